What follows belongs to an exercise in optimizing a design on an open flow for small area, a short achievable clock period and few clock cycles per item; a production flow would make more cautious choices.
At most, simulation tests tie the RTL to the original design; equivalence was not proved.
Runs are listed by start time; runs that overlapped did not see each other's results, and the first one shown may already differ from the original design.
Some runs may be left out. An edit can pass the tests and still lose a function that they never use.
The RTL of runs 2 to 15, 17, 18, 20 to 28, 30, 31, 33, 38, 40, 43, 44 and 47 was laid out without a check of its function.
Power figures rest on the tool's default switching activity, not on a simulated workload.

## config.mk

```make
export PLATFORM = sky130hd
export DESIGN_NAME = systolic_pe
export DESIGN_NICKNAME = systolic_pe
export VERILOG_FILES = /design/flow/design.v
export SDC_FILE = /design/flow/constraint.sdc
export NUM_CORES = 4
export LEC_CHECK = 0
export CAP_MARGIN = 20
export CORE_MARGIN = 2
export CORE_UTILIZATION = 40
export SLEW_MARGIN = 20
```

## design.v

```verilog
`default_nettype none
module systolic_pe(
  clk, reset, cntrl,
  i_stb, o_stb, i_busy, o_busy,
  data_in, weight_in, acc_in,
  acc_out, data_out, weight_out
);
  parameter data_size = 8;
  parameter acc_width = 32;
  input wire clk;
  input wire reset;
  input wire cntrl;
  input wire i_stb;
  input wire i_busy;
  input [data_size - 1:0] data_in;
  input [data_size - 1:0] weight_in;
  input [acc_width - 1:0] acc_in;
  output reg [acc_width - 1:0] acc_out;
  output reg [data_size - 1:0] data_out;
  output reg [data_size - 1:0] weight_out;
  output reg o_stb;
  output reg o_busy;
  reg [data_size + data_size - 1:0] mul_result; 
  reg [acc_width - 1:0] acc_reg;                 
  reg [data_size - 1:0] weight_reg;
  reg [data_size - 1:0] data_reg;
  localparam IDLE = 3'b000;
  localparam PROCESSING1 = 3'b001;
  localparam PROCESSING2 = 3'b010;
  localparam PROCESSING3 = 3'b011;
  localparam OUTPUT_READY = 3'b100;
  reg [2:0] state;
  always @(posedge clk) begin
    if (reset) begin
      o_stb <= 1'b0;
      o_busy <= 1'b0;
      acc_reg <= 0;
      mul_result <= 0;
      weight_reg <= 0;
      data_reg <= 0;
      state <= IDLE;
      acc_out <= 0;
      data_out <= 0;
      weight_out <= 0;
    end
    else begin
      case (state)
        IDLE: begin
          o_stb <= 1'b0;   
          if (i_stb) begin
            data_reg <= data_in;
            weight_reg <= weight_in;
            acc_reg <= acc_in;
            o_busy <= 1'b1;   
            state <= PROCESSING1;
          end
          else begin
            o_busy <= 1'b0;   
          end
        end
        PROCESSING1: begin
          mul_result <= data_reg * weight_reg;          
          state <= PROCESSING2;
        end
        PROCESSING2: begin
          acc_reg <= acc_reg + mul_result;   
          state <= PROCESSING3;
        end
        PROCESSING3: begin
          acc_out <= acc_reg;  
          data_out <= data_reg;  
          weight_out <= weight_reg;  
          o_stb <= 1'b1;   
          state <= OUTPUT_READY;  
        end
        OUTPUT_READY: begin
          if (!i_busy) begin
            o_stb <= 1'b0;
            if (i_stb) begin
              data_reg <= data_in;
              weight_reg <= weight_in;
              acc_reg <= acc_in;
              state <= PROCESSING1;
            end
            else begin
              o_busy <= 1'b0;
              state <= IDLE;
            end
          end else begin
            o_stb <= 1'b1;
            state <= OUTPUT_READY;
          end
        end
        default: state <= IDLE;
      endcase
    end
  end
endmodule
```

## constraint.sdc

```tcl
create_clock -name core_clock -period 5.0 [get_ports {clk}]
set_input_delay 1.0000 -clock core_clock [delete_from_list [all_inputs] [get_ports {clk}]]
set_output_delay 1.0000 -clock core_clock [all_outputs]
set_load 0.01 [all_outputs]
```

## run.sh

```bash
#!/bin/bash
# synth_recipe.tcl (not shown) runs the flow's synth.tcl, then flattens the netlist and writes it again
# the make line also repeats each setting of config.mk as NAME=value (left out here)
make -C /OpenROAD-flow-scripts/flow DESIGN_CONFIG=/design/flow/config.mk WORK_HOME=/design/flow/orfs CLKGATE_MAP_FILE= SYNTH_SCRIPT=/design/flow/synth_recipe.tcl finish
```

==> key figures, run 1 <==
Worst setup path
  – Critical Path AT: 4950 ps
  – RR Startpoint: data_reg[0]$_SDFFE_PP0P_
  – CP Launch Type: register
  – Critical path class: reg2reg
  – Reg2reg end: mul_result[12]$_SDFFE_PP0P_
  – Largest fanout on the critical path: 10
  – Slowest library cell on the worst path: fa_1
  – Reg2Reg Setup Slack: between 300 and 400 ps
  – Critical path cell sequence: nand2_1, fa_1, fa_1, inv_1, fa_1, inv_1, fa_1, inv_1, ha_1, o21a_1, o21ai_0, o21a_1, nor3_1, nor4b_1, a211o_1
  – Crit path to: mul_result[12]$_SDFFE_PP0P_
  – CP startpoint: data_reg[0]$_SDFFE_PP0P_
  – Most used cell, CP: fa_1
  – Reg2Reg Depth: 15
  – Crit. End Element: register
  – CP peak stage delay: ~570 ps
  – Worst EP required: approximately 5300 ps

Power
  – Clock group share of total power: 0.442
  – Cell Pwr Density: 319.5 nW/um^2
  – Comb pwr share: 0.186
  – Peak supply drop: roughly 0.23 mV
  – Leak Pwr: 3.821 nW
  – Net Sw Frac: 0.2979
  – Reported net switching power: 0.8842 mW
  – Pint: 2.084 mW
  – Power Total: ~3 mW
  – Seq pwr share: 0.372

Clock network
  – Clock Latency Late Sink: 430 ps
  – Root buf cell: clkbuf_16
  – Hold_buf cts: 0
  – Clock Path Buffers: 2
  – Clk sinks: around 120
  – H-tree Lvls: 4
  – CTS buffer count: 17
  – Cts repair resizes: 0
  – Clock-pin slew on the worst setup and hold paths: 60 ps
  – Clock tree from TritonCTS: built
  – Buffer count from post-CTS setup fixing: 0

Job
  – Maxcap violations: 0

Floorplanning
  – Total I/O pin count: 103
  – Die Y: between 100 and 150 um
  – Floorplan core area: 18520 um^2
  – Initial Util: 0.4047
  – Row count: 50
  – Die area: 19840 um^2
  – Die W: 140.9 um

Synth
  – Cell taking the most area after synthesis: dfxtp_1
  – Mapped Nets: 1090
  – Primary FF master, synth: dfxtp_1
  – Cell Area, Synth: 7493 um^2
  – FF+latch count, synth: 117
  – Seq/Total Area, Yosys: 0.3126
  – Syn avg cell area: 7.904 um^2
  – Yosys Warn Count: 1
  – Most instantiated library cell after synthesis: nand2_1
  – Synth top area share: 0.3126
  – Number of synthesized flops with an enable pin: 0
  – Post-synth top cells: nand2_1, dfxtp_1, a21oi_1
  – Top cells by area, synth: dfxtp_1, nand2_1, fa_1
  – Cells after Synth: 948
  – Synth cell types: 61
  – Post-synth ARST share: 0

STA
  – Final setup viols: 0
  – Final TNS setup: 0 ps
  – Worst-margin pin slew: 1064 ps
  – Fmax: 215.8 MHz
  – Crit share post-route: 0.9267
  – Tmin final: 4633 ps
  – Final Hold Viols: 0
  – Relative slew margins: 0.2882
  – Final worst slack: 366.6 ps
  – Hold_ws: 451.7 ps
  – Max-slew violation count: 0
  – Unrepaired setup endpoints after global routing: no
  – Skew final: 6.800 ps

Run status
  – Status: complete, no violations

Layout
  – Area growth, synth to finish: 23.96%
  – Non-filler cells, final: between 1000 and 1500
  – FILL cells: 1813
  – Fin util: 0.5016
  – Ratio of cells with drive above 1 in the final layout: 0.05604
  – N_diodes: 0
  – Fin nets: 1164
  – Final Cell Area: just over 9000 um^2

Global route
  – Pin count of the biggest net entering global routing: 82
  – Initial antenna violation count: 0
  – Gr usage total: 0.2115
  – Grt total ovfl: 0
  – First-pass GRT wire length: around 34000 um
  – Number of global-route vias before repair: ~6400

Drt
  – Wire per inst: between 15 and 20 um
  – Drt pass-1 iters: 4
  – Vias: between 6000 and 7000
  – Final ANT Viol Nets: 0
  – DR iter-0 viols: 476
  – Residual DRC count: 0
  – Final wirelength: 20210 um
  – Routed vias/inst: 5.222

Placed design
  – Pre-CTS WS: 425.4 ps
  – Dpl cells: 1237
  – Dpl hpwl: 14140 um
  – Placer Congestion: 0.8483
  – PortBufs: 101
  – Dpl cell area: between 8000 and 9000 um^2

Hold path
  – Hold Crit Class: reg2reg
-- critical path: cells and delay by family, from the launching register on --
| family | cells | cell delay, ps |
|---|---|---|
| flops | 1 | 520 |
| fa+ha+maj | 5 | 2480 |
| simple gates | 3 | 540 |
| buf+inv | 3 | 160 |
| compound gates | 4 | 800 |
-- cell type report --
type / instances / area (um^2) / area share
sequential: 117 / 2342 / 0.2522
clock buffer: 19 / 452.9 / 0.04876
multi-input combinational: 724 / 4750 / 0.5113
tap: 234 / 292.8 / 0.03152
inverter: 52 / 195.2 / 0.02101
clock inverter: 13 / 180.2 / 0.01940
timing repair buffer: 110 / 1076 / 0.1158
-- layer usage --
metal / GRT usage / part of all wire
met1: 0.2881 / 0.48
met2: 0.3425 / 0.46
met3: 0.04620 / 0.047
met4: 0.05421 / 0.0092
met5: 0 / 0
-- power by group through the flow --
stage	clock [mW]	combinational (mW)	sequential [mW]
2_1_floorplan	0	0.403	1.08
3_3_place_gp	0	0.547	1.12
3_5_place_dp	0	0.550	1.12
4_1_cts	1.33	0.556	1.10
5_1_grt	1.37	0.627	1.12
6_report	1.31	0.553	1.10
-- worst min path at each step --
stage | from | to | depth (start not counted)
global route | weight_out[4]$_SDFFE_PP0N_ | weight_out[4]$_SDFFE_PP0N_ | 2
detailed placement | data_out[1]$_SDFFE_PP0N_ | data_out[1]$_SDFFE_PP0N_ | 2
finish | weight_out[4]$_SDFFE_PP0N_ | weight_out[4]$_SDFFE_PP0N_ | 2
CTS | data_out[1]$_SDFFE_PP0N_ | data_out[1]$_SDFFE_PP0N_ | 2
floorplan | mul_result[10]$_SDFFE_PP0P_ | mul_result[10]$_SDFFE_PP0P_ | 2
global placement | data_out[1]$_SDFFE_PP0N_ | data_out[1]$_SDFFE_PP0N_ | 2
-- cells in the final DEF (no fill, tap or decap), types with 4 or more instances in the layout --
master | Yosys | layout
a21o_1 | 12 | 12
nand3_1 | 25 | 24
clkdlybuf4s50_1 | 0 | 100
nor2b_1 | 7 | 7
bufinv_16 | 0 | 4
a211oi_1 | 6 | 6
nor3_1 | 12 | 12
fa_1 | 37 | 37
xnor2_1 | 14 | 14
ha_1 | 52 | 52
clkbuf_16 | 0 | 17
and2_1 | 55 | 54
a31oi_1 | 9 | 9
a21oi_1 | 113 | 113
o21a_1 | 5 | 5
a311oi_1 | 5 | 5
xor2_1 | 12 | 12
dfxtp_1 | 117 | 117
nand4_1 | 6 | 6
a2111oi_0 | 4 | 4
and3_1 | 11 | 11
nor2_1 | 45 | 45
nand2_1 | 219 | 218
buf_4 | 1 | 10
nor4b_1 | 5 | 5
o21ai_0 | 16 | 16
clkinv_2 | 0 | 4
inv_1 | 52 | 52
o22ai_1 | 5 | 5
-- kinds of logic after synthesis --
family	after synthesis	share of synthesized area
XOR/XNOR	26	0.03039
flip-flops	117	0.3126
AO/OA/AOI/OAI	203	0.1660
buffers and inverters	107	0.05477
multiplexers	3	0.004174
adder cells (fa/ha/maj)	89	0.1857
AND/OR/NAND/NOR	403	0.2465
Testbench counts, summed over its fixed seeds: cycles 8,200, items 2,048.
==> run 2: changes to the inputs <==
==> design.v (replaced) <==
`default_nettype none
module systolic_pe(
  clk, reset, cntrl,
  i_stb, o_stb, i_busy, o_busy,
  data_in, weight_in, acc_in,
  acc_out, data_out, weight_out
);
  input wire clk;
  input wire reset;
  input wire cntrl;
  input wire i_stb;
  input wire i_busy;
  input wire [7:0] data_in;
  input wire [7:0] weight_in;
  input wire [31:0] acc_in;
  output wire [31:0] acc_out;
  output wire [7:0] data_out;
  output wire [7:0] weight_out;
  output wire o_stb;
  output wire o_busy;
  reg valid;
  wire load = ~valid | ~i_busy;
  always @(posedge clk) begin
    if (reset) valid <= 1'b0;
    else if (load) valid <= i_stb;
  end
  assign o_stb  = valid;
  assign o_busy = valid;
  wire pp0_0 = data_in[0] & weight_in[0];
  wire pp0_1 = data_in[0] & weight_in[1];
  wire pp0_2 = data_in[0] & weight_in[2];
  wire pp0_3 = data_in[0] & weight_in[3];
  wire pp0_4 = data_in[0] & weight_in[4];
  wire pp0_5 = data_in[0] & weight_in[5];
  wire pp0_6 = data_in[0] & weight_in[6];
  wire pp0_7 = data_in[0] & weight_in[7];
  wire pp1_0 = data_in[1] & weight_in[0];
  wire pp1_1 = data_in[1] & weight_in[1];
  wire pp1_2 = data_in[1] & weight_in[2];
  wire pp1_3 = data_in[1] & weight_in[3];
  wire pp1_4 = data_in[1] & weight_in[4];
  wire pp1_5 = data_in[1] & weight_in[5];
  wire pp1_6 = data_in[1] & weight_in[6];
  wire pp1_7 = data_in[1] & weight_in[7];
  wire pp2_0 = data_in[2] & weight_in[0];
  wire pp2_1 = data_in[2] & weight_in[1];
  wire pp2_2 = data_in[2] & weight_in[2];
  wire pp2_3 = data_in[2] & weight_in[3];
  wire pp2_4 = data_in[2] & weight_in[4];
  wire pp2_5 = data_in[2] & weight_in[5];
  wire pp2_6 = data_in[2] & weight_in[6];
  wire pp2_7 = data_in[2] & weight_in[7];
  wire pp3_0 = data_in[3] & weight_in[0];
  wire pp3_1 = data_in[3] & weight_in[1];
  wire pp3_2 = data_in[3] & weight_in[2];
  wire pp3_3 = data_in[3] & weight_in[3];
  wire pp3_4 = data_in[3] & weight_in[4];
  wire pp3_5 = data_in[3] & weight_in[5];
  wire pp3_6 = data_in[3] & weight_in[6];
  wire pp3_7 = data_in[3] & weight_in[7];
  wire pp4_0 = data_in[4] & weight_in[0];
  wire pp4_1 = data_in[4] & weight_in[1];
  wire pp4_2 = data_in[4] & weight_in[2];
  wire pp4_3 = data_in[4] & weight_in[3];
  wire pp4_4 = data_in[4] & weight_in[4];
  wire pp4_5 = data_in[4] & weight_in[5];
  wire pp4_6 = data_in[4] & weight_in[6];
  wire pp4_7 = data_in[4] & weight_in[7];
  wire pp5_0 = data_in[5] & weight_in[0];
  wire pp5_1 = data_in[5] & weight_in[1];
  wire pp5_2 = data_in[5] & weight_in[2];
  wire pp5_3 = data_in[5] & weight_in[3];
  wire pp5_4 = data_in[5] & weight_in[4];
  wire pp5_5 = data_in[5] & weight_in[5];
  wire pp5_6 = data_in[5] & weight_in[6];
  wire pp5_7 = data_in[5] & weight_in[7];
  wire pp6_0 = data_in[6] & weight_in[0];
  wire pp6_1 = data_in[6] & weight_in[1];
  wire pp6_2 = data_in[6] & weight_in[2];
  wire pp6_3 = data_in[6] & weight_in[3];
  wire pp6_4 = data_in[6] & weight_in[4];
  wire pp6_5 = data_in[6] & weight_in[5];
  wire pp6_6 = data_in[6] & weight_in[6];
  wire pp6_7 = data_in[6] & weight_in[7];
  wire pp7_0 = data_in[7] & weight_in[0];
  wire pp7_1 = data_in[7] & weight_in[1];
  wire pp7_2 = data_in[7] & weight_in[2];
  wire pp7_3 = data_in[7] & weight_in[3];
  wire pp7_4 = data_in[7] & weight_in[4];
  wire pp7_5 = data_in[7] & weight_in[5];
  wire pp7_6 = data_in[7] & weight_in[6];
  wire pp7_7 = data_in[7] & weight_in[7];
  wire ha0_s = pp0_5 ^ pp1_4;
  wire ha0_c = pp0_5 & pp1_4;
  wire fa0_s = pp0_6 ^ pp1_5 ^ pp2_4;
  wire fa0_c = (pp0_6 & pp1_5) | (pp0_6 & pp2_4) | (pp1_5 & pp2_4);
  wire ha1_s = pp3_3 ^ pp4_2;
  wire ha1_c = pp3_3 & pp4_2;
  wire fa1_s = pp0_7 ^ pp1_6 ^ pp2_5;
  wire fa1_c = (pp0_7 & pp1_6) | (pp0_7 & pp2_5) | (pp1_6 & pp2_5);
  wire fa2_s = pp3_4 ^ pp4_3 ^ pp5_2;
  wire fa2_c = (pp3_4 & pp4_3) | (pp3_4 & pp5_2) | (pp4_3 & pp5_2);
  wire ha2_s = pp6_1 ^ pp7_0;
  wire ha2_c = pp6_1 & pp7_0;
  wire fa3_s = pp1_7 ^ pp2_6 ^ pp3_5;
  wire fa3_c = (pp1_7 & pp2_6) | (pp1_7 & pp3_5) | (pp2_6 & pp3_5);
  wire fa4_s = pp4_4 ^ pp5_3 ^ pp6_2;
  wire fa4_c = (pp4_4 & pp5_3) | (pp4_4 & pp6_2) | (pp5_3 & pp6_2);
  wire ha3_s = pp7_1 ^ acc_in[8];
  wire ha3_c = pp7_1 & acc_in[8];
  wire fa5_s = pp2_7 ^ pp3_6 ^ pp4_5;
  wire fa5_c = (pp2_7 & pp3_6) | (pp2_7 & pp4_5) | (pp3_6 & pp4_5);
  wire fa6_s = pp5_4 ^ pp6_3 ^ pp7_2;
  wire fa6_c = (pp5_4 & pp6_3) | (pp5_4 & pp7_2) | (pp6_3 & pp7_2);
  wire fa7_s = pp3_7 ^ pp4_6 ^ pp5_5;
  wire fa7_c = (pp3_7 & pp4_6) | (pp3_7 & pp5_5) | (pp4_6 & pp5_5);
  wire ha4_s = pp0_3 ^ pp1_2;
  wire ha4_c = pp0_3 & pp1_2;
  wire fa8_s = pp0_4 ^ pp1_3 ^ pp2_2;
  wire fa8_c = (pp0_4 & pp1_3) | (pp0_4 & pp2_2) | (pp1_3 & pp2_2);
  wire ha5_s = pp3_1 ^ pp4_0;
  wire ha5_c = pp3_1 & pp4_0;
  wire fa9_s = pp2_3 ^ pp3_2 ^ pp4_1;
  wire fa9_c = (pp2_3 & pp3_2) | (pp2_3 & pp4_1) | (pp3_2 & pp4_1);
  wire fa10_s = pp5_0 ^ acc_in[5] ^ ha0_s;
  wire fa10_c = (pp5_0 & acc_in[5]) | (pp5_0 & ha0_s) | (acc_in[5] & ha0_s);
  wire fa11_s = ha0_c ^ pp5_1 ^ pp6_0;
  wire fa11_c = (ha0_c & pp5_1) | (ha0_c & pp6_0) | (pp5_1 & pp6_0);
  wire fa12_s = acc_in[6] ^ fa0_s ^ ha1_s;
  wire fa12_c = (acc_in[6] & fa0_s) | (acc_in[6] & ha1_s) | (fa0_s & ha1_s);
  wire fa13_s = fa0_c ^ ha1_c ^ acc_in[7];
  wire fa13_c = (fa0_c & ha1_c) | (fa0_c & acc_in[7]) | (ha1_c & acc_in[7]);
  wire fa14_s = fa1_s ^ fa2_s ^ ha2_s;
  wire fa14_c = (fa1_s & fa2_s) | (fa1_s & ha2_s) | (fa2_s & ha2_s);
  wire fa15_s = fa1_c ^ fa2_c ^ ha2_c;
  wire fa15_c = (fa1_c & fa2_c) | (fa1_c & ha2_c) | (fa2_c & ha2_c);
  wire fa16_s = fa3_s ^ fa4_s ^ ha3_s;
  wire fa16_c = (fa3_s & fa4_s) | (fa3_s & ha3_s) | (fa4_s & ha3_s);
  wire fa17_s = fa3_c ^ fa4_c ^ ha3_c;
  wire fa17_c = (fa3_c & fa4_c) | (fa3_c & ha3_c) | (fa4_c & ha3_c);
  wire fa18_s = acc_in[9] ^ fa5_s ^ fa6_s;
  wire fa18_c = (acc_in[9] & fa5_s) | (acc_in[9] & fa6_s) | (fa5_s & fa6_s);
  wire fa19_s = fa5_c ^ fa6_c ^ pp6_4;
  wire fa19_c = (fa5_c & fa6_c) | (fa5_c & pp6_4) | (fa6_c & pp6_4);
  wire fa20_s = pp7_3 ^ acc_in[10] ^ fa7_s;
  wire fa20_c = (pp7_3 & acc_in[10]) | (pp7_3 & fa7_s) | (acc_in[10] & fa7_s);
  wire fa21_s = fa7_c ^ pp4_7 ^ pp5_6;
  wire fa21_c = (fa7_c & pp4_7) | (fa7_c & pp5_6) | (pp4_7 & pp5_6);
  wire fa22_s = pp6_5 ^ pp7_4 ^ acc_in[11];
  wire fa22_c = (pp6_5 & pp7_4) | (pp6_5 & acc_in[11]) | (pp7_4 & acc_in[11]);
  wire fa23_s = pp5_7 ^ pp6_6 ^ pp7_5;
  wire fa23_c = (pp5_7 & pp6_6) | (pp5_7 & pp7_5) | (pp6_6 & pp7_5);
  wire ha6_s = pp0_2 ^ pp1_1;
  wire ha6_c = pp0_2 & pp1_1;
  wire fa24_s = pp2_1 ^ pp3_0 ^ acc_in[3];
  wire fa24_c = (pp2_1 & pp3_0) | (pp2_1 & acc_in[3]) | (pp3_0 & acc_in[3]);
  wire fa25_s = ha4_c ^ acc_in[4] ^ fa8_s;
  wire fa25_c = (ha4_c & acc_in[4]) | (ha4_c & fa8_s) | (acc_in[4] & fa8_s);
  wire fa26_s = fa8_c ^ ha5_c ^ fa9_s;
  wire fa26_c = (fa8_c & ha5_c) | (fa8_c & fa9_s) | (ha5_c & fa9_s);
  wire fa27_s = fa9_c ^ fa10_c ^ fa11_s;
  wire fa27_c = (fa9_c & fa10_c) | (fa9_c & fa11_s) | (fa10_c & fa11_s);
  wire fa28_s = fa11_c ^ fa12_c ^ fa13_s;
  wire fa28_c = (fa11_c & fa12_c) | (fa11_c & fa13_s) | (fa12_c & fa13_s);
  wire fa29_s = fa13_c ^ fa14_c ^ fa15_s;
  wire fa29_c = (fa13_c & fa14_c) | (fa13_c & fa15_s) | (fa14_c & fa15_s);
  wire fa30_s = fa15_c ^ fa16_c ^ fa17_s;
  wire fa30_c = (fa15_c & fa16_c) | (fa15_c & fa17_s) | (fa16_c & fa17_s);
  wire fa31_s = fa17_c ^ fa18_c ^ fa19_s;
  wire fa31_c = (fa17_c & fa18_c) | (fa17_c & fa19_s) | (fa18_c & fa19_s);
  wire fa32_s = fa19_c ^ fa20_c ^ fa21_s;
  wire fa32_c = (fa19_c & fa20_c) | (fa19_c & fa21_s) | (fa20_c & fa21_s);
  wire fa33_s = fa21_c ^ fa22_c ^ acc_in[12];
  wire fa33_c = (fa21_c & fa22_c) | (fa21_c & acc_in[12]) | (fa22_c & acc_in[12]);
  wire fa34_s = fa23_c ^ pp6_7 ^ pp7_6;
  wire fa34_c = (fa23_c & pp6_7) | (fa23_c & pp7_6) | (pp6_7 & pp7_6);
  wire ha7_s = pp0_1 ^ pp1_0;
  wire ha7_c = pp0_1 & pp1_0;
  wire fa35_s = pp2_0 ^ acc_in[2] ^ ha6_s;
  wire fa35_c = (pp2_0 & acc_in[2]) | (pp2_0 & ha6_s) | (acc_in[2] & ha6_s);
  wire fa36_s = ha6_c ^ ha4_s ^ fa24_s;
  wire fa36_c = (ha6_c & ha4_s) | (ha6_c & fa24_s) | (ha4_s & fa24_s);
  wire fa37_s = fa24_c ^ ha5_s ^ fa25_s;
  wire fa37_c = (fa24_c & ha5_s) | (fa24_c & fa25_s) | (ha5_s & fa25_s);
  wire fa38_s = fa25_c ^ fa10_s ^ fa26_s;
  wire fa38_c = (fa25_c & fa10_s) | (fa25_c & fa26_s) | (fa10_s & fa26_s);
  wire fa39_s = fa26_c ^ fa12_s ^ fa27_s;
  wire fa39_c = (fa26_c & fa12_s) | (fa26_c & fa27_s) | (fa12_s & fa27_s);
  wire fa40_s = fa27_c ^ fa14_s ^ fa28_s;
  wire fa40_c = (fa27_c & fa14_s) | (fa27_c & fa28_s) | (fa14_s & fa28_s);
  wire fa41_s = fa28_c ^ fa16_s ^ fa29_s;
  wire fa41_c = (fa28_c & fa16_s) | (fa28_c & fa29_s) | (fa16_s & fa29_s);
  wire fa42_s = fa29_c ^ fa18_s ^ fa30_s;
  wire fa42_c = (fa29_c & fa18_s) | (fa29_c & fa30_s) | (fa18_s & fa30_s);
  wire fa43_s = fa30_c ^ fa20_s ^ fa31_s;
  wire fa43_c = (fa30_c & fa20_s) | (fa30_c & fa31_s) | (fa20_s & fa31_s);
  wire fa44_s = fa31_c ^ fa22_s ^ fa32_s;
  wire fa44_c = (fa31_c & fa22_s) | (fa31_c & fa32_s) | (fa22_s & fa32_s);
  wire fa45_s = fa32_c ^ fa23_s ^ fa33_s;
  wire fa45_c = (fa32_c & fa23_s) | (fa32_c & fa33_s) | (fa23_s & fa33_s);
  wire fa46_s = fa33_c ^ acc_in[13] ^ fa34_s;
  wire fa46_c = (fa33_c & acc_in[13]) | (fa33_c & fa34_s) | (acc_in[13] & fa34_s);
  wire fa47_s = fa34_c ^ pp7_7 ^ acc_in[14];
  wire fa47_c = (fa34_c & pp7_7) | (fa34_c & acc_in[14]) | (pp7_7 & acc_in[14]);
  wire [16:0] row0 = {1'b0, fa47_c, fa46_c, fa45_c, fa44_c, fa43_c, fa42_c, fa41_c, fa40_c, fa39_c, fa38_c, fa37_c, fa36_c, fa35_c, ha7_c, acc_in[1], pp0_0};
  wire [16:0] row1 = {1'b0, acc_in[15], fa47_s, fa46_s, fa45_s, fa44_s, fa43_s, fa42_s, fa41_s, fa40_s, fa39_s, fa38_s, fa37_s, fa36_s, fa35_s, ha7_s, acc_in[0]};
  reg [7:0]  data_r;
  reg [7:0]  weight_r;
  reg [15:0] acc_hi_r;
  reg  [16:0] row0_r;
  reg  [16:0] row1_r;
  always @(posedge clk) begin
    if (load) begin
      data_r   <= data_in;
      weight_r <= weight_in;
      acc_hi_r <= acc_in[31:16];
      row0_r   <= row0;
      row1_r   <= row1;
    end
  end
  assign acc_out    = {acc_hi_r, row0_r[15:0]} + {15'd0, row1_r[16] | row0_r[16], row1_r[15:0]};
  assign data_out   = data_r;
  assign weight_out = weight_r;
endmodule
==> run 2 against run 1 <==
  * Final cell count decreased by 51%
  * Non-clock buffer count decreased by 8
  * Sequential power decreased by 31%
  * Highest routed layer unchanged
==> key figures, run 2 <==
STA
  – Worst-margin pin slew: 595.9 ps (was 1064 ps)
  – Tmin final: 4460 ps (was 4633 ps)
  – Final setup viols: 0 (unchanged)
  – Max-slew violation count: 0 (unchanged)
  – Crit share post-route: 0.8919 (was 0.9267)
  – Final TNS setup: 0 ps (unchanged)
  – Unrepaired setup endpoints after global routing: no (unchanged)
  – Relative slew margins: 0.6014 (was 0.2882)
  – Fmax: 224.2 MHz (was 215.8 MHz)
  – Skew final: 5.343 ps (was 6.800 ps)
  – Final Hold Viols: 0 (unchanged)

Clock network
  – Clock Path Buffers: 2 (unchanged)
  – Clock Latency Late Sink: 330 ps (was 430 ps)
  – CTS buffer count: 9 (was 17)
  – H-tree Lvls: 3 (was 4)
  – Cts repair resizes: 0 (unchanged)
  – Buffer count from post-CTS setup fixing: 0 (unchanged)
  – Clk sinks: 65 (was 117)
  – Clock tree from TritonCTS: built (unchanged)
  – Root buf cell: clkbuf_16 (unchanged)
  – Hold_buf cts: 0 (unchanged)
  – Clock-pin slew on the worst setup and hold paths: 60 ps (about the same)

Job
  – Maxcap violations: 0 (unchanged)

Synth
  – Seq/Total Area, Yosys: 0.4264 (was 0.3126)
  – Yosys Warn Count: 1 (unchanged)
  – Most instantiated library cell after synthesis: edfxtp_1 (was nand2_1)
  – Cell taking the most area after synthesis: edfxtp_1 (was dfxtp_1)
  – Synth top area share: 0.4220 (was 0.3126)
  – Primary FF master, synth: edfxtp_1 (was dfxtp_1)
  – Post-synth top cells: edfxtp_1, fa_1, and2_1 (was nand2_1, dfxtp_1, a21oi_1)
  – Number of synthesized flops with an enable pin: 64 (was 0)
  – Post-synth ARST share: 0 (unchanged)
  – Top cells by area, synth: edfxtp_1, fa_1, ha_1 (was dfxtp_1, nand2_1, fa_1)
  – Mapped Nets: 491 (was 1090)
  – Cell Area, Synth: 4554 um^2 (was 7493 um^2)
  – Syn avg cell area: 12.48 um^2 (was 7.904 um^2)
  – Synth cell types: 38 (was 61)
  – FF+latch count, synth: 65 (was 117)
  – Cells after Synth: 365 (was 948)

Floorplanning
  – Die W: 110.7 um (was 140.9 um)
  – Die Y: 110.7 um (was 140.9 um)
  – Total I/O pin count: 103 (unchanged)
  – Row count: 38 (was 50)
  – Die area: 12260 um^2 (was 19840 um^2)
  – Floorplan core area: 10980 um^2 (was 18520 um^2)
  – Initial Util: 0.4147 (was 0.4047)

Layout
  – Area growth, synth to finish: 32.64% (was 23.96%)
  – N_diodes: 0 (unchanged)
  – Most frequent cells in the layout: clkdlybuf4s50_1, edfxtp_1, fa_1 (was nand2_1, dfxtp_1, a21oi_1)
  – Ratio of cells with drive above 1 in the final layout: 0.04802 (was 0.05604)
  – FILL cells: 987 (was 1813)
  – Fin nets: 600 (was 1164)
  – Commonest non-fill, non-tap cell in the layout: clkdlybuf4s50_1 (was nand2_1)
  – Fin util: 0.5500 (was 0.5016)

Hold path
  – HP Start: valid$_SDFFE_PP0P_ (was weight_out[4]$_SDFFE_PP0N_)
  – Hold Crit Class: reg2reg (unchanged)
  – Worst Hold End: valid$_SDFFE_PP0P_ (was weight_out[4]$_SDFFE_PP0N_)
  – Hold path cells: 2 (unchanged)

Worst setup path
  – Reg2Reg Setup Slack: 3460 ps (was 370 ps)
  – Crit. End Element: output pin (was register)
  – Reg2Reg Depth: 2 (was 15)
  – CP Launch Type: register (unchanged)
  – Critical path class: reg2out (was reg2reg)
  – Critical Path AT: 3460 ps (was 4950 ps)
  – Reg2reg end: row1_r[4]$_DFFE_PP_ (was mul_result[12]$_SDFFE_PP0P_)
  – Worst EP required: 4000 ps (was 5310 ps)
  – Largest fanout on the critical path: 7 (was 10)
  – RR Startpoint: valid$_SDFFE_PP0P_ (was data_reg[0]$_SDFFE_PP0P_)

Power
  – Cell Pwr Density: 441.9 nW/um^2 (was 319.5 nW/um^2)
  – Leak Pwr: 2.538 nW (was 3.821 nW)
  – Peak supply drop: 0.2205 mV (was 0.2308 mV)

Drt
  – Residual DRC count: 0 (unchanged)
  – Final wirelength: 9320 um (was 20210 um)
  – Final ANT Viol Nets: 0 (unchanged)
  – Vias: 3020 (was 6627)
  – Wire per inst: 15.06 um (was 15.93 um)
  – Routed vias/inst: 4.879 (was 5.222)
  – DR iter-0 viols: 134 (was 476)
  – Drt pass-1 iters: 5 (was 4)

Global route
  – Initial antenna violation count: 0 (unchanged)
  – Number of global-route vias before repair: 3234 (was 6436)
  – Gr usage total: 0.1630 (was 0.2115)
  – Pin count of the biggest net entering global routing: 45 (was 82)
  – Grt total ovfl: 0 (unchanged)
  – First-pass GRT wire length: 15770 um (was 33530 um)

Placed design
  – PortBufs: 101 (unchanged)
  – Placer Congestion: 0.8228 (was 0.8483)
  – Dpl hpwl: 7301 um (was 14140 um)

Run status
  – Status: complete, no violations (unchanged)
run 2: cell types whose count changed in the layout (fill, tap and decap cells not counted), sizes merged, moves of 9 or more:
| cell | before | now |
|---|---|---|
| inv | 52 | 38 |
| o21ai | 17 | 6 |
| ha | 52 | 24 |
| nor3 | 12 | 1 |
| edfxtp | 0 | 64 |
| nand3 | 25 | 9 |
| dfxtp | 117 | 1 |
| nor2 | 45 | 10 |
| nand2 | 219 | 36 |
| and2 | 55 | 43 |
| fa | 37 | 49 |
| clkbuf | 19 | 10 |
| a21oi | 115 | 13 |
| buf | 10 | 1 |
run 2: cell families (layout without fill, tap and decap cells):
logic type | Yosys count | count (layout) | synth area share
simple gates | 111 | 111 | 0.1261
fa+ha+maj | 73 | 73 | 0.2813
flops | 65 | 65 | 0.4264
compound gates | 46 | 46 | 0.07582
buf+inv | 41 | 155 | 0.03462
xor+xnor | 29 | 29 | 0.05577
run 2: report_power, final:
part	total (mW)	switching, mW	internal, mW
logic	1.28	0.638	0.643
clock network	0.628	0.228	0.400
registers	0.760	0.0354	0.725
run 2: per-stage QoR:
| step | cells | setup WS, ps | hold slack (ps) | area, um^2 | power [mW] |
|---|---|---|---|---|---|
| 2_1_floorplan | 365 | 1651 | 548.9 | 4554 | 1.508 |
| 3_3_place_gp | 603 | 881.2 | 528.8 | 5732 | 2.053 |
| 3_5_place_dp | 603 | 878.6 | 544.9 | 5732 | 2.069 |
| 4_1_cts | 619 | 519.4 | 562.8 | 6036 | 2.707 |
| 5_1_grt | 619 | 233.2 | 629.4 | 6041 | 2.867 |
| 6_report | 619 | 540.3 | 577.6 | 6041 | 2.670 |
run 2: critical path: stages (launching register included):
cell	delay, ps
edfxtp_1	410
ha_1	300
a21oi_1	70
nand4b_1	250
a2111oi_2	500
nor2_2	110
o41ai_4	580
nand3_1	180
xnor2_1	180
clkdlybuf4s50_1	550
run 2: worst max-delay path by stage:
stage	slack, ps	cells past startpoint	start	to
2_1_floorplan	1650	8	row0_r[1]$_DFFE_PP_	acc_out[27]
3_3_place_gp	880	7	data_in[3]	row1_r[8]$_DFFE_PP_
3_5_place_dp	880	7	weight_in[4]	row1_r[9]$_DFFE_PP_
4_1_cts	520	9	row0_r[1]$_DFFE_PP_	acc_out[29]
5_1_grt	230	9	row0_r[1]$_DFFE_PP_	acc_out[29]
6_report	540	9	row0_r[1]$_DFFE_PP_	acc_out[29]
run 2: layout make-up:
type	instances	area (um^2)	area share
clock buffer	10	239.0	0.03956
sequential	65	1942	0.3215
inverter	37	138.9	0.02299
multi-input combinational	259	2462	0.4076
timing repair buffer	102	1018	0.1686
tap	140	175.2	0.02900
clock inverter	6	65.06	0.01077
run 2: metal layers:
metal,vias to the layer above,global-route usage,share of wire
li1,1471,-,-
met3,9,0.02515,0.033
met1,1474,0.2133,0.46
met2,66,0.2658,0.50
met5,-,0,0
met4,0,0.08000,0.015
==> run 3: changes to the inputs <==
--- a/design.v
+++ b/design.v
@@ -208,6 +208,9 @@
   reg [7:0]  weight_r;
   reg [15:0] acc_hi_r;
-  reg  [16:0] row0_r;
-  reg  [16:0] row1_r;
+  wire [8:0] sum_lo = row0[7:0] + row1[7:0];
+  reg  [7:0] sum_lo_r;
+  reg  [16:8] row0_r;
+  reg  [16:8] row1_r;
+  reg  cin_r;
   always @(posedge clk) begin
     if (load) begin
@@ -215,9 +218,12 @@
       weight_r <= weight_in;
       acc_hi_r <= acc_in[31:16];
-      row0_r   <= row0;
-      row1_r   <= row1;
+      sum_lo_r <= sum_lo[7:0];
+      cin_r    <= sum_lo[8];
+      row0_r   <= row0[16:8];
+      row1_r   <= row1[16:8];
     end
   end
-  assign acc_out    = {acc_hi_r, row0_r[15:0]} + {15'd0, row1_r[16] | row0_r[16], row1_r[15:0]};
+  wire [31:8] hi = {acc_hi_r, row0_r[15:8]} + {15'd0, row1_r[16] | row0_r[16], row1_r[15:8]} + cin_r;
+  assign acc_out    = {hi, sum_lo_r};
   assign data_out   = data_r;
   assign weight_out = weight_r;
==> run 3 against run 2 <==
  * Clock skew hardly changed
  * Global-route usage increased by 0.81 points
  * Sequential cell count down 7
  * Hold slack lost 16 ps
  * Synthesized cell count increased by 3.6%
  * Critical endpoint is now cin_r$_DFFE_PP_
  * Sequential share of layout area is 2.6 points lower
==> key figures, run 3 <==
Synth
  – Synth cell types: 42 (was 38)
  – Seq/Total Area, Yosys: 0.3937 (was 0.4264)
  – Primary FF master, synth: edfxtp_1 (unchanged)
  – Number of synthesized flops with an enable pin: 57 (was 64)
  – Cells after Synth: 378 (was 365)
  – Synth top area share: 0.3892 (was 0.4220)
  – Most instantiated library cell after synthesis: inv_1 (was edfxtp_1)
  – Cell Area, Synth: 4398 um^2 (was 4554 um^2)
  – Post-synth top cells: inv_1, edfxtp_1, fa_1 (was edfxtp_1, fa_1, and2_1)
  – FF+latch count, synth: 58 (was 65)
  – Syn avg cell area: 11.63 um^2 (was 12.48 um^2)
  – Top cells by area, synth: edfxtp_1, fa_1, ha_1 (unchanged)
  – Mapped Nets: 505 (was 491)
  – Yosys Warn Count: 1 (unchanged)
  – Cell taking the most area after synthesis: edfxtp_1 (unchanged)
  – Post-synth ARST share: 0 (unchanged)

Global route
  – Initial antenna violation count: 0 (unchanged)
  – Pin count of the biggest net entering global routing: 32 (was 45)
  – Gr usage total: 0.1711 (was 0.1630)
  – Grt total ovfl: 0 (unchanged)
  – First-pass GRT wire length: 15410 um (was 15770 um)
  – Number of global-route vias before repair: 3164 (was 3234)

STA
  – Tmin final: 4307 ps (was 4460 ps)
  – Unrepaired setup endpoints after global routing: no (unchanged)
  – Max-slew violation count: 0 (unchanged)
  – Worst-margin pin slew: 713.4 ps (was 595.9 ps)
  – Fmax: 232.2 MHz (was 224.2 MHz)
  – Final setup viols: 0 (unchanged)
  – Relative slew margins: 0.5227 (was 0.6014)
  – Skew final: 5.623 ps (was 5.343 ps)
  – Final Hold Viols: 0 (unchanged)
  – Final TNS setup: 0 ps (unchanged)
  – Crit share post-route: 0.8614 (was 0.8919)
  – Hold_ws: 561.9 ps (was 577.6 ps)

Worst setup path
  – Slowest library cell on the worst path: clkdlybuf4s50_1 (was o41ai_4)
  – Crit. End Element: register (was output pin)
  – CP peak stage delay: 680 ps (was 580 ps)
  – Critical Path AT: 4390 ps (was 3460 ps)
  – Worst EP required: 5080 ps (was 4000 ps)
  – Critical path cell sequence: clkdlybuf4s50_1, nand2_1, fa_1, fa_1, inv_1, fa_1, fa_1, ha_1, nor4_1, nor3_1 (was ha_1, a21oi_1, nand4b_1, a2111oi_2, nor2_2, o41ai_4, nand3_1, xnor2_1, clkdlybuf4s50_1)
  – Largest fanout on the critical path: 9 (was 7)
  – Critical path class: in2reg (was reg2out)
  – Most used cell, CP: fa_1
  – CP Launch Type: input port (was register)

Layout
  – Top reg by flops: acc_hi_r
  – Fin util: 0.5435 (was 0.5500)
  – Area growth, synth to finish: 33.37% (was 32.64%)
  – Final Cell Area: 5866 um^2 (was 6041 um^2)
  – N_diodes: 0 (unchanged)
  – Most frequent cells in the layout: clkdlybuf4s50_1, inv_1, edfxtp_1 (was clkdlybuf4s50_1, edfxtp_1, fa_1)
  – Fin nets: 623 (was 600)
  – Commonest non-fill, non-tap cell in the layout: clkdlybuf4s50_1 (unchanged)
  – Max FFs per register: 16
  – Ratio of cells with drive above 1 in the final layout: 0.06587 (was 0.04802)

Clock network
  – Clk sinks: 58 (was 65)
  – Clock tree from TritonCTS: built (unchanged)
  – Buffer count from post-CTS setup fixing: 0 (unchanged)
  – CTS buffer count: 9 (unchanged)
  – Hold_buf cts: 0 (unchanged)
  – Clock Path Buffers: 2 (unchanged)
  – H-tree Lvls: 3 (unchanged)
  – Clock-pin slew on the worst setup and hold paths: 70 ps (was 60 ps)
  – Root buf cell: clkbuf_8 (was clkbuf_16)
  – Cts repair resizes: 0 (unchanged)
  – Clock Latency Late Sink: 340 ps (was 330 ps)

Placed design
  – PortBufs: 101 (unchanged)
  – Dpl cell area: 5640 um^2 (was 5732 um^2)
  – Placer Congestion: 0.7843 (was 0.8228)
  – Dpl hpwl: 7456 um (was 7301 um)

Floorplanning
  – Total I/O pin count: 103 (unchanged)
  – Die W: 108.9 um (was 110.7 um)
  – Row count: 38 (unchanged)
  – Floorplan core area: 10790 um^2 (was 10980 um^2)
  – Die Y: 108.9 um (was 110.7 um)
  – Die area: 11850 um^2 (was 12260 um^2)
  – Initial Util: 0.4075 (was 0.4147)

Drt
  – Vias: 3037 (was 3020)
  – Residual DRC count: 0 (unchanged)
  – Routed vias/inst: 4.738 (was 4.879)
  – Final wirelength: 9164 um (was 9320 um)
  – Wire per inst: 14.30 um (was 15.06 um)
  – Final ANT Viol Nets: 0 (unchanged)
  – Drt pass-1 iters: 4 (was 5)
  – DR iter-0 viols: 66 (was 134)

Power
  – Cell Pwr Density: 391.6 nW/um^2 (was 441.9 nW/um^2)
  – Peak supply drop: 0.1648 mV (was 0.2205 mV)
  – Leak Pwr: 2.503 nW (was 2.538 nW)

Job
  – Maxcap violations: 0 (unchanged)

Run status
  – Status: complete, no violations (unchanged)

Hold path
  – Hold Crit Class: reg2reg (unchanged)
## run 3: changes by cell type after synthesis, moves of 5 or more
cell / before / now
inv_1: 37 / 68
xnor2_1: 22 / 14
edfxtp_1: 64 / 57
nand3_1: 9 / 2
nor2_1: 9 / 15
a21oi_1: 13 / 8
## run 3: area by class of cell
type / instances / area (um^2)
timing repair buffer: 111 / 1086
clock inverter: 7 / 101.3
inverter: 68 / 255.2
clock buffer: 9 / 123.9
tap: 140 / 175.2
sequential: 58 / 1732
fill: 979 / 4927
multi-input combinational: 248 / 2392
## run 3: through the flow
step                      power [mW]  cells  worst slack (ps)
after detailed placement       1.833    625             287.2
after global placement         1.808    625             348.2
after CTS                      2.329    641             665.0
after global routing           2.483    641             554.6
after floorplan                1.356    378              1129
final                          2.297    641             692.8
## run 3: path summary, 6_finish.rpt
kind | startpoint | slack (ps) | endpoint | cells after the start
min reg2reg | valid$_SDFFE_PP0P_ | 560 | valid$_SDFFE_PP0P_ | 2
max reg2reg | valid$_SDFFE_PP0P_ | 3290 | sum_lo_r[4]$_DFFE_PP_ | 2
max | data_in[0] | 690 | cin_r$_DFFE_PP_ | 10
min | valid$_SDFFE_PP0P_ | 560 | valid$_SDFFE_PP0P_ | 2
## run 3: cells by family (layout without fill, tap and decap cells)
logic type               after synthesis  count (layout)  synth area share
AND/OR/NAND/NOR                      109             109            0.1280
adder cells (fa/ha/maj)               74              74            0.2976
buffers and inverters                 72             195           0.06287
AO/OA/AOI/OAI                         40              40           0.06800
flip-flops                            58              58            0.3937
XOR/XNOR                              25              25           0.04979
## run 3: metal layers
metal	vias up	GRT usage	routed length [um]
met2	89	0.2786	4395
met3	6	0.03885	542
li1	1480	-	-
met4	0	0.05403	110
met5	-	0	0
met1	1462	0.2282	4115
## run 3: report_power, final
part | switching [mW] | internal, mW | total (mW)
clock network | 0.203 | 0.284 | 0.487
logic | 0.542 | 0.565 | 1.11
registers | 0.0378 | 0.666 | 0.704
## run 3: worst max-delay path: cells and delay by family
| kind | cells | cell delay, ps |
|---|---|---|
| adders and majority gates | 5 | 2150 |
| buffers and inverters | 2 | 730 |
| and+or+nand+nor | 3 | 500 |
==> run 4: changes to the inputs <==
==> flow/run.sh (new file) <==
#!/bin/bash
# The standard layout, with the port buffers made of plain buffer cells.
set -euo pipefail
export BUFFER_PORTS_ARGS="-buffer_cell sky130_fd_sc_hd__buf_2"
bash standard.sh finish > standard_flow.log 2>&1
==> standard.sh (new file) <==
#!/bin/bash
# synth_recipe.tcl (not shown) runs the flow's synth.tcl, then flattens the netlist and writes it again
# the make line also repeats each setting of config.mk as NAME=value (left out here)
make -C /OpenROAD-flow-scripts/flow DESIGN_CONFIG=/design/flow/config.mk WORK_HOME=/design/flow/orfs CLKGATE_MAP_FILE= SYNTH_SCRIPT=/design/flow/synth_recipe.tcl "${@:-finish}"
removed: run.sh
==> run 4 against run 3 <==
  * Count of clock-buffer cells in the layout is the same
  * Global-route usage fell by 0.71 points
  * First-iteration DRC count is 83% higher
  * Final cell count fell by 1.4%
  * Die area is the same
  * Maximum frequency grew 13%
  * Critical path depth up 2
  * Area after synthesis unchanged
  * Combinational power down 15%
  * Sequential cell count did not move
  * Core utilization down 5.3 points
  * Critical endpoint is now sum_lo_r[7]$_DFFE_PP_
  * Largest power group unchanged
==> key figures, run 4 <==
Run status
  – Status: complete, no violations (unchanged)

Synth
  – Primary FF master, synth: edfxtp_1 (unchanged)
  – Number of synthesized flops with an enable pin: 57 (unchanged)
  – Yosys Warn Count: 1 (unchanged)
  – Synth top area share: 0.3892 (unchanged)
  – Cell Area, Synth: 4398 um^2 (unchanged)
  – Seq/Total Area, Yosys: 0.3937 (unchanged)
  – FF+latch count, synth: 58 (unchanged)
  – Top cells by area, synth: edfxtp_1, fa_1, ha_1 (unchanged)
  – Cells after Synth: 378 (unchanged)
  – Mapped Nets: 505 (unchanged)
  – Post-synth ARST share: 0 (unchanged)
  – Synth cell types: 42 (unchanged)
  – Most instantiated library cell after synthesis: inv_1 (unchanged)
  – Post-synth top cells: inv_1, edfxtp_1, fa_1 (unchanged)
  – Cell taking the most area after synthesis: edfxtp_1 (unchanged)
  – Syn avg cell area: 11.63 um^2 (unchanged)

Global route
  – Pin count of the biggest net entering global routing: 58 (was 32)
  – Initial antenna violation count: 0 (unchanged)
  – First-pass GRT wire length: 14850 um (was 15410 um)
  – Grt total ovfl: 0 (unchanged)
  – Gr usage total: 0.1639 (was 0.1711)
  – Number of global-route vias before repair: 3133 (was 3164)

Layout
  – Final Cell Area: 5293 um^2 (was 5866 um^2)
  – Ratio of cells with drive above 1 in the final layout: 0.2541 (was 0.06587)
  – Most frequent cells in the layout: buf_2, inv_1, edfxtp_1 (was clkdlybuf4s50_1, inv_1, edfxtp_1)
  – FILL cells: 1015 (was 979)
  – Max FFs per register: 16 (unchanged)
  – Non-filler cells, final: 632 (was 641)
  – Area growth, synth to finish: 20.34% (was 33.37%)
  – Fin nets: 614 (was 623)
  – Commonest non-fill, non-tap cell in the layout: buf_2 (was clkdlybuf4s50_1)
  – Top reg by flops: acc_hi_r (unchanged)
  – N_diodes: 0 (unchanged)

Worst setup path
  – CP Launch Type: input port (unchanged)
  – Reg2Reg Setup Slack: 3620 ps (was 3290 ps)
  – RR Startpoint: valid$_SDFFE_PP0P_ (unchanged)
  – Reg2Reg Depth: 2 (unchanged)
  – Reg2reg end: row1_r[3]$_DFFE_PP_ (was sum_lo_r[4]$_DFFE_PP_)
  – Critical path class: in2reg (unchanged)
  – Largest fanout on the critical path: 9 (unchanged)
  – Worst EP required: 5090 ps (was 5080 ps)
  – Critical Path AT: 3920 ps (was 4390 ps)
  – Crit. End Element: register (unchanged)

Hold path
  – Hold Crit Class: reg2reg (unchanged)
  – HP Start: valid$_SDFFE_PP0P_ (unchanged)
  – Worst Hold End: valid$_SDFFE_PP0P_ (unchanged)
  – Hold path cells: 2 (unchanged)

Job
  – Maxcap violations: 0 (unchanged)

Clock network
  – Clock Path Buffers: 2 (unchanged)
  – Clk sinks: 58 (unchanged)
  – Clock-pin slew on the worst setup and hold paths: 80 ps (was 70 ps)
  – Root buf cell: clkbuf_8 (unchanged)
  – Clock tree from TritonCTS: built (unchanged)
  – Buffer count from post-CTS setup fixing: 0 (unchanged)
  – Hold_buf cts: 0 (unchanged)
  – Cts repair resizes: 0 (unchanged)
  – CTS buffer count: 9 (unchanged)
  – Clock Latency Late Sink: 330 ps (was 340 ps)
  – H-tree Lvls: 3 (unchanged)

Placed design
  – Pre-CTS WS: 847.5 ps (was 287.2 ps)
  – Dpl cells: 616 (was 625)
  – PortBufs: 101 (unchanged)
  – Dpl cell area: 5067 um^2 (was 5640 um^2)
  – Dpl hpwl: 6998 um (was 7456 um)
  – Placer Congestion: 0.8109 (was 0.7843)

STA
  – Crit share post-route: 0.7654 (was 0.8614)
  – Skew final: 9.990 ps (was 5.623 ps)
  – Final TNS setup: 0 ps (unchanged)
  – Max-slew violation count: 0 (unchanged)
  – Relative slew margins: 0.5144 (was 0.5227)
  – Fmax: 261.3 MHz (was 232.2 MHz)
  – Final worst slack: 1173 ps (was 692.8 ps)
  – Tmin final: 3827 ps (was 4307 ps)
  – Final setup viols: 0 (unchanged)
  – Unrepaired setup endpoints after global routing: no (unchanged)
  – Final Hold Viols: 0 (unchanged)
  – Worst-margin pin slew: 728.4 ps (was 713.4 ps)

Power
  – Cell Pwr Density: 402.3 nW/um^2 (was 391.6 nW/um^2)
  – Leak Pwr: 2.464 nW (was 2.503 nW)
  – Peak supply drop: 0.1438 mV (was 0.1648 mV)

Floorplanning
  – Initial Util: 0.4075 (unchanged)
  – Floorplan core area: 10790 um^2 (unchanged)
  – Die area: 11850 um^2 (unchanged)
  – Die Y: 108.9 um (unchanged)
  – Die W: 108.9 um (unchanged)
  – Row count: 38 (unchanged)
  – Total I/O pin count: 103 (unchanged)

Drt
  – Final ANT Viol Nets: 0 (unchanged)
  – Drt pass-1 iters: 4 (unchanged)
  – Wire per inst: 14.24 um (was 14.30 um)
  – Routed vias/inst: 4.809 (was 4.738)
  – Vias: 3039 (was 3037)
  – Final wirelength: 9001 um (was 9164 um)
  – Residual DRC count: 0 (unchanged)
  – DR iter-0 viols: 121 (was 66)
run 4: worst max-delay path by stage:
stage                         from                     to  slack, ps  depth (start not counted)
4_1_cts               weight_in[3]  sum_lo_r[7]$_DFFE_PP_       1200                         12
3_5_place_dp          weight_in[6]        cin_r$_DFFE_PP_        850                         10
6_report              weight_in[3]  sum_lo_r[7]$_DFFE_PP_       1170                         12
3_3_place_gp          weight_in[3]  sum_lo_r[7]$_DFFE_PP_        860                         12
2_1_floorplan         weight_in[3]  sum_lo_r[7]$_DFFE_PP_       1130                         11
5_1_grt        row0_r[0]$_DFFE_PP_            acc_out[22]       1070                         10
run 4: power by group:
| part | internal, mW | switching, mW |
|---|---|---|
| sequential | 0.666 | 0.0347 |
| clock | 0.284 | 0.199 |
| combinational | 0.408 | 0.537 |
run 4: cells by family after synthesis:
logic type,after synthesis,synth area share
simple gates,109,0.1280
fa+ha+maj,74,0.2976
buf+inv,72,0.06287
flops,58,0.3937
compound gates,40,0.06800
xor+xnor,25,0.04979
run 4: critical path, cell delays in order:
cell,delay (ps)
buf_2,170
and2_1,190
fa_1,530
inv_1,50
fa_1,450
fa_1,490
inv_1,40
ha_1,340
or2_2,290
a21oi_1,160
a31oi_1,70
xor2_1,150
run 4: metal layers:
| metal | GRT usage | routed length, um | part of all wire |
|---|---|---|---|
| met3 | 0.02391 | 474 | 0.053 |
| met1 | 0.2172 | 4094 | 0.45 |
| met2 | 0.2705 | 4295 | 0.48 |
| met5 | 0 | 0 | 0 |
| met4 | 0.06868 | 136 | 0.015 |
run 4: final cells by class:
cell class / instances / area, um^2 / area share
flip-flops and latches: 58 / 1732 / 0.3272
multi-input cells: 248 / 2392 / 0.4520
well taps: 140 / 175.2 / 0.03310
repair buffers: 102 / 513.0 / 0.09693
clock buffers: 9 / 123.9 / 0.02340
clock inverters: 7 / 101.3 / 0.01915
inverters: 68 / 255.2 / 0.04823
run 4: through the flow:
stage                       util  power (mW)  hold slack, ps
after CTS                 0.4904       2.158           556.7
after global placement    0.4695       1.644           520.5
after global routing      0.4904       2.312           615.1
after floorplan                -       1.356           548.9
final                     0.4904       2.129           554.4
after detailed placement  0.4695       1.663           546.1
==> run 5: changes to the inputs <==
==> run.sh (new file) <==
#!/bin/bash
# synth_recipe.tcl (not shown) runs the flow's synth.tcl, then flattens the netlist and writes it again
# the make line also repeats each setting of config.mk as NAME=value (left out here)
make -C /OpenROAD-flow-scripts/flow DESIGN_CONFIG=/design/flow/config.mk WORK_HOME=/design/flow/orfs CLKGATE_MAP_FILE= SYNTH_SCRIPT=/design/flow/synth_recipe.tcl finish
--- a/config.mk
+++ b/config.mk
@@ -9,3 +9,4 @@
 export CORE_MARGIN = 2
 export CORE_UTILIZATION = 40
+export SETUP_SLACK_MARGIN = 1.5
 export SLEW_MARGIN = 20
removed: flow/run.sh
removed: standard.sh
==> run 5 against run 4 <==
  * Register-to-register slack lost 350 ps
  * Final cell count grew 3.2%
  * Critical endpoint is now acc_out[26]
  * Sequential share of layout area shrank 4.9 points
  * Critical path type is now reg2out
  * Still clean
  * Combinational power grew 41%
  * Total power grew 21%
  * Non-clock buffer count grew 20
==> key figures, run 5 <==
Run status
  – Status: complete, no violations (unchanged)

Worst setup path
  – Critical Path AT: 2600 ps (was 3920 ps)
  – CP startpoint: row0_r[0]$_DFFE_PP_ (was weight_in[3])
  – Crit. End Element: output pin (was register)
  – Worst EP required: 4000 ps (was 5090 ps)
  – Critical path class: reg2out (was in2reg)
  – Crit path to: acc_out[26] (was sum_lo_r[7]$_DFFE_PP_)
  – RR Startpoint: valid$_SDFFE_PP0P_ (unchanged)
  – Reg2reg end: sum_lo_r[3]$_DFFE_PP_ (was row1_r[3]$_DFFE_PP_)
  – Reg2Reg Setup Slack: 3270 ps (was 3620 ps)
  – CP Launch Type: register (was input port)
  – Largest fanout on the critical path: 2 (was 9)
  – Reg2Reg Depth: 2 (unchanged)

Synth
  – Seq/Total Area, Yosys: 0.3937 (unchanged)
  – Post-synth ARST share: 0 (unchanged)
  – Primary FF master, synth: edfxtp_1 (unchanged)
  – Cell taking the most area after synthesis: edfxtp_1 (unchanged)
  – Post-synth top cells: inv_1, edfxtp_1, fa_1 (unchanged)
  – Cell Area, Synth: 4398 um^2 (unchanged)
  – Most instantiated library cell after synthesis: inv_1 (unchanged)
  – Top cells by area, synth: edfxtp_1, fa_1, ha_1 (unchanged)
  – Syn avg cell area: 11.63 um^2 (unchanged)
  – Synth cell types: 42 (unchanged)
  – Number of synthesized flops with an enable pin: 57 (unchanged)
  – Mapped Nets: 505 (unchanged)
  – Yosys Warn Count: 1 (unchanged)
  – Synth top area share: 0.3892 (unchanged)
  – Cells after Synth: 378 (unchanged)
  – FF+latch count, synth: 58 (unchanged)

STA
  – Fmax: 278.0 MHz (was 261.3 MHz)
  – Unrepaired setup endpoints after global routing: yes (was no)
  – Relative slew margins: 0.5590 (was 0.5144)
  – Worst-margin pin slew: 659.2 ps (was 728.4 ps)
  – Hold_ws: 558.8 ps (was 554.4 ps)
  – Final Hold Viols: 0 (unchanged)
  – Crit share post-route: 0.7195 (was 0.7654)
  – Final TNS setup: 0 ps (unchanged)
  – Max-slew violation count: 0 (unchanged)
  – Skew final: 13.65 ps (was 9.990 ps)
  – Tmin final: 3597 ps (was 3827 ps)
  – Final setup viols: 0 (unchanged)

Floorplanning
  – Floorplan core area: 10790 um^2 (unchanged)
  – Die W: 108.9 um (unchanged)
  – Die area: 11850 um^2 (unchanged)
  – Die Y: 108.9 um (unchanged)
  – Initial Util: 0.4075 (unchanged)
  – Row count: 38 (unchanged)
  – Total I/O pin count: 103 (unchanged)

Global route
  – Initial antenna violation count: 0 (unchanged)
  – Number of global-route vias before repair: 3289 (was 3133)
  – First-pass GRT wire length: 15700 um (was 14850 um)
  – Pin count of the biggest net entering global routing: 32 (was 58)
  – Gr usage total: 0.1764 (was 0.1639)
  – Grt total ovfl: 0 (unchanged)

Layout
  – Ratio of cells with drive above 1 in the final layout: 0.2129 (was 0.2541)
  – Area growth, synth to finish: 41.71% (was 20.34%)
  – Top reg by flops: acc_hi_r (unchanged)
  – N_diodes: 0 (unchanged)
  – Most frequent cells in the layout: clkdlybuf4s50_1, inv_1, edfxtp_1 (was buf_2, inv_1, edfxtp_1)
  – Commonest non-fill, non-tap cell in the layout: clkdlybuf4s50_1 (was buf_2)
  – Fin nets: 634 (was 614)
  – FILL cells: 945 (was 1015)
  – Max FFs per register: 16 (unchanged)

Power
  – Leak Pwr: 2.709 nW (was 2.464 nW)
  – Power Total: 2.576 mW (was 2.129 mW)
  – Peak supply drop: 0.1554 mV (was 0.1438 mV)
  – Cell Pwr Density: 413.3 nW/um^2 (was 402.3 nW/um^2)

Drt
  – Residual DRC count: 0 (unchanged)
  – Wire per inst: 15.30 um (was 14.24 um)
  – DR iter-0 viols: 75 (was 121)
  – Final ANT Viol Nets: 0 (unchanged)
  – Vias: 3149 (was 3039)
  – Final wirelength: 9975 um (was 9001 um)
  – Drt pass-1 iters: 4 (unchanged)
  – Routed vias/inst: 4.830 (was 4.809)

Clock network
  – Clock tree from TritonCTS: built (unchanged)
  – H-tree Lvls: 3 (unchanged)
  – Clk sinks: 58 (unchanged)
  – Clock Latency Late Sink: 350 ps (was 330 ps)
  – Clock Path Buffers: 2 (unchanged)
  – Root buf cell: clkbuf_8 (unchanged)
  – CTS buffer count: 9 (unchanged)
  – Clock-pin slew on the worst setup and hold paths: 80 ps (about the same)

Placed design
  – PortBufs: 101 (unchanged)
  – Placer Congestion: 0.8233 (was 0.8109)
  – Dpl hpwl: 7487 um (was 6998 um)

Hold path
  – Hold Crit Class: reg2reg (unchanged)

Job
  – Maxcap violations: 0 (unchanged)
## run 5: cell counts after synthesis
Identical to the previous run, type by type.
## run 5: per-layer routing
metal | wire, um | track usage | up-vias
li1 | - | - | 1500
met2 | 4871 | 0.2920 | 82
met5 | 0 | 0 | -
met4 | 144 | 0.05861 | 0
met3 | 559 | 0.03825 | 10
met1 | 4399 | 0.2313 | 1557
## run 5: through the flow
stage,util,cell area (um^2),setup WS (ps),cells
final,0.5774,6232,1403,652
after CTS,0.5633,6080,1337,648
after detailed placement,0.5274,5692,402.7,622
after floorplan,-,4472,1267,378
after global placement,0.5274,5692,436.1,622
after global routing,0.5774,6232,1263,652
## run 5: critical path, cell delays in order (launching register included)
cell and delay [ps]:
edfxtp_1 380, inv_1 80, fa_2 210, inv_2 40, fa_2 380, a211oi_2 220
o21ai_2 120, o2111ai_4 250, buf_6 150, buf_6 90, nor2_2 30, xor2_1 130
buf_2 150
## run 5: worst min-delay path by stage
stage                        from                 end  slack, ps  cells after the start
2_1_floorplan  valid$_SDFFE_PP0P_  valid$_SDFFE_PP0P_        550                      2
3_5_place_dp   valid$_SDFFE_PP0P_  valid$_SDFFE_PP0P_        550                      2
3_3_place_gp   valid$_SDFFE_PP0P_  valid$_SDFFE_PP0P_        530                      2
6_report       valid$_SDFFE_PP0P_  valid$_SDFFE_PP0P_        560                      2
5_1_grt        valid$_SDFFE_PP0P_  valid$_SDFFE_PP0P_        610                      2
4_1_cts        valid$_SDFFE_PP0P_  valid$_SDFFE_PP0P_        560                      2
## run 5: final cells by class
type,instances,area [um^2],area share
Sequential cell,58,1732,0.2779
Multi-Input combinational cell,248,2633,0.4224
Tap cell,140,175.2,0.02811
Clock inverter,7,125.1,0.02008
Inverter,68,255.2,0.04096
Timing Repair Buffer,122,1189,0.1907
Clock buffer,9,123.9,0.01988
## run 5: what timing repair did
item                                    4_1_cts  5_1_grt
gates resized for setup                     139       40
pin swaps                                    25       22
endpoints found under the setup margin       36       25
setup buffers                                10        4
hold buffers                                  0        0
## run 5: cell families (layout without fill, tap and decap cells)
group	after synthesis	after routing	share of synthesized area
adder cells (fa/ha/maj)	74	74	0.2976
XOR/XNOR	25	25	0.04979
AO/OA/AOI/OAI	40	40	0.06800
AND/OR/NAND/NOR	109	109	0.1280
buffers and inverters	72	206	0.06287
flip-flops	58	58	0.3937
## run 5: where the power goes
| group | switching (mW) | internal, mW | leakage, nW | total, mW |
|---|---|---|---|---|
| logic | 0.643 | 0.690 | 1.98 | 1.33 |
| clock network | 0.205 | 0.335 | 0.124 | 0.540 |
| registers | 0.0366 | 0.666 | 0.605 | 0.702 |
| total | 0.884 | 1.69 | 2.71 | 2.58 |
==> run 6: changes to the inputs <==
==> flow/run.sh (new file) <==
#!/bin/bash
# The standard layout, with two changes: Yosys's synth runs without its quick
# internal abc pass (so the full adders extract without inverters; the final
# abc mapping still runs), and the port buffers are plain buffer cells.
set -euo pipefail
export SYNTH_ARGS="-noabc"
export BUFFER_PORTS_ARGS="-buffer_cell sky130_fd_sc_hd__buf_2"
bash standard.sh finish > standard_flow.log 2>&1
==> standard.sh (new file) <==
#!/bin/bash
# synth_recipe.tcl (not shown) runs the flow's synth.tcl, then flattens the netlist and writes it again
# the make line also repeats each setting of config.mk as NAME=value (left out here)
make -C /OpenROAD-flow-scripts/flow DESIGN_CONFIG=/design/flow/config.mk WORK_HOME=/design/flow/orfs CLKGATE_MAP_FILE= SYNTH_SCRIPT=/design/flow/synth_recipe.tcl "${@:-finish}"
--- a/config.mk
+++ b/config.mk
@@ -9,4 +9,4 @@
 export CORE_MARGIN = 2
 export CORE_UTILIZATION = 40
-export SETUP_SLACK_MARGIN = 1.5
+export SETUP_SLACK_MARGIN = 0
 export SLEW_MARGIN = 20
removed: run.sh
==> run 6 against run 5 <==
  * Wire length decreased by 15%
  * Total power decreased by 18%
  * Count of clock-buffer cells in the layout increased by 1
  * Highest routed layer unchanged
  * Hold slack improved by 0.52 ps
  * Non-clock buffer count decreased by 20
  * Still clean on timing, DRC and antenna
  * Design area decreased by 19%
  * Area after synthesis decreased by 5.3%
  * Clock skew decreased by 6.0 ps
  * Final cell count decreased by 15%
  * Critical path depth decreased by 4
  * First-iteration DRC count increased by 12%
  * Sequential power about the same
==> key figures, run 6 <==
Power
  – Clock group share of total power: 0.216 (was 0.210)
  – Cell Pwr Density: 416.2 nW/um^2 (was 413.3 nW/um^2)
  – Net Sw Frac: 0.3500 (was 0.3434)
  – Reported net switching power: 0.7361 mW (was 0.8845 mW)
  – Peak supply drop: 0.1425 mV (was 0.1554 mV)
  – Leak Pwr: 2.205 nW (was 2.709 nW)
  – Seq pwr share: 0.335 (was 0.273)
  – Pint: 1.367 mW (was 1.691 mW)
  – Comb pwr share: 0.449 (was 0.518)

STA
  – Final setup viols: 0 (unchanged)
  – Unrepaired setup endpoints after global routing: no (was yes)
  – Final TNS setup: 0 ps (unchanged)
  – Final worst slack: 1081 ps (was 1403 ps)
  – Final Hold Viols: 0 (unchanged)
  – Tmin final: 3919 ps (was 3597 ps)
  – Hold_ws: 559.3 ps (was 558.8 ps)
  – Crit share post-route: 0.7837 (was 0.7195)
  – Worst-margin pin slew: 674.3 ps (was 659.2 ps)
  – Max-slew violation count: 0 (unchanged)
  – Fmax: 255.2 MHz (was 278.0 MHz)
  – Relative slew margins: 0.5489 (was 0.5590)
  – Skew final: 7.628 ps (was 13.65 ps)

Worst setup path
  – CP Launch Type: register (unchanged)
  – CP peak stage delay: 470 ps (was 380 ps)
  – Most used cell, CP: fa_1
  – Slowest library cell on the worst path: fa_1 (was edfxtp_1)
  – Critical path cell sequence: fa_1, fa_1, a211oi_1, nor2_2, o21ai_2, nor3_1, xor2_1, buf_2 (was inv_1, fa_2, inv_2, fa_2, a211oi_2, o21ai_2, o2111ai_4, buf_6, buf_6, nor2_2, xor2_1, buf_2)
  – Worst EP required: 4000 ps (about the same)
  – Critical Path AT: 2920 ps (was 2600 ps)
  – Top delay family on crit path: adder cells (unchanged)
  – Reg2Reg Setup Slack: 3340 ps (was 3270 ps)
  – Crit. End Element: output pin (unchanged)
  – Critical path class: reg2out (unchanged)
  – Worst path buffer plus inverter count: 1 (was 5)
  – Largest fanout on the critical path: 8 (was 2)

Layout
  – Commonest non-fill, non-tap cell in the layout: buf_2 (was clkdlybuf4s50_1)
  – Top reg by flops: acc_hi_r (unchanged)
  – Multi-input gate area: 2430 um^2 (was 2633 um^2)
  – FILL cells: 943 (was 945)
  – Area growth, synth to finish: 21.29% (was 41.71%)
  – Fin nets: 538 (was 634)
  – Fin util: 0.4939 (was 0.5774)
  – Ratio of cells with drive above 1 in the final layout: 0.3101 (was 0.2129)
  – N_diodes: 0 (unchanged)
  – Final Cell Area: 5054 um^2 (was 6232 um^2)
  – Area occupied by registers: 1732 um^2 (unchanged)
  – Most frequent cells in the layout: buf_2, and2_1, edfxtp_1 (was clkdlybuf4s50_1, inv_1, edfxtp_1)
  – Max FFs per register: 16 (unchanged)

Synth
  – Top cells by area, synth: edfxtp_1, fa_1, and2_1 (was edfxtp_1, fa_1, ha_1)
  – Syn avg cell area: 13.93 um^2 (was 11.63 um^2)
  – Cell Area, Synth: 4166 um^2 (was 4398 um^2)
  – Most instantiated library cell after synthesis: and2_1 (was inv_1)
  – Mapped Nets: 426 (was 505)
  – Synth cell types: 35 (was 42)
  – Primary FF master, synth: edfxtp_1 (unchanged)
  – Cell taking the most area after synthesis: edfxtp_1 (unchanged)
  – Synth top area share: 0.4108 (was 0.3892)
  – Post-synth ARST share: 0 (unchanged)
  – Cells after Synth: 299 (was 378)
  – Number of synthesized flops with an enable pin: 57 (unchanged)
  – Yosys Warn Count: 1 (unchanged)
  – Seq/Total Area, Yosys: 0.4156 (was 0.3937)
  – Post-synth top cells: and2_1, edfxtp_1, fa_1 (was inv_1, edfxtp_1, fa_1)
  – FF+latch count, synth: 58 (unchanged)

Placed design
  – Dpl cell area: 4845 um^2 (was 5692 um^2)
  – Placer Congestion: 0.7968 (was 0.8233)
  – Pre-CTS WS: 859.9 ps (was 402.7 ps)
  – Dpl hpwl: 6791 um (was 7487 um)
  – PortBufs: 101 (unchanged)

Global route
  – Gr usage total: 0.1622 (was 0.1764)
  – Pin count of the biggest net entering global routing: 30 (was 32)
  – Number of global-route vias before repair: 2853 (was 3289)
  – First-pass GRT wire length: 13890 um (was 15700 um)
  – Initial antenna violation count: 0 (unchanged)
  – Grt total ovfl: 0 (unchanged)

Drt
  – Routed vias/inst: 4.844 (was 4.830)
  – DR iter-0 viols: 84 (was 75)
  – Final ANT Viol Nets: 0 (unchanged)
  – Final wirelength: 8518 um (was 9975 um)
  – Drt pass-1 iters: 4 (unchanged)
  – Wire per inst: 15.43 um (was 15.30 um)
  – Vias: 2674 (was 3149)
  – Residual DRC count: 0 (unchanged)

Job
  – Maxcap violations: 0 (unchanged)

Clock network
  – Clock tree from TritonCTS: built (unchanged)
  – Hold_buf cts: 0 (unchanged)
  – Clk sinks: 58 (unchanged)
  – CTS buffer count: 9 (unchanged)
  – Buffer count from post-CTS setup fixing: 0 (was 10)
  – Clock-pin slew on the worst setup and hold paths: 60 ps (was 80 ps)
  – Clock Latency Late Sink: 330 ps (was 350 ps)
  – Root buf cell: clkbuf_8 (unchanged)
  – Clock Path Buffers: 2 (unchanged)
  – H-tree Lvls: 3 (unchanged)
  – Cts repair resizes: 0 (was 139)

Hold path
  – Hold Crit Class: reg2reg (unchanged)

Floorplanning
  – Die W: 106.1 um (was 108.9 um)
  – Die Y: 106.1 um (was 108.9 um)
  – Total I/O pin count: 103 (unchanged)
  – Die area: 11250 um^2 (was 11850 um^2)
  – Initial Util: 0.4072 (was 0.4075)
  – Row count: 37 (was 38)
  – Floorplan core area: 10230 um^2 (was 10790 um^2)

Run status
  – Status: complete, no violations (unchanged)
run 6: power groups by stage:
stage                     Sequential (mW)  Clock, mW  Combinational [mW]
after floorplan                     0.730          0               0.626
after global placement              0.713          0               0.927
after global routing                0.718      0.488                1.07
after detailed placement            0.716          0               0.949
final                               0.705      0.453               0.945
after CTS                           0.707      0.470               0.956
run 6: logic make-up after synthesis:
kind of cell               count (synthesis)  synth area share
AOI/OAI and AO/OA                         28           0.04895
xor gates and xnor gates                  27           0.05676
adders and majority gates                 74            0.3141
buffers and inverters                      1          0.001802
DFF                                       58            0.4156
and+or+nand+nor                          111            0.1628
run 6: layout make-up:
cell class / instances / area share
Sequential cell: 58 / 0.3427
Multi-Input combinational cell: 240 / 0.4808
Clock buffer: 10 / 0.02525
Timing Repair Buffer: 102 / 0.1015
Tap cell: 136 / 0.03367
Clock inverter: 6 / 0.01609
run 6: worst paths after layout:
| check | startpoint | to | cells after the start |
|---|---|---|---|
| max reg2reg | valid$_SDFFE_PP0P_ | weight_r[6]$_DFFE_PP_ | 2 |
| max | row1_r[0]$_DFFE_PP_ | acc_out[20] | 8 |
| min reg2reg | valid$_SDFFE_PP0P_ | valid$_SDFFE_PP0P_ | 2 |
| min | valid$_SDFFE_PP0P_ | valid$_SDFFE_PP0P_ | 2 |
run 6: metal layers:
| metal | track usage | routed length (um) | part of all wire |
|---|---|---|---|
| met5 | 0 | 0 | 0 |
| met4 | 0.05921 | 107 | 0.013 |
| met3 | 0.03311 | 416 | 0.049 |
| met2 | 0.2705 | 4114 | 0.48 |
| met1 | 0.2107 | 3879 | 0.46 |
run 6: worst min-delay path, delay by kind of cell (launching register included):
kind | cells | cell delay, ps
flip-flops | 1 | 340
AO/OA/AOI/OAI | 1 | 130
AND/OR/NAND/NOR | 1 | 50
run 6: through the flow:
step | power (mW) | instances
after floorplan | 1.355 | 299
after global placement | 1.641 | 536
after detailed placement | 1.665 | 536
after CTS | 2.134 | 552
after global routing | 2.272 | 552
final | 2.103 | 552
==> run 7: changes to the inputs <==
--- a/design.v
+++ b/design.v
@@ -208,8 +208,8 @@
   reg [7:0]  weight_r;
   reg [15:0] acc_hi_r;
-  wire [8:0] sum_lo = row0[7:0] + row1[7:0];
-  reg  [7:0] sum_lo_r;
-  reg  [16:8] row0_r;
-  reg  [16:8] row1_r;
+  wire [4:0] sum_lo = row0[3:0] + row1[3:0];
+  reg  [3:0] sum_lo_r;
+  reg  [16:4] row0_r;
+  reg  [16:4] row1_r;
   reg  cin_r;
   always @(posedge clk) begin
@@ -218,11 +218,11 @@
       weight_r <= weight_in;
       acc_hi_r <= acc_in[31:16];
-      sum_lo_r <= sum_lo[7:0];
-      cin_r    <= sum_lo[8];
-      row0_r   <= row0[16:8];
-      row1_r   <= row1[16:8];
+      sum_lo_r <= sum_lo[3:0];
+      cin_r    <= sum_lo[4];
+      row0_r   <= row0[16:4];
+      row1_r   <= row1[16:4];
     end
   end
-  wire [31:8] hi = {acc_hi_r, row0_r[15:8]} + {15'd0, row1_r[16] | row0_r[16], row1_r[15:8]} + cin_r;
+  wire [31:4] hi = {acc_hi_r, row0_r[15:4]} + {15'd0, row1_r[16] | row0_r[16], row1_r[15:4]} + cin_r;
   assign acc_out    = {hi, sum_lo_r};
   assign data_out   = data_r;
==> run 7 against run 6 <==
  * Still clean
  * Critical endpoint is now acc_out[12]
  * Maximum frequency up 1.0%
  * Total power rose by 5.6%
  * Core utilization rose by 0.64 points
  * Wire length is 2.2% higher
==> key figures, run 7 <==
Floorplanning
  – Floorplan core area: 10420 um^2 (was 10230 um^2)
  – Total I/O pin count: 103 (unchanged)
  – Die W: 107.8 um (was 106.1 um)
  – Die Y: 107.8 um (was 106.1 um)
  – Die area: 11630 um^2 (was 11250 um^2)
  – Row count: 37 (unchanged)
  – Initial Util: 0.4141 (was 0.4072)

STA
  – Final TNS setup: 0 ps (unchanged)
  – Unrepaired setup endpoints after global routing: no (unchanged)
  – Hold_ws: 543.1 ps (was 559.3 ps)
  – Relative slew margins: 0.4184 (was 0.5489)
  – Skew final: 6.629 ps (was 7.628 ps)
  – Worst-margin pin slew: 869.3 ps (was 674.3 ps)
  – Final setup viols: 0 (unchanged)
  – Final Hold Viols: 0 (unchanged)
  – Final worst slack: 1122 ps (was 1081 ps)
  – Tmin final: 3878 ps (was 3919 ps)
  – Crit share post-route: 0.7756 (was 0.7837)
  – Max-slew violation count: 0 (unchanged)
  – Fmax: 257.9 MHz (was 255.2 MHz)

Placed design
  – Dpl cell area: 4991 um^2 (was 4845 um^2)
  – Dpl hpwl: 6799 um (was 6791 um)
  – Pre-CTS WS: 1445 ps (was 859.9 ps)
  – PortBufs: 101 (unchanged)
  – Placer Congestion: 0.8537 (was 0.7968)

Power
  – Leak Pwr: 2.309 nW (was 2.205 nW)
  – Cell Pwr Density: 426.3 nW/um^2 (was 416.2 nW/um^2)
  – Peak supply drop: 0.1799 mV (was 0.1425 mV)

Run status
  – Status: complete, no violations (unchanged)

Layout
  – Top reg by flops: acc_hi_r (unchanged)
  – Final Cell Area: 5211 um^2 (was 5054 um^2)
  – N_diodes: 0 (unchanged)
  – Ratio of cells with drive above 1 in the final layout: 0.2984 (was 0.3101)
  – FILL cells: 944 (was 943)
  – Max FFs per register: 16 (unchanged)
  – Fin util: 0.5003 (was 0.4939)
  – Commonest non-fill, non-tap cell in the layout: buf_2 (unchanged)
  – Most frequent cells in the layout: buf_2, and2_1, edfxtp_1 (unchanged)
  – Fin nets: 551 (was 538)
  – Area growth, synth to finish: 20.83% (was 21.29%)

Synth
  – Cell Area, Synth: 4313 um^2 (was 4166 um^2)
  – Post-synth ARST share: 0 (unchanged)
  – Synth cell types: 32 (was 35)
  – Seq/Total Area, Yosys: 0.4294 (was 0.4156)
  – Post-synth top cells: and2_1, edfxtp_1, fa_1 (unchanged)
  – Number of synthesized flops with an enable pin: 61 (was 57)
  – Cell taking the most area after synthesis: edfxtp_1 (unchanged)
  – Syn avg cell area: 13.82 um^2 (was 13.93 um^2)
  – Yosys Warn Count: 1 (unchanged)
  – Top cells by area, synth: edfxtp_1, fa_1, and2_1 (unchanged)
  – Cells after Synth: 312 (was 299)
  – Synth top area share: 0.4247 (was 0.4108)
  – Mapped Nets: 439 (was 426)
  – Most instantiated library cell after synthesis: and2_1 (unchanged)
  – FF+latch count, synth: 62 (was 58)
  – Primary FF master, synth: edfxtp_1 (unchanged)

Clock network
  – Clock Latency Late Sink: 340 ps (was 330 ps)
  – Clock-pin slew on the worst setup and hold paths: 70 ps (was 60 ps)
  – Clk sinks: 62 (was 58)
  – Clock Path Buffers: 2 (unchanged)
  – H-tree Lvls: 3 (unchanged)
  – Hold_buf cts: 0 (unchanged)
  – Clock tree from TritonCTS: built (unchanged)
  – Cts repair resizes: 0 (unchanged)
  – Buffer count from post-CTS setup fixing: 0 (unchanged)
  – Root buf cell: clkbuf_8 (unchanged)
  – CTS buffer count: 9 (unchanged)

Worst setup path
  – Largest fanout on the critical path: 3 (was 8)
  – Crit. End Element: output pin (unchanged)
  – CP Launch Type: register (unchanged)
  – Critical path class: reg2out (unchanged)
  – Worst EP required: 4000 ps (about the same)
  – Critical Path AT: 2880 ps (was 2920 ps)

Drt
  – Routed vias/inst: 4.881 (was 4.844)
  – DR iter-0 viols: 118 (was 84)
  – Vias: 2758 (was 2674)
  – Final ANT Viol Nets: 0 (unchanged)
  – Wire per inst: 15.41 um (was 15.43 um)
  – Drt pass-1 iters: 4 (unchanged)
  – Residual DRC count: 0 (unchanged)
  – Final wirelength: 8705 um (was 8518 um)

Global route
  – Gr usage total: 0.1593 (was 0.1622)
  – Number of global-route vias before repair: 2862 (was 2853)
  – Pin count of the biggest net entering global routing: 36 (was 30)
  – First-pass GRT wire length: 14090 um (was 13890 um)
  – Initial antenna violation count: 0 (unchanged)
  – Grt total ovfl: 0 (unchanged)

Hold path
  – Hold Crit Class: reg2reg (unchanged)

Job
  – Maxcap violations: 0 (unchanged)
## run 7: cell types whose count changed in the layout (fill, tap and decap cells not counted), moves of 3 or more
cell / previous run / this run
edfxtp_1: 57 / 61
nand3_1: 2 / 7
xnor2_1: 10 / 13
inv_1: 0 / 4
a21o_1: 3 / 7
o21ai_0: 2 / 6
nor4b_2: 3 / 0
a21oi_1: 10 / 14
nor3b_1: 4 / 0
a211oi_1: 4 / 0
## run 7: cells by family (layout without fill, tap and decap cells)
kind of cell               count (synthesis)  count (layout)  synth area share
buffers and inverters                      5             122          0.005222
and+or+nand+nor                          108             108            0.1511
AOI/OAI and AO/OA                         35              35           0.05396
adders and majority gates                 74              74            0.3035
xor gates and xnor gates                  28              28           0.05686
DFF                                       62              62            0.4294
## run 7: layer usage
metal  share of wire  global-route usage
met5               0                   0
met4           0.013             0.06227
met2            0.49              0.2592
met3           0.048             0.02663
met1            0.45              0.2134
## run 7: power by group
group          internal [mW]  switching (mW)  total (mW)  leakage [nW]
clock                  0.281           0.209       0.490         0.102
combinational          0.446           0.547       0.993          1.56
sequential             0.701          0.0384       0.739         0.649
total                   1.43           0.794        2.22          2.31
## run 7: final timing paths
path                       startpoint             endpoint  slack (ps)  depth (start not counted)
setup reg to reg   valid$_SDFFE_PP0P_  row0_r[5]$_DFFE_PP_        3210                          2
setup / recovery  row0_r[0]$_DFFE_PP_          acc_out[12]        1120                          9
hold / removal     valid$_SDFFE_PP0P_   valid$_SDFFE_PP0P_         540                          2
hold reg to reg    valid$_SDFFE_PP0P_   valid$_SDFFE_PP0P_         540                          2
## run 7: final cells by class
class	instances	area, um^2	area share
multi-input cells	245	2441	0.4684
flip-flops and latches	62	1852	0.3553
repair buffers	102	513.0	0.09844
well taps	136	170.2	0.03265
clock buffers	9	123.9	0.02377
clock inverters	7	96.34	0.01849
inverters	4	15.01	0.002881
## run 7: through the flow
step | instances | total power [mW]
global placement | 549 | 1.736
global route | 565 | 2.404
detailed placement | 549 | 1.754
finish | 565 | 2.222
floorplan | 312 | 1.409
CTS | 565 | 2.253
## run 7: worst max-delay path, cell delays in order, from the launching register on
cell and delay, ps:
edfxtp_1 400, fa_1 500, fa_1 430, a21o_2 220, nand3_1 100, a21o_1 170, or2b_1 230, a21oi_1 170
xnor2_1 160, buf_2 160
==> run 8: changes to the inputs <==
--- a/design.v
+++ b/design.v
@@ -208,8 +208,8 @@
   reg [7:0]  weight_r;
   reg [15:0] acc_hi_r;
-  wire [4:0] sum_lo = row0[3:0] + row1[3:0];
-  reg  [3:0] sum_lo_r;
-  reg  [16:4] row0_r;
-  reg  [16:4] row1_r;
+  wire [8:0] sum_lo = row0[7:0] + row1[7:0];
+  reg  [7:0] sum_lo_r;
+  reg  [16:8] row0_r;
+  reg  [16:8] row1_r;
   reg  cin_r;
   always @(posedge clk) begin
@@ -218,11 +218,11 @@
       weight_r <= weight_in;
       acc_hi_r <= acc_in[31:16];
-      sum_lo_r <= sum_lo[3:0];
-      cin_r    <= sum_lo[4];
-      row0_r   <= row0[16:4];
-      row1_r   <= row1[16:4];
+      sum_lo_r <= sum_lo[7:0];
+      cin_r    <= sum_lo[8];
+      row0_r   <= row0[16:8];
+      row1_r   <= row1[16:8];
     end
   end
-  wire [31:4] hi = {acc_hi_r, row0_r[15:4]} + {15'd0, row1_r[16] | row0_r[16], row1_r[15:4]} + cin_r;
+  wire [31:8] hi = {acc_hi_r, row0_r[15:8]} + {15'd0, row1_r[16] | row0_r[16], row1_r[15:8]} + cin_r;
   assign acc_out    = {hi, sum_lo_r};
   assign data_out   = data_r;
--- a/config.mk
+++ b/config.mk
@@ -9,4 +9,4 @@
 export CORE_MARGIN = 2
 export CORE_UTILIZATION = 40
-export SETUP_SLACK_MARGIN = 0
+export SETUP_SLACK_MARGIN = 1.0
 export SLEW_MARGIN = 20
==> run 8 against run 7 <==
  * Area after synthesis fell by 3.4%
  * Clock power is 7.1% lower
  * Register-to-register slack improved by 130 ps
  * Count of clock-buffer cells in the layout up 1
  * Clock skew grew 1.0 ps
  * Hold slack improved by 16 ps
  * Critical path type is now in2reg
  * Largest cell class unchanged
  * Highest routed layer unchanged
==> key figures, run 8 <==
Worst setup path
  – Largest fanout on the critical path: 9 (was 3)
  – Critical path class: in2reg (was reg2out)
  – Worst EP required: 5080 ps (was 4000 ps)
  – Crit. End Element: register (was output pin)
  – Reg2Reg Depth: 2 (unchanged)
  – CP Launch Type: input port (was register)
  – Critical Path AT: 3880 ps (was 2880 ps)

Synth
  – Number of synthesized flops with an enable pin: 57 (was 61)
  – Yosys Warn Count: 1 (unchanged)
  – Top cells by area, synth: edfxtp_1, fa_1, and2_1 (unchanged)
  – Mapped Nets: 426 (was 439)
  – Most instantiated library cell after synthesis: and2_1 (unchanged)
  – Synth top area share: 0.4108 (was 0.4247)
  – Post-synth top cells: and2_1, edfxtp_1, fa_1 (unchanged)
  – Seq/Total Area, Yosys: 0.4156 (was 0.4294)
  – Synth cell types: 35 (was 32)
  – Syn avg cell area: 13.93 um^2 (was 13.82 um^2)
  – Cell taking the most area after synthesis: edfxtp_1 (unchanged)
  – Cell Area, Synth: 4166 um^2 (was 4313 um^2)
  – Primary FF master, synth: edfxtp_1 (unchanged)
  – FF+latch count, synth: 58 (was 62)
  – Cells after Synth: 299 (was 312)
  – Post-synth ARST share: 0 (unchanged)

Layout
  – Top reg by flops: acc_hi_r (unchanged)
  – Area occupied by registers: 1732 um^2 (was 1852 um^2)
  – Fin util: 0.4952 (was 0.5003)
  – Most frequent cells in the layout: buf_2, and2_1, edfxtp_1 (unchanged)
  – Ratio of cells with drive above 1 in the final layout: 0.3125 (was 0.2984)
  – FILL cells: 945 (was 944)
  – N_diodes: 0 (unchanged)
  – Area growth, synth to finish: 21.59% (was 20.83%)
  – Multi-input gate area: 2442 um^2 (was 2441 um^2)
  – Fin nets: 538 (was 551)
  – Max FFs per register: 16 (unchanged)
  – Final Cell Area: 5066 um^2 (was 5211 um^2)
  – Commonest non-fill, non-tap cell in the layout: buf_2 (unchanged)
  – Non-filler cells, final: 552 (was 565)

Clock network
  – Buffer count from post-CTS setup fixing: 0 (unchanged)
  – Clock Path Buffers: 2 (unchanged)
  – Clk sinks: 58 (was 62)
  – Clock-pin slew on the worst setup and hold paths: 60 ps (was 70 ps)
  – Clock tree from TritonCTS: built (unchanged)
  – CTS buffer count: 9 (unchanged)
  – Root buf cell: clkbuf_8 (unchanged)
  – Clock Latency Late Sink: 330 ps (was 340 ps)
  – H-tree Lvls: 3 (unchanged)

Floorplanning
  – Total I/O pin count: 103 (unchanged)
  – Die Y: 106.1 um (was 107.8 um)
  – Die W: 106.1 um (was 107.8 um)
  – Die area: 11250 um^2 (was 11630 um^2)
  – Row count: 37 (unchanged)
  – Floorplan core area: 10230 um^2 (was 10420 um^2)
  – Initial Util: 0.4072 (was 0.4141)

Drt
  – Drt pass-1 iters: 4 (unchanged)
  – Residual DRC count: 0 (unchanged)
  – Final ANT Viol Nets: 0 (unchanged)
  – Final wirelength: 8533 um (was 8705 um)
  – Wire per inst: 15.46 um (was 15.41 um)
  – Vias: 2682 (was 2758)
  – Routed vias/inst: 4.859 (was 4.881)
  – DR iter-0 viols: 60 (was 118)

STA
  – Skew final: 7.628 ps (was 6.629 ps)
  – Crit share post-route: 0.7613 (was 0.7756)
  – Final worst slack: 1193 ps (was 1122 ps)
  – Final Hold Viols: 0 (unchanged)
  – Final setup viols: 0 (unchanged)
  – Relative slew margins: 0.5492 (was 0.4184)
  – Tmin final: 3807 ps (was 3878 ps)
  – Fmax: 262.7 MHz (was 257.9 MHz)
  – Worst-margin pin slew: 673.8 ps (was 869.3 ps)
  – Max-slew violation count: 0 (unchanged)
  – Final TNS setup: 0 ps (unchanged)
  – Unrepaired setup endpoints after global routing: no (unchanged)
  – Hold_ws: 559.3 ps (was 543.1 ps)

Placed design
  – Dpl hpwl: 6791 um (was 6799 um)
  – PortBufs: 101 (unchanged)
  – Placer Congestion: 0.7968 (was 0.8537)
  – Dpl cells: 536 (was 549)
  – Dpl cell area: 4845 um^2 (was 4991 um^2)
  – Pre-CTS WS: 859.9 ps (was 1445 ps)

Power
  – Net Sw Frac: 0.3522 (was 0.3574)
  – Reported net switching power: 0.7464 mW (was 0.7941 mW)
  – Cell Pwr Density: 418.3 nW/um^2 (was 426.3 nW/um^2)
  – Comb pwr share: 0.453 (was 0.447)
  – Peak supply drop: 0.1424 mV (was 0.1799 mV)
  – Power Total: 2.119 mW (was 2.222 mW)
  – Leak Pwr: 2.207 nW (was 2.309 nW)
  – Pint: 1.373 mW (was 1.428 mW)
  – Clock group share of total power: 0.215 (was 0.220)
  – Seq pwr share: 0.333 (about the same)

Hold path
  – Hold Crit Class: reg2reg (unchanged)
  – Hold path cells: 2 (unchanged)

Job
  – Maxcap violations: 0 (unchanged)

Global route
  – Pin count of the biggest net entering global routing: 30 (was 36)
  – First-pass GRT wire length: 13890 um (was 14090 um)
  – Initial antenna violation count: 0 (unchanged)
  – Gr usage total: 0.1622 (was 0.1593)
  – Grt total ovfl: 0 (unchanged)
  – Number of global-route vias before repair: 2853 (was 2862)

Run status
  – Status: complete, no violations (unchanged)
==> run 8: power groups by stage <==
stage | registers [mW] | clock network, mW | logic [mW]
after floorplan | 0.730 | 0 | 0.626
after global placement | 0.713 | 0 | 0.927
after detailed placement | 0.716 | 0 | 0.949
after CTS | 0.707 | 0.470 | 0.956
after global routing | 0.718 | 0.488 | 1.08
final | 0.705 | 0.455 | 0.959
==> run 8: per-layer routing <==
metal / vias up / share of wire / global-route usage
met4: 0 / 0.013 / 0.05921
li1: 1273 / - / -
met2: 78 / 0.48 / 0.2705
met1: 1323 / 0.45 / 0.2107
met5: - / 0 / 0
met3: 8 / 0.051 / 0.03311
==> run 8: kinds of logic (layout without fill, tap and decap cells) <==
kind of cell	after synthesis	after routing	share of synthesized area
adder cells (fa/ha/maj)	74	74	0.3141
AO/OA/AOI/OAI	28	28	0.04895
buffers and inverters	1	118	0.001802
AND/OR/NAND/NOR	111	111	0.1628
XOR/XNOR	27	27	0.05676
flip-flops	58	58	0.4156
==> run 8: repair_timing <==
action,in CTS,in global routing
resized for setup,0,2
hold buffers,0,0
endpoints found under the setup margin,0,8
==> run 8: path summary, 6_finish.rpt <==
path	startpoint	end	slack [ps]
min reg2reg	valid$_SDFFE_PP0P_	valid$_SDFFE_PP0P_	560
max	weight_in[5]	sum_lo_r[7]$_DFFE_PP_	1190
max reg2reg	valid$_SDFFE_PP0P_	weight_r[6]$_DFFE_PP_	3340
min	valid$_SDFFE_PP0P_	valid$_SDFFE_PP0P_	560
==> run 8: layout make-up <==
type / count / share of cell area
Multi-Input combinational cell: 240 / 0.4821
Sequential cell: 58 / 0.3418
Timing Repair Buffer: 102 / 0.1013
Tap cell: 136 / 0.03359
Clock buffer: 10 / 0.02519
Clock inverter: 6 / 0.01605
==> run 8: critical path: stages <==
cell and delay (ps):
buf_2 160, and2_1 180, ha_1 310, fa_1 410, fa_1 530, fa_1 420, ha_1 230, or3_1 360
o211ai_1 200, xnor2_1 90
==> run 9: changes to the inputs <==
--- a/config.mk
+++ b/config.mk
@@ -9,4 +9,4 @@
 export CORE_MARGIN = 2
 export CORE_UTILIZATION = 40
-export SETUP_SLACK_MARGIN = 1.0
+export SETUP_SLACK_MARGIN = 2.0
 export SLEW_MARGIN = 20
==> run 9 against run 8 <==
  * Sequential power about the same
  * Critical path type is now reg2out
  * Via count grew 0.34%
  * Core utilization grew 5.3 points
  * Clock skew up 0.81 ps
  * Sequential cell count did not move
  * Still clean on timing, DRC and antenna
  * Combinational power rose by 26%
  * Clock power decreased by 5.7%
  * Non-clock buffer count up 9
  * Total power up 11%
  * Maximum frequency grew 5.4%
  * Wire length up 0.42%
  * Critical endpoint is now acc_out[26]
  * Highest routed layer unchanged
  * Critical path depth shrank 1
  * Largest cell class unchanged
==> key figures, run 9 <==
Synth
  – Top cells by area, synth: edfxtp_1, fa_1, and2_1 (unchanged)
  – Cell taking the most area after synthesis: edfxtp_1 (unchanged)
  – Cell Area, Synth: 4166 um^2 (unchanged)
  – Number of synthesized flops with an enable pin: 57 (unchanged)
  – Mapped Nets: 426 (unchanged)
  – Yosys Warn Count: 1 (unchanged)
  – Synth top area share: 0.4108 (unchanged)
  – Cells after Synth: 299 (unchanged)
  – Post-synth top cells: and2_1, edfxtp_1, fa_1 (unchanged)
  – Primary FF master, synth: edfxtp_1 (unchanged)
  – FF+latch count, synth: 58 (unchanged)
  – Post-synth ARST share: 0 (unchanged)
  – Seq/Total Area, Yosys: 0.4156 (unchanged)
  – Syn avg cell area: 13.93 um^2 (unchanged)
  – Most instantiated library cell after synthesis: and2_1 (unchanged)
  – Synth cell types: 35 (unchanged)

Global route
  – Pin count of the biggest net entering global routing: 58 (was 30)
  – Grt total ovfl: 0 (unchanged)
  – First-pass GRT wire length: 13910 um (was 13890 um)
  – Gr usage total: 0.1596 (was 0.1622)
  – Number of global-route vias before repair: 2881 (was 2853)
  – Initial antenna violation count: 0 (unchanged)

Floorplanning
  – Total I/O pin count: 103 (unchanged)
  – Die Y: 106.1 um (unchanged)
  – Row count: 37 (unchanged)
  – Die area: 11250 um^2 (unchanged)
  – Floorplan core area: 10230 um^2 (unchanged)
  – Initial Util: 0.4072 (unchanged)
  – Die W: 106.1 um (unchanged)

Hold path
  – HP Start: valid$_SDFFE_PP0P_ (unchanged)
  – Hold path cells: 2 (unchanged)
  – Hold Crit Class: reg2reg (unchanged)
  – Worst Hold End: valid$_SDFFE_PP0P_ (unchanged)

STA
  – Max-slew violation count: 0 (unchanged)
  – Relative slew margins: 0.5323 (was 0.5492)
  – Tmin final: 3612 ps (was 3807 ps)
  – Final setup viols: 0 (unchanged)
  – Final Hold Viols: 0 (unchanged)
  – Fmax: 276.8 MHz (was 262.7 MHz)
  – Unrepaired setup endpoints after global routing: yes (was no)
  – Crit share post-route: 0.7224 (was 0.7613)
  – Worst-margin pin slew: 701.5 ps (was 673.8 ps)
  – Skew final: 8.439 ps (was 7.628 ps)
  – Final TNS setup: 0 ps (unchanged)

Placed design
  – Dpl hpwl: 6533 um (was 6791 um)
  – PortBufs: 101 (unchanged)
  – Placer Congestion: 0.7826 (was 0.7968)

Clock network
  – Clock-pin slew on the worst setup and hold paths: 70 ps (was 60 ps)
  – Root buf cell: clkbuf_8 (unchanged)
  – Clock tree from TritonCTS: built (unchanged)
  – Clock Latency Late Sink: 330 ps (about the same)
  – CTS buffer count: 9 (unchanged)
  – Hold_buf cts: 0 (unchanged)
  – Clock Path Buffers: 2 (unchanged)
  – Clk sinks: 58 (unchanged)
  – H-tree Lvls: 3 (unchanged)

Worst setup path
  – Crit. End Element: output pin (was register)
  – Critical path class: reg2out (was in2reg)
  – Critical Path AT: 2610 ps (was 3880 ps)
  – Largest fanout on the critical path: 8 (was 9)
  – Reg2Reg Depth: 2 (unchanged)
  – CP Launch Type: register (was input port)
  – Reg2reg end: row1_r[4]$_DFFE_PP_ (was weight_r[6]$_DFFE_PP_)
  – Reg2Reg Setup Slack: 3660 ps (was 3340 ps)
  – RR Startpoint: valid$_SDFFE_PP0P_ (unchanged)
  – Worst EP required: 4000 ps (was 5080 ps)

Power
  – Power Total: 2.351 mW (was 2.119 mW)
  – Peak supply drop: 0.2261 mV (was 0.1424 mV)
  – Leak Pwr: 2.395 nW (was 2.207 nW)
  – Cell Pwr Density: 418.9 nW/um^2 (was 418.3 nW/um^2)

Drt
  – Residual DRC count: 0 (unchanged)
  – Wire per inst: 15.27 um (was 15.46 um)
  – Final ANT Viol Nets: 0 (unchanged)
  – Final wirelength: 8569 um (was 8533 um)
  – DR iter-0 viols: 87 (was 60)
  – Routed vias/inst: 4.797 (was 4.859)
  – Vias: 2691 (was 2682)
  – Drt pass-1 iters: 4 (unchanged)

Layout
  – Fin nets: 547 (was 538)
  – Ratio of cells with drive above 1 in the final layout: 0.5082 (was 0.3125)
  – Area growth, synth to finish: 34.71% (was 21.59%)
  – Most frequent cells in the layout: buf_2, edfxtp_1, and2_1 (was buf_2, and2_1, edfxtp_1)
  – Top reg by flops: acc_hi_r (unchanged)
  – N_diodes: 0 (unchanged)
  – Commonest non-fill, non-tap cell in the layout: buf_2 (unchanged)
  – Max FFs per register: 16 (unchanged)

Run status
  – Status: complete, no violations (unchanged)

Job
  – Maxcap violations: 0 (unchanged)
run 9: changes by cell type in the layout (fill, tap and decap cells not counted), sizes merged:
cell | previous run | this run
inv | 0 | 2
buf | 102 | 111
bufinv | 2 | 1
clkbuf | 10 | 9
run 9: cell families after synthesis:
logic type,Yosys count,share of synthesized area
AOI/OAI and AO/OA,28,0.04895
xor gates and xnor gates,27,0.05676
adders and majority gates,74,0.3141
buffers and inverters,1,0.001802
DFF,58,0.4156
and+or+nand+nor,111,0.1628
run 9: worst max-delay path by stage:
stage	start	end	slack (ps)
floorplan	weight_in[5]	sum_lo_r[7]$_DFFE_PP_	1250
global route	cin_r$_DFFE_PP_	acc_out[26]	1290
CTS	data_in[1]	sum_lo_r[7]$_DFFE_PP_	1340
finish	cin_r$_DFFE_PP_	acc_out[26]	1390
detailed placement	data_in[0]	sum_lo_r[7]$_DFFE_PP_	920
global placement	data_in[0]	sum_lo_r[7]$_DFFE_PP_	980
run 9: what timing repair did:
action | 4_1_cts | 5_1_grt
gates cloned | 0 | 0
pin swaps | 32 | 45
gates resized for setup | 55 | 31
endpoints found under the setup margin | 30 | 31
setup buffers | 4 | 5
run 9: per-stage QoR:
step	area [um^2]	hold slack, ps	setup WS [ps]	util	instances
global placement	4975	520.2	984.2	0.4862	536
CTS	5438	550.3	1337	0.5315	556
floorplan	4297	548.9	1247	-	299
global route	5613	577.2	1289	0.5486	561
detailed placement	4975	537.0	918.7	0.4862	536
finish	5613	547.5	1388	0.5486	561
run 9: critical path: stages, from the launching register on:
cell and delay, ps:
edfxtp_1 410, fa_2 440, fa_2 390, a211oi_2 240
nor2_2 100, o21ai_4 150, buf_12 170, nor4b_4 60
xor2_1 160, buf_2 150
run 9: cell type report:
cell class | count | area [um^2]
Timing Repair Buffer | 111 | 716.9
Sequential cell | 58 | 1732
Multi-Input combinational cell | 240 | 2794
Fill cell | 896 | 4618
Clock buffer | 9 | 123.9
Clock inverter | 7 | 76.32
Tap cell | 136 | 170.2
run 9: where the power goes:
part	switching, mW	leakage, nW	internal (mW)	total, mW
registers	0.0402	0.605	0.667	0.707
clock network	0.196	0.0979	0.233	0.429
logic	0.618	1.69	0.597	1.21
run 9: per-layer routing:
metal,part of all wire,up-vias,wire length [um],global-route usage
met2,0.49,72,4165,0.2650
met4,0.0089,0,76,0.04793
met5,0,-,0,0
li1,-,1295,-,-
met1,0.46,1319,3955,0.2144
met3,0.043,5,372,0.03004
==> run 10: changes to the inputs <==
--- a/config.mk
+++ b/config.mk
@@ -9,4 +9,4 @@
 export CORE_MARGIN = 2
 export CORE_UTILIZATION = 40
-export SETUP_SLACK_MARGIN = 2.0
+export SETUP_SLACK_MARGIN = 2.5
 export SLEW_MARGIN = 20
==> run 10 against run 9 <==
  * Still clean
  * Combinational power up 6%
  * Wire length up 6.6%
  * Synthesized cell count unchanged
  * Worst setup slack better by 46 ps
  * Hold slack better by 0.62 ps
  * Final cell count up 1.8%
  * Sequential share of layout area down 1.3 points
  * Non-clock buffer count up 10
  * Via count up 2.3%
  * First-iteration DRC count down 6.9%
  * Core utilization up 2.5 points
  * Sequential cell count unchanged
  * Largest cell class unchanged
==> key figures, run 10 <==
STA
  – Hold_ws: 548.1 ps (was 547.5 ps)
  – Worst-margin pin slew: 762.2 ps (was 701.5 ps)
  – Final setup viols: 0 (unchanged)
  – Crit share post-route: 0.7131 (was 0.7224)
  – Skew final: 9.073 ps (was 8.439 ps)
  – Tmin final: 3566 ps (was 3612 ps)
  – Relative slew margins: 0.4903 (was 0.5323)
  – Fmax: 280.4 MHz (was 276.8 MHz)
  – Unrepaired setup endpoints after global routing: yes (unchanged)
  – Final Hold Viols: 0 (unchanged)
  – Final TNS setup: 0 ps (unchanged)
  – Max-slew violation count: 0 (unchanged)

Synth
  – Number of synthesized flops with an enable pin: 57 (unchanged)
  – Cell taking the most area after synthesis: edfxtp_1 (unchanged)
  – Primary FF master, synth: edfxtp_1 (unchanged)
  – Cell Area, Synth: 4166 um^2 (unchanged)
  – Most instantiated library cell after synthesis: and2_1 (unchanged)
  – Synth cell types: 35 (unchanged)
  – Post-synth top cells: and2_1, edfxtp_1, fa_1 (unchanged)
  – Top cells by area, synth: edfxtp_1, fa_1, and2_1 (unchanged)
  – Post-synth ARST share: 0 (unchanged)
  – Mapped Nets: 426 (unchanged)
  – FF+latch count, synth: 58 (unchanged)
  – Yosys Warn Count: 1 (unchanged)
  – Seq/Total Area, Yosys: 0.4156 (unchanged)
  – Synth top area share: 0.4108 (unchanged)
  – Cells after Synth: 299 (unchanged)
  – Syn avg cell area: 13.93 um^2 (unchanged)

Layout
  – Commonest non-fill, non-tap cell in the layout: buf_2 (unchanged)
  – N_diodes: 0 (unchanged)
  – Ratio of cells with drive above 1 in the final layout: 0.5448 (was 0.5082)
  – Most frequent cells in the layout: buf_2, edfxtp_1, and2_1 (unchanged)
  – Fin nets: 557 (was 547)
  – Area growth, synth to finish: 40.81% (was 34.71%)
  – Max FFs per register: 16 (unchanged)
  – Top reg by flops: acc_hi_r (unchanged)

Drt
  – Wire per inst: 16.00 um (was 15.27 um)
  – Vias: 2753 (was 2691)
  – Final wirelength: 9135 um (was 8569 um)
  – Final ANT Viol Nets: 0 (unchanged)
  – Routed vias/inst: 4.821 (was 4.797)
  – DR iter-0 viols: 81 (was 87)
  – Residual DRC count: 0 (unchanged)
  – Drt pass-1 iters: 4 (unchanged)

Floorplanning
  – Initial Util: 0.4072 (unchanged)
  – Die W: 106.1 um (unchanged)
  – Floorplan core area: 10230 um^2 (unchanged)
  – Row count: 37 (unchanged)
  – Total I/O pin count: 103 (unchanged)
  – Die area: 11250 um^2 (unchanged)
  – Die Y: 106.1 um (unchanged)

Worst setup path
  – RR Startpoint: valid$_SDFFE_PP0P_ (unchanged)
  – Reg2Reg Setup Slack: 3630 ps (was 3660 ps)
  – Critical path class: in2reg (was reg2out)
  – Reg2reg end: sum_lo_r[1]$_DFFE_PP_ (was row1_r[4]$_DFFE_PP_)
  – Largest fanout on the critical path: 5 (was 8)
  – CP Launch Type: input port (was register)
  – CP startpoint: data_in[0] (was cin_r$_DFFE_PP_)
  – Crit path to: cin_r$_DFFE_PP_ (was acc_out[26])
  – Critical Path AT: 3650 ps (was 2610 ps)
  – Crit. End Element: register (was output pin)
  – Reg2Reg Depth: 2 (unchanged)
  – Worst EP required: 5080 ps (was 4000 ps)

Clock network
  – H-tree Lvls: 3 (unchanged)
  – CTS buffer count: 9 (unchanged)
  – Clock-pin slew on the worst setup and hold paths: 70 ps (about the same)
  – Hold_buf cts: 0 (unchanged)
  – Clock Path Buffers: 2 (unchanged)
  – Clk sinks: 58 (unchanged)
  – Clock Latency Late Sink: 330 ps (about the same)
  – Root buf cell: clkbuf_8 (unchanged)
  – Clock tree from TritonCTS: built (unchanged)

Run status
  – Status: complete, no violations (unchanged)

Power
  – Leak Pwr: 2.512 nW (was 2.395 nW)
  – Cell Pwr Density: 416.2 nW/um^2 (was 418.9 nW/um^2)
  – Peak supply drop: 0.2379 mV (was 0.2261 mV)

Job
  – Maxcap violations: 0 (unchanged)

Placed design
  – Dpl hpwl: 6729 um (was 6533 um)
  – Placer Congestion: 0.7785 (was 0.7826)
  – PortBufs: 101 (unchanged)

Global route
  – Number of global-route vias before repair: 3001 (was 2881)
  – Grt total ovfl: 0 (unchanged)
  – First-pass GRT wire length: 14550 um (was 13910 um)
  – Pin count of the biggest net entering global routing: 58 (unchanged)
  – Gr usage total: 0.1694 (was 0.1596)
  – Initial antenna violation count: 0 (unchanged)

Hold path
  – HP Start: valid$_SDFFE_PP0P_ (unchanged)
  – Hold path cells: 2 (unchanged)
  – Hold Crit Class: reg2reg (unchanged)
[run 10: cell families (layout without fill, tap and decap cells)]
kind of cell | after synthesis | count (layout) | share of synthesized area
adder cells (fa/ha/maj) | 74 | 74 | 0.3141
flip-flops | 58 | 58 | 0.4156
buffers and inverters | 1 | 137 | 0.001802
AO/OA/AOI/OAI | 28 | 28 | 0.04895
XOR/XNOR | 27 | 27 | 0.05676
AND/OR/NAND/NOR | 111 | 111 | 0.1628
[run 10: worst max-delay path: stages]
cell and delay, ps:
buf_12 100, and2_4 150, fa_2 400, fa_2 560, fa_1 430, fa_2 540
ha_1 260, a21oi_1 140, a21oi_1 60
[run 10: area by class of cell]
type | instances | area [um^2]
tap | 136 | 170.2
timing repair buffer | 121 | 879.6
fill | 876 | 4364
sequential | 58 | 1732
multi-input combinational | 240 | 2878
clock buffer | 9 | 123.9
clock inverter | 7 | 83.83
[run 10: power breakdown]
part	total (mW)	switching, mW	internal, mW
clock network	0.452	0.177	0.274
registers	0.709	0.0420	0.667
logic	1.28	0.628	0.653
[run 10: metal layers]
metal  global-route usage  up-vias  routed length [um]
met5                    0        -                   0
met4              0.05545        0                  82
met3              0.02820        5                 315
met2               0.2945       58                4737
met1               0.2162     1377                3999
li1                     -     1313                   -
[run 10: repair_timing]
action | 4_1_cts | 5_1_grt
setup endpoints to repair | 42 | 43
cloned | 1 | 0
setup buffers | 10 | 8
resized for setup | 76 | 30
pin swaps | 54 | 42
[run 10: worst min-delay path by stage]
stage	endpoint	slack, ps
after floorplan	valid$_SDFFE_PP0P_	560
after global placement	valid$_SDFFE_PP0P_	530
after detailed placement	valid$_SDFFE_PP0P_	540
after CTS	valid$_SDFFE_PP0P_	550
after global routing	valid$_SDFFE_PP0P_	590
final	valid$_SDFFE_PP0P_	550
[run 10: metrics by stage]
step / worst slack [ps] / std cells / utilization / total power [mW] / instance area (um^2)
finish: 1434 / 571 / 0.5734 / 2.442 / 5867
global route: 1324 / 571 / 0.5734 / 2.619 / 5867
global placement: 980.1 / 536 / 0.4931 / 1.732 / 5045
detailed placement: 974.2 / 536 / 0.4931 / 1.754 / 5045
CTS: 1349 / 563 / 0.5556 / 2.396 / 5684
floorplan: 1247 / 299 / - / 1.446 / 4369
==> run 11: changes to the inputs <==
--- a/design.v
+++ b/design.v
@@ -224,6 +224,7 @@
     end
   end
-  wire [31:8] hi = {acc_hi_r, row0_r[15:8]} + {15'd0, row1_r[16] | row0_r[16], row1_r[15:8]} + cin_r;
-  assign acc_out    = {hi, sum_lo_r};
+  wire [9:0] mid = {row0_r[15:8], cin_r} + {row1_r[15:8], cin_r};
+  wire [15:0] hi = acc_hi_r + {15'd0, mid[9] | row0_r[16] | row1_r[16]};
+  assign acc_out    = {hi, mid[8:1], sum_lo_r};
   assign data_out   = data_r;
   assign weight_out = weight_r;
--- a/config.mk
+++ b/config.mk
@@ -9,4 +9,4 @@
 export CORE_MARGIN = 2
 export CORE_UTILIZATION = 40
-export SETUP_SLACK_MARGIN = 2.5
+export SETUP_SLACK_MARGIN = 0
 export SLEW_MARGIN = 20
==> run 11 against run 10 <==
  * Still clean on timing, DRC and antenna
  * Sequential power shrank 1%
  * Global-route usage shrank 1.7 points
  * Critical path depth increased by 2
  * Worst setup slack got worse by 500 ps
  * Total power shrank 12%
  * Register-to-register slack got worse by 290 ps
  * First-iteration DRC count rose by 60%
  * Maximum frequency fell by 12%
  * Core utilization decreased by 8.2 points
==> key figures, run 11 <==
Run status
  – Status: complete, no violations (unchanged)

Worst setup path
  – Reg2Reg Setup Slack: 3340 ps (was 3630 ps)
  – Crit. End Element: output pin (was register)
  – CP Launch Type: register (was input port)
  – Reg2Reg Depth: 2 (unchanged)
  – Reg2reg end: row0_r[1]$_DFFE_PP_ (was sum_lo_r[1]$_DFFE_PP_)
  – CP startpoint: row1_r[0]$_DFFE_PP_ (was data_in[0])
  – Worst EP required: 4000 ps (was 5080 ps)
  – RR Startpoint: valid$_SDFFE_PP0P_ (unchanged)
  – Critical Path AT: 3060 ps (was 3650 ps)
  – Largest fanout on the critical path: 4 (was 5)
  – Critical path class: reg2out (was in2reg)

Synth
  – Yosys Warn Count: 1 (unchanged)
  – Top cells by area, synth: edfxtp_1, fa_1, and2_1 (unchanged)
  – Seq/Total Area, Yosys: 0.4180 (was 0.4156)
  – Mapped Nets: 430 (was 426)
  – Cell taking the most area after synthesis: edfxtp_1 (unchanged)
  – Cell Area, Synth: 4143 um^2 (was 4166 um^2)
  – FF+latch count, synth: 58 (unchanged)
  – Post-synth top cells: and2_1, edfxtp_1, fa_1 (unchanged)
  – Synth top area share: 0.4132 (was 0.4108)
  – Cells after Synth: 301 (was 299)
  – Synth cell types: 31 (was 35)
  – Number of synthesized flops with an enable pin: 57 (unchanged)
  – Syn avg cell area: 13.76 um^2 (was 13.93 um^2)
  – Primary FF master, synth: edfxtp_1 (unchanged)
  – Most instantiated library cell after synthesis: and2_1 (unchanged)
  – Post-synth ARST share: 0 (unchanged)

Drt
  – Wire per inst: 14.86 um (was 16.00 um)
  – Residual DRC count: 0 (unchanged)
  – Routed vias/inst: 4.769 (was 4.821)
  – Final ANT Viol Nets: 0 (unchanged)
  – Vias: 2604 (was 2753)
  – DR iter-0 viols: 130 (was 81)
  – Final wirelength: 8115 um (was 9135 um)
  – Drt pass-1 iters: 4 (unchanged)

Clock network
  – Clock Latency Late Sink: 330 ps (about the same)
  – Root buf cell: clkbuf_8 (unchanged)
  – Cts repair resizes: 0 (was 76)
  – Clk sinks: 58 (unchanged)
  – Clock-pin slew on the worst setup and hold paths: 70 ps (about the same)
  – CTS buffer count: 9 (unchanged)
  – Clock Path Buffers: 2 (unchanged)
  – Buffer count from post-CTS setup fixing: 0 (was 10)
  – Hold_buf cts: 0 (unchanged)
  – Clock tree from TritonCTS: built (unchanged)
  – H-tree Lvls: 3 (unchanged)

Hold path
  – HP Start: valid$_SDFFE_PP0P_ (unchanged)
  – Worst Hold End: valid$_SDFFE_PP0P_ (unchanged)
  – Hold path cells: 2 (unchanged)
  – Hold Crit Class: reg2reg (unchanged)

Layout
  – Area occupied by registers: 1732 um^2 (unchanged)
  – Ratio of cells with drive above 1 in the final layout: 0.3000 (was 0.5448)
  – FILL cells: 930 (was 876)
  – Commonest non-fill, non-tap cell in the layout: buf_2 (unchanged)
  – Fin util: 0.4919 (was 0.5734)
  – Top reg by flops: acc_hi_r (unchanged)
  – Max FFs per register: 16 (unchanged)
  – Multi-input gate area: 2335 um^2 (was 2878 um^2)
  – Most frequent cells in the layout: buf_2, and2_1, edfxtp_1 (was buf_2, edfxtp_1, and2_1)
  – N_diodes: 0 (unchanged)
  – Area growth, synth to finish: 20.93% (was 40.81%)
  – Fin nets: 534 (was 557)

Global route
  – Gr usage total: 0.1521 (was 0.1694)
  – Number of global-route vias before repair: 2668 (was 3001)
  – Initial antenna violation count: 0 (unchanged)
  – First-pass GRT wire length: 13030 um (was 14550 um)
  – Pin count of the biggest net entering global routing: 30 (was 58)
  – Grt total ovfl: 0 (unchanged)

STA
  – Relative slew margins: 0.5360 (was 0.4903)
  – Final Hold Viols: 0 (unchanged)
  – Tmin final: 4061 ps (was 3566 ps)
  – Max-slew violation count: 0 (unchanged)
  – Final worst slack: 938.8 ps (was 1434 ps)
  – Skew final: 7.427 ps (was 9.073 ps)
  – Final TNS setup: 0 ps (unchanged)
  – Crit share post-route: 0.8122 (was 0.7131)
  – Hold_ws: 545.9 ps (was 548.1 ps)
  – Unrepaired setup endpoints after global routing: no (was yes)
  – Final setup viols: 0 (unchanged)
  – Worst-margin pin slew: 693.6 ps (was 762.2 ps)
  – Fmax: 246.2 MHz (was 280.4 MHz)

Floorplanning
  – Initial Util: 0.4068 (was 0.4072)
  – Die Y: 105.8 um (was 106.1 um)
  – Die W: 105.8 um (was 106.1 um)
  – Total I/O pin count: 103 (unchanged)
  – Row count: 37 (unchanged)
  – Die area: 11190 um^2 (was 11250 um^2)
  – Floorplan core area: 10180 um^2 (was 10230 um^2)

Placed design
  – Placer Congestion: 0.7557 (was 0.7785)
  – Pre-CTS WS: 716.5 ps (was 974.2 ps)
  – Dpl hpwl: 6582 um (was 6729 um)
  – PortBufs: 101 (unchanged)

Power
  – Cell Pwr Density: 428.6 nW/um^2 (was 416.2 nW/um^2)
  – Leak Pwr: 2.226 nW (was 2.512 nW)
  – Peak supply drop: 0.1682 mV (was 0.2379 mV)

Job
  – Maxcap violations: 0 (unchanged)
[run 11: changes by cell type in the layout (fill, tap and decap cells not counted), moves of 14 or more]
cell | before | now
fa_2 | 33 | 0
and2_4 | 21 | 0
buf_4 | 15 | 1
buf_2 | 84 | 101
fa_1 | 18 | 50
and2_1 | 44 | 64
[run 11: critical path: stages (launching register included)]
cell and delay [ps]:
edfxtp_1 430, ha_1 300, a21o_1 100, a21oi_1 110, o31ai_1 420, a31o_2 230
ha_1 220, ha_1 250, and3_1 250, nand4_1 130, xnor2_1 140, buf_2 140
[run 11: final cells by class]
class	count	share of cell area
multi-input cells	231	0.4660
inverters	3	0.002248
clock buffers	9	0.02473
flip-flops and latches	58	0.3457
clock inverters	7	0.02498
well taps	136	0.03397
repair buffers	102	0.1024
[run 11: stage by stage]
step / area, um^2 / power [mW] / std cells
6_report: 5010 / 2.147 / 546
5_1_grt: 5010 / 2.299 / 546
4_1_cts: 5010 / 2.179 / 546
3_5_place_dp: 4761 / 1.642 / 530
3_3_place_gp: 4761 / 1.611 / 530
2_1_floorplan: 4143 / 1.444 / 301
[run 11: cell families after synthesis]
family | share of synthesized area
compound gates | 0.03957
xor+xnor | 0.05708
fa+ha+maj | 0.3201
buf+inv | 0.01903
flops | 0.4180
simple gates | 0.1462
[run 11: worst max-delay path by stage]
stage                            end
4_1_cts                  acc_out[28]
3_5_place_dp   sum_lo_r[7]$_DFFE_PP_
2_1_floorplan  sum_lo_r[7]$_DFFE_PP_
5_1_grt                  acc_out[26]
6_report                 acc_out[26]
3_3_place_gp   sum_lo_r[7]$_DFFE_PP_
[run 11: metal layers]
metal	share of wire	up-vias	routed length, um	GRT usage
met5	0	-	0	0
met4	0.012	0	99	0.04511
met3	0.038	9	309	0.03340
met2	0.50	60	4051	0.2622
met1	0.45	1282	3654	0.1922
li1	-	1253	-	-
[run 11: power by group]
part | switching [mW] | total (mW) | leakage [nW] | internal, mW
clock network | 0.195 | 0.530 | 0.124 | 0.335
logic | 0.497 | 0.916 | 1.50 | 0.419
registers | 0.0357 | 0.702 | 0.605 | 0.666
==> run 12: changes to the inputs <==
--- a/design.v
+++ b/design.v
@@ -208,8 +208,8 @@
   reg [7:0]  weight_r;
   reg [15:0] acc_hi_r;
-  wire [8:0] sum_lo = row0[7:0] + row1[7:0];
-  reg  [7:0] sum_lo_r;
-  reg  [16:8] row0_r;
-  reg  [16:8] row1_r;
+  wire [4:0] sum_lo = row0[3:0] + row1[3:0];
+  reg  [3:0] sum_lo_r;
+  reg  [16:4] row0_r;
+  reg  [16:4] row1_r;
   reg  cin_r;
   always @(posedge clk) begin
@@ -218,13 +218,13 @@
       weight_r <= weight_in;
       acc_hi_r <= acc_in[31:16];
-      sum_lo_r <= sum_lo[7:0];
-      cin_r    <= sum_lo[8];
-      row0_r   <= row0[16:8];
-      row1_r   <= row1[16:8];
+      sum_lo_r <= sum_lo[3:0];
+      cin_r    <= sum_lo[4];
+      row0_r   <= row0[16:4];
+      row1_r   <= row1[16:4];
     end
   end
-  wire [9:0] mid = {row0_r[15:8], cin_r} + {row1_r[15:8], cin_r};
-  wire [15:0] hi = acc_hi_r + {15'd0, mid[9] | row0_r[16] | row1_r[16]};
-  assign acc_out    = {hi, mid[8:1], sum_lo_r};
+  wire [13:0] mid = {row0_r[15:4], cin_r} + {row1_r[15:4], cin_r};
+  wire [15:0] hi = acc_hi_r + {15'd0, mid[13] | row0_r[16] | row1_r[16]};
+  assign acc_out    = {hi, mid[12:1], sum_lo_r};
   assign data_out   = data_r;
   assign weight_out = weight_r;
==> run 12 against run 11 <==
  * Sequential cell count up 4
  * Register-to-register slack got worse by 60 ps
  * Design area is 2.4% higher
  * Worst setup slack lost 160 ps
  * Global-route usage increased by 0.89 points
  * Wire length rose by 7.2%
  * Die area up 4.7%
  * First-iteration DRC count up 3.8%
  * Maximum frequency fell by 3.7%
  * Critical endpoint is now acc_out[30]
==> key figures, run 12 <==
Global route
  – First-pass GRT wire length: 14170 um (was 13030 um)
  – Initial antenna violation count: 0 (unchanged)
  – Number of global-route vias before repair: 2882 (was 2668)
  – Pin count of the biggest net entering global routing: 35 (was 30)
  – Gr usage total: 0.1610 (was 0.1521)
  – Grt total ovfl: 0 (unchanged)

Clock network
  – Cts repair resizes: 0 (unchanged)
  – Clock Path Buffers: 2 (unchanged)
  – Hold_buf cts: 0 (unchanged)
  – Clock Latency Late Sink: 350 ps (was 330 ps)
  – Clock-pin slew on the worst setup and hold paths: 80 ps (was 70 ps)
  – Root buf cell: clkbuf_8 (unchanged)
  – Buffer count from post-CTS setup fixing: 0 (unchanged)
  – H-tree Lvls: 3 (unchanged)
  – CTS buffer count: 9 (unchanged)
  – Clock tree from TritonCTS: built (unchanged)
  – Clk sinks: 62 (was 58)

Layout
  – Area growth, synth to finish: 18.12% (was 20.93%)
  – Most frequent cells in the layout: buf_2, and2_1, edfxtp_1 (unchanged)
  – Max FFs per register: 16 (unchanged)
  – Fin nets: 545 (was 534)
  – Final Cell Area: 5131 um^2 (was 5010 um^2)
  – Top reg by flops: acc_hi_r (unchanged)
  – Ratio of cells with drive above 1 in the final layout: 0.2827 (was 0.3000)
  – Commonest non-fill, non-tap cell in the layout: buf_2 (unchanged)
  – N_diodes: 0 (unchanged)

Drt
  – Drt pass-1 iters: 4 (unchanged)
  – Vias: 2710 (was 2604)
  – Wire per inst: 15.50 um (was 14.86 um)
  – Final ANT Viol Nets: 0 (unchanged)
  – Final wirelength: 8698 um (was 8115 um)
  – DR iter-0 viols: 135 (was 130)
  – Residual DRC count: 0 (unchanged)
  – Routed vias/inst: 4.831 (was 4.769)

STA
  – Max-slew violation count: 0 (unchanged)
  – Unrepaired setup endpoints after global routing: no (unchanged)
  – Worst-margin pin slew: 781.2 ps (was 693.6 ps)
  – Relative slew margins: 0.4774 (was 0.5360)
  – Crit share post-route: 0.8436 (was 0.8122)
  – Tmin final: 4218 ps (was 4061 ps)
  – Fmax: 237.1 MHz (was 246.2 MHz)
  – Final Hold Viols: 0 (unchanged)
  – Final TNS setup: 0 ps (unchanged)
  – Skew final: 5.579 ps (was 7.427 ps)
  – Final setup viols: 0 (unchanged)
  – Final worst slack: 782.0 ps (was 938.8 ps)

Hold path
  – Hold path cells: 2 (unchanged)
  – Hold Crit Class: reg2reg (unchanged)

Synth
  – Top cells by area, synth: edfxtp_1, fa_1, and2_1 (unchanged)
  – Most instantiated library cell after synthesis: and2_1 (unchanged)
  – FF+latch count, synth: 62 (was 58)
  – Cell taking the most area after synthesis: edfxtp_1 (unchanged)
  – Mapped Nets: 446 (was 430)
  – Seq/Total Area, Yosys: 0.4263 (was 0.4180)
  – Cells after Synth: 317 (was 301)
  – Post-synth ARST share: 0 (unchanged)
  – Primary FF master, synth: edfxtp_1 (unchanged)
  – Synth cell types: 36 (was 31)
  – Number of synthesized flops with an enable pin: 61 (was 57)
  – Yosys Warn Count: 1 (unchanged)
  – Cell Area, Synth: 4344 um^2 (was 4143 um^2)
  – Synth top area share: 0.4217 (was 0.4132)
  – Syn avg cell area: 13.70 um^2 (was 13.76 um^2)
  – Post-synth top cells: and2_1, edfxtp_1, fa_1 (unchanged)

Placed design
  – Dpl cell area: 4933 um^2 (was 4761 um^2)
  – Pre-CTS WS: 1105 ps (was 716.5 ps)
  – Dpl hpwl: 6783 um (was 6582 um)
  – PortBufs: 101 (unchanged)
  – Placer Congestion: 0.7904 (was 0.7557)

Floorplanning
  – Die Y: 108.2 um (was 105.8 um)
  – Die W: 108.2 um (was 105.8 um)
  – Total I/O pin count: 103 (unchanged)
  – Die area: 11710 um^2 (was 11190 um^2)
  – Floorplan core area: 10700 um^2 (was 10180 um^2)
  – Row count: 38 (was 37)
  – Initial Util: 0.4061 (was 0.4068)

Run status
  – Status: complete, no violations (unchanged)

Worst setup path
  – Reg2Reg Setup Slack: 3280 ps (was 3340 ps)
  – Crit. End Element: output pin (unchanged)
  – Largest fanout on the critical path: 5 (was 4)
  – Critical path class: reg2out (unchanged)
  – Critical Path AT: 3220 ps (was 3060 ps)
  – CP Launch Type: register (unchanged)
  – Worst EP required: 4000 ps (about the same)
  – Reg2Reg Depth: 2 (unchanged)

Job
  – Maxcap violations: 0 (unchanged)

Power
  – Leak Pwr: 2.245 nW (was 2.226 nW)
  – Power Total: 2.198 mW (was 2.147 mW)
  – Cell Pwr Density: 428.4 nW/um^2 (was 428.6 nW/um^2)
  – Peak supply drop: 0.1672 mV (was 0.1682 mV)
run 12: cell types whose count changed in the layout (fill, tap and decap cells not counted), sizes merged, moves of 2 or more:
cell      before  now
a21oi          8   12
clkinvlp       0    3
and3           5    3
o41ai          2    0
a21o           4    8
nor3           4    1
o21ai          2    7
bufinv         3    1
nor2          11    4
a211o          0    2
nand4          2    4
edfxtp        57   61
run 12: worst paths after layout:
check                           start                  end
setup / recovery  row0_r[2]$_DFFE_PP_          acc_out[30]
hold / removal     valid$_SDFFE_PP0P_   valid$_SDFFE_PP0P_
setup reg to reg   valid$_SDFFE_PP0P_  row0_r[8]$_DFFE_PP_
hold reg to reg    valid$_SDFFE_PP0P_   valid$_SDFFE_PP0P_
run 12: logic make-up (layout without fill, tap and decap cells):
family / Yosys count / in the layout / share of synthesized area
fa+ha+maj: 76 / 76 / 0.3053
xor+xnor: 25 / 25 / 0.05040
simple gates: 100 / 100 / 0.1362
compound gates: 38 / 38 / 0.05675
buf+inv: 16 / 120 / 0.02506
flops: 62 / 62 / 0.4263
run 12: final cells by class:
type / instances / area, um^2
inverters: 2 / 7.507
clock inverters: 7 / 73.82
well taps: 140 / 175.2
multi-input cells: 239 / 2386
clock buffers: 9 / 123.9
repair buffers: 102 / 513.0
fillers: 990 / 5567
flip-flops and latches: 62 / 1852
run 12: power breakdown:
group | total (mW) | switching [mW] | internal [mW]
combinational | 1.02 | 0.567 | 0.451
clock | 0.445 | 0.214 | 0.231
sequential | 0.735 | 0.0352 | 0.700
run 12: metal layers:
metal / vias to the layer above / GRT usage / share of wire
li1: 1308 / - / -
met1: 1304 / 0.2088 / 0.46
met2: 83 / 0.2565 / 0.46
met3: 15 / 0.04099 / 0.057
met4: 0 / 0.07051 / 0.020
met5: - / 0 / 0
run 12: worst max-delay path: stages (launching register included):
cell	delay [ps]
edfxtp_1	380
ha_1	370
a21o_1	210
a21oi_1	210
nand2_1	130
a41oi_1	310
o21ai_0	170
ha_1	240
ha_1	250
and3_1	210
nand3_1	120
xnor2_1	120
buf_2	150
run 12: per-stage QoR:
| step | cells | hold slack, ps | util |
|---|---|---|---|
| CTS | 561 | 544.7 | 0.4796 |
| floorplan | 317 | 548.9 | - |
| detailed placement | 545 | 531.8 | 0.4612 |
| global route | 561 | 620.7 | 0.4796 |
| finish | 561 | 544.0 | 0.4796 |
| global placement | 545 | 519.2 | 0.4612 |
==> run 13: changes to the inputs <==
--- a/design.v
+++ b/design.v
@@ -225,5 +225,23 @@
   end
   wire [13:0] mid = {row0_r[15:4], cin_r} + {row1_r[15:4], cin_r};
-  wire [15:0] hi = acc_hi_r + {15'd0, mid[13] | row0_r[16] | row1_r[16]};
+  wire inc = mid[13] | row0_r[16] | row1_r[16];
+  wire [15:0] all1;
+  assign all1[0] = 1'b1;
+  assign all1[1] = &acc_hi_r[0:0];
+  assign all1[2] = &acc_hi_r[1:0];
+  assign all1[3] = &acc_hi_r[2:0];
+  assign all1[4] = &acc_hi_r[3:0];
+  assign all1[5] = &acc_hi_r[4:0];
+  assign all1[6] = &acc_hi_r[5:0];
+  assign all1[7] = &acc_hi_r[6:0];
+  assign all1[8] = &acc_hi_r[7:0];
+  assign all1[9] = &acc_hi_r[8:0];
+  assign all1[10] = &acc_hi_r[9:0];
+  assign all1[11] = &acc_hi_r[10:0];
+  assign all1[12] = &acc_hi_r[11:0];
+  assign all1[13] = &acc_hi_r[12:0];
+  assign all1[14] = &acc_hi_r[13:0];
+  assign all1[15] = &acc_hi_r[14:0];
+  wire [15:0] hi = acc_hi_r ^ (all1 & {16{inc}});
   assign acc_out    = {hi, mid[12:1], sum_lo_r};
   assign data_out   = data_r;
==> run 13 against run 12 <==
  * Still clean on timing, DRC and antenna
  * Worst setup slack improved by 570 ps
  * Via count increased by 2.0%
  * Total power rose by 6.5%
  * Synthesized cell count shrank 1.6%
  * Sequential power hardly changed
  * Wire length rose by 0.72%
  * Area after synthesis is 0.17% lower
  * Non-clock buffer count is the same
  * Maximum frequency increased by 16%
  * Global-route usage is 0.54 points higher
  * Hold slack better by 7.4 ps
  * Largest cell class unchanged
  * Largest power group unchanged
  * Highest routed layer unchanged
==> key figures, run 13 <==
Run status
  – Status: complete, no violations (unchanged)

Synth
  – Synth cell types: 40 (was 36)
  – Number of synthesized flops with an enable pin: 61 (unchanged)
  – FF+latch count, synth: 62 (unchanged)
  – Mux cell area share after synthesis: 0 (unchanged)
  – Post-synthesis xor/xnor area fraction: 0.05655 (was 0.05040)
  – Synth Area in Adders: 0.3029 (was 0.3053)
  – Syn avg cell area: 13.90 um^2 (was 13.70 um^2)
  – Cells after Synth: 312 (was 317)
  – Post-synth top cells: and2_1, edfxtp_1, fa_1 (unchanged)
  – Yosys Warn Count: 1 (unchanged)
  – Top cells by area, synth: edfxtp_1, fa_1, and2_1 (unchanged)
  – Synth Area in Compound Gates: 0.06809 (was 0.05674)
  – Main combinational cell family by area after synthesis: adder cells (unchanged)
  – Most instantiated library cell after synthesis: and2_1 (unchanged)
  – Cell taking the most area after synthesis: edfxtp_1 (unchanged)
  – Synth Area in Simple Gates: 0.1399 (was 0.1362)
  – Mapped Nets: 440 (was 446)
  – Primary FF master, synth: edfxtp_1 (unchanged)
  – Synth top area share: 0.4224 (was 0.4217)
  – Seq/Total Area, Yosys: 0.4270 (was 0.4263)
  – Post-synth ARST share: 0 (unchanged)
  – Cell Area, Synth: 4337 um^2 (was 4344 um^2)

Power
  – Power Total: 2.341 mW (was 2.198 mW)
  – Leak Pwr: 2.305 nW (was 2.245 nW)
  – Seq pwr share: 0.315 (was 0.335)
  – Net Sw Frac: 0.3574 (was 0.3712)
  – Pint: 1.504 mW (was 1.382 mW)
  – Peak supply drop: 0.2188 mV (was 0.1672 mV)
  – Cell Pwr Density: 444.9 nW/um^2 (was 428.4 nW/um^2)
  – Comb pwr share: 0.454 (was 0.463)
  – Clock group share of total power: 0.231 (was 0.202)
  – Reported net switching power: 0.8366 mW (was 0.8160 mW)

Clock network
  – Cts repair resizes: 0 (unchanged)
  – Clk sinks: 62 (unchanged)
  – Root buf cell: clkbuf_8 (unchanged)
  – Buffer count from post-CTS setup fixing: 0 (unchanged)
  – Clock tree from TritonCTS: built (unchanged)
  – Clock Path Buffers: 2 (unchanged)
  – H-tree Lvls: 3 (unchanged)
  – CTS buffer count: 9 (unchanged)
  – Hold_buf cts: 0 (unchanged)
  – Clock Latency Late Sink: 360 ps (was 350 ps)
  – Clock-pin slew on the worst setup and hold paths: 70 ps (was 80 ps)

Drt
  – Final wirelength: 8761 um (was 8698 um)
  – Residual DRC count: 0 (unchanged)
  – Final ANT Viol Nets: 0 (unchanged)
  – DR iter-0 viols: 116 (was 135)
  – Wire per inst: 15.42 um (was 15.50 um)
  – Drt pass-1 iters: 4 (unchanged)
  – Routed vias/inst: 4.866 (was 4.831)
  – Vias: 2764 (was 2710)

STA
  – Worst-margin pin slew: 688.2 ps (was 781.2 ps)
  – Fmax: 274.0 MHz (was 237.1 MHz)
  – Unrepaired setup endpoints after global routing: no (unchanged)
  – Final Hold Viols: 0 (unchanged)
  – Skew final: 10.50 ps (was 5.579 ps)
  – Final setup viols: 0 (unchanged)
  – Final TNS setup: 0 ps (unchanged)
  – Tmin final: 3649 ps (was 4218 ps)
  – Relative slew margins: 0.5396 (was 0.4774)
  – Crit share post-route: 0.7299 (was 0.8436)
  – Max-slew violation count: 0 (unchanged)

Floorplanning
  – Die W: 108.1 um (was 108.2 um)
  – Initial Util: 0.4054 (was 0.4061)
  – Die Y: 108.1 um (was 108.2 um)
  – Floorplan core area: 10700 um^2 (unchanged)
  – Die area: 11690 um^2 (was 11710 um^2)
  – Row count: 38 (unchanged)
  – Total I/O pin count: 103 (unchanged)

Global route
  – Grt total ovfl: 0 (unchanged)
  – Initial antenna violation count: 0 (unchanged)
  – Number of global-route vias before repair: 3056 (was 2882)
  – Gr usage total: 0.1664 (was 0.1610)
  – Pin count of the biggest net entering global routing: 37 (was 35)
  – First-pass GRT wire length: 14560 um (was 14170 um)

Hold path
  – Hold Crit Class: reg2reg (unchanged)
  – Worst Hold End: valid$_SDFFE_PP0P_ (unchanged)
  – HP Start: valid$_SDFFE_PP0P_ (unchanged)
  – Hold path cells: 2 (unchanged)

Worst setup path
  – Critical path class: reg2out (unchanged)
  – Worst EP required: 4000 ps (about the same)
  – CP Launch Type: register (unchanged)
  – Critical Path AT: 2650 ps (was 3220 ps)
  – Reg2reg end: row1_r[0]$_DFFE_PP_ (was row0_r[8]$_DFFE_PP_)
  – Largest fanout on the critical path: 3 (was 5)
  – Reg2Reg Depth: 2 (unchanged)
  – Crit. End Element: output pin (unchanged)
  – Reg2Reg Setup Slack: 3270 ps (was 3280 ps)
  – RR Startpoint: valid$_SDFFE_PP0P_ (unchanged)

Job
  – Maxcap violations: 0 (unchanged)

Placed design
  – Dpl hpwl: 6739 um (was 6783 um)
  – PortBufs: 101 (unchanged)
  – Placer Congestion: 0.7793 (was 0.7904)

Layout
  – N_diodes: 0 (unchanged)
  – FILL cells: 978 (was 990)
  – Fin nets: 551 (was 545)
  – Most frequent cells in the layout: buf_2, and2_1, edfxtp_1 (unchanged)
  – Area growth, synth to finish: 21.32% (was 18.12%)
  – Commonest non-fill, non-tap cell in the layout: buf_2 (unchanged)
  – Ratio of cells with drive above 1 in the final layout: 0.2967 (was 0.2827)
  – Top reg by flops: acc_hi_r (unchanged)
  – Max FFs per register: 16 (unchanged)
==> run 13: cell count changes in the layout (fill, tap and decap cells not counted), moves of 2 or more <==
cell	before	now
and3_1	3	0
a211o_1	2	0
bufinv_16	1	3
nand2b_1	0	2
nand3_1	7	5
o21a_1	0	2
xnor2_1	18	20
==> run 13: per-layer routing <==
layer | global-route usage | vias up | wire length (um)
li1 | - | 1323 | -
met4 | 0.06502 | 0 | 138
met3 | 0.04099 | 11 | 481
met5 | 0 | - | 0
met2 | 0.2794 | 72 | 4172
met1 | 0.2076 | 1358 | 3968
==> run 13: power by group through the flow <==
stage | combinational [mW] | sequential [mW] | clock, mW
global placement | 1.06 | 0.745 | 0
detailed placement | 1.07 | 0.749 | 0
CTS | 1.07 | 0.738 | 0.557
global route | 1.20 | 0.748 | 0.583
finish | 1.06 | 0.737 | 0.542
floorplan | 0.714 | 0.752 | 0
==> run 13: critical path: stages, from the launching register on <==
cell and delay (ps):
edfxtp_1 430, fa_1 470, a21oi_1 230, o21ai_1 130
a2111o_1 400, a31o_1 230, a21oi_2 140, xnor2_1 130
buf_2 150
==> run 13: worst max-delay path by stage <==
stage                                    from                  end
after floorplan                  weight_in[7]  row1_r[4]$_DFFE_PP_
after global placement             data_in[1]  row1_r[5]$_DFFE_PP_
after detailed placement           data_in[4]  row1_r[5]$_DFFE_PP_
after CTS                 row0_r[0]$_DFFE_PP_          acc_out[13]
after global routing      row0_r[0]$_DFFE_PP_          acc_out[13]
final                     row0_r[0]$_DFFE_PP_          acc_out[13]
==> run 13: stage by stage <==
step / setup slack [ps] / hold slack, ps / std cells / instance area (um^2) / util
floorplan: 1715 / 548.9 / 312 / 4337 / -
global placement: 1462 / 523.4 / 552 / 5015 / 0.4688
detailed placement: 1434 / 548.8 / 552 / 5015 / 0.4688
CTS: 1313 / 561.9 / 568 / 5261 / 0.4918
global route: 1214 / 593.0 / 568 / 5261 / 0.4918
finish: 1351 / 551.4 / 568 / 5261 / 0.4918
==> run 13: cells by family after synthesis <==
group | after synthesis
fa+ha+maj | 75
compound gates | 41
xor+xnor | 28
simple gates | 101
buf+inv | 5
flops | 62
==> run 13: cell type report <==
type | instances | area, um^2 | area share
clock buffer | 9 | 123.9 | 0.02354
sequential | 62 | 1852 | 0.3520
tap | 140 | 175.2 | 0.03329
inverter | 3 | 11.26 | 0.002140
clock inverter | 7 | 122.6 | 0.02331
multi-input combinational | 245 | 2464 | 0.4683
timing repair buffer | 102 | 513.0 | 0.09750
==> run 14: changes to the inputs <==
==> design.v (replaced) <==
`default_nettype none
module systolic_pe(
  clk, reset, cntrl,
  i_stb, o_stb, i_busy, o_busy,
  data_in, weight_in, acc_in,
  acc_out, data_out, weight_out
);
  input wire clk;
  input wire reset;
  input wire cntrl;
  input wire i_stb;
  input wire i_busy;
  input wire [7:0] data_in;
  input wire [7:0] weight_in;
  input wire [31:0] acc_in;
  output wire [31:0] acc_out;
  output wire [7:0] data_out;
  output wire [7:0] weight_out;
  output wire o_stb;
  output wire o_busy;
  reg valid;
  wire load = ~valid | ~i_busy;
  always @(posedge clk) begin
    if (reset) valid <= 1'b0;
    else if (load) valid <= i_stb;
  end
  assign o_stb  = valid;
  assign o_busy = valid;
  wire pp0_0 = data_in[0] & weight_in[0];
  wire pp0_1 = data_in[0] & weight_in[1];
  wire pp0_2 = data_in[0] & weight_in[2];
  wire pp0_3 = data_in[0] & weight_in[3];
  wire pp0_4 = data_in[0] & weight_in[4];
  wire pp0_5 = data_in[0] & weight_in[5];
  wire pp0_6 = data_in[0] & weight_in[6];
  wire pp0_7 = data_in[0] & weight_in[7];
  wire pp1_0 = data_in[1] & weight_in[0];
  wire pp1_1 = data_in[1] & weight_in[1];
  wire pp1_2 = data_in[1] & weight_in[2];
  wire pp1_3 = data_in[1] & weight_in[3];
  wire pp1_4 = data_in[1] & weight_in[4];
  wire pp1_5 = data_in[1] & weight_in[5];
  wire pp1_6 = data_in[1] & weight_in[6];
  wire pp1_7 = data_in[1] & weight_in[7];
  wire pp2_0 = data_in[2] & weight_in[0];
  wire pp2_1 = data_in[2] & weight_in[1];
  wire pp2_2 = data_in[2] & weight_in[2];
  wire pp2_3 = data_in[2] & weight_in[3];
  wire pp2_4 = data_in[2] & weight_in[4];
  wire pp2_5 = data_in[2] & weight_in[5];
  wire pp2_6 = data_in[2] & weight_in[6];
  wire pp2_7 = data_in[2] & weight_in[7];
  wire pp3_0 = data_in[3] & weight_in[0];
  wire pp3_1 = data_in[3] & weight_in[1];
  wire pp3_2 = data_in[3] & weight_in[2];
  wire pp3_3 = data_in[3] & weight_in[3];
  wire pp3_4 = data_in[3] & weight_in[4];
  wire pp3_5 = data_in[3] & weight_in[5];
  wire pp3_6 = data_in[3] & weight_in[6];
  wire pp3_7 = data_in[3] & weight_in[7];
  wire pp4_0 = data_in[4] & weight_in[0];
  wire pp4_1 = data_in[4] & weight_in[1];
  wire pp4_2 = data_in[4] & weight_in[2];
  wire pp4_3 = data_in[4] & weight_in[3];
  wire pp4_4 = data_in[4] & weight_in[4];
  wire pp4_5 = data_in[4] & weight_in[5];
  wire pp4_6 = data_in[4] & weight_in[6];
  wire pp4_7 = data_in[4] & weight_in[7];
  wire pp5_0 = data_in[5] & weight_in[0];
  wire pp5_1 = data_in[5] & weight_in[1];
  wire pp5_2 = data_in[5] & weight_in[2];
  wire pp5_3 = data_in[5] & weight_in[3];
  wire pp5_4 = data_in[5] & weight_in[4];
  wire pp5_5 = data_in[5] & weight_in[5];
  wire pp5_6 = data_in[5] & weight_in[6];
  wire pp5_7 = data_in[5] & weight_in[7];
  wire pp6_0 = data_in[6] & weight_in[0];
  wire pp6_1 = data_in[6] & weight_in[1];
  wire pp6_2 = data_in[6] & weight_in[2];
  wire pp6_3 = data_in[6] & weight_in[3];
  wire pp6_4 = data_in[6] & weight_in[4];
  wire pp6_5 = data_in[6] & weight_in[5];
  wire pp6_6 = data_in[6] & weight_in[6];
  wire pp6_7 = data_in[6] & weight_in[7];
  wire pp7_0 = data_in[7] & weight_in[0];
  wire pp7_1 = data_in[7] & weight_in[1];
  wire pp7_2 = data_in[7] & weight_in[2];
  wire pp7_3 = data_in[7] & weight_in[3];
  wire pp7_4 = data_in[7] & weight_in[4];
  wire pp7_5 = data_in[7] & weight_in[5];
  wire pp7_6 = data_in[7] & weight_in[6];
  wire pp7_7 = data_in[7] & weight_in[7];
  wire ha0_s = acc_in[5] ^ pp0_5;
  wire ha0_c = acc_in[5] & pp0_5;
  wire fa0_s = acc_in[6] ^ pp0_6 ^ pp1_5;
  wire fa0_c = (acc_in[6] & pp0_6) | (acc_in[6] & pp1_5) | (pp0_6 & pp1_5);
  wire ha1_s = pp2_4 ^ pp3_3;
  wire ha1_c = pp2_4 & pp3_3;
  wire fa1_s = acc_in[7] ^ pp0_7 ^ pp1_6;
  wire fa1_c = (acc_in[7] & pp0_7) | (acc_in[7] & pp1_6) | (pp0_7 & pp1_6);
  wire fa2_s = pp2_5 ^ pp3_4 ^ pp4_3;
  wire fa2_c = (pp2_5 & pp3_4) | (pp2_5 & pp4_3) | (pp3_4 & pp4_3);
  wire ha2_s = pp5_2 ^ pp6_1;
  wire ha2_c = pp5_2 & pp6_1;
  wire fa3_s = acc_in[8] ^ pp1_7 ^ pp2_6;
  wire fa3_c = (acc_in[8] & pp1_7) | (acc_in[8] & pp2_6) | (pp1_7 & pp2_6);
  wire fa4_s = pp3_5 ^ pp4_4 ^ pp5_3;
  wire fa4_c = (pp3_5 & pp4_4) | (pp3_5 & pp5_3) | (pp4_4 & pp5_3);
  wire ha3_s = pp6_2 ^ pp7_1;
  wire ha3_c = pp6_2 & pp7_1;
  wire fa5_s = acc_in[9] ^ pp2_7 ^ pp3_6;
  wire fa5_c = (acc_in[9] & pp2_7) | (acc_in[9] & pp3_6) | (pp2_7 & pp3_6);
  wire fa6_s = pp4_5 ^ pp5_4 ^ pp6_3;
  wire fa6_c = (pp4_5 & pp5_4) | (pp4_5 & pp6_3) | (pp5_4 & pp6_3);
  wire fa7_s = acc_in[10] ^ pp3_7 ^ pp4_6;
  wire fa7_c = (acc_in[10] & pp3_7) | (acc_in[10] & pp4_6) | (pp3_7 & pp4_6);
  wire ha4_s = acc_in[3] ^ pp0_3;
  wire ha4_c = acc_in[3] & pp0_3;
  wire fa8_s = acc_in[4] ^ pp0_4 ^ pp1_3;
  wire fa8_c = (acc_in[4] & pp0_4) | (acc_in[4] & pp1_3) | (pp0_4 & pp1_3);
  wire ha5_s = pp2_2 ^ pp3_1;
  wire ha5_c = pp2_2 & pp3_1;
  wire fa9_s = pp1_4 ^ pp2_3 ^ pp3_2;
  wire fa9_c = (pp1_4 & pp2_3) | (pp1_4 & pp3_2) | (pp2_3 & pp3_2);
  wire fa10_s = pp4_1 ^ pp5_0 ^ ha0_s;
  wire fa10_c = (pp4_1 & pp5_0) | (pp4_1 & ha0_s) | (pp5_0 & ha0_s);
  wire fa11_s = pp4_2 ^ pp5_1 ^ pp6_0;
  wire fa11_c = (pp4_2 & pp5_1) | (pp4_2 & pp6_0) | (pp5_1 & pp6_0);
  wire fa12_s = ha0_c ^ ha1_s ^ fa0_s;
  wire fa12_c = (ha0_c & ha1_s) | (ha0_c & fa0_s) | (ha1_s & fa0_s);
  wire fa13_s = pp7_0 ^ ha1_c ^ ha2_s;
  wire fa13_c = (pp7_0 & ha1_c) | (pp7_0 & ha2_s) | (ha1_c & ha2_s);
  wire fa14_s = fa0_c ^ fa1_s ^ fa2_s;
  wire fa14_c = (fa0_c & fa1_s) | (fa0_c & fa2_s) | (fa1_s & fa2_s);
  wire fa15_s = ha2_c ^ ha3_s ^ fa1_c;
  wire fa15_c = (ha2_c & ha3_s) | (ha2_c & fa1_c) | (ha3_s & fa1_c);
  wire fa16_s = fa2_c ^ fa3_s ^ fa4_s;
  wire fa16_c = (fa2_c & fa3_s) | (fa2_c & fa4_s) | (fa3_s & fa4_s);
  wire fa17_s = pp7_2 ^ ha3_c ^ fa3_c;
  wire fa17_c = (pp7_2 & ha3_c) | (pp7_2 & fa3_c) | (ha3_c & fa3_c);
  wire fa18_s = fa4_c ^ fa5_s ^ fa6_s;
  wire fa18_c = (fa4_c & fa5_s) | (fa4_c & fa6_s) | (fa5_s & fa6_s);
  wire fa19_s = pp5_5 ^ pp6_4 ^ pp7_3;
  wire fa19_c = (pp5_5 & pp6_4) | (pp5_5 & pp7_3) | (pp6_4 & pp7_3);
  wire fa20_s = fa5_c ^ fa6_c ^ fa7_s;
  wire fa20_c = (fa5_c & fa6_c) | (fa5_c & fa7_s) | (fa6_c & fa7_s);
  wire fa21_s = acc_in[11] ^ pp4_7 ^ pp5_6;
  wire fa21_c = (acc_in[11] & pp4_7) | (acc_in[11] & pp5_6) | (pp4_7 & pp5_6);
  wire fa22_s = pp6_5 ^ pp7_4 ^ fa7_c;
  wire fa22_c = (pp6_5 & pp7_4) | (pp6_5 & fa7_c) | (pp7_4 & fa7_c);
  wire fa23_s = acc_in[12] ^ pp5_7 ^ pp6_6;
  wire fa23_c = (acc_in[12] & pp5_7) | (acc_in[12] & pp6_6) | (pp5_7 & pp6_6);
  wire ha6_s = acc_in[2] ^ pp0_2;
  wire ha6_c = acc_in[2] & pp0_2;
  wire fa24_s = pp1_2 ^ pp2_1 ^ pp3_0;
  wire fa24_c = (pp1_2 & pp2_1) | (pp1_2 & pp3_0) | (pp2_1 & pp3_0);
  wire fa25_s = pp4_0 ^ ha4_c ^ ha5_s;
  wire fa25_c = (pp4_0 & ha4_c) | (pp4_0 & ha5_s) | (ha4_c & ha5_s);
  wire fa26_s = ha5_c ^ fa8_c ^ fa9_s;
  wire fa26_c = (ha5_c & fa8_c) | (ha5_c & fa9_s) | (fa8_c & fa9_s);
  wire fa27_s = fa9_c ^ fa11_s ^ fa10_c;
  wire fa27_c = (fa9_c & fa11_s) | (fa9_c & fa10_c) | (fa11_s & fa10_c);
  wire fa28_s = fa11_c ^ fa13_s ^ fa12_c;
  wire fa28_c = (fa11_c & fa13_s) | (fa11_c & fa12_c) | (fa13_s & fa12_c);
  wire fa29_s = fa13_c ^ fa15_s ^ fa14_c;
  wire fa29_c = (fa13_c & fa15_s) | (fa13_c & fa14_c) | (fa15_s & fa14_c);
  wire fa30_s = fa15_c ^ fa17_s ^ fa16_c;
  wire fa30_c = (fa15_c & fa17_s) | (fa15_c & fa16_c) | (fa17_s & fa16_c);
  wire fa31_s = fa19_s ^ fa17_c ^ fa18_c;
  wire fa31_c = (fa19_s & fa17_c) | (fa19_s & fa18_c) | (fa17_c & fa18_c);
  wire fa32_s = fa19_c ^ fa21_s ^ fa22_s;
  wire fa32_c = (fa19_c & fa21_s) | (fa19_c & fa22_s) | (fa21_s & fa22_s);
  wire fa33_s = pp7_5 ^ fa21_c ^ fa23_s;
  wire fa33_c = (pp7_5 & fa21_c) | (pp7_5 & fa23_s) | (fa21_c & fa23_s);
  wire fa34_s = acc_in[13] ^ pp6_7 ^ pp7_6;
  wire fa34_c = (acc_in[13] & pp6_7) | (acc_in[13] & pp7_6) | (pp6_7 & pp7_6);
  wire ha7_s = acc_in[1] ^ pp0_1;
  wire ha7_c = acc_in[1] & pp0_1;
  wire fa35_s = pp1_1 ^ pp2_0 ^ ha6_s;
  wire fa35_c = (pp1_1 & pp2_0) | (pp1_1 & ha6_s) | (pp2_0 & ha6_s);
  wire fa36_s = ha6_c ^ ha4_s ^ fa24_s;
  wire fa36_c = (ha6_c & ha4_s) | (ha6_c & fa24_s) | (ha4_s & fa24_s);
  wire fa37_s = fa24_c ^ fa8_s ^ fa25_s;
  wire fa37_c = (fa24_c & fa8_s) | (fa24_c & fa25_s) | (fa8_s & fa25_s);
  wire fa38_s = fa25_c ^ fa10_s ^ fa26_s;
  wire fa38_c = (fa25_c & fa10_s) | (fa25_c & fa26_s) | (fa10_s & fa26_s);
  wire fa39_s = fa26_c ^ fa12_s ^ fa27_s;
  wire fa39_c = (fa26_c & fa12_s) | (fa26_c & fa27_s) | (fa12_s & fa27_s);
  wire fa40_s = fa14_s ^ fa27_c ^ fa28_s;
  wire fa40_c = (fa14_s & fa27_c) | (fa14_s & fa28_s) | (fa27_c & fa28_s);
  wire fa41_s = fa16_s ^ fa28_c ^ fa29_s;
  wire fa41_c = (fa16_s & fa28_c) | (fa16_s & fa29_s) | (fa28_c & fa29_s);
  wire fa42_s = fa18_s ^ fa29_c ^ fa30_s;
  wire fa42_c = (fa18_s & fa29_c) | (fa18_s & fa30_s) | (fa29_c & fa30_s);
  wire fa43_s = fa20_s ^ fa30_c ^ fa31_s;
  wire fa43_c = (fa20_s & fa30_c) | (fa20_s & fa31_s) | (fa30_c & fa31_s);
  wire fa44_s = fa20_c ^ fa32_s ^ fa31_c;
  wire fa44_c = (fa20_c & fa32_s) | (fa20_c & fa31_c) | (fa32_s & fa31_c);
  wire fa45_s = fa22_c ^ fa33_s ^ fa32_c;
  wire fa45_c = (fa22_c & fa33_s) | (fa22_c & fa32_c) | (fa33_s & fa32_c);
  wire fa46_s = fa23_c ^ fa34_s ^ fa33_c;
  wire fa46_c = (fa23_c & fa34_s) | (fa23_c & fa33_c) | (fa34_s & fa33_c);
  wire fa47_s = acc_in[14] ^ pp7_7 ^ fa34_c;
  wire fa47_c = (acc_in[14] & pp7_7) | (acc_in[14] & fa34_c) | (pp7_7 & fa34_c);
  wire [16:0] row0 = {1'b0, fa47_c, fa46_c, fa45_c, fa44_c, fa43_c, fa42_c, fa41_c, fa40_c, fa39_c, fa38_c, fa37_c, fa36_c, fa35_c, ha7_c, pp1_0, acc_in[0]};
  wire [16:0] row1 = {1'b0, acc_in[15], fa47_s, fa46_s, fa45_s, fa44_s, fa43_s, fa42_s, fa41_s, fa40_s, fa39_s, fa38_s, fa37_s, fa36_s, fa35_s, ha7_s, pp0_0};
  wire top = row0[16] | row1[16];
  reg [7:0]  data_r;
  reg [7:0]  weight_r;
  reg [15:0] acc_hi_r;
  wire [6:0] sum_lo = row0[5:0] + row1[5:0];
  reg  [5:0] sum_lo_r;
  reg  [16:6] row0_r;
  reg  [15:6] row1_r;
  reg  cin_r;
  always @(posedge clk) begin
    if (load) begin
      data_r   <= data_in;
      weight_r <= weight_in;
      acc_hi_r <= acc_in[31:16];
      sum_lo_r <= sum_lo[5:0];
      cin_r    <= sum_lo[6];
      row0_r   <= {top, row0[15:6]};
      row1_r   <= row1[15:6];
    end
  end
  wire [11:0] mid = {row0_r[15:6], cin_r} + {row1_r[15:6], cin_r};
  wire inc = mid[11] | row0_r[16];
  wire [15:0] all1;
  assign all1[0] = 1'b1;
  assign all1[1] = &acc_hi_r[0:0];
  assign all1[2] = &acc_hi_r[1:0];
  assign all1[3] = &acc_hi_r[2:0];
  assign all1[4] = &acc_hi_r[3:0];
  assign all1[5] = &acc_hi_r[4:0];
  assign all1[6] = &acc_hi_r[5:0];
  assign all1[7] = &acc_hi_r[6:0];
  assign all1[8] = &acc_hi_r[7:0];
  assign all1[9] = &acc_hi_r[8:0];
  assign all1[10] = &acc_hi_r[9:0];
  assign all1[11] = &acc_hi_r[10:0];
  assign all1[12] = &acc_hi_r[11:0];
  assign all1[13] = &acc_hi_r[12:0];
  assign all1[14] = &acc_hi_r[13:0];
  assign all1[15] = &acc_hi_r[14:0];
  wire [15:0] hi = acc_hi_r ^ (all1 & {16{inc}});
  assign acc_out    = {hi, mid[10:1], sum_lo_r};
  assign data_out   = data_r;
  assign weight_out = weight_r;
endmodule
==> run 14 against run 13 <==
  * Hold slack worse by 3.2 ps
  * Still clean
  * Critical path depth up 1
  * Largest cell class unchanged
  * First-iteration DRC count up 6.9%
  * Final cell count down 1.2%
  * Sequential share of layout area up 0.092 points
  * Largest power group unchanged
  * Global-route usage down 0.52 points
  * Clock skew down 1.0 ps
  * Area after synthesis down 3.2%
  * Sequential power down 2%
  * Clock power down 19%
  * Combinational power down 7%
  * Non-clock buffer count unchanged
==> key figures, run 14 <==
Synth
  – Top cells by area, synth: edfxtp_1, fa_1, and2_1 (unchanged)
  – Post-synth top cells: and2_1, edfxtp_1, fa_1 (unchanged)
  – Synth top area share: 0.4219 (was 0.4224)
  – Post-synth ARST share: 0 (unchanged)
  – Cells after Synth: 308 (was 312)
  – Most instantiated library cell after synthesis: and2_1 (unchanged)
  – Yosys Warn Count: 1 (unchanged)
  – Cell taking the most area after synthesis: edfxtp_1 (unchanged)
  – Mapped Nets: 436 (was 440)
  – Number of synthesized flops with an enable pin: 59 (was 61)
  – Cell Area, Synth: 4199 um^2 (was 4337 um^2)
  – Synth cell types: 31 (was 40)
  – Syn avg cell area: 13.63 um^2 (was 13.90 um^2)
  – FF+latch count, synth: 60 (was 62)
  – Seq/Total Area, Yosys: 0.4267 (was 0.4270)
  – Primary FF master, synth: edfxtp_1 (unchanged)

Global route
  – Number of global-route vias before repair: 2840 (was 3056)
  – Grt total ovfl: 0 (unchanged)
  – Pin count of the biggest net entering global routing: 45 (was 37)
  – First-pass GRT wire length: 13830 um (was 14560 um)
  – Initial antenna violation count: 0 (unchanged)
  – Gr usage total: 0.1612 (was 0.1664)

Drt
  – DR iter-0 viols: 124 (was 116)
  – Wire per inst: 14.95 um (was 15.42 um)
  – Routed vias/inst: 4.800 (was 4.866)
  – Residual DRC count: 0 (unchanged)
  – Final ANT Viol Nets: 0 (unchanged)
  – Vias: 2693 (was 2764)
  – Drt pass-1 iters: 4 (unchanged)
  – Final wirelength: 8388 um (was 8761 um)

Layout
  – Most frequent cells in the layout: buf_2, and2_1, edfxtp_1 (unchanged)
  – Max FFs per register: 16 (unchanged)
  – N_diodes: 0 (unchanged)
  – Area growth, synth to finish: 20.92% (was 21.32%)
  – Commonest non-fill, non-tap cell in the layout: buf_2 (unchanged)
  – Fin nets: 548 (was 551)
  – Ratio of cells with drive above 1 in the final layout: 0.2988 (was 0.2967)
  – Top reg by flops: acc_hi_r (unchanged)
  – Fin util: 0.4940 (was 0.4918)

Floorplanning
  – Die area: 11330 um^2 (was 11690 um^2)
  – Floorplan core area: 10280 um^2 (was 10700 um^2)
  – Initial Util: 0.4086 (was 0.4054)
  – Row count: 37 (was 38)
  – Total I/O pin count: 103 (unchanged)
  – Die W: 106.5 um (was 108.1 um)
  – Die Y: 106.5 um (was 108.1 um)

Worst setup path
  – Worst EP required: 4000 ps (about the same)
  – Reg2Reg Depth: 2 (unchanged)
  – Crit. End Element: output pin (unchanged)
  – CP Launch Type: register (unchanged)
  – Critical path class: reg2out (unchanged)
  – Largest fanout on the critical path: 6 (was 3)
  – Critical Path AT: 2660 ps (was 2650 ps)

STA
  – Final TNS setup: 0 ps (unchanged)
  – Skew final: 9.500 ps (was 10.50 ps)
  – Tmin final: 3656 ps (was 3649 ps)
  – Relative slew margins: 0.5845 (was 0.5396)
  – Unrepaired setup endpoints after global routing: no (unchanged)
  – Final setup viols: 0 (unchanged)
  – Worst-margin pin slew: 619.5 ps (was 688.2 ps)
  – Fmax: 273.5 MHz (was 274.0 MHz)
  – Max-slew violation count: 0 (unchanged)
  – Final Hold Viols: 0 (unchanged)
  – Crit share post-route: 0.7312 (was 0.7299)

Hold path
  – Hold path cells: 2 (unchanged)
  – Hold Crit Class: reg2reg (unchanged)

Power
  – Leak Pwr: 2.218 nW (was 2.305 nW)
  – Cell Pwr Density: 423.9 nW/um^2 (was 444.9 nW/um^2)
  – Peak supply drop: 0.1908 mV (was 0.2188 mV)

Clock network
  – Buffer count from post-CTS setup fixing: 0 (unchanged)
  – Clk sinks: 60 (was 62)
  – H-tree Lvls: 3 (unchanged)
  – Cts repair resizes: 0 (unchanged)
  – Clock-pin slew on the worst setup and hold paths: 70 ps (about the same)
  – Clock tree from TritonCTS: built (unchanged)
  – Clock Path Buffers: 2 (unchanged)
  – Hold_buf cts: 0 (unchanged)
  – CTS buffer count: 9 (unchanged)
  – Root buf cell: clkbuf_8 (unchanged)
  – Clock Latency Late Sink: 350 ps (was 360 ps)

Placed design
  – Dpl hpwl: 6501 um (was 6739 um)
  – Placer Congestion: 0.8383 (was 0.7793)
  – PortBufs: 101 (unchanged)

Run status
  – Status: complete, no violations (unchanged)

Job
  – Maxcap violations: 0 (unchanged)
[run 14: layer usage]
layer  vias up  global-route usage  part of all wire
li1       1295                   -                 -
met1      1302              0.2152              0.47
met2        84              0.2537              0.46
met3        12             0.04169             0.058
met4         0             0.06215             0.019
met5         -                   0                 0
[run 14: final cells by class]
cell class / count / area (um^2)
fillers: 953 / 5200
clock inverters: 7 / 76.32
flip-flops and latches: 60 / 1792
repair buffers: 102 / 513.0
inverters: 5 / 18.77
well taps: 136 / 170.2
multi-input cells: 242 / 2384
clock buffers: 9 / 123.9
[run 14: stage by stage]
step | cells | total power [mW] | setup slack [ps] | area (um^2) | hold WS, ps
floorplan | 308 | 1.400 | 1762 | 4199 | 548.9
finish | 561 | 2.152 | 1344 | 5077 | 548.2
global route | 561 | 2.335 | 1104 | 5077 | 591.2
global placement | 545 | 1.711 | 1483 | 4877 | 531.7
CTS | 561 | 2.179 | 1257 | 5077 | 553.4
detailed placement | 545 | 1.728 | 1457 | 4877 | 540.0
[run 14: logic make-up (layout without fill, tap and decap cells)]
group,count (synthesis),in the layout,synth area share
fa+ha+maj,75,75,0.3129
simple gates,107,107,0.1448
buf+inv,6,123,0.006259
flops,60,60,0.4267
compound gates,32,32,0.05095
xor+xnor,28,28,0.05840
[run 14: where the power goes]
| part | internal [mW] | leakage [nW] | switching, mW |
|---|---|---|---|
| clock | 0.232 | 0.0958 | 0.206 |
| combinational | 0.444 | 1.50 | 0.547 |
| sequential | 0.686 | 0.627 | 0.0364 |
[run 14: worst paths after layout]
kind                            slack (ps)                start                     to
worst max-delay path                  1340  row0_r[7]$_DFFE_PP_            acc_out[18]
worst min-delay path                   550   valid$_SDFFE_PP0P_     valid$_SDFFE_PP0P_
worst min register to register         550   valid$_SDFFE_PP0P_     valid$_SDFFE_PP0P_
worst max register to register        3420   valid$_SDFFE_PP0P_  acc_hi_r[1]$_DFFE_PP_
[run 14: worst max-delay path: stages (launching register included)]
cell and delay [ps]:
edfxtp_1 370, ha_1 380, a21oi_1 160, nor2_1 80
a211oi_1 500, and2_2 290, inv_1 60, and3_1 190
xor2_1 130, buf_2 140
==> run 15: changes to the inputs <==
--- a/design.v
+++ b/design.v
@@ -209,8 +209,8 @@
   reg [7:0]  weight_r;
   reg [15:0] acc_hi_r;
-  wire [6:0] sum_lo = row0[5:0] + row1[5:0];
-  reg  [5:0] sum_lo_r;
-  reg  [16:6] row0_r;
-  reg  [15:6] row1_r;
+  wire [5:0] sum_lo = row0[4:0] + row1[4:0];
+  reg  [4:0] sum_lo_r;
+  reg  [16:5] row0_r;
+  reg  [15:5] row1_r;
   reg  cin_r;
   always @(posedge clk) begin
@@ -219,12 +219,12 @@
       weight_r <= weight_in;
       acc_hi_r <= acc_in[31:16];
-      sum_lo_r <= sum_lo[5:0];
-      cin_r    <= sum_lo[6];
-      row0_r   <= {top, row0[15:6]};
-      row1_r   <= row1[15:6];
+      sum_lo_r <= sum_lo[4:0];
+      cin_r    <= sum_lo[5];
+      row0_r   <= {top, row0[15:5]};
+      row1_r   <= row1[15:5];
     end
   end
-  wire [11:0] mid = {row0_r[15:6], cin_r} + {row1_r[15:6], cin_r};
-  wire inc = mid[11] | row0_r[16];
+  wire [12:0] mid = {row0_r[15:5], cin_r} + {row1_r[15:5], cin_r};
+  wire inc = mid[12] | row0_r[16];
   wire [15:0] all1;
   assign all1[0] = 1'b1;
@@ -245,5 +245,5 @@
   assign all1[15] = &acc_hi_r[14:0];
   wire [15:0] hi = acc_hi_r ^ (all1 & {16{inc}});
-  assign acc_out    = {hi, mid[10:1], sum_lo_r};
+  assign acc_out    = {hi, mid[11:1], sum_lo_r};
   assign data_out   = data_r;
   assign weight_out = weight_r;
==> run 15 against run 14 <==
  * Wire length increased by 3.0%
  * Critical path depth unchanged
  * Register-to-register slack got worse by 240 ps
  * Total power increased by 7.0%
  * Via count increased by 0.78%
  * Sequential power increased by 1%
  * Area after synthesis increased by 2.1%
==> key figures, run 15 <==
Run status
  – Status: complete, no violations (unchanged)

Clock network
  – Clock-pin slew on the worst setup and hold paths: 90 ps (was 70 ps)
  – Clock Latency Late Sink: 350 ps (about the same)
  – Cts repair resizes: 0 (unchanged)
  – H-tree Lvls: 3 (unchanged)
  – CTS buffer count: 9 (unchanged)
  – Clock Path Buffers: 2 (unchanged)
  – Root buf cell: clkbuf_8 (unchanged)
  – Clk sinks: 61 (was 60)
  – Hold_buf cts: 0 (unchanged)
  – Buffer count from post-CTS setup fixing: 0 (unchanged)
  – Clock tree from TritonCTS: built (unchanged)

Synth
  – Synth cell types: 35 (was 31)
  – Post-synth top cells: and2_1, edfxtp_1, fa_1 (unchanged)
  – Cells after Synth: 307 (was 308)
  – Syn avg cell area: 13.97 um^2 (was 13.63 um^2)
  – Primary FF master, synth: edfxtp_1 (unchanged)
  – Most instantiated library cell after synthesis: and2_1 (unchanged)
  – Cell Area, Synth: 4288 um^2 (was 4199 um^2)
  – Seq/Total Area, Yosys: 0.4249 (was 0.4267)
  – Mapped Nets: 435 (was 436)
  – Synth top area share: 0.4202 (was 0.4219)
  – Top cells by area, synth: edfxtp_1, fa_1, and2_1 (unchanged)
  – Synth Area in Compound Gates: 0.05953 (was 0.05095)
  – Post-synth ARST share: 0 (unchanged)
  – Main combinational cell family by area after synthesis: adder cells (unchanged)
  – Post-synthesis xor/xnor area fraction: 0.05719 (was 0.05840)
  – FF+latch count, synth: 61 (was 60)
  – Number of synthesized flops with an enable pin: 60 (was 59)
  – Cell taking the most area after synthesis: edfxtp_1 (unchanged)
  – Mux cell area share after synthesis: 0 (unchanged)
  – Synth Area in Simple Gates: 0.1459 (was 0.1448)
  – Yosys Warn Count: 1 (unchanged)
  – Synth Area in Adders: 0.3064 (was 0.3129)

Global route
  – Initial antenna violation count: 0 (unchanged)
  – Pin count of the biggest net entering global routing: 42 (was 45)
  – Gr usage total: 0.1629 (was 0.1612)
  – First-pass GRT wire length: 14200 um (was 13830 um)
  – Number of global-route vias before repair: 2888 (was 2840)
  – Grt total ovfl: 0 (unchanged)

Worst setup path
  – Critical path class: reg2out (unchanged)
  – Crit. End Element: output pin (unchanged)
  – Slowest library cell on the worst path: fa_1 (was a211oi_1)
  – CP Launch Type: register (unchanged)
  – Critical path cell sequence: fa_1, a211oi_2, nor3_2, nor4_1, o31a_1, inv_1, ha_1, xor2_1, buf_2 (was ha_1, a21oi_1, nor2_1, a211oi_1, and2_2, inv_1, and3_1, xor2_1, buf_2)
  – Critical Path AT: 3030 ps (was 2660 ps)
  – CP peak stage delay: 500 ps (about the same)
  – CP startpoint: row0_r[0]$_DFFE_PP_ (was row0_r[7]$_DFFE_PP_)
  – RR Startpoint: valid$_SDFFE_PP0P_ (unchanged)
  – Largest fanout on the critical path: 11 (was 6)
  – Worst EP required: 4000 ps (about the same)

Power
  – Leak Pwr: 2.263 nW (was 2.218 nW)
  – Cell Pwr Density: 444.0 nW/um^2 (was 423.9 nW/um^2)
  – Peak supply drop: 0.2227 mV (was 0.1908 mV)

Drt
  – Vias: 2714 (was 2693)
  – Wire per inst: 15.45 um (was 14.95 um)
  – Drt pass-1 iters: 4 (unchanged)
  – Final wirelength: 8636 um (was 8388 um)
  – Final ANT Viol Nets: 0 (unchanged)
  – Routed vias/inst: 4.855 (was 4.800)
  – DR iter-0 viols: 69 (was 124)
  – Residual DRC count: 0 (unchanged)

STA
  – Worst-margin pin slew: 978.4 ps (was 619.5 ps)
  – Crit share post-route: 0.8066 (was 0.7312)
  – Relative slew margins: 0.3454 (was 0.5845)
  – Fmax: 248.0 MHz (was 273.5 MHz)
  – Final setup viols: 0 (unchanged)
  – Final Hold Viols: 0 (unchanged)
  – Max-slew violation count: 0 (unchanged)
  – Hold_ws: 548.2 ps (about the same)
  – Unrepaired setup endpoints after global routing: no (unchanged)
  – Tmin final: 4033 ps (was 3656 ps)
  – Final TNS setup: 0 ps (unchanged)
  – Skew final: 16.62 ps (was 9.500 ps)

Layout
  – N_diodes: 0 (unchanged)
  – Area growth, synth to finish: 21.01% (was 20.92%)
  – Ratio of cells with drive above 1 in the final layout: 0.2979 (was 0.2988)
  – Commonest non-fill, non-tap cell in the layout: buf_2 (unchanged)
  – Most frequent cells in the layout: buf_2, and2_1, edfxtp_1 (unchanged)
  – Fin nets: 546 (was 548)
  – Final Cell Area: 5189 um^2 (was 5077 um^2)
  – Non-filler cells, final: 559 (was 561)
  – Max FFs per register: 16 (unchanged)
  – Top reg by flops: acc_hi_r (unchanged)
  – Fin util: 0.5004 (was 0.4940)

Floorplanning
  – Die Y: 107.5 um (was 106.5 um)
  – Die area: 11560 um^2 (was 11330 um^2)
  – Row count: 37 (unchanged)
  – Die W: 107.5 um (was 106.5 um)
  – Total I/O pin count: 103 (unchanged)
  – Initial Util: 0.4135 (was 0.4086)
  – Floorplan core area: 10370 um^2 (was 10280 um^2)

Placed design
  – Dpl cell area: 4955 um^2 (was 4877 um^2)
  – Dpl cells: 543 (was 545)
  – Dpl hpwl: 6578 um (was 6501 um)
  – Placer Congestion: 0.8090 (was 0.8383)
  – PortBufs: 101 (unchanged)

Hold path
  – Hold Crit Class: reg2reg (unchanged)
  – HP Start: valid$_SDFFE_PP0P_ (unchanged)

Job
  – Maxcap violations: 0 (unchanged)
run 15: area by class of cell:
class	count	area, um^2
Multi-Input combinational cell	242	2442
Clock inverter	5	82.58
Fill cell	961	5181
Tap cell	136	170.2
Inverter	2	7.507
Timing Repair Buffer	102	513.0
Clock buffer	11	151.4
Sequential cell	61	1822
run 15: kinds of logic after synthesis:
kind of cell / after synthesis
compound gates: 32
fa+ha+maj: 75
flops: 61
xor+xnor: 28
buf+inv: 4
simple gates: 107
run 15: layer usage:
| layer | wire, um | GRT usage | vias up |
|---|---|---|---|
| met2 | 4075 | 0.2520 | 66 |
| li1 | - | - | 1300 |
| met5 | 0 | 0 | - |
| met1 | 4078 | 0.2217 | 1336 |
| met4 | 156 | 0.06868 | 0 |
| met3 | 325 | 0.03632 | 12 |
run 15: path summary, 6_finish.rpt:
| path | depth (start not counted) | end | slack (ps) |
|---|---|---|---|
| setup reg to reg | 2 | weight_r[4]$_DFFE_PP_ | 3180 |
| setup / recovery | 9 | acc_out[17] | 970 |
| hold reg to reg | 2 | valid$_SDFFE_PP0P_ | 550 |
| hold / removal | 2 | valid$_SDFFE_PP0P_ | 550 |
run 15: power breakdown:
group | switching [mW] | internal [mW] | total [mW] | leakage, nW
Clock | 0.207 | 0.308 | 0.515 | 0.108
Combinational | 0.589 | 0.470 | 1.06 | 1.52
Sequential | 0.0356 | 0.695 | 0.730 | 0.638
run 15: critical path: cells and delay by family, from the launching register on:
family,cells,cell delay [ps]
compound gates,2,830
fa+ha+maj,2,710
flops,1,420
buf+inv,2,230
simple gates,2,360
xor+xnor,1,140
run 15: through the flow:
step	total power, mW	setup WS, ps
after floorplan	1.474	1760
after global routing	2.480	747.1
after global placement	1.803	1395
final	2.304	967.1
after CTS	2.332	952.6
after detailed placement	1.817	1347
==> run 16: changes to the inputs <==
==> design.v (replaced) <==
`default_nettype none
module systolic_pe(
  clk, reset, cntrl,
  i_stb, o_stb, i_busy, o_busy,
  data_in, weight_in, acc_in,
  acc_out, data_out, weight_out
);
  input wire clk;
  input wire reset;
  input wire cntrl;
  input wire i_stb;
  input wire i_busy;
  input wire [7:0] data_in;
  input wire [7:0] weight_in;
  input wire [31:0] acc_in;
  output wire [31:0] acc_out;
  output wire [7:0] data_out;
  output wire [7:0] weight_out;
  output wire o_stb;
  output wire o_busy;
  reg valid;
  wire load = ~valid | ~i_busy;
  always @(posedge clk) begin
    if (reset) valid <= 1'b0;
    else if (load) valid <= i_stb;
  end
  assign o_stb  = valid;
  assign o_busy = valid;
  wire pp0_0 = data_in[0] & weight_in[0];
  wire pp0_1 = data_in[0] & weight_in[1];
  wire pp0_2 = data_in[0] & weight_in[2];
  wire pp0_3 = data_in[0] & weight_in[3];
  wire pp0_4 = data_in[0] & weight_in[4];
  wire pp0_5 = data_in[0] & weight_in[5];
  wire pp0_6 = data_in[0] & weight_in[6];
  wire pp0_7 = data_in[0] & weight_in[7];
  wire pp1_0 = data_in[1] & weight_in[0];
  wire pp1_1 = data_in[1] & weight_in[1];
  wire pp1_2 = data_in[1] & weight_in[2];
  wire pp1_3 = data_in[1] & weight_in[3];
  wire pp1_4 = data_in[1] & weight_in[4];
  wire pp1_5 = data_in[1] & weight_in[5];
  wire pp1_6 = data_in[1] & weight_in[6];
  wire pp1_7 = data_in[1] & weight_in[7];
  wire pp2_0 = data_in[2] & weight_in[0];
  wire pp2_1 = data_in[2] & weight_in[1];
  wire pp2_2 = data_in[2] & weight_in[2];
  wire pp2_3 = data_in[2] & weight_in[3];
  wire pp2_4 = data_in[2] & weight_in[4];
  wire pp2_5 = data_in[2] & weight_in[5];
  wire pp2_6 = data_in[2] & weight_in[6];
  wire pp2_7 = data_in[2] & weight_in[7];
  wire pp3_0 = data_in[3] & weight_in[0];
  wire pp3_1 = data_in[3] & weight_in[1];
  wire pp3_2 = data_in[3] & weight_in[2];
  wire pp3_3 = data_in[3] & weight_in[3];
  wire pp3_4 = data_in[3] & weight_in[4];
  wire pp3_5 = data_in[3] & weight_in[5];
  wire pp3_6 = data_in[3] & weight_in[6];
  wire pp3_7 = data_in[3] & weight_in[7];
  wire pp4_0 = data_in[4] & weight_in[0];
  wire pp4_1 = data_in[4] & weight_in[1];
  wire pp4_2 = data_in[4] & weight_in[2];
  wire pp4_3 = data_in[4] & weight_in[3];
  wire pp4_4 = data_in[4] & weight_in[4];
  wire pp4_5 = data_in[4] & weight_in[5];
  wire pp4_6 = data_in[4] & weight_in[6];
  wire pp4_7 = data_in[4] & weight_in[7];
  wire pp5_0 = data_in[5] & weight_in[0];
  wire pp5_1 = data_in[5] & weight_in[1];
  wire pp5_2 = data_in[5] & weight_in[2];
  wire pp5_3 = data_in[5] & weight_in[3];
  wire pp5_4 = data_in[5] & weight_in[4];
  wire pp5_5 = data_in[5] & weight_in[5];
  wire pp5_6 = data_in[5] & weight_in[6];
  wire pp5_7 = data_in[5] & weight_in[7];
  wire pp6_0 = data_in[6] & weight_in[0];
  wire pp6_1 = data_in[6] & weight_in[1];
  wire pp6_2 = data_in[6] & weight_in[2];
  wire pp6_3 = data_in[6] & weight_in[3];
  wire pp6_4 = data_in[6] & weight_in[4];
  wire pp6_5 = data_in[6] & weight_in[5];
  wire pp6_6 = data_in[6] & weight_in[6];
  wire pp6_7 = data_in[6] & weight_in[7];
  wire pp7_0 = data_in[7] & weight_in[0];
  wire pp7_1 = data_in[7] & weight_in[1];
  wire pp7_2 = data_in[7] & weight_in[2];
  wire pp7_3 = data_in[7] & weight_in[3];
  wire pp7_4 = data_in[7] & weight_in[4];
  wire pp7_5 = data_in[7] & weight_in[5];
  wire pp7_6 = data_in[7] & weight_in[6];
  wire pp7_7 = data_in[7] & weight_in[7];
  wire ha0_s = pp0_5 ^ pp1_4;
  wire ha0_c = pp0_5 & pp1_4;
  wire fa0_s = pp0_6 ^ pp1_5 ^ pp2_4;
  wire fa0_c = (pp0_6 & pp1_5) | (pp0_6 & pp2_4) | (pp1_5 & pp2_4);
  wire ha1_s = pp3_3 ^ pp4_2;
  wire ha1_c = pp3_3 & pp4_2;
  wire fa1_s = pp0_7 ^ pp1_6 ^ pp2_5;
  wire fa1_c = (pp0_7 & pp1_6) | (pp0_7 & pp2_5) | (pp1_6 & pp2_5);
  wire fa2_s = pp3_4 ^ pp4_3 ^ pp5_2;
  wire fa2_c = (pp3_4 & pp4_3) | (pp3_4 & pp5_2) | (pp4_3 & pp5_2);
  wire ha2_s = pp6_1 ^ pp7_0;
  wire ha2_c = pp6_1 & pp7_0;
  wire fa3_s = pp1_7 ^ pp2_6 ^ pp3_5;
  wire fa3_c = (pp1_7 & pp2_6) | (pp1_7 & pp3_5) | (pp2_6 & pp3_5);
  wire fa4_s = pp4_4 ^ pp5_3 ^ pp6_2;
  wire fa4_c = (pp4_4 & pp5_3) | (pp4_4 & pp6_2) | (pp5_3 & pp6_2);
  wire ha3_s = pp7_1 ^ acc_in[8];
  wire ha3_c = pp7_1 & acc_in[8];
  wire fa5_s = pp2_7 ^ pp3_6 ^ pp4_5;
  wire fa5_c = (pp2_7 & pp3_6) | (pp2_7 & pp4_5) | (pp3_6 & pp4_5);
  wire fa6_s = pp5_4 ^ pp6_3 ^ pp7_2;
  wire fa6_c = (pp5_4 & pp6_3) | (pp5_4 & pp7_2) | (pp6_3 & pp7_2);
  wire fa7_s = pp3_7 ^ pp4_6 ^ pp5_5;
  wire fa7_c = (pp3_7 & pp4_6) | (pp3_7 & pp5_5) | (pp4_6 & pp5_5);
  wire ha4_s = pp0_3 ^ pp1_2;
  wire ha4_c = pp0_3 & pp1_2;
  wire fa8_s = pp0_4 ^ pp1_3 ^ pp2_2;
  wire fa8_c = (pp0_4 & pp1_3) | (pp0_4 & pp2_2) | (pp1_3 & pp2_2);
  wire ha5_s = pp3_1 ^ pp4_0;
  wire ha5_c = pp3_1 & pp4_0;
  wire fa9_s = pp2_3 ^ pp3_2 ^ pp4_1;
  wire fa9_c = (pp2_3 & pp3_2) | (pp2_3 & pp4_1) | (pp3_2 & pp4_1);
  wire fa10_s = pp5_0 ^ acc_in[5] ^ ha0_s;
  wire fa10_c = (pp5_0 & acc_in[5]) | (pp5_0 & ha0_s) | (acc_in[5] & ha0_s);
  wire fa11_s = ha0_c ^ pp5_1 ^ pp6_0;
  wire fa11_c = (ha0_c & pp5_1) | (ha0_c & pp6_0) | (pp5_1 & pp6_0);
  wire fa12_s = acc_in[6] ^ fa0_s ^ ha1_s;
  wire fa12_c = (acc_in[6] & fa0_s) | (acc_in[6] & ha1_s) | (fa0_s & ha1_s);
  wire fa13_s = fa0_c ^ ha1_c ^ acc_in[7];
  wire fa13_c = (fa0_c & ha1_c) | (fa0_c & acc_in[7]) | (ha1_c & acc_in[7]);
  wire fa14_s = fa1_s ^ fa2_s ^ ha2_s;
  wire fa14_c = (fa1_s & fa2_s) | (fa1_s & ha2_s) | (fa2_s & ha2_s);
  wire fa15_s = fa1_c ^ fa2_c ^ ha2_c;
  wire fa15_c = (fa1_c & fa2_c) | (fa1_c & ha2_c) | (fa2_c & ha2_c);
  wire fa16_s = fa3_s ^ fa4_s ^ ha3_s;
  wire fa16_c = (fa3_s & fa4_s) | (fa3_s & ha3_s) | (fa4_s & ha3_s);
  wire fa17_s = fa3_c ^ fa4_c ^ ha3_c;
  wire fa17_c = (fa3_c & fa4_c) | (fa3_c & ha3_c) | (fa4_c & ha3_c);
  wire fa18_s = acc_in[9] ^ fa5_s ^ fa6_s;
  wire fa18_c = (acc_in[9] & fa5_s) | (acc_in[9] & fa6_s) | (fa5_s & fa6_s);
  wire fa19_s = fa5_c ^ fa6_c ^ pp6_4;
  wire fa19_c = (fa5_c & fa6_c) | (fa5_c & pp6_4) | (fa6_c & pp6_4);
  wire fa20_s = pp7_3 ^ acc_in[10] ^ fa7_s;
  wire fa20_c = (pp7_3 & acc_in[10]) | (pp7_3 & fa7_s) | (acc_in[10] & fa7_s);
  wire fa21_s = fa7_c ^ pp4_7 ^ pp5_6;
  wire fa21_c = (fa7_c & pp4_7) | (fa7_c & pp5_6) | (pp4_7 & pp5_6);
  wire fa22_s = pp6_5 ^ pp7_4 ^ acc_in[11];
  wire fa22_c = (pp6_5 & pp7_4) | (pp6_5 & acc_in[11]) | (pp7_4 & acc_in[11]);
  wire fa23_s = pp5_7 ^ pp6_6 ^ pp7_5;
  wire fa23_c = (pp5_7 & pp6_6) | (pp5_7 & pp7_5) | (pp6_6 & pp7_5);
  wire ha6_s = pp0_2 ^ pp1_1;
  wire ha6_c = pp0_2 & pp1_1;
  wire fa24_s = pp2_1 ^ pp3_0 ^ acc_in[3];
  wire fa24_c = (pp2_1 & pp3_0) | (pp2_1 & acc_in[3]) | (pp3_0 & acc_in[3]);
  wire fa25_s = ha4_c ^ acc_in[4] ^ fa8_s;
  wire fa25_c = (ha4_c & acc_in[4]) | (ha4_c & fa8_s) | (acc_in[4] & fa8_s);
  wire fa26_s = fa8_c ^ ha5_c ^ fa9_s;
  wire fa26_c = (fa8_c & ha5_c) | (fa8_c & fa9_s) | (ha5_c & fa9_s);
  wire fa27_s = fa9_c ^ fa10_c ^ fa11_s;
  wire fa27_c = (fa9_c & fa10_c) | (fa9_c & fa11_s) | (fa10_c & fa11_s);
  wire fa28_s = fa11_c ^ fa12_c ^ fa13_s;
  wire fa28_c = (fa11_c & fa12_c) | (fa11_c & fa13_s) | (fa12_c & fa13_s);
  wire fa29_s = fa13_c ^ fa14_c ^ fa15_s;
  wire fa29_c = (fa13_c & fa14_c) | (fa13_c & fa15_s) | (fa14_c & fa15_s);
  wire fa30_s = fa15_c ^ fa16_c ^ fa17_s;
  wire fa30_c = (fa15_c & fa16_c) | (fa15_c & fa17_s) | (fa16_c & fa17_s);
  wire fa31_s = fa17_c ^ fa18_c ^ fa19_s;
  wire fa31_c = (fa17_c & fa18_c) | (fa17_c & fa19_s) | (fa18_c & fa19_s);
  wire fa32_s = fa19_c ^ fa20_c ^ fa21_s;
  wire fa32_c = (fa19_c & fa20_c) | (fa19_c & fa21_s) | (fa20_c & fa21_s);
  wire fa33_s = fa21_c ^ fa22_c ^ acc_in[12];
  wire fa33_c = (fa21_c & fa22_c) | (fa21_c & acc_in[12]) | (fa22_c & acc_in[12]);
  wire fa34_s = fa23_c ^ pp6_7 ^ pp7_6;
  wire fa34_c = (fa23_c & pp6_7) | (fa23_c & pp7_6) | (pp6_7 & pp7_6);
  wire ha7_s = pp0_1 ^ pp1_0;
  wire ha7_c = pp0_1 & pp1_0;
  wire fa35_s = pp2_0 ^ acc_in[2] ^ ha6_s;
  wire fa35_c = (pp2_0 & acc_in[2]) | (pp2_0 & ha6_s) | (acc_in[2] & ha6_s);
  wire fa36_s = ha6_c ^ ha4_s ^ fa24_s;
  wire fa36_c = (ha6_c & ha4_s) | (ha6_c & fa24_s) | (ha4_s & fa24_s);
  wire fa37_s = fa24_c ^ ha5_s ^ fa25_s;
  wire fa37_c = (fa24_c & ha5_s) | (fa24_c & fa25_s) | (ha5_s & fa25_s);
  wire fa38_s = fa25_c ^ fa10_s ^ fa26_s;
  wire fa38_c = (fa25_c & fa10_s) | (fa25_c & fa26_s) | (fa10_s & fa26_s);
  wire fa39_s = fa26_c ^ fa12_s ^ fa27_s;
  wire fa39_c = (fa26_c & fa12_s) | (fa26_c & fa27_s) | (fa12_s & fa27_s);
  wire fa40_s = fa27_c ^ fa14_s ^ fa28_s;
  wire fa40_c = (fa27_c & fa14_s) | (fa27_c & fa28_s) | (fa14_s & fa28_s);
  wire fa41_s = fa28_c ^ fa16_s ^ fa29_s;
  wire fa41_c = (fa28_c & fa16_s) | (fa28_c & fa29_s) | (fa16_s & fa29_s);
  wire fa42_s = fa29_c ^ fa18_s ^ fa30_s;
  wire fa42_c = (fa29_c & fa18_s) | (fa29_c & fa30_s) | (fa18_s & fa30_s);
  wire fa43_s = fa30_c ^ fa20_s ^ fa31_s;
  wire fa43_c = (fa30_c & fa20_s) | (fa30_c & fa31_s) | (fa20_s & fa31_s);
  wire fa44_s = fa31_c ^ fa22_s ^ fa32_s;
  wire fa44_c = (fa31_c & fa22_s) | (fa31_c & fa32_s) | (fa22_s & fa32_s);
  wire fa45_s = fa32_c ^ fa23_s ^ fa33_s;
  wire fa45_c = (fa32_c & fa23_s) | (fa32_c & fa33_s) | (fa23_s & fa33_s);
  wire fa46_s = fa33_c ^ acc_in[13] ^ fa34_s;
  wire fa46_c = (fa33_c & acc_in[13]) | (fa33_c & fa34_s) | (acc_in[13] & fa34_s);
  wire fa47_s = fa34_c ^ pp7_7 ^ acc_in[14];
  wire fa47_c = (fa34_c & pp7_7) | (fa34_c & acc_in[14]) | (pp7_7 & acc_in[14]);
  wire [16:0] row0 = {1'b0, fa47_c, fa46_c, fa45_c, fa44_c, fa43_c, fa42_c, fa41_c, fa40_c, fa39_c, fa38_c, fa37_c, fa36_c, fa35_c, ha7_c, acc_in[1], pp0_0};
  wire [16:0] row1 = {1'b0, acc_in[15], fa47_s, fa46_s, fa45_s, fa44_s, fa43_s, fa42_s, fa41_s, fa40_s, fa39_s, fa38_s, fa37_s, fa36_s, fa35_s, ha7_s, acc_in[0]};
  reg [7:0]  data_r;
  reg [7:0]  weight_r;
  reg [15:0] acc_hi_r;
  wire [6:0] sum_lo = row0[5:0] + row1[5:0];
  reg  [5:0] sum_lo_r;
  reg  [16:6] row0_r;
  reg  [16:6] row1_r;
  reg  cin_r;
  always @(posedge clk) begin
    if (load) begin
      data_r   <= data_in;
      weight_r <= weight_in;
      acc_hi_r <= acc_in[31:16];
      sum_lo_r <= sum_lo[5:0];
      cin_r    <= sum_lo[6];
      row0_r   <= row0[16:6];
      row1_r   <= row1[16:6];
    end
  end
  wire [11:0] mid = {row0_r[15:6], cin_r} + {row1_r[15:6], cin_r};
  wire inc = mid[11] | row0_r[16] | row1_r[16];
  wire [15:0] all1;
  assign all1[0] = 1'b1;
  assign all1[1] = &acc_hi_r[0:0];
  assign all1[2] = &acc_hi_r[1:0];
  assign all1[3] = &acc_hi_r[2:0];
  assign all1[4] = &acc_hi_r[3:0];
  assign all1[5] = &acc_hi_r[4:0];
  assign all1[6] = &acc_hi_r[5:0];
  assign all1[7] = &acc_hi_r[6:0];
  assign all1[8] = &acc_hi_r[7:0];
  assign all1[9] = &acc_hi_r[8:0];
  assign all1[10] = &acc_hi_r[9:0];
  assign all1[11] = &acc_hi_r[10:0];
  assign all1[12] = &acc_hi_r[11:0];
  assign all1[13] = &acc_hi_r[12:0];
  assign all1[14] = &acc_hi_r[13:0];
  assign all1[15] = &acc_hi_r[14:0];
  wire [15:0] hi = acc_hi_r ^ (all1 & {16{inc}});
  assign acc_out    = {hi, mid[10:1], sum_lo_r};
  assign data_out   = data_r;
  assign weight_out = weight_r;
endmodule
==> run 16 against run 15 <==
  * Still clean on timing, DRC and antenna
  * Register-to-register slack improved by 50 ps
  * Final cell count increased by 0.36%
  * Wire length decreased by 3.6%
  * Clock power about the same
  * Design area decreased by 1.6%
  * Worst setup slack improved by 440 ps
  * Die area decreased by 2.0%
  * Sequential cell count decreased by 1
  * Count of clock-buffer cells in the layout decreased by 1
  * Non-clock buffer count unchanged
  * Area after synthesis decreased by 2.1%
  * Via count decreased by 2.1%
  * Critical path type unchanged
  * Largest power group unchanged
==> key figures, run 16 <==
Run status
  – Status: complete, no violations (unchanged)

Power
  – Peak supply drop: 0.1463 mV (was 0.2227 mV)
  – Leak Pwr: 2.242 nW (was 2.263 nW)
  – Cell Pwr Density: 435.8 nW/um^2 (was 444.0 nW/um^2)

Global route
  – Gr usage total: 0.1568 (was 0.1629)
  – First-pass GRT wire length: 13450 um (was 14200 um)
  – Number of global-route vias before repair: 2771 (was 2888)
  – Initial antenna violation count: 0 (unchanged)
  – Grt total ovfl: 0 (unchanged)
  – Pin count of the biggest net entering global routing: 44 (was 42)

Worst setup path
  – Reg2reg end: sum_lo_r[5]$_DFFE_PP_ (was weight_r[4]$_DFFE_PP_)
  – Critical path class: reg2out (unchanged)
  – Largest fanout on the critical path: 3 (was 11)
  – Worst EP required: 4000 ps (about the same)
  – Crit path to: acc_out[13] (was acc_out[17])
  – RR Startpoint: valid$_SDFFE_PP0P_ (unchanged)
  – Crit. End Element: output pin (unchanged)
  – Reg2Reg Setup Slack: 3230 ps (was 3180 ps)
  – CP Launch Type: register (unchanged)
  – Critical Path AT: 2600 ps (was 3030 ps)
  – CP startpoint: row0_r[0]$_DFFE_PP_ (unchanged)
  – Reg2Reg Depth: 2 (unchanged)

Floorplanning
  – Die Y: 106.5 um (was 107.5 um)
  – Die W: 106.5 um (was 107.5 um)
  – Row count: 37 (unchanged)
  – Initial Util: 0.4086 (was 0.4135)
  – Die area: 11330 um^2 (was 11560 um^2)
  – Total I/O pin count: 103 (unchanged)
  – Floorplan core area: 10280 um^2 (was 10370 um^2)

Clock network
  – Clock-pin slew on the worst setup and hold paths: 70 ps (was 90 ps)
  – Root buf cell: clkbuf_8 (unchanged)
  – Clock Path Buffers: 2 (unchanged)
  – Clock tree from TritonCTS: built (unchanged)
  – Clock Latency Late Sink: 340 ps (was 350 ps)
  – Clk sinks: 60 (was 61)
  – H-tree Lvls: 3 (unchanged)
  – Hold_buf cts: 0 (unchanged)
  – CTS buffer count: 9 (unchanged)
  – Buffer count from post-CTS setup fixing: 0 (unchanged)
  – Cts repair resizes: 0 (unchanged)

Synth
  – Mapped Nets: 436 (was 435)
  – Post-synth ARST share: 0 (unchanged)
  – Syn avg cell area: 13.63 um^2 (was 13.97 um^2)
  – Top cells by area, synth: edfxtp_1, fa_1, and2_1 (unchanged)
  – Post-synth top cells: and2_1, edfxtp_1, fa_1 (unchanged)
  – Most instantiated library cell after synthesis: and2_1 (unchanged)
  – Primary FF master, synth: edfxtp_1 (unchanged)
  – Synth cell types: 31 (was 35)
  – Number of synthesized flops with an enable pin: 59 (was 60)
  – Synth top area share: 0.4219 (was 0.4202)
  – Seq/Total Area, Yosys: 0.4267 (was 0.4249)
  – Cell Area, Synth: 4199 um^2 (was 4288 um^2)
  – Cell taking the most area after synthesis: edfxtp_1 (unchanged)
  – Yosys Warn Count: 1 (unchanged)
  – FF+latch count, synth: 60 (was 61)
  – Cells after Synth: 308 (was 307)

Placed design
  – Placer Congestion: 0.7815 (was 0.8090)
  – PortBufs: 101 (unchanged)
  – Dpl cells: 545 (was 543)
  – Dpl hpwl: 6549 um (was 6578 um)
  – Dpl cell area: 4877 um^2 (was 4955 um^2)

Layout
  – Commonest non-fill, non-tap cell in the layout: buf_2 (unchanged)
  – Fin nets: 548 (was 546)
  – Final Cell Area: 5107 um^2 (was 5189 um^2)
  – N_diodes: 0 (unchanged)
  – Max FFs per register: 16 (unchanged)
  – Most frequent cells in the layout: buf_2, and2_1, edfxtp_1 (unchanged)
  – Ratio of cells with drive above 1 in the final layout: 0.2918 (was 0.2979)
  – FILL cells: 957 (was 961)
  – Top reg by flops: acc_hi_r (unchanged)
  – Non-filler cells, final: 561 (was 559)
  – Area growth, synth to finish: 21.63% (was 21.01%)

STA
  – Unrepaired setup endpoints after global routing: no (unchanged)
  – Final TNS setup: 0 ps (unchanged)
  – Fmax: 278.0 MHz (was 248.0 MHz)
  – Relative slew margins: 0.3532 (was 0.3454)
  – Skew final: 11.18 ps (was 16.62 ps)
  – Crit share post-route: 0.7194 (was 0.8066)
  – Max-slew violation count: 0 (unchanged)
  – Tmin final: 3597 ps (was 4033 ps)
  – Final setup viols: 0 (unchanged)
  – Final Hold Viols: 0 (unchanged)
  – Worst-margin pin slew: 966.8 ps (was 978.4 ps)

Drt
  – Routed vias/inst: 4.738 (was 4.855)
  – Wire per inst: 14.85 um (was 15.45 um)
  – Residual DRC count: 0 (unchanged)
  – Drt pass-1 iters: 4 (unchanged)
  – Vias: 2658 (was 2714)
  – Final ANT Viol Nets: 0 (unchanged)
  – Final wirelength: 8329 um (was 8636 um)
  – DR iter-0 viols: 100 (was 69)

Hold path
  – Hold Crit Class: reg2reg (unchanged)

Job
  – Maxcap violations: 0 (unchanged)
run 16: cell types whose count changed after synthesis, moves of 3 or more:
cell and delta:
nand2_1 -3, nor4_1 -3, xnor2_1 +6, xor2_1 -6, nor2_1 +8, inv_1 +3
o21ai_0 +3
run 16: metal layers:
layer / GRT usage / wire, um / up-vias
met5: 0 / 0 / -
met1: 0.2018 / 3739 / 1299
met3: 0.03556 / 370 / 7
li1: - / - / 1290
met4: 0.05566 / 120 / 0
met2: 0.2614 / 4098 / 62
run 16: worst min-delay path by stage:
stage | from | endpoint | slack (ps) | depth (start not counted)
after CTS | valid$_SDFFE_PP0P_ | valid$_SDFFE_PP0P_ | 560 | 2
after floorplan | valid$_SDFFE_PP0P_ | valid$_SDFFE_PP0P_ | 550 | 2
after global placement | valid$_SDFFE_PP0P_ | valid$_SDFFE_PP0P_ | 510 | 2
final | valid$_SDFFE_PP0P_ | valid$_SDFFE_PP0P_ | 550 | 2
after detailed placement | valid$_SDFFE_PP0P_ | valid$_SDFFE_PP0P_ | 540 | 2
after global routing | valid$_SDFFE_PP0P_ | valid$_SDFFE_PP0P_ | 590 | 2
run 16: area by class of cell:
type                    instances  area, um^2  share of cell area
well taps                     136       170.2             0.03332
flip-flops and latches         60        1792              0.3508
inverters                       5       18.77            0.003675
multi-input cells             242        2384              0.4667
repair buffers                102       513.0              0.1004
clock inverters                 6       102.6             0.02009
clock buffers                  10       127.6             0.02499
run 16: metrics by stage:
stage	utilization	power (mW)	worst slack, ps	hold WS (ps)
final	0.4970	2.226	1403	551.2
after global routing	0.4970	2.392	1208	587.7
after CTS	0.4970	2.256	1356	561.9
after detailed placement	0.4746	1.727	1217	542.3
after global placement	0.4746	1.698	1282	514.5
after floorplan	-	1.395	1561	548.9
run 16: report_power, final:
part / switching, mW / internal, mW / total, mW
clock network: 0.189 / 0.327 / 0.516
registers: 0.0374 / 0.686 / 0.723
logic: 0.541 / 0.445 / 0.987
run 16: cells by family (layout without fill, tap and decap cells):
family | Yosys count | count (layout) | share of synthesized area
AND/OR/NAND/NOR | 107 | 107 | 0.1448
AO/OA/AOI/OAI | 32 | 32 | 0.05095
adder cells (fa/ha/maj) | 75 | 75 | 0.3129
XOR/XNOR | 28 | 28 | 0.05840
flip-flops | 60 | 60 | 0.4267
buffers and inverters | 6 | 123 | 0.006259
run 16: worst max-delay path, cell delays in order, from the launching register on:
cell      delay, ps
edfxtp_1        420
fa_1            470
a21o_2          220
a21oi_1         220
o21ai_0         190
o41ai_1         420
xnor2_1         160
buf_2           150
Testbench counts for the RTL of run 16, summed over its fixed seeds: cycles 2,056, items 2,048.
==> run 17: changes to the inputs <==
==> design.v: back to that of run 14 <==
--- a/config.mk
+++ b/config.mk
@@ -9,4 +9,4 @@
 export CORE_MARGIN = 2
 export CORE_UTILIZATION = 40
-export SETUP_SLACK_MARGIN = 0
+export SETUP_SLACK_MARGIN = 1.5
 export SLEW_MARGIN = 20
==> run 17 against run 16 <==
  * Hold slack got worse by 3.0 ps
  * Critical path depth increased by 1
  * Design area is 4.7% higher
  * Combinational power grew 24%
  * Still clean on timing, DRC and antenna
  * Synthesized cell count is the same
  * Non-clock buffer count grew 9
  * Sequential share of layout area fell by 1.6 points
  * Area after synthesis is the same
==> key figures, run 17 <==
Global route
  – Met1 Use GR: 0.2202 (was 0.2018)
  – Pin count of the biggest net entering global routing: 45 (was 44)
  – GRT busiest layer: met2 (unchanged)
  – Initial antenna violation count: 0 (unchanged)
  – Met3 Use GR: 0.04169 (was 0.03556)
  – Grt total ovfl: 0 (unchanged)
  – Number of global-route vias before repair: 2903 (was 2771)
  – Gr usage total: 0.1645 (was 0.1568)
  – GR Layer Usage met2: 0.2596 (was 0.2614)
  – First-pass GRT wire length: 14170 um (was 13450 um)

Drt
  – Vias: 2743 (was 2658)
  – Routed vias/inst: 4.812 (was 4.738)
  – DR iter-0 viols: 114 (was 100)
  – Drt pass-1 iters: 4 (unchanged)
  – Residual DRC count: 0 (unchanged)
  – Final ANT Viol Nets: 0 (unchanged)
  – Wire per inst: 15.33 um (was 14.85 um)
  – Final wirelength: 8737 um (was 8329 um)

STA
  – Relative slew margins: 0.6444 (was 0.3532)
  – Max-slew violation count: 0 (unchanged)
  – Final setup viols: 0 (unchanged)
  – Unrepaired setup endpoints after global routing: yes (was no)
  – Final TNS setup: 0 ps (unchanged)
  – Fmax: 291.1 MHz (was 278.0 MHz)
  – Crit share post-route: 0.6870 (was 0.7194)
  – Skew final: 9.543 ps (was 11.18 ps)
  – Tmin final: 3435 ps (was 3597 ps)
  – Final Hold Viols: 0 (unchanged)
  – Worst-margin pin slew: 533.4 ps (was 966.8 ps)

Synth
  – Top cells by area, synth: edfxtp_1, fa_1, and2_1 (unchanged)
  – Mapped Nets: 436 (unchanged)
  – Post-synth ARST share: 0 (unchanged)
  – Cell Area, Synth: 4199 um^2 (unchanged)
  – Synth cell types: 31 (unchanged)
  – Seq/Total Area, Yosys: 0.4267 (unchanged)
  – Yosys Warn Count: 1 (unchanged)
  – Primary FF master, synth: edfxtp_1 (unchanged)
  – Cells after Synth: 308 (unchanged)
  – Number of synthesized flops with an enable pin: 59 (unchanged)
  – Most instantiated library cell after synthesis: and2_1 (unchanged)
  – Synth top area share: 0.4219 (unchanged)
  – Post-synth top cells: and2_1, edfxtp_1, fa_1 (unchanged)
  – Cell taking the most area after synthesis: edfxtp_1 (unchanged)
  – Syn avg cell area: 13.63 um^2 (unchanged)
  – FF+latch count, synth: 60 (unchanged)

Layout
  – Fin nets: 557 (was 548)
  – Area growth, synth to finish: 27.29% (was 21.63%)
  – N_diodes: 0 (unchanged)
  – Max FFs per register: 16 (unchanged)
  – Ratio of cells with drive above 1 in the final layout: 0.3641 (was 0.2918)
  – Most frequent cells in the layout: buf_2, and2_1, edfxtp_1 (unchanged)
  – FILL cells: 916 (was 957)
  – Commonest non-fill, non-tap cell in the layout: buf_2 (unchanged)
  – Final Cell Area: 5345 um^2 (was 5107 um^2)
  – Top reg by flops: acc_hi_r (unchanged)

Clock network
  – Clock tree from TritonCTS: built (unchanged)
  – Clock-pin slew on the worst setup and hold paths: 70 ps (about the same)
  – Hold_buf cts: 0 (unchanged)
  – Clock Latency Late Sink: 350 ps (was 340 ps)
  – H-tree Lvls: 3 (unchanged)
  – Clk sinks: 60 (unchanged)
  – Clock Path Buffers: 2 (unchanged)
  – CTS buffer count: 9 (unchanged)
  – Root buf cell: clkbuf_8 (unchanged)

Power
  – Leak Pwr: 2.286 nW (was 2.242 nW)
  – Net Sw Frac: 0.3739 (was 0.3449)
  – Cell Pwr Density: 450.6 nW/um^2 (was 435.8 nW/um^2)
  – Peak supply drop: 0.1925 mV (was 0.1463 mV)
  – Reported net switching power: 0.9007 mW (was 0.7676 mW)
  – Comb pwr share: 0.506 (was 0.443)
  – Pint: 1.508 mW (was 1.458 mW)
  – Seq pwr share: 0.312 (was 0.325)
  – Clock group share of total power: 0.183 (was 0.232)

Floorplanning
  – Die area: 11330 um^2 (unchanged)
  – Die W: 106.5 um (unchanged)
  – Initial Util: 0.4086 (unchanged)
  – Die Y: 106.5 um (unchanged)
  – Row count: 37 (unchanged)
  – Total I/O pin count: 103 (unchanged)
  – Floorplan core area: 10280 um^2 (unchanged)

Worst setup path
  – Critical Path AT: 2440 ps (was 2600 ps)
  – RR Startpoint: valid$_SDFFE_PP0P_ (unchanged)
  – Reg2reg end: acc_hi_r[1]$_DFFE_PP_ (was sum_lo_r[5]$_DFFE_PP_)
  – Worst EP required: 4000 ps (about the same)
  – Critical path class: reg2out (unchanged)
  – Reg2Reg Depth: 2 (unchanged)
  – CP startpoint: row1_r[10]$_DFFE_PP_ (was row0_r[0]$_DFFE_PP_)
  – Reg2Reg Setup Slack: 3420 ps (was 3230 ps)
  – Crit. End Element: output pin (unchanged)
  – Largest fanout on the critical path: 5 (was 3)
  – CP Launch Type: register (unchanged)

Placed design
  – Dpl cell area: 4877 um^2 (unchanged)
  – Dpl hpwl: 6501 um (was 6549 um)
  – PortBufs: 101 (unchanged)
  – Placer Congestion: 0.8383 (was 0.7815)

Run status
  – Status: complete, no violations (unchanged)

Hold path
  – HP Start: valid$_SDFFE_PP0P_ (unchanged)
  – Hold path cells: 2 (unchanged)
  – Worst Hold End: valid$_SDFFE_PP0P_ (unchanged)
  – Hold Crit Class: reg2reg (unchanged)

Job
  – Maxcap violations: 0 (unchanged)
==> run 17: metal layers <==
layer | share of wire | vias to the layer above
met4 | 0.019 | 0
met1 | 0.47 | 1339
met5 | 0 | -
li1 | - | 1311
met3 | 0.051 | 12
met2 | 0.46 | 81
==> run 17: how the worst max path moves through the flow <==
stage,to
after global placement,cin_r$_DFFE_PP_
after CTS,acc_out[28]
final,acc_out[26]
after detailed placement,cin_r$_DFFE_PP_
after global routing,acc_out[17]
after floorplan,cin_r$_DFFE_PP_
==> run 17: layout make-up <==
class	instances	area, um^2	share of cell area
clock buffer	9	123.9	0.02317
clock inverter	7	76.32	0.01428
inverter	5	18.77	0.003511
multi-input combinational	242	2584	0.4834
sequential	60	1792	0.3352
tap	136	170.2	0.03184
timing repair buffer	111	580.6	0.1086
==> run 17: timing repair <==
action	CTS	global route
gates resized for setup	11	22
setup buffers	6	3
endpoints found under the setup margin	18	14
pin swaps	11	13
==> run 17: logic make-up after synthesis <==
| group | count (synthesis) | synth area share |
|---|---|---|
| simple gates | 107 | 0.1448 |
| fa+ha+maj | 75 | 0.3129 |
| flops | 60 | 0.4267 |
| compound gates | 32 | 0.05095 |
| xor+xnor | 28 | 0.05840 |
| buf+inv | 6 | 0.006259 |
==> run 17: through the flow <==
stage / setup slack (ps) / total power, mW / hold WS (ps) / utilization / instances
after CTS: 1501 / 2.302 / 553.4 / 0.5066 / 567
after global placement: 1483 / 1.711 / 531.7 / 0.4746 / 545
after global routing: 1414 / 2.594 / 591.2 / 0.5201 / 570
after detailed placement: 1457 / 1.728 / 540.0 / 0.4746 / 545
final: 1565 / 2.409 / 548.2 / 0.5201 / 570
after floorplan: 1762 / 1.400 / 548.9 / - / 308
==> run 17: power by group through the flow <==
stage | Combinational [mW] | Sequential (mW) | Clock (mW)
after CTS | 1.11 | 0.741 | 0.454
after global placement | 0.977 | 0.734 | 0
after floorplan | 0.654 | 0.746 | 0
final | 1.22 | 0.751 | 0.440
after global routing | 1.35 | 0.763 | 0.478
after detailed placement | 0.993 | 0.735 | 0
==> run 17: critical path: stages, from the launching register on <==
cell and delay [ps]:
edfxtp_1 420, ha_4 310, nand3_4 80, nor3_4 250, o21ai_4 100, a2111o_1 470, nor3_2 160, xor2_1 150
buf_2 140
==> run 18: changes to the inputs <==
--- a/config.mk
+++ b/config.mk
@@ -8,5 +8,5 @@
 export CAP_MARGIN = 20
 export CORE_MARGIN = 2
-export CORE_UTILIZATION = 40
+export CORE_UTILIZATION = 60
 export SETUP_SLACK_MARGIN = 1.5
 export SLEW_MARGIN = 20
==> run 18 against run 17 <==
  * Still clean
  * Synthesized cell count stayed put
  * Via count is 0.33% lower
  * Area after synthesis stayed put
  * Total power is 1.9% lower
  * Non-clock buffer count is 4 lower
  * Sequential cell count stayed put
  * Count of clock-buffer cells in the layout stayed put
  * Global-route usage is 5.9 points higher
  * Critical endpoint is now acc_out[13]
  * Largest cell class unchanged
  * Largest power group unchanged
  * Highest routed layer unchanged
==> key figures, run 18 <==
Worst setup path
  – Critical path class: reg2out (unchanged)
  – Worst EP required: 4000 ps (about the same)
  – Critical Path AT: 2500 ps (was 2440 ps)
  – Top delay family on crit path: compound AO/OA/AOI/OAI gates (unchanged)
  – Worst path buffer plus inverter count: 2 (was 1)
  – Largest fanout on the critical path: 3 (was 5)
  – Critical path cell sequence: buf_4, fa_2, a21o_2, a21oi_4, o21ai_2, o41ai_2, xnor2_1, buf_2 (was ha_4, nand3_4, nor3_4, o21ai_4, a2111o_1, nor3_2, xor2_1, buf_2)
  – Crit. End Element: output pin (unchanged)
  – Slowest library cell on the worst path: edfxtp_1 (was a2111o_1)
  – CP Launch Type: register (unchanged)
  – CP peak stage delay: 430 ps (was 470 ps)

STA
  – Skew final: 12.73 ps (was 9.543 ps)
  – Worst-margin pin slew: 671.5 ps (was 533.4 ps)
  – Final TNS setup: 0 ps (unchanged)
  – Final setup viols: 0 (unchanged)
  – Unrepaired setup endpoints after global routing: yes (unchanged)
  – Max-slew violation count: 0 (unchanged)
  – Fmax: 285.9 MHz (was 291.1 MHz)
  – Final Hold Viols: 0 (unchanged)
  – Tmin final: 3498 ps (was 3435 ps)
  – Crit share post-route: 0.6997 (was 0.6870)
  – Relative slew margins: 0.5523 (was 0.6444)

Synth
  – Cells after Synth: 308 (unchanged)
  – Cell taking the most area after synthesis: edfxtp_1 (unchanged)
  – Synth cell types: 31 (unchanged)
  – Seq/Total Area, Yosys: 0.4267 (unchanged)
  – Most instantiated library cell after synthesis: and2_1 (unchanged)
  – Syn avg cell area: 13.63 um^2 (unchanged)
  – Post-synth ARST share: 0 (unchanged)
  – Number of synthesized flops with an enable pin: 59 (unchanged)
  – Synth top area share: 0.4219 (unchanged)
  – Yosys Warn Count: 1 (unchanged)
  – Primary FF master, synth: edfxtp_1 (unchanged)
  – Post-synth top cells: and2_1, edfxtp_1, fa_1 (unchanged)
  – Mapped Nets: 436 (unchanged)
  – Cell Area, Synth: 4199 um^2 (unchanged)
  – FF+latch count, synth: 60 (unchanged)
  – Top cells by area, synth: edfxtp_1, fa_1, and2_1 (unchanged)

Power
  – Comb pwr share: 0.486 (was 0.506)
  – Clock group share of total power: 0.196 (was 0.183)
  – Leak Pwr: 2.267 nW (was 2.286 nW)
  – Seq pwr share: 0.319 (was 0.312)
  – Peak supply drop: 0.2489 mV (was 0.1925 mV)
  – Cell Pwr Density: 452.3 nW/um^2 (was 450.6 nW/um^2)
  – Net Sw Frac: 0.3566 (was 0.3739)
  – Pint: 1.521 mW (was 1.508 mW)
  – Power Total: 2.364 mW (was 2.409 mW)
  – Reported net switching power: 0.8430 mW (was 0.9007 mW)

Layout
  – Area growth, synth to finish: 24.46% (was 27.29%)
  – N_diodes: 0 (unchanged)
  – Multi-input gate area: 2530 um^2 (was 2584 um^2)
  – Ratio of cells with drive above 1 in the final layout: 0.3372 (was 0.3641)
  – Area occupied by registers: 1792 um^2 (unchanged)
  – Top reg by flops: acc_hi_r (unchanged)
  – Max FFs per register: 16 (unchanged)
  – Commonest non-fill, non-tap cell in the layout: buf_2 (unchanged)
  – Most frequent cells in the layout: buf_2, and2_1, edfxtp_1 (unchanged)
  – Fin nets: 553 (was 557)
  – FILL cells: 445 (was 916)
  – Final Cell Area: 5226 um^2 (was 5345 um^2)

Global route
  – Number of global-route vias before repair: 2755 (was 2903)
  – First-pass GRT wire length: 12890 um (was 14170 um)
  – Pin count of the biggest net entering global routing: 54 (was 45)
  – Gr usage total: 0.2238 (was 0.1645)
  – Initial antenna violation count: 0 (unchanged)
  – Grt total ovfl: 0 (unchanged)

Drt
  – Wire per inst: 15.98 um (was 15.33 um)
  – Final wirelength: 8405 um (was 8737 um)
  – Routed vias/inst: 5.198 (was 4.812)
  – Vias: 2734 (was 2743)
  – DR iter-0 viols: 98 (was 114)
  – Drt pass-1 iters: 4 (unchanged)
  – Final ANT Viol Nets: 0 (unchanged)
  – Residual DRC count: 0 (unchanged)

Clock network
  – H-tree Lvls: 3 (unchanged)
  – Hold_buf cts: 0 (unchanged)
  – Clock-pin slew on the worst setup and hold paths: 70 ps (about the same)
  – Clk sinks: 60 (unchanged)
  – Clock tree from TritonCTS: built (unchanged)
  – Root buf cell: clkbuf_8 (unchanged)
  – CTS buffer count: 9 (unchanged)
  – Clock Latency Late Sink: 330 ps (was 350 ps)
  – Clock Path Buffers: 2 (unchanged)

Floorplanning
  – Die W: 87.66 um (was 106.5 um)
  – Row count: 30 (was 37)
  – Total I/O pin count: 103 (unchanged)
  – Die Y: 87.66 um (was 106.5 um)
  – Floorplan core area: 6794 um^2 (was 10280 um^2)
  – Initial Util: 0.6180 (was 0.4086)
  – Die area: 7683 um^2 (was 11330 um^2)

Placed design
  – Dpl cell area: 4827 um^2 (was 4877 um^2)
  – PortBufs: 101 (unchanged)
  – Dpl hpwl: 6258 um (was 6501 um)
  – Placer Congestion: 0.8707 (was 0.8383)

Hold path
  – Hold Crit Class: reg2reg (unchanged)

Job
  – Maxcap violations: 0 (unchanged)

Run status
  – Status: complete, no violations (unchanged)
==> run 18: cell count changes in the layout (fill, tap and decap cells not counted), sizes merged <==
cell / delta
bufinv: +1
clkinvlp: -1
buf: -4
clkinv: +1
inv: -1
==> run 18: power groups by stage <==
stage	registers, mW	logic, mW	clock network (mW)
after floorplan	0.746	0.654	0
after global placement	0.734	0.965	0
after detailed placement	0.737	0.992	0
after CTS	0.739	1.04	0.473
after global routing	0.763	1.28	0.494
final	0.753	1.15	0.462
==> run 18: path summary, 6_finish.rpt <==
kind | start | to | slack, ps | cells after the start
worst max-delay path | row0_r[0]$_DFFE_PP_ | acc_out[13] | 1500 | 8
worst min-delay path | valid$_SDFFE_PP0P_ | valid$_SDFFE_PP0P_ | 540 | 2
worst min register to register | valid$_SDFFE_PP0P_ | valid$_SDFFE_PP0P_ | 540 | 2
worst max register to register | valid$_SDFFE_PP0P_ | acc_hi_r[6]$_DFFE_PP_ | 3530 | 2
==> run 18: repair_timing <==
item                                    CTS  global route
pin swaps                                 3             8
resized for setup                         7            15
hold endpoints to repair                  0             0
endpoints found under the setup margin   10            14
setup buffers                             1             4
==> run 18: final cells by class <==
class | count | area share
timing repair buffer | 107 | 0.1053
clock inverter | 7 | 0.01748
tap | 96 | 0.02298
clock buffer | 9 | 0.02370
inverter | 5 | 0.003591
sequential | 60 | 0.3428
multi-input combinational | 242 | 0.4841
==> run 18: tightest hold or removal path, cell delays in order (launching register included) <==
cell	delay (ps)
dfxtp_1	340
a21oi_1	130
nor2_1	40
==> run 18: metrics by stage <==
step / std cells / hold slack (ps) / worst slack [ps] / utilization
2_1_floorplan: 308 / 548.9 / 1762 / -
3_3_place_gp: 505 / 517.7 / 1487 / 0.7105
3_5_place_dp: 505 / 534.4 / 1459 / 0.7105
4_1_cts: 522 / 547.4 / 1509 / 0.7518
5_1_grt: 526 / 569.6 / 1343 / 0.7692
6_report: 526 / 544.4 / 1502 / 0.7692
==> run 18: logic make-up after synthesis <==
| family | Yosys count | share of synthesized area |
|---|---|---|
| AO/OA/AOI/OAI | 32 | 0.05095 |
| flip-flops | 60 | 0.4267 |
| AND/OR/NAND/NOR | 107 | 0.1448 |
| adder cells (fa/ha/maj) | 75 | 0.3129 |
| buffers and inverters | 6 | 0.006259 |
| XOR/XNOR | 28 | 0.05840 |
==> run 18: routing by layer <==
metal | up-vias | part of all wire | GRT usage
li1 | 1301 | - | -
met1 | 1330 | 0.42 | 0.2958
met2 | 89 | 0.50 | 0.3685
met3 | 14 | 0.059 | 0.04618
met4 | 0 | 0.018 | 0.08531
met5 | - | 0 | 0
==> run 19: changes to the inputs <==
--- a/design.v
+++ b/design.v
@@ -209,8 +209,8 @@
   reg [7:0]  weight_r;
   reg [15:0] acc_hi_r;
-  wire [6:0] sum_lo = row0[5:0] + row1[5:0];
-  reg  [5:0] sum_lo_r;
-  reg  [16:6] row0_r;
-  reg  [15:6] row1_r;
+  wire [7:0] sum_lo = row0[6:0] + row1[6:0];
+  reg  [6:0] sum_lo_r;
+  reg  [16:7] row0_r;
+  reg  [15:7] row1_r;
   reg  cin_r;
   always @(posedge clk) begin
@@ -219,12 +219,12 @@
       weight_r <= weight_in;
       acc_hi_r <= acc_in[31:16];
-      sum_lo_r <= sum_lo[5:0];
-      cin_r    <= sum_lo[6];
-      row0_r   <= {top, row0[15:6]};
-      row1_r   <= row1[15:6];
+      sum_lo_r <= sum_lo[6:0];
+      cin_r    <= sum_lo[7];
+      row0_r   <= {top, row0[15:7]};
+      row1_r   <= row1[15:7];
     end
   end
-  wire [11:0] mid = {row0_r[15:6], cin_r} + {row1_r[15:6], cin_r};
-  wire inc = mid[11] | row0_r[16];
+  wire [10:0] mid = {row0_r[15:7], cin_r} + {row1_r[15:7], cin_r};
+  wire inc = mid[10] | row0_r[16];
   wire [15:0] all1;
   assign all1[0] = 1'b1;
@@ -245,5 +245,5 @@
   assign all1[15] = &acc_hi_r[14:0];
   wire [15:0] hi = acc_hi_r ^ (all1 & {16{inc}});
-  assign acc_out    = {hi, mid[10:1], sum_lo_r};
+  assign acc_out    = {hi, mid[9:1], sum_lo_r};
   assign data_out   = data_r;
   assign weight_out = weight_r;
--- a/config.mk
+++ b/config.mk
@@ -8,5 +8,5 @@
 export CAP_MARGIN = 20
 export CORE_MARGIN = 2
-export CORE_UTILIZATION = 60
-export SETUP_SLACK_MARGIN = 1.5
+export CORE_UTILIZATION = 40
+export SETUP_SLACK_MARGIN = 0
 export SLEW_MARGIN = 20
==> run 19 against run 18 <==
  * Maximum frequency decreased by 7.3%
  * Largest power group unchanged
  * Register-to-register slack improved by 110 ps
  * Critical path depth stayed put
  * Area after synthesis decreased by 0.74%
  * Critical endpoint is now acc_out[17]
  * Worst setup slack lost 280 ps
  * First-iteration DRC count is 38% higher
  * Synthesized cell count fell by 0.65%
==> key figures, run 19 <==
Run status
  – Status: complete, no violations (unchanged)

Clock network
  – CTS buffer count: 9 (unchanged)
  – Clock Path Buffers: 2 (unchanged)
  – Clk sinks: 59 (was 60)
  – Clock-pin slew on the worst setup and hold paths: 70 ps (about the same)
  – Hold_buf cts: 0 (unchanged)
  – Root buf cell: clkbuf_8 (unchanged)
  – Clock Latency Late Sink: 340 ps (was 330 ps)
  – Cts repair resizes: 0 (was 7)
  – Clock tree from TritonCTS: built (unchanged)
  – H-tree Lvls: 3 (unchanged)
  – Buffer count from post-CTS setup fixing: 0 (was 1)

STA
  – Skew final: 7.912 ps (was 12.73 ps)
  – Final Hold Viols: 0 (unchanged)
  – Worst-margin pin slew: 931.9 ps (was 671.5 ps)
  – Tmin final: 3774 ps (was 3498 ps)
  – Crit share post-route: 0.7549 (was 0.6997)
  – Final TNS setup: 0 ps (unchanged)
  – Max-slew violation count: 0 (unchanged)
  – Unrepaired setup endpoints after global routing: no (was yes)
  – Fmax: 264.9 MHz (was 285.9 MHz)
  – Final setup viols: 0 (unchanged)
  – Relative slew margins: 0.3764 (was 0.5523)

Layout
  – N_diodes: 0 (unchanged)
  – Multi-input gate area: 2376 um^2 (was 2530 um^2)
  – Fin nets: 542 (was 553)
  – Non-filler cells, final: 555 (was 526)
  – Top reg by flops: acc_hi_r (unchanged)
  – Commonest non-fill, non-tap cell in the layout: buf_2 (unchanged)
  – Ratio of cells with drive above 1 in the final layout: 0.2912 (was 0.3372)
  – Area growth, synth to finish: 21.50% (was 24.46%)
  – Max FFs per register: 16 (unchanged)
  – Fin util: 0.4949 (was 0.7692)
  – Final Cell Area: 5064 um^2 (was 5226 um^2)
  – Area occupied by registers: 1762 um^2 (was 1792 um^2)
  – Most frequent cells in the layout: buf_2, and2_1, edfxtp_1 (unchanged)
  – FILL cells: 916 (was 445)

Floorplanning
  – Floorplan core area: 10230 um^2 (was 6794 um^2)
  – Die W: 106.1 um (was 87.66 um)
  – Die Y: 106.1 um (was 87.66 um)
  – Die area: 11250 um^2 (was 7683 um^2)
  – Total I/O pin count: 103 (unchanged)
  – Row count: 37 (was 30)
  – Initial Util: 0.4074 (was 0.6180)

Synth
  – Top cells by area, synth: edfxtp_1, fa_1, and2_1 (unchanged)
  – Post-synth top cells: and2_1, edfxtp_1, fa_1 (unchanged)
  – Mapped Nets: 434 (was 436)
  – Seq/Total Area, Yosys: 0.4227 (was 0.4267)
  – Primary FF master, synth: edfxtp_1 (unchanged)
  – Synth cell types: 30 (was 31)
  – FF+latch count, synth: 59 (was 60)
  – Syn avg cell area: 13.62 um^2 (was 13.63 um^2)
  – Number of synthesized flops with an enable pin: 58 (was 59)
  – Most instantiated library cell after synthesis: and2_1 (unchanged)
  – Cell taking the most area after synthesis: edfxtp_1 (unchanged)
  – Synth top area share: 0.4179 (was 0.4219)
  – Post-synth ARST share: 0 (unchanged)
  – Cell Area, Synth: 4168 um^2 (was 4199 um^2)
  – Cells after Synth: 306 (was 308)
  – Yosys Warn Count: 1 (unchanged)

Global route
  – Initial antenna violation count: 0 (unchanged)
  – Gr usage total: 0.1571 (was 0.2238)
  – Grt total ovfl: 0 (unchanged)
  – Pin count of the biggest net entering global routing: 59 (was 54)
  – Number of global-route vias before repair: 2827 (was 2755)
  – First-pass GRT wire length: 13590 um (was 12890 um)

Placed design
  – Dpl hpwl: 6536 um (was 6258 um)
  – Dpl cell area: 4825 um^2 (was 4827 um^2)
  – PortBufs: 101 (unchanged)
  – Placer Congestion: 0.7767 (was 0.8707)
  – Dpl cells: 539 (was 505)

Hold path
  – Hold Crit Class: reg2reg (unchanged)

Worst setup path
  – Critical Path AT: 2770 ps (was 2500 ps)
  – Largest fanout on the critical path: 15 (was 3)
  – Crit. End Element: output pin (unchanged)
  – Reg2Reg Depth: 2 (unchanged)
  – Reg2Reg Setup Slack: 3640 ps (was 3530 ps)
  – Crit path to: acc_out[17] (was acc_out[13])
  – Worst EP required: 4000 ps (about the same)
  – Reg2reg end: row0_r[4]$_DFFE_PP_ (was acc_hi_r[6]$_DFFE_PP_)
  – CP startpoint: row0_r[7]$_DFFE_PP_ (was row0_r[0]$_DFFE_PP_)
  – RR Startpoint: valid$_SDFFE_PP0P_ (unchanged)
  – CP Launch Type: register (unchanged)
  – Critical path class: reg2out (unchanged)

Power
  – Leak Pwr: 2.206 nW (was 2.267 nW)
  – Power Total: 2.181 mW (was 2.364 mW)
  – Peak supply drop: 0.1509 mV (was 0.2489 mV)
  – Cell Pwr Density: 430.7 nW/um^2 (was 452.3 nW/um^2)

Drt
  – Final ANT Viol Nets: 0 (unchanged)
  – Vias: 2714 (was 2734)
  – Drt pass-1 iters: 4 (unchanged)
  – Final wirelength: 8291 um (was 8405 um)
  – DR iter-0 viols: 135 (was 98)
  – Residual DRC count: 0 (unchanged)
  – Wire per inst: 14.94 um (was 15.98 um)
  – Routed vias/inst: 4.890 (was 5.198)

Job
  – Maxcap violations: 0 (unchanged)
==> run 19: cell count changes in the layout (fill, tap and decap cells not counted), moves of 4 or more <==
cell / change
ha_1: +8
ha_4: -8
and3_1: +5
buf_4: -5
nand2_1: -5
xor2_1: -5
inv_1: -4
nand3_1: +4
nor2_1: -4
o21a_1: +4
==> run 19: worst min-delay path by stage <==
stage / start / cells after the start / to / slack [ps]
finish: valid$_SDFFE_PP0P_ / 2 / valid$_SDFFE_PP0P_ / 550
global route: valid$_SDFFE_PP0P_ / 2 / valid$_SDFFE_PP0P_ / 610
CTS: valid$_SDFFE_PP0P_ / 2 / valid$_SDFFE_PP0P_ / 560
detailed placement: valid$_SDFFE_PP0P_ / 2 / valid$_SDFFE_PP0P_ / 540
global placement: valid$_SDFFE_PP0P_ / 2 / valid$_SDFFE_PP0P_ / 530
floorplan: valid$_SDFFE_PP0P_ / 2 / valid$_SDFFE_PP0P_ / 550
==> run 19: routing by layer <==
metal  vias up  part of all wire  track usage  wire length (um)
met5         -                 0            0                 0
met4         0             0.015      0.05733               126
met3        10             0.060      0.03250               499
met2        86              0.46       0.2479              3852
met1      1329              0.46       0.2160              3812
li1       1289                 -            -                 -
==> run 19: through the flow <==
| stage | worst slack (ps) | hold slack, ps |
|---|---|---|
| 2_1_floorplan | 1457 | 548.9 |
| 3_3_place_gp | 1194 | 529.4 |
| 3_5_place_dp | 1174 | 542.3 |
| 4_1_cts | 1204 | 555.6 |
| 5_1_grt | 958.2 | 612.8 |
| 6_report | 1226 | 546.8 |
==> run 19: where the power goes <==
group | internal (mW) | leakage, nW | switching [mW] | total, mW
combinational | 0.428 | 1.47 | 0.514 | 0.942
sequential | 0.677 | 0.616 | 0.0400 | 0.717
clock | 0.330 | 0.117 | 0.192 | 0.522
total | 1.43 | 2.21 | 0.746 | 2.18
==> run 19: cell families after synthesis <==
logic type | Yosys count | synth area share
buffers and inverters | 6 | 0.007803
and+or+nand+nor | 112 | 0.1579
xor gates and xnor gates | 26 | 0.05464
AOI/OAI and AO/OA | 28 | 0.04173
DFF | 59 | 0.4227
adders and majority gates | 75 | 0.3152
==> run 19: cell type report <==
class | instances | area share
clock buffers | 9 | 0.02446
clock inverters | 7 | 0.02273
inverters | 1 | 0.0007413
multi-input cells | 241 | 0.4692
flip-flops and latches | 59 | 0.3479
well taps | 136 | 0.03361
repair buffers | 102 | 0.1013
==> run 19: worst max-delay path, stage by stage, from the launching register on <==
cell and delay (ps):
edfxtp_1 370, ha_1 400, a21oi_1 130, nand3_1 110
o21ai_0 100, nor2_1 720, ha_1 310, xor2_1 150
buf_2 140
Testbench counts for the RTL of run 19, summed over its fixed seeds: cycles 2,056, items 2,048.
==> run 20: changes to the inputs <==
--- a/design.v
+++ b/design.v
@@ -209,8 +209,8 @@
   reg [7:0]  weight_r;
   reg [15:0] acc_hi_r;
-  wire [7:0] sum_lo = row0[6:0] + row1[6:0];
-  reg  [6:0] sum_lo_r;
-  reg  [16:7] row0_r;
-  reg  [15:7] row1_r;
+  wire [8:0] sum_lo = row0[7:0] + row1[7:0];
+  reg  [7:0] sum_lo_r;
+  reg  [16:8] row0_r;
+  reg  [15:8] row1_r;
   reg  cin_r;
   always @(posedge clk) begin
@@ -219,12 +219,12 @@
       weight_r <= weight_in;
       acc_hi_r <= acc_in[31:16];
-      sum_lo_r <= sum_lo[6:0];
-      cin_r    <= sum_lo[7];
-      row0_r   <= {top, row0[15:7]};
-      row1_r   <= row1[15:7];
+      sum_lo_r <= sum_lo[7:0];
+      cin_r    <= sum_lo[8];
+      row0_r   <= {top, row0[15:8]};
+      row1_r   <= row1[15:8];
     end
   end
-  wire [10:0] mid = {row0_r[15:7], cin_r} + {row1_r[15:7], cin_r};
-  wire inc = mid[10] | row0_r[16];
+  wire [9:0] mid = {row0_r[15:8], cin_r} + {row1_r[15:8], cin_r};
+  wire inc = mid[9] | row0_r[16];
   wire [15:0] all1;
   assign all1[0] = 1'b1;
@@ -245,5 +245,5 @@
   assign all1[15] = &acc_hi_r[14:0];
   wire [15:0] hi = acc_hi_r ^ (all1 & {16{inc}});
-  assign acc_out    = {hi, mid[9:1], sum_lo_r};
+  assign acc_out    = {hi, mid[8:1], sum_lo_r};
   assign data_out   = data_r;
   assign weight_out = weight_r;
==> run 20 against run 19 <==
  * First-iteration DRC count shrank 39%
  * Still clean
  * Area after synthesis down 1.1%
  * Synthesized cell count down 1.3%
  * Count of clock-buffer cells in the layout unchanged
  * Worst setup slack better by 150 ps
  * Largest power group unchanged
  * Largest cell class unchanged
  * Critical path depth is 1 higher
  * Design area is 0.72% lower
  * Clock skew increased by 2.9 ps
==> key figures, run 20 <==
Run status
  – Status: complete, no violations (unchanged)

Power
  – Reported net switching power: 0.7354 mW (was 0.7463 mW)
  – Seq pwr share: 0.325 (was 0.329)
  – Comb pwr share: 0.422 (was 0.432)
  – Pint: 1.427 mW (was 1.434 mW)
  – Peak supply drop: 0.2005 mV (was 0.1509 mV)
  – Net Sw Frac: 0.3401 (was 0.3422)
  – Leak Pwr: 2.185 nW (was 2.206 nW)
  – Cell Pwr Density: 430.1 nW/um^2 (was 430.7 nW/um^2)
  – Clock group share of total power: 0.253 (was 0.239)
  – Power Total: 2.162 mW (was 2.181 mW)

Clock network
  – Root buf cell: clkbuf_8 (unchanged)
  – Buffer count from post-CTS setup fixing: 0 (unchanged)
  – CTS buffer count: 9 (unchanged)
  – Clk sinks: 58 (was 59)
  – Clock-pin slew on the worst setup and hold paths: 80 ps (was 70 ps)
  – Clock tree from TritonCTS: built (unchanged)
  – Clock Latency Late Sink: 340 ps (about the same)
  – Clock Path Buffers: 2 (unchanged)
  – Hold_buf cts: 0 (unchanged)
  – Cts repair resizes: 0 (unchanged)
  – H-tree Lvls: 3 (unchanged)

Floorplanning
  – Die area: 11130 um^2 (was 11250 um^2)
  – Row count: 37 (unchanged)
  – Die W: 105.5 um (was 106.1 um)
  – Initial Util: 0.4048 (was 0.4074)
  – Die Y: 105.5 um (was 106.1 um)
  – Floorplan core area: 10180 um^2 (was 10230 um^2)
  – Total I/O pin count: 103 (unchanged)

Worst setup path
  – CP peak stage delay: 550 ps (was 720 ps)
  – Largest fanout on the critical path: 9 (was 15)
  – Reg2Reg Depth: 2 (unchanged)
  – Reg2Reg Setup Slack: 3640 ps (about the same)
  – Crit. End Element: register (was output pin)
  – Critical path class: in2reg (was reg2out)
  – Worst EP required: 5080 ps (was 4000 ps)
  – Most used cell, CP: fa_1 (was ha_1)
  – Top delay family on crit path: adder cells (was simple AND/OR/NAND/NOR gates)
  – Worst path buffer plus inverter count: 1 (unchanged)
  – CP startpoint: weight_in[5] (was row0_r[7]$_DFFE_PP_)
  – Slowest library cell on the worst path: fa_1 (was nor2_1)
  – Critical path cell sequence: buf_2, and2_1, ha_1, fa_1, fa_1, fa_1, ha_1, o41ai_1, xnor2_1 (was ha_1, a21oi_1, nand3_1, o21ai_0, nor2_1, ha_1, xor2_1, buf_2)
  – CP Launch Type: input port (was register)
  – CP Depth: 9 (was 8)
  – RR Startpoint: valid$_SDFFE_PP0P_ (unchanged)
  – Critical Path AT: 3710 ps (was 2770 ps)

Drt
  – Wire per inst: 14.76 um (was 14.94 um)
  – DR iter-0 viols: 82 (was 135)
  – Final wirelength: 8164 um (was 8291 um)
  – Routed vias/inst: 4.729 (was 4.890)
  – Drt pass-1 iters: 4 (unchanged)
  – Vias: 2615 (was 2714)
  – Residual DRC count: 0 (unchanged)
  – Final ANT Viol Nets: 0 (unchanged)

Placed design
  – PortBufs: 101 (unchanged)
  – Placer Congestion: 0.7860 (was 0.7767)
  – Dpl hpwl: 6373 um (was 6536 um)

Synth
  – Cells after Synth: 302 (was 306)
  – Synth top area share: 0.4152 (was 0.4179)
  – Top cells by area, synth: edfxtp_1, fa_1, and2_1 (unchanged)
  – Primary FF master, synth: edfxtp_1 (unchanged)
  – Post-synth ARST share: 0 (unchanged)
  – Most instantiated library cell after synthesis: and2_1 (unchanged)
  – FF+latch count, synth: 58 (was 59)
  – Mapped Nets: 430 (was 434)
  – Synth cell types: 30 (unchanged)
  – Cell Area, Synth: 4123 um^2 (was 4168 um^2)
  – Syn avg cell area: 13.65 um^2 (was 13.62 um^2)
  – Number of synthesized flops with an enable pin: 57 (was 58)
  – Cell taking the most area after synthesis: edfxtp_1 (unchanged)
  – Seq/Total Area, Yosys: 0.4200 (was 0.4227)
  – Post-synth top cells: and2_1, edfxtp_1, fa_1 (unchanged)
  – Yosys Warn Count: 1 (unchanged)

Job
  – Maxcap violations: 0 (unchanged)

STA
  – Final TNS setup: 0 ps (unchanged)
  – Unrepaired setup endpoints after global routing: no (unchanged)
  – Fmax: 275.6 MHz (was 264.9 MHz)
  – Crit share post-route: 0.7256 (was 0.7549)
  – Skew final: 10.79 ps (was 7.912 ps)
  – Tmin final: 3628 ps (was 3774 ps)
  – Worst-margin pin slew: 720.9 ps (was 931.9 ps)
  – Final setup viols: 0 (unchanged)
  – Relative slew margins: 0.5194 (was 0.3764)
  – Final Hold Viols: 0 (unchanged)
  – Max-slew violation count: 0 (unchanged)

Hold path
  – Hold Crit Class: reg2reg (unchanged)
  – HP Start: valid$_SDFFE_PP0P_ (unchanged)
  – Hold path cells: 2 (unchanged)

Global route
  – Grt total ovfl: 0 (unchanged)
  – Initial antenna violation count: 0 (unchanged)
  – Gr usage total: 0.1541 (was 0.1571)
  – Number of global-route vias before repair: 2723 (was 2827)
  – First-pass GRT wire length: 13220 um (was 13590 um)
  – Pin count of the biggest net entering global routing: 58 (was 59)

Layout
  – Commonest non-fill, non-tap cell in the layout: buf_2 (unchanged)
  – Top reg by flops: acc_hi_r (unchanged)
  – Fin nets: 540 (was 542)
  – Area growth, synth to finish: 21.94% (was 21.50%)
  – Ratio of cells with drive above 1 in the final layout: 0.2998 (was 0.2912)
  – FILL cells: 926 (was 916)
  – Max FFs per register: 16 (unchanged)
  – Most frequent cells in the layout: buf_2, and2_1, edfxtp_1 (unchanged)
  – N_diodes: 0 (unchanged)
[run 20: power groups by stage]
stage | sequential, mW | clock [mW] | combinational, mW
final | 0.703 | 0.546 | 0.913
after global placement | 0.713 | 0 | 0.905
after CTS | 0.706 | 0.560 | 0.925
after detailed placement | 0.716 | 0 | 0.918
after global routing | 0.713 | 0.582 | 1.02
after floorplan | 0.729 | 0 | 0.604
[run 20: final cells by class]
| type | count | area [um^2] | area share |
|---|---|---|---|
| repair buffers | 102 | 513.0 | 0.1020 |
| clock buffers | 9 | 123.9 | 0.02464 |
| multi-input cells | 241 | 2364 | 0.4701 |
| well taps | 136 | 170.2 | 0.03385 |
| flip-flops and latches | 58 | 1732 | 0.3444 |
| clock inverters | 7 | 125.1 | 0.02489 |
[run 20: kinds of logic (layout without fill, tap and decap cells)]
| group | after synthesis | count (layout) | synth area share |
|---|---|---|---|
| simple gates | 116 | 116 | 0.1612 |
| fa+ha+maj | 75 | 75 | 0.3187 |
| flops | 58 | 58 | 0.4200 |
| xor+xnor | 28 | 28 | 0.05948 |
| compound gates | 22 | 22 | 0.03338 |
| buf+inv | 3 | 118 | 0.007284 |
[run 20: layer usage]
layer	GRT usage	up-vias	wire length [um]
met5	0	-	0
met1	0.2157	1258	3863
met4	0.04229	0	30
met3	0.03463	5	477
li1	-	1265	-
met2	0.2433	87	3793
[run 20: tightest hold or removal path, delay by kind of cell, from the launching register on]
family	cells	cell delay (ps)
and+or+nand+nor	1	50
AOI/OAI and AO/OA	1	120
DFF	1	340
[run 20: path summary, 6_finish.rpt]
kind,endpoint
max,sum_lo_r[7]$_DFFE_PP_
min,valid$_SDFFE_PP0P_
max reg2reg,weight_r[6]$_DFFE_PP_
min reg2reg,valid$_SDFFE_PP0P_
[run 20: stage by stage]
step / util / area, um^2 / cells / hold WS, ps / worst slack, ps
2_1_floorplan: - / 4123 / 302 / 548.9 / 1331
3_3_place_gp: 0.4692 / 4778 / 537 / 523.4 / 1030
3_5_place_dp: 0.4692 / 4778 / 537 / 547.9 / 1005
4_1_cts: 0.4936 / 5027 / 553 / 555.3 / 1375
5_1_grt: 0.4936 / 5027 / 553 / 565.9 / 1253
6_report: 0.4936 / 5027 / 553 / 545.1 / 1372
==> run 21: changes to the inputs <==
--- a/config.mk
+++ b/config.mk
@@ -10,3 +10,3 @@
 export CORE_UTILIZATION = 40
 export SETUP_SLACK_MARGIN = 0
-export SLEW_MARGIN = 20
+export SLEW_MARGIN = 70
==> run 21 against run 20 <==
  * Design area up 0.55%
  * Worst setup slack improved by 13 ps
  * Clock skew shrank 5.0 ps
  * Total power rose by 0.11%
  * Final cell count rose by 0.18%
  * Count of clock-buffer cells in the layout did not move
  * Global-route usage up 0.24 points
  * Die area is the same
  * Sequential share of layout area fell by 0.19 points
  * First-iteration DRC count is 23% higher
  * Highest routed layer unchanged
==> key figures, run 21 <==
Clock network
  – Clk sinks: 58 (unchanged)
  – Cts repair resizes: 0 (unchanged)
  – Clock tree from TritonCTS: built (unchanged)
  – Buffer count from post-CTS setup fixing: 0 (unchanged)
  – Clock-pin slew on the worst setup and hold paths: 80 ps (about the same)
  – Root buf cell: clkbuf_8 (unchanged)
  – Clock Path Buffers: 2 (unchanged)
  – Clock Latency Late Sink: 340 ps (about the same)
  – CTS buffer count: 9 (unchanged)
  – Hold_buf cts: 0 (unchanged)
  – H-tree Lvls: 3 (unchanged)

Floorplanning
  – Die Y: 105.5 um (unchanged)
  – Die W: 105.5 um (unchanged)
  – Die area: 11130 um^2 (unchanged)
  – Row count: 37 (unchanged)
  – Initial Util: 0.4048 (unchanged)
  – Total I/O pin count: 103 (unchanged)
  – Floorplan core area: 10180 um^2 (unchanged)

Layout
  – Commonest non-fill, non-tap cell in the layout: buf_2 (unchanged)
  – FILL cells: 926 (unchanged)
  – Most frequent cells in the layout: buf_2, and2_1, edfxtp_1 (unchanged)
  – Top reg by flops: acc_hi_r (unchanged)
  – Multi-input gate area: 2364 um^2 (unchanged)
  – Area growth, synth to finish: 22.61% (was 21.94%)
  – Ratio of cells with drive above 1 in the final layout: 0.3014 (was 0.2998)
  – N_diodes: 0 (unchanged)
  – Area occupied by registers: 1732 um^2 (unchanged)
  – Fin nets: 541 (was 540)
  – Max FFs per register: 16 (unchanged)

Drt
  – Vias: 2632 (was 2615)
  – Final wirelength: 8298 um (was 8164 um)
  – Final ANT Viol Nets: 0 (unchanged)
  – DR iter-0 viols: 101 (was 82)
  – Residual DRC count: 0 (unchanged)
  – Wire per inst: 14.98 um (was 14.76 um)
  – Drt pass-1 iters: 4 (unchanged)
  – Routed vias/inst: 4.751 (was 4.729)

Power
  – Cell Pwr Density: 428.3 nW/um^2 (was 430.1 nW/um^2)
  – Peak supply drop: 0.2025 mV (was 0.2005 mV)
  – Power Total: 2.165 mW (was 2.162 mW)
  – Leak Pwr: 2.199 nW (was 2.185 nW)

Synth
  – Cells after Synth: 302 (unchanged)
  – Mux cell area share after synthesis: 0 (unchanged)
  – Seq/Total Area, Yosys: 0.4200 (unchanged)
  – Post-synth top cells: and2_1, edfxtp_1, fa_1 (unchanged)
  – Synth cell types: 30 (unchanged)
  – Synth Area in Compound Gates: 0.03338 (unchanged)
  – Synth Area in Simple Gates: 0.1612 (unchanged)
  – Cell Area, Synth: 4123 um^2 (unchanged)
  – Top cells by area, synth: edfxtp_1, fa_1, and2_1 (unchanged)
  – Main combinational cell family by area after synthesis: adder cells (unchanged)
  – Number of synthesized flops with an enable pin: 57 (unchanged)
  – Syn avg cell area: 13.65 um^2 (unchanged)
  – Primary FF master, synth: edfxtp_1 (unchanged)
  – Yosys Warn Count: 1 (unchanged)
  – Most instantiated library cell after synthesis: and2_1 (unchanged)
  – Post-synth ARST share: 0 (unchanged)
  – Synth top area share: 0.4152 (unchanged)
  – FF+latch count, synth: 58 (unchanged)
  – Cell taking the most area after synthesis: edfxtp_1 (unchanged)
  – Mapped Nets: 430 (unchanged)
  – Synth Area in Adders: 0.3187 (unchanged)
  – Post-synthesis xor/xnor area fraction: 0.05948 (unchanged)

Worst setup path
  – Crit. End Element: register (unchanged)
  – CP Launch Type: input port (unchanged)
  – Largest fanout on the critical path: 9 (unchanged)
  – Worst EP required: 5080 ps (about the same)
  – Critical path class: in2reg (unchanged)
  – Reg2Reg Depth: 3 (was 2)
  – Critical Path AT: 3700 ps (was 3710 ps)

Global route
  – Number of global-route vias before repair: 2794 (was 2723)
  – Gr usage total: 0.1566 (was 0.1541)
  – First-pass GRT wire length: 13430 um (was 13220 um)
  – Pin count of the biggest net entering global routing: 58 (unchanged)
  – Initial antenna violation count: 0 (unchanged)
  – Grt total ovfl: 0 (unchanged)

STA
  – Worst-margin pin slew: 367.3 ps (was 720.9 ps)
  – Fmax: 276.7 MHz (was 275.6 MHz)
  – Final TNS setup: 0 ps (unchanged)
  – Tmin final: 3615 ps (was 3628 ps)
  – Relative slew margins: 0.7519 (was 0.5194)
  – Hold_ws: 575.8 ps (was 545.1 ps)
  – Unrepaired setup endpoints after global routing: no (unchanged)
  – Final setup viols: 0 (unchanged)
  – Max-slew violation count: 0 (unchanged)
  – Final Hold Viols: 0 (unchanged)
  – Crit share post-route: 0.7229 (was 0.7256)
  – Skew final: 5.791 ps (was 10.79 ps)

Placed design
  – PortBufs: 101 (unchanged)
  – Placer Congestion: 0.7860 (unchanged)
  – Dpl hpwl: 6409 um (was 6373 um)

Job
  – Maxcap violations: 0 (unchanged)

Run status
  – Status: complete, no violations (unchanged)

Hold path
  – Hold Crit Class: reg2reg (unchanged)
  – Hold path cells: 2 (unchanged)
## run 21: cell count changes in the layout (fill, tap and decap cells not counted), sizes merged
cell  delta
buf      +1
## run 21: power breakdown
group          switching, mW  internal [mW]
logic                  0.489          0.427
registers             0.0350          0.667
clock network          0.212          0.335
## run 21: worst paths after layout
path                           start                     to  slack (ps)
setup / recovery        weight_in[5]  sum_lo_r[7]$_DFFE_PP_        1390
hold reg to reg   valid$_SDFFE_PP0P_     valid$_SDFFE_PP0P_         580
hold / removal    valid$_SDFFE_PP0P_     valid$_SDFFE_PP0P_         580
setup reg to reg  valid$_SDFFE_PP0P_  sum_lo_r[1]$_DFFE_PP_        3810
## run 21: area by class of cell
class | count | share of cell area
flip-flops and latches | 58 | 0.3426
clock inverters | 7 | 0.02475
well taps | 136 | 0.03366
repair buffers | 103 | 0.1069
multi-input cells | 241 | 0.4676
clock buffers | 9 | 0.02450
## run 21: worst max-delay path, stage by stage
cell     delay, ps
buf_2          150
and2_1         170
ha_1           280
fa_1           390
fa_1           550
fa_1           420
ha_1           220
o41ai_1        420
xnor2_1        100
## run 21: metal layers
metal / global-route usage / part of all wire / wire [um] / vias to the layer above
met2: 0.2488 / 0.47 / 3920 / 79
met5: 0 / 0 / 0 / -
met3: 0.04020 / 0.055 / 456 / 4
met4: 0.04605 / 0.0053 / 44 / 0
met1: 0.2129 / 0.47 / 3877 / 1282
li1: - / - / - / 1267
## run 21: through the flow
step	cells	setup slack, ps	cell area, um^2	utilization
floorplan	302	1331	4123	-
global placement	537	1030	4778	0.4692
detailed placement	537	1007	4786	0.4699
CTS	553	1388	5035	0.4943
global route	554	1226	5055	0.4963
finish	554	1385	5055	0.4963
## run 21: cells by family (layout without fill, tap and decap cells)
logic type,after synthesis,after routing
DFF,58,58
AOI/OAI and AO/OA,22,22
buffers and inverters,3,119
and+or+nand+nor,116,116
adders and majority gates,75,75
xor gates and xnor gates,28,28
==> run 22: changes to the inputs <==
--- a/config.mk
+++ b/config.mk
@@ -10,3 +10,3 @@
 export CORE_UTILIZATION = 40
 export SETUP_SLACK_MARGIN = 0
-export SLEW_MARGIN = 70
+export SLEW_MARGIN = 85
==> run 22 against run 21 <==
  * Worst setup slack got worse by 880 ps
  * Clock skew increased by 7.6 ps
  * Non-clock buffer count increased by 6
  * Maximum frequency decreased by 20%
  * Still clean
  * Largest power group unchanged
  * Global-route usage decreased by 0.12 points
==> key figures, run 22 <==
Clock network
  – Clock-pin slew on the worst setup and hold paths: 80 ps (about the same)
  – Clock Latency Late Sink: 340 ps (about the same)
  – Hold_buf cts: 0 (unchanged)
  – Clock tree from TritonCTS: built (unchanged)
  – Buffer count from post-CTS setup fixing: 0 (unchanged)
  – Clk sinks: 58 (unchanged)
  – CTS buffer count: 9 (unchanged)
  – Cts repair resizes: 0 (unchanged)
  – H-tree Lvls: 3 (unchanged)
  – Clock Path Buffers: 2 (unchanged)
  – Root buf cell: clkbuf_8 (unchanged)

Drt
  – Vias: 2684 (was 2632)
  – Routed vias/inst: 4.793 (was 4.751)
  – Final wirelength: 8324 um (was 8298 um)
  – Drt pass-1 iters: 4 (unchanged)
  – Final ANT Viol Nets: 0 (unchanged)
  – DR iter-0 viols: 88 (was 101)
  – Residual DRC count: 0 (unchanged)
  – Wire per inst: 14.86 um (was 14.98 um)

Global route
  – Met3 Use GR: 0.03216 (was 0.04020)
  – Number of global-route vias before repair: 2819 (was 2794)
  – First-pass GRT wire length: 13470 um (was 13430 um)
  – GRT busiest layer: met2 (unchanged)
  – Pin count of the biggest net entering global routing: 19 (was 58)
  – Initial antenna violation count: 0 (unchanged)
  – Gr usage total: 0.1553 (was 0.1566)
  – Grt total ovfl: 0 (unchanged)
  – Met1 Use GR: 0.2161 (was 0.2129)
  – GR Layer Usage met2: 0.2465 (was 0.2488)

Synth
  – FF+latch count, synth: 58 (unchanged)
  – Cell taking the most area after synthesis: edfxtp_1 (unchanged)
  – Syn avg cell area: 13.65 um^2 (unchanged)
  – Synth top area share: 0.4152 (unchanged)
  – Primary FF master, synth: edfxtp_1 (unchanged)
  – Yosys Warn Count: 1 (unchanged)
  – Mapped Nets: 430 (unchanged)
  – Synth cell types: 30 (unchanged)
  – Number of synthesized flops with an enable pin: 57 (unchanged)
  – Most instantiated library cell after synthesis: and2_1 (unchanged)
  – Post-synth top cells: and2_1, edfxtp_1, fa_1 (unchanged)
  – Cells after Synth: 302 (unchanged)
  – Post-synth ARST share: 0 (unchanged)
  – Top cells by area, synth: edfxtp_1, fa_1, and2_1 (unchanged)
  – Cell Area, Synth: 4123 um^2 (unchanged)
  – Seq/Total Area, Yosys: 0.4200 (unchanged)

Worst setup path
  – Critical path class: in2reg (unchanged)
  – Worst EP required: 5090 ps (was 5080 ps)
  – Reg2reg end: sum_lo_r[1]$_DFFE_PP_ (unchanged)
  – Critical Path AT: 4580 ps (was 3700 ps)
  – RR Startpoint: valid$_SDFFE_PP0P_ (unchanged)
  – Largest fanout on the critical path: 9 (unchanged)
  – CP Launch Type: input port (unchanged)
  – Crit. End Element: register (unchanged)
  – Reg2Reg Depth: 4 (was 3)
  – CP startpoint: weight_in[5] (unchanged)
  – Reg2Reg Setup Slack: 3780 ps (was 3810 ps)

Layout
  – Commonest non-fill, non-tap cell in the layout: buf_2 (unchanged)
  – Final Cell Area: 5201 um^2 (was 5055 um^2)
  – FILL cells: 923 (was 926)
  – Fin nets: 547 (was 541)
  – N_diodes: 0 (unchanged)
  – Max FFs per register: 16 (unchanged)
  – Area growth, synth to finish: 26.16% (was 22.61%)
  – Most frequent cells in the layout: buf_2, and2_1, edfxtp_1 (unchanged)
  – Ratio of cells with drive above 1 in the final layout: 0.3231 (was 0.3014)
  – Top reg by flops: acc_hi_r (unchanged)

Placed design
  – Placer Congestion: 0.7860 (unchanged)
  – PortBufs: 101 (unchanged)
  – Dpl cell area: 4932 um^2 (was 4786 um^2)
  – Dpl hpwl: 6652 um (was 6409 um)

Floorplanning
  – Die W: 105.5 um (unchanged)
  – Total I/O pin count: 103 (unchanged)
  – Die area: 11130 um^2 (unchanged)
  – Initial Util: 0.4048 (unchanged)
  – Floorplan core area: 10180 um^2 (unchanged)
  – Row count: 37 (unchanged)
  – Die Y: 105.5 um (unchanged)

Run status
  – Status: complete, no violations (unchanged)

Power
  – Cell Pwr Density: 430.1 nW/um^2 (was 428.3 nW/um^2)
  – Power Total: 2.237 mW (was 2.165 mW)
  – Peak supply drop: 0.1884 mV (was 0.2025 mV)
  – Leak Pwr: 2.249 nW (was 2.199 nW)

STA
  – Final TNS setup: 0 ps (unchanged)
  – Final Hold Viols: 0 (unchanged)
  – Unrepaired setup endpoints after global routing: no (unchanged)
  – Tmin final: 4490 ps (was 3615 ps)
  – Worst-margin pin slew: 218.6 ps (was 367.3 ps)
  – Final setup viols: 0 (unchanged)
  – Fmax: 222.7 MHz (was 276.7 MHz)
  – Relative slew margins: 0.8527 (was 0.7519)
  – Max-slew violation count: 0 (unchanged)
  – Skew final: 13.37 ps (was 5.791 ps)
  – Crit share post-route: 0.8981 (was 0.7229)

Hold path
  – Hold path cells: 2 (unchanged)
  – Worst Hold End: valid$_SDFFE_PP0P_ (unchanged)
  – HP Start: valid$_SDFFE_PP0P_ (unchanged)
  – Hold Crit Class: reg2reg (unchanged)

Job
  – Maxcap violations: 0 (unchanged)
## run 22: changes by cell type in the layout (fill, tap and decap cells not counted), sizes merged
cell | before | now
buf | 103 | 105
clkdlybuf4s50 | 0 | 4
## run 22: report_power, final
part	leakage [nW]	total, mW	switching [mW]	internal, mW
sequential	0.605	0.703	0.0358	0.667
combinational	1.52	0.993	0.513	0.480
clock	0.124	0.542	0.206	0.335
total	2.25	2.24	0.755	1.48
## run 22: final cells by class
cell class	instances	area (um^2)	area share
clock inverter	7	125.1	0.02406
clock buffer	9	123.9	0.02382
multi-input combinational	241	2420	0.4652
tap	136	170.2	0.03272
sequential	58	1732	0.3329
timing repair buffer	109	630.6	0.1212
## run 22: kinds of logic after synthesis
family	share of synthesized area
adder cells (fa/ha/maj)	0.3187
buffers and inverters	0.007284
flip-flops	0.4200
AO/OA/AOI/OAI	0.03338
AND/OR/NAND/NOR	0.1612
XOR/XNOR	0.05948
## run 22: layer usage
metal | share of wire | vias to the layer above
li1 | - | 1284
met1 | 0.48 | 1319
met2 | 0.47 | 77
met3 | 0.048 | 4
met4 | 0.0037 | 0
met5 | 0 | -
## run 22: critical path, cell delays in order
cell and delay [ps]:
buf_2 150, and2_1 170, ha_1 280, fa_1 390
fa_1 550, fa_1 420, ha_1 320, o21ai_0 90
nand2b_1 90, o41ai_2 50, clkdlybuf4s50_1 520, clkdlybuf4s50_1 480
xnor2_1 60
## run 22: worst max path at each step
stage,end,slack [ps],cells after the start
after floorplan,sum_lo_r[7]$_DFFE_PP_,1330,8
after global placement,sum_lo_r[7]$_DFFE_PP_,1030,9
after detailed placement,sum_lo_r[7]$_DFFE_PP_,140,13
after CTS,sum_lo_r[7]$_DFFE_PP_,500,13
after global routing,sum_lo_r[7]$_DFFE_PP_,400,13
final,sum_lo_r[7]$_DFFE_PP_,510,13
## run 22: through the flow
stage	cells	utilization	hold WS [ps]	worst slack [ps]
final	560	0.5107	571.2	509.7
after global routing	560	0.5107	596.8	401.8
after global placement	537	0.4692	523.4	1030
after detailed placement	544	0.4843	571.6	140.9
after floorplan	302	-	548.9	1331
after CTS	560	0.5087	583.0	503.1
==> run 23: changes to the inputs <==
--- a/config.mk
+++ b/config.mk
@@ -9,4 +9,4 @@
 export CORE_MARGIN = 2
 export CORE_UTILIZATION = 40
-export SETUP_SLACK_MARGIN = 0
-export SLEW_MARGIN = 85
+export SETUP_SLACK_MARGIN = 1.5
+export SLEW_MARGIN = 20
==> run 23 against run 22 <==
  * Still clean on timing, DRC and antenna
  * Final cell count down 0.54%
  * Sequential power hardly changed
  * Clock skew is 2.5 ps higher
==> key figures, run 23 <==
STA
  – Relative slew margins: 0.5272 (was 0.8527)
  – Final Hold Viols: 0 (unchanged)
  – Unrepaired setup endpoints after global routing: yes (was no)
  – Final setup viols: 0 (unchanged)
  – Fmax: 287.6 MHz (was 222.7 MHz)
  – Skew final: 15.83 ps (was 13.37 ps)
  – Worst-margin pin slew: 709.2 ps (was 218.6 ps)
  – Final TNS setup: 0 ps (unchanged)
  – Tmin final: 3477 ps (was 4490 ps)
  – Max-slew violation count: 0 (unchanged)
  – Hold_ws: 553.2 ps (was 571.2 ps)
  – Crit share post-route: 0.6955 (was 0.8981)

Clock network
  – Root buf cell: clkbuf_8 (unchanged)
  – Clock Latency Late Sink: 330 ps (was 340 ps)
  – Clk sinks: 58 (unchanged)
  – CTS buffer count: 9 (unchanged)
  – Clock tree from TritonCTS: built (unchanged)
  – Hold_buf cts: 0 (unchanged)
  – Clock Path Buffers: 2 (unchanged)
  – Clock-pin slew on the worst setup and hold paths: 80 ps (about the same)
  – H-tree Lvls: 3 (unchanged)

Layout
  – FILL cells: 920 (was 923)
  – Top reg by flops: acc_hi_r (unchanged)
  – Area growth, synth to finish: 27.01% (was 26.16%)
  – N_diodes: 0 (unchanged)
  – Most frequent cells in the layout: buf_2, and2_1, edfxtp_1 (unchanged)
  – Commonest non-fill, non-tap cell in the layout: buf_2 (unchanged)
  – Non-filler cells, final: 557 (was 560)
  – Final Cell Area: 5236 um^2 (was 5201 um^2)
  – Ratio of cells with drive above 1 in the final layout: 0.3539 (was 0.3231)
  – Fin nets: 544 (was 547)
  – Max FFs per register: 16 (unchanged)

Floorplanning
  – Total I/O pin count: 103 (unchanged)
  – Initial Util: 0.4048 (unchanged)
  – Die W: 105.5 um (unchanged)
  – Floorplan core area: 10180 um^2 (unchanged)
  – Die Y: 105.5 um (unchanged)
  – Row count: 37 (unchanged)
  – Die area: 11130 um^2 (unchanged)

Synth
  – Cell Area, Synth: 4123 um^2 (unchanged)
  – FF+latch count, synth: 58 (unchanged)
  – Yosys Warn Count: 1 (unchanged)
  – Most instantiated library cell after synthesis: and2_1 (unchanged)
  – Post-synth ARST share: 0 (unchanged)
  – Mapped Nets: 430 (unchanged)
  – Synth top area share: 0.4152 (unchanged)
  – Syn avg cell area: 13.65 um^2 (unchanged)
  – Top cells by area, synth: edfxtp_1, fa_1, and2_1 (unchanged)
  – Cells after Synth: 302 (unchanged)
  – Seq/Total Area, Yosys: 0.4200 (unchanged)
  – Number of synthesized flops with an enable pin: 57 (unchanged)
  – Cell taking the most area after synthesis: edfxtp_1 (unchanged)
  – Post-synth top cells: and2_1, edfxtp_1, fa_1 (unchanged)
  – Primary FF master, synth: edfxtp_1 (unchanged)
  – Synth cell types: 30 (unchanged)

Power
  – Reported net switching power: 0.7752 mW (was 0.7554 mW)
  – Cell Pwr Density: 437.5 nW/um^2 (was 430.1 nW/um^2)
  – Seq pwr share: 0.307 (was 0.314)
  – Pint: 1.516 mW (was 1.482 mW)
  – Comb pwr share: 0.460 (was 0.444)
  – Leak Pwr: 2.239 nW (was 2.249 nW)
  – Net Sw Frac: 0.3384 (was 0.3377)
  – Peak supply drop: 0.1958 mV (was 0.1884 mV)
  – Clock group share of total power: 0.233 (was 0.242)

Hold path
  – Hold Crit Class: reg2reg (unchanged)
  – HP Start: valid$_SDFFE_PP0P_ (unchanged)
  – Worst Hold End: valid$_SDFFE_PP0P_ (unchanged)
  – Hold path cells: 2 (unchanged)

Placed design
  – PortBufs: 101 (unchanged)
  – Dpl cells: 537 (was 544)
  – Dpl cell area: 4821 um^2 (was 4932 um^2)
  – Dpl hpwl: 6479 um (was 6652 um)
  – Placer Congestion: 0.8015 (was 0.7860)

Drt
  – Residual DRC count: 0 (unchanged)
  – Routed vias/inst: 4.711 (was 4.793)
  – Final wirelength: 8322 um (was 8324 um)
  – Final ANT Viol Nets: 0 (unchanged)
  – Wire per inst: 14.94 um (was 14.86 um)
  – Drt pass-1 iters: 4 (unchanged)
  – Vias: 2624 (was 2684)
  – DR iter-0 viols: 131 (was 88)

Run status
  – Status: complete, no violations (unchanged)

Job
  – Maxcap violations: 0 (unchanged)

Worst setup path
  – Crit. End Element: register (unchanged)
  – RR Startpoint: valid$_SDFFE_PP0P_ (unchanged)
  – CP Launch Type: input port (unchanged)
  – Reg2Reg Depth: 2 (was 4)
  – Largest fanout on the critical path: 7 (was 9)
  – Reg2reg end: row0_r[0]$_DFFE_PP_ (was sum_lo_r[1]$_DFFE_PP_)
  – Critical Path AT: 3550 ps (was 4580 ps)
  – Reg2Reg Setup Slack: 3640 ps (was 3780 ps)
  – Worst EP required: 5070 ps (was 5090 ps)
  – Critical path class: in2reg (unchanged)

Global route
  – Initial antenna violation count: 0 (unchanged)
  – First-pass GRT wire length: 13450 um (was 13470 um)
  – Number of global-route vias before repair: 2761 (was 2819)
  – Grt total ovfl: 0 (unchanged)
  – Pin count of the biggest net entering global routing: 58 (was 19)
  – Gr usage total: 0.1548 (was 0.1553)
run 23: routing by layer:
| metal | vias to the layer above | track usage | routed length [um] |
|---|---|---|---|
| met5 | - | 0 | 0 |
| met4 | 0 | 0.05357 | 48 |
| met3 | 4 | 0.02041 | 322 |
| met2 | 63 | 0.2571 | 4126 |
| met1 | 1282 | 0.2101 | 3825 |
| li1 | 1275 | - | - |
run 23: per-stage QoR:
step | worst slack [ps] | utilization | total power [mW]
2_1_floorplan | 1413 | - | 1.357
3_3_place_gp | 1136 | 0.4733 | 1.645
3_5_place_dp | 1149 | 0.4733 | 1.670
4_1_cts | 1501 | 0.4988 | 2.224
5_1_grt | 1472 | 0.5141 | 2.457
6_report | 1523 | 0.5141 | 2.291
run 23: logic make-up after synthesis:
kind of cell | after synthesis | synth area share
compound gates | 22 | 0.03338
fa+ha+maj | 75 | 0.3187
simple gates | 116 | 0.1612
xor+xnor | 28 | 0.05948
flops | 58 | 0.4200
buf+inv | 3 | 0.007284
run 23: how the worst max path moves through the flow:
stage / start / to / slack [ps]
floorplan: weight_in[6] / cin_r$_DFFE_PP_ / 1410
global route: row1_r[8]$_DFFE_PP_ / acc_out[15] / 1470
detailed placement: weight_in[5] / sum_lo_r[7]$_DFFE_PP_ / 1150
global placement: weight_in[6] / cin_r$_DFFE_PP_ / 1140
CTS: weight_in[5] / sum_lo_r[7]$_DFFE_PP_ / 1500
finish: data_in[0] / cin_r$_DFFE_PP_ / 1520
run 23: layout make-up:
type / count / area, um^2 / area share
tap: 136 / 170.2 / 0.03250
multi-input combinational: 241 / 2486 / 0.4748
sequential: 58 / 1732 / 0.3307
clock inverter: 7 / 125.1 / 0.02389
timing repair buffer: 106 / 599.3 / 0.1145
clock buffer: 9 / 123.9 / 0.02366
run 23: critical path, cell delays in order:
cell	delay, ps
buf_12	110
and2_4	150
fa_1	480
fa_2	400
fa_1	480
fa_1	570
ha_4	220
nor2_1	80
a21oi_1	40
run 23: power groups by stage:
stage	Sequential [mW]	Clock, mW	Combinational (mW)
floorplan	0.729	0	0.628
global placement	0.714	0	0.931
detailed placement	0.716	0	0.953
CTS	0.707	0.550	0.967
global route	0.715	0.570	1.17
finish	0.704	0.534	1.05
run 23: what timing repair did:
item / 4_1_cts / 5_1_grt
resized for setup: 2 / 42
hold endpoints to repair: 0 / 0
pin swaps: 1 / 24
endpoints found under the setup margin: 3 / 4
setup buffers: 0 / 4
==> run 24: changes to the inputs <==
--- a/flow/run.sh
+++ b/flow/run.sh
@@ -5,4 +5,4 @@
 set -euo pipefail
 export SYNTH_ARGS="-noabc"
-export BUFFER_PORTS_ARGS="-buffer_cell sky130_fd_sc_hd__buf_2"
+export BUFFER_PORTS_ARGS="-buffer_cell sky130_fd_sc_hd__buf_1"
 bash standard.sh finish > standard_flow.log 2>&1
==> run 24 against run 23 <==
  * Final cell count shrank 0.18%
  * Core utilization shrank 1.6 points
  * Largest power group unchanged
  * Total power shrank 1.2%
  * Still clean on timing, DRC and antenna
  * Largest cell class unchanged
  * Highest routed layer unchanged
==> key figures, run 24 <==
Layout
  – Commonest non-fill, non-tap cell in the layout: buf_1 (was buf_2)
  – Max FFs per register: 16 (unchanged)
  – Area growth, synth to finish: 23.13% (was 27.01%)
  – Top reg by flops: acc_hi_r (unchanged)
  – Fin nets: 543 (was 544)
  – N_diodes: 0 (unchanged)
  – Most frequent cells in the layout: buf_1, and2_1, edfxtp_1 (was buf_2, and2_1, edfxtp_1)
  – Ratio of cells with drive above 1 in the final layout: 0.1429 (was 0.3539)
  – FILL cells: 948 (was 920)

Job
  – Maxcap violations: 0 (unchanged)

Drt
  – Wire per inst: 15.39 um (was 14.94 um)
  – DR iter-0 viols: 96 (was 131)
  – Final ANT Viol Nets: 0 (unchanged)
  – Residual DRC count: 0 (unchanged)
  – Vias: 2656 (was 2624)
  – Routed vias/inst: 4.777 (was 4.711)
  – Final wirelength: 8555 um (was 8322 um)
  – Drt pass-1 iters: 6 (was 4)

Worst setup path
  – Reg2Reg Setup Slack: 3630 ps (was 3640 ps)
  – RR Startpoint: valid$_SDFFE_PP0P_ (unchanged)
  – Reg2Reg Depth: 2 (unchanged)
  – Crit. End Element: register (unchanged)
  – Worst EP required: 5080 ps (was 5070 ps)
  – Reg2reg end: sum_lo_r[4]$_DFFE_PP_ (was row0_r[0]$_DFFE_PP_)
  – CP Launch Type: input port (unchanged)
  – Critical path class: in2reg (unchanged)
  – Critical Path AT: 3580 ps (was 3550 ps)
  – Largest fanout on the critical path: 9 (was 7)

Clock network
  – Clock-pin slew on the worst setup and hold paths: 80 ps (about the same)
  – Clock tree from TritonCTS: built (unchanged)
  – Root buf cell: clkbuf_8 (unchanged)
  – Clk sinks: 58 (unchanged)
  – H-tree Lvls: 3 (unchanged)
  – Hold_buf cts: 0 (unchanged)
  – Clock Path Buffers: 2 (unchanged)
  – Clock Latency Late Sink: 350 ps (was 330 ps)
  – CTS buffer count: 9 (unchanged)

Synth
  – Number of synthesized flops with an enable pin: 57 (unchanged)
  – Primary FF master, synth: edfxtp_1 (unchanged)
  – Most instantiated library cell after synthesis: and2_1 (unchanged)
  – Post-synth ARST share: 0 (unchanged)
  – Top cells by area, synth: edfxtp_1, fa_1, and2_1 (unchanged)
  – Synth cell types: 30 (unchanged)
  – Synth top area share: 0.4152 (unchanged)
  – Yosys Warn Count: 1 (unchanged)
  – Seq/Total Area, Yosys: 0.4200 (unchanged)
  – FF+latch count, synth: 58 (unchanged)
  – Mapped Nets: 430 (unchanged)
  – Cell taking the most area after synthesis: edfxtp_1 (unchanged)
  – Cells after Synth: 302 (unchanged)
  – Post-synth top cells: and2_1, edfxtp_1, fa_1 (unchanged)
  – Syn avg cell area: 13.65 um^2 (unchanged)
  – Cell Area, Synth: 4123 um^2 (unchanged)

Power
  – Cell Pwr Density: 446.0 nW/um^2 (was 437.5 nW/um^2)
  – Leak Pwr: 1.979 nW (was 2.239 nW)
  – Peak supply drop: 0.1795 mV (was 0.1958 mV)

STA
  – Final setup viols: 0 (unchanged)
  – Fmax: 286.1 MHz (was 287.6 MHz)
  – Crit share post-route: 0.6991 (was 0.6955)
  – Tmin final: 3496 ps (was 3477 ps)
  – Worst-margin pin slew: 718.3 ps (was 709.2 ps)
  – Skew final: 15.23 ps (was 15.83 ps)
  – Final TNS setup: 0 ps (unchanged)
  – Hold_ws: 551.3 ps (was 553.2 ps)
  – Max-slew violation count: 0 (unchanged)
  – Final Hold Viols: 0 (unchanged)
  – Unrepaired setup endpoints after global routing: yes (unchanged)
  – Relative slew margins: 0.5212 (was 0.5272)

Global route
  – Pin count of the biggest net entering global routing: 58 (unchanged)
  – Number of global-route vias before repair: 2820 (was 2761)
  – Gr usage total: 0.1622 (was 0.1548)
  – Grt total ovfl: 0 (unchanged)
  – Initial antenna violation count: 0 (unchanged)
  – First-pass GRT wire length: 13830 um (was 13450 um)

Hold path
  – Hold Crit Class: reg2reg (unchanged)
  – HP Start: valid$_SDFFE_PP0P_ (unchanged)
  – Hold path cells: 2 (unchanged)
  – Worst Hold End: valid$_SDFFE_PP0P_ (unchanged)

Placed design
  – Dpl hpwl: 6351 um (was 6479 um)
  – PortBufs: 101 (unchanged)
  – Placer Congestion: 0.7635 (was 0.8015)

Run status
  – Status: complete, no violations (unchanged)

Floorplanning
  – Die W: 105.5 um (unchanged)
  – Initial Util: 0.4048 (unchanged)
  – Floorplan core area: 10180 um^2 (unchanged)
  – Row count: 37 (unchanged)
  – Die Y: 105.5 um (unchanged)
  – Total I/O pin count: 103 (unchanged)
  – Die area: 11130 um^2 (unchanged)
[run 24: cell counts after synthesis]
No cell type changed its count.
[run 24: final cells by class]
cell class / instances / area [um^2] / area share
Tap cell: 136 / 170.2 / 0.03352
Sequential cell: 58 / 1732 / 0.3411
Multi-Input combinational cell: 242 / 2496 / 0.4917
Timing Repair Buffer: 104 / 429.2 / 0.08455
Clock buffer: 9 / 123.9 / 0.02440
Clock inverter: 7 / 125.1 / 0.02465
[run 24: repair_timing]
action / CTS / global route
endpoints found under the setup margin: 5 / 12
buffers inserted: 0 / 2
pin swaps: 1 / 14
gates cloned: 0 / 1
gates resized for setup: 16 / 21
[run 24: critical path: stages]
cell and delay (ps):
buf_4 150, and2_4 170, ha_4 230, fa_2 350
fa_1 530, fa_1 460, ha_4 300, o21ai_1 60
nand2b_1 110, o41ai_4 90, xnor2_1 130
[run 24: worst max-delay path by stage]
stage / startpoint / end / slack [ps] / cells past startpoint
finish: weight_in[5] / sum_lo_r[7]$_DFFE_PP_ / 1500 / 11
global route: row1_r[8]$_DFFE_PP_ / acc_out[17] / 1460 / 9
CTS: weight_in[0] / sum_lo_r[7]$_DFFE_PP_ / 1490 / 10
detailed placement: weight_in[5] / sum_lo_r[7]$_DFFE_PP_ / 970 / 11
global placement: weight_in[5] / sum_lo_r[7]$_DFFE_PP_ / 1000 / 11
floorplan: weight_in[6] / cin_r$_DFFE_PP_ / 1410 / 8
[run 24: per-stage QoR]
stage | cells | instance area (um^2) | utilization | worst slack (ps) | power [mW]
2_1_floorplan | 302 | 4165 | - | 1413 | 1.357
5_1_grt | 556 | 5076 | 0.4984 | 1455 | 2.430
4_1_cts | 553 | 4971 | 0.4881 | 1494 | 2.189
6_report | 556 | 5076 | 0.4984 | 1504 | 2.264
3_5_place_dp | 537 | 4695 | 0.4609 | 975.0 | 1.623
3_3_place_gp | 537 | 4695 | 0.4609 | 998.4 | 1.604
[run 24: where the power goes]
group	internal (mW)	leakage [nW]	total, mW	switching, mW
registers	0.668	0.605	0.708	0.0402
clock network	0.335	0.124	0.544	0.209
logic	0.465	1.25	1.01	0.546
total	1.47	1.98	2.26	0.795
[run 24: logic make-up (layout without fill, tap and decap cells)]
family | count (synthesis) | count (layout) | synth area share
AND/OR/NAND/NOR | 116 | 117 | 0.1612
adder cells (fa/ha/maj) | 75 | 75 | 0.3187
AO/OA/AOI/OAI | 22 | 22 | 0.03338
buffers and inverters | 3 | 120 | 0.007284
flip-flops | 58 | 58 | 0.4200
XOR/XNOR | 28 | 28 | 0.05948
[run 24: layer usage]
layer  wire, um  global-route usage  vias up
met5          0                   0        -
met4        153             0.06673        0
met3        325             0.02783       11
met2       4197              0.2673       69
met1       3878              0.2133     1299
li1           -                   -     1277
==> run 25: changes to the inputs <==
--- a/flow/run.sh
+++ b/flow/run.sh
@@ -5,4 +5,5 @@
 set -euo pipefail
 export SYNTH_ARGS="-noabc"
-export BUFFER_PORTS_ARGS="-buffer_cell sky130_fd_sc_hd__buf_1"
+export BUFFER_PORTS_ARGS="-buffer_cell sky130_fd_sc_hd__buf_2"
+export CTS_ARGS="-sink_clustering_enable -repair_clock_nets -sink_clustering_size 30 -sink_clustering_max_diameter 200 -dont_use_dummy_load"
 bash standard.sh finish > standard_flow.log 2>&1
==> run 25 against run 24 <==
  * Die area stayed put
  * Final cell count shrank 1.1%
  * Via count down 1.1%
  * Critical endpoint unchanged
  * Largest power group unchanged
==> key figures, run 25 <==
Power
  – Cell Pwr Density: 403.0 nW/um^2 (was 446.0 nW/um^2)
  – Net Sw Frac: 0.3511 (was 0.3514)
  – Pint: 1.343 mW (was 1.468 mW)
  – Peak supply drop: 0.1209 mV (was 0.1795 mV)
  – Power Total: 2.069 mW (was 2.264 mW)
  – Comb pwr share: 0.508 (was 0.447)
  – Seq pwr share: 0.341 (was 0.313)
  – Clock group share of total power: 0.151 (was 0.240)
  – Leak Pwr: 2.191 nW (was 1.979 nW)
  – Reported net switching power: 0.7263 mW (was 0.7955 mW)

Clock network
  – Root buf cell: clkbuf_8 (unchanged)
  – H-tree Lvls: 3 (unchanged)
  – CTS buffer count: 9 (unchanged)
  – Clock Latency Late Sink: 330 ps (was 350 ps)
  – Clock tree from TritonCTS: built (unchanged)
  – Hold_buf cts: 0 (unchanged)
  – Clk sinks: 58 (unchanged)
  – Clock Path Buffers: 2 (unchanged)
  – Clock-pin slew on the worst setup and hold paths: 60 ps (was 80 ps)

STA
  – Crit share post-route: 0.6952 (was 0.6991)
  – Tmin final: 3476 ps (was 3496 ps)
  – Final setup viols: 0 (unchanged)
  – Fmax: 287.7 MHz (was 286.1 MHz)
  – Skew final: 23.16 ps (was 15.23 ps)
  – Relative slew margins: 0.5310 (was 0.5212)
  – Final TNS setup: 0 ps (unchanged)
  – Hold_ws: 551.0 ps (was 551.3 ps)
  – Worst-margin pin slew: 703.6 ps (was 718.3 ps)
  – Max-slew violation count: 0 (unchanged)
  – Final Hold Viols: 0 (unchanged)
  – Unrepaired setup endpoints after global routing: yes (unchanged)

Worst setup path
  – Reg2reg end: row0_r[1]$_DFFE_PP_ (was sum_lo_r[4]$_DFFE_PP_)
  – Slowest library cell on the worst path: fa_2 (was fa_1)
  – Crit. End Element: register (unchanged)
  – Worst EP required: 5060 ps (was 5080 ps)
  – Critical path cell sequence: buf_6, and2_4, fa_2, fa_1, fa_1, ha_4, o21ai_2, nand2b_1, o41ai_4, xnor2_1 (was buf_4, and2_4, ha_4, fa_2, fa_1, fa_1, ha_4, o21ai_1, nand2b_1, o41ai_4, xnor2_1)
  – Critical path class: in2reg (unchanged)
  – RR Startpoint: valid$_SDFFE_PP0P_ (unchanged)
  – Reg2Reg Setup Slack: 3640 ps (was 3630 ps)
  – CP startpoint: data_in[3] (was weight_in[5])
  – Reg2Reg Depth: 2 (unchanged)
  – Most used cell, CP: fa_1
  – Critical Path AT: 3540 ps (was 3580 ps)
  – Worst path buffer plus inverter count: 1 (unchanged)
  – Top delay family on crit path: adder cells (unchanged)
  – CP Launch Type: input port (unchanged)
  – Largest fanout on the critical path: 9 (unchanged)
  – CP peak stage delay: 580 ps (was 530 ps)

Layout
  – Multi-input gate area: 2486 um^2 (was 2496 um^2)
  – Area occupied by registers: 1732 um^2 (unchanged)
  – Most frequent cells in the layout: buf_2, and2_1, edfxtp_1 (was buf_1, and2_1, edfxtp_1)
  – Fin nets: 544 (was 543)
  – Top reg by flops: acc_hi_r (unchanged)
  – FILL cells: 929 (was 948)
  – Area growth, synth to finish: 24.52% (was 23.13%)
  – Commonest non-fill, non-tap cell in the layout: buf_2 (was buf_1)
  – Ratio of cells with drive above 1 in the final layout: 0.3430 (was 0.1429)
  – Final Cell Area: 5134 um^2 (was 5076 um^2)
  – Max FFs per register: 16 (unchanged)
  – N_diodes: 0 (unchanged)

Synth
  – Seq/Total Area, Yosys: 0.4200 (unchanged)
  – Cell taking the most area after synthesis: edfxtp_1 (unchanged)
  – Synth top area share: 0.4152 (unchanged)
  – Number of synthesized flops with an enable pin: 57 (unchanged)
  – Cells after Synth: 302 (unchanged)
  – Syn avg cell area: 13.65 um^2 (unchanged)
  – Mux cell area share after synthesis: 0 (unchanged)
  – Cell Area, Synth: 4123 um^2 (unchanged)
  – Mapped Nets: 430 (unchanged)
  – Post-synth ARST share: 0 (unchanged)
  – Yosys Warn Count: 1 (unchanged)
  – FF+latch count, synth: 58 (unchanged)
  – Post-synthesis xor/xnor area fraction: 0.05948 (unchanged)
  – Primary FF master, synth: edfxtp_1 (unchanged)
  – Most instantiated library cell after synthesis: and2_1 (unchanged)
  – Synth Area in Compound Gates: 0.03338 (unchanged)
  – Main combinational cell family by area after synthesis: adder cells (unchanged)
  – Post-synth top cells: and2_1, edfxtp_1, fa_1 (unchanged)
  – Top cells by area, synth: edfxtp_1, fa_1, and2_1 (unchanged)
  – Synth cell types: 30 (unchanged)
  – Synth Area in Adders: 0.3187 (unchanged)
  – Synth Area in Simple Gates: 0.1612 (unchanged)

Global route
  – Gr usage total: 0.1560 (was 0.1622)
  – Pin count of the biggest net entering global routing: 58 (unchanged)
  – First-pass GRT wire length: 13410 um (was 13830 um)
  – Initial antenna violation count: 0 (unchanged)
  – Number of global-route vias before repair: 2760 (was 2820)
  – Grt total ovfl: 0 (unchanged)

Drt
  – Vias: 2627 (was 2656)
  – Routed vias/inst: 4.776 (was 4.777)
  – Wire per inst: 15.28 um (was 15.39 um)
  – Drt pass-1 iters: 5 (was 6)
  – DR iter-0 viols: 102 (was 96)
  – Residual DRC count: 0 (unchanged)
  – Final wirelength: 8406 um (was 8555 um)
  – Final ANT Viol Nets: 0 (unchanged)

Job
  – Maxcap violations: 0 (unchanged)

Run status
  – Status: complete, no violations (unchanged)

Floorplanning
  – Die Y: 105.5 um (unchanged)
  – Die W: 105.5 um (unchanged)
  – Floorplan core area: 10180 um^2 (unchanged)
  – Row count: 37 (unchanged)
  – Die area: 11130 um^2 (unchanged)
  – Total I/O pin count: 103 (unchanged)
  – Initial Util: 0.4048 (unchanged)

Hold path
  – Hold Crit Class: reg2reg (unchanged)
  – Hold path cells: 2 (unchanged)
  – HP Start: valid$_SDFFE_PP0P_ (unchanged)
  – Worst Hold End: valid$_SDFFE_PP0P_ (unchanged)

Placed design
  – Dpl cell area: 4821 um^2 (was 4695 um^2)
  – Placer Congestion: 0.8015 (was 0.7635)
  – Dpl hpwl: 6479 um (was 6351 um)
  – PortBufs: 101 (unchanged)
## run 25: cell counts after synthesis
Identical to the previous run, type by type.
## run 25: metal layers
layer,part of all wire,global-route usage,vias up
met1,0.45,0.2065,1293
met3,0.039,0.03340,4
met4,0.0079,0.04793,0
met2,0.51,0.2585,65
li1,-,-,1265
met5,0,0,-
## run 25: final cells by class
class / instances / share of cell area
multi-input cells: 241 / 0.4843
flip-flops and latches: 58 / 0.3373
repair buffers: 106 / 0.1211
well taps: 136 / 0.03315
clock buffers: 9 / 0.02413
## run 25: power by group through the flow
stage / Clock (mW) / Combinational [mW] / Sequential, mW
global route: 0.349 / 1.18 / 0.715
finish: 0.312 / 1.05 / 0.705
global placement: 0 / 0.931 / 0.714
floorplan: 0 / 0.628 / 0.729
CTS: 0.327 / 0.977 / 0.707
detailed placement: 0 / 0.953 / 0.716
## run 25: worst register-to-register path, stage by stage, from the launching register on
cell and delay, ps:
dfxtp_1 330, nand2_2 60, buf_4 550
## run 25: how the worst max path moves through the flow
stage                                       end  slack (ps)  cells after the start
after detailed placement  sum_lo_r[7]$_DFFE_PP_        1150                     11
after global placement          cin_r$_DFFE_PP_        1140                      9
after global routing                acc_out[15]        1480                      9
final                     sum_lo_r[7]$_DFFE_PP_        1520                     10
after CTS                           acc_out[17]        1500                      9
after floorplan                 cin_r$_DFFE_PP_        1410                      8
## run 25: timing repair
| item | in CTS | in global routing |
|---|---|---|
| resized for setup | 2 | 47 |
| setup endpoints to repair | 3 | 4 |
| pin swaps | 2 | 19 |
| gates cloned | 0 | 1 |
| buffers inserted | 0 | 3 |
## run 25: cells by family (layout without fill, tap and decap cells)
family,Yosys count,count (layout)
xor gates and xnor gates,28,28
DFF,58,58
and+or+nand+nor,116,116
buffers and inverters,3,115
AOI/OAI and AO/OA,22,22
adders and majority gates,75,75
## run 25: stage by stage
stage	cells	utilization	worst slack, ps
after global placement	537	0.4733	1136
after CTS	546	0.4873	1503
final	550	0.5041	1524
after detailed placement	537	0.4733	1149
after global routing	550	0.5041	1484
after floorplan	302	-	1413
==> run 26: changes to the inputs <==
==> flow/run.sh (replaced) <==
#!/bin/bash
# The standard layout, with two changes: Yosys's synth runs without its quick
# internal abc pass (so the full adders extract without inverters; the final
# abc mapping still runs), and the port buffers are plain buffer cells.
set -euo pipefail
export SYNTH_ARGS="-noabc"
export BUFFER_PORTS_ARGS="-buffer_cell sky130_fd_sc_hd__buf_1"
export CTS_ARGS="-sink_clustering_enable -repair_clock_nets -dont_use_dummy_load"
bash standard.sh finish > standard_flow.log 2>&1
==> run 26 against run 25 <==
  * Largest power group unchanged
  * Total power down 1.2%
  * Hold slack got worse by 4.6 ps
  * Worst setup slack gained 6.5 ps
  * Sequential share of layout area grew 0.83 points
  * Critical path depth unchanged
  * First-iteration DRC count down 31%
  * Global-route usage increased by 0.54 points
  * Final cell count down 0.18%
  * Highest routed layer unchanged
  * Sequential cell count stayed put
  * Sequential power about the same
  * Synthesized cell count is the same
==> key figures, run 26 <==
Clock network
  – Root buf cell: clkbuf_8 (unchanged)
  – Hold_buf cts: 0 (unchanged)
  – CTS buffer count: 9 (unchanged)
  – Clock-pin slew on the worst setup and hold paths: 70 ps (was 60 ps)
  – Clock Path Buffers: 2 (unchanged)
  – Clock tree from TritonCTS: built (unchanged)
  – H-tree Lvls: 3 (unchanged)
  – Clk sinks: 58 (unchanged)
  – Clock Latency Late Sink: 340 ps (was 330 ps)

Placed design
  – Pre-CTS WS: 975.0 ps (was 1149 ps)
  – Dpl hpwl: 6351 um (was 6479 um)
  – Dpl cell area: 4695 um^2 (was 4821 um^2)
  – PortBufs: 101 (unchanged)
  – Placer Congestion: 0.7635 (was 0.8015)

STA
  – Fmax: 288.2 MHz (was 287.7 MHz)
  – Max-slew violation count: 0 (unchanged)
  – Skew final: 16.74 ps (was 23.16 ps)
  – Final setup viols: 0 (unchanged)
  – Tmin final: 3469 ps (was 3476 ps)
  – Final worst slack: 1531 ps (was 1524 ps)
  – Crit share post-route: 0.6939 (was 0.6952)
  – Final Hold Viols: 0 (unchanged)
  – Final TNS setup: 0 ps (unchanged)
  – Relative slew margins: 0.5228 (was 0.5310)
  – Unrepaired setup endpoints after global routing: yes (unchanged)
  – Worst-margin pin slew: 715.7 ps (was 703.6 ps)
  – Hold_ws: 546.5 ps (was 551.0 ps)

Floorplanning
  – Die Y: 105.5 um (unchanged)
  – Row count: 37 (unchanged)
  – Die W: 105.5 um (unchanged)
  – Floorplan core area: 10180 um^2 (unchanged)
  – Die area: 11130 um^2 (unchanged)
  – Initial Util: 0.4048 (unchanged)
  – Total I/O pin count: 103 (unchanged)

Synth
  – Main combinational cell family by area after synthesis: adder cells (unchanged)
  – Most instantiated library cell after synthesis: and2_1 (unchanged)
  – Mux cell area share after synthesis: 0 (unchanged)
  – Mapped Nets: 430 (unchanged)
  – Synth top area share: 0.4152 (unchanged)
  – Syn avg cell area: 13.65 um^2 (unchanged)
  – Seq/Total Area, Yosys: 0.4200 (unchanged)
  – Post-synthesis xor/xnor area fraction: 0.05948 (unchanged)
  – Primary FF master, synth: edfxtp_1 (unchanged)
  – Yosys Warn Count: 1 (unchanged)
  – Synth Area in Simple Gates: 0.1612 (unchanged)
  – Post-synth ARST share: 0 (unchanged)
  – Synth Area in Adders: 0.3187 (unchanged)
  – Post-synth top cells: and2_1, edfxtp_1, fa_1 (unchanged)
  – Cells after Synth: 302 (unchanged)
  – FF+latch count, synth: 58 (unchanged)
  – Cell taking the most area after synthesis: edfxtp_1 (unchanged)
  – Top cells by area, synth: edfxtp_1, fa_1, and2_1 (unchanged)
  – Number of synthesized flops with an enable pin: 57 (unchanged)
  – Synth Area in Compound Gates: 0.03338 (unchanged)
  – Cell Area, Synth: 4123 um^2 (unchanged)
  – Synth cell types: 30 (unchanged)

Drt
  – Vias: 2641 (was 2627)
  – Top sig layer: met4 (unchanged)
  – Met2 WL: 4294 um (was 4251 um)
  – DR iter-0 viols: 70 (was 102)
  – Wire per inst: 15.70 um (was 15.28 um)
  – Final ANT Viol Nets: 0 (unchanged)
  – Met3 routed WL: 373 um (was 330 um)
  – Routed vias/inst: 4.811 (was 4.776)
  – Residual DRC count: 0 (unchanged)
  – M1 WL: 3811 um (was 3757 um)
  – Final wirelength: 8618 um (was 8406 um)
  – Drt pass-1 iters: 4 (was 5)

Global route
  – Number of global-route vias before repair: 2799 (was 2760)
  – Gr usage total: 0.1614 (was 0.1560)
  – First-pass GRT wire length: 13770 um (was 13410 um)
  – Grt total ovfl: 0 (unchanged)
  – Pin count of the biggest net entering global routing: 58 (unchanged)
  – Initial antenna violation count: 0 (unchanged)

Layout
  – Area occupied by registers: 1732 um^2 (unchanged)
  – FILL cells: 950 (was 929)
  – Max FFs per register: 16 (unchanged)
  – Fin nets: 543 (was 544)
  – Multi-input gate area: 2514 um^2 (was 2486 um^2)
  – N_diodes: 0 (unchanged)
  – Commonest non-fill, non-tap cell in the layout: buf_1 (was buf_2)
  – Top reg by flops: acc_hi_r (unchanged)
  – Ratio of cells with drive above 1 in the final layout: 0.1356 (was 0.3430)
  – Area growth, synth to finish: 21.55% (was 24.52%)
  – Fin util: 0.4920 (was 0.5041)
  – Most frequent cells in the layout: buf_1, and2_1, edfxtp_1 (was buf_2, and2_1, edfxtp_1)
  – Final Cell Area: 5011 um^2 (was 5134 um^2)

Worst setup path
  – Critical path cell sequence: buf_6, and2_4, fa_1, fa_1, fa_1, ha_4, o21ai_2, nand2b_1, o41ai_4, xnor2_1 (was buf_6, and2_4, fa_2, fa_1, fa_1, ha_4, o21ai_2, nand2b_1, o41ai_4, xnor2_1)
  – Crit. End Element: register (unchanged)
  – Critical path class: in2reg (unchanged)
  – Critical Path AT: 3530 ps (was 3540 ps)
  – CP peak stage delay: 610 ps (was 580 ps)
  – Slowest library cell on the worst path: fa_1 (was fa_2)
  – CP Launch Type: input port (unchanged)
  – Worst EP required: 5060 ps (about the same)
  – Largest fanout on the critical path: 9 (unchanged)
  – Most used cell, CP: fa_1 (unchanged)

Power
  – Cell Pwr Density: 407.8 nW/um^2 (was 403.0 nW/um^2)
  – Leak Pwr: 1.938 nW (was 2.191 nW)
  – Peak supply drop: 0.1416 mV (was 0.1209 mV)

Hold path
  – Hold Crit Class: reg2reg (unchanged)

Job
  – Maxcap violations: 0 (unchanged)

Run status
  – Status: complete, no violations (unchanged)
run 26: cell counts after synthesis:
Identical to the previous run, type by type.
run 26: worst max-delay path, delay by kind of cell:
family,cells,cell delay [ps]
adder cells (fa/ha/maj),4,1850
AO/OA/AOI/OAI,2,200
buffers and inverters,1,110
AND/OR/NAND/NOR,2,260
XOR/XNOR,1,110
run 26: logic make-up (layout without fill, tap and decap cells):
kind of cell	Yosys count	count (layout)
and+or+nand+nor	116	117
adders and majority gates	75	75
DFF	58	58
xor gates and xnor gates	28	28
AOI/OAI and AO/OA	22	22
buffers and inverters	3	113
run 26: worst paths after layout:
kind | to | startpoint | depth (start not counted) | slack (ps)
worst min-delay path | valid$_SDFFE_PP0P_ | valid$_SDFFE_PP0P_ | 2 | 550
worst min register to register | valid$_SDFFE_PP0P_ | valid$_SDFFE_PP0P_ | 2 | 550
worst max register to register | row0_r[0]$_DFFE_PP_ | valid$_SDFFE_PP0P_ | 2 | 3630
worst max-delay path | sum_lo_r[7]$_DFFE_PP_ | data_in[3] | 10 | 1530
run 26: routing by layer:
layer  vias up  global-route usage
met5         -                   0
li1       1267                   -
met2        68              0.2659
met3        11             0.02845
met4         0             0.06673
met1      1295              0.2117
run 26: where the power goes:
part,leakage (nW),switching [mW],internal [mW]
clock network,0.0647,0.160,0.159
registers,0.605,0.0393,0.669
logic,1.27,0.546,0.469
run 26: through the flow:
stage / instances / total power, mW
CTS: 546 / 1.979
global placement: 537 / 1.604
finish: 549 / 2.044
detailed placement: 537 / 1.623
floorplan: 302 / 1.357
global route: 549 / 2.211
run 26: layout make-up:
class | instances | area share
clock buffer | 9 | 0.02472
multi-input combinational | 242 | 0.5016
sequential | 58 | 0.3456
tap | 136 | 0.03396
timing repair buffer | 104 | 0.09413
run 26: repair_timing:
action / in CTS / in global routing
pin swaps: 1 / 14
setup buffers: 0 / 2
gates cloned: 0 / 1
resized for setup: 17 / 44
endpoints found under the setup margin: 4 / 10
==> run 27: changes to the inputs <==
--- a/flow/run.sh
+++ b/flow/run.sh
@@ -6,4 +6,4 @@
 export SYNTH_ARGS="-noabc"
 export BUFFER_PORTS_ARGS="-buffer_cell sky130_fd_sc_hd__buf_1"
-export CTS_ARGS="-sink_clustering_enable -repair_clock_nets -dont_use_dummy_load"
+export CTS_ARGS="-sink_clustering_enable -repair_clock_nets -dont_use_dummy_load -buf_list sky130_fd_sc_hd__clkbuf_16 -sink_clustering_size 60 -sink_clustering_max_diameter 500"
 bash standard.sh finish > standard_flow.log 2>&1
==> run 27 against run 26 <==
  * Still clean
  * First-iteration DRC count rose by 56%
  * Clock skew decreased by 5.0 ps
  * Wire length decreased by 1.6%
  * Critical endpoint unchanged
  * Largest power group unchanged
==> key figures, run 27 <==
STA
  – Fmax: 286.8 MHz (was 288.2 MHz)
  – Relative slew margins: 0.5267 (was 0.5228)
  – Hold_ws: 547.2 ps (was 546.5 ps)
  – Final worst slack: 1513 ps (was 1531 ps)
  – Final Hold Viols: 0 (unchanged)
  – Tmin final: 3487 ps (was 3469 ps)
  – Final TNS setup: 0 ps (unchanged)
  – Final setup viols: 0 (unchanged)
  – Unrepaired setup endpoints after global routing: yes (unchanged)
  – Skew final: 11.74 ps (was 16.74 ps)
  – Worst-margin pin slew: 709.9 ps (was 715.7 ps)
  – Crit share post-route: 0.6973 (was 0.6939)
  – Max-slew violation count: 0 (unchanged)

Global route
  – Met1 Use GR: 0.2121 (was 0.2117)
  – GRT busiest layer: met2 (unchanged)
  – Number of global-route vias before repair: 2792 (was 2799)
  – Grt total ovfl: 0 (unchanged)
  – Initial antenna violation count: 0 (unchanged)
  – Gr usage total: 0.1610 (was 0.1614)
  – First-pass GRT wire length: 13730 um (was 13770 um)
  – Met3 Use GR: 0.02845 (unchanged)
  – Pin count of the biggest net entering global routing: 58 (unchanged)
  – GR Layer Usage met2: 0.2645 (was 0.2659)

Layout
  – Max FFs per register: 16 (unchanged)
  – Top reg by flops: acc_hi_r (unchanged)
  – Most frequent cells in the layout: buf_1, edfxtp_1, and2_1 (was buf_1, and2_1, edfxtp_1)
  – Commonest non-fill, non-tap cell in the layout: buf_1 (unchanged)
  – N_diodes: 0 (unchanged)
  – Non-filler cells, final: 551 (was 549)
  – Ratio of cells with drive above 1 in the final layout: 0.1518 (was 0.1356)
  – Fin nets: 545 (was 543)
  – Area growth, synth to finish: 25.16% (was 21.55%)
  – FILL cells: 941 (was 950)

Synth
  – Yosys Warn Count: 1 (unchanged)
  – Cells after Synth: 302 (unchanged)
  – Post-synth ARST share: 0 (unchanged)
  – Top cells by area, synth: edfxtp_1, fa_1, and2_1 (unchanged)
  – Synth top area share: 0.4152 (unchanged)
  – Cell Area, Synth: 4123 um^2 (unchanged)
  – Most instantiated library cell after synthesis: and2_1 (unchanged)
  – Mapped Nets: 430 (unchanged)
  – Synth cell types: 30 (unchanged)
  – Syn avg cell area: 13.65 um^2 (unchanged)
  – Primary FF master, synth: edfxtp_1 (unchanged)
  – Cell taking the most area after synthesis: edfxtp_1 (unchanged)
  – FF+latch count, synth: 58 (unchanged)
  – Seq/Total Area, Yosys: 0.4200 (unchanged)
  – Number of synthesized flops with an enable pin: 57 (unchanged)
  – Post-synth top cells: and2_1, edfxtp_1, fa_1 (unchanged)

Power
  – Seq pwr share: 0.316 (was 0.347)
  – Leak Pwr: 2.020 nW (was 1.938 nW)
  – Cell Pwr Density: 434.2 nW/um^2 (was 407.8 nW/um^2)
  – Clock group share of total power: 0.221 (was 0.156)
  – Reported net switching power: 0.7696 mW (was 0.7460 mW)
  – Comb pwr share: 0.463 (was 0.497)
  – Peak supply drop: 0.1492 mV (was 0.1416 mV)
  – Pint: 1.471 mW (was 1.298 mW)
  – Net Sw Frac: 0.3435 (was 0.3650)

Worst setup path
  – Reg2reg end: weight_r[4]$_DFFE_PP_ (was row0_r[0]$_DFFE_PP_)
  – Reg2Reg Depth: 2 (unchanged)
  – Worst EP required: 5060 ps (about the same)
  – Crit. End Element: register (unchanged)
  – RR Startpoint: valid$_SDFFE_PP0P_ (unchanged)
  – Reg2Reg Setup Slack: 3640 ps (was 3630 ps)
  – Largest fanout on the critical path: 9 (unchanged)
  – Critical path class: in2reg (unchanged)
  – CP Launch Type: input port (unchanged)
  – Critical Path AT: 3540 ps (was 3530 ps)

Clock network
  – Clock Latency Late Sink: 320 ps (was 340 ps)
  – Root buf cell: clkbuf_16 (was clkbuf_8)
  – Clock Path Buffers: 2 (unchanged)
  – Clk sinks: 58 (unchanged)
  – Clock-pin slew on the worst setup and hold paths: 50 ps (was 70 ps)
  – H-tree Lvls: 3 (unchanged)
  – CTS buffer count: 9 (unchanged)
  – Clock tree from TritonCTS: built (unchanged)

Placed design
  – PortBufs: 101 (unchanged)
  – Dpl hpwl: 6351 um (unchanged)
  – Placer Congestion: 0.7635 (unchanged)
  – Pre-CTS WS: 975.0 ps (unchanged)
  – Dpl cells: 537 (unchanged)

Drt
  – Final wirelength: 8484 um (was 8618 um)
  – Vias: 2611 (was 2641)
  – Residual DRC count: 0 (unchanged)
  – Routed vias/inst: 4.739 (was 4.811)
  – DR iter-0 viols: 109 (was 70)
  – Final ANT Viol Nets: 0 (unchanged)
  – Drt pass-1 iters: 4 (unchanged)
  – Wire per inst: 15.40 um (was 15.70 um)

Run status
  – Status: complete, no violations (unchanged)

Hold path
  – Hold Crit Class: reg2reg (unchanged)
  – HP Start: valid$_SDFFE_PP0P_ (unchanged)
  – Hold path cells: 2 (unchanged)
  – Worst Hold End: valid$_SDFFE_PP0P_ (unchanged)

Floorplanning
  – Total I/O pin count: 103 (unchanged)
  – Floorplan core area: 10180 um^2 (unchanged)
  – Die Y: 105.5 um (unchanged)
  – Row count: 37 (unchanged)
  – Die area: 11130 um^2 (unchanged)
  – Die W: 105.5 um (unchanged)
  – Initial Util: 0.4048 (unchanged)

Job
  – Maxcap violations: 0 (unchanged)
-- run 27: cell counts after synthesis --
Identical to the previous run, type by type.
-- run 27: kinds of logic (layout without fill, tap and decap cells) --
group / after synthesis / count (layout) / synth area share
AOI/OAI and AO/OA: 22 / 22 / 0.03338
xor gates and xnor gates: 28 / 28 / 0.05948
adders and majority gates: 75 / 75 / 0.3187
buffers and inverters: 3 / 116 / 0.007284
DFF: 58 / 58 / 0.4200
and+or+nand+nor: 116 / 116 / 0.1612
-- run 27: metrics by stage --
step                      instance area, um^2  utilization  power, mW
final                                    5160       0.5066      2.240
after global routing                     5160       0.5066      2.409
after CTS                                4960       0.4870      2.159
after detailed placement                 4695       0.4609      1.623
after global placement                   4695       0.4609      1.604
after floorplan                          4165            -      1.357
-- run 27: worst max-delay path, stage by stage --
cell and delay (ps):
buf_4 150, and2_4 170, fa_2 540, fa_1 440
fa_1 610, ha_4 230, o21ai_2 130, nand2b_1 100
o41ai_4 70, xnor2_1 100
-- run 27: power groups by stage --
stage	Combinational (mW)	Clock, mW	Sequential [mW]
4_1_cts	0.939	0.511	0.710
2_1_floorplan	0.628	0	0.729
3_5_place_dp	0.906	0	0.717
3_3_place_gp	0.890	0	0.714
5_1_grt	1.16	0.532	0.718
6_report	1.04	0.496	0.708
-- run 27: worst max-delay path by stage --
stage	to	cells after the start	slack, ps	from
2_1_floorplan	cin_r$_DFFE_PP_	8	1410	weight_in[6]
3_3_place_gp	sum_lo_r[7]$_DFFE_PP_	11	1000	weight_in[5]
3_5_place_dp	sum_lo_r[7]$_DFFE_PP_	11	970	weight_in[5]
4_1_cts	sum_lo_r[7]$_DFFE_PP_	10	1490	data_in[2]
5_1_grt	acc_out[17]	9	1430	row1_r[8]$_DFFE_PP_
6_report	sum_lo_r[7]$_DFFE_PP_	10	1510	data_in[1]
-- run 27: what timing repair did --
action | 4_1_cts | 5_1_grt
endpoints found under the setup margin | 5 | 5
cloned | 0 | 1
pin swaps | 2 | 20
hold buffers | 0 | 0
gates resized for setup | 17 | 59
setup buffers | 0 | 4
-- run 27: cell type report --
cell class,count,area [um^2],area share
timing repair buffer,107,536.8,0.1040
clock buffer,9,225.2,0.04365
multi-input combinational,241,2496,0.4838
sequential,58,1732,0.3356
tap,136,170.2,0.03298
-- run 27: routing by layer --
layer  wire length, um  share of wire
met2              4228           0.50
met4               140          0.017
met5                 0              0
met3               391          0.046
met1              3724           0.44
==> run 28: changes to the inputs <==
--- a/flow/run.sh
+++ b/flow/run.sh
@@ -6,4 +6,4 @@
 export SYNTH_ARGS="-noabc"
 export BUFFER_PORTS_ARGS="-buffer_cell sky130_fd_sc_hd__buf_1"
-export CTS_ARGS="-sink_clustering_enable -repair_clock_nets -dont_use_dummy_load -buf_list sky130_fd_sc_hd__clkbuf_16 -sink_clustering_size 60 -sink_clustering_max_diameter 500"
+export CTS_ARGS="-sink_clustering_enable -repair_clock_nets -dont_use_dummy_load"
 bash standard.sh finish > standard_flow.log 2>&1
--- a/config.mk
+++ b/config.mk
@@ -9,4 +9,4 @@
 export CORE_MARGIN = 2
 export CORE_UTILIZATION = 40
-export SETUP_SLACK_MARGIN = 1.5
+export SETUP_SLACK_MARGIN = 1.3
 export SLEW_MARGIN = 20
==> run 28 against run 27 <==
  * Still clean on timing, DRC and antenna
  * Wire length fell by 1.2%
  * Final cell count decreased by 0.91%
  * Non-clock buffer count shrank 5
  * Sequential share of layout area rose by 2.4 points
  * Critical path depth increased by 1
  * Sequential cell count is the same
  * Count of clock-buffer cells in the layout stayed put
==> key figures, run 28 <==
Run status
  – Status: complete, no violations (unchanged)

Synth
  – Number of synthesized flops with an enable pin: 57 (unchanged)
  – Syn avg cell area: 13.65 um^2 (unchanged)
  – Synth cell types: 30 (unchanged)
  – Seq/Total Area, Yosys: 0.4200 (unchanged)
  – Post-synth ARST share: 0 (unchanged)
  – FF+latch count, synth: 58 (unchanged)
  – Cells after Synth: 302 (unchanged)
  – Post-synth top cells: and2_1, edfxtp_1, fa_1 (unchanged)
  – Primary FF master, synth: edfxtp_1 (unchanged)
  – Top cells by area, synth: edfxtp_1, fa_1, and2_1 (unchanged)
  – Synth top area share: 0.4152 (unchanged)
  – Mapped Nets: 430 (unchanged)
  – Yosys Warn Count: 1 (unchanged)
  – Most instantiated library cell after synthesis: and2_1 (unchanged)
  – Cell taking the most area after synthesis: edfxtp_1 (unchanged)
  – Cell Area, Synth: 4123 um^2 (unchanged)

Power
  – Reported net switching power: 0.6955 mW (was 0.7696 mW)
  – Seq pwr share: 0.367 (was 0.316)
  – Comb pwr share: 0.465 (was 0.463)
  – Leak Pwr: 1.879 nW (was 2.020 nW)
  – Pint: 1.225 mW (was 1.471 mW)
  – Clock group share of total power: 0.168 (was 0.221)
  – Power Total: 1.920 mW (was 2.240 mW)
  – Cell Pwr Density: 399.1 nW/um^2 (was 434.2 nW/um^2)
  – Net Sw Frac: 0.3622 (was 0.3435)
  – Peak supply drop: 0.1383 mV (was 0.1492 mV)

STA
  – Final setup viols: 0 (unchanged)
  – Fmax: 277.2 MHz (was 286.8 MHz)
  – Skew final: 15.43 ps (was 11.74 ps)
  – Hold_ws: 548.2 ps (was 547.2 ps)
  – Relative slew margins: 0.5106 (was 0.5267)
  – Tmin final: 3607 ps (was 3487 ps)
  – Worst-margin pin slew: 734.0 ps (was 709.9 ps)
  – Final TNS setup: 0 ps (unchanged)
  – Max-slew violation count: 0 (unchanged)
  – Final Hold Viols: 0 (unchanged)
  – Unrepaired setup endpoints after global routing: no (was yes)
  – Crit share post-route: 0.7214 (was 0.6973)

Drt
  – Drt pass-1 iters: 4 (unchanged)
  – Wire per inst: 15.35 um (was 15.40 um)
  – Final ANT Viol Nets: 0 (unchanged)
  – Final wirelength: 8381 um (was 8484 um)
  – Routed vias/inst: 4.811 (was 4.739)
  – Vias: 2627 (was 2611)
  – Residual DRC count: 0 (unchanged)
  – DR iter-0 viols: 113 (was 109)

Layout
  – Fin nets: 540 (was 545)
  – Fin util: 0.4724 (was 0.5066)
  – FILL cells: 946 (was 941)
  – N_diodes: 0 (unchanged)
  – Area growth, synth to finish: 16.69% (was 25.16%)
  – Ratio of cells with drive above 1 in the final layout: 0.07317 (was 0.1518)
  – Top reg by flops: acc_hi_r (unchanged)
  – Most frequent cells in the layout: buf_1, and2_1, edfxtp_1 (was buf_1, edfxtp_1, and2_1)
  – Commonest non-fill, non-tap cell in the layout: buf_1 (unchanged)
  – Max FFs per register: 16 (unchanged)

Worst setup path
  – Reg2Reg Depth: 2 (unchanged)
  – Critical path cell sequence: buf_2, and2_1, ha_1, fa_1, fa_1, fa_1, ha_4, o21ai_0, nand2b_1, o41ai_2, xnor2_1 (was buf_4, and2_4, fa_2, fa_1, fa_1, ha_4, o21ai_2, nand2b_1, o41ai_4, xnor2_1)
  – CP Launch Type: input port (unchanged)
  – Reg2reg end: sum_lo_r[3]$_DFFE_PP_ (was weight_r[4]$_DFFE_PP_)
  – Largest fanout on the critical path: 9 (unchanged)
  – Critical Path AT: 3680 ps (was 3540 ps)
  – Reg2Reg Setup Slack: 3610 ps (was 3640 ps)
  – Worst EP required: 5070 ps (was 5060 ps)
  – CP peak stage delay: 520 ps (was 610 ps)
  – Slowest library cell on the worst path: fa_1 (unchanged)
  – Crit. End Element: register (unchanged)
  – RR Startpoint: valid$_SDFFE_PP0P_ (unchanged)
  – Critical path class: in2reg (unchanged)
  – Most used cell, CP: fa_1 (unchanged)

Global route
  – Initial antenna violation count: 0 (unchanged)
  – Grt total ovfl: 0 (unchanged)
  – Pin count of the biggest net entering global routing: 58 (unchanged)
  – First-pass GRT wire length: 13660 um (was 13730 um)
  – Number of global-route vias before repair: 2810 (was 2792)
  – Gr usage total: 0.1607 (was 0.1610)

Placed design
  – Placer Congestion: 0.7758 (was 0.7635)
  – Dpl hpwl: 6391 um (was 6351 um)
  – PortBufs: 101 (unchanged)

Floorplanning
  – Die W: 105.5 um (unchanged)
  – Floorplan core area: 10180 um^2 (unchanged)
  – Die Y: 105.5 um (unchanged)
  – Row count: 37 (unchanged)
  – Initial Util: 0.4048 (unchanged)
  – Total I/O pin count: 103 (unchanged)
  – Die area: 11130 um^2 (unchanged)

Clock network
  – Clock Path Buffers: 2 (unchanged)
  – H-tree Lvls: 3 (unchanged)
  – Clock tree from TritonCTS: built (unchanged)
  – Hold_buf cts: 0 (unchanged)
  – Buffer count from post-CTS setup fixing: 0 (unchanged)
  – Root buf cell: clkbuf_8 (was clkbuf_16)
  – Clk sinks: 58 (unchanged)
  – Clock-pin slew on the worst setup and hold paths: 60 ps (was 50 ps)
  – Clock Latency Late Sink: 330 ps (was 320 ps)
  – CTS buffer count: 9 (unchanged)

Hold path
  – Hold path cells: 2 (unchanged)
  – Worst Hold End: valid$_SDFFE_PP0P_ (unchanged)
  – HP Start: valid$_SDFFE_PP0P_ (unchanged)
  – Hold Crit Class: reg2reg (unchanged)

Job
  – Maxcap violations: 0 (unchanged)
==> run 28: cell counts after synthesis <==
No cell type changed its count.
==> run 28: cells by family after synthesis <==
group	count (synthesis)	share of synthesized area
xor+xnor	28	0.05948
flops	58	0.4200
buf+inv	3	0.007284
simple gates	116	0.1612
fa+ha+maj	75	0.3187
compound gates	22	0.03338
==> run 28: stage by stage <==
stage	instances	instance area, um^2	setup slack, ps
after global routing	546	4811	1318
final	546	4811	1393
after CTS	546	4780	1340
after global placement	537	4652	931.4
after detailed placement	537	4652	907.3
after floorplan	302	4123	1331
==> run 28: critical path, delay by kind of cell <==
family	cells	cell delay [ps]
adder cells (fa/ha/maj)	5	1970
XOR/XNOR	1	130
AND/OR/NAND/NOR	2	270
AO/OA/AOI/OAI	2	170
buffers and inverters	1	150
==> run 28: what timing repair did <==
action	in CTS	in global routing
gates resized for setup	3	10
hold endpoints to repair	0	0
endpoints found under the setup margin	2	2
pin swaps	0	2
==> run 28: worst max-delay path by stage <==
stage / from / endpoint
after floorplan: weight_in[5] / sum_lo_r[7]$_DFFE_PP_
after global placement: weight_in[5] / sum_lo_r[7]$_DFFE_PP_
after detailed placement: weight_in[5] / sum_lo_r[7]$_DFFE_PP_
after CTS: data_in[0] / sum_lo_r[7]$_DFFE_PP_
after global routing: row0_r[0]$_DFFE_PP_ / acc_out[17]
final: weight_in[5] / sum_lo_r[7]$_DFFE_PP_
==> run 28: power groups by stage <==
stage | Clock (mW) | Combinational, mW | Sequential [mW]
6_report | 0.322 | 0.893 | 0.704
5_1_grt | 0.355 | 1.02 | 0.715
4_1_cts | 0.340 | 0.888 | 0.707
3_3_place_gp | 0 | 0.863 | 0.714
2_1_floorplan | 0 | 0.604 | 0.729
3_5_place_dp | 0 | 0.882 | 0.716
==> run 28: area by class of cell <==
cell class                      instances  area, um^2  area share
Sequential cell                        58        1732      0.3599
Tap cell                              136       170.2     0.03537
Multi-Input combinational cell        241        2386      0.4960
Clock buffer                            9       123.9     0.02575
Timing Repair Buffer                  102       399.1     0.08297
==> run 28: routing by layer <==
| metal | track usage | vias to the layer above | wire length [um] |
|---|---|---|---|
| li1 | - | 1259 | - |
| met1 | 0.2193 | 1283 | 4117 |
| met3 | 0.02721 | 9 | 327 |
| met4 | 0.06579 | 0 | 103 |
| met2 | 0.2562 | 76 | 3833 |
| met5 | 0 | - | 0 |
==> run 29: changes to the inputs <==
--- a/design.v
+++ b/design.v
@@ -209,8 +209,8 @@
   reg [7:0]  weight_r;
   reg [15:0] acc_hi_r;
-  wire [8:0] sum_lo = row0[7:0] + row1[7:0];
-  reg  [7:0] sum_lo_r;
-  reg  [16:8] row0_r;
-  reg  [15:8] row1_r;
+  wire [7:0] sum_lo = row0[6:0] + row1[6:0];
+  reg  [6:0] sum_lo_r;
+  reg  [16:7] row0_r;
+  reg  [15:7] row1_r;
   reg  cin_r;
   always @(posedge clk) begin
@@ -219,12 +219,12 @@
       weight_r <= weight_in;
       acc_hi_r <= acc_in[31:16];
-      sum_lo_r <= sum_lo[7:0];
-      cin_r    <= sum_lo[8];
-      row0_r   <= {top, row0[15:8]};
-      row1_r   <= row1[15:8];
+      sum_lo_r <= sum_lo[6:0];
+      cin_r    <= sum_lo[7];
+      row0_r   <= {top, row0[15:7]};
+      row1_r   <= row1[15:7];
     end
   end
-  wire [9:0] mid = {row0_r[15:8], cin_r} + {row1_r[15:8], cin_r};
-  wire inc = mid[9] | row0_r[16];
+  wire [10:0] mid = {row0_r[15:7], cin_r} + {row1_r[15:7], cin_r};
+  wire inc = mid[10] | row0_r[16];
   wire [15:0] all1;
   assign all1[0] = 1'b1;
@@ -245,5 +245,5 @@
   assign all1[15] = &acc_hi_r[14:0];
   wire [15:0] hi = acc_hi_r ^ (all1 & {16{inc}});
-  assign acc_out    = {hi, mid[8:1], sum_lo_r};
+  assign acc_out    = {hi, mid[9:1], sum_lo_r};
   assign data_out   = data_r;
   assign weight_out = weight_r;
--- a/config.mk
+++ b/config.mk
@@ -9,4 +9,4 @@
 export CORE_MARGIN = 2
 export CORE_UTILIZATION = 40
-export SETUP_SLACK_MARGIN = 1.3
+export SETUP_SLACK_MARGIN = 1.5
 export SLEW_MARGIN = 20
==> run 29 against run 28 <==
  * Design area increased by 1.4%
  * Via count up 1.8%
  * Still clean on timing, DRC and antenna
  * Largest cell class unchanged
  * Clock power about the same
  * Count of clock-buffer cells in the layout did not move
  * Final cell count grew 0.55%
  * Core utilization rose by 0.45 points
  * Area after synthesis rose by 1.1%
  * Critical path type unchanged
  * Register-to-register slack worse by 170 ps
  * Die area rose by 1.1%
==> key figures, run 29 <==
Hold path
  – Hold path cells: 2 (unchanged)
  – Hold Crit Class: reg2reg (unchanged)

Worst setup path
  – Slowest library cell on the worst path: fa_1 (unchanged)
  – Critical Path AT: 3510 ps (was 3680 ps)
  – Top delay family on crit path: adder cells (unchanged)
  – Critical path class: in2reg (unchanged)
  – Critical path cell sequence: buf_2, and2_4, fa_1, fa_1, fa_1, ha_1, or2_4, o21a_1 (was buf_2, and2_1, ha_1, fa_1, fa_1, fa_1, ha_4, o21ai_0, nand2b_1, o41ai_2, xnor2_1)
  – Crit. End Element: register (unchanged)
  – Largest fanout on the critical path: 9 (unchanged)
  – Most used cell, CP: fa_1 (unchanged)
  – CP peak stage delay: 560 ps (was 520 ps)
  – Worst path buffer plus inverter count: 1 (unchanged)
  – CP Launch Type: input port (unchanged)
  – Reg2Reg Depth: 2 (unchanged)
  – Worst EP required: 5080 ps (was 5070 ps)
  – CP Depth: 8 (was 11)

Synth
  – Post-synth ARST share: 0 (unchanged)
  – Primary FF master, synth: edfxtp_1 (unchanged)
  – Post-synth top cells: and2_1, edfxtp_1, fa_1 (unchanged)
  – Synth Area in Simple Gates: 0.1579 (was 0.1612)
  – Synth top area share: 0.4179 (was 0.4152)
  – Mapped Nets: 434 (was 430)
  – Synth cell types: 30 (unchanged)
  – Most instantiated library cell after synthesis: and2_1 (unchanged)
  – Number of synthesized flops with an enable pin: 58 (was 57)
  – Cell Area, Synth: 4168 um^2 (was 4123 um^2)
  – Yosys Warn Count: 1 (unchanged)
  – Synth Area in Adders: 0.3152 (was 0.3187)
  – Top cells by area, synth: edfxtp_1, fa_1, and2_1 (unchanged)
  – Synth Area in Compound Gates: 0.04173 (was 0.03338)
  – Main combinational cell family by area after synthesis: adder cells (unchanged)
  – Cell taking the most area after synthesis: edfxtp_1 (unchanged)
  – Post-synthesis xor/xnor area fraction: 0.05464 (was 0.05948)
  – Seq/Total Area, Yosys: 0.4227 (was 0.4200)
  – Syn avg cell area: 13.62 um^2 (was 13.65 um^2)
  – Mux cell area share after synthesis: 0 (unchanged)
  – Cells after Synth: 306 (was 302)
  – FF+latch count, synth: 59 (was 58)

Drt
  – Routed vias/inst: 4.872 (was 4.811)
  – DR iter-0 viols: 152 (was 113)
  – Final wirelength: 8353 um (was 8381 um)
  – Wire per inst: 15.21 um (was 15.35 um)
  – Final ANT Viol Nets: 0 (unchanged)
  – Met3 routed WL: 422 um (was 327 um)
  – Vias: 2675 (was 2627)
  – Met2 WL: 3913 um (was 3833 um)
  – Drt pass-1 iters: 4 (unchanged)
  – M1 WL: 3910 um (was 4117 um)
  – Top sig layer: met4 (unchanged)
  – Residual DRC count: 0 (unchanged)

Power
  – Leak Pwr: 1.913 nW (was 1.879 nW)
  – Cell Pwr Density: 405.7 nW/um^2 (was 399.1 nW/um^2)
  – Peak supply drop: 0.1747 mV (was 0.1383 mV)

Placed design
  – PortBufs: 101 (unchanged)
  – Placer Congestion: 0.7730 (was 0.7758)
  – Dpl cell area: 4703 um^2 (was 4652 um^2)
  – Pre-CTS WS: 1045 ps (was 907.3 ps)
  – Dpl hpwl: 6634 um (was 6391 um)
  – Dpl cells: 539 (was 537)

Global route
  – Pin count of the biggest net entering global routing: 43 (was 58)
  – Gr usage total: 0.1608 (was 0.1607)
  – Number of global-route vias before repair: 2804 (was 2810)
  – Grt total ovfl: 0 (unchanged)
  – Initial antenna violation count: 0 (unchanged)
  – First-pass GRT wire length: 13770 um (was 13660 um)

STA
  – Final TNS setup: 0 ps (unchanged)
  – Crit share post-route: 0.6869 (was 0.7214)
  – Unrepaired setup endpoints after global routing: yes (was no)
  – Final setup viols: 0 (unchanged)
  – Worst-margin pin slew: 532.7 ps (was 734.0 ps)
  – Final Hold Viols: 0 (unchanged)
  – Hold_ws: 552.2 ps (was 548.2 ps)
  – Fmax: 291.2 MHz (was 277.2 MHz)
  – Final worst slack: 1566 ps (was 1393 ps)
  – Tmin final: 3434 ps (was 3607 ps)
  – Skew final: 27.83 ps (was 15.43 ps)
  – Max-slew violation count: 0 (unchanged)
  – Relative slew margins: 0.6449 (was 0.5106)

Job
  – Maxcap violations: 0 (unchanged)

Floorplanning
  – Die area: 11250 um^2 (was 11130 um^2)
  – Floorplan core area: 10230 um^2 (was 10180 um^2)
  – Die Y: 106.1 um (was 105.5 um)
  – Die W: 106.1 um (was 105.5 um)
  – Total I/O pin count: 103 (unchanged)
  – Row count: 37 (unchanged)
  – Initial Util: 0.4074 (was 0.4048)

Layout
  – N_diodes: 0 (unchanged)
  – Final Cell Area: 4878 um^2 (was 4811 um^2)
  – Fin nets: 543 (was 540)
  – Commonest non-fill, non-tap cell in the layout: buf_1 (unchanged)
  – Top reg by flops: acc_hi_r (unchanged)
  – Area growth, synth to finish: 17.05% (was 16.69%)
  – Ratio of cells with drive above 1 in the final layout: 0.07264 (was 0.07317)
  – Non-filler cells, final: 549 (was 546)
  – Most frequent cells in the layout: buf_1, and2_1, edfxtp_1 (unchanged)
  – Max FFs per register: 16 (unchanged)

Run status
  – Status: complete, no violations (unchanged)

Clock network
  – Root buf cell: clkbuf_8 (unchanged)
  – Clk sinks: 59 (was 58)
  – Clock Latency Late Sink: 350 ps (was 330 ps)
  – CTS buffer count: 9 (unchanged)
  – Clock Path Buffers: 2 (unchanged)
  – H-tree Lvls: 3 (unchanged)
  – Hold_buf cts: 0 (unchanged)
  – Clock tree from TritonCTS: built (unchanged)
  – Clock-pin slew on the worst setup and hold paths: 50 ps (was 60 ps)
## run 29: cell types whose count changed after synthesis, sizes merged, moves of 3 or more
cell,previous run,this run
nand2,9,4
nand3,7,11
nor2,15,12
xnor2,24,21
## run 29: cells by family after synthesis
group	Yosys count
AO/OA/AOI/OAI	28
buffers and inverters	6
adder cells (fa/ha/maj)	75
XOR/XNOR	26
AND/OR/NAND/NOR	112
flip-flops	59
## run 29: worst reg2reg max path, delay by kind of cell (launching register included)
kind                   cells  cell delay, ps
buffers and inverters      1             540
flip-flops                 1             340
AND/OR/NAND/NOR            1             310
## run 29: path summary, 6_finish.rpt
kind / endpoint / slack, ps / from
setup reg to reg: sum_lo_r[3]$_DFFE_PP_ / 3440 / valid$_SDFFE_PP0P_
setup / recovery: sum_lo_r[5]$_DFFE_PP_ / 1570 / data_in[3]
hold / removal: valid$_SDFFE_PP0P_ / 550 / valid$_SDFFE_PP0P_
hold reg to reg: valid$_SDFFE_PP0P_ / 550 / valid$_SDFFE_PP0P_
## run 29: final cells by class
type                            count  area [um^2]
Clock buffer                        9        123.9
Fill cell                         980         5353
Inverter                            1        3.754
Timing Repair Buffer              103        417.9
Multi-Input combinational cell    241         2401
Sequential cell                    59         1762
Tap cell                          136        170.2
## run 29: per-layer routing
layer | vias to the layer above | GRT usage
met5 | - | 0
met4 | 0 | 0.05357
met3 | 7 | 0.03801
met2 | 69 | 0.2585
met1 | 1314 | 0.2160
li1 | 1285 | -
## run 29: per-stage QoR
stage | utilization | power [mW]
after global placement | 0.4597 | 1.618
after detailed placement | 0.4597 | 1.645
after CTS | 0.4738 | 1.985
after floorplan | - | 1.368
after global routing | 0.4768 | 2.147
final | 0.4768 | 1.979
## run 29: repair_timing
item / 4_1_cts / 5_1_grt
pin swaps: 0 / 4
setup endpoints to repair: 17 / 11
setup buffers: 0 / 1
gates resized for setup: 9 / 5
## run 29: power breakdown
| part | switching, mW | total, mW | internal, mW |
|---|---|---|---|
| clock network | 0.160 | 0.319 | 0.159 |
| logic | 0.533 | 0.943 | 0.410 |
| registers | 0.0396 | 0.717 | 0.677 |
Testbench counts for the RTL of run 29, summed over its fixed seeds: cycles 2,056, items 2,048.
==> run 30: changes to the inputs <==
--- a/design.v
+++ b/design.v
@@ -209,8 +209,8 @@
   reg [7:0]  weight_r;
   reg [15:0] acc_hi_r;
-  wire [7:0] sum_lo = row0[6:0] + row1[6:0];
-  reg  [6:0] sum_lo_r;
-  reg  [16:7] row0_r;
-  reg  [15:7] row1_r;
+  wire [9:0] sum_lo = row0[8:0] + row1[8:0];
+  reg  [8:0] sum_lo_r;
+  reg  [16:9] row0_r;
+  reg  [15:9] row1_r;
   reg  cin_r;
   always @(posedge clk) begin
@@ -219,12 +219,12 @@
       weight_r <= weight_in;
       acc_hi_r <= acc_in[31:16];
-      sum_lo_r <= sum_lo[6:0];
-      cin_r    <= sum_lo[7];
-      row0_r   <= {top, row0[15:7]};
-      row1_r   <= row1[15:7];
+      sum_lo_r <= sum_lo[8:0];
+      cin_r    <= sum_lo[9];
+      row0_r   <= {top, row0[15:9]};
+      row1_r   <= row1[15:9];
     end
   end
-  wire [10:0] mid = {row0_r[15:7], cin_r} + {row1_r[15:7], cin_r};
-  wire inc = mid[10] | row0_r[16];
+  wire [8:0] mid = {row0_r[15:9], cin_r} + {row1_r[15:9], cin_r};
+  wire inc = mid[8] | row0_r[16];
   wire [15:0] all1;
   assign all1[0] = 1'b1;
@@ -245,5 +245,5 @@
   assign all1[15] = &acc_hi_r[14:0];
   wire [15:0] hi = acc_hi_r ^ (all1 & {16{inc}});
-  assign acc_out    = {hi, mid[9:1], sum_lo_r};
+  assign acc_out    = {hi, mid[7:1], sum_lo_r};
   assign data_out   = data_r;
   assign weight_out = weight_r;
==> run 30 against run 29 <==
  * Core utilization up 4.3 points
  * Synthesized cell count down 2.3%
  * Worst setup slack lost 410 ps
  * Critical path depth increased by 2
  * Sequential power fell by 0.7%
  * Clock skew shrank 9.9 ps
  * Maximum frequency down 11%
  * Critical endpoint is now sum_lo_r[8]$_DFFE_PP_
  * Highest routed layer unchanged
  * Sequential cell count fell by 2
  * Largest power group unchanged
  * Design area rose by 8.5%
  * Wire length rose by 9.5%
  * Combinational power is 23% higher
==> key figures, run 30 <==
Hold path
  – Hold path cells: 2 (unchanged)
  – Hold Crit Class: reg2reg (unchanged)
  – HP Start: valid$_SDFFE_PP0P_ (unchanged)
  – Worst Hold End: valid$_SDFFE_PP0P_ (unchanged)

Floorplanning
  – Row count: 37 (unchanged)
  – Floorplan core area: 10180 um^2 (was 10230 um^2)
  – Initial Util: 0.4070 (was 0.4074)
  – Die area: 11190 um^2 (was 11250 um^2)
  – Total I/O pin count: 103 (unchanged)
  – Die W: 105.8 um (was 106.1 um)
  – Die Y: 105.8 um (was 106.1 um)

STA
  – Crit share post-route: 0.7695 (was 0.6869)
  – Skew final: 17.96 ps (was 27.83 ps)
  – Worst-margin pin slew: 718.8 ps (was 532.7 ps)
  – Final setup viols: 0 (unchanged)
  – Final TNS setup: 0 ps (unchanged)
  – Fmax: 259.9 MHz (was 291.2 MHz)
  – Tmin final: 3848 ps (was 3434 ps)
  – Final worst slack: 1152 ps (was 1566 ps)
  – Unrepaired setup endpoints after global routing: yes (unchanged)
  – Hold_ws: 551.0 ps (was 552.2 ps)
  – Final Hold Viols: 0 (unchanged)
  – Max-slew violation count: 0 (unchanged)
  – Relative slew margins: 0.5208 (was 0.6449)

Clock network
  – Clock tree from TritonCTS: built (unchanged)
  – CTS buffer count: 9 (unchanged)
  – H-tree Lvls: 3 (unchanged)
  – Clock Latency Late Sink: 330 ps (was 350 ps)
  – Root buf cell: clkbuf_8 (unchanged)
  – Clk sinks: 57 (was 59)
  – Hold_buf cts: 0 (unchanged)
  – Clock-pin slew on the worst setup and hold paths: 60 ps (was 50 ps)
  – Clock Path Buffers: 2 (unchanged)

Synth
  – Cell taking the most area after synthesis: edfxtp_1 (unchanged)
  – Top cells by area, synth: edfxtp_1, fa_1, and2_1 (unchanged)
  – Post-synth top cells: and2_1, edfxtp_1, fa_1 (unchanged)
  – Synth cell types: 39 (was 30)
  – Primary FF master, synth: edfxtp_1 (unchanged)
  – FF+latch count, synth: 57 (was 59)
  – Seq/Total Area, Yosys: 0.4105 (was 0.4227)
  – Mapped Nets: 427 (was 434)
  – Syn avg cell area: 13.86 um^2 (was 13.62 um^2)
  – Cells after Synth: 299 (was 306)
  – Yosys Warn Count: 1 (unchanged)
  – Number of synthesized flops with an enable pin: 56 (was 58)
  – Most instantiated library cell after synthesis: and2_1 (unchanged)
  – Post-synth ARST share: 0 (unchanged)
  – Synth top area share: 0.4057 (was 0.4179)
  – Cell Area, Synth: 4145 um^2 (was 4168 um^2)

Placed design
  – Placer Congestion: 0.8030 (was 0.7730)
  – Dpl cell area: 4775 um^2 (was 4703 um^2)
  – PortBufs: 101 (unchanged)
  – Pre-CTS WS: 511.0 ps (was 1045 ps)
  – Dpl hpwl: 6886 um (was 6634 um)

Layout
  – Commonest non-fill, non-tap cell in the layout: buf_1 (unchanged)
  – N_diodes: 0 (unchanged)
  – Final Cell Area: 5295 um^2 (was 4878 um^2)
  – Area growth, synth to finish: 27.74% (was 17.05%)
  – Ratio of cells with drive above 1 in the final layout: 0.2354 (was 0.07264)
  – Max FFs per register: 16 (unchanged)
  – Most frequent cells in the layout: buf_1, and2_1, edfxtp_1 (unchanged)
  – Top reg by flops: acc_hi_r (unchanged)
  – Fin nets: 559 (was 543)

Worst setup path
  – Reg2Reg Depth: 2 (unchanged)
  – RR Startpoint: valid$_SDFFE_PP0P_ (unchanged)
  – Largest fanout on the critical path: 8 (was 9)
  – CP Launch Type: input port (unchanged)
  – Reg2reg end: cin_r$_DFFE_PP_ (was sum_lo_r[3]$_DFFE_PP_)
  – Worst EP required: 5080 ps (about the same)
  – Critical path class: in2reg (unchanged)
  – Reg2Reg Setup Slack: 3620 ps (was 3440 ps)
  – Critical Path AT: 3930 ps (was 3510 ps)
  – Crit. End Element: register (unchanged)

Global route
  – Initial antenna violation count: 0 (unchanged)
  – Pin count of the biggest net entering global routing: 57 (was 43)
  – Gr usage total: 0.1720 (was 0.1608)
  – Number of global-route vias before repair: 2947 (was 2804)
  – Grt total ovfl: 0 (unchanged)
  – First-pass GRT wire length: 14530 um (was 13770 um)

Run status
  – Status: complete, no violations (unchanged)

Job
  – Maxcap violations: 0 (unchanged)

Drt
  – Residual DRC count: 0 (unchanged)
  – Vias: 2760 (was 2675)
  – Wire per inst: 16.19 um (was 15.21 um)
  – Drt pass-1 iters: 4 (unchanged)
  – Final wirelength: 9149 um (was 8353 um)
  – Routed vias/inst: 4.885 (was 4.872)
  – Final ANT Viol Nets: 0 (unchanged)
  – DR iter-0 viols: 113 (was 152)

Power
  – Leak Pwr: 2.079 nW (was 1.913 nW)
  – Peak supply drop: 0.1504 mV (was 0.1747 mV)
  – Cell Pwr Density: 412.5 nW/um^2 (was 405.7 nW/um^2)
## run 30: cell types whose count changed in the layout (fill, tap and decap cells not counted), sizes merged, moves of 4 or more
| cell | delta |
|---|---|
| and3 | -7 |
| buf | +21 |
| and2 | +4 |
| nand2 | +6 |
| nor2 | -6 |
## run 30: routing by layer
layer  share of wire  global-route usage  vias up
met5               0                   0        -
met4           0.020             0.06485        0
met3           0.044             0.04020       13
met2            0.49              0.2820       73
met1            0.44              0.2226     1358
li1                -                   -     1316
## run 30: timing repair
action,4_1_cts,5_1_grt
endpoints found under the setup margin,9,17
resized for setup,39,59
cloned,0,1
pin swaps,18,32
buffers inserted,8,8
## run 30: worst max path at each step
| stage | end | start | slack (ps) | cells after the start |
|---|---|---|---|---|
| floorplan | sum_lo_r[8]$_DFFE_PP_ | weight_in[6] | 1010 | 9 |
| global placement | sum_lo_r[8]$_DFFE_PP_ | data_in[1] | 610 | 10 |
| detailed placement | sum_lo_r[8]$_DFFE_PP_ | data_in[1] | 510 | 10 |
| CTS | sum_lo_r[8]$_DFFE_PP_ | weight_in[5] | 1080 | 10 |
| global route | sum_lo_r[8]$_DFFE_PP_ | data_in[0] | 1080 | 10 |
| finish | sum_lo_r[8]$_DFFE_PP_ | data_in[0] | 1150 | 10 |
## run 30: cells by family (layout without fill, tap and decap cells)
family / after synthesis / after routing / synth area share
buffers and inverters: 4 / 134 / 0.004528
AND/OR/NAND/NOR: 105 / 105 / 0.1512
XOR/XNOR: 26 / 26 / 0.05494
adder cells (fa/ha/maj): 75 / 75 / 0.3169
flip-flops: 57 / 57 / 0.4105
AO/OA/AOI/OAI: 32 / 32 / 0.06188
## run 30: area by class of cell
cell class,count,area [um^2]
fillers,921,4890
multi-input cells,238,2603
flip-flops and latches,57,1702
clock buffers,9,123.9
well taps,136,170.2
inverters,3,11.26
repair buffers,122,685.7
## run 30: worst max-delay path, stage by stage
cell     delay [ps]
buf_12          110
and2_4          150
fa_1            500
fa_2            360
fa_1            530
fa_1            420
ha_2            190
or4_4           510
o21ai_2          80
xnor2_1          80
## run 30: through the flow
stage	std cells	util	power, mW
3_3_place_gp	539	0.4688	1.653
2_1_floorplan	299	-	1.399
4_1_cts	556	0.4964	2.077
5_1_grt	565	0.5199	2.348
3_5_place_dp	539	0.4688	1.677
6_report	565	0.5199	2.184
## run 30: power breakdown
part	switching, mW	leakage, nW	internal [mW]
clock	0.154	0.0647	0.159
sequential	0.0509	0.594	0.661
combinational	0.594	1.42	0.566
total	0.799	2.08	1.39
==> run 31: changes to the inputs <==
--- a/design.v
+++ b/design.v
@@ -209,8 +209,8 @@
   reg [7:0]  weight_r;
   reg [15:0] acc_hi_r;
-  wire [9:0] sum_lo = row0[8:0] + row1[8:0];
-  reg  [8:0] sum_lo_r;
-  reg  [16:9] row0_r;
-  reg  [15:9] row1_r;
+  wire [8:0] sum_lo = row0[7:0] + row1[7:0];
+  reg  [7:0] sum_lo_r;
+  reg  [16:8] row0_r;
+  reg  [15:8] row1_r;
   reg  cin_r;
   always @(posedge clk) begin
@@ -219,12 +219,12 @@
       weight_r <= weight_in;
       acc_hi_r <= acc_in[31:16];
-      sum_lo_r <= sum_lo[8:0];
-      cin_r    <= sum_lo[9];
-      row0_r   <= {top, row0[15:9]};
-      row1_r   <= row1[15:9];
+      sum_lo_r <= sum_lo[7:0];
+      cin_r    <= sum_lo[8];
+      row0_r   <= {top, row0[15:8]};
+      row1_r   <= row1[15:8];
     end
   end
-  wire [8:0] mid = {row0_r[15:9], cin_r} + {row1_r[15:9], cin_r};
-  wire inc = mid[8] | row0_r[16];
+  wire [9:0] mid = {row0_r[15:8], cin_r} + {row1_r[15:8], cin_r};
+  wire inc = mid[9] | row0_r[16];
   wire [15:0] all1;
   assign all1[0] = 1'b1;
@@ -245,5 +245,5 @@
   assign all1[15] = &acc_hi_r[14:0];
   wire [15:0] hi = acc_hi_r ^ (all1 & {16{inc}});
-  assign acc_out    = {hi, mid[7:1], sum_lo_r};
+  assign acc_out    = {hi, mid[8:1], sum_lo_r};
   assign data_out   = data_r;
   assign weight_out = weight_r;
--- a/config.mk
+++ b/config.mk
@@ -8,5 +8,5 @@
 export CAP_MARGIN = 20
 export CORE_MARGIN = 2
-export CORE_UTILIZATION = 40
+export CORE_UTILIZATION = 55
 export SETUP_SLACK_MARGIN = 1.5
 export SLEW_MARGIN = 20
==> run 31 against run 30 <==
  * Via count decreased by 5.0%
  * Clock skew increased by 2.7 ps
  * Worst setup slack improved by 360 ps
  * Synthesized cell count increased by 1.0%
  * Die area decreased by 27%
  * Core utilization increased by 15 points
  * Global-route usage increased by 3.2 points
  * Sequential share of layout area increased by 3.3 points
  * Still clean
  * Critical path type unchanged
==> key figures, run 31 <==
Run status
  – Status: complete, no violations (unchanged)

STA
  – Tmin final: 3484 ps (was 3848 ps)
  – Relative slew margins: 0.5386 (was 0.5208)
  – Final worst slack: 1516 ps (was 1152 ps)
  – Final TNS setup: 0 ps (unchanged)
  – Final Hold Viols: 0 (unchanged)
  – Final setup viols: 0 (unchanged)
  – Worst-margin pin slew: 692.1 ps (was 718.8 ps)
  – Crit share post-route: 0.6969 (was 0.7695)
  – Max-slew violation count: 0 (unchanged)
  – Unrepaired setup endpoints after global routing: yes (unchanged)
  – Fmax: 287.0 MHz (was 259.9 MHz)
  – Skew final: 20.68 ps (was 17.96 ps)

Power
  – Peak supply drop: 0.1481 mV (was 0.1504 mV)
  – Leak Pwr: 1.908 nW (was 2.079 nW)
  – Cell Pwr Density: 404.6 nW/um^2 (was 412.5 nW/um^2)

Job
  – Maxcap violations: 0 (unchanged)

Worst setup path
  – Critical path class: in2reg (unchanged)
  – Most used cell, CP: fa_1 (unchanged)
  – Reg2Reg Setup Slack: 3630 ps (was 3620 ps)
  – Crit. End Element: register (unchanged)
  – CP peak stage delay: 530 ps (about the same)
  – RR Startpoint: valid$_SDFFE_PP0P_ (unchanged)
  – Reg2Reg Depth: 2 (unchanged)
  – Slowest library cell on the worst path: fa_1 (unchanged)
  – Critical Path AT: 3530 ps (was 3930 ps)
  – Critical path cell sequence: clkbuf_4, and2_4, fa_1, fa_2, fa_1, fa_1, ha_4, nor2_2, a21oi_1 (was buf_12, and2_4, fa_1, fa_2, fa_1, fa_1, ha_2, or4_4, o21ai_2, xnor2_1)
  – Largest fanout on the critical path: 9 (was 8)
  – Reg2reg end: sum_lo_r[6]$_DFFE_PP_ (was cin_r$_DFFE_PP_)
  – Worst EP required: 5040 ps (was 5080 ps)
  – CP Launch Type: input port (unchanged)

Layout
  – Top reg by flops: acc_hi_r (unchanged)
  – Non-filler cells, final: 510 (was 565)
  – Ratio of cells with drive above 1 in the final layout: 0.1241 (was 0.2354)
  – Commonest non-fill, non-tap cell in the layout: buf_1 (unchanged)
  – Final Cell Area: 4892 um^2 (was 5295 um^2)
  – Fin nets: 541 (was 559)
  – Area growth, synth to finish: 18.66% (was 27.74%)
  – Max FFs per register: 16 (unchanged)
  – Most frequent cells in the layout: buf_1, and2_1, edfxtp_1 (unchanged)
  – N_diodes: 0 (unchanged)

Synth
  – FF+latch count, synth: 58 (was 57)
  – Post-synth ARST share: 0 (unchanged)
  – Syn avg cell area: 13.65 um^2 (was 13.86 um^2)
  – Cell taking the most area after synthesis: edfxtp_1 (unchanged)
  – Mapped Nets: 430 (was 427)
  – Top cells by area, synth: edfxtp_1, fa_1, and2_1 (unchanged)
  – Most instantiated library cell after synthesis: and2_1 (unchanged)
  – Yosys Warn Count: 1 (unchanged)
  – Synth top area share: 0.4152 (was 0.4057)
  – Cells after Synth: 302 (was 299)
  – Post-synth top cells: and2_1, edfxtp_1, fa_1 (unchanged)
  – Synth cell types: 30 (was 39)
  – Seq/Total Area, Yosys: 0.4200 (was 0.4105)
  – Cell Area, Synth: 4123 um^2 (was 4145 um^2)
  – Primary FF master, synth: edfxtp_1 (unchanged)
  – Number of synthesized flops with an enable pin: 57 (was 56)

Clock network
  – Clock tree from TritonCTS: built (unchanged)
  – CTS buffer count: 9 (unchanged)
  – Clock Latency Late Sink: 320 ps (was 330 ps)
  – Clock Path Buffers: 2 (unchanged)
  – H-tree Lvls: 3 (unchanged)
  – Hold_buf cts: 0 (unchanged)
  – Clk sinks: 58 (was 57)
  – Clock-pin slew on the worst setup and hold paths: 60 ps (about the same)
  – Root buf cell: clkbuf_8 (unchanged)

Placed design
  – Dpl hpwl: 5978 um (was 6886 um)
  – Dpl cell area: 4648 um^2 (was 4775 um^2)
  – Pre-CTS WS: 1010 ps (was 511.0 ps)
  – Placer Congestion: 0.8117 (was 0.8030)
  – Dpl cells: 500 (was 539)
  – PortBufs: 101 (unchanged)

Floorplanning
  – Floorplan core area: 7253 um^2 (was 10180 um^2)
  – Die area: 8205 um^2 (was 11190 um^2)
  – Die W: 90.58 um (was 105.8 um)
  – Row count: 31 (was 37)
  – Initial Util: 0.5684 (was 0.4070)
  – Total I/O pin count: 103 (unchanged)
  – Die Y: 90.58 um (was 105.8 um)

Hold path
  – HP Start: valid$_SDFFE_PP0P_ (unchanged)
  – Hold path cells: 2 (unchanged)
  – Hold Crit Class: reg2reg (unchanged)
  – Worst Hold End: valid$_SDFFE_PP0P_ (unchanged)

Global route
  – Initial antenna violation count: 0 (unchanged)
  – Gr usage total: 0.2040 (was 0.1720)
  – Number of global-route vias before repair: 2735 (was 2947)
  – Grt total ovfl: 0 (unchanged)
  – First-pass GRT wire length: 12940 um (was 14530 um)
  – Pin count of the biggest net entering global routing: 58 (was 57)

Drt
  – DR iter-0 viols: 84 (was 113)
  – Residual DRC count: 0 (unchanged)
  – Final ANT Viol Nets: 0 (unchanged)
  – Vias: 2622 (was 2760)
  – Wire per inst: 15.04 um (was 16.19 um)
  – Drt pass-1 iters: 4 (unchanged)
  – Final wirelength: 7669 um (was 9149 um)
  – Routed vias/inst: 5.141 (was 4.885)
[run 31: changes by cell type after synthesis, moves of 3 or more]
cell      before  now
xor2_1         8    4
nor2b_1        0    5
and3_1         1    4
inv_1          3    0
a21oi_1        6    9
xnor2_1       18   24
and2_1        67   64
a211oi_1       4    0
nor2_1         6   15
[run 31: final cells by class]
type | instances | area (um^2)
fillers | 595 | 2361
clock buffers | 9 | 123.9
well taps | 99 | 123.9
repair buffers | 103 | 436.7
multi-input cells | 241 | 2476
flip-flops and latches | 58 | 1732
[run 31: how the worst max path moves through the flow]
stage                                 end  cells past startpoint         start
global route        sum_lo_r[7]$_DFFE_PP_                     11  weight_in[5]
finish                    cin_r$_DFFE_PP_                      9  weight_in[6]
CTS                 sum_lo_r[7]$_DFFE_PP_                     10  weight_in[0]
floorplan                 cin_r$_DFFE_PP_                      8  weight_in[6]
detailed placement  sum_lo_r[7]$_DFFE_PP_                     10    data_in[4]
global placement          cin_r$_DFFE_PP_                      9  weight_in[5]
[run 31: stage by stage]
step	total power, mW	util	hold slack [ps]
CTS	1.958	0.6633	582.4
floorplan	1.357	-	548.9
finish	1.980	0.6745	575.3
global route	2.135	0.6745	646.6
global placement	1.599	0.6408	526.2
detailed placement	1.617	0.6408	566.0
[run 31: timing repair]
action	4_1_cts	5_1_grt
gates resized for setup	16	28
endpoints found under the setup margin	5	6
pin swaps	1	14
buffers inserted	0	1
[run 31: worst max-delay path, delay by kind of cell]
family                     cells  cell delay (ps)
buffers and inverters          1              160
AOI/OAI and AO/OA              1               50
and+or+nand+nor                2              260
adders and majority gates      5             2060
[run 31: logic make-up after synthesis]
family | synth area share
simple gates | 0.1612
xor+xnor | 0.05948
buf+inv | 0.007284
compound gates | 0.03338
fa+ha+maj | 0.3187
flops | 0.4200
[run 31: metal layers]
metal  track usage  part of all wire
met4       0.05000            0.0074
met1        0.2812              0.46
met2        0.3333              0.49
met3       0.04424             0.044
met5             0                 0
[run 31: where the power goes]
| group | total [mW] | switching [mW] | internal (mW) |
|---|---|---|---|
| Sequential | 0.706 | 0.0372 | 0.669 |
| Combinational | 0.971 | 0.524 | 0.447 |
| Clock | 0.302 | 0.143 | 0.159 |
==> run 32: changes to the inputs <==
--- a/design.v
+++ b/design.v
@@ -209,8 +209,8 @@
   reg [7:0]  weight_r;
   reg [15:0] acc_hi_r;
-  wire [8:0] sum_lo = row0[7:0] + row1[7:0];
-  reg  [7:0] sum_lo_r;
-  reg  [16:8] row0_r;
-  reg  [15:8] row1_r;
+  wire [7:0] sum_lo = row0[6:0] + row1[6:0];
+  reg  [6:0] sum_lo_r;
+  reg  [16:7] row0_r;
+  reg  [15:7] row1_r;
   reg  cin_r;
   always @(posedge clk) begin
@@ -219,12 +219,12 @@
       weight_r <= weight_in;
       acc_hi_r <= acc_in[31:16];
-      sum_lo_r <= sum_lo[7:0];
-      cin_r    <= sum_lo[8];
-      row0_r   <= {top, row0[15:8]};
-      row1_r   <= row1[15:8];
+      sum_lo_r <= sum_lo[6:0];
+      cin_r    <= sum_lo[7];
+      row0_r   <= {top, row0[15:7]};
+      row1_r   <= row1[15:7];
     end
   end
-  wire [9:0] mid = {row0_r[15:8], cin_r} + {row1_r[15:8], cin_r};
-  wire inc = mid[9] | row0_r[16];
+  wire [10:0] mid = {row0_r[15:7], cin_r} + {row1_r[15:7], cin_r};
+  wire inc = mid[10] | row0_r[16];
   wire [15:0] all1;
   assign all1[0] = 1'b1;
@@ -245,5 +245,5 @@
   assign all1[15] = &acc_hi_r[14:0];
   wire [15:0] hi = acc_hi_r ^ (all1 & {16{inc}});
-  assign acc_out    = {hi, mid[8:1], sum_lo_r};
+  assign acc_out    = {hi, mid[9:1], sum_lo_r};
   assign data_out   = data_r;
   assign weight_out = weight_r;
==> flow/run.sh (replaced) <==
#!/bin/bash
# The standard layout (standard.sh) with three changes:
# - Yosys's synth runs without its quick internal abc pass, so the full adders
#   are extracted without extra inverters; the final abc mapping still runs.
# - The port buffers are buf_1 cells; timing repair upsizes the critical ones.
# - Clock tree synthesis inserts no dummy loads.
# standard.sh writes each tool's log under orfs/logs; its own output goes to
# standard_flow.log here.
set -euo pipefail
export SYNTH_ARGS="-noabc"
export BUFFER_PORTS_ARGS="-buffer_cell sky130_fd_sc_hd__buf_1"
export CTS_ARGS="-sink_clustering_enable -repair_clock_nets -dont_use_dummy_load"
bash standard.sh finish > standard_flow.log 2>&1
--- a/config.mk
+++ b/config.mk
@@ -8,5 +8,5 @@
 export CAP_MARGIN = 20
 export CORE_MARGIN = 2
-export CORE_UTILIZATION = 55
+export CORE_UTILIZATION = 40
 export SETUP_SLACK_MARGIN = 1.5
 export SLEW_MARGIN = 20
==> run 32 against run 31 <==
  * Critical endpoint is now sum_lo_r[5]$_DFFE_PP_
  * Count of clock-buffer cells in the layout unchanged
  * Sequential share of layout area is 0.72 points higher
  * Synthesized cell count is 1.3% higher
  * Still clean
  * Largest cell class unchanged
==> key figures, run 32 <==
Placed design
  – Dpl hpwl: 6634 um (was 5978 um)
  – Placer Congestion: 0.7730 (was 0.8117)
  – PortBufs: 101 (unchanged)
  – Pre-CTS WS: 1045 ps (was 1010 ps)
  – Dpl cell area: 4703 um^2 (was 4648 um^2)

Clock network
  – Clk sinks: 59 (was 58)
  – Clock-pin slew on the worst setup and hold paths: 50 ps (was 60 ps)
  – Clock tree from TritonCTS: built (unchanged)
  – H-tree Lvls: 3 (unchanged)
  – Clock Latency Late Sink: 350 ps (was 320 ps)
  – Root buf cell: clkbuf_8 (unchanged)
  – CTS buffer count: 9 (unchanged)
  – Clock Path Buffers: 2 (unchanged)

Synth
  – FF+latch count, synth: 59 (was 58)
  – Seq/Total Area, Yosys: 0.4227 (was 0.4200)
  – Synth cell types: 30 (unchanged)
  – Yosys Warn Count: 1 (unchanged)
  – Synth top area share: 0.4179 (was 0.4152)
  – Post-synth ARST share: 0 (unchanged)
  – Primary FF master, synth: edfxtp_1 (unchanged)
  – Cell taking the most area after synthesis: edfxtp_1 (unchanged)
  – Cells after Synth: 306 (was 302)
  – Cell Area, Synth: 4168 um^2 (was 4123 um^2)
  – Post-synth top cells: and2_1, edfxtp_1, fa_1 (unchanged)
  – Most instantiated library cell after synthesis: and2_1 (unchanged)
  – Mapped Nets: 434 (was 430)
  – Number of synthesized flops with an enable pin: 58 (was 57)
  – Syn avg cell area: 13.62 um^2 (was 13.65 um^2)
  – Top cells by area, synth: edfxtp_1, fa_1, and2_1 (unchanged)

Layout
  – Final Cell Area: 4878 um^2 (was 4892 um^2)
  – Fin nets: 543 (was 541)
  – N_diodes: 0 (unchanged)
  – Most frequent cells in the layout: buf_1, and2_1, edfxtp_1 (unchanged)
  – Ratio of cells with drive above 1 in the final layout: 0.07264 (was 0.1241)
  – Commonest non-fill, non-tap cell in the layout: buf_1 (unchanged)
  – Max FFs per register: 16 (unchanged)
  – Top reg by flops: acc_hi_r (unchanged)
  – Area growth, synth to finish: 17.05% (was 18.66%)

Job
  – Maxcap violations: 0 (unchanged)

Floorplanning
  – Die W: 106.1 um (was 90.58 um)
  – Die area: 11250 um^2 (was 8205 um^2)
  – Row count: 37 (was 31)
  – Die Y: 106.1 um (was 90.58 um)
  – Initial Util: 0.4074 (was 0.5684)
  – Total I/O pin count: 103 (unchanged)
  – Floorplan core area: 10230 um^2 (was 7253 um^2)

Hold path
  – Hold Crit Class: reg2reg (unchanged)

STA
  – Final Hold Viols: 0 (unchanged)
  – Skew final: 27.83 ps (was 20.68 ps)
  – Worst-margin pin slew: 532.7 ps (was 692.1 ps)
  – Unrepaired setup endpoints after global routing: yes (unchanged)
  – Final setup viols: 0 (unchanged)
  – Crit share post-route: 0.6869 (was 0.6969)
  – Max-slew violation count: 0 (unchanged)
  – Relative slew margins: 0.6449 (was 0.5386)
  – Hold_ws: 552.2 ps (was 575.3 ps)
  – Final worst slack: 1566 ps (was 1516 ps)
  – Final TNS setup: 0 ps (unchanged)
  – Tmin final: 3434 ps (was 3484 ps)
  – Fmax: 291.2 MHz (was 287.0 MHz)

Global route
  – First-pass GRT wire length: 13770 um (was 12940 um)
  – Pin count of the biggest net entering global routing: 43 (was 58)
  – Number of global-route vias before repair: 2804 (was 2735)
  – Grt total ovfl: 0 (unchanged)
  – Initial antenna violation count: 0 (unchanged)
  – Gr usage total: 0.1608 (was 0.2040)

Power
  – Cell Pwr Density: 405.7 nW/um^2 (was 404.6 nW/um^2)
  – Power Total: 1.979 mW (was 1.980 mW)
  – Peak supply drop: 0.1747 mV (was 0.1481 mV)
  – Leak Pwr: 1.913 nW (was 1.908 nW)

Drt
  – Final ANT Viol Nets: 0 (unchanged)
  – Routed vias/inst: 4.872 (was 5.141)
  – Vias: 2675 (was 2622)
  – Drt pass-1 iters: 4 (unchanged)
  – Wire per inst: 15.21 um (was 15.04 um)
  – Final wirelength: 8353 um (was 7669 um)
  – Residual DRC count: 0 (unchanged)
  – DR iter-0 viols: 152 (was 84)

Worst setup path
  – CP Launch Type: input port (unchanged)
  – Crit. End Element: register (unchanged)
  – Critical Path AT: 3510 ps (was 3530 ps)
  – Largest fanout on the critical path: 9 (unchanged)
  – Critical path class: in2reg (unchanged)
  – Worst EP required: 5080 ps (was 5040 ps)

Run status
  – Status: complete, no violations (unchanged)
==> run 32: cell count changes after synthesis, moves of 3 or more <==
cell	before	now
nor2_1	15	12
nand3_1	7	11
xnor2_1	24	21
nand2_1	8	4
==> run 32: logic make-up after synthesis <==
kind of cell	count (synthesis)	share of synthesized area
DFF	59	0.4227
xor gates and xnor gates	26	0.05464
adders and majority gates	75	0.3152
and+or+nand+nor	112	0.1579
AOI/OAI and AO/OA	28	0.04173
buffers and inverters	6	0.007803
==> run 32: layout make-up <==
class,count,area [um^2]
clock buffers,9,123.9
inverters,1,3.754
repair buffers,103,417.9
well taps,136,170.2
fillers,980,5353
multi-input cells,241,2401
flip-flops and latches,59,1762
==> run 32: path summary, 6_finish.rpt <==
check | start | end | slack (ps) | depth (start not counted)
min reg2reg | valid$_SDFFE_PP0P_ | valid$_SDFFE_PP0P_ | 550 | 2
max reg2reg | valid$_SDFFE_PP0P_ | sum_lo_r[3]$_DFFE_PP_ | 3440 | 2
max | data_in[3] | sum_lo_r[5]$_DFFE_PP_ | 1570 | 8
min | valid$_SDFFE_PP0P_ | valid$_SDFFE_PP0P_ | 550 | 2
==> run 32: per-stage QoR <==
stage | utilization | cells
after global placement | 0.4597 | 539
after detailed placement | 0.4597 | 539
after CTS | 0.4738 | 548
after floorplan | - | 306
after global routing | 0.4768 | 549
final | 0.4768 | 549
==> run 32: worst max-delay path, stage by stage <==
cell and delay [ps]:
buf_2 160, and2_4 170, fa_1 560, fa_1 450, fa_1 470, ha_1 310, or2_4 230, o21a_1 160
==> run 32: routing by layer <==
layer	GRT usage	wire, um
met1	0.2160	3910
met2	0.2585	3913
met5	0	0
met3	0.03801	422
met4	0.05357	106
==> run 32: repair_timing <==
| action | 4_1_cts | 5_1_grt |
|---|---|---|
| pin swaps | 0 | 4 |
| hold buffers | 0 | 0 |
| setup endpoints to repair | 17 | 11 |
| resized for setup | 9 | 5 |
| setup buffers | 0 | 1 |
==> run 32: where the power goes <==
group | switching, mW | leakage (nW) | total, mW | internal (mW)
Combinational | 0.533 | 1.23 | 0.943 | 0.410
Clock | 0.160 | 0.0647 | 0.319 | 0.159
Sequential | 0.0396 | 0.616 | 0.717 | 0.677
Testbench counts for the RTL of run 32, summed over its fixed seeds: cycles 2,056, items 2,048.
==> run 33: changes to the inputs <==
--- a/design.v
+++ b/design.v
@@ -209,8 +209,8 @@
   reg [7:0]  weight_r;
   reg [15:0] acc_hi_r;
-  wire [7:0] sum_lo = row0[6:0] + row1[6:0];
-  reg  [6:0] sum_lo_r;
-  reg  [16:7] row0_r;
-  reg  [15:7] row1_r;
+  wire [6:0] sum_lo = row0[5:0] + row1[5:0];
+  reg  [5:0] sum_lo_r;
+  reg  [16:6] row0_r;
+  reg  [15:6] row1_r;
   reg  cin_r;
   always @(posedge clk) begin
@@ -219,12 +219,12 @@
       weight_r <= weight_in;
       acc_hi_r <= acc_in[31:16];
-      sum_lo_r <= sum_lo[6:0];
-      cin_r    <= sum_lo[7];
-      row0_r   <= {top, row0[15:7]};
-      row1_r   <= row1[15:7];
+      sum_lo_r <= sum_lo[5:0];
+      cin_r    <= sum_lo[6];
+      row0_r   <= {top, row0[15:6]};
+      row1_r   <= row1[15:6];
     end
   end
-  wire [10:0] mid = {row0_r[15:7], cin_r} + {row1_r[15:7], cin_r};
-  wire inc = mid[10] | row0_r[16];
+  wire [11:0] mid = {row0_r[15:6], cin_r} + {row1_r[15:6], cin_r};
+  wire inc = mid[11] | row0_r[16];
   wire [15:0] all1;
   assign all1[0] = 1'b1;
@@ -245,5 +245,5 @@
   assign all1[15] = &acc_hi_r[14:0];
   wire [15:0] hi = acc_hi_r ^ (all1 & {16{inc}});
-  assign acc_out    = {hi, mid[9:1], sum_lo_r};
+  assign acc_out    = {hi, mid[10:1], sum_lo_r};
   assign data_out   = data_r;
   assign weight_out = weight_r;
==> flow/run.sh (replaced) <==
#!/bin/bash
# The standard layout, with two changes: Yosys's synth runs without its quick
# internal abc pass (so the full adders extract without inverters; the final
# abc mapping still runs), and the port buffers are plain buffer cells.
set -euo pipefail
export SYNTH_ARGS="-noabc"
export BUFFER_PORTS_ARGS="-buffer_cell sky130_fd_sc_hd__buf_1"
export CTS_ARGS="-sink_clustering_enable -repair_clock_nets -dont_use_dummy_load"
bash standard.sh finish > standard_flow.log 2>&1
==> run 33 against run 32 <==
  * Critical path type is now reg2out
  * Combinational power increased by 18%
  * Final cell count increased by 2.2%
  * Count of clock-buffer cells in the layout unchanged
  * Still clean on timing, DRC and antenna
  * Worst setup slack got worse by 67 ps
  * Clock power about the same
  * Critical endpoint is now acc_out[24]
  * Clock skew decreased by 5.2 ps
  * Non-clock buffer count increased by 6
==> key figures, run 33 <==
Drt
  – Routed vias/inst: 4.865 (was 4.872)
  – Final wirelength: 8605 um (was 8353 um)
  – DR iter-0 viols: 116 (was 152)
  – Vias: 2729 (was 2675)
  – Final ANT Viol Nets: 0 (unchanged)
  – Wire per inst: 15.34 um (was 15.21 um)
  – Residual DRC count: 0 (unchanged)
  – Drt pass-1 iters: 6 (was 4)

Run status
  – Status: complete, no violations (unchanged)

Clock network
  – Clock Latency Late Sink: 330 ps (was 350 ps)
  – CTS buffer count: 9 (unchanged)
  – Clock Path Buffers: 2 (unchanged)
  – Clk sinks: 60 (was 59)
  – Clock-pin slew on the worst setup and hold paths: 70 ps (was 50 ps)
  – Clock tree from TritonCTS: built (unchanged)
  – Hold_buf cts: 0 (unchanged)
  – H-tree Lvls: 3 (unchanged)
  – Root buf cell: clkbuf_8 (unchanged)

Global route
  – First-pass GRT wire length: 13940 um (was 13770 um)
  – Initial antenna violation count: 0 (unchanged)
  – Number of global-route vias before repair: 2913 (was 2804)
  – Pin count of the biggest net entering global routing: 45 (was 43)
  – Gr usage total: 0.1605 (was 0.1608)
  – Grt total ovfl: 0 (unchanged)

Floorplanning
  – Row count: 37 (unchanged)
  – Floorplan core area: 10280 um^2 (was 10230 um^2)
  – Die Y: 106.5 um (was 106.1 um)
  – Die W: 106.5 um (was 106.1 um)
  – Total I/O pin count: 103 (unchanged)
  – Die area: 11330 um^2 (was 11250 um^2)
  – Initial Util: 0.4086 (was 0.4074)

STA
  – Tmin final: 3501 ps (was 3434 ps)
  – Unrepaired setup endpoints after global routing: yes (unchanged)
  – Final TNS setup: 0 ps (unchanged)
  – Max-slew violation count: 0 (unchanged)
  – Crit share post-route: 0.7003 (was 0.6869)
  – Relative slew margins: 0.6474 (was 0.6449)
  – Final Hold Viols: 0 (unchanged)
  – Hold_ws: 552.3 ps (was 552.2 ps)
  – Skew final: 22.63 ps (was 27.83 ps)
  – Fmax: 285.6 MHz (was 291.2 MHz)
  – Final setup viols: 0 (unchanged)
  – Worst-margin pin slew: 528.8 ps (was 532.7 ps)

Power
  – Peak supply drop: 0.1765 mV (was 0.1747 mV)
  – Power Total: 2.174 mW (was 1.979 mW)
  – Leak Pwr: 1.987 nW (was 1.913 nW)
  – Cell Pwr Density: 427.9 nW/um^2 (was 405.7 nW/um^2)

Synth
  – Most instantiated library cell after synthesis: and2_1 (unchanged)
  – Seq/Total Area, Yosys: 0.4267 (was 0.4227)
  – Synth Area in Adders: 0.3129 (was 0.3152)
  – Synth Area in Compound Gates: 0.05095 (was 0.04173)
  – Post-synth top cells: and2_1, edfxtp_1, fa_1 (unchanged)
  – Number of synthesized flops with an enable pin: 59 (was 58)
  – Synth Area in Simple Gates: 0.1448 (was 0.1579)
  – Cells after Synth: 308 (was 306)
  – Syn avg cell area: 13.63 um^2 (was 13.62 um^2)
  – Mux cell area share after synthesis: 0 (unchanged)
  – Cell taking the most area after synthesis: edfxtp_1 (unchanged)
  – Synth cell types: 31 (was 30)
  – Primary FF master, synth: edfxtp_1 (unchanged)
  – Mapped Nets: 436 (was 434)
  – Main combinational cell family by area after synthesis: adder cells (unchanged)
  – Yosys Warn Count: 1 (unchanged)
  – Cell Area, Synth: 4199 um^2 (was 4168 um^2)
  – Synth top area share: 0.4219 (was 0.4179)
  – Post-synthesis xor/xnor area fraction: 0.05840 (was 0.05464)
  – FF+latch count, synth: 60 (was 59)
  – Top cells by area, synth: edfxtp_1, fa_1, and2_1 (unchanged)
  – Post-synth ARST share: 0 (unchanged)

Layout
  – Commonest non-fill, non-tap cell in the layout: buf_1 (unchanged)
  – Ratio of cells with drive above 1 in the final layout: 0.1200 (was 0.07264)
  – Most frequent cells in the layout: buf_1, and2_1, edfxtp_1 (unchanged)
  – Final Cell Area: 5081 um^2 (was 4878 um^2)
  – Fin nets: 555 (was 543)
  – Top reg by flops: acc_hi_r (unchanged)
  – Area growth, synth to finish: 21.01% (was 17.05%)
  – N_diodes: 0 (unchanged)
  – Max FFs per register: 16 (unchanged)

Worst setup path
  – Critical Path AT: 2500 ps (was 3510 ps)
  – Worst EP required: 4000 ps (was 5080 ps)
  – Crit. End Element: output pin (was register)
  – CP Launch Type: register (was input port)
  – Critical path class: reg2out (was in2reg)
  – Largest fanout on the critical path: 5 (was 9)

Placed design
  – PortBufs: 101 (unchanged)
  – Dpl cell area: 4751 um^2 (was 4703 um^2)
  – Placer Congestion: 0.8318 (was 0.7730)
  – Dpl hpwl: 6467 um (was 6634 um)

Job
  – Maxcap violations: 0 (unchanged)

Hold path
  – Hold Crit Class: reg2reg (unchanged)
==> run 33: changes by cell type after synthesis, moves of 3 or more <==
cell     before  now
o21a_1        4    0
and3_1        6    1
nor2_1       12   16
xnor2_1      21   18
nand3_1      11    7
xor2_1        5   10
nand4_1       5    2
nand2_1       4    9
inv_1         1    5
==> run 33: cell families after synthesis <==
| group | Yosys count |
|---|---|
| flip-flops | 60 |
| AO/OA/AOI/OAI | 32 |
| buffers and inverters | 6 |
| adder cells (fa/ha/maj) | 75 |
| AND/OR/NAND/NOR | 107 |
| XOR/XNOR | 28 |
==> run 33: critical path: stages, from the launching register on <==
cell and delay (ps):
edfxtp_1 460, ha_4 320, a211oi_4 70, nor3_4 250, o21ai_4 100, a2111o_1 520
nor2_1 150, xor2_1 170, clkbuf_2 150
==> run 33: metrics by stage <==
| step | worst slack [ps] | cells | util |
|---|---|---|---|
| 2_1_floorplan | 1762 | 308 | - |
| 3_3_place_gp | 1320 | 545 | 0.4623 |
| 3_5_place_dp | 1284 | 545 | 0.4623 |
| 4_1_cts | 1486 | 557 | 0.4845 |
| 5_1_grt | 1413 | 561 | 0.4944 |
| 6_report | 1499 | 561 | 0.4944 |
==> run 33: power by group <==
part / leakage (nW) / switching [mW] / total, mW / internal (mW)
clock: 0.0647 / 0.161 / 0.320 / 0.160
combinational: 1.30 / 0.606 / 1.11 / 0.499
sequential: 0.627 / 0.0589 / 0.748 / 0.689
==> run 33: what timing repair did <==
item,in CTS,in global routing
gates resized for setup,11,25
setup buffers,3,4
setup endpoints to repair,15,15
gates cloned,0,0
pin swaps,8,10
==> run 33: path summary, 6_finish.rpt <==
kind / endpoint / slack [ps] / startpoint / cells past startpoint
min: valid$_SDFFE_PP0P_ / 550 / valid$_SDFFE_PP0P_ / 2
min reg2reg: valid$_SDFFE_PP0P_ / 550 / valid$_SDFFE_PP0P_ / 2
max: acc_out[24] / 1500 / row0_r[0]$_DFFE_PP_ / 8
max reg2reg: row0_r[0]$_DFFE_PP_ / 3420 / valid$_SDFFE_PP0P_ / 2
==> run 33: cell type report <==
class	instances	area [um^2]
inverters	5	18.77
multi-input cells	242	2526
clock buffers	9	123.9
fillers	936	5196
repair buffers	109	450.4
well taps	136	170.2
flip-flops and latches	60	1792
==> run 33: layer usage <==
metal,global-route usage,wire length [um],up-vias
li1,-,-,1295
met1,0.2138,3982,1330
met2,0.2578,3997,93
met3,0.03863,495,11
met4,0.05659,130,0
met5,0,0,-
==> run 34: changes to the inputs <==
--- a/design.v
+++ b/design.v
@@ -209,8 +209,8 @@
   reg [7:0]  weight_r;
   reg [15:0] acc_hi_r;
-  wire [6:0] sum_lo = row0[5:0] + row1[5:0];
-  reg  [5:0] sum_lo_r;
-  reg  [16:6] row0_r;
-  reg  [15:6] row1_r;
+  wire [7:0] sum_lo = row0[6:0] + row1[6:0];
+  reg  [6:0] sum_lo_r;
+  reg  [16:7] row0_r;
+  reg  [15:7] row1_r;
   reg  cin_r;
   always @(posedge clk) begin
@@ -219,12 +219,12 @@
       weight_r <= weight_in;
       acc_hi_r <= acc_in[31:16];
-      sum_lo_r <= sum_lo[5:0];
-      cin_r    <= sum_lo[6];
-      row0_r   <= {top, row0[15:6]};
-      row1_r   <= row1[15:6];
+      sum_lo_r <= sum_lo[6:0];
+      cin_r    <= sum_lo[7];
+      row0_r   <= {top, row0[15:7]};
+      row1_r   <= row1[15:7];
     end
   end
-  wire [11:0] mid = {row0_r[15:6], cin_r} + {row1_r[15:6], cin_r};
-  wire inc = mid[11] | row0_r[16];
+  wire [10:0] mid = {row0_r[15:7], cin_r} + {row1_r[15:7], cin_r};
+  wire inc = mid[10] | row0_r[16];
   wire [15:0] all1;
   assign all1[0] = 1'b1;
@@ -245,5 +245,5 @@
   assign all1[15] = &acc_hi_r[14:0];
   wire [15:0] hi = acc_hi_r ^ (all1 & {16{inc}});
-  assign acc_out    = {hi, mid[10:1], sum_lo_r};
+  assign acc_out    = {hi, mid[9:1], sum_lo_r};
   assign data_out   = data_r;
   assign weight_out = weight_r;
--- a/config.mk
+++ b/config.mk
@@ -9,4 +9,4 @@
 export CORE_MARGIN = 2
 export CORE_UTILIZATION = 40
-export SETUP_SLACK_MARGIN = 1.5
+export SETUP_SLACK_MARGIN = 1.7
 export SLEW_MARGIN = 20
==> run 34 against run 33 <==
  * Count of clock-buffer cells in the layout did not move
  * Die area fell by 0.71%
  * Worst setup slack improved by 160 ps
  * Clock skew fell by 1.3 ps
  * Final cell count fell by 2.0%
  * Global-route usage barely moved
  * Register-to-register slack improved by 220 ps
  * Maximum frequency rose by 4.7%
  * Hold slack got worse by 7.7 ps
  * Wire length rose by 0.69%
  * Largest power group unchanged
==> key figures, run 34 <==
Run status
  – Status: complete, no violations (unchanged)

Drt
  – Wire per inst: 15.75 um (was 15.34 um)
  – DR iter-0 viols: 97 (was 116)
  – Final wirelength: 8664 um (was 8605 um)
  – Final ANT Viol Nets: 0 (unchanged)
  – Drt pass-1 iters: 6 (unchanged)
  – Routed vias/inst: 4.969 (was 4.865)
  – Residual DRC count: 0 (unchanged)
  – Vias: 2733 (was 2729)

Synth
  – FF+latch count, synth: 59 (was 60)
  – Yosys Warn Count: 1 (unchanged)
  – Number of synthesized flops with an enable pin: 58 (was 59)
  – Seq/Total Area, Yosys: 0.4227 (was 0.4267)
  – Cell Area, Synth: 4168 um^2 (was 4199 um^2)
  – Post-synth ARST share: 0 (unchanged)
  – Primary FF master, synth: edfxtp_1 (unchanged)
  – Post-synth top cells: and2_1, edfxtp_1, fa_1 (unchanged)
  – Most instantiated library cell after synthesis: and2_1 (unchanged)
  – Top cells by area, synth: edfxtp_1, fa_1, and2_1 (unchanged)
  – Cells after Synth: 306 (was 308)
  – Syn avg cell area: 13.62 um^2 (was 13.63 um^2)
  – Mapped Nets: 434 (was 436)
  – Synth cell types: 30 (was 31)
  – Synth top area share: 0.4179 (was 0.4219)
  – Cell taking the most area after synthesis: edfxtp_1 (unchanged)

STA
  – Final TNS setup: 0 ps (unchanged)
  – Final Hold Viols: 0 (unchanged)
  – Final setup viols: 0 (unchanged)
  – Unrepaired setup endpoints after global routing: yes (unchanged)
  – Worst-margin pin slew: 718.2 ps (was 528.8 ps)
  – Hold_ws: 544.7 ps (was 552.3 ps)
  – Crit share post-route: 0.6687 (was 0.7003)
  – Max-slew violation count: 0 (unchanged)
  – Skew final: 21.35 ps (was 22.63 ps)
  – Tmin final: 3343 ps (was 3501 ps)
  – Final worst slack: 1657 ps (was 1499 ps)
  – Relative slew margins: 0.5212 (was 0.6474)
  – Fmax: 299.1 MHz (was 285.6 MHz)

Global route
  – Number of global-route vias before repair: 2769 (was 2913)
  – Initial antenna violation count: 0 (unchanged)
  – Gr usage total: 0.1607 (was 0.1605)
  – Met3 Use GR: 0.03004 (was 0.03863)
  – Met1 Use GR: 0.2183 (was 0.2138)
  – Pin count of the biggest net entering global routing: 59 (was 45)
  – Grt total ovfl: 0 (unchanged)
  – GRT busiest layer: met2 (unchanged)
  – GR Layer Usage met2: 0.2654 (was 0.2578)
  – First-pass GRT wire length: 13880 um (was 13940 um)

Clock network
  – Clk sinks: 59 (was 60)
  – Clock Latency Late Sink: 340 ps (was 330 ps)
  – Hold_buf cts: 0 (unchanged)
  – Root buf cell: clkbuf_8 (unchanged)
  – H-tree Lvls: 3 (unchanged)
  – Clock Path Buffers: 2 (unchanged)
  – CTS buffer count: 9 (unchanged)
  – Clock tree from TritonCTS: built (unchanged)
  – Clock-pin slew on the worst setup and hold paths: 60 ps (was 70 ps)

Power
  – Peak supply drop: 0.1567 mV (was 0.1765 mV)
  – Leak Pwr: 2.019 nW (was 1.987 nW)
  – Clock group share of total power: 0.146 (was 0.147)
  – Comb pwr share: 0.516 (was 0.509)
  – Cell Pwr Density: 417.3 nW/um^2 (was 427.9 nW/um^2)
  – Pint: 1.349 mW (was 1.348 mW)
  – Power Total: 2.156 mW (was 2.174 mW)
  – Net Sw Frac: 0.3742 (was 0.3799)
  – Reported net switching power: 0.8067 mW (was 0.8261 mW)
  – Seq pwr share: 0.338 (was 0.344)

Worst setup path
  – Critical Path AT: 3420 ps (was 2500 ps)
  – Largest fanout on the critical path: 9 (was 5)
  – Crit. End Element: register (was output pin)
  – Worst EP required: 5070 ps (was 4000 ps)
  – Critical path class: in2reg (was reg2out)
  – CP Launch Type: input port (was register)

Layout
  – N_diodes: 0 (unchanged)
  – Fin util: 0.5050 (was 0.4944)
  – Max FFs per register: 16 (unchanged)
  – Top reg by flops: acc_hi_r (unchanged)
  – Area growth, synth to finish: 23.96% (was 21.01%)
  – Fin nets: 544 (was 555)
  – Most frequent cells in the layout: buf_1, and2_1, edfxtp_1 (unchanged)
  – Ratio of cells with drive above 1 in the final layout: 0.1908 (was 0.1200)
  – Commonest non-fill, non-tap cell in the layout: buf_1 (unchanged)

Floorplanning
  – Die W: 106.1 um (was 106.5 um)
  – Die Y: 106.1 um (was 106.5 um)
  – Row count: 37 (unchanged)
  – Initial Util: 0.4074 (was 0.4086)
  – Floorplan core area: 10230 um^2 (was 10280 um^2)
  – Die area: 11250 um^2 (was 11330 um^2)
  – Total I/O pin count: 103 (unchanged)

Placed design
  – Pre-CTS WS: 1044 ps (was 1284 ps)
  – Dpl hpwl: 6540 um (was 6467 um)
  – Placer Congestion: 0.7792 (was 0.8318)
  – PortBufs: 101 (unchanged)

Hold path
  – Hold Crit Class: reg2reg (unchanged)

Job
  – Maxcap violations: 0 (unchanged)
-- run 34: worst max-delay path, stage by stage --
cell and delay (ps):
buf_6 110, and2_4 160, fa_1 550, fa_1 450
fa_1 540, ha_4 220, or2_4 220, o21a_1 160
-- run 34: final timing paths --
path	start	to	slack (ps)	cells past startpoint
max	data_in[2]	sum_lo_r[5]$_DFFE_PP_	1660	8
min	valid$_SDFFE_PP0P_	valid$_SDFFE_PP0P_	540	2
max reg2reg	valid$_SDFFE_PP0P_	row0_r[4]$_DFFE_PP_	3640	2
min reg2reg	valid$_SDFFE_PP0P_	valid$_SDFFE_PP0P_	540	2
-- run 34: repair_timing --
item	CTS	global route
gates resized for setup	35	63
setup buffers	1	0
gates cloned	0	1
setup endpoints to repair	25	22
pin swaps	9	14
-- run 34: kinds of logic (layout without fill, tap and decap cells) --
family,Yosys count,after routing,share of synthesized area
buffers and inverters,6,114,0.007803
DFF,59,59,0.4227
and+or+nand+nor,112,112,0.1579
adders and majority gates,75,75,0.3152
AOI/OAI and AO/OA,28,28,0.04173
xor gates and xnor gates,26,26,0.05464
-- run 34: power groups by stage --
stage               Sequential (mW)  Combinational, mW  Clock, mW
finish                        0.729               1.11      0.315
global route                  0.739               1.24      0.355
CTS                           0.722              0.995      0.334
detailed placement            0.731              0.921          0
global placement              0.727              0.892          0
floorplan                     0.736              0.632          0
-- run 34: layer usage --
metal,routed length [um],share of wire,vias to the layer above
li1,-,-,1286
met1,4078,0.47,1360
met2,4132,0.48,83
met3,399,0.046,4
met4,54,0.0062,0
met5,0,0,-
-- run 34: final cells by class --
type                    count  area (um^2)
clock buffers               9        123.9
fillers                   931         5065
inverters                   1        3.754
multi-input cells         241         2604
flip-flops and latches     59         1762
well taps                 136        170.2
repair buffers            104        503.0
-- run 34: per-stage QoR --
step | instance area, um^2 | std cells
after floorplan | 4175 | 306
after global placement | 4706 | 539
after detailed placement | 4706 | 539
after CTS | 4952 | 549
after global routing | 5166 | 550
final | 5166 | 550
Testbench counts for the RTL of run 34, summed over its fixed seeds: cycles 2,056, items 2,048.
==> run 35: changes to the inputs <==
--- a/flow/run.sh
+++ b/flow/run.sh
@@ -6,4 +6,4 @@
 export SYNTH_ARGS="-noabc"
 export BUFFER_PORTS_ARGS="-buffer_cell sky130_fd_sc_hd__buf_1"
-export CTS_ARGS="-sink_clustering_enable -repair_clock_nets -dont_use_dummy_load"
+export CTS_ARGS="-sink_clustering_enable -repair_clock_nets -dont_use_dummy_load -buf_list sky130_fd_sc_hd__clkbuf_4"
 bash standard.sh finish > standard_flow.log 2>&1
--- a/config.mk
+++ b/config.mk
@@ -9,4 +9,4 @@
 export CORE_MARGIN = 2
 export CORE_UTILIZATION = 40
-export SETUP_SLACK_MARGIN = 1.7
+export SETUP_SLACK_MARGIN = 1.5
 export SLEW_MARGIN = 20
==> run 35 against run 34 <==
  * First-iteration DRC count increased by 58%
  * Still clean on timing, DRC and antenna
  * Total power decreased by 10%
  * Sequential cell count unchanged
  * Die area unchanged
  * Critical path depth unchanged
  * Worst setup slack got worse by 80 ps
  * Area after synthesis unchanged
==> key figures, run 35 <==
Floorplanning
  – Row count: 37 (unchanged)
  – Total I/O pin count: 103 (unchanged)
  – Initial Util: 0.4074 (unchanged)
  – Die Y: 106.1 um (unchanged)
  – Die W: 106.1 um (unchanged)
  – Die area: 11250 um^2 (unchanged)
  – Floorplan core area: 10230 um^2 (unchanged)

STA
  – Relative slew margins: 0.6473 (was 0.5212)
  – Max-slew violation count: 0 (unchanged)
  – Final Hold Viols: 0 (unchanged)
  – Fmax: 292.1 MHz (was 299.1 MHz)
  – Worst-margin pin slew: 529.0 ps (was 718.2 ps)
  – Final setup viols: 0 (unchanged)
  – Skew final: 40.79 ps (was 21.35 ps)
  – Tmin final: 3423 ps (was 3343 ps)
  – Unrepaired setup endpoints after global routing: yes (unchanged)
  – Final TNS setup: 0 ps (unchanged)
  – Crit share post-route: 0.6847 (was 0.6687)

Clock network
  – H-tree Lvls: 3 (unchanged)
  – Root buf cell: clkbuf_4 (was clkbuf_8)
  – CTS buffer count: 9 (unchanged)
  – Clock-pin slew on the worst setup and hold paths: 70 ps (was 60 ps)
  – Clock Latency Late Sink: 430 ps (was 340 ps)
  – Clock tree from TritonCTS: built (unchanged)
  – Clock Path Buffers: 2 (unchanged)
  – Clk sinks: 59 (unchanged)

Synth
  – Top cells by area, synth: edfxtp_1, fa_1, and2_1 (unchanged)
  – Yosys Warn Count: 1 (unchanged)
  – FF+latch count, synth: 59 (unchanged)
  – Most instantiated library cell after synthesis: and2_1 (unchanged)
  – Cell taking the most area after synthesis: edfxtp_1 (unchanged)
  – Cells after Synth: 306 (unchanged)
  – Syn avg cell area: 13.62 um^2 (unchanged)
  – Post-synth ARST share: 0 (unchanged)
  – Post-synth top cells: and2_1, edfxtp_1, fa_1 (unchanged)
  – Synth cell types: 30 (unchanged)
  – Primary FF master, synth: edfxtp_1 (unchanged)
  – Cell Area, Synth: 4168 um^2 (unchanged)
  – Synth top area share: 0.4179 (unchanged)
  – Seq/Total Area, Yosys: 0.4227 (unchanged)
  – Mapped Nets: 434 (unchanged)
  – Number of synthesized flops with an enable pin: 58 (unchanged)

Layout
  – Fin nets: 543 (was 544)
  – Area occupied by registers: 1762 um^2 (unchanged)
  – Area growth, synth to finish: 16.57% (was 23.96%)
  – Non-filler cells, final: 549 (was 550)
  – Most frequent cells in the layout: buf_1, and2_1, edfxtp_1 (unchanged)
  – Max FFs per register: 16 (unchanged)
  – FILL cells: 975 (was 931)
  – Top reg by flops: acc_hi_r (unchanged)
  – N_diodes: 0 (unchanged)
  – Commonest non-fill, non-tap cell in the layout: buf_1 (unchanged)
  – Multi-input gate area: 2439 um^2 (was 2604 um^2)
  – Ratio of cells with drive above 1 in the final layout: 0.08475 (was 0.1908)

Worst setup path
  – CP Launch Type: input port (unchanged)
  – Crit. End Element: register (unchanged)
  – Critical Path AT: 3570 ps (was 3420 ps)
  – CP peak stage delay: 570 ps (was 550 ps)
  – Largest fanout on the critical path: 9 (unchanged)
  – Most used cell, CP: fa_1 (unchanged)
  – Critical path class: in2reg (unchanged)
  – CP startpoint: data_in[3] (was data_in[2])
  – Critical path cell sequence: clkbuf_2, and2_4, fa_1, fa_1, fa_1, ha_1, or2_4, o21a_1 (was buf_6, and2_4, fa_1, fa_1, fa_1, ha_4, or2_4, o21a_1)
  – Worst path buffer plus inverter count: 1 (unchanged)
  – Top delay family on crit path: adder cells (unchanged)
  – Worst EP required: 5150 ps (was 5070 ps)
  – RR Startpoint: valid$_SDFFE_PP0P_ (unchanged)
  – Slowest library cell on the worst path: fa_1 (unchanged)

Power
  – Cell Pwr Density: 397.4 nW/um^2 (was 417.3 nW/um^2)
  – Peak supply drop: 0.1356 mV (was 0.1567 mV)
  – Leak Pwr: 1.890 nW (was 2.019 nW)

Global route
  – Number of global-route vias before repair: 2807 (was 2769)
  – First-pass GRT wire length: 13810 um (was 13880 um)
  – Initial antenna violation count: 0 (unchanged)
  – Pin count of the biggest net entering global routing: 43 (was 59)
  – Gr usage total: 0.1624 (was 0.1607)
  – Grt total ovfl: 0 (unchanged)

Drt
  – Wire per inst: 15.38 um (was 15.75 um)
  – Final wirelength: 8446 um (was 8664 um)
  – DR iter-0 viols: 153 (was 97)
  – Vias: 2701 (was 2733)
  – Residual DRC count: 0 (unchanged)
  – Drt pass-1 iters: 4 (was 6)
  – Routed vias/inst: 4.920 (was 4.969)
  – Final ANT Viol Nets: 0 (unchanged)

Placed design
  – Dpl cells: 539 (unchanged)
  – Dpl hpwl: 6634 um (was 6540 um)
  – Placer Congestion: 0.7730 (was 0.7792)
  – PortBufs: 101 (unchanged)

Hold path
  – Hold Crit Class: reg2reg (unchanged)
  – HP Start: valid$_SDFFE_PP0P_ (unchanged)

Job
  – Maxcap violations: 0 (unchanged)

Run status
  – Status: complete, no violations (unchanged)
-- run 35: cell counts after synthesis --
No cell type changed its count.
-- run 35: repair_timing --
action                     4_1_cts  5_1_grt
resized for setup                7       13
buffers inserted                 0        1
hold buffers                     0        0
setup endpoints to repair       19       20
pin swaps                        0        4
-- run 35: per-stage QoR --
| stage | worst slack [ps] | total power [mW] | utilization | area [um^2] | hold WS (ps) |
|---|---|---|---|---|---|
| 2_1_floorplan | 1464 | 1.368 | - | 4173 | 548.9 |
| 3_3_place_gp | 1069 | 1.618 | 0.4597 | 4703 | 539.7 |
| 3_5_place_dp | 1045 | 1.645 | 0.4597 | 4703 | 549.8 |
| 4_1_cts | 1496 | 1.900 | 0.4680 | 4788 | 559.2 |
| 5_1_grt | 1430 | 2.097 | 0.4749 | 4858 | 606.8 |
| 6_report | 1577 | 1.931 | 0.4749 | 4858 | 555.6 |
-- run 35: cells by family (layout without fill, tap and decap cells) --
logic type               Yosys count  count (layout)  share of synthesized area
adder cells (fa/ha/maj)           75              75                     0.3152
flip-flops                        59              59                     0.4227
AO/OA/AOI/OAI                     28              28                    0.04173
XOR/XNOR                          26              26                    0.05464
AND/OR/NAND/NOR                  112             112                     0.1579
buffers and inverters              6             113                   0.007803
-- run 35: worst register-to-register path: cells and delay by family (launching register included) --
| kind | cells | cell delay, ps |
|---|---|---|
| simple gates | 1 | 310 |
| buf+inv | 1 | 540 |
| flops | 1 | 340 |
-- run 35: path summary, 6_finish.rpt --
kind | end | slack (ps) | cells past startpoint
setup / recovery | sum_lo_r[5]$_DFFE_PP_ | 1580 | 8
hold / removal | valid$_SDFFE_PP0P_ | 560 | 2
setup reg to reg | weight_r[2]$_DFFE_PP_ | 3440 | 2
hold reg to reg | valid$_SDFFE_PP0P_ | 560 | 2
-- run 35: layer usage --
metal  global-route usage  wire length (um)  vias to the layer above
met4              0.06203               110                        0
met3              0.03801               479                       10
li1                     -                 -                     1284
met1               0.2168              3902                     1330
met5                    0                 0                        -
met2               0.2590              3953                       77
-- run 35: cell type report --
| class | instances | share of cell area |
|---|---|---|
| Clock buffer | 9 | 0.01391 |
| Tap cell | 136 | 0.03502 |
| Timing Repair Buffer | 103 | 0.08576 |
| Sequential cell | 59 | 0.3626 |
| Multi-Input combinational cell | 241 | 0.5019 |
| Inverter | 1 | 0.0007726 |
-- run 35: power by group --
part / internal (mW) / switching (mW) / total, mW
Sequential: 0.676 / 0.0434 / 0.719
Combinational: 0.429 / 0.544 / 0.973
Clock: 0.0834 / 0.154 / 0.238
Total: 1.19 / 0.742 / 1.93
==> run 36: changes to the inputs <==
--- a/flow/run.sh
+++ b/flow/run.sh
@@ -6,4 +6,4 @@
 export SYNTH_ARGS="-noabc"
 export BUFFER_PORTS_ARGS="-buffer_cell sky130_fd_sc_hd__buf_1"
-export CTS_ARGS="-sink_clustering_enable -repair_clock_nets -dont_use_dummy_load -buf_list sky130_fd_sc_hd__clkbuf_4"
+export CTS_ARGS="-sink_clustering_enable -repair_clock_nets -dont_use_dummy_load"
 bash standard.sh finish > standard_flow.log 2>&1
--- a/config.mk
+++ b/config.mk
@@ -9,4 +9,4 @@
 export CORE_MARGIN = 2
 export CORE_UTILIZATION = 40
-export SETUP_SLACK_MARGIN = 1.5
+export SETUP_SLACK_MARGIN = 1.3
 export SLEW_MARGIN = 20
==> run 36 against run 35 <==
  * Via count is 1.0% lower
  * Highest routed layer unchanged
  * Maximum frequency is 4.8% lower
  * Critical endpoint unchanged
  * Core utilization is 0.23 points lower
  * Clock skew is 24 ps lower
  * Count of clock-buffer cells in the layout stayed put
  * Total power is 1.0% higher
  * Sequential share of layout area is 0.18 points higher
  * Hold slack worse by 0.63 ps
  * Clock power is 33% higher
  * First-iteration DRC count is 14% lower
  * Largest power group unchanged
  * Design area is 0.49% lower
  * Critical path type unchanged
==> key figures, run 36 <==
Run status
  – Status: complete, no violations (unchanged)

Worst setup path
  – Critical path class: in2reg (unchanged)
  – RR Startpoint: valid$_SDFFE_PP0P_ (unchanged)
  – Reg2reg end: row0_r[0]$_DFFE_PP_ (was weight_r[2]$_DFFE_PP_)
  – Worst EP required: 5070 ps (was 5150 ps)
  – Critical Path AT: 3670 ps (was 3570 ps)
  – Crit. End Element: register (unchanged)
  – Largest fanout on the critical path: 9 (unchanged)
  – Reg2Reg Setup Slack: 3630 ps (was 3440 ps)
  – CP Launch Type: input port (unchanged)
  – Reg2Reg Depth: 2 (unchanged)

Layout
  – Most frequent cells in the layout: buf_1, and2_1, edfxtp_1 (unchanged)
  – Top reg by flops: acc_hi_r (unchanged)
  – FILL cells: 989 (was 975)
  – N_diodes: 0 (unchanged)
  – Fin util: 0.4725 (was 0.4749)
  – Non-filler cells, final: 548 (was 549)
  – Area growth, synth to finish: 16.00% (was 16.57%)
  – Area occupied by registers: 1762 um^2 (unchanged)
  – Final Cell Area: 4835 um^2 (was 4858 um^2)
  – Multi-input gate area: 2384 um^2 (was 2439 um^2)
  – Fin nets: 542 (was 543)
  – Ratio of cells with drive above 1 in the final layout: 0.04854 (was 0.08475)
  – Max FFs per register: 16 (unchanged)
  – Commonest non-fill, non-tap cell in the layout: buf_1 (unchanged)

Synth
  – Syn avg cell area: 13.62 um^2 (unchanged)
  – Primary FF master, synth: edfxtp_1 (unchanged)
  – Number of synthesized flops with an enable pin: 58 (unchanged)
  – Yosys Warn Count: 1 (unchanged)
  – Synth Area in Compound Gates: 0.04173 (unchanged)
  – Synth Area in Adders: 0.3152 (unchanged)
  – Synth Area in Simple Gates: 0.1579 (unchanged)
  – Post-synth top cells: and2_1, edfxtp_1, fa_1 (unchanged)
  – Post-synth ARST share: 0 (unchanged)
  – Mux cell area share after synthesis: 0 (unchanged)
  – Cell taking the most area after synthesis: edfxtp_1 (unchanged)
  – FF+latch count, synth: 59 (unchanged)
  – Cell Area, Synth: 4168 um^2 (unchanged)
  – Cells after Synth: 306 (unchanged)
  – Mapped Nets: 434 (unchanged)
  – Post-synthesis xor/xnor area fraction: 0.05464 (unchanged)
  – Synth top area share: 0.4179 (unchanged)
  – Top cells by area, synth: edfxtp_1, fa_1, and2_1 (unchanged)
  – Most instantiated library cell after synthesis: and2_1 (unchanged)
  – Seq/Total Area, Yosys: 0.4227 (unchanged)
  – Main combinational cell family by area after synthesis: adder cells (unchanged)
  – Synth cell types: 30 (unchanged)

Floorplanning
  – Row count: 37 (unchanged)
  – Die area: 11250 um^2 (unchanged)
  – Die W: 106.1 um (unchanged)
  – Total I/O pin count: 103 (unchanged)
  – Initial Util: 0.4074 (unchanged)
  – Floorplan core area: 10230 um^2 (unchanged)
  – Die Y: 106.1 um (unchanged)

Clock network
  – Clk sinks: 59 (unchanged)
  – Clock tree from TritonCTS: built (unchanged)
  – Clock-pin slew on the worst setup and hold paths: 60 ps (was 70 ps)
  – CTS buffer count: 9 (unchanged)
  – Buffer count from post-CTS setup fixing: 0 (unchanged)
  – Clock Path Buffers: 2 (unchanged)
  – Root buf cell: clkbuf_8 (was clkbuf_4)
  – Clock Latency Late Sink: 340 ps (was 430 ps)
  – H-tree Lvls: 3 (unchanged)
  – Hold_buf cts: 0 (unchanged)
  – Cts repair resizes: 1 (was 7)

STA
  – Unrepaired setup endpoints after global routing: no (was yes)
  – Tmin final: 3594 ps (was 3423 ps)
  – Crit share post-route: 0.7189 (was 0.6847)
  – Fmax: 278.2 MHz (was 292.1 MHz)
  – Final worst slack: 1406 ps (was 1577 ps)
  – Relative slew margins: 0.5192 (was 0.6473)
  – Skew final: 16.63 ps (was 40.79 ps)
  – Final setup viols: 0 (unchanged)
  – Final Hold Viols: 0 (unchanged)
  – Worst-margin pin slew: 721.2 ps (was 529.0 ps)
  – Max-slew violation count: 0 (unchanged)
  – Final TNS setup: 0 ps (unchanged)

Global route
  – Initial antenna violation count: 0 (unchanged)
  – Number of global-route vias before repair: 2894 (was 2807)
  – First-pass GRT wire length: 13740 um (was 13810 um)
  – Gr usage total: 0.1583 (was 0.1624)
  – Pin count of the biggest net entering global routing: 59 (was 43)
  – Grt total ovfl: 0 (unchanged)

Placed design
  – Dpl cells: 539 (unchanged)
  – Placer Congestion: 0.7911 (was 0.7730)
  – Dpl hpwl: 6606 um (was 6634 um)
  – Pre-CTS WS: 1026 ps (was 1045 ps)
  – Dpl cell area: 4698 um^2 (was 4703 um^2)
  – PortBufs: 101 (unchanged)

Drt
  – Drt pass-1 iters: 4 (unchanged)
  – Vias: 2674 (was 2701)
  – Routed vias/inst: 4.880 (was 4.920)
  – Final wirelength: 8414 um (was 8446 um)
  – DR iter-0 viols: 132 (was 153)
  – Final ANT Viol Nets: 0 (unchanged)
  – Residual DRC count: 0 (unchanged)
  – Wire per inst: 15.35 um (was 15.38 um)

Hold path
  – Worst Hold End: valid$_SDFFE_PP0P_ (unchanged)
  – Hold Crit Class: reg2reg (unchanged)
  – Hold path cells: 2 (unchanged)
  – HP Start: valid$_SDFFE_PP0P_ (unchanged)

Power
  – Cell Pwr Density: 403.4 nW/um^2 (was 397.4 nW/um^2)
  – Peak supply drop: 0.1371 mV (was 0.1356 mV)
  – Leak Pwr: 1.887 nW (was 1.890 nW)

Job
  – Maxcap violations: 0 (unchanged)
-- run 36: changes by cell type in the layout (fill, tap and decap cells not counted), moves of 2 or more --
cell | before | now
clkbuf_4 | 9 | 0
clkbuf_8 | 0 | 9
buf_1 | 93 | 97
buf_2 | 4 | 0
a21oi_1 | 8 | 10
a21oi_2 | 2 | 0
ha_1 | 23 | 25
-- run 36: worst max path at each step --
stage	cells after the start	from	slack [ps]	end
after floorplan	7	data_in[1]	1460	sum_lo_r[5]$_DFFE_PP_
after global placement	8	weight_in[3]	1070	sum_lo_r[5]$_DFFE_PP_
after detailed placement	8	data_in[1]	1030	sum_lo_r[5]$_DFFE_PP_
after CTS	8	data_in[1]	1380	sum_lo_r[5]$_DFFE_PP_
after global routing	8	row1_r[7]$_DFFE_PP_	1300	acc_out[17]
final	8	weight_in[4]	1410	sum_lo_r[5]$_DFFE_PP_
-- run 36: area by class of cell --
type,instances,area share
clock buffers,9,0.02562
inverters,1,0.0007764
multi-input cells,241,0.4930
flip-flops and latches,59,0.3644
well taps,136,0.03520
repair buffers,102,0.08100
-- run 36: per-layer routing --
| metal | share of wire | global-route usage | vias up |
|---|---|---|---|
| met2 | 0.48 | 0.2691 | 72 |
| met5 | 0 | 0 | - |
| met4 | 0.0097 | 0.03947 | 0 |
| li1 | - | - | 1282 |
| met3 | 0.043 | 0.03433 | 6 |
| met1 | 0.46 | 0.2076 | 1314 |
-- run 36: power by group --
| group | internal [mW] | switching, mW | total (mW) | leakage (nW) |
|---|---|---|---|---|
| Combinational | 0.387 | 0.528 | 0.915 | 1.21 |
| Clock | 0.160 | 0.156 | 0.316 | 0.0647 |
| Sequential | 0.678 | 0.0417 | 0.719 | 0.616 |
| Total | 1.22 | 0.726 | 1.95 | 1.89 |
-- run 36: worst max-delay path, stage by stage --
cell and delay [ps]:
buf_1 270, and2_1 220, fa_1 410, fa_1 550, fa_1 430, ha_1 320
or2_2 300, o21a_1 160
-- run 36: cells by family after synthesis --
| kind of cell | count (synthesis) |
|---|---|
| buffers and inverters | 6 |
| xor gates and xnor gates | 26 |
| adders and majority gates | 75 |
| AOI/OAI and AO/OA | 28 |
| DFF | 59 |
| and+or+nand+nor | 112 |
-- run 36: stage by stage --
stage	hold slack [ps]	power [mW]
after floorplan	548.9	1.363
after global placement	539.8	1.613
after detailed placement	551.1	1.647
after CTS	560.0	1.978
after global routing	644.4	2.120
final	555.0	1.950
==> run 37: changes to the inputs <==
--- a/config.mk
+++ b/config.mk
@@ -9,4 +9,5 @@
 export CORE_MARGIN = 2
 export CORE_UTILIZATION = 40
-export SETUP_SLACK_MARGIN = 1.3
+export PLACE_DENSITY = 0.8
+export SETUP_SLACK_MARGIN = 1.5
 export SLEW_MARGIN = 20
==> run 37 against run 36 <==
  * Combinational power increased by 5.7%
  * Area after synthesis unchanged
  * Worst setup slack improved by 160 ps
  * Design area increased by 1.1%
  * Critical path type unchanged
  * Critical endpoint unchanged
  * Largest cell class unchanged
  * Largest power group unchanged
==> key figures, run 37 <==
Synth
  – Seq/Total Area, Yosys: 0.4227 (unchanged)
  – FF+latch count, synth: 59 (unchanged)
  – Primary FF master, synth: edfxtp_1 (unchanged)
  – Syn avg cell area: 13.62 um^2 (unchanged)
  – Mapped Nets: 434 (unchanged)
  – Top cells by area, synth: edfxtp_1, fa_1, and2_1 (unchanged)
  – Number of synthesized flops with an enable pin: 58 (unchanged)
  – Synth top area share: 0.4179 (unchanged)
  – Post-synth top cells: and2_1, edfxtp_1, fa_1 (unchanged)
  – Post-synth ARST share: 0 (unchanged)
  – Yosys Warn Count: 1 (unchanged)
  – Synth cell types: 30 (unchanged)
  – Cell taking the most area after synthesis: edfxtp_1 (unchanged)
  – Most instantiated library cell after synthesis: and2_1 (unchanged)
  – Cells after Synth: 306 (unchanged)
  – Cell Area, Synth: 4168 um^2 (unchanged)

Worst setup path
  – Worst EP required: 5070 ps (about the same)
  – Reg2Reg Setup Slack: 3640 ps (was 3630 ps)
  – Largest fanout on the critical path: 9 (unchanged)
  – Critical path class: in2reg (unchanged)
  – Critical Path AT: 3500 ps (was 3670 ps)
  – CP Launch Type: input port (unchanged)
  – Crit. End Element: register (unchanged)

Floorplanning
  – Total I/O pin count: 103 (unchanged)
  – Initial Util: 0.4074 (unchanged)
  – Die W: 106.1 um (unchanged)
  – Floorplan core area: 10230 um^2 (unchanged)
  – Die Y: 106.1 um (unchanged)
  – Die area: 11250 um^2 (unchanged)
  – Row count: 37 (unchanged)

Drt
  – Final ANT Viol Nets: 0 (unchanged)
  – Routed vias/inst: 5.004 (was 4.880)
  – Vias: 2747 (was 2674)
  – Drt pass-1 iters: 4 (unchanged)
  – Residual DRC count: 0 (unchanged)
  – Final wirelength: 8456 um (was 8414 um)
  – Wire per inst: 15.40 um (was 15.35 um)
  – DR iter-0 viols: 110 (was 132)

Layout
  – FILL cells: 896 (was 989)
  – N_diodes: 0 (unchanged)
  – Commonest non-fill, non-tap cell in the layout: buf_1 (unchanged)
  – Non-filler cells, final: 549 (was 548)
  – Most frequent cells in the layout: buf_1, and2_1, edfxtp_1 (unchanged)
  – Final Cell Area: 4888 um^2 (was 4835 um^2)
  – Fin nets: 543 (was 542)
  – Ratio of cells with drive above 1 in the final layout: 0.08232 (was 0.04854)
  – Max FFs per register: 16 (unchanged)
  – Area growth, synth to finish: 17.29% (was 16.00%)
  – Top reg by flops: acc_hi_r (unchanged)

STA
  – Worst-margin pin slew: 710.1 ps (was 721.2 ps)
  – Skew final: 19.82 ps (was 16.63 ps)
  – Crit share post-route: 0.6860 (was 0.7189)
  – Unrepaired setup endpoints after global routing: yes (was no)
  – Fmax: 291.6 MHz (was 278.2 MHz)
  – Final setup viols: 0 (unchanged)
  – Relative slew margins: 0.5266 (was 0.5192)
  – Final TNS setup: 0 ps (unchanged)
  – Max-slew violation count: 0 (unchanged)
  – Final Hold Viols: 0 (unchanged)
  – Tmin final: 3430 ps (was 3594 ps)
  – Final worst slack: 1570 ps (was 1406 ps)

Placed design
  – PortBufs: 101 (unchanged)
  – Placer Congestion: 0.8243 (was 0.7911)
  – Pre-CTS WS: 1075 ps (was 1026 ps)
  – Dpl cells: 539 (unchanged)
  – Dpl hpwl: 6785 um (was 6606 um)
  – Dpl cell area: 4703 um^2 (was 4698 um^2)

Global route
  – Gr usage total: 0.1589 (was 0.1583)
  – Grt total ovfl: 0 (unchanged)
  – Pin count of the biggest net entering global routing: 59 (unchanged)
  – Initial antenna violation count: 0 (unchanged)
  – Number of global-route vias before repair: 2912 (was 2894)
  – First-pass GRT wire length: 13730 um (was 13740 um)

Clock network
  – Clock-pin slew on the worst setup and hold paths: 50 ps (was 60 ps)
  – Hold_buf cts: 0 (unchanged)
  – Clk sinks: 59 (unchanged)
  – H-tree Lvls: 3 (unchanged)
  – Clock Path Buffers: 2 (unchanged)
  – CTS buffer count: 9 (unchanged)
  – Clock Latency Late Sink: 350 ps (was 340 ps)
  – Root buf cell: clkbuf_8 (unchanged)
  – Clock tree from TritonCTS: built (unchanged)

Job
  – Maxcap violations: 0 (unchanged)

Power
  – Leak Pwr: 1.918 nW (was 1.887 nW)
  – Peak supply drop: 0.1283 mV (was 0.1371 mV)
  – Cell Pwr Density: 408.4 nW/um^2 (was 403.4 nW/um^2)

Run status
  – Status: complete, no violations (unchanged)

Hold path
  – Hold Crit Class: reg2reg (unchanged)
## run 37: cell count changes in the layout (fill, tap and decap cells not counted), moves of 2 or more
cell,before,now
a21oi_2,0,2
clkbuf_2,4,6
a21oi_1,10,8
buf_1,97,90
buf_2,0,5
## run 37: timing repair
item	in CTS	in global routing
endpoints found under the setup margin	17	20
pin swaps	0	4
resized for setup	8	10
buffers inserted	0	1
## run 37: cells by family after synthesis
family                     after synthesis  share of synthesized area
xor gates and xnor gates                26                    0.05464
and+or+nand+nor                        112                     0.1579
AOI/OAI and AO/OA                       28                    0.04173
buffers and inverters                    6                   0.007803
adders and majority gates               75                     0.3152
DFF                                     59                     0.4227
## run 37: worst paths after layout
kind | startpoint | endpoint | cells after the start
worst max-delay path | data_in[3] | sum_lo_r[5]$_DFFE_PP_ | 8
worst min-delay path | valid$_SDFFE_PP0P_ | valid$_SDFFE_PP0P_ | 2
worst max register to register | valid$_SDFFE_PP0P_ | sum_lo_r[1]$_DFFE_PP_ | 2
worst min register to register | valid$_SDFFE_PP0P_ | valid$_SDFFE_PP0P_ | 2
## run 37: worst max-delay path: stages
cell	delay [ps]
buf_2	160
and2_4	180
fa_1	560
fa_1	440
fa_1	460
ha_1	310
or2_4	230
o21a_1	160
## run 37: final cells by class
cell class                      instances  area, um^2  area share
Inverter                                1       3.754   0.0007679
Multi-Input combinational cell        241        2409      0.4927
Sequential cell                        59        1762      0.3604
Tap cell                              136       170.2     0.03481
Timing Repair Buffer                  103       420.4     0.08600
Clock buffer                            9       123.9     0.02534
## run 37: per-stage QoR
| stage | hold WS, ps | utilization | power [mW] |
|---|---|---|---|
| floorplan | 548.9 | - | 1.368 |
| global placement | 522.9 | 0.4597 | 1.617 |
| detailed placement | 538.9 | 0.4597 | 1.658 |
| CTS | 546.0 | 0.4736 | 1.991 |
| global route | 599.5 | 0.4778 | 2.158 |
| finish | 543.1 | 0.4778 | 1.997 |
## run 37: per-layer routing
layer | global-route usage | part of all wire
met5 | 0 | 0
met4 | 0.06203 | 0.015
met3 | 0.04476 | 0.051
met2 | 0.2724 | 0.52
met1 | 0.1899 | 0.41
## run 37: report_power, final
part           switching (mW)  total (mW)  internal [mW]
Sequential             0.0418       0.720          0.678
Clock                   0.151       0.310          0.159
Combinational           0.552       0.967          0.415
## Run 38: large edit since run 37, in outline
design.v: 250 -> 250 lines; modules unchanged: 0
  systolic_pe: edited, 249 -> 249 lines, shown in part
==> module systolic_pe as of run 38, first 54 of 249 lines <==
module systolic_pe(
  clk, reset, cntrl,
  i_stb, o_stb, i_busy, o_busy,
  data_in, weight_in, acc_in,
  acc_out, data_out, weight_out
);
  input wire clk;
  input wire reset;
  input wire cntrl;
  input wire i_stb;
  input wire i_busy;
  input wire [7:0] data_in;
  input wire [7:0] weight_in;
  input wire [31:0] acc_in;
  output wire [31:0] acc_out;
  output wire [7:0] data_out;
  output wire [7:0] weight_out;
  output wire o_stb;
  output wire o_busy;
  reg valid;
  wire load = ~valid | ~i_busy;
  always @(posedge clk) begin
    if (reset) valid <= 1'b0;
    else if (load) valid <= i_stb;
  end
  assign o_stb  = valid;
  assign o_busy = valid;
  wire pp0_0 = data_in[0] & weight_in[0];
  wire pp0_1 = data_in[0] & weight_in[1];
  wire pp0_2 = data_in[0] & weight_in[2];
  wire pp0_3 = data_in[0] & weight_in[3];
  wire pp0_4 = data_in[0] & weight_in[4];
  wire pp0_5 = data_in[0] & weight_in[5];
  wire pp0_6 = data_in[0] & weight_in[6];
  wire pp0_7 = data_in[0] & weight_in[7];
  wire pp1_0 = data_in[1] & weight_in[0];
  wire pp1_1 = data_in[1] & weight_in[1];
  wire pp1_2 = data_in[1] & weight_in[2];
  wire pp1_3 = data_in[1] & weight_in[3];
  wire pp1_4 = data_in[1] & weight_in[4];
  wire pp1_5 = data_in[1] & weight_in[5];
  wire pp1_6 = data_in[1] & weight_in[6];
  wire pp1_7 = data_in[1] & weight_in[7];
  wire pp2_0 = data_in[2] & weight_in[0];
  wire pp2_1 = data_in[2] & weight_in[1];
  wire pp2_2 = data_in[2] & weight_in[2];
  wire pp2_3 = data_in[2] & weight_in[3];
  wire pp2_4 = data_in[2] & weight_in[4];
  wire pp2_5 = data_in[2] & weight_in[5];
  wire pp2_6 = data_in[2] & weight_in[6];
  wire pp2_7 = data_in[2] & weight_in[7];
  wire pp3_0 = data_in[3] & weight_in[0];
  wire pp3_1 = data_in[3] & weight_in[1];
  wire pp3_2 = data_in[3] & weight_in[2];
--- a/config.mk
+++ b/config.mk
@@ -9,5 +9,4 @@
 export CORE_MARGIN = 2
 export CORE_UTILIZATION = 40
-export PLACE_DENSITY = 0.8
 export SETUP_SLACK_MARGIN = 1.5
 export SLEW_MARGIN = 20
==> run 38 against run 37 <==
  * Still clean on timing, DRC and antenna
  * Critical endpoint unchanged
  * Register-to-register slack got worse by 210 ps
  * Worst setup slack got worse by 7.6 ps
  * Design area increased by 1.6%
  * Largest cell class unchanged
==> key figures, run 38 <==
Drt
  – Drt pass-1 iters: 4 (unchanged)
  – Routed vias/inst: 4.971 (was 5.004)
  – Final wirelength: 8722 um (was 8456 um)
  – Final ANT Viol Nets: 0 (unchanged)
  – Residual DRC count: 0 (unchanged)
  – Vias: 2739 (was 2747)
  – Wire per inst: 15.83 um (was 15.40 um)
  – DR iter-0 viols: 152 (was 110)

Floorplanning
  – Total I/O pin count: 103 (unchanged)
  – Row count: 37 (unchanged)
  – Die area: 11250 um^2 (unchanged)
  – Die Y: 106.1 um (unchanged)
  – Initial Util: 0.4074 (unchanged)
  – Floorplan core area: 10230 um^2 (unchanged)
  – Die W: 106.1 um (unchanged)

Worst setup path
  – RR Startpoint: valid$_SDFFE_PP0P_ (unchanged)
  – Reg2Reg Setup Slack: 3430 ps (was 3640 ps)
  – Critical Path AT: 3520 ps (was 3500 ps)
  – Critical path class: in2reg (unchanged)
  – Crit. End Element: register (unchanged)
  – Top delay family on crit path: adder cells (unchanged)
  – CP startpoint: data_in[4] (was data_in[3])
  – Largest fanout on the critical path: 9 (unchanged)
  – Worst EP required: 5080 ps (was 5070 ps)
  – CP peak stage delay: 560 ps (about the same)
  – CP Launch Type: input port (unchanged)
  – Slowest library cell on the worst path: fa_1 (unchanged)
  – Critical path cell sequence: buf_1, buf_4, and2_4, fa_1, fa_1, fa_1, ha_4, or2_4, o21a_1 (was buf_2, and2_4, fa_1, fa_1, fa_1, ha_1, or2_4, o21a_1)
  – Worst path buffer plus inverter count: 2 (was 1)
  – Most used cell, CP: fa_1 (unchanged)

Global route
  – Initial antenna violation count: 0 (unchanged)
  – Pin count of the biggest net entering global routing: 43 (was 59)
  – First-pass GRT wire length: 13940 um (was 13730 um)
  – Gr usage total: 0.1637 (was 0.1589)
  – Number of global-route vias before repair: 2841 (was 2912)
  – Grt total ovfl: 0 (unchanged)

Power
  – Power Total: 2.036 mW (was 1.997 mW)
  – Pint: 1.273 mW (was 1.251 mW)
  – Clock group share of total power: 0.158 (was 0.155)
  – Seq pwr share: 0.351 (was 0.360)
  – Reported net switching power: 0.7629 mW (was 0.7451 mW)
  – Net Sw Frac: 0.3748 (was 0.3732)
  – Cell Pwr Density: 409.8 nW/um^2 (was 408.4 nW/um^2)
  – Comb pwr share: 0.491 (was 0.484)
  – Peak supply drop: 0.1491 mV (was 0.1283 mV)
  – Leak Pwr: 1.939 nW (was 1.918 nW)

Synth
  – Top cells by area, synth: edfxtp_1, fa_1, and2_1 (unchanged)
  – Post-synth top cells: and2_1, edfxtp_1, fa_1 (unchanged)
  – Primary FF master, synth: edfxtp_1 (unchanged)
  – Cells after Synth: 306 (unchanged)
  – Synth top area share: 0.4179 (unchanged)
  – Yosys Warn Count: 1 (unchanged)
  – FF+latch count, synth: 59 (unchanged)
  – Seq/Total Area, Yosys: 0.4227 (unchanged)
  – Most instantiated library cell after synthesis: and2_1 (unchanged)
  – Syn avg cell area: 13.62 um^2 (unchanged)
  – Number of synthesized flops with an enable pin: 58 (unchanged)
  – Mapped Nets: 434 (unchanged)
  – Synth cell types: 30 (unchanged)
  – Post-synth ARST share: 0 (unchanged)
  – Cell taking the most area after synthesis: edfxtp_1 (unchanged)
  – Cell Area, Synth: 4168 um^2 (unchanged)

Layout
  – Area occupied by registers: 1762 um^2 (unchanged)
  – FILL cells: 954 (was 896)
  – Commonest non-fill, non-tap cell in the layout: buf_1 (unchanged)
  – Fin nets: 545 (was 543)
  – Multi-input gate area: 2470 um^2 (was 2409 um^2)
  – Area growth, synth to finish: 19.18% (was 17.29%)
  – Max FFs per register: 16 (unchanged)
  – Ratio of cells with drive above 1 in the final layout: 0.1084 (was 0.08232)
  – N_diodes: 0 (unchanged)
  – Top reg by flops: acc_hi_r (unchanged)
  – Most frequent cells in the layout: buf_1, and2_1, edfxtp_1 (unchanged)

STA
  – Unrepaired setup endpoints after global routing: yes (unchanged)
  – Worst-margin pin slew: 528.6 ps (was 710.1 ps)
  – Skew final: 20.48 ps (was 19.82 ps)
  – Fmax: 290.9 MHz (was 291.6 MHz)
  – Crit share post-route: 0.6875 (was 0.6860)
  – Final Hold Viols: 0 (unchanged)
  – Tmin final: 3438 ps (was 3430 ps)
  – Max-slew violation count: 0 (unchanged)
  – Hold_ws: 550.6 ps (was 543.1 ps)
  – Final setup viols: 0 (unchanged)
  – Final TNS setup: 0 ps (unchanged)
  – Final worst slack: 1563 ps (was 1570 ps)
  – Relative slew margins: 0.6476 (was 0.5266)

Clock network
  – Clk sinks: 59 (unchanged)
  – CTS buffer count: 9 (unchanged)
  – Clock tree from TritonCTS: built (unchanged)
  – H-tree Lvls: 3 (unchanged)
  – Hold_buf cts: 0 (unchanged)
  – Clock-pin slew on the worst setup and hold paths: 50 ps (about the same)
  – Root buf cell: clkbuf_8 (unchanged)
  – Clock Latency Late Sink: 350 ps (about the same)
  – Clock Path Buffers: 2 (unchanged)

Hold path
  – Hold Crit Class: reg2reg (unchanged)
  – HP Start: valid$_SDFFE_PP0P_ (unchanged)

Placed design
  – Pre-CTS WS: 1009 ps (was 1075 ps)
  – PortBufs: 101 (unchanged)
  – Placer Congestion: 0.7899 (was 0.8243)
  – Dpl hpwl: 6621 um (was 6785 um)

Job
  – Maxcap violations: 0 (unchanged)

Run status
  – Status: complete, no violations (unchanged)
run 38: cell types whose count changed in the layout (fill, tap and decap cells not counted), moves of 2 or more:
cell      before  now
buf_4          1    4
clkbuf_2       6    3
and2_1        63   61
and2_4         1    3
buf_1         90   92
fa_1          50   48
fa_2           0    2
ha_1          24   22
ha_4           0    2
run 38: worst paths after layout:
kind | endpoint | cells past startpoint
min | valid$_SDFFE_PP0P_ | 2
max | sum_lo_r[5]$_DFFE_PP_ | 9
min reg2reg | valid$_SDFFE_PP0P_ | 2
max reg2reg | row1_r[8]$_DFFE_PP_ | 2
run 38: metrics by stage:
stage	std cells	util	cell area, um^2
2_1_floorplan	306	-	4175
3_3_place_gp	541	0.4614	4721
3_5_place_dp	541	0.4614	4721
4_1_cts	550	0.4755	4865
5_1_grt	551	0.4855	4967
6_report	551	0.4855	4967
run 38: cells by family (layout without fill, tap and decap cells):
group / Yosys count / after routing / synth area share
simple gates: 112 / 112 / 0.1579
compound gates: 28 / 28 / 0.04173
xor+xnor: 26 / 26 / 0.05464
buf+inv: 6 / 115 / 0.007803
flops: 59 / 59 / 0.4227
fa+ha+maj: 75 / 75 / 0.3152
run 38: what timing repair did:
action | 4_1_cts | 5_1_grt
pin swaps | 1 | 9
setup endpoints to repair | 19 | 13
gates resized for setup | 10 | 20
buffers inserted | 0 | 1
cloned | 0 | 0
run 38: tightest hold or removal path, stage by stage (launching register included):
cell     delay [ps]
dfxtp_1         330
a21oi_1         130
nor2_1           40
run 38: routing by layer:
layer	vias up	track usage	wire length [um]
met5	-	0	0
met4	0	0.06391	100
met3	9	0.03740	465
met2	96	0.2608	4184
met1	1348	0.2188	3972
li1	1286	-	-
run 38: power by group through the flow:
stage / logic, mW / registers [mW] / clock network (mW)
final: 0.999 / 0.714 / 0.322
after global routing: 1.12 / 0.726 / 0.366
after CTS: 0.926 / 0.715 / 0.343
after detailed placement: 0.912 / 0.725 / 0
after global placement: 0.888 / 0.724 / 0
after floorplan: 0.627 / 0.735 / 0
run 38: final cells by class:
type | count | area share
Multi-Input combinational cell | 241 | 0.4972
Sequential cell | 59 | 0.3547
Timing Repair Buffer | 105 | 0.08816
Tap cell | 136 | 0.03426
Clock buffer | 9 | 0.02494
Inverter | 1 | 0.0007557
==> run 39: changes to the inputs <==
==> design.v: back to that of run 19 <==
--- a/config.mk
+++ b/config.mk
@@ -6,4 +6,5 @@
 export NUM_CORES = 4
 export LEC_CHECK = 0
+export ABC_AREA = 1
 export CAP_MARGIN = 20
 export CORE_MARGIN = 2
==> run 39 against run 38 <==
  * Design area up 7.6%
  * Die area rose by 9.0%
  * Global-route usage fell by 0.21 points
  * Largest power group unchanged
  * Sequential share of layout area is 2.5 points lower
  * Area after synthesis is 9.4% higher
  * Still clean on timing, DRC and antenna
  * Register-to-register slack got worse by 110 ps
  * Synthesized cell count grew 58%
  * Hold slack better by 290 ps
  * Critical endpoint is now sum_lo_r[6]$_DFFE_PP_
==> key figures, run 39 <==
Drt
  – Residual DRC count: 0 (unchanged)
  – Drt pass-1 iters: 4 (unchanged)
  – Final ANT Viol Nets: 0 (unchanged)
  – Vias: 3397 (was 2739)
  – DR iter-0 viols: 200 (was 152)
  – Final wirelength: 9642 um (was 8722 um)
  – Routed vias/inst: 4.725 (was 4.971)
  – Wire per inst: 13.41 um (was 15.83 um)

Clock network
  – Clock Path Buffers: 2 (unchanged)
  – Clk sinks: 59 (unchanged)
  – Root buf cell: clkbuf_16 (was clkbuf_8)
  – H-tree Lvls: 3 (unchanged)
  – CTS buffer count: 9 (unchanged)
  – Clock Latency Late Sink: 320 ps (was 350 ps)
  – Hold_buf cts: 0 (unchanged)
  – Clock tree from TritonCTS: built (unchanged)
  – Clock-pin slew on the worst setup and hold paths: 50 ps (about the same)

Layout
  – Final Cell Area: 5344 um^2 (was 4967 um^2)
  – Commonest non-fill, non-tap cell in the layout: nand2_1 (was buf_1)
  – FILL cells: 1047 (was 954)
  – Max FFs per register: 16 (unchanged)
  – Area occupied by registers: 1762 um^2 (unchanged)
  – Most frequent cells in the layout: nand2_1, inv_1, buf_1 (was buf_1, and2_1, edfxtp_1)
  – Fin util: 0.4866 (was 0.4855)
  – Area growth, synth to finish: 17.24% (was 19.18%)
  – Non-filler cells, final: 719 (was 551)
  – Fin nets: 709 (was 545)
  – Multi-input gate area: 2384 um^2 (was 2470 um^2)
  – Top reg by flops: acc_hi_r (unchanged)
  – N_diodes: 0 (unchanged)
  – Ratio of cells with drive above 1 in the final layout: 0.05527 (was 0.1084)

Worst setup path
  – Critical path cell sequence: clkbuf_2, nand2_1, inv_1, fa_1, fa_1, fa_1, ha_4, nand2_1, inv_1, nand4_1, nand3_1, xor2_1 (was buf_1, buf_4, and2_4, fa_1, fa_1, fa_1, ha_4, or2_4, o21a_1)
  – Critical path class: in2reg (unchanged)
  – Reg2Reg Depth: 2 (unchanged)
  – Largest fanout on the critical path: 9 (unchanged)
  – Crit. End Element: register (unchanged)
  – Worst EP required: 5070 ps (was 5080 ps)
  – Reg2Reg Setup Slack: 3320 ps (was 3430 ps)
  – Critical Path AT: 3470 ps (was 3520 ps)
  – Reg2reg end: data_r[1]$_DFFE_PP_ (was row1_r[8]$_DFFE_PP_)
  – CP Launch Type: input port (unchanged)
  – Most used cell, CP: fa_1 (unchanged)
  – RR Startpoint: valid$_SDFFE_PP0P_ (unchanged)
  – CP peak stage delay: 550 ps (was 560 ps)
  – CP startpoint: data_in[1] (was data_in[4])
  – Slowest library cell on the worst path: fa_1 (unchanged)

Job
  – Maxcap violations: 0 (unchanged)

Synth
  – Primary FF master, synth: edfxtp_1 (unchanged)
  – Number of synthesized flops with an enable pin: 58 (unchanged)
  – FF+latch count, synth: 59 (unchanged)
  – Yosys Warn Count: 1 (unchanged)
  – Post-synth ARST share: 0 (unchanged)
  – Synth cell types: 22 (was 30)
  – Cells after Synth: 483 (was 306)
  – Top cells by area, synth: edfxtp_1, fa_1, nand2_1 (was edfxtp_1, fa_1, and2_1)
  – Synth top area share: 0.3821 (was 0.4179)
  – Most instantiated library cell after synthesis: nand2_1 (was and2_1)
  – Seq/Total Area, Yosys: 0.3865 (was 0.4227)
  – Syn avg cell area: 9.437 um^2 (was 13.62 um^2)
  – Mapped Nets: 611 (was 434)
  – Post-synth top cells: nand2_1, inv_1, edfxtp_1 (was and2_1, edfxtp_1, fa_1)
  – Cell Area, Synth: 4558 um^2 (was 4168 um^2)
  – Cell taking the most area after synthesis: edfxtp_1 (unchanged)

STA
  – Final setup viols: 0 (unchanged)
  – Relative slew margins: 0.5511 (was 0.6476)
  – Fmax: 294.4 MHz (was 290.9 MHz)
  – Tmin final: 3397 ps (was 3438 ps)
  – Max-slew violation count: 0 (unchanged)
  – Final Hold Viols: 0 (unchanged)
  – Unrepaired setup endpoints after global routing: yes (unchanged)
  – Skew final: 10.01 ps (was 20.48 ps)
  – Crit share post-route: 0.6794 (was 0.6875)
  – Final TNS setup: 0 ps (unchanged)
  – Hold_ws: 836.7 ps (was 550.6 ps)
  – Worst-margin pin slew: 671.0 ps (was 528.6 ps)

Floorplanning
  – Die W: 110.8 um (was 106.1 um)
  – Die area: 12270 um^2 (was 11250 um^2)
  – Floorplan core area: 10980 um^2 (was 10230 um^2)
  – Row count: 38 (was 37)
  – Total I/O pin count: 103 (unchanged)
  – Initial Util: 0.4150 (was 0.4074)
  – Die Y: 110.8 um (was 106.1 um)

Hold path
  – Worst Hold End: valid$_SDFFE_PP0P_ (unchanged)
  – HP Start: reset (was valid$_SDFFE_PP0P_)
  – Hold path cells: 2 (unchanged)
  – Hold Crit Class: in2reg (was reg2reg)

Placed design
  – Placer Congestion: 0.8567 (was 0.7899)
  – Dpl hpwl: 7532 um (was 6621 um)
  – Dpl cells: 706 (was 541)
  – PortBufs: 101 (unchanged)
  – Dpl cell area: 5061 um^2 (was 4721 um^2)

Global route
  – Pin count of the biggest net entering global routing: 33 (was 43)
  – Number of global-route vias before repair: 3373 (was 2841)
  – Initial antenna violation count: 0 (unchanged)
  – First-pass GRT wire length: 15860 um (was 13940 um)
  – Grt total ovfl: 0 (unchanged)
  – Gr usage total: 0.1616 (was 0.1637)

Run status
  – Status: complete, no violations (unchanged)

Power
  – Peak supply drop: 0.1642 mV (was 0.1491 mV)
  – Leak Pwr: 2.788 nW (was 1.939 nW)
  – Cell Pwr Density: 418.3 nW/um^2 (was 409.8 nW/um^2)
[run 39: cell count changes after synthesis, sizes merged, moves of 8 or more]
cell    delta
inv       +97
nand3     +18
xnor2     -17
and3       -8
and2      -64
clkbuf    +15
nand2    +144
[run 39: repair_timing]
item | in CTS | in global routing
gates resized for setup | 2 | 11
endpoints found under the setup margin | 3 | 5
buffers inserted | 0 | 3
cloned | 0 | 1
pin swaps | 0 | 1
[run 39: logic make-up (layout without fill, tap and decap cells)]
kind of cell / after synthesis / after routing / share of synthesized area
and+or+nand+nor: 201 / 202 / 0.1781
buffers and inverters: 118 / 213 / 0.1018
adders and majority gates: 75 / 75 / 0.2882
DFF: 59 / 59 / 0.3865
AOI/OAI and AO/OA: 19 / 19 / 0.02415
xor gates and xnor gates: 11 / 11 / 0.02114
[run 39: how the worst max path moves through the flow]
| stage | end | slack (ps) | depth (start not counted) |
|---|---|---|---|
| after floorplan | sum_lo_r[6]$_DFFE_PP_ | 1410 | 12 |
| after global placement | sum_lo_r[6]$_DFFE_PP_ | 1160 | 12 |
| after detailed placement | sum_lo_r[6]$_DFFE_PP_ | 1150 | 12 |
| after CTS | sum_lo_r[6]$_DFFE_PP_ | 1520 | 12 |
| after global routing | sum_lo_r[6]$_DFFE_PP_ | 1490 | 12 |
| final | sum_lo_r[6]$_DFFE_PP_ | 1600 | 12 |
[run 39: final cells by class]
type                       count  area share
clock buffer                   9     0.04214
inverter                      98     0.06884
multi-input combinational    307      0.4460
sequential                    59      0.3297
tap                          140     0.03278
timing repair buffer         106     0.08054
[run 39: stage by stage]
stage / setup slack (ps) / total power [mW]
after global placement: 1162 / 1.713
after detailed placement: 1152 / 1.731
final: 1603 / 2.235
after global routing: 1487 / 2.436
after floorplan: 1407 / 1.453
after CTS: 1522 / 2.252
[run 39: per-layer routing]
metal | part of all wire | track usage
met5 | 0 | 0
met4 | 0.0032 | 0.03500
met3 | 0.049 | 0.04101
met2 | 0.49 | 0.2724
met1 | 0.46 | 0.2117
[run 39: power breakdown]
| group | switching (mW) | total, mW | leakage, nW | internal, mW |
|---|---|---|---|---|
| clock | 0.182 | 0.495 | 0.111 | 0.313 |
| sequential | 0.0392 | 0.719 | 0.616 | 0.680 |
| combinational | 0.625 | 1.02 | 2.06 | 0.396 |
| total | 0.847 | 2.24 | 2.79 | 1.39 |
[run 39: critical path, delay by kind of cell]
kind	cells	cell delay, ps
adder cells (fa/ha/maj)	4	1740
AND/OR/NAND/NOR	4	300
buffers and inverters	3	270
XOR/XNOR	1	140
Testbench counts for the RTL of run 39, summed over its fixed seeds: cycles 2,056, items 2,048.
==> run 40: changes to the inputs <==
--- a/design.v
+++ b/design.v
@@ -209,8 +209,8 @@
   reg [7:0]  weight_r;
   reg [15:0] acc_hi_r;
-  wire [7:0] sum_lo = row0[6:0] + row1[6:0];
-  reg  [6:0] sum_lo_r;
-  reg  [16:7] row0_r;
-  reg  [15:7] row1_r;
+  wire [8:0] sum_lo = row0[7:0] + row1[7:0];
+  reg  [7:0] sum_lo_r;
+  reg  [16:8] row0_r;
+  reg  [15:8] row1_r;
   reg  cin_r;
   always @(posedge clk) begin
@@ -219,12 +219,12 @@
       weight_r <= weight_in;
       acc_hi_r <= acc_in[31:16];
-      sum_lo_r <= sum_lo[6:0];
-      cin_r    <= sum_lo[7];
-      row0_r   <= {top, row0[15:7]};
-      row1_r   <= row1[15:7];
+      sum_lo_r <= sum_lo[7:0];
+      cin_r    <= sum_lo[8];
+      row0_r   <= {top, row0[15:8]};
+      row1_r   <= row1[15:8];
     end
   end
-  wire [10:0] mid = {row0_r[15:7], cin_r} + {row1_r[15:7], cin_r};
-  wire inc = mid[10] | row0_r[16];
+  wire [9:0] mid = {row0_r[15:8], cin_r} + {row1_r[15:8], cin_r};
+  wire inc = mid[9] | row0_r[16];
   wire [15:0] all1;
   assign all1[0] = 1'b1;
@@ -245,5 +245,5 @@
   assign all1[15] = &acc_hi_r[14:0];
   wire [15:0] hi = acc_hi_r ^ (all1 & {16{inc}});
-  assign acc_out    = {hi, mid[9:1], sum_lo_r};
+  assign acc_out    = {hi, mid[8:1], sum_lo_r};
   assign data_out   = data_r;
   assign weight_out = weight_r;
==> run 40 against run 39 <==
  * Area after synthesis shrank 1.3%
  * Clock skew shrank 4.7 ps
  * Design area shrank 0.16%
  * Final cell count shrank 0.83%
  * Via count shrank 0.91%
  * Sequential cell count shrank 1
  * Maximum frequency shrank 3.7%
  * Core utilization grew 0.34 points
  * Critical path depth grew 1
  * Clock power shrank 34%
==> key figures, run 40 <==
Run status
  – Status: complete, no violations (unchanged)

Drt
  – Wire per inst: 13.66 um (was 13.41 um)
  – Final ANT Viol Nets: 0 (unchanged)
  – Routed vias/inst: 4.721 (was 4.725)
  – Residual DRC count: 0 (unchanged)
  – Vias: 3366 (was 3397)
  – DR iter-0 viols: 252 (was 200)
  – Drt pass-1 iters: 4 (unchanged)
  – Final wirelength: 9739 um (was 9642 um)

Global route
  – Initial antenna violation count: 0 (unchanged)
  – Number of global-route vias before repair: 3235 (was 3373)
  – Grt total ovfl: 0 (unchanged)
  – Pin count of the biggest net entering global routing: 31 (was 33)
  – Gr usage total: 0.1641 (was 0.1616)
  – First-pass GRT wire length: 14950 um (was 15860 um)

Power
  – Net Sw Frac: 0.3961 (was 0.3788)
  – Pint: 1.250 mW (was 1.389 mW)
  – Cell Pwr Density: 388.0 nW/um^2 (was 418.3 nW/um^2)
  – Power Total: 2.070 mW (was 2.235 mW)
  – Seq pwr share: 0.341 (was 0.322)
  – Reported net switching power: 0.8198 mW (was 0.8467 mW)
  – Peak supply drop: 0.1812 mV (was 0.1642 mV)
  – Comb pwr share: 0.500 (was 0.457)
  – Clock group share of total power: 0.159 (was 0.222)
  – Leak Pwr: 2.737 nW (was 2.788 nW)

Layout
  – Max FFs per register: 16 (unchanged)
  – Fin nets: 703 (was 709)
  – FILL cells: 1030 (was 1047)
  – Non-filler cells, final: 713 (was 719)
  – N_diodes: 0 (unchanged)
  – Most frequent cells in the layout: nand2_1, inv_1, buf_1 (unchanged)
  – Ratio of cells with drive above 1 in the final layout: 0.1065 (was 0.05527)
  – Area growth, synth to finish: 18.64% (was 17.24%)
  – Fin util: 0.4900 (was 0.4866)
  – Commonest non-fill, non-tap cell in the layout: nand2_1 (unchanged)
  – Top reg by flops: acc_hi_r (unchanged)

Placed design
  – Dpl hpwl: 7331 um (was 7532 um)
  – Pre-CTS WS: 842.9 ps (was 1152 ps)
  – PortBufs: 101 (unchanged)
  – Dpl cells: 696 (was 706)
  – Placer Congestion: 0.8067 (was 0.8567)

STA
  – Tmin final: 3526 ps (was 3397 ps)
  – Unrepaired setup endpoints after global routing: yes (unchanged)
  – Crit share post-route: 0.7053 (was 0.6794)
  – Skew final: 5.270 ps (was 10.01 ps)
  – Final TNS setup: 0 ps (unchanged)
  – Final worst slack: 1474 ps (was 1603 ps)
  – Fmax: 283.6 MHz (was 294.4 MHz)
  – Worst-margin pin slew: 705.8 ps (was 671.0 ps)
  – Max-slew violation count: 0 (unchanged)
  – Final setup viols: 0 (unchanged)
  – Relative slew margins: 0.5278 (was 0.5511)
  – Final Hold Viols: 0 (unchanged)

Floorplanning
  – Die area: 12110 um^2 (was 12270 um^2)
  – Die W: 110.0 um (was 110.8 um)
  – Die Y: 110.0 um (was 110.8 um)
  – Total I/O pin count: 103 (unchanged)
  – Initial Util: 0.4130 (was 0.4150)
  – Floorplan core area: 10890 um^2 (was 10980 um^2)
  – Row count: 38 (unchanged)

Synth
  – Mapped Nets: 601 (was 611)
  – Number of synthesized flops with an enable pin: 57 (was 58)
  – Post-synth ARST share: 0 (unchanged)
  – Most instantiated library cell after synthesis: nand2_1 (unchanged)
  – Synth cell types: 27 (was 22)
  – Top cells by area, synth: edfxtp_1, fa_1, nand2_1 (unchanged)
  – Cells after Synth: 473 (was 483)
  – FF+latch count, synth: 58 (was 59)
  – Syn avg cell area: 9.507 um^2 (was 9.437 um^2)
  – Post-synth top cells: nand2_1, inv_1, edfxtp_1 (unchanged)
  – Seq/Total Area, Yosys: 0.3851 (was 0.3865)
  – Primary FF master, synth: edfxtp_1 (unchanged)
  – Yosys Warn Count: 1 (unchanged)
  – Cell Area, Synth: 4497 um^2 (was 4558 um^2)
  – Cell taking the most area after synthesis: edfxtp_1 (unchanged)
  – Synth top area share: 0.3806 (was 0.3821)

Job
  – Maxcap violations: 0 (unchanged)

Worst setup path
  – Top delay family on crit path: adder cells (unchanged)
  – CP peak stage delay: 570 ps (was 550 ps)
  – CP Launch Type: input port (unchanged)
  – Crit. End Element: register (unchanged)
  – Critical path class: in2reg (unchanged)
  – Most used cell, CP: nand2_1 (was fa_1)
  – Critical path cell sequence: buf_2, nand2_1, inv_1, fa_1, fa_1, fa_1, ha_4, inv_2, o21bai_1, a31oi_1, nand2_1, nand2_1, nand2_1 (was clkbuf_2, nand2_1, inv_1, fa_1, fa_1, fa_1, ha_4, nand2_1, inv_1, nand4_1, nand3_1, xor2_1)
  – Slowest library cell on the worst path: fa_1 (unchanged)
  – Largest fanout on the critical path: 9 (unchanged)
  – Worst path buffer plus inverter count: 3 (unchanged)
  – Worst EP required: 5090 ps (was 5070 ps)
  – Critical Path AT: 3620 ps (was 3470 ps)

Clock network
  – H-tree Lvls: 3 (unchanged)
  – Clock Path Buffers: 2 (unchanged)
  – Root buf cell: clkbuf_8 (was clkbuf_16)
  – Clock Latency Late Sink: 330 ps (was 320 ps)
  – Clock tree from TritonCTS: built (unchanged)
  – Hold_buf cts: 0 (unchanged)
  – CTS buffer count: 9 (unchanged)
  – Clk sinks: 58 (was 59)
  – Clock-pin slew on the worst setup and hold paths: 60 ps (was 50 ps)

Hold path
  – Hold Crit Class: in2reg (unchanged)
## run 40: cell count changes in the layout (fill, tap and decap cells not counted), sizes merged, moves of 2 or more
cell    before  now
nor3         5    2
buf         96  109
nand3       30   26
a21o         4    1
a21oi       11   13
xnor2        4    1
nand2      148  145
xor2         7   12
clkbuf      19   10
## run 40: repair_timing
item | 4_1_cts | 5_1_grt
resized for setup | 15 | 33
buffers inserted | 0 | 7
cloned | 0 | 1
pin swaps | 2 | 4
setup endpoints to repair | 5 | 5
## run 40: final timing paths
kind	start	to	slack, ps	cells after the start
setup / recovery	data_in[4]	sum_lo_r[7]$_DFFE_PP_	1470	13
hold / removal	reset	valid$_SDFFE_PP0P_	820	2
setup reg to reg	valid$_SDFFE_PP0P_	sum_lo_r[4]$_DFFE_PP_	3310	2
hold reg to reg	valid$_SDFFE_PP0P_	valid$_SDFFE_PP0P_	1020	2
## run 40: area by class of cell
type / instances / area [um^2] / area share
clock buffer: 9 / 123.9 / 0.02322
sequential: 58 / 1732 / 0.3246
multi-input combinational: 298 / 2421 / 0.4538
timing repair buffer: 110 / 515.5 / 0.09662
tap: 140 / 175.2 / 0.03283
inverter: 98 / 367.9 / 0.06895
## run 40: routing by layer
metal	vias up	global-route usage	wire length, um
met5	-	0	0
met4	0	0.05425	117
met3	10	0.04586	820
met2	120	0.2739	4623
met1	1589	0.2056	4177
li1	1647	-	-
## run 40: cell families (layout without fill, tap and decap cells)
| logic type | count (synthesis) | count (layout) | share of synthesized area |
|---|---|---|---|
| adder cells (fa/ha/maj) | 75 | 75 | 0.2922 |
| flip-flops | 58 | 58 | 0.3851 |
| AND/OR/NAND/NOR | 191 | 192 | 0.1714 |
| XOR/XNOR | 13 | 13 | 0.02532 |
| buffers and inverters | 118 | 217 | 0.1041 |
| AO/OA/AOI/OAI | 18 | 18 | 0.02198 |
## run 40: metrics by stage
step / area [um^2] / hold WS (ps)
finish: 5335 / 815.5
global route: 5335 / 789.0
CTS: 5180 / 797.3
detailed placement: 5030 / 1049
global placement: 5030 / 1006
floorplan: 4597 / 1069
## run 40: power groups by stage
stage	clock, mW	combinational [mW]	sequential, mW
2_1_floorplan	0	0.729	0.729
3_3_place_gp	0	0.977	0.715
3_5_place_dp	0	0.999	0.718
4_1_cts	0.347	1.00	0.708
5_1_grt	0.368	1.18	0.719
6_report	0.329	1.03	0.706
==> run 41: changes to the inputs <==
--- a/design.v
+++ b/design.v
@@ -209,8 +209,8 @@
   reg [7:0]  weight_r;
   reg [15:0] acc_hi_r;
-  wire [8:0] sum_lo = row0[7:0] + row1[7:0];
-  reg  [7:0] sum_lo_r;
-  reg  [16:8] row0_r;
-  reg  [15:8] row1_r;
+  wire [7:0] sum_lo = row0[6:0] + row1[6:0];
+  reg  [6:0] sum_lo_r;
+  reg  [16:7] row0_r;
+  reg  [15:7] row1_r;
   reg  cin_r;
   always @(posedge clk) begin
@@ -219,12 +219,12 @@
       weight_r <= weight_in;
       acc_hi_r <= acc_in[31:16];
-      sum_lo_r <= sum_lo[7:0];
-      cin_r    <= sum_lo[8];
-      row0_r   <= {top, row0[15:8]};
-      row1_r   <= row1[15:8];
+      sum_lo_r <= sum_lo[6:0];
+      cin_r    <= sum_lo[7];
+      row0_r   <= {top, row0[15:7]};
+      row1_r   <= row1[15:7];
     end
   end
-  wire [9:0] mid = {row0_r[15:8], cin_r} + {row1_r[15:8], cin_r};
-  wire inc = mid[9] | row0_r[16];
+  wire [10:0] mid = {row0_r[15:7], cin_r} + {row1_r[15:7], cin_r};
+  wire inc = mid[10] | row0_r[16];
   wire [15:0] all1;
   assign all1[0] = 1'b1;
@@ -245,5 +245,5 @@
   assign all1[15] = &acc_hi_r[14:0];
   wire [15:0] hi = acc_hi_r ^ (all1 & {16{inc}});
-  assign acc_out    = {hi, mid[8:1], sum_lo_r};
+  assign acc_out    = {hi, mid[9:1], sum_lo_r};
   assign data_out   = data_r;
   assign weight_out = weight_r;
--- a/config.mk
+++ b/config.mk
@@ -6,8 +6,8 @@
 export NUM_CORES = 4
 export LEC_CHECK = 0
-export ABC_AREA = 1
 export CAP_MARGIN = 20
 export CORE_MARGIN = 2
 export CORE_UTILIZATION = 40
-export SETUP_SLACK_MARGIN = 1.5
+export SETUP_SLACK_MARGIN = 1.7
 export SLEW_MARGIN = 20
+export TNS_END_PERCENT = 10
==> run 41 against run 40 <==
  * Hold slack worse by 260 ps
  * Combinational power is 5% lower
  * Sequential share of layout area is 3.2 points higher
  * Synthesized cell count is 35% lower
  * Worst setup slack better by 130 ps
  * Wire length is 13% lower
  * Sequential power is 2% higher
  * Die area is 7.1% lower
  * Final cell count is 23% lower
  * Sequential cell count is 1 higher
  * Still clean
  * Highest routed layer unchanged
  * Critical path depth is 5 lower
==> key figures, run 41 <==
Floorplanning
  – Floorplan core area: 10230 um^2 (was 10890 um^2)
  – Row count: 37 (was 38)
  – Die Y: 106.1 um (was 110.0 um)
  – Die area: 11250 um^2 (was 12110 um^2)
  – Total I/O pin count: 103 (unchanged)
  – Initial Util: 0.4074 (was 0.4130)
  – Die W: 106.1 um (was 110.0 um)

Worst setup path
  – Reg2reg end: sum_lo_r[3]$_DFFE_PP_ (was sum_lo_r[4]$_DFFE_PP_)
  – Critical path class: in2reg (unchanged)
  – Worst EP required: 5080 ps (was 5090 ps)
  – Largest fanout on the critical path: 9 (unchanged)
  – RR Startpoint: valid$_SDFFE_PP0P_ (unchanged)
  – Reg2Reg Setup Slack: 3430 ps (was 3310 ps)
  – Critical Path AT: 3470 ps (was 3620 ps)
  – Crit. End Element: register (unchanged)
  – Slowest library cell on the worst path: fa_1 (unchanged)
  – Reg2Reg Depth: 2 (unchanged)
  – CP Launch Type: input port (unchanged)
  – CP peak stage delay: 570 ps (about the same)
  – Most used cell, CP: fa_1 (was nand2_1)
  – Critical path cell sequence: buf_4, and2_4, fa_1, fa_1, fa_1, ha_4, or2_4, o21a_1 (was buf_2, nand2_1, inv_1, fa_1, fa_1, fa_1, ha_4, inv_2, o21bai_1, a31oi_1, nand2_1, nand2_1, nand2_1)

Layout
  – Area growth, synth to finish: 18.43% (was 18.64%)
  – Ratio of cells with drive above 1 in the final layout: 0.1065 (about the same)
  – Fin nets: 543 (was 703)
  – N_diodes: 0 (unchanged)
  – Max FFs per register: 16 (unchanged)
  – Most frequent cells in the layout: buf_1, and2_1, edfxtp_1 (was nand2_1, inv_1, buf_1)
  – Commonest non-fill, non-tap cell in the layout: buf_1 (was nand2_1)
  – Top reg by flops: acc_hi_r (unchanged)

Synth
  – Syn avg cell area: 13.62 um^2 (was 9.507 um^2)
  – Most instantiated library cell after synthesis: and2_1 (was nand2_1)
  – Cell taking the most area after synthesis: edfxtp_1 (unchanged)
  – Seq/Total Area, Yosys: 0.4227 (was 0.3851)
  – Number of synthesized flops with an enable pin: 58 (was 57)
  – Cells after Synth: 306 (was 473)
  – Synth cell types: 30 (was 27)
  – Post-synth ARST share: 0 (unchanged)
  – Mapped Nets: 434 (was 601)
  – FF+latch count, synth: 59 (was 58)
  – Post-synth top cells: and2_1, edfxtp_1, fa_1 (was nand2_1, inv_1, edfxtp_1)
  – Synth top area share: 0.4179 (was 0.3806)
  – Top cells by area, synth: edfxtp_1, fa_1, and2_1 (was edfxtp_1, fa_1, nand2_1)
  – Primary FF master, synth: edfxtp_1 (unchanged)
  – Cell Area, Synth: 4168 um^2 (was 4497 um^2)
  – Yosys Warn Count: 1 (unchanged)

Global route
  – First-pass GRT wire length: 13890 um (was 14950 um)
  – Number of global-route vias before repair: 2830 (was 3235)
  – Pin count of the biggest net entering global routing: 43 (was 31)
  – Grt total ovfl: 0 (unchanged)
  – Gr usage total: 0.1620 (was 0.1641)
  – Initial antenna violation count: 0 (unchanged)

STA
  – Fmax: 294.5 MHz (was 283.6 MHz)
  – Skew final: 26.12 ps (was 5.270 ps)
  – Crit share post-route: 0.6791 (was 0.7053)
  – Tmin final: 3395 ps (was 3526 ps)
  – Final TNS setup: 0 ps (unchanged)
  – Hold_ws: 552.3 ps (was 815.5 ps)
  – Relative slew margins: 0.6453 (was 0.5278)
  – Max-slew violation count: 0 (unchanged)
  – Worst-margin pin slew: 532.1 ps (was 705.8 ps)
  – Unrepaired setup endpoints after global routing: yes (unchanged)
  – Final Hold Viols: 0 (unchanged)
  – Final setup viols: 0 (unchanged)

Power
  – Clock group share of total power: 0.160 (was 0.159)
  – Comb pwr share: 0.485 (was 0.500)
  – Peak supply drop: 0.1506 mV (was 0.1812 mV)
  – Cell Pwr Density: 410.1 nW/um^2 (was 388.0 nW/um^2)
  – Net Sw Frac: 0.3727 (was 0.3961)
  – Leak Pwr: 1.932 nW (was 2.737 nW)
  – Pint: 1.270 mW (was 1.250 mW)
  – Reported net switching power: 0.7545 mW (was 0.8198 mW)
  – Seq pwr share: 0.355 (was 0.341)

Drt
  – Residual DRC count: 0 (unchanged)
  – Drt pass-1 iters: 4 (unchanged)
  – Final ANT Viol Nets: 0 (unchanged)
  – Vias: 2687 (was 3366)
  – Final wirelength: 8429 um (was 9739 um)
  – Routed vias/inst: 4.894 (was 4.721)
  – Wire per inst: 15.35 um (was 13.66 um)
  – DR iter-0 viols: 141 (was 252)

Clock network
  – Root buf cell: clkbuf_8 (unchanged)
  – Clock Latency Late Sink: 350 ps (was 330 ps)
  – CTS buffer count: 9 (unchanged)
  – Clk sinks: 59 (was 58)
  – Clock Path Buffers: 2 (unchanged)
  – Hold_buf cts: 0 (unchanged)
  – Clock-pin slew on the worst setup and hold paths: 50 ps (was 60 ps)
  – Clock tree from TritonCTS: built (unchanged)
  – H-tree Lvls: 3 (unchanged)

Job
  – Maxcap violations: 0 (unchanged)

Hold path
  – Hold path cells: 2 (unchanged)
  – Hold Crit Class: reg2reg (was in2reg)
  – Worst Hold End: valid$_SDFFE_PP0P_ (unchanged)
  – HP Start: valid$_SDFFE_PP0P_ (was reset)

Placed design
  – Dpl hpwl: 6634 um (was 7331 um)
  – PortBufs: 101 (unchanged)
  – Placer Congestion: 0.7730 (was 0.8067)

Run status
  – Status: complete, no violations (unchanged)
==> run 41: cell type report <==
| cell class | count | area [um^2] |
|---|---|---|
| Fill cell | 969 | 5295 |
| Multi-Input combinational cell | 241 | 2449 |
| Sequential cell | 59 | 1762 |
| Timing Repair Buffer | 103 | 427.9 |
| Tap cell | 136 | 170.2 |
| Clock buffer | 9 | 123.9 |
| Inverter | 1 | 3.754 |
==> run 41: how the worst max path moves through the flow <==
stage	start	to	slack, ps
global route	row1_r[7]$_DFFE_PP_	acc_out[17]	1550
detailed placement	data_in[1]	sum_lo_r[5]$_DFFE_PP_	1050
floorplan	data_in[3]	sum_lo_r[5]$_DFFE_PP_	1460
CTS	row0_r[0]$_DFFE_PP_	acc_out[13]	1590
global placement	data_in[1]	sum_lo_r[5]$_DFFE_PP_	1070
finish	data_in[1]	sum_lo_r[5]$_DFFE_PP_	1600
==> run 41: per-layer routing <==
layer / vias to the layer above / GRT usage / routed length [um]
met5: - / 0 / 0
met4: 0 / 0.05357 / 163
met3: 11 / 0.03801 / 412
met2: 74 / 0.2631 / 3930
met1: 1319 / 0.2156 / 3922
li1: 1283 / - / -
==> run 41: power by group through the flow <==
stage          sequential [mW]  combinational [mW]  clock, mW
2_1_floorplan            0.736               0.632          0
3_3_place_gp             0.726               0.891          0
3_5_place_dp             0.729               0.916          0
4_1_cts                  0.719               0.965      0.334
5_1_grt                  0.729                1.11      0.353
6_report                 0.719               0.983      0.323
==> run 41: kinds of logic (layout without fill, tap and decap cells) <==
group	Yosys count	in the layout	synth area share
adder cells (fa/ha/maj)	75	75	0.3152
AND/OR/NAND/NOR	112	112	0.1579
AO/OA/AOI/OAI	28	28	0.04173
buffers and inverters	6	113	0.007803
flip-flops	59	59	0.4227
XOR/XNOR	26	26	0.05464
==> run 41: through the flow <==
| step | total power, mW | cells | setup slack (ps) | area [um^2] | utilization |
|---|---|---|---|---|---|
| after floorplan | 1.368 | 306 | 1464 | 4173 | - |
| after global placement | 1.618 | 539 | 1069 | 4703 | 0.4597 |
| after detailed placement | 1.645 | 539 | 1045 | 4703 | 0.4597 |
| after CTS | 2.019 | 549 | 1589 | 4893 | 0.4783 |
| after global routing | 2.193 | 549 | 1552 | 4936 | 0.4825 |
| final | 2.024 | 549 | 1605 | 4936 | 0.4825 |
==> run 41: critical path, delay by kind of cell <==
kind	cells	cell delay, ps
AND/OR/NAND/NOR	2	390
AO/OA/AOI/OAI	1	160
buffers and inverters	1	150
adder cells (fa/ha/maj)	4	1790
==> run 41: timing repair <==
action                                  4_1_cts  5_1_grt
endpoints found under the setup margin       22       30
pin swaps                                     4        7
resized for setup                            16       15
buffers inserted                              1        0
Testbench counts for the RTL of run 41, summed over its fixed seeds: cycles 2,056, items 2,048.
==> run 42: changes to the inputs <==
--- a/config.mk
+++ b/config.mk
@@ -9,5 +9,5 @@
 export CORE_MARGIN = 2
 export CORE_UTILIZATION = 40
-export SETUP_SLACK_MARGIN = 1.7
+export SETUP_SLACK_MARGIN = 1.9
 export SLEW_MARGIN = 20
 export TNS_END_PERCENT = 10
==> run 42 against run 41 <==
  * Combinational power grew 8%
  * Still clean
  * Sequential share of layout area shrank 1.1 points
  * Core utilization grew 1.5 points
  * Final cell count grew 0.55%
  * Critical path type unchanged
  * Sequential power grew 0.6%
  * Count of clock-buffer cells in the layout is the same
==> key figures, run 42 <==
Global route
  – Gr usage total: 0.1647 (was 0.1620)
  – Initial antenna violation count: 0 (unchanged)
  – Pin count of the biggest net entering global routing: 43 (unchanged)
  – Number of global-route vias before repair: 2882 (was 2830)
  – First-pass GRT wire length: 14120 um (was 13890 um)
  – Grt total ovfl: 0 (unchanged)

Layout
  – Ratio of cells with drive above 1 in the final layout: 0.1442 (was 0.1065)
  – Max FFs per register: 16 (unchanged)
  – N_diodes: 0 (unchanged)
  – Fin nets: 546 (was 543)
  – Most frequent cells in the layout: buf_1, and2_1, edfxtp_1 (unchanged)
  – Commonest non-fill, non-tap cell in the layout: buf_1 (unchanged)
  – Top reg by flops: acc_hi_r (unchanged)
  – Area growth, synth to finish: 22.22% (was 18.43%)
  – Non-filler cells, final: 552 (was 549)
  – Fin util: 0.4979 (was 0.4825)

STA
  – Max-slew violation count: 0 (unchanged)
  – Tmin final: 3334 ps (was 3395 ps)
  – Final TNS setup: 0 ps (unchanged)
  – Fmax: 299.9 MHz (was 294.5 MHz)
  – Worst-margin pin slew: 530.0 ps (was 532.1 ps)
  – Final setup viols: 0 (unchanged)
  – Final Hold Viols: 0 (unchanged)
  – Relative slew margins: 0.6466 (was 0.6453)
  – Skew final: 24.82 ps (was 26.12 ps)
  – Crit share post-route: 0.6668 (was 0.6791)
  – Unrepaired setup endpoints after global routing: yes (unchanged)

Synth
  – Synth cell types: 30 (unchanged)
  – Mapped Nets: 434 (unchanged)
  – Seq/Total Area, Yosys: 0.4227 (unchanged)
  – Syn avg cell area: 13.62 um^2 (unchanged)
  – Yosys Warn Count: 1 (unchanged)
  – Post-synth ARST share: 0 (unchanged)
  – FF+latch count, synth: 59 (unchanged)
  – Number of synthesized flops with an enable pin: 58 (unchanged)
  – Top cells by area, synth: edfxtp_1, fa_1, and2_1 (unchanged)
  – Cell Area, Synth: 4168 um^2 (unchanged)
  – Cells after Synth: 306 (unchanged)
  – Most instantiated library cell after synthesis: and2_1 (unchanged)
  – Cell taking the most area after synthesis: edfxtp_1 (unchanged)
  – Synth top area share: 0.4179 (unchanged)
  – Post-synth top cells: and2_1, edfxtp_1, fa_1 (unchanged)
  – Primary FF master, synth: edfxtp_1 (unchanged)

Power
  – Pint: 1.329 mW (was 1.270 mW)
  – Seq pwr share: 0.343 (was 0.355)
  – Net Sw Frac: 0.3701 (was 0.3727)
  – Clock group share of total power: 0.154 (was 0.160)
  – Peak supply drop: 0.1528 mV (was 0.1506 mV)
  – Cell Pwr Density: 414.4 nW/um^2 (was 410.1 nW/um^2)
  – Comb pwr share: 0.504 (was 0.485)
  – Reported net switching power: 0.7812 mW (was 0.7545 mW)
  – Leak Pwr: 1.975 nW (was 1.932 nW)

Placed design
  – Dpl cells: 539 (unchanged)
  – PortBufs: 101 (unchanged)
  – Placer Congestion: 0.7730 (unchanged)
  – Dpl hpwl: 6634 um (unchanged)

Drt
  – Final wirelength: 8648 um (was 8429 um)
  – Drt pass-1 iters: 4 (unchanged)
  – Wire per inst: 15.67 um (was 15.35 um)
  – Routed vias/inst: 4.937 (was 4.894)
  – Final ANT Viol Nets: 0 (unchanged)
  – Vias: 2725 (was 2687)
  – Residual DRC count: 0 (unchanged)
  – DR iter-0 viols: 136 (was 141)

Floorplanning
  – Die Y: 106.1 um (unchanged)
  – Total I/O pin count: 103 (unchanged)
  – Initial Util: 0.4074 (unchanged)
  – Floorplan core area: 10230 um^2 (unchanged)
  – Die area: 11250 um^2 (unchanged)
  – Row count: 37 (unchanged)
  – Die W: 106.1 um (unchanged)

Clock network
  – Clock Path Buffers: 2 (unchanged)
  – Clock Latency Late Sink: 350 ps (about the same)
  – Clock-pin slew on the worst setup and hold paths: 50 ps (about the same)
  – Clock tree from TritonCTS: built (unchanged)
  – Root buf cell: clkbuf_8 (unchanged)
  – Clk sinks: 59 (unchanged)
  – Hold_buf cts: 0 (unchanged)
  – CTS buffer count: 9 (unchanged)
  – H-tree Lvls: 3 (unchanged)

Worst setup path
  – Critical path class: in2reg (unchanged)
  – Critical Path AT: 3410 ps (was 3470 ps)
  – Crit. End Element: register (unchanged)
  – Largest fanout on the critical path: 9 (unchanged)
  – Worst EP required: 5080 ps (about the same)
  – CP Launch Type: input port (unchanged)

Job
  – Maxcap violations: 0 (unchanged)

Hold path
  – Hold Crit Class: reg2reg (unchanged)

Run status
  – Status: complete, no violations (unchanged)
==> run 42: cell counts after synthesis <==
No cell type changed its count.
==> run 42: worst paths after layout <==
kind | from | to | slack (ps) | depth (start not counted)
worst max-delay path | weight_in[4] | sum_lo_r[5]$_DFFE_PP_ | 1670 | 8
worst min-delay path | valid$_SDFFE_PP0P_ | valid$_SDFFE_PP0P_ | 550 | 2
worst max register to register | valid$_SDFFE_PP0P_ | data_r[2]$_DFFE_PP_ | 3440 | 2
worst min register to register | valid$_SDFFE_PP0P_ | valid$_SDFFE_PP0P_ | 550 | 2
==> run 42: kinds of logic after synthesis <==
logic type,count (synthesis),synth area share
compound gates,28,0.04173
xor+xnor,26,0.05464
flops,59,0.4227
buf+inv,6,0.007803
fa+ha+maj,75,0.3152
simple gates,112,0.1579
==> run 42: cell type report <==
| type | instances | area, um^2 |
|---|---|---|
| fillers | 945 | 5137 |
| multi-input cells | 241 | 2536 |
| flip-flops and latches | 59 | 1762 |
| repair buffers | 106 | 498.0 |
| well taps | 136 | 170.2 |
| clock buffers | 9 | 123.9 |
| inverters | 1 | 3.754 |
==> run 42: critical path, stage by stage <==
cell    delay [ps]
buf_6          110
and2_4         160
fa_1           560
fa_1           440
fa_1           540
ha_4           220
or2_4          220
o21a_1         160
==> run 42: repair_timing <==
| action | in CTS | in global routing |
|---|---|---|
| buffers inserted | 3 | 0 |
| gates cloned | 0 | 1 |
| gates resized for setup | 40 | 18 |
| setup endpoints to repair | 35 | 36 |
| pin swaps | 10 | 5 |
==> run 42: through the flow <==
step | setup WS (ps) | hold WS, ps | total power, mW | instance area [um^2]
after detailed placement | 1045 | 549.8 | 1.645 | 4703
after global placement | 1069 | 539.7 | 1.618 | 4703
final | 1666 | 552.4 | 2.111 | 5094
after floorplan | 1464 | 548.9 | 1.368 | 4173
after global routing | 1600 | 600.9 | 2.279 | 5094
after CTS | 1688 | 556.1 | 2.074 | 4994
==> run 42: routing by layer <==
metal  GRT usage  part of all wire  wire, um
met4     0.06767             0.016       140
met5           0                 0         0
met1      0.2177              0.46      3952
met2      0.2673              0.48      4134
met3     0.03250             0.049       421
==> run 42: power groups by stage <==
stage	clock network (mW)	logic, mW	registers, mW
after floorplan	0	0.632	0.736
after global placement	0	0.891	0.726
after detailed placement	0	0.916	0.729
after CTS	0.334	1.02	0.724
after global routing	0.354	1.19	0.734
final	0.324	1.06	0.723
==> run 43: changes to the inputs <==
--- a/design.v
+++ b/design.v
@@ -209,9 +209,10 @@
   reg [7:0]  weight_r;
   reg [15:0] acc_hi_r;
-  wire [7:0] sum_lo = row0[6:0] + row1[6:0];
-  reg  [6:0] sum_lo_r;
-  reg  [16:7] row0_r;
-  reg  [15:7] row1_r;
+  wire [6:0] sum_lo = row0[5:0] + row1[5:0];
+  reg  [5:0] sum_lo_r;
   reg  cin_r;
+  reg  [15:6] p_r;
+  reg  [15:6] g_r;
+  reg  top_r;
   always @(posedge clk) begin
     if (load) begin
@@ -219,12 +220,77 @@
       weight_r <= weight_in;
       acc_hi_r <= acc_in[31:16];
-      sum_lo_r <= sum_lo[6:0];
-      cin_r    <= sum_lo[7];
-      row0_r   <= {top, row0[15:7]};
-      row1_r   <= row1[15:7];
+      sum_lo_r <= sum_lo[5:0];
+      cin_r    <= sum_lo[6];
+      p_r      <= row0[15:6] ^ row1[15:6];
+      g_r      <= row0[15:6] & row1[15:6];
+      top_r    <= top;
     end
   end
-  wire [10:0] mid = {row0_r[15:7], cin_r} + {row1_r[15:7], cin_r};
-  wire inc = mid[10] | row0_r[16];
+  wire gk1_1 = g_r[6] | (p_r[6] & cin_r);
+  wire gk1_2 = g_r[7] | (p_r[7] & g_r[6]);
+  wire pk1_2 = p_r[7] & p_r[6];
+  wire gk1_3 = g_r[8] | (p_r[8] & g_r[7]);
+  wire pk1_3 = p_r[8] & p_r[7];
+  wire gk1_4 = g_r[9] | (p_r[9] & g_r[8]);
+  wire pk1_4 = p_r[9] & p_r[8];
+  wire gk1_5 = g_r[10] | (p_r[10] & g_r[9]);
+  wire pk1_5 = p_r[10] & p_r[9];
+  wire gk1_6 = g_r[11] | (p_r[11] & g_r[10]);
+  wire pk1_6 = p_r[11] & p_r[10];
+  wire gk1_7 = g_r[12] | (p_r[12] & g_r[11]);
+  wire pk1_7 = p_r[12] & p_r[11];
+  wire gk1_8 = g_r[13] | (p_r[13] & g_r[12]);
+  wire pk1_8 = p_r[13] & p_r[12];
+  wire gk1_9 = g_r[14] | (p_r[14] & g_r[13]);
+  wire pk1_9 = p_r[14] & p_r[13];
+  wire gk1_10 = g_r[15] | (p_r[15] & g_r[14]);
+  wire pk1_10 = p_r[15] & p_r[14];
+  wire gk2_2 = gk1_2 | (pk1_2 & cin_r);
+  wire gk2_3 = gk1_3 | (pk1_3 & gk1_1);
+  wire pk2_3 = pk1_3 & 1'b0;
+  wire gk2_4 = gk1_4 | (pk1_4 & gk1_2);
+  wire pk2_4 = pk1_4 & pk1_2;
+  wire gk2_5 = gk1_5 | (pk1_5 & gk1_3);
+  wire pk2_5 = pk1_5 & pk1_3;
+  wire gk2_6 = gk1_6 | (pk1_6 & gk1_4);
+  wire pk2_6 = pk1_6 & pk1_4;
+  wire gk2_7 = gk1_7 | (pk1_7 & gk1_5);
+  wire pk2_7 = pk1_7 & pk1_5;
+  wire gk2_8 = gk1_8 | (pk1_8 & gk1_6);
+  wire pk2_8 = pk1_8 & pk1_6;
+  wire gk2_9 = gk1_9 | (pk1_9 & gk1_7);
+  wire pk2_9 = pk1_9 & pk1_7;
+  wire gk2_10 = gk1_10 | (pk1_10 & gk1_8);
+  wire pk2_10 = pk1_10 & pk1_8;
+  wire gk3_4 = gk2_4 | (pk2_4 & cin_r);
+  wire gk3_5 = gk2_5 | (pk2_5 & gk1_1);
+  wire pk3_5 = pk2_5 & 1'b0;
+  wire gk3_6 = gk2_6 | (pk2_6 & gk2_2);
+  wire pk3_6 = pk2_6 & 1'b0;
+  wire gk3_7 = gk2_7 | (pk2_7 & gk2_3);
+  wire pk3_7 = pk2_7 & pk2_3;
+  wire gk3_8 = gk2_8 | (pk2_8 & gk2_4);
+  wire pk3_8 = pk2_8 & pk2_4;
+  wire gk3_9 = gk2_9 | (pk2_9 & gk2_5);
+  wire pk3_9 = pk2_9 & pk2_5;
+  wire gk3_10 = gk2_10 | (pk2_10 & gk2_6);
+  wire pk3_10 = pk2_10 & pk2_6;
+  wire gk4_8 = gk3_8 | (pk3_8 & cin_r);
+  wire gk4_9 = gk3_9 | (pk3_9 & gk1_1);
+  wire pk4_9 = pk3_9 & 1'b0;
+  wire gk4_10 = gk3_10 | (pk3_10 & gk2_2);
+  wire pk4_10 = pk3_10 & 1'b0;
+  wire [15:6] mid;
+  assign mid[6] = p_r[6] ^ cin_r;
+  assign mid[7] = p_r[7] ^ gk1_1;
+  assign mid[8] = p_r[8] ^ gk2_2;
+  assign mid[9] = p_r[9] ^ gk2_3;
+  assign mid[10] = p_r[10] ^ gk3_4;
+  assign mid[11] = p_r[11] ^ gk3_5;
+  assign mid[12] = p_r[12] ^ gk3_6;
+  assign mid[13] = p_r[13] ^ gk3_7;
+  assign mid[14] = p_r[14] ^ gk4_8;
+  assign mid[15] = p_r[15] ^ gk4_9;
+  wire inc = gk4_10 | top_r;
   wire [15:0] all1;
   assign all1[0] = 1'b1;
@@ -245,5 +311,5 @@
   assign all1[15] = &acc_hi_r[14:0];
   wire [15:0] hi = acc_hi_r ^ (all1 & {16{inc}});
-  assign acc_out    = {hi, mid[9:1], sum_lo_r};
+  assign acc_out    = {hi, mid, sum_lo_r};
   assign data_out   = data_r;
   assign weight_out = weight_r;
--- a/config.mk
+++ b/config.mk
@@ -9,5 +9,4 @@
 export CORE_MARGIN = 2
 export CORE_UTILIZATION = 40
-export SETUP_SLACK_MARGIN = 1.9
+export SETUP_SLACK_MARGIN = 1.5
 export SLEW_MARGIN = 20
-export TNS_END_PERCENT = 10
==> run 43 against run 42 <==
  * Design area fell by 3.3%
  * Wire length shrank 4.2%
  * Highest routed layer unchanged
  * Hold slack improved by 22 ps
  * Register-to-register slack improved by 170 ps
  * Via count shrank 1.5%
  * Global-route usage down 0.87 points
  * Maximum frequency decreased by 2.9%
  * Sequential power increased by about 10%
  * Core utilization fell by 1.9 points
  * Still clean on timing, DRC and antenna
  * First-iteration DRC count decreased by 36%
==> key figures, run 43 <==
Floorplanning
  – Initial Util: 0.4115 (was 0.4074)
  – Die Y: 106.8 um (was 106.1 um)
  – Die area: 11410 um^2 (was 11250 um^2)
  – Total I/O pin count: 103 (unchanged)
  – Die W: 106.8 um (was 106.1 um)
  – Row count: 37 (unchanged)
  – Floorplan core area: 10280 um^2 (was 10230 um^2)

STA
  – Skew final: 21.43 ps (was 24.82 ps)
  – Crit share post-route: 0.6869 (was 0.6668)
  – Worst-margin pin slew: 719.5 ps (was 530.0 ps)
  – Relative slew margins: 0.5204 (was 0.6466)
  – Max-slew violation count: 0 (unchanged)
  – Unrepaired setup endpoints after global routing: yes (unchanged)
  – Final Hold Viols: 0 (unchanged)
  – Final setup viols: 0 (unchanged)
  – Tmin final: 3435 ps (was 3334 ps)
  – Final TNS setup: 0 ps (unchanged)
  – Fmax: 291.2 MHz (was 299.9 MHz)

Synth
  – Mapped Nets: 435 (was 434)
  – Post-synth top cells: and2_1, edfxtp_1, fa_1 (unchanged)
  – Post-synth ARST share: 0 (unchanged)
  – Cells after Synth: 307 (was 306)
  – Most instantiated library cell after synthesis: and2_1 (unchanged)
  – Synth top area share: 0.4189 (was 0.4179)
  – FF+latch count, synth: 60 (was 59)
  – Seq/Total Area, Yosys: 0.4237 (was 0.4227)
  – Synth cell types: 36 (was 30)
  – Yosys Warn Count: 1 (unchanged)
  – Primary FF master, synth: edfxtp_1 (unchanged)
  – Top cells by area, synth: edfxtp_1, fa_1, and2_1 (unchanged)
  – Cell taking the most area after synthesis: edfxtp_1 (unchanged)
  – Syn avg cell area: 13.78 um^2 (was 13.62 um^2)
  – Cell Area, Synth: 4229 um^2 (was 4168 um^2)
  – Number of synthesized flops with an enable pin: 59 (was 58)

Layout
  – Multi-input gate area: 2422 um^2 (was 2536 um^2)
  – Area occupied by registers: 1792 um^2 (was 1762 um^2)
  – Commonest non-fill, non-tap cell in the layout: buf_1 (unchanged)
  – N_diodes: 0 (unchanged)
  – Top reg by flops: acc_hi_r (unchanged)
  – Fin nets: 547 (was 546)
  – FILL cells: 963 (was 945)
  – Area growth, synth to finish: 16.45% (was 22.22%)
  – Ratio of cells with drive above 1 in the final layout: 0.08153 (was 0.1442)
  – Final Cell Area: 4925 um^2 (was 5094 um^2)
  – Most frequent cells in the layout: buf_1, and2_1, edfxtp_1 (unchanged)
  – Non-filler cells, final: 553 (was 552)
  – Max FFs per register: 16 (unchanged)
  – Fin util: 0.4792 (was 0.4979)

Worst setup path
  – Critical path cell sequence: buf_2, and2_1, fa_1, fa_1, fa_1, fa_1, ha_1 (was buf_6, and2_4, fa_1, fa_1, fa_1, ha_4, or2_4, o21a_1)
  – Worst path buffer plus inverter count: 1 (unchanged)
  – Slowest library cell on the worst path: fa_1 (unchanged)
  – Critical path class: in2reg (unchanged)
  – Critical Path AT: 3500 ps (was 3410 ps)
  – CP peak stage delay: 560 ps (about the same)
  – Worst EP required: 5060 ps (was 5080 ps)
  – CP startpoint: weight_in[7] (was weight_in[4])
  – Crit. End Element: register (unchanged)
  – Largest fanout on the critical path: 9 (unchanged)
  – Top delay family on crit path: adder cells (unchanged)
  – RR Startpoint: valid$_SDFFE_PP0P_ (unchanged)
  – CP Launch Type: input port (unchanged)
  – Most used cell, CP: fa_1 (unchanged)

Clock network
  – Clk sinks: 60 (was 59)
  – Clock Path Buffers: 2 (unchanged)
  – Clock tree from TritonCTS: built (unchanged)
  – Clock Latency Late Sink: 340 ps (was 350 ps)
  – Root buf cell: clkbuf_8 (unchanged)
  – H-tree Lvls: 3 (unchanged)
  – CTS buffer count: 9 (unchanged)
  – Buffer count from post-CTS setup fixing: 0 (was 3)
  – Clock-pin slew on the worst setup and hold paths: 70 ps (was 50 ps)

Drt
  – Residual DRC count: 0 (unchanged)
  – Drt pass-1 iters: 4 (unchanged)
  – Final ANT Viol Nets: 0 (unchanged)
  – Routed vias/inst: 4.855 (was 4.937)
  – DR iter-0 viols: 87 (was 136)
  – Final wirelength: 8285 um (was 8648 um)
  – Vias: 2685 (was 2725)
  – Wire per inst: 14.98 um (was 15.67 um)

Global route
  – Grt total ovfl: 0 (unchanged)
  – Pin count of the biggest net entering global routing: 60 (was 43)
  – Number of global-route vias before repair: 2914 (was 2882)
  – First-pass GRT wire length: 13570 um (was 14120 um)
  – Initial antenna violation count: 0 (unchanged)
  – Gr usage total: 0.1560 (was 0.1647)

Hold path
  – HP Start: valid$_SDFFE_PP0P_ (unchanged)
  – Hold Crit Class: reg2reg (unchanged)

Power
  – Peak supply drop: 0.1386 mV (was 0.1528 mV)
  – Power Total: 1.925 mW (was 2.111 mW)
  – Leak Pwr: 1.949 nW (was 1.975 nW)
  – Cell Pwr Density: 390.8 nW/um^2 (was 414.4 nW/um^2)

Job
  – Maxcap violations: 0 (unchanged)

Placed design
  – Dpl cell area: 4781 um^2 (was 4703 um^2)
  – Dpl hpwl: 6548 um (was 6634 um)
  – PortBufs: 101 (unchanged)
  – Dpl cells: 544 (was 539)
  – Placer Congestion: 0.7541 (was 0.7730)

Run status
  – Status: complete, no violations (unchanged)
run 43: layout make-up:
type / instances / share of cell area
timing repair buffer: 102 / 0.08155
multi-input combinational: 242 / 0.4919
clock buffer: 9 / 0.02515
inverter: 4 / 0.003049
tap: 136 / 0.03455
sequential: 60 / 0.3638
run 43: timing repair:
action / CTS / global route
gates cloned: 0 / 0
endpoints found under the setup margin: 9 / 8
resized for setup: 10 / 4
endpoints found under the hold margin: 0 / 0
hold buffers: 0 / 0
run 43: tightest hold or removal path, cell delays in order (launching register included):
cell	delay (ps)
dfxtp_1	340
a21oi_1	140
nor2_1	50
run 43: path summary, 6_finish.rpt:
path / endpoint / depth (start not counted) / slack (ps)
worst min register to register: valid$_SDFFE_PP0P_ / 2 / 570
worst max register to register: sum_lo_r[0]$_DFFE_PP_ / 2 / 3610
worst min-delay path: valid$_SDFFE_PP0P_ / 2 / 570
worst max-delay path: p_r[9]$_DFFE_PP_ / 7 / 1570
run 43: per-layer routing:
layer	part of all wire	track usage
met5	0	0
met4	0.014	0.05844
met3	0.047	0.03161
met2	0.48	0.2643
met1	0.46	0.1979
run 43: kinds of logic (layout without fill, tap and decap cells):
family	count (synthesis)	after routing	share of synthesized area
DFF	60	60	0.4237
xor gates and xnor gates	26	26	0.05385
adders and majority gates	75	75	0.3089
buffers and inverters	5	115	0.005325
and+or+nand+nor	104	104	0.1456
AOI/OAI and AO/OA	37	37	0.06272
run 43: through the flow:
| step | worst slack (ps) | hold slack, ps |
|---|---|---|
| after floorplan | 1498 | 548.9 |
| after global placement | 1043 | 524.9 |
| after detailed placement | 1018 | 564.6 |
| after CTS | 1473 | 577.3 |
| after global routing | 1492 | 606.2 |
| final | 1565 | 574.6 |
run 43: power by group:
| group | internal [mW] | total (mW) | switching [mW] |
|---|---|---|---|
| clock network | 0.159 | 0.311 | 0.152 |
| registers | 0.707 | 0.795 | 0.0875 |
| logic | 0.359 | 0.819 | 0.460 |
| total | 1.23 | 1.92 | 0.699 |
==> run 44: changes to the inputs <==
--- a/design.v
+++ b/design.v
@@ -209,9 +209,9 @@
   reg [7:0]  weight_r;
   reg [15:0] acc_hi_r;
-  wire [6:0] sum_lo = row0[5:0] + row1[5:0];
-  reg  [5:0] sum_lo_r;
+  wire [7:0] sum_lo = row0[6:0] + row1[6:0];
+  reg  [6:0] sum_lo_r;
   reg  cin_r;
-  reg  [15:6] p_r;
-  reg  [15:6] g_r;
+  reg  [15:7] p_r;
+  reg  [15:7] g_r;
   reg  top_r;
   always @(posedge clk) begin
@@ -220,30 +220,28 @@
       weight_r <= weight_in;
       acc_hi_r <= acc_in[31:16];
-      sum_lo_r <= sum_lo[5:0];
-      cin_r    <= sum_lo[6];
-      p_r      <= row0[15:6] ^ row1[15:6];
-      g_r      <= row0[15:6] & row1[15:6];
+      sum_lo_r <= sum_lo[6:0];
+      cin_r    <= sum_lo[7];
+      p_r      <= row0[15:7] ^ row1[15:7];
+      g_r      <= row0[15:7] & row1[15:7];
       top_r    <= top;
     end
   end
-  wire gk1_1 = g_r[6] | (p_r[6] & cin_r);
-  wire gk1_2 = g_r[7] | (p_r[7] & g_r[6]);
-  wire pk1_2 = p_r[7] & p_r[6];
-  wire gk1_3 = g_r[8] | (p_r[8] & g_r[7]);
-  wire pk1_3 = p_r[8] & p_r[7];
-  wire gk1_4 = g_r[9] | (p_r[9] & g_r[8]);
-  wire pk1_4 = p_r[9] & p_r[8];
-  wire gk1_5 = g_r[10] | (p_r[10] & g_r[9]);
-  wire pk1_5 = p_r[10] & p_r[9];
-  wire gk1_6 = g_r[11] | (p_r[11] & g_r[10]);
-  wire pk1_6 = p_r[11] & p_r[10];
-  wire gk1_7 = g_r[12] | (p_r[12] & g_r[11]);
-  wire pk1_7 = p_r[12] & p_r[11];
-  wire gk1_8 = g_r[13] | (p_r[13] & g_r[12]);
-  wire pk1_8 = p_r[13] & p_r[12];
-  wire gk1_9 = g_r[14] | (p_r[14] & g_r[13]);
-  wire pk1_9 = p_r[14] & p_r[13];
-  wire gk1_10 = g_r[15] | (p_r[15] & g_r[14]);
-  wire pk1_10 = p_r[15] & p_r[14];
+  wire gk1_1 = g_r[7] | (p_r[7] & cin_r);
+  wire gk1_2 = g_r[8] | (p_r[8] & g_r[7]);
+  wire pk1_2 = p_r[8] & p_r[7];
+  wire gk1_3 = g_r[9] | (p_r[9] & g_r[8]);
+  wire pk1_3 = p_r[9] & p_r[8];
+  wire gk1_4 = g_r[10] | (p_r[10] & g_r[9]);
+  wire pk1_4 = p_r[10] & p_r[9];
+  wire gk1_5 = g_r[11] | (p_r[11] & g_r[10]);
+  wire pk1_5 = p_r[11] & p_r[10];
+  wire gk1_6 = g_r[12] | (p_r[12] & g_r[11]);
+  wire pk1_6 = p_r[12] & p_r[11];
+  wire gk1_7 = g_r[13] | (p_r[13] & g_r[12]);
+  wire pk1_7 = p_r[13] & p_r[12];
+  wire gk1_8 = g_r[14] | (p_r[14] & g_r[13]);
+  wire pk1_8 = p_r[14] & p_r[13];
+  wire gk1_9 = g_r[15] | (p_r[15] & g_r[14]);
+  wire pk1_9 = p_r[15] & p_r[14];
   wire gk2_2 = gk1_2 | (pk1_2 & cin_r);
   wire gk2_3 = gk1_3 | (pk1_3 & gk1_1);
@@ -261,6 +259,4 @@
   wire gk2_9 = gk1_9 | (pk1_9 & gk1_7);
   wire pk2_9 = pk1_9 & pk1_7;
-  wire gk2_10 = gk1_10 | (pk1_10 & gk1_8);
-  wire pk2_10 = pk1_10 & pk1_8;
   wire gk3_4 = gk2_4 | (pk2_4 & cin_r);
   wire gk3_5 = gk2_5 | (pk2_5 & gk1_1);
@@ -274,23 +270,18 @@
   wire gk3_9 = gk2_9 | (pk2_9 & gk2_5);
   wire pk3_9 = pk2_9 & pk2_5;
-  wire gk3_10 = gk2_10 | (pk2_10 & gk2_6);
-  wire pk3_10 = pk2_10 & pk2_6;
   wire gk4_8 = gk3_8 | (pk3_8 & cin_r);
   wire gk4_9 = gk3_9 | (pk3_9 & gk1_1);
   wire pk4_9 = pk3_9 & 1'b0;
-  wire gk4_10 = gk3_10 | (pk3_10 & gk2_2);
-  wire pk4_10 = pk3_10 & 1'b0;
-  wire [15:6] mid;
-  assign mid[6] = p_r[6] ^ cin_r;
-  assign mid[7] = p_r[7] ^ gk1_1;
-  assign mid[8] = p_r[8] ^ gk2_2;
-  assign mid[9] = p_r[9] ^ gk2_3;
-  assign mid[10] = p_r[10] ^ gk3_4;
-  assign mid[11] = p_r[11] ^ gk3_5;
-  assign mid[12] = p_r[12] ^ gk3_6;
-  assign mid[13] = p_r[13] ^ gk3_7;
-  assign mid[14] = p_r[14] ^ gk4_8;
-  assign mid[15] = p_r[15] ^ gk4_9;
-  wire inc = gk4_10 | top_r;
+  wire [15:7] mid;
+  assign mid[7] = p_r[7] ^ cin_r;
+  assign mid[8] = p_r[8] ^ gk1_1;
+  assign mid[9] = p_r[9] ^ gk2_2;
+  assign mid[10] = p_r[10] ^ gk2_3;
+  assign mid[11] = p_r[11] ^ gk3_4;
+  assign mid[12] = p_r[12] ^ gk3_5;
+  assign mid[13] = p_r[13] ^ gk3_6;
+  assign mid[14] = p_r[14] ^ gk3_7;
+  assign mid[15] = p_r[15] ^ gk4_8;
+  wire inc = gk4_9 | top_r;
   wire [15:0] all1;
   assign all1[0] = 1'b1;
==> run 44 against run 43 <==
  * Total power shrank 0.16%
  * Design area grew 0.23%
  * Core utilization grew 0.11 points
  * Worst setup slack lost 5.4 ps
  * Wire length grew 0.64%
  * Critical path type unchanged
==> key figures, run 44 <==
Synth
  – Yosys Warn Count: 1 (unchanged)
  – FF+latch count, synth: 59 (was 60)
  – Primary FF master, synth: edfxtp_1 (unchanged)
  – Mux cell area share after synthesis: 0 (unchanged)
  – Mapped Nets: 436 (was 435)
  – Cell taking the most area after synthesis: edfxtp_1 (unchanged)
  – Synth Area in Adders: 0.3091 (was 0.3089)
  – Post-synth ARST share: 0 (unchanged)
  – Most instantiated library cell after synthesis: and2_1 (unchanged)
  – Top cells by area, synth: edfxtp_1, fa_1, and2_1 (unchanged)
  – Cells after Synth: 308 (was 307)
  – Main combinational cell family by area after synthesis: adder cells (unchanged)
  – Synth Area in Compound Gates: 0.04677 (was 0.06272)
  – Post-synthesis xor/xnor area fraction: 0.05595 (was 0.05385)
  – Number of synthesized flops with an enable pin: 58 (was 59)
  – Synth Area in Simple Gates: 0.1634 (was 0.1456)
  – Cell Area, Synth: 4227 um^2 (was 4229 um^2)
  – Post-synth top cells: and2_1, edfxtp_1, fa_1 (unchanged)
  – Synth top area share: 0.4121 (was 0.4189)
  – Seq/Total Area, Yosys: 0.4168 (was 0.4237)
  – Syn avg cell area: 13.72 um^2 (was 13.78 um^2)
  – Synth cell types: 36 (unchanged)

Layout
  – Fin nets: 548 (was 547)
  – Area occupied by registers: 1762 um^2 (was 1792 um^2)
  – N_diodes: 0 (unchanged)
  – Ratio of cells with drive above 1 in the final layout: 0.09330 (was 0.08153)
  – FILL cells: 952 (was 963)
  – Most frequent cells in the layout: buf_1, and2_1, edfxtp_1 (unchanged)
  – Max FFs per register: 16 (unchanged)
  – Top reg by flops: acc_hi_r (unchanged)
  – Commonest non-fill, non-tap cell in the layout: buf_1 (unchanged)
  – Multi-input gate area: 2454 um^2 (was 2422 um^2)
  – Area growth, synth to finish: 16.78% (was 16.45%)

Global route
  – Grt total ovfl: 0 (unchanged)
  – Number of global-route vias before repair: 2787 (was 2914)
  – Gr usage total: 0.1580 (was 0.1560)
  – First-pass GRT wire length: 13610 um (was 13570 um)
  – Pin count of the biggest net entering global routing: 32 (was 60)
  – Initial antenna violation count: 0 (unchanged)

Floorplanning
  – Die W: 106.8 um (about the same)
  – Row count: 37 (unchanged)
  – Floorplan core area: 10280 um^2 (unchanged)
  – Initial Util: 0.4112 (was 0.4115)
  – Die area: 11400 um^2 (was 11410 um^2)
  – Total I/O pin count: 103 (unchanged)
  – Die Y: 106.8 um (about the same)

Hold path
  – Hold Crit Class: reg2reg (unchanged)

Worst setup path
  – Critical path class: in2reg (unchanged)
  – Largest fanout on the critical path: 9 (unchanged)
  – Worst EP required: 5070 ps (was 5060 ps)
  – Critical Path AT: 3510 ps (was 3500 ps)
  – Crit. End Element: register (unchanged)
  – CP Launch Type: input port (unchanged)

Power
  – Pint: 1.220 mW (was 1.225 mW)
  – Comb pwr share: 0.434 (was 0.425)
  – Cell Pwr Density: 389.3 nW/um^2 (was 390.8 nW/um^2)
  – Leak Pwr: 1.979 nW (was 1.949 nW)
  – Seq pwr share: 0.403 (was 0.413)
  – Peak supply drop: 0.1612 mV (was 0.1386 mV)
  – Clock group share of total power: 0.164 (was 0.162)
  – Reported net switching power: 0.7017 mW (was 0.6995 mW)
  – Power Total: 1.922 mW (was 1.925 mW)
  – Net Sw Frac: 0.3652 (was 0.3634)

Job
  – Maxcap violations: 0 (unchanged)

STA
  – Skew final: 11.86 ps (was 21.43 ps)
  – Final setup viols: 0 (unchanged)
  – Tmin final: 3440 ps (was 3435 ps)
  – Fmax: 290.7 MHz (was 291.2 MHz)
  – Worst-margin pin slew: 763.8 ps (was 719.5 ps)
  – Final Hold Viols: 0 (unchanged)
  – Unrepaired setup endpoints after global routing: no (was yes)
  – Final TNS setup: 0 ps (unchanged)
  – Max-slew violation count: 0 (unchanged)
  – Relative slew margins: 0.4890 (was 0.5204)
  – Crit share post-route: 0.6880 (was 0.6869)

Drt
  – Final wirelength: 8338 um (was 8285 um)
  – Routed vias/inst: 4.838 (was 4.855)
  – Final ANT Viol Nets: 0 (unchanged)
  – Drt pass-1 iters: 4 (unchanged)
  – Wire per inst: 15.05 um (was 14.98 um)
  – Vias: 2680 (was 2685)
  – DR iter-0 viols: 111 (was 87)
  – Residual DRC count: 0 (unchanged)

Clock network
  – Clock tree from TritonCTS: built (unchanged)
  – CTS buffer count: 9 (unchanged)
  – Clock-pin slew on the worst setup and hold paths: 60 ps (was 70 ps)
  – Clk sinks: 59 (was 60)
  – Hold_buf cts: 0 (unchanged)
  – Clock Path Buffers: 2 (unchanged)
  – Root buf cell: clkbuf_8 (unchanged)
  – Clock Latency Late Sink: 330 ps (was 340 ps)
  – H-tree Lvls: 3 (unchanged)

Run status
  – Status: complete, no violations (unchanged)

Placed design
  – PortBufs: 101 (unchanged)
  – Placer Congestion: 0.8003 (was 0.7541)
  – Dpl hpwl: 6621 um (was 6548 um)
==> run 44: layer usage <==
| metal | track usage | wire length, um |
|---|---|---|
| met3 | 0.04012 | 398 |
| met2 | 0.2607 | 4159 |
| met1 | 0.2052 | 3687 |
| met4 | 0.05009 | 93 |
| met5 | 0 | 0 |
==> run 44: cells by family after synthesis <==
| family | after synthesis |
|---|---|
| simple gates | 111 |
| xor+xnor | 27 |
| buf+inv | 6 |
| flops | 59 |
| compound gates | 30 |
| fa+ha+maj | 75 |
==> run 44: cell type report <==
cell class | count | area share
clock buffers | 9 | 0.02510
inverters | 4 | 0.003042
multi-input cells | 243 | 0.4971
flip-flops and latches | 59 | 0.3569
well taps | 136 | 0.03447
repair buffers | 103 | 0.08340
==> run 44: per-stage QoR <==
step	area [um^2]	instances	hold slack [ps]	setup WS, ps	utilization
2_1_floorplan	4227	308	548.9	1498	-
3_3_place_gp	4767	544	526.9	1058	0.4638
3_5_place_dp	4767	544	541.8	1047	0.4638
4_1_cts	4903	553	549.4	1501	0.4771
5_1_grt	4936	554	604.7	1512	0.4803
6_report	4936	554	547.5	1560	0.4803
==> run 44: critical path: stages <==
cell and delay [ps]:
buf_2 160, and2_1 190, fa_1 470, fa_1 440, fa_1 550, fa_1 420
ha_1 280
==> run 44: power groups by stage <==
stage / registers, mW / logic (mW) / clock network, mW
2_1_floorplan: 0.785 / 0.566 / 0
3_3_place_gp: 0.783 / 0.802 / 0
3_5_place_dp: 0.784 / 0.819 / 0
4_1_cts: 0.774 / 0.828 / 0.331
5_1_grt: 0.789 / 0.943 / 0.351
6_report: 0.774 / 0.834 / 0.315
==> run 44: final timing paths <==
kind | to | cells after the start | slack, ps | start
min reg2reg | valid$_SDFFE_PP0P_ | 2 | 550 | valid$_SDFFE_PP0P_
max | p_r[7]$_DFFE_PP_ | 7 | 1560 | weight_in[6]
max reg2reg | p_r[7]$_DFFE_PP_ | 2 | 3290 | valid$_SDFFE_PP0P_
min | valid$_SDFFE_PP0P_ | 2 | 550 | valid$_SDFFE_PP0P_
==> run 44: repair_timing <==
item | CTS | global route
setup endpoints to repair | 7 | 8
pin swaps | 0 | 2
setup buffers | 0 | 1
resized for setup | 10 | 8
==> run 45: changes to the inputs <==
==> design.v: back to that of run 19 <==
--- a/config.mk
+++ b/config.mk
@@ -9,4 +9,5 @@
 export CORE_MARGIN = 2
 export CORE_UTILIZATION = 40
+export GPL_TIMING_DRIVEN = 0
 export SETUP_SLACK_MARGIN = 1.5
 export SLEW_MARGIN = 20
==> run 45 against run 44 <==
  * Still clean on timing, DRC and antenna
  * Sequential share of layout area unchanged
  * Design area unchanged
  * Sequential cell count unchanged
  * Register-to-register slack better by 380 ps
  * Die area down 1.3%
  * Sequential power fell by 7.0%
  * Global-route usage up 0.53 points
  * Combinational power grew 16%
  * Non-clock buffer count rose by 5
  * First-iteration DRC count increased by 17%
  * Count of clock-buffer cells in the layout stayed put
  * Total power grew 4.5%
  * Largest power group unchanged
==> key figures, run 45 <==
Synth
  – Syn avg cell area: 13.62 um^2 (was 13.72 um^2)
  – Seq/Total Area, Yosys: 0.4227 (was 0.4168)
  – Most instantiated library cell after synthesis: and2_1 (unchanged)
  – Cells after Synth: 306 (was 308)
  – Cell taking the most area after synthesis: edfxtp_1 (unchanged)
  – Synth top area share: 0.4179 (was 0.4121)
  – FF+latch count, synth: 59 (unchanged)
  – Yosys Warn Count: 1 (unchanged)
  – Mapped Nets: 434 (was 436)
  – Post-synth ARST share: 0 (unchanged)
  – Synth cell types: 30 (was 36)
  – Cell Area, Synth: 4168 um^2 (was 4227 um^2)
  – Post-synth top cells: and2_1, edfxtp_1, fa_1 (unchanged)
  – Number of synthesized flops with an enable pin: 58 (unchanged)
  – Primary FF master, synth: edfxtp_1 (unchanged)
  – Top cells by area, synth: edfxtp_1, fa_1, and2_1 (unchanged)

Power
  – Peak supply drop: 0.1426 mV (was 0.1612 mV)
  – Seq pwr share: 0.359 (was 0.403)
  – Cell Pwr Density: 406.7 nW/um^2 (was 389.3 nW/um^2)
  – Reported net switching power: 0.7485 mW (was 0.7017 mW)
  – Leak Pwr: 1.949 nW (was 1.979 nW)
  – Comb pwr share: 0.483 (was 0.434)
  – Net Sw Frac: 0.3729 (was 0.3652)
  – Pint: 1.259 mW (was 1.220 mW)
  – Clock group share of total power: 0.159 (was 0.164)

Floorplanning
  – Die W: 106.1 um (was 106.8 um)
  – Die Y: 106.1 um (was 106.8 um)
  – Floorplan core area: 10230 um^2 (was 10280 um^2)
  – Initial Util: 0.4074 (was 0.4112)
  – Row count: 37 (unchanged)
  – Total I/O pin count: 103 (unchanged)
  – Die area: 11250 um^2 (was 11400 um^2)

STA
  – Tmin final: 3440 ps (about the same)
  – Fmax: 290.7 MHz (about the same)
  – Final TNS setup: 0 ps (unchanged)
  – Max-slew violation count: 0 (unchanged)
  – Unrepaired setup endpoints after global routing: yes (was no)
  – Final Hold Viols: 0 (unchanged)
  – Skew final: 19.24 ps (was 11.86 ps)
  – Worst-margin pin slew: 764.4 ps (was 763.8 ps)
  – Final setup viols: 0 (unchanged)
  – Crit share post-route: 0.6879 (was 0.6880)
  – Relative slew margins: 0.4904 (was 0.4890)

Worst setup path
  – Critical path class: in2reg (unchanged)
  – Critical path cell sequence: buf_2, and2_4, fa_1, fa_1, fa_1, ha_1, or2_4, o21a_1 (was buf_2, and2_1, fa_1, fa_1, fa_1, fa_1, ha_1)
  – Reg2Reg Depth: 1 (was 2)
  – CP startpoint: data_in[3] (was weight_in[6])
  – Most used cell, CP: fa_1 (unchanged)
  – Worst EP required: 5090 ps (was 5070 ps)
  – CP Launch Type: input port (unchanged)
  – Crit. End Element: register (unchanged)
  – Worst path buffer plus inverter count: 1 (unchanged)
  – Slowest library cell on the worst path: fa_1 (unchanged)
  – RR Startpoint: valid$_SDFFE_PP0P_ (unchanged)
  – CP peak stage delay: 550 ps (about the same)
  – Largest fanout on the critical path: 9 (unchanged)
  – CP Depth: 8 (was 7)
  – Critical Path AT: 3530 ps (was 3510 ps)
  – Top delay family on crit path: adder cells (unchanged)

Layout
  – Max FFs per register: 16 (unchanged)
  – Fin nets: 548 (unchanged)
  – Non-filler cells, final: 554 (unchanged)
  – Area growth, synth to finish: 18.43% (was 16.78%)
  – FILL cells: 953 (was 952)
  – Commonest non-fill, non-tap cell in the layout: buf_1 (unchanged)
  – Most frequent cells in the layout: buf_1, and2_1, edfxtp_1 (unchanged)
  – Ratio of cells with drive above 1 in the final layout: 0.09809 (was 0.09330)
  – Top reg by flops: acc_hi_r (unchanged)
  – N_diodes: 0 (unchanged)

Job
  – Maxcap violations: 0 (unchanged)

Clock network
  – Clock Latency Late Sink: 350 ps (was 330 ps)
  – Clock Path Buffers: 2 (unchanged)
  – CTS buffer count: 9 (unchanged)
  – H-tree Lvls: 3 (unchanged)
  – Root buf cell: clkbuf_8 (unchanged)
  – Clock tree from TritonCTS: built (unchanged)
  – Clock-pin slew on the worst setup and hold paths: 60 ps (about the same)
  – Hold_buf cts: 0 (unchanged)
  – Clk sinks: 59 (unchanged)

Hold path
  – Hold Crit Class: reg2reg (unchanged)
  – Hold path cells: 2 (unchanged)
  – HP Start: valid$_SDFFE_PP0P_ (unchanged)

Placed design
  – Dpl cells: 543 (was 544)
  – Dpl hpwl: 6615 um (was 6621 um)
  – PortBufs: 101 (unchanged)
  – Placer Congestion: 0.7798 (was 0.8003)

Global route
  – Grt total ovfl: 0 (unchanged)
  – Gr usage total: 0.1633 (was 0.1580)
  – Number of global-route vias before repair: 2905 (was 2787)
  – Initial antenna violation count: 0 (unchanged)
  – First-pass GRT wire length: 14080 um (was 13610 um)
  – Pin count of the biggest net entering global routing: 59 (was 32)

Drt
  – Routed vias/inst: 4.868 (was 4.838)
  – Drt pass-1 iters: 4 (unchanged)
  – Residual DRC count: 0 (unchanged)
  – Wire per inst: 15.55 um (was 15.05 um)
  – DR iter-0 viols: 130 (was 111)
  – Final wirelength: 8616 um (was 8338 um)
  – Final ANT Viol Nets: 0 (unchanged)
  – Vias: 2697 (was 2680)

Run status
  – Status: complete, no violations (unchanged)
-- run 45: changes by cell type in the layout (fill, tap and decap cells not counted), moves of 4 or more --
cell / before / now
nand2_1: 8 / 3
nand3_1: 5 / 10
xor2_1: 10 / 5
nor2_1: 7 / 11
o21a_1: 0 / 4
xnor2_1: 17 / 21
-- run 45: per-stage QoR --
step           utilization  area [um^2]  setup WS, ps  hold slack [ps]  power [mW]
2_1_floorplan            -         4173          1464            548.9       1.368
3_3_place_gp        0.4615         4722          1041            521.8       1.625
3_5_place_dp        0.4623         4730          1022            575.7       1.653
4_1_cts             0.4767         4877          1488            582.1       1.997
5_1_grt             0.4825         4936          1427            602.5       2.170
6_report            0.4825         4936          1560            576.7       2.007
-- run 45: logic make-up (layout without fill, tap and decap cells) --
group | after synthesis | after routing | share of synthesized area
and+or+nand+nor | 112 | 112 | 0.1579
adders and majority gates | 75 | 75 | 0.3152
DFF | 59 | 59 | 0.4227
AOI/OAI and AO/OA | 28 | 28 | 0.04173
xor gates and xnor gates | 26 | 26 | 0.05464
buffers and inverters | 6 | 118 | 0.007803
-- run 45: area by class of cell --
| cell class | count | area, um^2 | share of cell area |
|---|---|---|---|
| clock buffers | 9 | 123.9 | 0.02510 |
| multi-input cells | 241 | 2430 | 0.4923 |
| flip-flops and latches | 59 | 1762 | 0.3569 |
| well taps | 136 | 170.2 | 0.03447 |
| plain buffers | 5 | 37.54 | 0.007605 |
| repair buffers | 103 | 409.1 | 0.08289 |
| inverters | 1 | 3.754 | 0.0007605 |
-- run 45: tightest hold or removal path, stage by stage (launching register included) --
cell     delay (ps)
dfxtp_1         350
a21oi_1         140
nor2_1           50
-- run 45: layer usage --
layer | up-vias | routed length [um] | GRT usage
met3 | 7 | 382 | 0.03556
met1 | 1325 | 4082 | 0.2157
met4 | 0 | 101 | 0.04981
met5 | - | 0 | 0
met2 | 76 | 4050 | 0.2710
li1 | 1289 | - | -
-- run 45: power by group through the flow --
stage          registers (mW)  clock network, mW  logic, mW
2_1_floorplan           0.736                  0      0.632
3_3_place_gp            0.726                  0      0.899
3_5_place_dp            0.729                  0      0.924
4_1_cts                 0.720              0.336      0.941
5_1_grt                 0.732              0.351       1.09
6_report                0.720              0.319      0.969
-- run 45: worst paths after layout --
path / end / slack [ps]
min: valid$_SDFFE_PP0P_ / 580
min reg2reg: valid$_SDFFE_PP0P_ / 580
max: sum_lo_r[5]$_DFFE_PP_ / 1560
max reg2reg: acc_hi_r[4]$_DFFE_PP_ / 3670
-- run 45: what timing repair did --
item                       4_1_cts  5_1_grt
setup buffers                    0        2
pin swaps                        0        3
setup endpoints to repair       14       15
resized for setup               12       15
Testbench counts for the RTL of run 45, summed over its fixed seeds: cycles 2,056, items 2,048.
==> run 46: changes to the inputs <==
--- a/config.mk
+++ b/config.mk
@@ -8,6 +8,5 @@
 export CAP_MARGIN = 20
 export CORE_MARGIN = 2
-export CORE_UTILIZATION = 40
-export GPL_TIMING_DRIVEN = 0
+export CORE_UTILIZATION = 30
 export SETUP_SLACK_MARGIN = 1.5
 export SLEW_MARGIN = 20
==> run 46 against run 45 <==
  * First-iteration DRC count fell by 48%
  * Core utilization shrank 11 points
  * Sequential share of layout area is 0.76 points lower
  * Critical endpoint unchanged
==> key figures, run 46 <==
Clock network
  – Clock Path Buffers: 2 (unchanged)
  – H-tree Lvls: 3 (unchanged)
  – Clock Latency Late Sink: 330 ps (was 350 ps)
  – Clock-pin slew on the worst setup and hold paths: 40 ps (was 60 ps)
  – Root buf cell: clkbuf_16 (was clkbuf_8)
  – Clock tree from TritonCTS: built (unchanged)
  – Hold_buf cts: 0 (unchanged)
  – Clk sinks: 59 (unchanged)
  – CTS buffer count: 9 (unchanged)

Floorplanning
  – Total I/O pin count: 103 (unchanged)
  – Row count: 43 (was 37)
  – Floorplan core area: 13720 um^2 (was 10230 um^2)
  – Die W: 121.9 um (was 106.1 um)
  – Die Y: 121.9 um (was 106.1 um)
  – Die area: 14850 um^2 (was 11250 um^2)
  – Initial Util: 0.3038 (was 0.4074)

Global route
  – Initial antenna violation count: 0 (unchanged)
  – Number of global-route vias before repair: 2942 (was 2905)
  – Grt total ovfl: 0 (unchanged)
  – Gr usage total: 0.1255 (was 0.1633)
  – First-pass GRT wire length: 14290 um (was 14080 um)
  – Pin count of the biggest net entering global routing: 59 (unchanged)

Synth
  – Mux cell area share after synthesis: 0 (unchanged)
  – Synth Area in Adders: 0.3152 (unchanged)
  – Synth Area in Compound Gates: 0.04173 (unchanged)
  – Post-synth ARST share: 0 (unchanged)
  – Yosys Warn Count: 1 (unchanged)
  – Cell Area, Synth: 4168 um^2 (unchanged)
  – Synth cell types: 30 (unchanged)
  – Synth Area in Simple Gates: 0.1579 (unchanged)
  – Synth top area share: 0.4179 (unchanged)
  – Cell taking the most area after synthesis: edfxtp_1 (unchanged)
  – Seq/Total Area, Yosys: 0.4227 (unchanged)
  – Mapped Nets: 434 (unchanged)
  – FF+latch count, synth: 59 (unchanged)
  – Syn avg cell area: 13.62 um^2 (unchanged)
  – Post-synth top cells: and2_1, edfxtp_1, fa_1 (unchanged)
  – Cells after Synth: 306 (unchanged)
  – Number of synthesized flops with an enable pin: 58 (unchanged)
  – Main combinational cell family by area after synthesis: adder cells (unchanged)
  – Most instantiated library cell after synthesis: and2_1 (unchanged)
  – Post-synthesis xor/xnor area fraction: 0.05464 (unchanged)
  – Top cells by area, synth: edfxtp_1, fa_1, and2_1 (unchanged)
  – Primary FF master, synth: edfxtp_1 (unchanged)

Drt
  – DR iter-0 viols: 68 (was 130)
  – Vias: 2682 (was 2697)
  – Final wirelength: 8664 um (was 8616 um)
  – Wire per inst: 14.56 um (was 15.55 um)
  – Routed vias/inst: 4.508 (was 4.868)
  – Final ANT Viol Nets: 0 (unchanged)
  – Residual DRC count: 0 (unchanged)
  – Drt pass-1 iters: 4 (unchanged)

Layout
  – FILL cells: 1356 (was 953)
  – Fin nets: 545 (was 548)
  – Commonest non-fill, non-tap cell in the layout: buf_1 (unchanged)
  – Top reg by flops: acc_hi_r (unchanged)
  – Max FFs per register: 16 (unchanged)
  – Ratio of cells with drive above 1 in the final layout: 0.08434 (was 0.09809)
  – Most frequent cells in the layout: buf_1, and2_1, edfxtp_1 (unchanged)
  – Area growth, synth to finish: 21.01% (was 18.43%)
  – Fin util: 0.3676 (was 0.4825)
  – Final Cell Area: 5044 um^2 (was 4936 um^2)
  – Non-filler cells, final: 595 (was 554)
  – N_diodes: 0 (unchanged)

STA
  – Relative slew margins: 0.5276 (was 0.4904)
  – Crit share post-route: 0.6867 (was 0.6879)
  – Unrepaired setup endpoints after global routing: no (was yes)
  – Final Hold Viols: 0 (unchanged)
  – Tmin final: 3434 ps (was 3440 ps)
  – Hold_ws: 547.1 ps (was 576.7 ps)
  – Final setup viols: 0 (unchanged)
  – Skew final: 16.64 ps (was 19.24 ps)
  – Final worst slack: 1566 ps (was 1560 ps)
  – Max-slew violation count: 0 (unchanged)
  – Fmax: 291.2 MHz (was 290.7 MHz)
  – Worst-margin pin slew: 708.5 ps (was 764.4 ps)
  – Final TNS setup: 0 ps (unchanged)

Power
  – Cell Pwr Density: 428.8 nW/um^2 (was 406.7 nW/um^2)
  – Peak supply drop: 0.1820 mV (was 0.1426 mV)
  – Leak Pwr: 1.966 nW (was 1.949 nW)
  – Power Total: 2.163 mW (was 2.007 mW)

Job
  – Maxcap violations: 0 (unchanged)

Worst setup path
  – Top delay family on crit path: adder cells (unchanged)
  – Critical path cell sequence: buf_2, and2_4, fa_1, fa_1, fa_1, ha_1, or2_4, o21a_1 (unchanged)
  – Critical path class: in2reg (unchanged)
  – CP Launch Type: input port (unchanged)
  – Slowest library cell on the worst path: fa_1 (unchanged)
  – Worst path buffer plus inverter count: 1 (unchanged)
  – Critical Path AT: 3500 ps (was 3530 ps)
  – Most used cell, CP: fa_1 (unchanged)
  – CP peak stage delay: 540 ps (was 550 ps)
  – Worst EP required: 5070 ps (was 5090 ps)
  – Crit. End Element: register (unchanged)
  – Largest fanout on the critical path: 9 (unchanged)

Placed design
  – Dpl cells: 583 (was 543)
  – Dpl hpwl: 7015 um (was 6615 um)
  – Placer Congestion: 0.7832 (was 0.7798)
  – Pre-CTS WS: 1049 ps (was 1022 ps)
  – PortBufs: 101 (unchanged)
  – Dpl cell area: 4758 um^2 (was 4730 um^2)

Hold path
  – Hold Crit Class: reg2reg (unchanged)

Run status
  – Status: complete, no violations (unchanged)
## run 46: worst reg2reg max path, delay by kind of cell, from the launching register on
kind / cells / cell delay, ps
simple gates: 1 / 60
buf+inv: 1 / 560
flops: 1 / 330
## run 46: metal layers
layer	global-route usage	up-vias	routed length, um
li1	-	1288	-
met1	0.1531	1315	3726
met2	0.2133	67	4333
met3	0.03324	12	448
met4	0.04670	0	155
met5	0	-	0
## run 46: final timing paths
path / from / endpoint / slack, ps / cells after the start
max: data_in[3] / sum_lo_r[5]$_DFFE_PP_ / 1570 / 8
min: valid$_SDFFE_PP0P_ / valid$_SDFFE_PP0P_ / 550 / 2
max reg2reg: valid$_SDFFE_PP0P_ / sum_lo_r[2]$_DFFE_PP_ / 3650 / 2
min reg2reg: valid$_SDFFE_PP0P_ / valid$_SDFFE_PP0P_ / 550 / 2
## run 46: what timing repair did
action                     in CTS  in global routing
gates resized for setup        10                  7
setup endpoints to repair      18                 19
pin swaps                       0                  4
buffers inserted                0                  3
## run 46: kinds of logic (layout without fill, tap and decap cells)
logic type,count (synthesis),count (layout)
buf+inv,6,115
flops,59,59
compound gates,28,28
xor+xnor,26,26
fa+ha+maj,75,75
simple gates,112,112
## run 46: cell type report
type / instances / area [um^2] / share of cell area
clock buffer: 9 / 225.2 / 0.04465
multi-input combinational: 241 / 2406 / 0.4771
inverter: 1 / 3.754 / 0.0007442
tap: 180 / 225.2 / 0.04465
sequential: 59 / 1762 / 0.3493
timing repair buffer: 105 / 421.7 / 0.08360
## run 46: power by group
group / switching (mW) / total (mW) / internal (mW)
clock: 0.173 / 0.484 / 0.312
combinational: 0.548 / 0.956 / 0.408
sequential: 0.0430 / 0.722 / 0.679
==> run 47: changes to the inputs <==
==> design.v: back to that of run 43 <==
--- a/config.mk
+++ b/config.mk
@@ -8,5 +8,5 @@
 export CAP_MARGIN = 20
 export CORE_MARGIN = 2
-export CORE_UTILIZATION = 30
-export SETUP_SLACK_MARGIN = 1.5
+export CORE_UTILIZATION = 40
+export SETUP_SLACK_MARGIN = 1.3
 export SLEW_MARGIN = 20
==> run 47 against run 46 <==
  * Clock skew rose by 4.8 ps
  * Register-to-register slack got worse by 40 ps
  * Combinational power fell by 15%
  * Global-route usage rose by 3.0 points
  * Critical path depth fell by 1
  * Die area fell by 23%
  * Design area fell by 2.7%
  * Via count fell by 0.34%
  * Largest cell class unchanged
  * Total power fell by 11%
  * Non-clock buffer count fell by 3
  * Clock power fell by 36%
  * Core utilization rose by 11 points
  * Largest power group unchanged
==> key figures, run 47 <==
STA
  – Unrepaired setup endpoints after global routing: no (unchanged)
  – Final setup viols: 0 (unchanged)
  – Max-slew violation count: 0 (unchanged)
  – Final TNS setup: 0 ps (unchanged)
  – Skew final: 21.41 ps (was 16.64 ps)
  – Relative slew margins: 0.5205 (was 0.5276)
  – Fmax: 276.9 MHz (was 291.2 MHz)
  – Worst-margin pin slew: 719.3 ps (was 708.5 ps)
  – Final Hold Viols: 0 (unchanged)
  – Crit share post-route: 0.7224 (was 0.6867)
  – Tmin final: 3612 ps (was 3434 ps)

Synth
  – Mapped Nets: 435 (was 434)
  – Primary FF master, synth: edfxtp_1 (unchanged)
  – Post-synthesis xor/xnor area fraction: 0.05385 (was 0.05464)
  – Cell Area, Synth: 4229 um^2 (was 4168 um^2)
  – Synth Area in Adders: 0.3089 (was 0.3152)
  – Synth Area in Compound Gates: 0.06272 (was 0.04173)
  – Most instantiated library cell after synthesis: and2_1 (unchanged)
  – Post-synth top cells: and2_1, edfxtp_1, fa_1 (unchanged)
  – Cells after Synth: 307 (was 306)
  – Mux cell area share after synthesis: 0 (unchanged)
  – Synth Area in Simple Gates: 0.1456 (was 0.1579)
  – Top cells by area, synth: edfxtp_1, fa_1, and2_1 (unchanged)
  – Synth top area share: 0.4189 (was 0.4179)
  – Post-synth ARST share: 0 (unchanged)
  – Number of synthesized flops with an enable pin: 59 (was 58)
  – Yosys Warn Count: 1 (unchanged)
  – Main combinational cell family by area after synthesis: adder cells (unchanged)
  – Syn avg cell area: 13.78 um^2 (was 13.62 um^2)
  – Seq/Total Area, Yosys: 0.4237 (was 0.4227)
  – Synth cell types: 36 (was 30)
  – Cell taking the most area after synthesis: edfxtp_1 (unchanged)
  – FF+latch count, synth: 60 (was 59)

Layout
  – Final Cell Area: 4907 um^2 (was 5044 um^2)
  – Multi-input gate area: 2417 um^2 (was 2406 um^2)
  – Ratio of cells with drive above 1 in the final layout: 0.05276 (was 0.08434)
  – Max FFs per register: 16 (unchanged)
  – Commonest non-fill, non-tap cell in the layout: buf_1 (unchanged)
  – FILL cells: 967 (was 1356)
  – Most frequent cells in the layout: buf_1, and2_1, edfxtp_1 (unchanged)
  – Area occupied by registers: 1792 um^2 (was 1762 um^2)
  – Fin nets: 547 (was 545)
  – Top reg by flops: acc_hi_r (unchanged)
  – N_diodes: 0 (unchanged)
  – Area growth, synth to finish: 16.04% (was 21.01%)

Placed design
  – Dpl cell area: 4781 um^2 (was 4758 um^2)
  – Dpl hpwl: 6548 um (was 7015 um)
  – Placer Congestion: 0.7541 (was 0.7832)
  – PortBufs: 101 (unchanged)

Worst setup path
  – Critical path class: in2reg (unchanged)
  – Reg2reg end: sum_lo_r[0]$_DFFE_PP_ (was sum_lo_r[2]$_DFFE_PP_)
  – Crit. End Element: register (unchanged)
  – Reg2Reg Setup Slack: 3610 ps (was 3650 ps)
  – Worst EP required: 5060 ps (was 5070 ps)
  – Largest fanout on the critical path: 9 (unchanged)
  – RR Startpoint: valid$_SDFFE_PP0P_ (unchanged)
  – CP Launch Type: input port (unchanged)
  – Crit path to: p_r[9]$_DFFE_PP_ (was sum_lo_r[5]$_DFFE_PP_)
  – Reg2Reg Depth: 2 (unchanged)
  – Critical Path AT: 3680 ps (was 3500 ps)
  – CP startpoint: data_in[1] (was data_in[3])

Drt
  – Vias: 2673 (was 2682)
  – Drt pass-1 iters: 4 (unchanged)
  – Residual DRC count: 0 (unchanged)
  – Routed vias/inst: 4.834 (was 4.508)
  – DR iter-0 viols: 82 (was 68)
  – Wire per inst: 14.97 um (was 14.56 um)
  – Final ANT Viol Nets: 0 (unchanged)
  – Final wirelength: 8281 um (was 8664 um)

Clock network
  – Clock-pin slew on the worst setup and hold paths: 70 ps (was 40 ps)
  – Clock Latency Late Sink: 340 ps (was 330 ps)
  – Hold_buf cts: 0 (unchanged)
  – H-tree Lvls: 3 (unchanged)
  – Clock tree from TritonCTS: built (unchanged)
  – CTS buffer count: 9 (unchanged)
  – Root buf cell: clkbuf_8 (was clkbuf_16)
  – Clk sinks: 60 (was 59)
  – Clock Path Buffers: 2 (unchanged)

Floorplanning
  – Die Y: 106.8 um (was 121.9 um)
  – Total I/O pin count: 103 (unchanged)
  – Die area: 11410 um^2 (was 14850 um^2)
  – Row count: 37 (was 43)
  – Initial Util: 0.4115 (was 0.3038)
  – Die W: 106.8 um (was 121.9 um)
  – Floorplan core area: 10280 um^2 (was 13720 um^2)

Global route
  – Pin count of the biggest net entering global routing: 60 (was 59)
  – Grt total ovfl: 0 (unchanged)
  – Gr usage total: 0.1560 (was 0.1255)
  – Initial antenna violation count: 0 (unchanged)
  – First-pass GRT wire length: 13570 um (was 14290 um)
  – Number of global-route vias before repair: 2914 (was 2942)

Power
  – Clock group share of total power: 0.162 (was 0.224)
  – Seq pwr share: 0.414 (was 0.334)
  – Leak Pwr: 1.924 nW (was 1.966 nW)
  – Comb pwr share: 0.424 (was 0.442)
  – Cell Pwr Density: 391.6 nW/um^2 (was 428.8 nW/um^2)
  – Peak supply drop: 0.1383 mV (was 0.1820 mV)
  – Pint: 1.223 mW (was 1.399 mW)
  – Net Sw Frac: 0.3637 (was 0.3531)
  – Reported net switching power: 0.6988 mW (was 0.7636 mW)

Run status
  – Status: complete, no violations (unchanged)

Hold path
  – Hold Crit Class: reg2reg (unchanged)

Job
  – Maxcap violations: 0 (unchanged)
[run 47: cell count changes after synthesis, moves of 3 or more]
cell,change
nand2_1,+5
nor2_1,-6
a21o_1,+3
a211oi_2,+3
nand2b_1,+3
and3_1,-3
o21a_1,-3
inv_1,+3
nand3_1,-4
[run 47: area by class of cell]
type,instances,area share
repair buffers,102,0.07930
flip-flops and latches,60,0.3651
inverters,4,0.003060
multi-input cells,242,0.4926
well taps,136,0.03468
clock buffers,9,0.02524
[run 47: worst min path at each step]
stage | endpoint | cells past startpoint | from
5_1_grt | valid$_SDFFE_PP0P_ | 2 | valid$_SDFFE_PP0P_
3_5_place_dp | valid$_SDFFE_PP0P_ | 2 | valid$_SDFFE_PP0P_
6_report | valid$_SDFFE_PP0P_ | 2 | valid$_SDFFE_PP0P_
4_1_cts | valid$_SDFFE_PP0P_ | 2 | valid$_SDFFE_PP0P_
2_1_floorplan | valid$_SDFFE_PP0P_ | 2 | valid$_SDFFE_PP0P_
3_3_place_gp | valid$_SDFFE_PP0P_ | 2 | valid$_SDFFE_PP0P_
[run 47: what timing repair did]
action,CTS,global route
setup buffers,0,0
gates resized for setup,0,2
setup endpoints to repair,0,2
[run 47: metrics by stage]
| stage | hold WS (ps) | instances | util | total power, mW | setup WS (ps) |
|---|---|---|---|---|---|
| detailed placement | 564.6 | 544 | 0.4652 | 1.630 | 1018 |
| global route | 606.2 | 553 | 0.4775 | 2.090 | 1300 |
| finish | 574.6 | 553 | 0.4775 | 1.922 | 1388 |
| floorplan | 548.9 | 307 | - | 1.354 | 1498 |
| CTS | 577.3 | 553 | 0.4772 | 1.954 | 1372 |
| global placement | 524.9 | 544 | 0.4652 | 1.608 | 1043 |
[run 47: logic make-up after synthesis]
logic type / Yosys count
AO/OA/AOI/OAI: 37
flip-flops: 60
adder cells (fa/ha/maj): 75
AND/OR/NAND/NOR: 104
buffers and inverters: 5
XOR/XNOR: 26
[run 47: per-layer routing]
metal  routed length (um)  global-route usage  up-vias
li1                     -                   -     1301
met1                 3747              0.1979     1301
met2                 4014              0.2643       64
met3                  400             0.03161        7
met4                  118             0.05844        0
met5                    0                   0        -
[run 47: critical path, cell delays in order]
cell	delay [ps]
buf_1	310
and2_1	210
fa_1	460
fa_1	430
fa_1	530
fa_1	430
ha_1	290
[run 47: power by group through the flow]
stage                     registers, mW  logic [mW]  clock network [mW]
after floorplan                   0.802       0.552                   0
after global placement            0.801       0.807                   0
after detailed placement          0.806       0.824                   0
after CTS                         0.796       0.831               0.328
after global routing              0.812       0.934               0.345
final                             0.795       0.816               0.311

[what the ideal ports hide]
The results above use ideal ports. As a check the final layouts listed here were re-extracted and re-timed, cells and wires unchanged.
Step 1 assumes that a clkbuf_16 drives the clock port and a buf_2 every other input.
Step 2, shift: input delay + t, output delay - t, t = (earliest + latest rising clock arrival at the registers) / 2. This alone moves slack from input paths to output paths.
Slacks: ideal / step 1 / step 2; pairs: ideal / step 1.
run | t (ns) | slack for setup (ns) | hold slack, ns | pins driven straight from the clock port
run 1 | 0.465 | 0.367 / 0.367 / 0.367 | 0.452 / 0.452 / 0.452 | 1
run 2 | 0.362 | 0.540 / 0.504 / 0.866 | 0.578 / 0.578 / 0.578 | 1
run 3 | 0.366 | 0.693 / 0.703 / 0.337 | 0.562 / 0.562 / 0.562 | 1
run 4 | 0.359 | 1.173 / 1.184 / 0.825 | 0.554 / 0.554 / 0.554 | 1
run 5 | 0.370 | 1.403 / 1.371 / 1.033 | 0.559 / 0.559 / 0.559 | 1
run 6 | 0.357 | 1.081 / 1.051 / 0.847 | 0.559 / 0.559 / 0.559 | 1
run 7 | 0.370 | 1.122 / 1.090 / 1.446 | 0.543 / 0.543 / 0.543 | 1
run 8 | 0.357 | 1.193 / 1.203 / 0.846 | 0.559 / 0.559 / 0.559 | 1
run 9 | 0.358 | 1.388 / 1.358 / 1.062 | 0.548 / 0.548 / 0.548 | 1
run 10 | 0.354 | 1.434 / 1.404 / 1.049 | 0.548 / 0.548 / 0.548 | 1
run 11 | 0.361 | 0.939 / 0.912 / 0.729 | 0.546 / 0.546 / 0.546 | 1
run 12 | 0.377 | 0.782 / 0.750 / 1.126 | 0.544 / 0.544 / 0.544 | 1
run 13 | 0.384 | 1.351 / 1.318 / 1.451 | 0.551 / 0.551 / 0.551 | 1
run 14 | 0.379 | 1.344 / 1.314 / 1.473 | 0.548 / 0.548 / 0.548 | 1
run 15 | 0.379 | 0.967 / 0.932 / 1.310 | 0.548 / 0.548 / 0.548 | 1
run 16 | 0.365 | 1.403 / 1.369 / 1.174 | 0.551 / 0.551 / 0.551 | 1
run 17 | 0.381 | 1.565 / 1.535 / 1.473 | 0.548 / 0.548 / 0.548 | 1
run 18 | 0.352 | 1.502 / 1.473 / 1.445 | 0.544 / 0.544 / 0.544 | 1
run 19 | 0.364 | 1.226 / 1.196 / 1.171 | 0.547 / 0.547 / 0.547 | 1
run 20 | 0.364 | 1.372 / 1.379 / 1.015 | 0.545 / 0.545 / 0.545 | 1
run 21 | 0.366 | 1.385 / 1.392 / 1.025 | 0.576 / 0.576 / 0.576 | 1
run 22 | 0.358 | 0.510 / 0.516 / 0.158 | 0.571 / 0.571 / 0.571 | 1
run 23 | 0.354 | 1.523 / 1.499 / 1.145 | 0.553 / 0.553 / 0.553 | 1
run 24 | 0.369 | 1.504 / 1.513 / 1.144 | 0.551 / 0.551 / 0.551 | 1
run 25 | 0.350 | 1.524 / 1.488 / 1.139 | 0.551 / 0.551 / 0.551 | 1
run 26 | 0.362 | 1.531 / 1.530 / 1.168 | 0.546 / 0.546 / 0.546 | 1
run 27 | 0.353 | 1.513 / 1.490 / 1.137 | 0.547 / 0.547 / 0.547 | 1
run 28 | 0.359 | 1.393 / 1.402 / 1.042 | 0.548 / 0.548 / 0.548 | 1
run 29 | 0.362 | 1.566 / 1.579 / 1.217 | 0.552 / 0.552 / 0.552 | 1
run 30 | 0.356 | 1.152 / 1.133 / 0.778 | 0.551 / 0.551 / 0.551 | 1
run 31 | 0.339 | 1.516 / 1.525 / 1.186 | 0.575 / 0.575 / 0.575 | 1
run 32 | 0.362 | 1.566 / 1.579 / 1.217 | 0.552 / 0.552 / 0.552 | 1
run 33 | 0.355 | 1.499 / 1.467 / 1.296 | 0.552 / 0.552 / 0.552 | 1
run 34 | 0.353 | 1.657 / 1.655 / 1.305 | 0.545 / 0.545 / 0.545 | 1
run 35 | 0.434 | 1.577 / 1.586 / 1.152 | 0.556 / 0.556 / 0.556 | 1
run 36 | 0.350 | 1.406 / 1.414 / 1.064 | 0.555 / 0.555 / 0.555 | 1
run 37 | 0.360 | 1.570 / 1.579 / 1.219 | 0.543 / 0.543 / 0.543 | 1
run 38 | 0.363 | 1.562 / 1.575 / 1.212 | 0.551 / 0.551 / 0.551 | 1
run 39 | 0.349 | 1.603 / 1.614 / 1.265 | 0.837 / 0.827 / 1.021 | 1
run 40 | 0.360 | 1.474 / 1.484 / 1.123 | 0.816 / 0.809 / 1.024 | 1
run 41 | 0.366 | 1.605 / 1.616 / 1.250 | 0.552 / 0.552 / 0.552 | 1
run 42 | 0.367 | 1.666 / 1.665 / 1.298 | 0.552 / 0.552 / 0.552 | 1
run 43 | 0.356 | 1.565 / 1.578 / 1.222 | 0.575 / 0.575 / 0.575 | 1
run 44 | 0.356 | 1.560 / 1.570 / 1.214 | 0.548 / 0.548 / 0.548 | 1
run 45 | 0.362 | 1.560 / 1.560 / 1.212 | 0.577 / 0.577 / 0.577 | 1
run 46 | 0.358 | 1.566 / 1.585 / 1.227 | 0.547 / 0.547 / 0.547 | 1
run 47 | 0.356 | 1.388 / 1.395 / 1.039 | 0.575 / 0.575 / 0.575 | 1
After both steps setup and hold are still met in every run listed. For run 35, which loses most, drivers alone change the setup slack by +0.009 ns; drivers and shift together by -0.425 ns.
